This is an optimization exercise on Yosys and OpenROAD, whose aim is a short achievable clock period and few clock cycles, not a production implementation.
At most, simulation tests tie the RTL to the original design; equivalence was not proved.
The runs stand in the order in which they began. Some may have run side by side, so a run need not build on the results above it, and the first need not be the original design.
Some runs may be left out. An edit can pass the tests and still lose a function that they never use.
Function not checked in runs 4 to 8, 10 to 12, 14 to 19, 22, 24 to 36 and 39: the RTL went through the layout flow alone.
No activity file was given, so power comes from the tool's default toggle rates.

## flow/constraint.sdc

```tcl
create_clock -name core_clock -period 9.0 [get_ports {clk}]
set_input_delay 1.8000 -clock core_clock [delete_from_list [all_inputs] [get_ports {clk}]]
set_output_delay 1.8000 -clock core_clock [all_outputs]
set_load 0.01 [all_outputs]
```

## flow/design.v

```verilog
module mips(input  logic        clk, reset,
            output logic [31:0] pc,
            input  logic [31:0] instr,
            output logic        memwrite,
            output logic [31:0] aluout, writedata,
            input  logic [31:0] readdata);
  logic       regdst, regwrite, pcsrc, zero, AvsB;
  logic [1:0] memtoreg, alusrc, jump;
  logic [2:0] alucontrol;
   controller c(instr[31:26], instr[5:0],
                instr[28:26], zero, AvsB,
                memwrite, pcsrc, regdst, regwrite,
                memtoreg, alusrc, jump, alucontrol);
    datapath dp(clk, reset, pcsrc, regdst, regwrite, 
                memtoreg, alusrc, jump, alucontrol, 
                instr, readdata, pc, aluout, writedata, 
                zero, AvsB);
endmodule
module controller(input  logic [5:0] op, funct, 
                  input  logic [2:0] imFunct,
                  input  logic       zero, AvsB,
                  output logic       memwrite,
                  output logic       pcsrc, 
                  output logic       regdst, regwrite, 
                  output logic [1:0] memtoreg, alusrc, jump, 
                  output logic [2:0] alucontrol);
  logic [1:0] aluop, branch;
  maindec md(op, funct, memwrite, regdst, 
             regwrite, memtoreg, branch, 
             aluop, alusrc, jump);
  aludec ad(funct, aluop, imFunct, alucontrol);
  assign pcsrc = (branch[1] & AvsB) | (branch[0] & zero);
endmodule
module maindec(input  logic [5:0] op, funct, 
               output logic       memwrite,
               output logic       regdst, regwrite,
               output logic [1:0] memtoreg, branch,
               output logic [1:0] aluop, alusrc, jump);
  logic [12:0] controls;
  assign {regwrite, regdst, alusrc, branch, memwrite, 
          memtoreg, jump, aluop} = controls;
  always_comb
    case(op)
      6'b000000: begin
        if (funct == 5'b001000)
          controls <= 13'b0000000001000;  
        else
          controls <= 13'b1100000000010;  
      end
      6'b100011: controls <= 13'b1001000010000;  
      6'b101011: controls <= 13'b0001001000000;  
      6'b000100: controls <= 13'b0000010000001;  
      6'b001000: controls <= 13'b1001000000000;  
      6'b000010: controls <= 13'b0000000000100;  
      6'b000111: controls <= 13'b0000100000000;  
      6'b100001: controls <= 13'b1001000100000;  
      6'b001110: controls <= 13'b1010000000011;  
      6'b100100: controls <= 13'b1001000110000;  
      6'b001100: controls <= 13'b1010000000011;  
      default:   controls <= 13'bxxxxxxxxxxxxx;  
    endcase
endmodule
module aludec(input  logic [5:0] funct,
              input  logic [1:0] aluop, 
              input  logic [2:0] imFunct,
              output logic [2:0] alucontrol);
  always_comb
    case(aluop)
      2'b00: alucontrol <= 3'b010;  
      2'b01: alucontrol <= 3'b110;  
      2'b10: case(funct)            
            6'b100000: alucontrol <= 3'b010;  
            6'b100010: alucontrol <= 3'b110;  
            6'b100100: alucontrol <= 3'b000;  
            6'b100101: alucontrol <= 3'b001;  
            6'b101010: alucontrol <= 3'b111;  
            6'b000010: alucontrol <= 3'b011;  
            default:   alucontrol <= 3'bxxx;  
        endcase
      2'b11: case(imFunct)                  
            3'b100:  alucontrol <= 3'b000;  
            3'b110:  alucontrol <= 3'b101;  
            default: alucontrol <= 3'bxxx;  
        endcase
      default: alucontrol <= 3'bxxx;  
    endcase
endmodule
module datapath(input  logic         clk, reset,
                input  logic         pcsrc, regdst,
                input  logic         regwrite, 
                input  logic [1:0]   memtoreg, alusrc, jump, 
                input  logic [2:0]   alucontrol, 
                input  logic [31:0]  instr, readdata,
                output logic [31:0]  pc, 
                output logic [31:0]  aluout, writedata,
                output logic         zero, AvsB);
  logic [4:0]  writereg;
  logic [31:0] pcnext, pcnextbr, pcplus4, pcbranch;
  logic [31:0] signimm, signimmsh, zeroimm;
  logic [31:0] srca, srcb;
  logic [31:0] result, readHalf, readByte;
  logic [31:0] EMPTY;
  assign EMPTY = 32'b0;   
  flopr #(32) pcreg(clk, reset, pcnext, pc);
  adder       pcadd1(pc, 32'b100, pcplus4);
  sl2         immsh(signimm, signimmsh);
  adder       pcadd2(pcplus4, signimmsh, pcbranch);
  mux2 #(32)  pcbrmux(pcplus4, pcbranch, pcsrc, pcnextbr);
  mux4 #(32)  pcmux(pcnextbr, {pcplus4[31:28],instr[25:0],2'b00}, result, EMPTY, jump, pcnext);
  regfile   rf(clk, regwrite, instr[25:21], instr[20:16], writereg, result, srca, writedata);
  mux2 #(5) wrmux(instr[20:16], instr[15:11], regdst, writereg);
  assign readHalf = 32'(signed'(readdata[15:0]));
  assign readByte = {24'b000000000000000000000000, readdata[7:0]};
  mux4 #(32) resmux(aluout, readdata, readHalf, readByte, memtoreg, result);
  signext    se(instr[15:0], signimm);
  zeroext    ze(instr[15:0], zeroimm);
  mux4 #(32) srcbmux(writedata, signimm, zeroimm, EMPTY, alusrc, srcb);
  alu        alu(srca, srcb, alucontrol, instr[10:6], aluout, zero, AvsB);
endmodule
module regfile(input  logic clk,
               input  logic we3,
               input  logic [4:0] ra1, ra2, wa3, 
               input  logic [31:0] wd3, 
               output logic [31:0] rd1, rd2);
  logic [31:0] rf[31:0];
  always_ff @(posedge clk)
    if (we3) rf[wa3] <= wd3;
  assign rd1 = (ra1 != 0) ? rf[ra1] : 0;
  assign rd2 = (ra2 != 0) ? rf[ra2] : 0;
endmodule
module adder(input  logic [31:0] a, b, 
             output logic [31:0] y);
  assign y = a + b;
endmodule
module sl2(input  logic [31:0] a,
           output logic [31:0] y);
  assign y = {a[29:0], 2'b00};
endmodule
module signext(input  logic [15:0] a, 
               output logic [31:0] y);
  assign y = {{16{a[15]}}, a};
endmodule
module zeroext(input  logic [15:0] a, 
               output logic [31:0] y);
  assign y = {16'b0000000000000000, a};
endmodule
module flopr #(parameter WIDTH = 8) 
              (input  logic             clk, reset, 
               input  logic [WIDTH-1:0] d, 
               output logic [WIDTH-1:0] q);
  always_ff @(posedge clk, posedge reset)
    if (reset) q <= 0;
    else       q <= d;
endmodule
module mux2 #(parameter WIDTH = 8) 
             (input  logic [WIDTH-1:0] d0, d1,  
              input  logic             s, 
              output logic [WIDTH-1:0] y);
  assign y = s ? d1 : d0;
endmodule
module mux4 #(parameter WIDTH = 8) 
             (input  logic [WIDTH-1:0] d0, d1, d2, d3, 
              input  logic [1:0]       s, 
              output logic [WIDTH-1:0] y);
  always_comb
    case (s)
        2'b00: y <= d0;
        2'b01: y <= d1;
        2'b10: y <= d2;
        2'b11: y <= d3;
        default: y <= d0;
    endcase
endmodule
module alu(input  logic [31:0] a, b,
           input  logic [2:0]  alucontrol, 
           input  logic [4:0]  shamt,
           output logic [31:0] result, 
           output logic        zero, AvsB);
  logic [31:0] condinvb, sum;
  assign condinvb = alucontrol[2] ? ~b : b;
  assign sum = a + condinvb + alucontrol[2];
  always_comb
    casez (alucontrol)
      3'bz00: result <= a & condinvb;
      3'b001: result <= a | condinvb;
      3'bz10: result <= sum;
      3'b111: result <= sum[31];
      3'b101: result <= a ^ b;
      3'b011: result <= condinvb >> shamt;
    endcase
  assign zero = (result == 32'b0);
  assign AvsB = a > b;
endmodule
```

## flow/run.sh

```bash
#!/bin/bash
# synth_recipe.tcl (not shown) runs the flow's synth.tcl, then flattens the netlist and writes it again
# the make line also repeats each setting of config.mk as NAME=value (left out here)
make -C /OpenROAD-flow-scripts/flow DESIGN_CONFIG=/design/flow/config.mk WORK_HOME=/design/flow/orfs CLKGATE_MAP_FILE= SYNTH_SCRIPT=/design/flow/synth_recipe.tcl finish
```

## flow/config.mk

```make
export PLATFORM = sky130hd
export DESIGN_NAME = mips
export DESIGN_NICKNAME = mips
export VERILOG_FILES = /design/flow/design.v
export SDC_FILE = /design/flow/constraint.sdc
export NUM_CORES = 4
export LEC_CHECK = 0
export CAP_MARGIN = 20
export CORE_MARGIN = 2
export CORE_UTILIZATION = 40
export SETUP_SLACK_MARGIN = 3
export SLEW_MARGIN = 20
```

==> flow_summary_export.csv, run 1 <==
group,metric,value,unit
outcome,run_status,"timing/DRC/antenna clean",
clock_tree,clockBufferDepth,3,
setup_path,critPathArrivalTime,6.64,ns
clock_tree,cts-buffers-inserted,110,
clock_tree,clk_latency,0.77,ns
drt,post_drt_wl_per_cell,36.8,um
synth,ys_warn_count,6,
die,standard_cell_rows,141,
clock_tree,cts_tree,"built",
synth,avgSynthCellArea,14.0,um2
drt,detail_route.vias_per_cell,6.61,
power_and_ir_drop,p_leak,29.9,nW
clock_tree,ctsHoldBuffers,0,
die,floorplan.die.height,390,um
power_and_ir_drop,cellPowerDensity,237,nW/um2
sta,period_share,93.8,%
die,start_util,40.3,%
drt,drt_wl_total,271000,um
power_and_ir_drop,total_power,19.1,mW
sta,tightest_slew,1.34,ns
synth,ys_seq_area_share,52.9,%
run,max_capacitance_violation_count,0,
cells_and_area,num-nets-final,5555,
drt,routed-via-count,48800,
synth,synth_ff_type,"sky130_fd_sc_hd__edfxtp_1",
sta,slew_violations,0,
synth,post_synth_arst_share,3.03,%
sta,timing.final.hold_violations,0,
cells_and_area,multiInputGateArea,29100,um2
synth,top_area_cells_in_the_synthesized_netlist,"sky130_fd_sc_hd__edfxtp_1 (52%), sky130_fd_sc_hd__mux4_2 (14%), sky130_fd_sc_hd__mux2i_1 (6.1%), sky130_fd_sc_hd__ha_1 (2.6%), sky130_fd_sc_hd__a22oi_1 (2.2%)",
global_route,number_of_global_route_vias_before_repair,46500,
sta,clock_skew,0.0860,ns
drt,drt_iter0_drc,7335,
power_and_ir_drop,vdd_drop_max,0.154,mV
synth,ys_top_cells_by_count,"sky130_fd_sc_hd__edfxtp_1 (1024), sky130_fd_sc_hd__mux4_2 (375), sky130_fd_sc_hd__mux2i_1 (363), sky130_fd_sc_hd__nor2_1 (218), sky130_fd_sc_hd__nand2_1 (193)",
synth,synth.top_cell.area_share,51.6,%
sta,grt_setup_unrepaired,"true",
drt,first_pass_iters,6,
clock_tree,cts-root-buf,"sky130_fd_sc_hd__clkbuf_16",
synth,postSynthCellCount,4267,
die,dieArea,152000,um2
clock_tree,clkSlewWorstSetupHoldPaths,0.06,ns
setup_path,cp_max_fo,7,
global_route,grt-ovfl-total,0,
setup_path,cp-start-kind,"primary input",
sta,setup_viol_count_final,0,
sta,slew_headroom,10.6,%
cells_and_area,area.growth.synth_to_final,35.1,%
global_route,global_route.usage.total,33.2,%
synth,synth_edf_count,1024,
synth,synth_largest_area_cell,"sky130_fd_sc_hd__edfxtp_1",
setup_path,crit_type,"primary input to output port",
die,core-area,148000,um2
sta,fmax,118,MHz
place,buffer_ports.inserted,162,
setup_path,end_kind,"output port",
sta,timing.final.crit_period,8.44,ns
setup_path,critPathRequiredTime,7.20,ns
synth,yosysMostFrequentCell,"sky130_fd_sc_hd__edfxtp_1",
place,detailed_place_hpwl,180000,um
clock_tree,clock-sinks,1056,
cells_and_area,ratio_of_cells_with_drive_above_1_in_the_final_layout,40.8,%
hold_path,holdCritPathClass,"flop to flop",
cells_and_area,filler_cell_count,12000,
place,weighted_congestion_at_the_end_of_routability_driven_global_placement,1.00,
clock_tree,htreeDepth,3,
drt,antenna_left,0,
place,postPlaceCellArea,69500,um2
global_route,antenna_violations_before_repair,10,
cells_and_area,area.sequential,31600,um2
global_route,grt_start_max_net_pins,44,
synth,synth_area,59600,um2
cells_and_area,final_core_utilization,54.5,%
die,design.portCount,163,
global_route,grt_pass1_wl,355000,um
synth,postSynthRegisterBits,1056,
die,die_width,390,um
drt,drc,0,
cells_and_area,finish.instance_area,80600,um2
synth,synth_cell_types,106,
flip-flops by register name, indices dropped and copies added, names as in the netlist:
signal / flops
dp.rf.rf: 1024
dp.pcreg.q: 32
critical path, cell delays in order:
cell and delay (ns):
sky130_fd_sc_hd__buf_12 0.11, sky130_fd_sc_hd__buf_16 0.15, sky130_fd_sc_hd__buf_12 0.13, sky130_fd_sc_hd__buf_16 0.15
sky130_fd_sc_hd__mux4_2 0.49, sky130_fd_sc_hd__mux2_2 0.28, sky130_fd_sc_hd__a22o_1 0.21, sky130_fd_sc_hd__nor3_4 0.23
sky130_fd_sc_hd__nor3_2 0.12, sky130_fd_sc_hd__ha_1 0.33, sky130_fd_sc_hd__inv_1 0.09, sky130_fd_sc_hd__nor2_1 0.06
sky130_fd_sc_hd__o21ai_1 0.11, sky130_fd_sc_hd__nand2b_1 0.12, sky130_fd_sc_hd__or4_4 0.53, sky130_fd_sc_hd__o31a_1 0.36
sky130_fd_sc_hd__buf_4 0.18, sky130_fd_sc_hd__buf_6 0.11, sky130_fd_sc_hd__buf_4 0.13, sky130_fd_sc_hd__o21ai_2 0.15
sky130_fd_sc_hd__mux2_4 0.33, sky130_fd_sc_hd__a211oi_4 0.23, sky130_fd_sc_hd__inv_1 0.06, sky130_fd_sc_hd__buf_2 0.14
cells by family after synthesis:
| kind of cell | count (synthesis) | synth area share [%] |
|---|---|---|
| multiplexers | 794 | 21.3 |
| adder cells (fa/ha/maj) | 128 | 2.71 |
| buffers and inverters | 411 | 3.25 |
| flip-flops | 1056 | 52.9 |
| XOR/XNOR | 115 | 1.69 |
| AND/OR/NAND/NOR | 870 | 7.33 |
| AO/OA/AOI/OAI | 893 | 10.8 |
timing repair:
action	CTS	global route
setup endpoints to repair	1160	1350
endpoints found under the hold margin	0	0
setup buffers	126	145
resized for setup	440	483
pin swaps	118	145
cloned	16	54
cells in the final DEF (no fill, tap or decap), drive strengths merged, types with 109 or more instances in the layout:
master / Yosys / final
a21oi: 169 / 170
a22oi: 179 / 179
buf: 130 / 1107
clkbuf: 175 / 185
edfxtp: 1024 / 1024
ha: 126 / 126
inv: 105 / 109
mux2i: 363 / 363
mux4: 375 / 375
nand2: 193 / 193
nand3: 118 / 118
nor2: 219 / 221
final timing paths:
| path | from | endpoint | slack, ns | cells past startpoint |
|---|---|---|---|---|
| max in group asynchronous | reset | dp.pcreg.q[2] | 7.19 | 3 |
| max reg2reg | dp.rf.rf[15][0] | dp.rf.rf[29][24] | 1.72 | 43 |
| min in group asynchronous | reset | dp.pcreg.q[15] | 1.44 | 3 |
| min reg2reg | dp.pcreg.q[1] | dp.pcreg.q[1] | 0.60 | 2 |
| max | instr[21] | aluout[23] | 0.56 | 24 |
| min | dp.pcreg.q[1] | dp.pcreg.q[1] | 0.60 | 2 |
per-stage QoR:
| step | setup WS, ns | cells | TNS [ns] | hold slack [ns] |
|---|---|---|---|---|
| floorplan | 0.694 | 4267 | 0 | 0.556 |
| global placement | -0.807 | 6833 | -16.51 | 0.589 |
| detailed placement | -0.727 | 6838 | -12.79 | 0.599 |
| CTS | 0.573 | 7181 | 0 | 0.612 |
| global route | 0.513 | 7381 | 0 | 0.625 |
| finish | 0.561 | 7383 | 0 | 0.601 |
per-layer routing:
| metal | track usage [%] | share of wire, % | up-vias | wire length [um] |
|---|---|---|---|---|
| met5 | 0 | 0.083 | - | 224 |
| met4 | 19.5 | 7.1 | 14 | 19300 |
| met3 | 7.97 | 13 | 825 | 35500 |
| met2 | 51.4 | 44 | 3548 | 119000 |
| met1 | 42.6 | 36 | 24800 | 97000 |
| li1 | - | - | 19600 | - |
power by group:
| group | internal, mW | switching [mW] |
|---|---|---|
| Sequential | 6.39 | 0.155 |
| Combinational | 3.67 | 4.42 |
| Clock | 2.48 | 2.01 |
| Total | 12.5 | 6.59 |
layout make-up:
cell class | instances | area share (%)
Timing Repair Buffer | 1284 | 16.9
Multi-Input combinational cell | 2803 | 36.1
Inverter | 106 | 0.494
Clock inverter | 67 | 0.744
Sequential cell | 1056 | 39.1
Clock buffer | 134 | 3.58
Tap cell | 1930 | 3.00
Antenna cell | 3 | 0.00931
Testbench counts, summed over its fixed seeds: cycles 11,047.
==> run 2, diff against run 1 <==
==> flow/design.v (replaced) <==
module mips(input  logic        clk, reset,
            output logic [31:0] pc,
            input  logic [31:0] instr,
            output logic        memwrite,
            output logic [31:0] aluout, writedata,
            input  logic [31:0] readdata);
  localparam logic [5:0] OP_R    = 6'b000000;
  localparam logic [5:0] OP_J    = 6'b000010;
  localparam logic [5:0] OP_BEQ  = 6'b000100;
  localparam logic [5:0] OP_BGTZ = 6'b000111;
  localparam logic [5:0] OP_ADDI = 6'b001000;
  localparam logic [5:0] OP_ANDI = 6'b001100;
  localparam logic [5:0] OP_XORI = 6'b001110;
  localparam logic [5:0] OP_LH   = 6'b100001;
  localparam logic [5:0] OP_LW   = 6'b100011;
  localparam logic [5:0] OP_LHU  = 6'b100100;
  localparam logic [5:0] OP_SW   = 6'b101011;
  logic [31:0] pcF;
  logic        validD, predD;
  logic [31:0] irD, pc4D;
  logic        validE;
  logic        regwE, memwE, loadE, brEqE, brGtE, jrE, predE;
  logic        selAdd, selAnd, selOr, selXor, selSlt, selSrl, subE;
  logic [1:0]  ldtE;
  logic [4:0]  destE, shamtE;
  logic [31:0] opAE, opBE, sdE, altE;
  logic        fwdAE, fwdBE, fwdSE;
  logic        regwM, memwM;
  logic [1:0]  ldtM;      
  logic [4:0]  destM;
  logic [31:0] aluM, sdM;
  logic [31:0] rf [1:31];
  logic [31:0] resultM;
  always_comb
    case (ldtM)
      2'd1:    resultM = readdata;
      2'd2:    resultM = {{16{readdata[15]}}, readdata[15:0]};
      2'd3:    resultM = {24'b0, readdata[7:0]};
      default: resultM = aluM;
    endcase
  always_ff @(posedge clk)
    if (regwM) rf[destM] <= resultM;
  assign aluout    = aluM;
  assign writedata = sdM;
  assign memwrite  = memwM;
  logic [31:0] a, b, sd, binv, sum, alures;
  logic        taken, redirE;
  logic [31:0] tgtE;
  assign a  = fwdAE ? aluM : opAE;
  assign b  = fwdBE ? aluM : opBE;
  assign sd = fwdSE ? aluM : sdE;
  assign binv = subE ? ~b : b;
  assign sum  = a + binv + {31'b0, subE};
  assign alures = ({32{selAdd}} & sum)
                | ({32{selAnd}} & (a & b))
                | ({32{selOr}}  & (a | b))
                | ({32{selXor}} & (a ^ b))
                | ({32{selSlt}} & {31'b0, sum[31]})
                | ({32{selSrl}} & (b >> shamtE));
  assign taken  = (brEqE & (a == b)) | (brGtE & (a > b));
  assign redirE = validE & (jrE | ((brEqE | brGtE) & (taken != predE)));
  assign tgtE   = jrE ? (a + b) : altE;
  logic [5:0]  opD, fnD;
  logic [4:0]  rsD, rtD, rdD, destD;
  logic [31:0] seD, zeD, rsv, rtv;
  logic        isR, isJR, isLoad, isSW, isBEQ, isBGTZ, isADDI, isANDI, isXORI;
  logic        useRt, regwD, stall;
  assign opD = irD[31:26];
  assign fnD = irD[5:0];
  assign rsD = irD[25:21];
  assign rtD = irD[20:16];
  assign rdD = irD[15:11];
  assign seD = {{16{irD[15]}}, irD[15:0]};
  assign zeD = {16'b0, irD[15:0]};
  assign isR    = (opD == OP_R);
  assign isJR   = isR & (fnD == 6'b001000);
  assign isLoad = (opD == OP_LW) | (opD == OP_LH) | (opD == OP_LHU);
  assign isSW   = (opD == OP_SW);
  assign isBEQ  = (opD == OP_BEQ);
  assign isBGTZ = (opD == OP_BGTZ);
  assign isADDI = (opD == OP_ADDI);
  assign isANDI = (opD == OP_ANDI);
  assign isXORI = (opD == OP_XORI);
  assign useRt = isR | isBEQ | isBGTZ | isSW;
  assign destD = isR ? rdD : rtD;
  assign regwD = ((isR & ~isJR) | isLoad | isADDI | isANDI | isXORI) & (destD != 5'd0);
  assign rsv = (rsD == 5'd0) ? 32'b0 : (regwM & (destM == rsD)) ? resultM : rf[rsD];
  assign rtv = (rtD == 5'd0) ? 32'b0 : (regwM & (destM == rtD)) ? resultM : rf[rtD];
  logic hitA, hitB;
  assign hitA = validE & regwE & (destE == rsD);
  assign hitB = validE & regwE & (destE == rtD);
  assign stall = validD & validE & loadE & ((hitA & (opD != OP_J)) | (useRt & hitB));
  logic [31:0] brtgtD;
  assign brtgtD = pc4D + {seD[29:0], 2'b00};
  logic [31:0] pc4F, jtgtF, btgtF, seF;
  logic [5:0]  opF;
  logic        isJF, predF;
  assign opF   = instr[31:26];
  assign pc4F  = pcF + 32'd4;
  assign seF   = {{16{instr[15]}}, instr[15:0]};
  assign isJF  = (opF == OP_J);
  assign predF = ((opF == OP_BEQ)  & ((instr[25:21] == instr[20:16]) | instr[15])) |
                 ((opF == OP_BGTZ) & ((instr[20:16] == 5'd0) | instr[15]));
  assign jtgtF = {pc4F[31:28], instr[25:0], 2'b00};
  assign btgtF = pc4F + {seF[29:0], 2'b00};
  assign pc = pcF;
  always_ff @(posedge clk, posedge reset)
    if (reset)       pcF <= 32'b0;
    else if (redirE) pcF <= tgtE;
    else if (stall)  pcF <= pcF;
    else if (isJF)   pcF <= jtgtF;
    else if (predF)  pcF <= btgtF;
    else             pcF <= pc4F;
  always_ff @(posedge clk, posedge reset)
    if (reset)       validD <= 1'b0;
    else if (redirE) validD <= 1'b0;
    else if (!stall) validD <= 1'b1;
  always_ff @(posedge clk)
    if (!stall) begin
      irD   <= instr;
      pc4D  <= pc4F;
      predD <= predF;
    end
  logic killE;
  assign killE = redirE | stall | ~validD;
  always_ff @(posedge clk, posedge reset)
    if (reset) validE <= 1'b0;
    else       validE <= ~killE;
  always_ff @(posedge clk) begin
    regwE  <= regwD;
    memwE  <= isSW;
    loadE  <= isLoad;
    brEqE  <= isBEQ;
    brGtE  <= isBGTZ;
    jrE    <= isJR;
    predE  <= predD;
    ldtE   <= (opD == OP_LW) ? 2'd1 : (opD == OP_LH) ? 2'd2 : (opD == OP_LHU) ? 2'd3 : 2'd0;
    destE  <= destD;
    shamtE <= irD[10:6];
    subE   <= isBEQ | (isR & ((fnD == 6'b100010) | (fnD == 6'b101010)));
    selAdd <= isLoad | isSW | isADDI | (isR & ((fnD == 6'b100000) | (fnD == 6'b100010)));
    selAnd <= isANDI | (isR & (fnD == 6'b100100));
    selOr  <= isR & (fnD == 6'b100101);
    selXor <= isXORI;
    selSlt <= isR & (fnD == 6'b101010);
    selSrl <= isR & (fnD == 6'b000010);
    opAE   <= rsv;
    opBE   <= (isLoad | isSW | isADDI) ? seD : (isANDI | isXORI) ? zeD : rtv;
    sdE    <= rtv;
    fwdAE  <= hitA;
    fwdBE  <= hitB & (isR | isBEQ | isBGTZ);
    fwdSE  <= hitB;
    altE   <= predD ? pc4D : brtgtD;
  end
  always_ff @(posedge clk, posedge reset)
    if (reset) begin
      regwM <= 1'b0;
      memwM <= 1'b0;
    end else begin
      regwM <= validE & regwE;
      memwM <= validE & memwE;
    end
  always_ff @(posedge clk) begin
    ldtM  <= ldtE;
    destM <= destE;
    aluM  <= alures;
    sdM   <= sd;
  end
endmodule
==> flow/flow/run.sh (new file) <==
#!/bin/bash
set -euo pipefail
bash standard.sh finish SETUP_SLACK_MARGIN=6.6 > make_finish.log 2>&1
==> flow/standard.sh (new file) <==
#!/bin/bash
# synth_recipe.tcl (not shown) runs the flow's synth.tcl, then flattens the netlist and writes it again
# the make line also repeats each setting of config.mk as NAME=value (left out here)
make -C /OpenROAD-flow-scripts/flow DESIGN_CONFIG=/design/flow/config.mk WORK_HOME=/design/flow/orfs CLKGATE_MAP_FILE= SYNTH_SCRIPT=/design/flow/synth_recipe.tcl "${@:-finish}"
--- a/flow/config.mk
+++ b/flow/config.mk
@@ -8,5 +8,5 @@
 export CAP_MARGIN = 20
 export CORE_MARGIN = 2
 export CORE_UTILIZATION = 40
-export SETUP_SLACK_MARGIN = 3
+export SETUP_SLACK_MARGIN = 5
 export SLEW_MARGIN = 20
removed: flow/run.sh
==> flow_summary_export.csv, run 2 <==
group,metric,value,unit
clock_tree,cts-buffers-inserted,145,
die,dieArea,176000,um2
cells_and_area,final_core_utilization,55.0,%
die,design.portCount,163,
cells_and_area,final_common_cell,"sky130_fd_sc_hd__edfxtp_1",
setup_path,cp_max_fo,5,
cells_and_area,commonest_cells_after_routing_fill_and_taps_aside,"sky130_fd_sc_hd__edfxtp_1 (1057), sky130_fd_sc_hd__mux4_2 (508), sky130_fd_sc_hd__buf_4 (419)",
clock_tree,cts_tree,"built",
setup_path,critPathArrivalTime,4.78,ns
clock_tree,clock-sinks,1326,
synth,synth_area,68900,um2
outcome,run_status,"timing/DRC/antenna clean",
place,weighted_congestion_at_the_end_of_routability_driven_global_placement,0.935,
clock_tree,ctsHoldBuffers,0,
sta,slew_violations,0,
sta,setup_viol_count_final,0,
synth,ys_seq_area_share,54.2,%
cells_and_area,ratio_of_cells_with_drive_above_1_in_the_final_layout,46.0,%
global_route,number_of_global_route_vias_before_repair,51000,
cells_and_area,area.growth.synth_to_final,36.8,%
synth,top_area_cells_in_the_synthesized_netlist,"sky130_fd_sc_hd__edfxtp_1 (46%), sky130_fd_sc_hd__mux4_2 (17%), sky130_fd_sc_hd__dfxtp_1 (6.8%), sky130_fd_sc_hd__mux2i_1 (3.9%), sky130_fd_sc_hd__ha_1 (3.4%)",
drt,post_drt_wl_per_cell,34.6,um
clock_tree,clockBufferDepth,3,
setup_path,timing.critical_path.slowest_cell_delay,0.54,ns
synth,synth_cell_types,88,
drt,drc,0,
synth,post_synth_arst_share,2.71,%
synth,postSynthCellCount,4876,
die,start_util,40.2,%
cells_and_area,largest-register,"rf",
synth,postSynthRegisterBits,1326,
sta,slew_headroom,26.4,%
sta,timing.final.crit_period,4.10,ns
drt,first_pass_iters,7,
synth,ys_warn_count,1,
synth,synth_edf_count,1057,
synth,yosysMostFrequentCell,"sky130_fd_sc_hd__edfxtp_1",
setup_path,cp-start-kind,"flop",
setup_path,r2r-end,"pcF[31]",
global_route,global_route.usage.total,31.2,%
sta,timing.final.hold_violations,0,
power_and_ir_drop,cellPowerDensity,210,nW/um2
synth,ys_top_cells_by_count,"sky130_fd_sc_hd__edfxtp_1 (1057), sky130_fd_sc_hd__mux4_2 (508), sky130_fd_sc_hd__a21oi_1 (280), sky130_fd_sc_hd__mux2i_1 (271), sky130_fd_sc_hd__nor2_1 (270)",
global_route,grt_start_max_net_pins,62,
run,max_capacitance_violation_count,0,
sta,tns,0,ns
clock_tree,clk_latency,0.81,ns
place,buffer_ports.inserted,162,
drt,drt_iter0_drc,6836,
setup_path,crit_type,"flop to flop",
global_route,grt-ovfl-total,0,
setup_path,crit-reg2reg-launch,"pcF[5]",
sta,tightest_slew,1.10,ns
setup_path,critPathRequiredTime,9.68,ns
clock_tree,clkSlewWorstSetupHoldPaths,0.06,ns
place,postPlaceCellArea,74600,um2
setup_path,crit_family,"compound AO/OA/AOI/OAI gates",
setup_path,end_kind,"flop",
hold_path,holdCritPathClass,"flop to flop",
synth,avgSynthCellArea,14.1,um2
cells_and_area,number_of_flip_flops_in_the_largest_register,992,
die,floorplan.die.height,419,um
sta,fmax,244,MHz
drt,drt_wl_total,281000,um
hold_path,worstHoldPathCells,0,
setup_path,r2r.worst_path.cells,16,
synth,synth_ff_type,"sky130_fd_sc_hd__edfxtp_1",
clock_tree,cts-root-buf,"sky130_fd_sc_hd__clkbuf_16",
cells_and_area,num-nets-final,5973,
setup_path,cell_chain_of_the_critical_path,"and3_4 -> and3_4 -> and4_4 -> buf_12 -> and3_1 -> xor2_1 -> ha_1 -> a21oi_1 -> o31ai_2 -> nor2b_1 -> a221o_1 -> o22ai_4 -> o21a_1 -> o211ai_1 -> xor2_1 -> a211o_1",
synth,synth_largest_area_cell,"sky130_fd_sc_hd__edfxtp_1",
setup_path,timing.critical_path.slowest_stage_cell,"sky130_fd_sc_hd__xor2_1",
sta,period_share,45.6,%
hold_path,hp-start,"ldtE[0]",
power_and_ir_drop,vdd_drop_max,0.207,mV
setup_path,number_of_buffers_and_inverters_on_the_critical_path,1,
global_route,antenna_violations_before_repair,3,
place,detailed_place_hpwl,148000,um
drt,detail_route.vias_per_cell,6.46,
die,die_width,419,um
synth,synth.top_cell.area_share,46.1,%
drt,antenna_left,0,
hold_path,timing.hold.worst_endpoint,"ldtM[0]",
power_and_ir_drop,p_leak,33.9,nW
die,standard_cell_rows,152,
drt,routed-via-count,52600,
clock_tree,htreeDepth,4,
setup_path,worst-r2r-setup-slack,4.90,ns
die,core-area,171000,um2
sta,clock_skew,0.0438,ns
sta,grt_setup_unrepaired,"true",
cells_and_area,finish.instance_area,94200,um2
global_route,grt_pass1_wl,386000,um
## run 2: report_power, final
group          switching (mW)  internal [mW]  leakage, nW  total (mW)
Sequential              0.284           7.06         12.2        7.34
Combinational            3.31           2.94         19.3        6.25
Clock                    2.59           3.59         2.37        6.18
Total                    6.18           13.6         33.9        19.8
## run 2: how the worst max path moves through the flow
stage	start	endpoint	slack [ns]	depth (start not counted)
finish	pcF[5]	pcF[31]	4.90	16
global route	pcF[5]	pcF[29]	4.85	18
CTS	pcF[5]	pcF[31]	4.98	16
detailed placement	fwdBE	pcF[22]	3.69	13
global placement	instr[18]	pcF[10]	3.77	14
floorplan	instr[14]	pcF[31]	4.80	12
## run 2: per-layer routing
metal / vias up / GRT usage [%] / part of all wire, % / wire, um
met3: 938 / 7.99 / 11 / 30600
met4: 2 / 18.4 / 7.3 / 20400
met2: 3547 / 49.3 / 46 / 129000
li1: 21100 / - / - / -
met5: - / 0 / 0.0046 / 13
met1: 27000 / 38.7 / 36 / 101000
## run 2: metrics by stage
stage	worst slack (ns)	power [mW]	instances	hold slack (ns)
after CTS	4.98	19.2	7973	0.327
after floorplan	4.80	10.3	4876	0.310
after global placement	3.77	11.8	7106	0.311
after global routing	4.85	20.3	8139	0.338
final	4.90	19.8	8140	0.326
after detailed placement	3.69	11.8	7106	0.314
## run 2: repair_timing
action / CTS / global route
gates resized for setup: 1565 / 446
gates cloned: 108 / 9
endpoints found under the setup margin: 2026 / 1001
buffers inserted: 501 / 157
pin swaps: 236 / 216
## run 2: layout make-up
type	count	area (um2)
Antenna cell	1	2.50
Clock buffer	186	4050
Sequential cell	1326	37500
Multi-Input combinational cell	3110	36000
Tap cell	2310	2890
Clock inverter	72	818
Fill cell	13300	77100
Timing Repair Buffer	1006	12400
Inverter	129	509
## run 2: cell families (layout without fill, tap and decap cells)
kind of cell,Yosys count,after routing,share of synthesized area (%)
AO/OA/AOI/OAI,991,1015,9.27
adder cells (fa/ha/maj),189,189,3.48
other,0,1,0
flip-flops,1326,1326,54.2
XOR/XNOR,184,184,2.34
AND/OR/NAND/NOR,823,828,5.62
multiplexers,893,894,22.4
buffers and inverters,470,1393,2.74
Testbench counts for the RTL of run 2, summed over its fixed seeds: cycles 12,224.
==> run 3, diff against run 2 <==
==> flow/run.sh (new file) <==
#!/bin/bash
# synth_recipe.tcl (not shown) runs the flow's synth.tcl, then flattens the netlist and writes it again
# the make line also repeats each setting of config.mk as NAME=value (left out here)
make -C /OpenROAD-flow-scripts/flow DESIGN_CONFIG=/design/flow/config.mk WORK_HOME=/design/flow/orfs CLKGATE_MAP_FILE= SYNTH_SCRIPT=/design/flow/synth_recipe.tcl finish
removed: flow/flow/run.sh
removed: flow/standard.sh
==> flow_summary_export.csv, run 3 <==
group,metric,value,unit
outcome,run_status,"timing/DRC/antenna clean",
synth,synth_largest_area_cell,"sky130_fd_sc_hd__edfxtp_1",
synth,post_synth_arst_share,2.71,%
setup_path,timing.critical_path.slowest_cell_delay,0.53,ns
synth,synth_ff_type,"sky130_fd_sc_hd__edfxtp_1",
setup_path,cell_chain_of_the_critical_path,"clkdlybuf4s50_1 -> ha_4 -> a211o_1 -> a2111oi_4 -> o31ai_2 -> nor2b_1 -> a221o_1 -> o22ai_4 -> o21a_1 -> o211ai_1 -> xor2_1 -> a211o_1",
cells_and_area,final_common_cell,"sky130_fd_sc_hd__edfxtp_1",
global_route,grt_pass1_wl,335000,um
synth,yosysMostFrequentCell,"sky130_fd_sc_hd__edfxtp_1",
place,postPlaceCellArea,73500,um2
sta,slew_headroom,28.2,%
synth,synth_area,68900,um2
die,die_width,419,um
clock_tree,clock-sinks,1326,
die,floorplan.die.height,419,um
setup_path,cp-start-kind,"primary input",
clock_tree,clkSlewWorstSetupHoldPaths,0.06,ns
drt,post_drt_wl_per_cell,31.7,um
die,dieArea,176000,um2
cells_and_area,ratio_of_cells_with_drive_above_1_in_the_final_layout,28.4,%
global_route,grt-ovfl-total,0,
power_and_ir_drop,cellPowerDensity,220,nW/um2
drt,drc,0,
sta,final_hold_slack,0.325,ns
sta,grt_setup_unrepaired,"true",
cells_and_area,num-nets-final,5376,
sta,slew_violations,0,
sta,tightest_slew,1.08,ns
clock_tree,ctsHoldBuffers,0,
synth,synth_cell_types,88,
synth,avgSynthCellArea,14.1,um2
synth,synth.top_cell.area_share,46.1,%
cells_and_area,number_of_flip_flops_in_the_largest_register,992,
drt,first_pass_iters,8,
sta,period_share,45.7,%
clock_tree,clk_latency,0.80,ns
place,buffer_ports.inserted,162,
sta,fmax,243,MHz
run,max_capacitance_violation_count,0,
die,standard_cell_rows,152,
setup_path,critPathArrivalTime,4.78,ns
synth,ys_seq_area_share,54.2,%
power_and_ir_drop,total_power,18.0,mW
drt,detail_route.vias_per_cell,6.23,
drt,routed-via-count,47100,
cells_and_area,final_core_utilization,47.8,%
cells_and_area,area.growth.synth_to_final,18.8,%
synth,ys_top_cells_by_count,"sky130_fd_sc_hd__edfxtp_1 (1057), sky130_fd_sc_hd__mux4_2 (508), sky130_fd_sc_hd__a21oi_1 (280), sky130_fd_sc_hd__mux2i_1 (271), sky130_fd_sc_hd__nor2_1 (270)",
setup_path,cp_max_fo,4,
power_and_ir_drop,vdd_drop_max,0.215,mV
synth,synth_edf_count,1057,
setup_path,end_kind,"flop",
sta,timing.final.crit_period,4.11,ns
global_route,antenna_violations_before_repair,3,
sta,timing.final.hold_violations,0,
die,design.portCount,163,
clock_tree,cts_tree,"built",
setup_path,critPathRequiredTime,9.67,ns
power_and_ir_drop,p_leak,28.3,nW
drt,drt_wl_total,239000,um
place,detailed_place_hpwl,148000,um
hold_path,holdCritPathClass,"flop to flop",
synth,ys_warn_count,1,
setup_path,crit_type,"primary input to flop",
synth,postSynthRegisterBits,1326,
clock_tree,clockBufferDepth,3,
synth,postSynthCellCount,4876,
drt,drt_iter0_drc,5299,
cells_and_area,finish.instance_area,81900,um2
synth,top_area_cells_in_the_synthesized_netlist,"sky130_fd_sc_hd__edfxtp_1 (46%), sky130_fd_sc_hd__mux4_2 (17%), sky130_fd_sc_hd__dfxtp_1 (6.8%), sky130_fd_sc_hd__mux2i_1 (3.9%), sky130_fd_sc_hd__ha_1 (3.4%)",
drt,antenna_left,0,
setup_path,timing.critical_path.slowest_stage_cell,"sky130_fd_sc_hd__clkdlybuf4s50_1",
clock_tree,htreeDepth,4,
cells_and_area,filler_cell_count,14700,
die,core-area,171000,um2
global_route,grt_start_max_net_pins,117,
setup_path,critical-path-top-cell-by-count,"sky130_fd_sc_hd__a211o_1",
sta,tns,0,ns
global_route,number_of_global_route_vias_before_repair,46000,
place,weighted_congestion_at_the_end_of_routability_driven_global_placement,0.974,
cells_and_area,largest-register,"rf",
sta,clock_skew,0.0320,ns
clock_tree,cts-root-buf,"sky130_fd_sc_hd__clkbuf_16",
global_route,global_route.usage.total,26.7,%
clock_tree,cts-buffers-inserted,143,
die,start_util,40.2,%
cells_and_area,commonest_cells_after_routing_fill_and_taps_aside,"sky130_fd_sc_hd__edfxtp_1 (1057), sky130_fd_sc_hd__mux4_2 (508), sky130_fd_sc_hd__a21oi_1 (261)",
sta,setup_viol_count_final,0,
## run 3: cell type report
class / count / area [um2] / area share, %
Inverter: 129 / 490 / 0.599
Clock buffer: 182 / 3850 / 4.70
Multi-Input combinational cell: 3083 / 32300 / 39.4
Timing Repair Buffer: 437 / 4230 / 5.17
Clock inverter: 81 / 734 / 0.897
Sequential cell: 1326 / 37400 / 45.6
Tap cell: 2310 / 2890 / 3.53
Antenna cell: 4 / 10.0 / 0.0122
Timing Repair inverter: 1 / 5.00 / 0.00611
## run 3: kinds of logic (layout without fill, tap and decap cells)
logic type / count (synthesis) / in the layout / share of synthesized area, %
buffers and inverters: 470 / 830 / 2.74
DFF: 1326 / 1326 / 54.2
AOI/OAI and AO/OA: 991 / 992 / 9.27
adders and majority gates: 189 / 189 / 3.48
and+or+nand+nor: 823 / 825 / 5.62
xor gates and xnor gates: 184 / 184 / 2.34
muxes: 893 / 893 / 22.4
other: 0 / 4 / 0
## run 3: path summary, 6_finish.rpt
check / from / endpoint / slack, ns / depth (start not counted)
max: instr[13] / pcF[31] / 4.89 / 12
min: ldtE[1] / ldtM[1] / 0.33 / 0
max reg2reg: fwdBE / aluM[26] / 4.91 / 15
min reg2reg: ldtE[1] / ldtM[1] / 0.33 / 0
max in group asynchronous: reset / pcF[5] / 7.09 / 3
min in group asynchronous: reset / pcF[22] / 1.48 / 3
## run 3: power breakdown
group,switching (mW),internal (mW)
Combinational,2.66,2.05
Clock,2.52,3.30
Sequential,0.412,7.05
## run 3: critical path, delay by kind of cell
kind	cells	cell delay, ns
adder cells (fa/ha/maj)	1	0.23
AND/OR/NAND/NOR	1	0.14
XOR/XNOR	1	0.19
AO/OA/AOI/OAI	8	1.88
buffers and inverters	1	0.53
## run 3: layer usage
layer	global-route usage (%)	part of all wire [%]	vias up
met2	43.2	48	2290
met3	4.91	8.3	527
li1	-	-	19800
met4	13.5	5.7	0
met5	0	0	-
met1	34.3	39	24400
## run 3: through the flow
stage          instances  worst slack, ns
6_report            7553             4.89
3_5_place_dp        7122             3.28
3_3_place_gp        7122             3.31
4_1_cts             7454             4.86
2_1_floorplan       4876             4.74
5_1_grt             7550             4.78
## run 3: timing repair
item / in CTS / in global routing
resized for setup: 274 / 215
endpoints found under the setup margin: 65 / 61
gates cloned: 8 / 6
pin swaps: 34 / 89
setup buffers: 61 / 89
==> run 4, diff against run 3 <==
--- a/flow/design.v
+++ b/flow/design.v
@@ -50,16 +50,21 @@
   assign b  = fwdBE ? aluM : opBE;
   assign sd = fwdSE ? aluM : sdE;
   assign binv = subE ? ~b : b;
-  assign sum  = a + binv + {31'b0, subE};
+  ksadd #(32) u_alu_add(.a(a), .b(binv), .cin(subE), .s(sum));
   assign alures = ({32{selAdd}} & sum)
                 | ({32{selAnd}} & (a & b))
                 | ({32{selOr}}  & (a | b))
                 | ({32{selXor}} & (a ^ b))
                 | ({32{selSlt}} & {31'b0, sum[31]})
                 | ({32{selSrl}} & (b >> shamtE));
-  assign taken  = (brEqE & (a == b)) | (brGtE & (a > b));
+  logic [31:0] jrsum;
+  logic        a_gt_b, a_gt_b_n;
+  ksadd #(32) u_jr_add(.a(a), .b(b), .cin(1'b0), .s(jrsum));
+  kscarry #(32) u_gt(.a(b), .b(~a), .cin(1'b1), .cout(a_gt_b_n));
+  assign a_gt_b = ~a_gt_b_n;
+  assign taken  = (brEqE & (a == b)) | (brGtE & a_gt_b);
   assign redirE = validE & (jrE | ((brEqE | brGtE) & (taken != predE)));
-  assign tgtE   = jrE ? (a + b) : altE;
+  assign tgtE   = jrE ? jrsum : altE;
   logic [5:0]  opD, fnD;
   logic [4:0]  rsD, rtD, rdD, destD;
   logic [31:0] seD, zeD, rsv, rtv;
@@ -91,18 +96,28 @@
   assign hitB = validE & regwE & (destE == rtD);
   assign stall = validD & validE & loadE & ((hitA & (opD != OP_J)) | (useRt & hitB));
   logic [31:0] brtgtD;
-  assign brtgtD = pc4D + {seD[29:0], 2'b00};
+  ksadd #(30) u_brtgt(.a(pc4D[31:2]), .b(seD[29:0]), .cin(1'b0), .s(brtgtD[31:2]));
+  assign brtgtD[1:0] = pc4D[1:0];
   logic [31:0] pc4F, jtgtF, btgtF, seF;
   logic [5:0]  opF;
   logic        isJF, predF;
   assign opF   = instr[31:26];
-  assign pc4F  = pcF + 32'd4;
+  logic [29:0] pcinc;
+  ksinc #(30) u_pcinc(.a(pcF[31:2]), .s(pcinc));
+  assign pc4F = {pcinc, pcF[1:0]};
   assign seF   = {{16{instr[15]}}, instr[15:0]};
   assign isJF  = (opF == OP_J);
   assign predF = ((opF == OP_BEQ)  & ((instr[25:21] == instr[20:16]) | instr[15])) |
                  ((opF == OP_BGTZ) & ((instr[20:16] == 5'd0) | instr[15]));
   assign jtgtF = {pc4F[31:28], instr[25:0], 2'b00};
-  assign btgtF = pc4F + {seF[29:0], 2'b00};
+  logic [15:0] btlo;
+  logic        btc;
+  logic [13:0] bhi, bhim, bhip;
+  ksadd_co #(16) u_btlo(.a(pcF[17:2]), .b(instr[15:0]), .cin(1'b1), .s(btlo), .cout(btc));
+  ksinc #(14) u_bhip(.a(pcF[31:18]), .s(bhip));
+  ksdec #(14) u_bhim(.a(pcF[31:18]), .s(bhim));
+  assign bhi = (btc == instr[15]) ? pcF[31:18] : (btc ? bhip : bhim);
+  assign btgtF = {bhi, btlo, pcF[1:0]};
   assign pc = pcF;
   always_ff @(posedge clk, posedge reset)
     if (reset)       pcF <= 32'b0;
@@ -167,3 +182,80 @@
     sdM   <= sd;
   end
 endmodule
+module ksadd #(parameter W = 32)
+              (input  logic [W-1:0] a, b,
+               input  logic         cin,
+               output logic [W-1:0] s);
+  logic [W-1:0] c;
+  logic         co;
+  kscarries #(W) u(.a(a), .b(b), .cin(cin), .c(c), .cout(co));
+  assign s = a ^ b ^ c;
+endmodule
+module ksadd_co #(parameter W = 32)
+                 (input  logic [W-1:0] a, b,
+                  input  logic         cin,
+                  output logic [W-1:0] s,
+                  output logic         cout);
+  logic [W-1:0] c;
+  kscarries #(W) u(.a(a), .b(b), .cin(cin), .c(c), .cout(cout));
+  assign s = a ^ b ^ c;
+endmodule
+module kscarry #(parameter W = 32)
+                (input  logic [W-1:0] a, b,
+                 input  logic         cin,
+                 output logic         cout);
+  logic [W-1:0] c;
+  kscarries #(W) u(.a(a), .b(b), .cin(cin), .c(c), .cout(cout));
+endmodule
+module kscarries #(parameter W = 32)
+                  (input  logic [W-1:0] a, b,
+                   input  logic         cin,
+                   output logic [W-1:0] c,
+                   output logic         cout);
+  localparam int L = $clog2(W + 1);
+  logic [W:0] g [0:L];
+  logic [W:0] p [0:L];
+  assign g[0][0] = cin;
+  assign p[0][0] = 1'b0;
+  assign g[0][W:1] = a & b;
+  assign p[0][W:1] = a ^ b;
+  for (genvar k = 0; k < L; k++) begin : lvl
+    for (genvar i = 0; i <= W; i++) begin : bit_
+      if (i >= (1 << k)) begin : m
+        assign g[k+1][i] = g[k][i] | (p[k][i] & g[k][i - (1 << k)]);
+        assign p[k+1][i] = p[k][i] & p[k][i - (1 << k)];
+      end else begin : t
+        assign g[k+1][i] = g[k][i];
+        assign p[k+1][i] = p[k][i];
+      end
+    end
+  end
+  assign c    = g[L][W-1:0];
+  assign cout = g[L][W];
+endmodule
+module ksinc #(parameter W = 30)
+              (input  logic [W-1:0] a,
+               output logic [W-1:0] s);
+  logic [W-1:0] c;
+  for (genvar i = 0; i < W; i++) begin : b_
+    if (i == 0) begin : z
+      assign c[i] = 1'b1;
+    end else begin : n
+      assign c[i] = &a[i-1:0];
+    end
+  end
+  assign s = a ^ c;
+endmodule
+module ksdec #(parameter W = 30)
+              (input  logic [W-1:0] a,
+               output logic [W-1:0] s);
+  logic [W-1:0] c;
+  for (genvar i = 0; i < W; i++) begin : b_
+    if (i == 0) begin : z
+      assign c[i] = 1'b1;
+    end else begin : n
+      assign c[i] = ~|a[i-1:0];
+    end
+  end
+  assign s = a ^ c;
+endmodule
==> flow/flow/run.sh (new file) <==
#!/bin/bash
set -euo pipefail
bash standard.sh finish SETUP_SLACK_MARGIN=6.6 > make_finish.log 2>&1
==> flow/standard.sh (new file) <==
#!/bin/bash
# synth_recipe.tcl (not shown) runs the flow's synth.tcl, then flattens the netlist and writes it again
# the make line also repeats each setting of config.mk as NAME=value (left out here)
make -C /OpenROAD-flow-scripts/flow DESIGN_CONFIG=/design/flow/config.mk WORK_HOME=/design/flow/orfs CLKGATE_MAP_FILE= SYNTH_SCRIPT=/design/flow/synth_recipe.tcl "${@:-finish}"
removed: flow/run.sh
==> flow_summary_export.csv, run 4 <==
group,metric,value,unit
cells_and_area,number_of_flip_flops_in_the_largest_register,992,
synth,postSynthRegisterBits,1326,
synth,synth-adder-area-share,3.31,%
sta,slew_headroom,23.6,%
cells_and_area,filler_cell_count,13200,
place,buffer_ports.inserted,162,
synth,yosys.area_share.xor_xnor,2.36,%
synth,synth_top_family_by_area,"multiplexers",
synth,synth_largest_area_cell,"sky130_fd_sc_hd__edfxtp_1",
drt,routed-via-count,52100,
synth,synth-simple-area-share,5.53,%
drt,drt_iter0_drc,7205,
sta,timing.final.hold_violations,0,
clock_tree,ctsHoldBuffers,0,
cells_and_area,largest-register,"rf",
drt,post_drt_wl_per_cell,35.0,um
cells_and_area,num-nets-final,5880,
synth,synth.mux.area_fraction,22.6,%
sta,clock_skew,0.0276,ns
power_and_ir_drop,vdd_drop_max,0.183,mV
die,floorplan.die.height,418,um
synth,yosysMostFrequentCell,"sky130_fd_sc_hd__edfxtp_1",
synth,synth.top_cell.area_share,46.4,%
setup_path,end_kind,"flop",
global_route,antenna_violations_before_repair,6,
synth,synth_edf_count,1057,
clock_tree,clock-sinks,1326,
outcome,run_status,"timing/DRC/antenna clean",
drt,detail_route.vias_per_cell,6.54,
drt,first_pass_iters,8,
drt,antenna_left,0,
synth,post_synth_arst_share,2.71,%
global_route,grt-ovfl-total,0,
synth,synth_area,68400,um2
synth,ys_top_cells_by_count,"sky130_fd_sc_hd__edfxtp_1 (1057), sky130_fd_sc_hd__mux4_2 (502), sky130_fd_sc_hd__nor2_1 (283), sky130_fd_sc_hd__a21oi_1 (278), sky130_fd_sc_hd__mux2i_1 (266)",
drt,drc,0,
global_route,global_route.usage.total,30.7,%
synth,top_area_cells_in_the_synthesized_netlist,"sky130_fd_sc_hd__edfxtp_1 (46%), sky130_fd_sc_hd__mux4_2 (17%), sky130_fd_sc_hd__dfxtp_1 (6.8%), sky130_fd_sc_hd__mux2i_1 (3.9%), sky130_fd_sc_hd__ha_1 (3.3%)",
cells_and_area,commonest_cells_after_routing_fill_and_taps_aside,"sky130_fd_sc_hd__edfxtp_1 (1057), sky130_fd_sc_hd__mux4_2 (502), sky130_fd_sc_hd__buf_4 (426)",
sta,period_share,48.7,%
power_and_ir_drop,total_power,18.8,mW
setup_path,cp-start-kind,"flop",
run,max_capacitance_violation_count,0,
clock_tree,clk_latency,0.81,ns
clock_tree,cts-buffers-inserted,143,
synth,synth_ff_type,"sky130_fd_sc_hd__edfxtp_1",
place,detailed_place_hpwl,142000,um
synth,ys_seq_area_share,54.5,%
synth,postSynthCellCount,4852,
clock_tree,htreeDepth,4,
sta,setup_viol_count_final,0,
sta,tns,0,ns
sta,fmax,228,MHz
setup_path,crit_type,"flop to flop",
global_route,grt_start_max_net_pins,63,
sta,tightest_slew,1.14,ns
synth,ys_warn_count,10,
power_and_ir_drop,cellPowerDensity,205,nW/um2
cells_and_area,area.growth.synth_to_final,34.5,%
hold_path,holdCritPathClass,"flop to flop",
die,standard_cell_rows,151,
die,core-area,170000,um2
die,die_width,418,um
cells_and_area,ratio_of_cells_with_drive_above_1_in_the_final_layout,43.4,%
global_route,grt_pass1_wl,379000,um
synth,avgSynthCellArea,14.1,um2
synth,synth_cell_types,78,
setup_path,critPathRequiredTime,9.72,ns
clock_tree,clkSlewWorstSetupHoldPaths,0.06,ns
synth,synth_compound_gate_area_share,8.91,%
setup_path,critPathArrivalTime,5.10,ns
die,design.portCount,163,
die,start_util,40.3,%
sta,grt_setup_unrepaired,"true",
setup_path,cp_max_fo,6,
drt,drt_wl_total,279000,um
global_route,number_of_global_route_vias_before_repair,49700,
clock_tree,clockBufferDepth,3,
cells_and_area,final_common_cell,"sky130_fd_sc_hd__edfxtp_1",
clock_tree,cts_tree,"built",
sta,slew_violations,0,
sta,timing.final.crit_period,4.39,ns
power_and_ir_drop,p_leak,33.2,nW
clock_tree,cts-root-buf,"sky130_fd_sc_hd__clkbuf_16",
place,weighted_congestion_at_the_end_of_routability_driven_global_placement,0.964,
die,dieArea,174000,um2
==> run 4: cell count changes after synthesis, sizes merged, moves of 13 or more <==
cell | previous run | this run
nand2 | 237 | 222
buf | 112 | 94
a222oi | 3 | 29
xor2 | 63 | 82
nor2 | 271 | 284
o221ai | 34 | 47
xnor2 | 121 | 102
a21o | 75 | 47
inv | 128 | 155
mux2 | 114 | 131
clkbuf | 229 | 247
o21ai | 244 | 219
==> run 4: cell type report <==
cell class	instances	area, um2	share of cell area, %
clock inverter	75	594	0.646
antenna	2	5.00	0.00544
inverter	158	656	0.713
multi-input combinational	3059	34700	37.7
tap	2218	2780	3.02
sequential	1326	37500	40.8
clock buffer	182	3860	4.20
timing repair inverter	10	189	0.205
timing repair buffer	936	11600	12.6
==> run 4: path summary, 6_finish.rpt <==
check	from	end	slack, ns	depth (start not counted)
setup / recovery	fwdBE	pcF[30]	4.61	15
hold / removal	ldtE[1]	ldtM[1]	0.33	0
setup reg to reg	fwdBE	pcF[30]	4.61	15
hold reg to reg	ldtE[1]	ldtM[1]	0.33	0
max in group asynchronous	reset	pcF[4]	6.85	2
min in group asynchronous	reset	pcF[21]	1.56	2
==> run 4: critical path, cell delays in order (launching register included) <==
cell	delay (ns)
sky130_fd_sc_hd__dfxtp_4	0.44
sky130_fd_sc_hd__buf_12	0.17
sky130_fd_sc_hd__buf_6	0.12
sky130_fd_sc_hd__mux2i_4	0.27
sky130_fd_sc_hd__ha_4	0.25
sky130_fd_sc_hd__or4_4	0.50
sky130_fd_sc_hd__or4_4	0.62
sky130_fd_sc_hd__or2_1	0.26
sky130_fd_sc_hd__o21a_1	0.21
sky130_fd_sc_hd__o211ai_4	0.21
sky130_fd_sc_hd__buf_12	0.15
sky130_fd_sc_hd__and2_4	0.21
sky130_fd_sc_hd__inv_12	0.05
sky130_fd_sc_hd__a31o_4	0.26
sky130_fd_sc_hd__or4_4	0.49
sky130_fd_sc_hd__o221ai_2	0.07
==> run 4: report_power, final <==
part	internal (mW)	switching, mW
clock network	3.20	2.54
logic	2.59	3.14
registers	7.06	0.301
total	12.8	5.98
==> run 4: kinds of logic after synthesis <==
logic type	count (synthesis)
flip-flops	1326
AO/OA/AOI/OAI	942
multiplexers	899
AND/OR/NAND/NOR	822
buffers and inverters	499
XOR/XNOR	184
adder cells (fa/ha/maj)	180
==> run 4: through the flow <==
step	setup slack [ns]	hold WS (ns)	area, um2	cells	util, %
4_1_cts	4.67	0.328	88000	7758	51.8
5_1_grt	4.57	0.332	92000	7964	54.2
3_3_place_gp	3.29	0.314	73700	6988	43.4
2_1_floorplan	4.87	0.310	70000	4852	-
3_5_place_dp	3.26	0.315	73700	6988	43.4
6_report	4.61	0.327	92000	7966	54.2
==> run 4: layer usage <==
layer  global-route usage (%)  part of all wire [%]  vias up
met5                        0                 0.011        -
met3                     7.04                    11      973
met1                     37.5                    35    26500
met2                     49.4                    47     3728
met4                     19.5                   8.0        4
li1                         -                     -    20900
==> run 4: repair_timing <==
action | in CTS | in global routing
gates cloned | 109 | 19
resized for setup | 1387 | 474
endpoints found under the hold margin | 0 | 0
setup buffers | 404 | 187
endpoints found under the setup margin | 1941 | 735
pin swaps | 136 | 182
==> run 5, diff against run 4 <==
--- a/flow/design.v
+++ b/flow/design.v
@@ -24,7 +24,6 @@
   logic [1:0]  ldtE;
   logic [4:0]  destE, shamtE;
   logic [31:0] opAE, opBE, sdE, altE;
-  logic        fwdAE, fwdBE, fwdSE;
   logic        regwM, memwM;
   logic [1:0]  ldtM;      
   logic [4:0]  destM;
@@ -46,9 +45,9 @@
   logic [31:0] a, b, sd, binv, sum, alures;
   logic        taken, redirE;
   logic [31:0] tgtE;
-  assign a  = fwdAE ? aluM : opAE;
-  assign b  = fwdBE ? aluM : opBE;
-  assign sd = fwdSE ? aluM : sdE;
+  assign a  = opAE;
+  assign b  = opBE;
+  assign sd = sdE;
   assign binv = subE ? ~b : b;
   ksadd #(32) u_alu_add(.a(a), .b(binv), .cin(subE), .s(sum));
   assign alures = ({32{selAdd}} & sum)
@@ -92,9 +91,12 @@
   assign rsv = (rsD == 5'd0) ? 32'b0 : (regwM & (destM == rsD)) ? resultM : rf[rsD];
   assign rtv = (rtD == 5'd0) ? 32'b0 : (regwM & (destM == rtD)) ? resultM : rf[rtD];
   logic hitA, hitB;
-  assign hitA = validE & regwE & (destE == rsD);
-  assign hitB = validE & regwE & (destE == rtD);
-  assign stall = validD & validE & loadE & ((hitA & (opD != OP_J)) | (useRt & hitB));
+  logic matchA, matchB;
+  assign matchA = validE & regwE & (destE == rsD);
+  assign matchB = validE & regwE & (destE == rtD);
+  assign hitA   = matchA & ~loadE;
+  assign hitB   = matchB & ~loadE;
+  assign stall = validD & loadE & ((matchA & (opD != OP_J)) | (useRt & matchB));
   logic [31:0] brtgtD;
   ksadd #(30) u_brtgt(.a(pc4D[31:2]), .b(seD[29:0]), .cin(1'b0), .s(brtgtD[31:2]));
   assign brtgtD[1:0] = pc4D[1:0];
@@ -159,12 +161,10 @@
     selXor <= isXORI;
     selSlt <= isR & (fnD == 6'b101010);
     selSrl <= isR & (fnD == 6'b000010);
-    opAE   <= rsv;
-    opBE   <= (isLoad | isSW | isADDI) ? seD : (isANDI | isXORI) ? zeD : rtv;
-    sdE    <= rtv;
-    fwdAE  <= hitA;
-    fwdBE  <= hitB & (isR | isBEQ | isBGTZ);
-    fwdSE  <= hitB;
+    opAE   <= hitA ? alures : rsv;
+    opBE   <= (isLoad | isSW | isADDI) ? seD : (isANDI | isXORI) ? zeD :
+              hitB ? alures : rtv;
+    sdE    <= hitB ? alures : rtv;
     altE   <= predD ? pc4D : brtgtD;
   end
   always_ff @(posedge clk, posedge reset)
==> flow/flow/run.sh (replaced) <==
#!/bin/bash
# Standard ORFS layout (standard.sh) with these changes to how it is
# made (constraints unchanged):
#  - ports are buffered with buf_4 instead of the default delay buffer, and
#    the resizer may change a cell's footprint.
set -euo pipefail
bash standard.sh finish SETUP_SLACK_MARGIN=6.6 MATCH_CELL_FOOTPRINT=0 \
  "BUFFER_PORTS_ARGS=-buffer_cell sky130_fd_sc_hd__buf_4" > make_finish.log 2>&1
==> flow_summary_export.csv, run 5 <==
group,metric,value,unit
outcome,run_status,"timing/DRC/antenna clean",
sta,slew_headroom,31.2,%
sta,timing.final.crit_period,3.82,ns
die,die_width,416,um
clock_tree,cts-root-buf,"sky130_fd_sc_hd__clkbuf_16",
synth,ys_seq_area_share,55.1,%
drt,drt_wl_total,256000,um
setup_path,cp_max_fo,10,
die,floorplan.die.height,416,um
cells_and_area,num-nets-final,5654,
sta,slew_violations,0,
place,detailed_place_hpwl,135000,um
setup_path,critPathRequiredTime,9.70,ns
hold_path,hp-start,"sdE[10]",
global_route,grt-ovfl-total,0,
setup_path,crit-reg2reg-launch,"subE",
drt,first_pass_iters,8,
synth,avgSynthCellArea,14.4,um2
setup_path,r2r-end,"sdE[30]",
cells_and_area,final_common_cell,"sky130_fd_sc_hd__edfxtp_1",
sta,grt_setup_unrepaired,"true",
die,dieArea,173000,um2
hold_path,timing.hold.worst_endpoint,"sdM[10]",
global_route,busiest_layer,"met2",
synth,synth.top_cell.area_share,46.8,%
clock_tree,cts_tree,"built",
synth,ys_warn_count,10,
global_route,grt_start_max_net_pins,65,
hold_path,holdCritPathClass,"flop to flop",
place,weighted_congestion_at_the_end_of_routability_driven_global_placement,0.944,
die,start_util,40.1,%
clock_tree,clk_latency,0.81,ns
sta,tns,0,ns
setup_path,end_kind,"flop",
synth,synth_edf_count,1057,
cells_and_area,commonest_cells_after_routing_fill_and_taps_aside,"sky130_fd_sc_hd__edfxtp_1 (1057), sky130_fd_sc_hd__mux4_2 (557), sky130_fd_sc_hd__buf_4 (440)",
synth,synth_area,67800,um2
synth,postSynthCellCount,4699,
global_route,antenna_violations_before_repair,6,
global_route,global_route.usage.total,28.3,%
drt,drc,0,
die,core-area,169000,um2
global_route,grt_pass1_wl,350000,um
cells_and_area,multiInputGateArea,33200,um2
die,design.portCount,163,
cells_and_area,number_of_flip_flops_in_the_largest_register,992,
clock_tree,cts-buffers-inserted,141,
clock_tree,clock-sinks,1328,
sta,period_share,42.5,%
clock_tree,htreeDepth,4,
drt,drt_iter0_drc,6132,
setup_path,cp-start-kind,"primary input",
sta,tightest_slew,1.03,ns
sta,clock_skew,0.0294,ns
cells_and_area,area.growth.synth_to_final,30.9,%
synth,ys_top_cells_by_count,"sky130_fd_sc_hd__edfxtp_1 (1057), sky130_fd_sc_hd__mux4_2 (557), sky130_fd_sc_hd__nor2_1 (290), sky130_fd_sc_hd__a21oi_1 (273), sky130_fd_sc_hd__dfxtp_1 (235)",
sta,final_hold_slack,0.323,ns
synth,yosysMostFrequentCell,"sky130_fd_sc_hd__edfxtp_1",
cells_and_area,area.sequential,37700,um2
sta,timing.final.hold_violations,0,
synth,top_area_cells_in_the_synthesized_netlist,"sky130_fd_sc_hd__edfxtp_1 (47%), sky130_fd_sc_hd__mux4_2 (18%), sky130_fd_sc_hd__dfxtp_1 (6.9%), sky130_fd_sc_hd__ha_1 (3.3%), sky130_fd_sc_hd__mux2i_1 (2.8%)",
synth,synth_cell_types,87,
global_route,globalRouteMet1Util,35.6,%
place,postPlaceCellArea,72500,um2
setup_path,startpoint_of_the_worst_setup_timing_path,"instr[0]",
clock_tree,clkSlewWorstSetupHoldPaths,0.06,ns
setup_path,crit_type,"primary input to flop",
sta,setup_viol_count_final,0,
power_and_ir_drop,cellPowerDensity,209,nW/um2
clock_tree,ctsHoldBuffers,0,
drt,detail_route.vias_per_cell,6.34,
cells_and_area,ratio_of_cells_with_drive_above_1_in_the_final_layout,44.9,%
cells_and_area,largest-register,"rf",
cells_and_area,finish.instance_area,88800,um2
drt,post_drt_wl_per_cell,33.1,um
drt,antenna_left,0,
power_and_ir_drop,vdd_drop_max,0.178,mV
synth,synth_ff_type,"sky130_fd_sc_hd__edfxtp_1",
die,standard_cell_rows,151,
synth,postSynthRegisterBits,1328,
sta,fmax,262,MHz
hold_path,worstHoldPathCells,0,
global_route,met3_usage,5.13,%
synth,post_synth_arst_share,2.71,%
clock_tree,clockBufferDepth,3,
setup_path,r2r.worst_path.cells,14,
cells_and_area,filler_cell_count,13500,
power_and_ir_drop,p_leak,31.9,nW
run,max_capacitance_violation_count,0,
setup_path,worst-r2r-setup-slack,5.22,ns
drt,routed-via-count,49100,
global_route,number_of_global_route_vias_before_repair,47400,
global_route,globalRouteMet2Util,46.3,%
synth,synth_largest_area_cell,"sky130_fd_sc_hd__edfxtp_1",
setup_path,critPathArrivalTime,4.52,ns
place,buffer_ports.inserted,162,
-- run 5: cell types whose count changed in the layout (fill, tap and decap cells not counted), moves of 55 or more --
cell and delta:
sky130_fd_sc_hd__dfxtp_1 -63, sky130_fd_sc_hd__mux2_2 -59, sky130_fd_sc_hd__buf_6 +76, sky130_fd_sc_hd__a211oi_1 +71, sky130_fd_sc_hd__mux4_2 +55, sky130_fd_sc_hd__buf_16 -65
-- run 5: where the power goes --
part,internal (mW),switching [mW]
clock network,3.27,2.56
logic,2.53,2.82
registers,7.06,0.357
-- run 5: cell type report --
class                           count  share of cell area [%]
Sequential cell                  1328                    42.5
Multi-Input combinational cell   2887                    37.4
Timing Repair Buffer              865                    10.9
Clock buffer                      178                    4.40
Tap cell                         2218                    3.13
Inverter                          178                   0.823
Clock inverter                     74                   0.716
Timing Repair inverter              5                  0.0874
Antenna cell                        9                  0.0254
-- run 5: how the worst max path moves through the flow --
stage	end	cells after the start
after floorplan	pcF[31]	13
after global placement	pcF[24]	12
after detailed placement	pcF[24]	12
after CTS	pcF[31]	13
after global routing	pcF[30]	16
final	pcF[30]	16
-- run 5: metrics by stage --
stage | total power, mW | setup slack [ns] | util [%] | instances
6_report | 18.6 | 5.18 | 52.6 | 7742
5_1_grt | 19.2 | 5.00 | 52.6 | 7735
4_1_cts | 18.0 | 5.23 | 50.4 | 7512
3_5_place_dp | 11.1 | 3.88 | 43.0 | 6846
3_3_place_gp | 11.1 | 3.84 | 43.0 | 6846
2_1_floorplan | 9.92 | 4.70 | - | 4699
-- run 5: critical path, stage by stage --
cell and delay (ns):
sky130_fd_sc_hd__buf_4 0.12, sky130_fd_sc_hd__inv_1 0.09, sky130_fd_sc_hd__ha_4 0.21, sky130_fd_sc_hd__o211ai_1 0.29, sky130_fd_sc_hd__a21oi_2 0.13, sky130_fd_sc_hd__o21ai_2 0.22, sky130_fd_sc_hd__o2111ai_2 0.18, sky130_fd_sc_hd__a31o_4 0.29
sky130_fd_sc_hd__buf_4 0.15, sky130_fd_sc_hd__buf_8 0.13, sky130_fd_sc_hd__nor2_1 0.15, sky130_fd_sc_hd__a221oi_1 0.14, sky130_fd_sc_hd__a211oi_2 0.25, sky130_fd_sc_hd__xor2_1 0.19, sky130_fd_sc_hd__nand2_1 0.08, sky130_fd_sc_hd__o211ai_1 0.09
-- run 5: what timing repair did --
action                                  in CTS  in global routing
gates cloned                                69                 21
setup buffers                              345                200
endpoints found under the setup margin    1856               1189
endpoints found under the hold margin        0                  0
gates resized for setup                    959                337
pin swaps                                  181                184
-- run 5: cells by family after synthesis --
kind of cell,after synthesis,share of synthesized area [%]
AOI/OAI and AO/OA,949,9.15
muxes,791,22.0
buffers and inverters,504,2.94
and+or+nand+nor,762,5.06
adders and majority gates,182,3.38
xor gates and xnor gates,183,2.36
DFF,1328,55.1
-- run 5: layer usage --
metal	wire (um)	share of wire, %
met4	17500	6.8
met1	93900	37
met3	22700	8.9
met2	122000	48
met5	0	0
==> run 6, diff against run 5 <==
--- a/flow/flow/run.sh
+++ b/flow/flow/run.sh
@@ -5,4 +5,4 @@
 #    the resizer may change a cell's footprint.
 set -euo pipefail
 bash standard.sh finish SETUP_SLACK_MARGIN=6.6 MATCH_CELL_FOOTPRINT=0 \
-  "BUFFER_PORTS_ARGS=-buffer_cell sky130_fd_sc_hd__buf_4" > make_finish.log 2>&1
+  "BUFFER_PORTS_ARGS=-buffer_cell sky130_fd_sc_hd__buf_4" CTS_CLUSTER_SIZE=30 CTS_CLUSTER_DIAMETER=80 > make_finish.log 2>&1
==> flow_summary_export.csv, run 6 <==
group,metric,value,unit
synth,synth-adder-area-share,3.38,%
sta,tightest_slew,1.02,ns
cells_and_area,final_core_utilization,50.6,%
setup_path,cell_chain_of_the_critical_path,"buf_8 -> ha_4 -> a21o_1 -> a21o_1 -> a221oi_4 -> o2111ai_2 -> a31o_4 -> buf_4 -> xnor2_4 -> a21oi_4 -> buf_6 -> nor2_1 -> a2111oi_2 -> a21o_1",
drt,drt_iter0_drc,6288,
run,max_capacitance_violation_count,0,
setup_path,critical-path-top-cell-by-count,"sky130_fd_sc_hd__a21o_1",
sta,timing.final.crit_period,3.87,ns
drt,post_drt_wl_per_cell,33.4,um
die,floorplan.die.height,416,um
setup_path,crit_type,"primary input to flop",
place,buffer_ports.inserted,162,
cells_and_area,num-nets-final,5533,
clock_tree,cts_tree,"built",
global_route,grt_pass1_wl,347000,um
cells_and_area,area.growth.synth_to_final,26.1,%
drt,routed-via-count,48300,
hold_path,timing.hold.worst_endpoint,"sdM[13]",
sta,setup_viol_count_final,0,
clock_tree,htreeDepth,2,
cells_and_area,final_common_cell,"sky130_fd_sc_hd__edfxtp_1",
synth,synth_compound_gate_area_share,9.15,%
synth,yosysMostFrequentCell,"sky130_fd_sc_hd__edfxtp_1",
setup_path,critPathArrivalTime,4.56,ns
sta,slew_violations,0,
drt,detail_route.vias_per_cell,6.41,
global_route,grt_start_max_net_pins,65,
die,standard_cell_rows,151,
cells_and_area,multiInputGateArea,33200,um2
synth,post_synth_arst_share,2.71,%
synth,synth_cell_types,87,
die,die_width,416,um
place,detailed_place_hpwl,135000,um
setup_path,cp_max_fo,6,
die,design.portCount,163,
synth,avgSynthCellArea,14.4,um2
clock_tree,cts-root-buf,"sky130_fd_sc_hd__clkbuf_16",
synth,synth-simple-area-share,5.06,%
setup_path,cp-start-kind,"primary input",
global_route,global_route.usage.total,28.0,%
setup_path,crit-reg2reg-launch,"subE",
synth,yosys.area_share.xor_xnor,2.36,%
sta,fmax,258,MHz
die,dieArea,173000,um2
synth,synth_edf_count,1057,
setup_path,worst-r2r-setup-slack,5.26,ns
clock_tree,clk_latency,0.77,ns
clock_tree,clockBufferDepth,3,
clock_tree,clkSlewWorstSetupHoldPaths,0.11,ns
setup_path,r2r.worst_path.cells,15,
cells_and_area,ratio_of_cells_with_drive_above_1_in_the_final_layout,43.3,%
cells_and_area,filler_cell_count,13900,
sta,tns,0,ns
hold_path,hp-start,"sdE[13]",
clock_tree,clock-sinks,1328,
setup_path,r2r-end,"opBE[0]",
drt,drc,0,
synth,synth_top_family_by_area,"multiplexers",
global_route,number_of_global_route_vias_before_repair,46400,
power_and_ir_drop,cellPowerDensity,189,nW/um2
setup_path,end_kind,"flop",
drt,antenna_left,0,
sta,clock_skew,0.0489,ns
synth,synth_ff_type,"sky130_fd_sc_hd__edfxtp_1",
drt,drt_wl_total,252000,um
die,core-area,169000,um2
synth,ys_top_cells_by_count,"sky130_fd_sc_hd__edfxtp_1 (1057), sky130_fd_sc_hd__mux4_2 (557), sky130_fd_sc_hd__nor2_1 (290), sky130_fd_sc_hd__a21oi_1 (273), sky130_fd_sc_hd__dfxtp_1 (235)",
cells_and_area,area.sequential,37700,um2
synth,synth.top_cell.area_share,46.8,%
sta,timing.final.hold_violations,0,
outcome,run_status,"timing/DRC/antenna clean",
synth,synth.mux.area_fraction,22.0,%
synth,ys_warn_count,10,
cells_and_area,largest-register,"rf",
synth,ys_seq_area_share,55.1,%
global_route,grt-ovfl-total,0,
hold_path,holdCritPathClass,"flop to flop",
hold_path,worstHoldPathCells,0,
synth,synth_area,67800,um2
global_route,antenna_violations_before_repair,5,
sta,grt_setup_unrepaired,"true",
synth,top_area_cells_in_the_synthesized_netlist,"sky130_fd_sc_hd__edfxtp_1 (47%), sky130_fd_sc_hd__mux4_2 (18%), sky130_fd_sc_hd__dfxtp_1 (6.9%), sky130_fd_sc_hd__ha_1 (3.3%), sky130_fd_sc_hd__mux2i_1 (2.8%)",
sta,slew_headroom,31.8,%
drt,first_pass_iters,6,
sta,period_share,43.0,%
clock_tree,cts-buffers-inserted,60,
place,weighted_congestion_at_the_end_of_routability_driven_global_placement,0.944,
setup_path,timing.critical_path.slowest_cell_delay,0.38,ns
synth,synth_largest_area_cell,"sky130_fd_sc_hd__edfxtp_1",
cells_and_area,number_of_flip_flops_in_the_largest_register,992,
power_and_ir_drop,vdd_drop_max,0.180,mV
power_and_ir_drop,p_leak,30.2,nW
synth,postSynthRegisterBits,1328,
synth,postSynthCellCount,4699,
die,start_util,40.1,%
cells_and_area,commonest_cells_after_routing_fill_and_taps_aside,"sky130_fd_sc_hd__edfxtp_1 (1057), sky130_fd_sc_hd__mux4_2 (557), sky130_fd_sc_hd__buf_4 (427)",
setup_path,timing.critical_path.slowest_stage_cell,"sky130_fd_sc_hd__a2111oi_2",
clock_tree,ctsHoldBuffers,0,
setup_path,critPathRequiredTime,9.69,ns
run 6: cell count changes in the layout (fill, tap and decap cells not counted), moves of 7 or more:
cell | previous run | this run
sky130_fd_sc_hd__clkbuf_16 | 192 | 96
sky130_fd_sc_hd__clkinv_1 | 19 | 5
sky130_fd_sc_hd__clkbuf_1 | 18 | 8
sky130_fd_sc_hd__buf_12 | 72 | 58
sky130_fd_sc_hd__buf_8 | 22 | 15
sky130_fd_sc_hd__clkinv_2 | 30 | 3
sky130_fd_sc_hd__buf_4 | 440 | 427
sky130_fd_sc_hd__clkbuf_8 | 12 | 2
run 6: kinds of logic (layout without fill, tap and decap cells):
family	count (synthesis)	count (layout)
and+or+nand+nor	762	763
other	0	3
muxes	791	791
adders and majority gates	182	182
buffers and inverters	504	1109
xor gates and xnor gates	183	183
AOI/OAI and AO/OA	949	968
DFF	1328	1328
run 6: repair_timing:
action                                 4_1_cts  5_1_grt
cloned                                      67       10
buffers inserted                           340      178
setup endpoints to repair                 1855     1081
pin swaps                                  193      175
endpoints found under the hold margin        0        0
resized for setup                          943      346
run 6: area by class of cell:
type / count / share of cell area [%]
Sequential cell: 1328 / 44.1
Multi-Input combinational cell: 2887 / 38.9
Timing Repair Buffer: 824 / 10.5
Tap cell: 2218 / 3.25
Clock buffer: 69 / 1.81
Inverter: 178 / 0.852
Clock inverter: 32 / 0.474
Timing Repair inverter: 6 / 0.0907
Antenna cell: 3 / 0.00878
run 6: power breakdown:
part	internal [mW]	switching (mW)	total, mW	leakage (nW)
clock	1.32	2.13	3.45	0.936
combinational	2.51	2.80	5.31	17.0
sequential	7.05	0.361	7.41	12.2
run 6: critical path: cells and delay by family:
family | cells | cell delay (ns)
AO/OA/AOI/OAI | 8 | 1.90
buffers and inverters | 3 | 0.41
XOR/XNOR | 1 | 0.16
adder cells (fa/ha/maj) | 1 | 0.24
AND/OR/NAND/NOR | 1 | 0.05
run 6: per-stage QoR:
step | std cells | hold slack, ns | worst slack (ns) | area, um2 | total power, mW
after floorplan | 4699 | 0.310 | 4.70 | 69100 | 9.92
after global placement | 6846 | 0.314 | 3.84 | 72500 | 11.1
after detailed placement | 6846 | 0.313 | 3.88 | 72500 | 11.1
after CTS | 7354 | 0.328 | 5.17 | 82400 | 15.5
after global routing | 7545 | 0.328 | 5.06 | 85500 | 16.7
final | 7545 | 0.331 | 5.13 | 85500 | 16.2
run 6: per-layer routing:
| layer | track usage (%) | share of wire (%) | routed length, um |
|---|---|---|---|
| met1 | 36.1 | 37 | 93300 |
| met2 | 46.3 | 48 | 120000 |
| met3 | 3.87 | 8.6 | 21600 |
| met4 | 14.5 | 6.5 | 16500 |
| met5 | 0 | 0.0052 | 13 |
run 6: worst max path at each step:
stage / start / to / slack [ns]
floorplan: instr[7] / pcF[31] / 4.70
global placement: instr[2] / pcF[24] / 3.84
detailed placement: instr[2] / pcF[24] / 3.88
CTS: instr[7] / pcF[31] / 5.17
global route: instr[7] / pcF[30] / 5.06
finish: instr[7] / pcF[24] / 5.13
==> run 7, diff against run 6 <==
--- a/flow/design.v
+++ b/flow/design.v
@@ -42,14 +42,13 @@
   assign aluout    = aluM;
   assign writedata = sdM;
   assign memwrite  = memwM;
-  logic [31:0] a, b, sd, binv, sum, alures;
+  logic [31:0] a, b, sd, sum, alures;
   logic        taken, redirE;
   logic [31:0] tgtE;
   assign a  = opAE;
   assign b  = opBE;
   assign sd = sdE;
-  assign binv = subE ? ~b : b;
-  ksadd #(32) u_alu_add(.a(a), .b(binv), .cin(subE), .s(sum));
+  ksadd #(32) u_alu_add(.a(a), .b(b), .cin(subE), .s(sum));
   assign alures = ({32{selAdd}} & sum)
                 | ({32{selAnd}} & (a & b))
                 | ({32{selOr}}  & (a | b))
@@ -86,6 +85,8 @@
   assign isANDI = (opD == OP_ANDI);
   assign isXORI = (opD == OP_XORI);
   assign useRt = isR | isBEQ | isBGTZ | isSW;
+  logic invD;
+  assign invD = isR & ((fnD == 6'b100010) | (fnD == 6'b101010));
   assign destD = isR ? rdD : rtD;
   assign regwD = ((isR & ~isJR) | isLoad | isADDI | isANDI | isXORI) & (destD != 5'd0);
   assign rsv = (rsD == 5'd0) ? 32'b0 : (regwM & (destM == rsD)) ? resultM : rf[rsD];
@@ -100,25 +101,27 @@
   logic [31:0] brtgtD;
   ksadd #(30) u_brtgt(.a(pc4D[31:2]), .b(seD[29:0]), .cin(1'b0), .s(brtgtD[31:2]));
   assign brtgtD[1:0] = pc4D[1:0];
-  logic [31:0] pc4F, jtgtF, btgtF, seF;
+  logic [31:0] pc4F, jtgtF, btgtF;
   logic [5:0]  opF;
   logic        isJF, predF;
   assign opF   = instr[31:26];
   logic [29:0] pcinc;
   ksinc #(30) u_pcinc(.a(pcF[31:2]), .s(pcinc));
   assign pc4F = {pcinc, pcF[1:0]};
-  assign seF   = {{16{instr[15]}}, instr[15:0]};
   assign isJF  = (opF == OP_J);
-  assign predF = ((opF == OP_BEQ)  & ((instr[25:21] == instr[20:16]) | instr[15])) |
-                 ((opF == OP_BGTZ) & ((instr[20:16] == 5'd0) | instr[15]));
+  logic shortF;
+  assign shortF = (instr[15:7] == 9'h000) | (instr[15:7] == 9'h1FF);
+  assign predF = shortF &
+                 (((opF == OP_BEQ)  & ((instr[25:21] == instr[20:16]) | instr[15])) |
+                  ((opF == OP_BGTZ) & ((instr[20:16] == 5'd0) | instr[15])));
   assign jtgtF = {pc4F[31:28], instr[25:0], 2'b00};
-  logic [15:0] btlo;
+  logic [7:0]  btlo;
   logic        btc;
-  logic [13:0] bhi, bhim, bhip;
-  ksadd_co #(16) u_btlo(.a(pcF[17:2]), .b(instr[15:0]), .cin(1'b1), .s(btlo), .cout(btc));
-  ksinc #(14) u_bhip(.a(pcF[31:18]), .s(bhip));
-  ksdec #(14) u_bhim(.a(pcF[31:18]), .s(bhim));
-  assign bhi = (btc == instr[15]) ? pcF[31:18] : (btc ? bhip : bhim);
+  logic [21:0] bhi, bhim, bhip;
+  ksadd_co #(8) u_btlo(.a(pcF[9:2]), .b(instr[7:0]), .cin(1'b1), .s(btlo), .cout(btc));
+  ksinc #(22) u_bhip(.a(pcF[31:10]), .s(bhip));
+  ksdec #(22) u_bhim(.a(pcF[31:10]), .s(bhim));
+  assign bhi = (btc == instr[7]) ? pcF[31:10] : (btc ? bhip : bhim);
   assign btgtF = {bhi, btlo, pcF[1:0]};
   assign pc = pcF;
   always_ff @(posedge clk, posedge reset)
@@ -154,7 +157,7 @@
     ldtE   <= (opD == OP_LW) ? 2'd1 : (opD == OP_LH) ? 2'd2 : (opD == OP_LHU) ? 2'd3 : 2'd0;
     destE  <= destD;
     shamtE <= irD[10:6];
-    subE   <= isBEQ | (isR & ((fnD == 6'b100010) | (fnD == 6'b101010)));
+    subE   <= invD;
     selAdd <= isLoad | isSW | isADDI | (isR & ((fnD == 6'b100000) | (fnD == 6'b100010)));
     selAnd <= isANDI | (isR & (fnD == 6'b100100));
     selOr  <= isR & (fnD == 6'b100101);
@@ -163,7 +166,7 @@
     selSrl <= isR & (fnD == 6'b000010);
     opAE   <= hitA ? alures : rsv;
     opBE   <= (isLoad | isSW | isADDI) ? seD : (isANDI | isXORI) ? zeD :
-              hitB ? alures : rtv;
+              {32{invD}} ^ (hitB ? alures : rtv);
     sdE    <= hitB ? alures : rtv;
     altE   <= predD ? pc4D : brtgtD;
   end
==> flow/flow/run.sh (replaced) <==
#!/bin/bash
# Standard ORFS layout (standard.sh) with these changes to how it is
# made (constraints unchanged):
#  - ports are buffered with buf_4 instead of the default delay buffer, and
#    the resizer may change a cell's footprint.
set -euo pipefail
bash standard.sh finish SETUP_SLACK_MARGIN=6.6 MATCH_CELL_FOOTPRINT=0 \
  "BUFFER_PORTS_ARGS=-buffer_cell sky130_fd_sc_hd__buf_4" CTS_CLUSTER_SIZE=20 CTS_CLUSTER_DIAMETER=60 > make_finish.log 2>&1
==> flow_summary_export.csv, run 7 <==
group,metric,value,unit
die,design.portCount,163,
drt,first_pass_iters,7,
global_route,grt-ovfl-total,0,
setup_path,timing.critical_path.slowest_stage_cell,"sky130_fd_sc_hd__a221o_2",
synth,ys_seq_area_share,55.0,%
sta,fmax,282,MHz
clock_tree,clk_latency,0.78,ns
synth,avgSynthCellArea,14.4,um2
place,buffer_ports.inserted,162,
synth,ys_top_cells_by_count,"sky130_fd_sc_hd__edfxtp_1 (1057), sky130_fd_sc_hd__mux4_2 (567), sky130_fd_sc_hd__a21oi_1 (273), sky130_fd_sc_hd__nor2_1 (269), sky130_fd_sc_hd__nand2_1 (265)",
die,start_util,40.2,%
drt,drt_wl_total,281000,um
synth,synth_ff_type,"sky130_fd_sc_hd__edfxtp_1",
cells_and_area,largest-register,"rf",
sta,clock_skew,0.0403,ns
setup_path,cp-start-kind,"primary input",
clock_tree,cts-buffers-inserted,108,
drt,detail_route.vias_per_cell,6.62,
sta,slew_violations,0,
clock_tree,cts_tree,"built",
sta,timing.final.crit_period,3.54,ns
drt,routed-via-count,51500,
setup_path,critPathRequiredTime,9.66,ns
drt,antenna_left,0,
global_route,grt_pass1_wl,386000,um
cells_and_area,filler_cell_count,13500,
setup_path,critPathArrivalTime,4.20,ns
outcome,run_status,"timing/DRC/antenna clean",
drt,drt_iter0_drc,7055,
synth,top_area_cells_in_the_synthesized_netlist,"sky130_fd_sc_hd__edfxtp_1 (47%), sky130_fd_sc_hd__mux4_2 (19%), sky130_fd_sc_hd__dfxtp_1 (6.9%), sky130_fd_sc_hd__mux2i_1 (2.7%), sky130_fd_sc_hd__ha_1 (2.6%)",
cells_and_area,ratio_of_cells_with_drive_above_1_in_the_final_layout,47.6,%
synth,synth_cell_types,93,
cells_and_area,final_core_utilization,53.3,%
drt,drc,0,
hold_path,holdCritPathClass,"flop to flop",
die,dieArea,173000,um2
clock_tree,ctsHoldBuffers,0,
global_route,grt_start_max_net_pins,64,
sta,timing.final.hold_violations,0,
setup_path,cell_chain_of_the_critical_path,"buf_12 -> inv_8 -> ha_4 -> o211ai_1 -> nand3_1 -> a221o_2 -> buf_6 -> and3_4 -> or2_4 -> mux2i_2 -> o31a_1 -> o2111ai_2 -> o21a_1",
power_and_ir_drop,vdd_drop_max,0.170,mV
run,max_capacitance_violation_count,0,
synth,synth_edf_count,1057,
sta,tns,0,ns
setup_path,end_kind,"flop",
cells_and_area,num-nets-final,5676,
sta,slew_headroom,21.1,%
synth,synth.top_cell.area_share,46.8,%
cells_and_area,final_common_cell,"sky130_fd_sc_hd__edfxtp_1",
synth,post_synth_arst_share,2.71,%
sta,setup_viol_count_final,0,
global_route,antenna_violations_before_repair,11,
drt,post_drt_wl_per_cell,36.1,um
place,detailed_place_hpwl,144000,um
setup_path,cp_max_fo,5,
synth,postSynthRegisterBits,1328,
setup_path,timing.critical_path.slowest_cell_delay,0.49,ns
clock_tree,clock-sinks,1328,
clock_tree,clkSlewWorstSetupHoldPaths,0.07,ns
clock_tree,cts-root-buf,"sky130_fd_sc_hd__clkbuf_16",
global_route,number_of_global_route_vias_before_repair,49900,
global_route,global_route.usage.total,31.6,%
place,weighted_congestion_at_the_end_of_routability_driven_global_placement,0.983,
die,core-area,169000,um2
synth,postSynthCellCount,4710,
synth,yosysMostFrequentCell,"sky130_fd_sc_hd__edfxtp_1",
die,floorplan.die.height,416,um
power_and_ir_drop,cellPowerDensity,195,nW/um2
sta,grt_setup_unrepaired,"true",
cells_and_area,area.growth.synth_to_final,32.6,%
clock_tree,clockBufferDepth,3,
sta,period_share,39.4,%
synth,ys_warn_count,10,
sta,tightest_slew,1.18,ns
synth,synth_area,67900,um2
clock_tree,htreeDepth,3,
setup_path,crit_type,"primary input to flop",
die,die_width,416,um
power_and_ir_drop,p_leak,31.5,nW
cells_and_area,number_of_flip_flops_in_the_largest_register,992,
synth,synth_largest_area_cell,"sky130_fd_sc_hd__edfxtp_1",
cells_and_area,commonest_cells_after_routing_fill_and_taps_aside,"sky130_fd_sc_hd__edfxtp_1 (1057), sky130_fd_sc_hd__mux4_2 (567), sky130_fd_sc_hd__buf_4 (482)",
die,standard_cell_rows,151,
run 7: cell types whose count changed in the layout (fill, tap and decap cells not counted), sizes merged, moves of 14 or more:
cell	delta
buf	+128
a211oi	+50
xor2	-44
inv	-21
clkbuf	+67
a21o	-31
nand4	+14
xnor2	+16
nor2	-21
ha	-41
a222oi	-15
o21ai	+59
nand2	+31
run 7: timing repair:
item	CTS	global route
pin swaps	257	146
resized for setup	1229	261
cloned	112	7
setup buffers	485	133
endpoints found under the setup margin	2287	959
endpoints found under the hold margin	0	0
run 7: cells by family after synthesis:
family,synth area share [%]
xor+xnor,2.00
buf+inv,3.18
mux,22.3
fa+ha+maj,2.65
flops,55.0
simple gates,5.53
compound gates,9.32
run 7: final timing paths:
check                          from      end  slack, ns  cells past startpoint
min in group asynchronous     reset   pcF[2]       1.24                      2
max in group asynchronous     reset  pcF[19]       7.14                      2
setup reg to reg           opAE[23]   pcF[3]       5.63                     14
hold / removal              sdE[12]  sdM[12]       0.33                      0
setup / recovery           instr[0]  pcF[19]       5.46                     13
hold reg to reg             sdE[12]  sdM[12]       0.33                      0
run 7: where the power goes:
group | switching [mW] | internal, mW
Clock | 2.60 | 2.61
Combinational | 2.77 | 2.32
Sequential | 0.265 | 7.01
run 7: through the flow:
step	setup slack, ns	std cells	power [mW]	hold WS, ns	instance area, um2
6_report	5.46	7779	17.6	0.326	90000
5_1_grt	5.40	7774	18.0	0.326	90000
4_1_cts	5.59	7634	17.1	0.326	87700
3_5_place_dp	4.40	6839	10.6	0.312	72300
3_3_place_gp	4.47	6839	10.6	0.312	72300
2_1_floorplan	5.12	4710	9.45	0.310	69000
run 7: area by class of cell:
type,count,area [um2],share of cell area (%)
timing repair inverter,1,5.00,0.00556
clock buffer,117,2810,3.12
inverter,137,576,0.639
sequential,1328,37700,41.9
multi-input combinational,2921,33800,37.6
tap,2218,2780,3.08
antenna,5,12.5,0.0139
timing repair buffer,971,11300,12.6
clock inverter,81,1010,1.13
run 7: worst max-delay path, delay by kind of cell:
family | cells | cell delay, ns
buffers and inverters | 3 | 0.31
multiplexers | 1 | 0.19
adder cells (fa/ha/maj) | 1 | 0.19
AND/OR/NAND/NOR | 3 | 0.56
AO/OA/AOI/OAI | 5 | 1.12
run 7: metal layers:
| layer | up-vias | GRT usage (%) | routed length [um] |
|---|---|---|---|
| met5 | - | 0 | 59 |
| met1 | 26300 | 39.1 | 97200 |
| met4 | 8 | 21.2 | 23900 |
| li1 | 20400 | - | - |
| met2 | 3872 | 49.3 | 128000 |
| met3 | 979 | 7.56 | 32100 |
==> run 8, diff against run 7 <==
--- a/flow/config.mk
+++ b/flow/config.mk
@@ -10,3 +10,5 @@
 export CORE_UTILIZATION = 40
 export SETUP_SLACK_MARGIN = 5
 export SLEW_MARGIN = 20
+export SYNTH_HIERARCHICAL = 1
+export SYNTH_MINIMUM_KEEP_SIZE = 0
==> flow_summary_export.csv, run 8 <==
group,metric,value,unit
outcome,run_status,"timing/DRC/antenna clean",
drt,drt_wl_total,272000,um
clock_tree,cts_tree,"built",
cells_and_area,layoutNonFillerInstCount,7757,
drt,post_drt_wl_per_cell,35.1,um
place,weighted_congestion_at_the_end_of_routability_driven_global_placement,0.915,
power_and_ir_drop,psw,5.51,mW
global_route,grt-ovfl-total,0,
cells_and_area,area.sequential,37700,um2
cells_and_area,largest-register,"rf",
cells_and_area,filler_cell_count,14600,
sta,clock_skew,0.0626,ns
sta,fmax,276,MHz
cells_and_area,commonest_cells_after_routing_fill_and_taps_aside,"sky130_fd_sc_hd__edfxtp_1 (1057), sky130_fd_sc_hd__mux4_2 (544), sky130_fd_sc_hd__buf_4 (355)",
setup_path,critPathRequiredTime,9.63,ns
cells_and_area,area.growth.synth_to_final,24.4,%
die,dieArea,182000,um2
synth,avgSynthCellArea,15.0,um2
die,floorplan.die.height,426,um
power_and_ir_drop,vdd_drop_max,0.183,mV
clock_tree,clkSlewWorstSetupHoldPaths,0.08,ns
cells_and_area,num-nets-final,5590,
place,buffer_ports.inserted,162,
cells_and_area,final_common_cell,"sky130_fd_sc_hd__edfxtp_1",
power_and_ir_drop,pwr-share-comb,27.8,%
clock_tree,cts-root-buf,"sky130_fd_sc_hd__clkbuf_16",
die,start_util,40.4,%
clock_tree,clockBufferDepth,3,
power_and_ir_drop,switching_share,31.3,%
die,core-area,176000,um2
setup_path,end_kind,"flop",
global_route,grt_start_max_net_pins,59,
die,die_width,426,um
drt,first_pass_iters,6,
power_and_ir_drop,cellPowerDensity,198,nW/um2
drt,antenna_left,0,
sta,tightest_slew,1.07,ns
power_and_ir_drop,seqPwrFrac,41.7,%
global_route,number_of_global_route_vias_before_repair,48600,
setup_path,critPathArrivalTime,4.25,ns
drt,routed-via-count,50500,
global_route,grt_pass1_wl,373000,um
sta,slew_headroom,28.6,%
synth,synth_area,71300,um2
synth,ys_warn_count,16,
global_route,global_route.usage.total,29.1,%
drt,drc,0,
drt,detail_route.vias_per_cell,6.51,
cells_and_area,number_of_flip_flops_in_the_largest_register,992,
die,standard_cell_rows,154,
power_and_ir_drop,p_leak,32.4,nW
clock_tree,clock-sinks,1328,
clock_tree,clk_latency,0.77,ns
sta,grt_setup_unrepaired,"true",
hold_path,holdCritPathClass,"flop to flop",
die,design.portCount,163,
sta,timing.final.hold_violations,0,
cells_and_area,ratio_of_cells_with_drive_above_1_in_the_final_layout,40.8,%
drt,drt_iter0_drc,6713,
sta,period_share,40.2,%
sta,tns,0,ns
sta,timing.final.crit_period,3.62,ns
sta,final_hold_slack,0.327,ns
place,detailed_place_hpwl,152000,um
sta,slew_violations,0,
power_and_ir_drop,power_report.internal_total,12.1,mW
clock_tree,cts-buffers-inserted,112,
setup_path,cp_max_fo,7,
global_route,antenna_violations_before_repair,9,
sta,setup_viol_count_final,0,
cells_and_area,multiInputGateArea,35200,um2
setup_path,crit_type,"flop to flop",
run,max_capacitance_violation_count,0,
power_and_ir_drop,share_clk_of_total_power,30.5,%
setup_path,cp-start-kind,"flop",
clock_tree,htreeDepth,3,
place,placedCellCount,7065,
synth,postSynthCellCount,4749,
==> run 8: power groups by stage <==
stage	sequential, mW	clock, mW	combinational (mW)
floorplan	7.37	0	2.59
global placement	7.56	0	3.68
detailed placement	7.56	0	3.70
CTS	7.32	5.41	4.51
global route	7.35	5.64	5.14
finish	7.33	5.37	4.89
==> run 8: routing by layer <==
metal / GRT usage, % / vias to the layer above / wire [um]
met4: 17.0 / 6 / 19900
li1: - / 20400 / -
met2: 47.0 / 3167 / 127000
met5: 0 / - / 46
met3: 5.40 / 785 / 27700
met1: 36.7 / 26100 / 97300
==> run 8: stage by stage <==
step                      utilization [%]  total power, mW  setup slack, ns  area (um2)
after CTS                            48.8             17.2             5.36       86100
after global routing                 50.2             18.1             5.32       88600
after floorplan                         -             9.96             5.25       72500
final                                50.2             17.6             5.38       88600
after detailed placement             43.2             11.3             4.44       76200
after global placement               43.2             11.2             4.52       76200
==> run 8: path summary, 6_finish.rpt <==
path	startpoint	endpoint	slack, ns	cells after the start
min in group asynchronous	reset	pcF[3]	1.26	2
setup / recovery	opBE[2]	opBE[30]	5.38	13
setup reg to reg	opBE[2]	opBE[30]	5.38	13
max in group asynchronous	reset	pcF[27]	7.11	2
hold reg to reg	sdE[6]	sdM[6]	0.33	0
hold / removal	sdE[6]	sdM[6]	0.33	0
==> run 8: timing repair <==
action	CTS	global route
endpoints found under the setup margin	1933	1026
setup buffers	274	135
pin swaps	139	130
hold endpoints to repair	0	0
gates resized for setup	679	249
hold buffers	0	0
gates cloned	48	18
==> run 8: final cells by class <==
class | instances | area share, %
inverters | 170 | 0.795
clock buffers | 121 | 3.31
multi-input cells | 2980 | 39.7
flip-flops and latches | 1328 | 42.6
well taps | 2340 | 3.30
repair inverters | 9 | 0.109
diodes | 7 | 0.0198
repair buffers | 713 | 8.91
clock inverters | 89 | 1.23
==> run 8: critical path: stages (launching register included) <==
cell and delay, ns:
sky130_fd_sc_hd__dfxtp_4 0.37, sky130_fd_sc_hd__ha_4 0.29, sky130_fd_sc_hd__a21o_1 0.13, sky130_fd_sc_hd__a21oi_2 0.09, sky130_fd_sc_hd__a21bo_4 0.27, sky130_fd_sc_hd__a2111o_1 0.46
sky130_fd_sc_hd__a21oi_4 0.28, sky130_fd_sc_hd__a221o_1 0.21, sky130_fd_sc_hd__xor3_1 0.21, sky130_fd_sc_hd__a22o_1 0.28, sky130_fd_sc_hd__a211oi_4 0.27, sky130_fd_sc_hd__o221ai_1 0.17
sky130_fd_sc_hd__o31a_1 0.34, sky130_fd_sc_hd__mux2i_1 0.13
==> run 9, diff against run 8 <==
--- a/flow/design.v
+++ b/flow/design.v
@@ -215,7 +215,7 @@
                    input  logic         cin,
                    output logic [W-1:0] c,
                    output logic         cout);
-  localparam int L = $clog2(W + 1);
+  localparam int L = (W < 2) ? 1 : (W < 4) ? 2 : (W < 8) ? 3 : (W < 16) ? 4 : (W < 32) ? 5 : 6;
   logic [W:0] g [0:L];
   logic [W:0] p [0:L];
   assign g[0][0] = cin;
--- a/flow/config.mk
+++ b/flow/config.mk
@@ -10,5 +10,3 @@
 export CORE_UTILIZATION = 40
 export SETUP_SLACK_MARGIN = 5
 export SLEW_MARGIN = 20
-export SYNTH_HIERARCHICAL = 1
-export SYNTH_MINIMUM_KEEP_SIZE = 0
==> flow_summary_export.csv, run 9 <==
group,metric,value,unit
synth,ys_seq_area_share,55.0,%
die,die_width,416,um
cells_and_area,ratio_of_cells_with_drive_above_1_in_the_final_layout,47.6,%
sta,timing.final.crit_period,3.54,ns
power_and_ir_drop,seqPwrFrac,41.4,%
synth,top_area_cells_in_the_synthesized_netlist,"sky130_fd_sc_hd__edfxtp_1 (47%), sky130_fd_sc_hd__mux4_2 (19%), sky130_fd_sc_hd__dfxtp_1 (6.9%), sky130_fd_sc_hd__mux2i_1 (2.7%), sky130_fd_sc_hd__ha_1 (2.6%)",
outcome,run_status,"timing/DRC/antenna clean",
drt,drc,0,
cells_and_area,number_of_flip_flops_in_the_largest_register,992,
power_and_ir_drop,p_leak,31.5,nW
synth,yosysMostFrequentCell,"sky130_fd_sc_hd__edfxtp_1",
drt,wirelength_met1,97200,um
drt,met3RoutedLength,32100,um
sta,slew_violations,0,
clock_tree,clockBufferDepth,3,
setup_path,critPathArrivalTime,4.20,ns
die,start_util,40.2,%
global_route,number_of_global_route_vias_before_repair,49900,
cells_and_area,area.growth.synth_to_final,32.6,%
global_route,grt_pass1_wl,386000,um
clock_tree,htreeDepth,3,
run,max_capacitance_violation_count,0,
place,placedCellCount,6839,
synth,synth_area,67900,um2
global_route,grt-ovfl-total,0,
cells_and_area,largest-register,"rf",
power_and_ir_drop,psw,5.63,mW
place,detailed_place_hpwl,144000,um
die,dieArea,173000,um2
drt,met2_length,128000,um
synth,avgSynthCellArea,14.4,um2
synth,synth_largest_area_cell,"sky130_fd_sc_hd__edfxtp_1",
drt,antenna_left,0,
power_and_ir_drop,power_report.internal_total,11.9,mW
sta,setup_viol_count_final,0,
die,core-area,169000,um2
synth,synth.top_cell.area_share,46.8,%
drt,post_drt_wl_per_cell,36.1,um
die,floorplan.die.height,416,um
sta,tns,0,ns
synth,synth_cell_types,93,
sta,final_hold_slack,0.326,ns
cells_and_area,num-nets-final,5676,
drt,routed-via-count,51500,
power_and_ir_drop,vdd_drop_max,0.170,mV
clock_tree,cts_tree,"built",
cells_and_area,final_common_cell,"sky130_fd_sc_hd__edfxtp_1",
synth,post_synth_arst_share,2.71,%
power_and_ir_drop,share_clk_of_total_power,29.7,%
setup_path,cp_max_fo,5,
setup_path,crit_type,"primary input to flop",
die,design.portCount,163,
sta,period_share,39.4,%
power_and_ir_drop,cellPowerDensity,195,nW/um2
drt,dr.max_layer_used,"met5",
clock_tree,cts-buffers-inserted,108,
global_route,antenna_violations_before_repair,11,
sta,timing.final.hold_violations,0,
synth,synth_edf_count,1057,
global_route,grt_start_max_net_pins,64,
sta,slew_headroom,21.1,%
sta,grt_setup_unrepaired,"true",
drt,drt_wl_total,281000,um
global_route,global_route.usage.total,31.6,%
setup_path,end_kind,"flop",
drt,detail_route.vias_per_cell,6.62,
clock_tree,cts-root-buf,"sky130_fd_sc_hd__clkbuf_16",
cells_and_area,layoutNonFillerInstCount,7779,
place,buffer_ports.inserted,162,
sta,tightest_slew,1.18,ns
power_and_ir_drop,pwr-share-comb,28.9,%
synth,ys_top_cells_by_count,"sky130_fd_sc_hd__edfxtp_1 (1057), sky130_fd_sc_hd__mux4_2 (567), sky130_fd_sc_hd__a21oi_1 (273), sky130_fd_sc_hd__nor2_1 (269), sky130_fd_sc_hd__nand2_1 (265)",
die,standard_cell_rows,151,
power_and_ir_drop,switching_share,32.1,%
drt,first_pass_iters,7,
synth,ys_warn_count,10,
drt,drt_iter0_drc,7055,
sta,fmax,282,MHz
hold_path,holdCritPathClass,"flop to flop",
setup_path,cp-start-kind,"primary input",
cells_and_area,commonest_cells_after_routing_fill_and_taps_aside,"sky130_fd_sc_hd__edfxtp_1 (1057), sky130_fd_sc_hd__mux4_2 (567), sky130_fd_sc_hd__buf_4 (482)",
sta,clock_skew,0.0403,ns
synth,postSynthRegisterBits,1328,
synth,synth_ff_type,"sky130_fd_sc_hd__edfxtp_1",
clock_tree,clock-sinks,1328,
clock_tree,clkSlewWorstSetupHoldPaths,0.07,ns
synth,postSynthCellCount,4710,
clock_tree,clk_latency,0.78,ns
setup_path,critPathRequiredTime,9.66,ns
place,weighted_congestion_at_the_end_of_routability_driven_global_placement,0.983,
[run 9: metrics by stage]
| step | setup slack [ns] | power, mW | area [um2] | utilization (%) |
|---|---|---|---|---|
| floorplan | 5.12 | 9.45 | 69000 | - |
| global placement | 4.47 | 10.6 | 72300 | 42.8 |
| detailed placement | 4.40 | 10.6 | 72300 | 42.8 |
| CTS | 5.59 | 17.1 | 87700 | 51.9 |
| global route | 5.40 | 18.0 | 90000 | 53.3 |
| finish | 5.46 | 17.6 | 90000 | 53.3 |
[run 9: critical path: stages]
cell and delay [ns]:
sky130_fd_sc_hd__buf_12 0.11, sky130_fd_sc_hd__inv_8 0.04, sky130_fd_sc_hd__ha_4 0.19, sky130_fd_sc_hd__o211ai_1 0.23, sky130_fd_sc_hd__nand3_1 0.18, sky130_fd_sc_hd__a221o_2 0.49
sky130_fd_sc_hd__buf_6 0.16, sky130_fd_sc_hd__and3_4 0.16, sky130_fd_sc_hd__or2_4 0.22, sky130_fd_sc_hd__mux2i_2 0.19, sky130_fd_sc_hd__o31a_1 0.19, sky130_fd_sc_hd__o2111ai_2 0.10
sky130_fd_sc_hd__o21a_1 0.11
[run 9: per-layer routing]
layer	up-vias	global-route usage [%]
met4	8	21.2
met3	979	7.56
met5	-	0
met2	3872	49.3
met1	26300	39.1
li1	20400	-
[run 9: power by group through the flow]
stage               clock [mW]  combinational (mW)  sequential, mW
finish                    5.21                5.09            7.27
global route              5.46                5.27            7.29
CTS                       5.24                4.61            7.26
detailed placement           0                3.17            7.46
global placement             0                3.18            7.46
floorplan                    0                2.15            7.30
[run 9: path summary, 6_finish.rpt]
| kind | from | end | slack, ns | cells past startpoint |
|---|---|---|---|---|
| worst max register to register | opAE[23] | pcF[3] | 5.63 | 14 |
| min in group asynchronous | reset | pcF[2] | 1.24 | 2 |
| worst min-delay path | sdE[12] | sdM[12] | 0.33 | 0 |
| worst min register to register | sdE[12] | sdM[12] | 0.33 | 0 |
| max in group asynchronous | reset | pcF[19] | 7.14 | 2 |
| worst max-delay path | instr[0] | pcF[19] | 5.46 | 13 |
[run 9: repair_timing]
item,CTS,global route
hold buffers,0,0
setup endpoints to repair,2287,959
buffers inserted,485,133
cloned,112,7
gates resized for setup,1229,261
pin swaps,257,146
[run 9: cells by family after synthesis]
| logic type | count (synthesis) | share of synthesized area (%) |
|---|---|---|
| adder cells (fa/ha/maj) | 142 | 2.65 |
| AO/OA/AOI/OAI | 993 | 9.32 |
| multiplexers | 798 | 22.3 |
| buffers and inverters | 485 | 3.18 |
| XOR/XNOR | 155 | 2.00 |
| AND/OR/NAND/NOR | 809 | 5.53 |
| flip-flops | 1328 | 55.0 |
[run 9: cell type report]
type	count	area (um2)
Clock buffer	117	2810
Inverter	137	576
Multi-Input combinational cell	2921	33800
Fill cell	13500	78900
Clock inverter	81	1010
Tap cell	2218	2780
Timing Repair inverter	1	5.00
Sequential cell	1328	37700
Antenna cell	5	12.5
Timing Repair Buffer	971	11300
Testbench counts for the RTL of run 9, summed over its fixed seeds: cycles 12,224.
==> run 10, diff against run 9 <==
--- a/flow/design.v
+++ b/flow/design.v
@@ -16,18 +16,22 @@
   localparam logic [5:0] OP_LHU  = 6'b100100;
   localparam logic [5:0] OP_SW   = 6'b101011;
   logic [31:0] pcF;
-  logic        validD, predD;
+  logic        validD, predD, fixD;
   logic [31:0] irD, pc4D;
   logic        validE;
-  logic        regwE, memwE, loadE, brEqE, brGtE, jrE, predE;
+  logic        regwE, memwE, loadE, brEqE, brGtE, jrE, predE, xE;
   logic        selAdd, selAnd, selOr, selXor, selSlt, selSrl, subE;
   logic [1:0]  ldtE;
   logic [4:0]  destE, shamtE;
   logic [31:0] opAE, opBE, sdE, altE;
+  logic        constE;    
+  logic [31:0] cvalE;
   logic        regwM, memwM;
   logic [1:0]  ldtM;      
   logic [4:0]  destM;
   logic [31:0] aluM, sdM;
+  logic        brGtM, jrM, gtM, predM;
+  logic [31:0] altM, jrsumM;
   logic [31:0] rf [1:31];
   logic [31:0] resultM;
   always_comb
@@ -60,9 +64,13 @@
   ksadd #(32) u_jr_add(.a(a), .b(b), .cin(1'b0), .s(jrsum));
   kscarry #(32) u_gt(.a(b), .b(~a), .cin(1'b1), .cout(a_gt_b_n));
   assign a_gt_b = ~a_gt_b_n;
-  assign taken  = (brEqE & (a == b)) | (brGtE & a_gt_b);
-  assign redirE = validE & (jrE | ((brEqE | brGtE) & (taken != predE)));
-  assign tgtE   = jrE ? jrsum : altE;
+  assign taken  = (a == b);
+  assign redirE = validE & brEqE & (taken ^ xE) & ~redirM;
+  assign tgtE   = altE;
+  logic        redirM;
+  logic [31:0] tgtM;
+  assign redirM = brGtM & (gtM ^ predM) | jrM;
+  assign tgtM   = jrM ? jrsumM : altM;
   logic [5:0]  opD, fnD;
   logic [4:0]  rsD, rtD, rdD, destD;
   logic [31:0] seD, zeD, rsv, rtv;
@@ -98,6 +106,34 @@
   assign hitA   = matchA & ~loadE;
   assign hitB   = matchB & ~loadE;
   assign stall = validD & loadE & ((matchA & (opD != OP_J)) | (useRt & matchB));
+  logic        eA, eB, mA, mB, zA, zB;
+  logic        cA, cB, aA, aB;        
+  logic        jrFast;
+  logic [31:0] ceam, jrtgtD, dtgt;
+  assign zA = (rsD == 5'd0);
+  assign zB = (rtD == 5'd0);
+  assign eA = validE & regwE & (destE == rsD);
+  assign eB = validE & regwE & (destE == rtD);
+  assign mA = regwM & (destM == rsD);
+  assign mB = regwM & (destM == rtD);
+  assign cA = ~zA & eA & constE;
+  assign cB = ~zB & eB & constE;
+  assign aA = ~zA & ~eA & mA & (ldtM == 2'd0);
+  assign aB = ~zB & ~eB & mB & (ldtM == 2'd0);
+  assign jrFast = isJR & (zA | cA | aA) & (zB | cB | aB);
+  ksadd #(32) u_ceam(.a(cvalE), .b(aluM), .cin(1'b0), .s(ceam));
+  always_comb
+    case ({cA, aA, cB, aB})
+      4'b1000, 4'b0010: jrtgtD = cvalE;
+      4'b0100, 4'b0001: jrtgtD = aluM;
+      4'b1001, 4'b0110: jrtgtD = ceam;
+      4'b1010:          jrtgtD = {cvalE[30:0], 1'b0};
+      4'b0101:          jrtgtD = {aluM[30:0], 1'b0};
+      default:          jrtgtD = 32'b0;
+    endcase
+  logic        redirD;
+  assign redirD = validD & (fixD | jrFast) & ~stall;
+  assign dtgt   = fixD ? brtgtD : jrtgtD;
   logic [31:0] brtgtD;
   ksadd #(30) u_brtgt(.a(pc4D[31:2]), .b(seD[29:0]), .cin(1'b0), .s(brtgtD[31:2]));
   assign brtgtD[1:0] = pc4D[1:0];
@@ -109,40 +145,37 @@
   ksinc #(30) u_pcinc(.a(pcF[31:2]), .s(pcinc));
   assign pc4F = {pcinc, pcF[1:0]};
   assign isJF  = (opF == OP_J);
-  logic shortF;
-  assign shortF = (instr[15:7] == 9'h000) | (instr[15:7] == 9'h1FF);
-  assign predF = shortF &
-                 (((opF == OP_BEQ)  & ((instr[25:21] == instr[20:16]) | instr[15])) |
-                  ((opF == OP_BGTZ) & ((instr[20:16] == 5'd0) | instr[15])));
+  assign predF = ((opF == OP_BEQ)  & ((instr[25:21] == instr[20:16]) | instr[15])) |
+                 ((opF == OP_BGTZ) & ((instr[20:16] == 5'd0) | instr[15]));
   assign jtgtF = {pc4F[31:28], instr[25:0], 2'b00};
   logic [7:0]  btlo;
-  logic        btc;
-  logic [21:0] bhi, bhim, bhip;
+  logic        btc, fixF;
   ksadd_co #(8) u_btlo(.a(pcF[9:2]), .b(instr[7:0]), .cin(1'b1), .s(btlo), .cout(btc));
-  ksinc #(22) u_bhip(.a(pcF[31:10]), .s(bhip));
-  ksdec #(22) u_bhim(.a(pcF[31:10]), .s(bhim));
-  assign bhi = (btc == instr[7]) ? pcF[31:10] : (btc ? bhip : bhim);
-  assign btgtF = {bhi, btlo, pcF[1:0]};
+  assign btgtF = {pcF[31:10], btlo, pcF[1:0]};
+  assign fixF  = (btc != instr[7]) | (instr[15:8] != {8{instr[7]}});
   assign pc = pcF;
   always_ff @(posedge clk, posedge reset)
     if (reset)       pcF <= 32'b0;
+    else if (redirM) pcF <= tgtM;
     else if (redirE) pcF <= tgtE;
     else if (stall)  pcF <= pcF;
+    else if (redirD) pcF <= dtgt;
     else if (isJF)   pcF <= jtgtF;
     else if (predF)  pcF <= btgtF;
     else             pcF <= pc4F;
   always_ff @(posedge clk, posedge reset)
     if (reset)       validD <= 1'b0;
-    else if (redirE) validD <= 1'b0;
-    else if (!stall) validD <= 1'b1;
+    else if (redirM | redirE) validD <= 1'b0;
+    else if (!stall) validD <= ~redirD;
   always_ff @(posedge clk)
     if (!stall) begin
       irD   <= instr;
       pc4D  <= pc4F;
       predD <= predF;
+      fixD  <= predF & fixF;
     end
   logic killE;
-  assign killE = redirE | stall | ~validD;
+  assign killE = redirM | redirE | stall | ~validD;
   always_ff @(posedge clk, posedge reset)
     if (reset) validE <= 1'b0;
     else       validE <= ~killE;
@@ -150,9 +183,12 @@
     regwE  <= regwD;
     memwE  <= isSW;
     loadE  <= isLoad;
-    brEqE  <= isBEQ;
-    brGtE  <= isBGTZ;
-    jrE    <= isJR;
+    brEqE  <= isBEQ | (isBGTZ & (rtD == 5'd0));
+    brGtE  <= isBGTZ & (rtD != 5'd0);
+    xE     <= isBEQ ? predD : ~predD;
+    jrE    <= isJR & ~jrFast;
+    constE <= (isADDI | isANDI | isXORI) & (rsD == 5'd0);
+    cvalE  <= isADDI ? seD : isXORI ? zeD : 32'b0;
     predE  <= predD;
     ldtE   <= (opD == OP_LW) ? 2'd1 : (opD == OP_LH) ? 2'd2 : (opD == OP_LHU) ? 2'd3 : 2'd0;
     destE  <= destD;
@@ -174,15 +210,23 @@
     if (reset) begin
       regwM <= 1'b0;
       memwM <= 1'b0;
+      brGtM <= 1'b0;
+      jrM   <= 1'b0;
     end else begin
-      regwM <= validE & regwE;
-      memwM <= validE & memwE;
+      regwM <= validE & regwE & ~redirM;
+      memwM <= validE & memwE & ~redirM;
+      brGtM <= validE & brGtE & ~redirM;
+      jrM   <= validE & jrE & ~redirM;
     end
   always_ff @(posedge clk) begin
     ldtM  <= ldtE;
     destM <= destE;
     aluM  <= alures;
     sdM   <= sd;
+    gtM    <= a_gt_b;
+    predM  <= predE;
+    altM   <= altE;
+    jrsumM <= jrsum;
   end
 endmodule
 module ksadd #(parameter W = 32)
==> flow_summary_export.csv, run 10 <==
group,metric,value,unit
clock_tree,clk_latency,0.78,ns
sta,setup_slack,5.56,ns
clock_tree,cts-buffers-inserted,114,
hold_path,holdCritPathClass,"flop to flop",
synth,synth_largest_area_cell,"sky130_fd_sc_hd__edfxtp_1",
global_route,number_of_global_route_vias_before_repair,52800,
sta,clock_skew,0.0476,ns
die,design.portCount,163,
drt,drt_iter0_drc,8396,
run,max_capacitance_violation_count,0,
clock_tree,ctsHoldBuffers,0,
synth,synth_ff_type,"sky130_fd_sc_hd__edfxtp_1",
die,start_util,40.1,%
setup_path,worst-path-stages,11,
power_and_ir_drop,total_power,19.3,mW
setup_path,crit_family,"compound AO/OA/AOI/OAI gates",
synth,avgSynthCellArea,14.0,um2
die,standard_cell_rows,156,
cells_and_area,number_of_flip_flops_in_the_largest_register,992,
setup_path,critPathRequiredTime,9.65,ns
place,buffer_ports.inserted,162,
sta,final_hold_slack,0.316,ns
sta,timing.final.hold_violations,0,
setup_path,r2r-end,"pcF[15]",
cells_and_area,largest-register,"rf",
sta,timing.final.crit_period,3.44,ns
synth,synth.top_cell.area_share,43.9,%
setup_path,crit_type,"primary input to flop",
power_and_ir_drop,p_leak,34.2,nW
die,core-area,180000,um2
setup_path,end_kind,"flop",
sta,tightest_slew,1.02,ns
synth,ys_warn_count,10,
power_and_ir_drop,cellPowerDensity,202,nW/um2
setup_path,number_of_buffers_and_inverters_on_the_critical_path,3,
cells_and_area,finish.instance_area,95500,um2
cells_and_area,layoutNonFillerInstCount,8442,
clock_tree,clock-sinks,1416,
setup_path,worst-r2r-setup-slack,5.58,ns
place,detailed_place_hpwl,166000,um
cells_and_area,num-nets-final,6207,
setup_path,startpoint_of_the_worst_setup_timing_path,"instr[25]",
die,dieArea,184000,um2
synth,synth_edf_count,1058,
global_route,grt-ovfl-total,0,
setup_path,timing.critical_path.slowest_cell_delay,0.46,ns
synth,post_synth_arst_share,2.68,%
cells_and_area,final_core_utilization,53.0,%
die,die_width,429,um
drt,detail_route.vias_per_cell,6.55,
synth,yosysMostFrequentCell,"sky130_fd_sc_hd__edfxtp_1",
outcome,run_status,"timing/DRC/antenna clean",
place,postPlaceCellArea,76900,um2
synth,top_area_cells_in_the_synthesized_netlist,"sky130_fd_sc_hd__edfxtp_1 (44%), sky130_fd_sc_hd__mux4_2 (18%), sky130_fd_sc_hd__dfxtp_1 (8.9%), sky130_fd_sc_hd__ha_1 (3.0%), sky130_fd_sc_hd__mux2i_1 (2.6%)",
synth,postSynthRegisterBits,1416,
synth,synth_area,72300,um2
sta,fmax,291,MHz
global_route,global_route.usage.total,32.0,%
synth,postSynthCellCount,5181,
setup_path,r2r.worst_path.cells,11,
drt,routed-via-count,55300,
drt,drt_wl_total,306000,um
cells_and_area,ratio_of_cells_with_drive_above_1_in_the_final_layout,47.2,%
cells_and_area,commonest_cells_after_routing_fill_and_taps_aside,"sky130_fd_sc_hd__edfxtp_1 (1058), sky130_fd_sc_hd__mux4_2 (577), sky130_fd_sc_hd__buf_4 (545)",
drt,antenna_left,0,
setup_path,cp-start-kind,"primary input",
global_route,grt_start_max_net_pins,65,
synth,ys_seq_area_share,54.1,%
synth,synth_cell_types,106,
place,placedCellCount,7469,
sta,grt_setup_unrepaired,"true",
place,weighted_congestion_at_the_end_of_routability_driven_global_placement,1.03,
cells_and_area,area.growth.synth_to_final,32.1,%
hold_path,worstHoldPathCells,0,
clock_tree,cts-root-buf,"sky130_fd_sc_hd__clkbuf_16",
clock_tree,cts_tree,"built",
setup_path,worstSetupEndpoint,"pcF[15]",
drt,drc,0,
setup_path,cp_max_fo,5,
setup_path,critPathArrivalTime,4.08,ns
drt,post_drt_wl_per_cell,36.2,um
power_and_ir_drop,vdd_drop_max,0.166,mV
place,pre_cts_slack,4.12,ns
sta,slew_headroom,32.1,%
drt,first_pass_iters,8,
global_route,antenna_violations_before_repair,11,
clock_tree,htreeDepth,3,
setup_path,crit-reg2reg-launch,"ldtM[1]",
sta,tns,0,ns
setup_path,cell_chain_of_the_critical_path,"buf_8 -> xor2_1 -> nor3_1 -> a31oi_1 -> or3_4 -> buf_4 -> buf_6 -> a221o_4 -> a22o_1 -> a222oi_1 -> a31oi_1",
sta,setup_viol_count_final,0,
clock_tree,clockBufferDepth,3,
synth,ys_top_cells_by_count,"sky130_fd_sc_hd__edfxtp_1 (1058), sky130_fd_sc_hd__mux4_2 (577), sky130_fd_sc_hd__nand2_1 (342), sky130_fd_sc_hd__dfxtp_1 (320), sky130_fd_sc_hd__a21oi_1 (308)",
cells_and_area,final_common_cell,"sky130_fd_sc_hd__edfxtp_1",
sta,period_share,38.2,%
setup_path,critical-path-top-cell-by-count,"sky130_fd_sc_hd__a31oi_1",
setup_path,timing.critical_path.slowest_stage_cell,"sky130_fd_sc_hd__a221o_4",
die,floorplan.die.height,429,um
clock_tree,clkSlewWorstSetupHoldPaths,0.08,ns
global_route,grt_pass1_wl,414000,um
sta,slew_violations,0,
==> run 10: changes by cell type in the layout (fill, tap and decap cells not counted), moves of 31 or more <==
cell,delta
sky130_fd_sc_hd__a211oi_1,-41
sky130_fd_sc_hd__a21o_1,+38
sky130_fd_sc_hd__buf_12,-31
sky130_fd_sc_hd__buf_4,+63
sky130_fd_sc_hd__buf_6,+32
sky130_fd_sc_hd__dfxtp_1,+87
sky130_fd_sc_hd__nand2_1,+70
==> run 10: report_power, final <==
group / leakage, nW / switching, mW / internal [mW]
clock: 1.98 / 2.76 / 2.81
sequential: 13.0 / 0.460 / 7.61
combinational: 19.2 / 3.13 / 2.58
total: 34.2 / 6.34 / 13.0
==> run 10: cell families after synthesis <==
logic type	after synthesis	synth area share [%]
AOI/OAI and AO/OA	1120	10.1
and+or+nand+nor	969	6.22
adders and majority gates	174	3.04
muxes	826	21.5
DFF	1416	54.1
buffers and inverters	511	2.96
xor gates and xnor gates	165	2.02
==> run 10: repair_timing <==
item / CTS / global route
gates resized for setup: 1376 / 369
endpoints found under the setup margin: 1354 / 958
pin swaps: 337 / 223
buffers inserted: 556 / 123
cloned: 63 / 9
==> run 10: worst min-delay path by stage <==
stage | startpoint | to | slack [ns]
finish | sdE[5] | sdM[5] | 0.32
global route | sdE[5] | sdM[5] | 0.32
CTS | sdE[5] | sdM[5] | 0.32
detailed placement | sdE[10] | sdM[10] | 0.31
global placement | sdE[3] | sdM[3] | 0.31
floorplan | ldtE[0] | ldtM[0] | 0.31
==> run 10: routing by layer <==
layer  GRT usage, %  share of wire [%]  up-vias
met4           23.8                9.2        2
met5              0             0.0043        -
li1               -                  -    22200
met2           48.6                 45     3898
met3           7.75                 11      972
met1           39.7                 35    28300
==> run 10: area by class of cell <==
class | count | area (um2)
antenna | 11 | 27.5
multi-input combinational | 3267 | 37300
clock buffer | 130 | 3030
clock inverter | 80 | 1060
sequential | 1416 | 39500
fill | 14300 | 84600
timing repair buffer | 1005 | 10900
inverter | 162 | 677
timing repair inverter | 1 | 7.51
tap | 2370 | 2970
==> run 11, diff against run 10 <==
--- a/flow/config.mk
+++ b/flow/config.mk
@@ -7,6 +7,7 @@
 export LEC_CHECK = 0
 export CAP_MARGIN = 20
 export CORE_MARGIN = 2
-export CORE_UTILIZATION = 40
+export CORE_UTILIZATION = 60
+export PLACE_DENSITY = 0.7
 export SETUP_SLACK_MARGIN = 5
 export SLEW_MARGIN = 20
==> flow_summary_export.csv, run 11 <==
group,metric,value,unit
power_and_ir_drop,vdd_drop_max,0.209,mV
synth,synth_largest_area_cell,"sky130_fd_sc_hd__edfxtp_1",
synth,synth.mux.area_fraction,21.5,%
sta,final_hold_slack,0.328,ns
synth,synth-adder-area-share,3.04,%
sta,fmax,275,MHz
synth,synth_area,72300,um2
cells_and_area,final_core_utilization,79.0,%
synth,synth_top_family_by_area,"multiplexers",
sta,tightest_slew,1.33,ns
sta,period_share,40.5,%
drt,routed-via-count,57900,
synth,postSynthCellCount,5181,
cells_and_area,ratio_of_cells_with_drive_above_1_in_the_final_layout,47.2,%
sta,grt_setup_unrepaired,"true",
global_route,number_of_global_route_vias_before_repair,54500,
synth,yosys.area_share.xor_xnor,2.02,%
sta,timing.final.crit_period,3.64,ns
cells_and_area,area.growth.synth_to_final,30.8,%
setup_path,worst-path-stages,12,
setup_path,cell_chain_of_the_critical_path,"buf_6 -> xor2_1 -> nor3_1 -> a31oi_1 -> or3_4 -> a221o_4 -> buf_6 -> and2_4 -> a2111oi_2 -> o21ai_1 -> o21ai_1 -> a21oi_1",
setup_path,critPathRequiredTime,9.64,ns
cells_and_area,filler_cell_count,6628,
synth,synth_ff_type,"sky130_fd_sc_hd__edfxtp_1",
power_and_ir_drop,p_leak,34.2,nW
setup_path,worstSetupEndpoint,"pcF[18]",
setup_path,worst-r2r-setup-slack,5.53,ns
setup_path,cp_max_fo,6,
global_route,grt_pass1_wl,401000,um
outcome,run_status,"timing/DRC/antenna clean",
die,start_util,60.4,%
sta,timing.final.hold_violations,0,
setup_path,crit-reg2reg-launch,"irD[17]",
die,standard_cell_rows,127,
place,weighted_congestion_at_the_end_of_routability_driven_global_placement,0.990,
synth,ys_seq_area_share,54.1,%
setup_path,r2r-end,"pcF[20]",
cells_and_area,commonest_cells_after_routing_fill_and_taps_aside,"sky130_fd_sc_hd__edfxtp_1 (1058), sky130_fd_sc_hd__mux4_2 (577), sky130_fd_sc_hd__buf_4 (576)",
clock_tree,clk_latency,0.80,ns
sta,slew_violations,0,
drt,detail_route.vias_per_cell,7.50,
setup_path,startpoint_of_the_worst_setup_timing_path,"instr[21]",
sta,tns,0,ns
clock_tree,cts_tree,"built",
sta,slew_headroom,11.0,%
hold_path,holdCritPathClass,"flop to flop",
cells_and_area,final_common_cell,"sky130_fd_sc_hd__edfxtp_1",
place,buffer_ports.inserted,162,
synth,synth-simple-area-share,6.22,%
synth,yosysMostFrequentCell,"sky130_fd_sc_hd__edfxtp_1",
die,die_width,351,um
drt,drt_iter0_drc,9922,
drt,drt_wl_total,299000,um
synth,synth_edf_count,1058,
sta,setup_viol_count_final,0,
place,detailed_place_hpwl,161000,um
synth,ys_warn_count,10,
cells_and_area,multiInputGateArea,37200,um2
run,max_capacitance_violation_count,0,
die,dieArea,123000,um2
synth,ys_top_cells_by_count,"sky130_fd_sc_hd__edfxtp_1 (1058), sky130_fd_sc_hd__mux4_2 (577), sky130_fd_sc_hd__nand2_1 (342), sky130_fd_sc_hd__dfxtp_1 (320), sky130_fd_sc_hd__a21oi_1 (308)",
global_route,antenna_violations_before_repair,18,
clock_tree,cts-buffers-inserted,118,
power_and_ir_drop,cellPowerDensity,204,nW/um2
synth,synth_cell_types,106,
setup_path,crit_family,"compound AO/OA/AOI/OAI gates",
cells_and_area,area.sequential,39500,um2
setup_path,number_of_buffers_and_inverters_on_the_critical_path,2,
synth,synth.top_cell.area_share,43.9,%
global_route,grt-ovfl-total,0,
clock_tree,clockBufferDepth,3,
drt,first_pass_iters,8,
clock_tree,cts-root-buf,"sky130_fd_sc_hd__clkbuf_16",
drt,drc,0,
global_route,grt_start_max_net_pins,65,
synth,post_synth_arst_share,2.68,%
setup_path,end_kind,"flop",
place,pre_cts_slack,4.37,ns
setup_path,critPathArrivalTime,4.28,ns
cells_and_area,num-nets-final,6243,
synth,avgSynthCellArea,14.0,um2
synth,top_area_cells_in_the_synthesized_netlist,"sky130_fd_sc_hd__edfxtp_1 (44%), sky130_fd_sc_hd__mux4_2 (18%), sky130_fd_sc_hd__dfxtp_1 (8.9%), sky130_fd_sc_hd__ha_1 (3.0%), sky130_fd_sc_hd__mux2i_1 (2.6%)",
global_route,global_route.usage.total,46.7,%
drt,post_drt_wl_per_cell,38.8,um
clock_tree,clock-sinks,1416,
clock_tree,clkSlewWorstSetupHoldPaths,0.07,ns
drt,antenna_left,0,
setup_path,cp-start-kind,"primary input",
setup_path,timing.critical_path.slowest_stage_cell,"sky130_fd_sc_hd__a221o_4",
setup_path,r2r.worst_path.cells,10,
clock_tree,htreeDepth,3,
die,design.portCount,163,
die,floorplan.die.height,351,um
synth,postSynthRegisterBits,1416,
synth,synth_compound_gate_area_share,10.1,%
setup_path,crit_type,"primary input to flop",
sta,clock_skew,0.0350,ns
cells_and_area,number_of_flip_flops_in_the_largest_register,992,
setup_path,timing.critical_path.slowest_cell_delay,0.43,ns
cells_and_area,largest-register,"rf",
die,core-area,120000,um2
sta,setup_slack,5.36,ns
## run 11: changes by cell type in the layout (fill, tap and decap cells not counted), moves of 8 or more
cell,before,now
sky130_fd_sc_hd__a21oi_2,69,77
sky130_fd_sc_hd__mux2i_1,145,126
sky130_fd_sc_hd__clkinv_8,14,6
sky130_fd_sc_hd__ha_1,100,117
sky130_fd_sc_hd__buf_4,545,576
sky130_fd_sc_hd__ha_2,22,13
sky130_fd_sc_hd__nand2_4,18,9
sky130_fd_sc_hd__buf_6,294,284
sky130_fd_sc_hd__o21ai_4,37,46
sky130_fd_sc_hd__ha_4,49,41
sky130_fd_sc_hd__mux2i_4,34,47
## run 11: power by group
part / total [mW] / switching, mW / internal [mW] / leakage, nW
logic: 5.69 / 3.11 / 2.57 / 19.2
clock network: 5.48 / 2.69 / 2.80 / 1.96
registers: 8.17 / 0.551 / 7.62 / 13.0
## run 11: what timing repair did
action | in CTS | in global routing
hold endpoints to repair | 0 | 0
buffers inserted | 530 | 183
cloned | 68 | 17
endpoints found under the setup margin | 1640 | 915
pin swaps | 295 | 286
resized for setup | 1319 | 410
hold buffers | 0 | 0
## run 11: cells by family after synthesis
group,Yosys count
xor gates and xnor gates,165
and+or+nand+nor,969
DFF,1416
muxes,826
buffers and inverters,511
AOI/OAI and AO/OA,1120
adders and majority gates,174
## run 11: how the worst min path moves through the flow
stage	depth (start not counted)	slack, ns	from	end
2_1_floorplan	0	0.31	ldtE[0]	ldtM[0]
3_3_place_gp	0	0.31	sdE[6]	sdM[6]
3_5_place_dp	0	0.31	sdE[7]	sdM[7]
4_1_cts	0	0.33	sdE[14]	sdM[14]
5_1_grt	0	0.33	sdE[10]	sdM[10]
6_report	0	0.33	sdE[11]	sdM[11]
## run 11: area by class of cell
class                      instances  area share, %
inverter                         162          0.708
timing repair buffer            1029           11.8
antenna                            8         0.0212
sequential                      1416           41.8
clock inverter                    82          0.992
tap                             1612           2.13
multi-input combinational       3275           39.3
timing repair inverter             1        0.00794
clock buffer                     132           3.27
## run 11: through the flow
| step | instance area, um2 | total power, mW | cells |
|---|---|---|---|
| 2_1_floorplan | 73200 | 10.3 | 5181 |
| 3_3_place_gp | 75700 | 11.7 | 6696 |
| 3_5_place_dp | 75700 | 11.7 | 6696 |
| 4_1_cts | 91100 | 18.5 | 7508 |
| 5_1_grt | 94600 | 19.7 | 7709 |
| 6_report | 94600 | 19.3 | 7717 |
## run 11: worst register-to-register path: stages (launching register included)
cell	delay, ns
sky130_fd_sc_hd__edfxtp_1	0.52
sky130_fd_sc_hd__xor2_1	0.21
sky130_fd_sc_hd__or4_4	0.59
sky130_fd_sc_hd__or2_4	0.34
sky130_fd_sc_hd__a21oi_4	0.35
sky130_fd_sc_hd__mux2_4	0.34
sky130_fd_sc_hd__nand2_2	0.11
sky130_fd_sc_hd__a31oi_4	0.39
sky130_fd_sc_hd__nor3_1	0.13
sky130_fd_sc_hd__a211o_1	0.29
sky130_fd_sc_hd__a21oi_1	0.12
## run 11: routing by layer
layer	wire length, um	track usage, %
met1	95900	57.8
met2	131000	69.8
met3	43500	14.9
met4	29100	33.5
met5	118	0
==> run 12, diff against run 11 <==
--- a/flow/design.v
+++ b/flow/design.v
@@ -52,7 +52,9 @@
   assign a  = opAE;
   assign b  = opBE;
   assign sd = sdE;
-  ksadd #(32) u_alu_add(.a(a), .b(b), .cin(subE), .s(sum));
+  logic [32:0] sumx;
+  assign sumx = {a, 1'b1} + {b, subE};
+  assign sum  = sumx[32:1];
   assign alures = ({32{selAdd}} & sum)
                 | ({32{selAnd}} & (a & b))
                 | ({32{selOr}}  & (a | b))
@@ -60,10 +62,9 @@
                 | ({32{selSlt}} & {31'b0, sum[31]})
                 | ({32{selSrl}} & (b >> shamtE));
   logic [31:0] jrsum;
-  logic        a_gt_b, a_gt_b_n;
-  ksadd #(32) u_jr_add(.a(a), .b(b), .cin(1'b0), .s(jrsum));
-  kscarry #(32) u_gt(.a(b), .b(~a), .cin(1'b1), .cout(a_gt_b_n));
-  assign a_gt_b = ~a_gt_b_n;
+  logic        a_gt_b;
+  assign jrsum = a + b;
+  assign a_gt_b = (a > b);
   assign taken  = (a == b);
   assign redirE = validE & brEqE & (taken ^ xE) & ~redirM;
   assign tgtE   = altE;
@@ -121,7 +122,7 @@
   assign aA = ~zA & ~eA & mA & (ldtM == 2'd0);
   assign aB = ~zB & ~eB & mB & (ldtM == 2'd0);
   assign jrFast = isJR & (zA | cA | aA) & (zB | cB | aB);
-  ksadd #(32) u_ceam(.a(cvalE), .b(aluM), .cin(1'b0), .s(ceam));
+  assign ceam = cvalE + aluM;
   always_comb
     case ({cA, aA, cB, aB})
       4'b1000, 4'b0010: jrtgtD = cvalE;
@@ -135,14 +136,14 @@
   assign redirD = validD & (fixD | jrFast) & ~stall;
   assign dtgt   = fixD ? brtgtD : jrtgtD;
   logic [31:0] brtgtD;
-  ksadd #(30) u_brtgt(.a(pc4D[31:2]), .b(seD[29:0]), .cin(1'b0), .s(brtgtD[31:2]));
+  assign brtgtD[31:2] = pc4D[31:2] + seD[29:0];
   assign brtgtD[1:0] = pc4D[1:0];
   logic [31:0] pc4F, jtgtF, btgtF;
   logic [5:0]  opF;
   logic        isJF, predF;
   assign opF   = instr[31:26];
   logic [29:0] pcinc;
-  ksinc #(30) u_pcinc(.a(pcF[31:2]), .s(pcinc));
+  assign pcinc = pcF[31:2] + 30'd1;
   assign pc4F = {pcinc, pcF[1:0]};
   assign isJF  = (opF == OP_J);
   assign predF = ((opF == OP_BEQ)  & ((instr[25:21] == instr[20:16]) | instr[15])) |
@@ -150,19 +151,23 @@
   assign jtgtF = {pc4F[31:28], instr[25:0], 2'b00};
   logic [7:0]  btlo;
   logic        btc, fixF;
-  ksadd_co #(8) u_btlo(.a(pcF[9:2]), .b(instr[7:0]), .cin(1'b1), .s(btlo), .cout(btc));
+  logic [9:0] btsum;
+  assign btsum = {1'b0, pcF[9:2], 1'b1} + {1'b0, instr[7:0], 1'b1};
+  assign btlo  = btsum[8:1];
+  assign btc   = btsum[9];
   assign btgtF = {pcF[31:10], btlo, pcF[1:0]};
   assign fixF  = (btc != instr[7]) | (instr[15:8] != {8{instr[7]}});
   assign pc = pcF;
-  always_ff @(posedge clk, posedge reset)
-    if (reset)       pcF <= 32'b0;
-    else if (redirM) pcF <= tgtM;
-    else if (redirE) pcF <= tgtE;
-    else if (stall)  pcF <= pcF;
-    else if (redirD) pcF <= dtgt;
-    else if (isJF)   pcF <= jtgtF;
-    else if (predF)  pcF <= btgtF;
-    else             pcF <= pc4F;
+  logic [31:0] pcbase, pcnext;
+  logic        ovr, selJ, selB;
+  assign ovr    = redirM | redirE | stall | redirD;
+  assign pcbase = redirM ? tgtM : redirE ? tgtE : stall ? pcF : redirD ? dtgt : pc4F;
+  assign selJ   = ~ovr & isJF;
+  assign selB   = ~ovr & predF;
+  pcsel u_pcsel(.base(pcbase), .jtgt(jtgtF), .btgt(btgtF), .selj(selJ), .selb(selB), .y(pcnext));
+  always_ff @(posedge clk, posedge reset)
+    if (reset) pcF <= 32'b0;
+    else       pcF <= pcnext;
   always_ff @(posedge clk, posedge reset)
     if (reset)       validD <= 1'b0;
     else if (redirM | redirE) validD <= 1'b0;
@@ -229,80 +234,8 @@
     jrsumM <= jrsum;
   end
 endmodule
-module ksadd #(parameter W = 32)
-              (input  logic [W-1:0] a, b,
-               input  logic         cin,
-               output logic [W-1:0] s);
-  logic [W-1:0] c;
-  logic         co;
-  kscarries #(W) u(.a(a), .b(b), .cin(cin), .c(c), .cout(co));
-  assign s = a ^ b ^ c;
+module pcsel(input  logic [31:0] base, jtgt, btgt,
+             input  logic        selj, selb,
+             output logic [31:0] y);
+  assign y = selj ? jtgt : selb ? btgt : base;
 endmodule
-module ksadd_co #(parameter W = 32)
-                 (input  logic [W-1:0] a, b,
-                  input  logic         cin,
-                  output logic [W-1:0] s,
-                  output logic         cout);
-  logic [W-1:0] c;
-  kscarries #(W) u(.a(a), .b(b), .cin(cin), .c(c), .cout(cout));
-  assign s = a ^ b ^ c;
-endmodule
-module kscarry #(parameter W = 32)
-                (input  logic [W-1:0] a, b,
-                 input  logic         cin,
-                 output logic         cout);
-  logic [W-1:0] c;
-  kscarries #(W) u(.a(a), .b(b), .cin(cin), .c(c), .cout(cout));
-endmodule
-module kscarries #(parameter W = 32)
-                  (input  logic [W-1:0] a, b,
-                   input  logic         cin,
-                   output logic [W-1:0] c,
-                   output logic         cout);
-  localparam int L = (W < 2) ? 1 : (W < 4) ? 2 : (W < 8) ? 3 : (W < 16) ? 4 : (W < 32) ? 5 : 6;
-  logic [W:0] g [0:L];
-  logic [W:0] p [0:L];
-  assign g[0][0] = cin;
-  assign p[0][0] = 1'b0;
-  assign g[0][W:1] = a & b;
-  assign p[0][W:1] = a ^ b;
-  for (genvar k = 0; k < L; k++) begin : lvl
-    for (genvar i = 0; i <= W; i++) begin : bit_
-      if (i >= (1 << k)) begin : m
-        assign g[k+1][i] = g[k][i] | (p[k][i] & g[k][i - (1 << k)]);
-        assign p[k+1][i] = p[k][i] & p[k][i - (1 << k)];
-      end else begin : t
-        assign g[k+1][i] = g[k][i];
-        assign p[k+1][i] = p[k][i];
-      end
-    end
-  end
-  assign c    = g[L][W-1:0];
-  assign cout = g[L][W];
-endmodule
-module ksinc #(parameter W = 30)
-              (input  logic [W-1:0] a,
-               output logic [W-1:0] s);
-  logic [W-1:0] c;
-  for (genvar i = 0; i < W; i++) begin : b_
-    if (i == 0) begin : z
-      assign c[i] = 1'b1;
-    end else begin : n
-      assign c[i] = &a[i-1:0];
-    end
-  end
-  assign s = a ^ c;
-endmodule
-module ksdec #(parameter W = 30)
-              (input  logic [W-1:0] a,
-               output logic [W-1:0] s);
-  logic [W-1:0] c;
-  for (genvar i = 0; i < W; i++) begin : b_
-    if (i == 0) begin : z
-      assign c[i] = 1'b1;
-    end else begin : n
-      assign c[i] = ~|a[i-1:0];
-    end
-  end
-  assign s = a ^ c;
-endmodule
--- a/flow/config.mk
+++ b/flow/config.mk
@@ -7,7 +7,8 @@
 export LEC_CHECK = 0
 export CAP_MARGIN = 20
 export CORE_MARGIN = 2
-export CORE_UTILIZATION = 60
-export PLACE_DENSITY = 0.7
+export CORE_UTILIZATION = 40
 export SETUP_SLACK_MARGIN = 5
 export SLEW_MARGIN = 20
+export SYNTH_HIERARCHICAL = 1
+export SYNTH_MINIMUM_KEEP_SIZE = 0
==> flow_summary_export.csv, run 12 <==
group,metric,value,unit
synth,post_synth_arst_share,2.68,%
place,detailed_place_hpwl,164000,um
setup_path,crit_type,"flop to flop",
synth,synth.top_cell.area_share,43.7,%
cells_and_area,num-nets-final,6331,
hold_path,holdCritPathClass,"flop to flop",
die,standard_cell_rows,156,
drt,drt_wl_total,297000,um
setup_path,r2r.worst_path.cells,16,
cells_and_area,area.growth.synth_to_final,33.4,%
global_route,number_of_global_route_vias_before_repair,53000,
global_route,antenna_violations_before_repair,9,
cells_and_area,final_core_utilization,53.7,%
die,core-area,181000,um2
synth,ys_seq_area_share,53.8,%
die,start_util,40.2,%
hold_path,hp-start,"sdE[20]",
global_route,grt-ovfl-total,0,
drt,first_pass_iters,8,
global_route,global_route.usage.total,30.3,%
place,weighted_congestion_at_the_end_of_routability_driven_global_placement,0.990,
clock_tree,htreeDepth,3,
cells_and_area,ratio_of_cells_with_drive_above_1_in_the_final_layout,48.3,%
clock_tree,clockBufferDepth,3,
die,die_width,430,um
cells_and_area,final_common_cell,"sky130_fd_sc_hd__edfxtp_1",
synth,ys_warn_count,7,
sta,slew_headroom,23.6,%
die,design.portCount,163,
power_and_ir_drop,cellPowerDensity,208,nW/um2
sta,timing.final.hold_violations,0,
sta,setup_viol_count_final,0,
clock_tree,clock-sinks,1416,
cells_and_area,commonest_cells_after_routing_fill_and_taps_aside,"sky130_fd_sc_hd__edfxtp_1 (1058), sky130_fd_sc_hd__buf_4 (656), sky130_fd_sc_hd__mux4_2 (573)",
sta,slew_violations,0,
synth,postSynthRegisterBits,1416,
synth,ys_top_cells_by_count,"sky130_fd_sc_hd__edfxtp_1 (1058), sky130_fd_sc_hd__mux4_2 (573), sky130_fd_sc_hd__dfxtp_1 (320), sky130_fd_sc_hd__nand2_1 (314), sky130_fd_sc_hd__a21oi_1 (301)",
setup_path,worst-r2r-setup-slack,5.51,ns
synth,synth_edf_count,1058,
synth,synth_cell_types,105,
sta,fmax,287,MHz
drt,antenna_left,0,
cells_and_area,filler_cell_count,14300,
run,max_capacitance_violation_count,0,
drt,detail_route.vias_per_cell,6.48,
sta,clock_skew,0.0602,ns
place,buffer_ports.inserted,162,
clock_tree,cts-root-buf,"sky130_fd_sc_hd__clkbuf_16",
sta,tns,0,ns
setup_path,crit-reg2reg-launch,"irD[1]",
drt,post_drt_wl_per_cell,34.6,um
sta,period_share,38.7,%
synth,avgSynthCellArea,14.0,um2
setup_path,r2r-end,"pcF[19]",
hold_path,timing.hold.worst_endpoint,"sdM[20]",
synth,synth_ff_type,"sky130_fd_sc_hd__edfxtp_1",
drt,drc,0,
power_and_ir_drop,p_leak,34.5,nW
sta,timing.final.crit_period,3.49,ns
power_and_ir_drop,vdd_drop_max,0.173,mV
synth,synth_area,72700,um2
synth,synth_largest_area_cell,"sky130_fd_sc_hd__edfxtp_1",
hold_path,worstHoldPathCells,0,
clock_tree,cts-buffers-inserted,118,
global_route,met3_usage,5.06,%
place,postPlaceCellArea,77000,um2
outcome,run_status,"timing/DRC/antenna clean",
global_route,globalRouteMet1Util,38.1,%
setup_path,end_kind,"flop",
setup_path,critPathRequiredTime,9.72,ns
clock_tree,clkSlewWorstSetupHoldPaths,0.07,ns
sta,grt_setup_unrepaired,"true",
setup_path,cp_max_fo,4,
global_route,globalRouteMet2Util,48.6,%
cells_and_area,finish.instance_area,96900,um2
die,dieArea,185000,um2
sta,tightest_slew,1.14,ns
setup_path,cp-start-kind,"flop",
cells_and_area,number_of_flip_flops_in_the_largest_register,992,
global_route,busiest_layer,"met2",
setup_path,critPathArrivalTime,4.20,ns
global_route,grt_pass1_wl,399000,um
clock_tree,cts_tree,"built",
cells_and_area,largest-register,"rf",
global_route,grt_start_max_net_pins,65,
clock_tree,clk_latency,0.82,ns
synth,postSynthCellCount,5194,
synth,top_area_cells_in_the_synthesized_netlist,"sky130_fd_sc_hd__edfxtp_1 (44%), sky130_fd_sc_hd__mux4_2 (18%), sky130_fd_sc_hd__dfxtp_1 (8.8%), sky130_fd_sc_hd__mux2i_1 (3.2%), sky130_fd_sc_hd__ha_1 (2.8%)",
die,floorplan.die.height,430,um
synth,yosysMostFrequentCell,"sky130_fd_sc_hd__edfxtp_1",
drt,drt_iter0_drc,7186,
drt,routed-via-count,55500,
run 12: changes by cell type in the layout (fill, tap and decap cells not counted), moves of 18 or more:
cell	before	now
sky130_fd_sc_hd__buf_4	576	656
sky130_fd_sc_hd__buf_6	284	308
sky130_fd_sc_hd__dfxtp_2	49	69
sky130_fd_sc_hd__inv_1	117	90
sky130_fd_sc_hd__mux2_2	41	21
sky130_fd_sc_hd__mux2i_1	126	176
sky130_fd_sc_hd__nand2_1	304	276
sky130_fd_sc_hd__nor2_1	226	191
sky130_fd_sc_hd__o22ai_1	14	32
sky130_fd_sc_hd__o22ai_4	17	37
run 12: cell families after synthesis:
| kind of cell | count (synthesis) | synth area share [%] |
|---|---|---|
| and+or+nand+nor | 906 | 5.76 |
| buffers and inverters | 533 | 3.39 |
| AOI/OAI and AO/OA | 1145 | 10.3 |
| muxes | 839 | 21.5 |
| xor gates and xnor gates | 184 | 2.22 |
| adders and majority gates | 170 | 2.98 |
| other | 1 | 0.00516 |
| DFF | 1416 | 53.8 |
run 12: area by class of cell:
| type | instances | area [um2] | share of cell area [%] |
|---|---|---|---|
| Timing Repair Buffer | 1151 | 12500 | 12.9 |
| Multi-Input combinational cell | 3256 | 37200 | 38.4 |
| Antenna cell | 4 | 10.0 | 0.0103 |
| Inverter | 152 | 639 | 0.659 |
| Tap cell | 2370 | 2970 | 3.06 |
| Sequential cell | 1416 | 39500 | 40.8 |
| Clock inverter | 93 | 1140 | 1.18 |
| Clock buffer | 125 | 3000 | 3.09 |
run 12: worst max path at each step:
stage,startpoint,endpoint,slack [ns],cells after the start
finish,irD[1],pcF[19],5.51,16
global route,irD[17],pcF[20],5.46,15
global placement,opBE[30],pcF[6],3.56,12
CTS,irD[5],pcF[29],5.62,14
detailed placement,opBE[30],pcF[27],3.41,12
floorplan,instr[18],pcF[12],5.41,9
run 12: power by group:
part           total, mW  internal (mW)  leakage [nW]  switching (mW)
registers           8.23           7.66          13.0           0.576
logic               6.32           2.94          19.6            3.38
clock network       5.63           2.85          2.00            2.78
total               20.2           13.4          34.5            6.74
run 12: routing by layer:
metal,vias to the layer above,part of all wire [%]
li1,22400,-
met1,28400,36
met2,3732,46
met3,974,9.7
met4,2,8.5
met5,-,0.0061
run 12: per-stage QoR:
step	hold WS [ns]	instances	power, mW	setup WS (ns)
global route	0.328	8566	20.7	5.46
CTS	0.317	8264	19.2	5.62
detailed placement	0.312	7464	12.1	3.41
global placement	0.312	7464	12.1	3.56
floorplan	0.310	5195	10.6	5.41
finish	0.317	8567	20.2	5.51
run 12: per-module statistics from Yosys, one instance, submodules excluded:
module,copies in the design,cell area [um2]
mips,1,71900
pcsel,1,714
run 12: critical path: stages (launching register included):
cell and delay, ns:
sky130_fd_sc_hd__edfxtp_1 0.48, sky130_fd_sc_hd__buf_6 0.17, sky130_fd_sc_hd__ha_4 0.22, sky130_fd_sc_hd__a211oi_4 0.22
sky130_fd_sc_hd__nor4_1 0.06, sky130_fd_sc_hd__or2_1 0.31, sky130_fd_sc_hd__o21ai_4 0.31, sky130_fd_sc_hd__buf_6 0.14
sky130_fd_sc_hd__o21ai_2 0.07, sky130_fd_sc_hd__a221o_1 0.35, sky130_fd_sc_hd__a21oi_2 0.15, sky130_fd_sc_hd__xor2_1 0.08
sky130_fd_sc_hd__buf_4 0.15, sky130_fd_sc_hd__or2_4 0.23, sky130_fd_sc_hd__a21oi_4 0.19, sky130_fd_sc_hd__mux2i_1 0.11
sky130_fd_sc_hd__o21ai_1 0.15
run 12: timing repair:
item	in CTS	in global routing
setup endpoints to repair	1660	618
endpoints found under the hold margin	0	0
gates cloned	62	28
hold buffers	0	0
pin swaps	265	312
gates resized for setup	1312	470
setup buffers	520	270
==> run 13, diff against run 12 <==
==> flow/design.v (replaced) <==
module mips(input  logic        clk, reset,
            output logic [31:0] pc,
            input  logic [31:0] instr,
            output logic        memwrite,
            output logic [31:0] aluout, writedata,
            input  logic [31:0] readdata);
  localparam logic [5:0] OP_R    = 6'b000000;
  localparam logic [5:0] OP_J    = 6'b000010;
  localparam logic [5:0] OP_BEQ  = 6'b000100;
  localparam logic [5:0] OP_BGTZ = 6'b000111;
  localparam logic [5:0] OP_ADDI = 6'b001000;
  localparam logic [5:0] OP_ANDI = 6'b001100;
  localparam logic [5:0] OP_XORI = 6'b001110;
  localparam logic [5:0] OP_LH   = 6'b100001;
  localparam logic [5:0] OP_LW   = 6'b100011;
  localparam logic [5:0] OP_LHU  = 6'b100100;
  localparam logic [5:0] OP_SW   = 6'b101011;
  logic [31:0] pcF;
  logic        validD, predD, fixD;
  logic [31:0] irD, pc4D;
  logic        validE;
  logic        regwE, memwE, loadE, brEqE, brGtE, jrE, predE;
  logic        selAdd, selAnd, selOr, selXor, selSlt, selSrl, subE;
  logic [1:0]  ldtE;
  logic [4:0]  destE, shamtE;
  logic [31:0] opAE, opBE, sdE, altE;
  logic        regwM, memwM;
  logic [1:0]  ldtM;      
  logic [4:0]  destM;
  logic [31:0] aluM, sdM;
  logic [31:0] rf [1:31];
  logic [31:0] resultM;
  always_comb
    case (ldtM)
      2'd1:    resultM = readdata;
      2'd2:    resultM = {{16{readdata[15]}}, readdata[15:0]};
      2'd3:    resultM = {24'b0, readdata[7:0]};
      default: resultM = aluM;
    endcase
  always_ff @(posedge clk)
    if (regwM) rf[destM] <= resultM;
  assign aluout    = aluM;
  assign writedata = sdM;
  assign memwrite  = memwM;
  logic [31:0] a, b, sd, sum, alures;
  logic        taken, redirE;
  logic [31:0] tgtE;
  assign a  = opAE;
  assign b  = opBE;
  assign sd = sdE;
  ksadd #(32) u_alu_add(.a(a), .b(b), .cin(subE), .s(sum));
  assign alures = ({32{selAdd}} & sum)
                | ({32{selAnd}} & (a & b))
                | ({32{selOr}}  & (a | b))
                | ({32{selXor}} & (a ^ b))
                | ({32{selSlt}} & {31'b0, sum[31]})
                | ({32{selSrl}} & (b >> shamtE));
  logic [31:0] jrsum;
  logic        a_gt_b, a_gt_b_n;
  ksadd #(32) u_jr_add(.a(a), .b(b), .cin(1'b0), .s(jrsum));
  kscarry #(32) u_gt(.a(b), .b(~a), .cin(1'b1), .cout(a_gt_b_n));
  assign a_gt_b = ~a_gt_b_n;
  assign taken  = (brEqE & (a == b)) | (brGtE & a_gt_b);
  assign redirE = validE & (jrE | ((brEqE | brGtE) & (taken != predE)));
  assign tgtE   = jrE ? jrsum : altE;
  logic [5:0]  opD, fnD;
  logic [4:0]  rsD, rtD, rdD, destD;
  logic [31:0] seD, zeD, rsv, rtv;
  logic        isR, isJR, isLoad, isSW, isBEQ, isBGTZ, isADDI, isANDI, isXORI;
  logic        useRt, regwD, stall;
  assign opD = irD[31:26];
  assign fnD = irD[5:0];
  assign rsD = irD[25:21];
  assign rtD = irD[20:16];
  assign rdD = irD[15:11];
  assign seD = {{16{irD[15]}}, irD[15:0]};
  assign zeD = {16'b0, irD[15:0]};
  assign isR    = (opD == OP_R);
  assign isJR   = isR & (fnD == 6'b001000);
  assign isLoad = (opD == OP_LW) | (opD == OP_LH) | (opD == OP_LHU);
  assign isSW   = (opD == OP_SW);
  assign isBEQ  = (opD == OP_BEQ);
  assign isBGTZ = (opD == OP_BGTZ);
  assign isADDI = (opD == OP_ADDI);
  assign isANDI = (opD == OP_ANDI);
  assign isXORI = (opD == OP_XORI);
  assign useRt = isR | isBEQ | isBGTZ | isSW;
  logic invD;
  assign invD = isR & ((fnD == 6'b100010) | (fnD == 6'b101010));
  assign destD = isR ? rdD : rtD;
  assign regwD = ((isR & ~isJR) | isLoad | isADDI | isANDI | isXORI) & (destD != 5'd0);
  assign rsv = (rsD == 5'd0) ? 32'b0 : (regwM & (destM == rsD)) ? resultM : rf[rsD];
  assign rtv = (rtD == 5'd0) ? 32'b0 : (regwM & (destM == rtD)) ? resultM : rf[rtD];
  logic hitA, hitB;
  logic matchA, matchB;
  assign matchA = validE & regwE & (destE == rsD);
  assign matchB = validE & regwE & (destE == rtD);
  assign hitA   = matchA & ~loadE;
  assign hitB   = matchB & ~loadE;
  assign stall = validD & loadE & ((matchA & (opD != OP_J)) | (useRt & matchB));
  logic        redirD;
  assign redirD = validD & fixD & ~stall;
  logic [31:0] brtgtD;
  ksadd #(30) u_brtgt(.a(pc4D[31:2]), .b(seD[29:0]), .cin(1'b0), .s(brtgtD[31:2]));
  assign brtgtD[1:0] = pc4D[1:0];
  logic [31:0] pc4F, jtgtF, btgtF;
  logic [5:0]  opF;
  logic        isJF, predF;
  assign opF   = instr[31:26];
  logic [29:0] pcinc;
  ksinc #(30) u_pcinc(.a(pcF[31:2]), .s(pcinc));
  assign pc4F = {pcinc, pcF[1:0]};
  assign isJF  = (opF == OP_J);
  assign predF = ((opF == OP_BEQ)  & ((instr[25:21] == instr[20:16]) | instr[15])) |
                 ((opF == OP_BGTZ) & ((instr[20:16] == 5'd0) | instr[15]));
  assign jtgtF = {pc4F[31:28], instr[25:0], 2'b00};
  logic [7:0]  btlo;
  logic        btc, fixF;
  ksadd_co #(8) u_btlo(.a(pcF[9:2]), .b(instr[7:0]), .cin(1'b1), .s(btlo), .cout(btc));
  assign btgtF = {pcF[31:10], btlo, pcF[1:0]};
  assign fixF  = (btc != instr[7]) | (instr[15:8] != {8{instr[7]}});
  assign pc = pcF;
  always_ff @(posedge clk, posedge reset)
    if (reset)       pcF <= 32'b0;
    else if (redirE) pcF <= tgtE;
    else if (stall)  pcF <= pcF;
    else if (redirD) pcF <= brtgtD;
    else if (isJF)   pcF <= jtgtF;
    else if (predF)  pcF <= btgtF;
    else             pcF <= pc4F;
  always_ff @(posedge clk, posedge reset)
    if (reset)       validD <= 1'b0;
    else if (redirE) validD <= 1'b0;
    else if (!stall) validD <= ~redirD;
  always_ff @(posedge clk)
    if (!stall) begin
      irD   <= instr;
      pc4D  <= pc4F;
      predD <= predF;
      fixD  <= predF & fixF;
    end
  logic killE;
  assign killE = redirE | stall | ~validD;
  always_ff @(posedge clk, posedge reset)
    if (reset) validE <= 1'b0;
    else       validE <= ~killE;
  always_ff @(posedge clk) begin
    regwE  <= regwD;
    memwE  <= isSW;
    loadE  <= isLoad;
    brEqE  <= isBEQ;
    brGtE  <= isBGTZ;
    jrE    <= isJR;
    predE  <= predD;
    ldtE   <= (opD == OP_LW) ? 2'd1 : (opD == OP_LH) ? 2'd2 : (opD == OP_LHU) ? 2'd3 : 2'd0;
    destE  <= destD;
    shamtE <= irD[10:6];
    subE   <= invD;
    selAdd <= isLoad | isSW | isADDI | (isR & ((fnD == 6'b100000) | (fnD == 6'b100010)));
    selAnd <= isANDI | (isR & (fnD == 6'b100100));
    selOr  <= isR & (fnD == 6'b100101);
    selXor <= isXORI;
    selSlt <= isR & (fnD == 6'b101010);
    selSrl <= isR & (fnD == 6'b000010);
    opAE   <= hitA ? alures : rsv;
    opBE   <= (isLoad | isSW | isADDI) ? seD : (isANDI | isXORI) ? zeD :
              {32{invD}} ^ (hitB ? alures : rtv);
    sdE    <= hitB ? alures : rtv;
    altE   <= predD ? pc4D : brtgtD;
  end
  always_ff @(posedge clk, posedge reset)
    if (reset) begin
      regwM <= 1'b0;
      memwM <= 1'b0;
    end else begin
      regwM <= validE & regwE;
      memwM <= validE & memwE;
    end
  always_ff @(posedge clk) begin
    ldtM  <= ldtE;
    destM <= destE;
    aluM  <= alures;
    sdM   <= sd;
  end
endmodule
module ksadd #(parameter W = 32)
              (input  logic [W-1:0] a, b,
               input  logic         cin,
               output logic [W-1:0] s);
  logic [W-1:0] c;
  logic         co;
  kscarries #(W) u(.a(a), .b(b), .cin(cin), .c(c), .cout(co));
  assign s = a ^ b ^ c;
endmodule
module ksadd_co #(parameter W = 32)
                 (input  logic [W-1:0] a, b,
                  input  logic         cin,
                  output logic [W-1:0] s,
                  output logic         cout);
  logic [W-1:0] c;
  kscarries #(W) u(.a(a), .b(b), .cin(cin), .c(c), .cout(cout));
  assign s = a ^ b ^ c;
endmodule
module kscarry #(parameter W = 32)
                (input  logic [W-1:0] a, b,
                 input  logic         cin,
                 output logic         cout);
  logic [W-1:0] c;
  kscarries #(W) u(.a(a), .b(b), .cin(cin), .c(c), .cout(cout));
endmodule
module kscarries #(parameter W = 32)
                  (input  logic [W-1:0] a, b,
                   input  logic         cin,
                   output logic [W-1:0] c,
                   output logic         cout);
  localparam int L = (W < 2) ? 1 : (W < 4) ? 2 : (W < 8) ? 3 : (W < 16) ? 4 : (W < 32) ? 5 : 6;
  logic [W:0] g [0:L];
  logic [W:0] p [0:L];
  assign g[0][0] = cin;
  assign p[0][0] = 1'b0;
  assign g[0][W:1] = a & b;
  assign p[0][W:1] = a ^ b;
  for (genvar k = 0; k < L; k++) begin : lvl
    for (genvar i = 0; i <= W; i++) begin : bit_
      if (i >= (1 << k)) begin : m
        assign g[k+1][i] = g[k][i] | (p[k][i] & g[k][i - (1 << k)]);
        assign p[k+1][i] = p[k][i] & p[k][i - (1 << k)];
      end else begin : t
        assign g[k+1][i] = g[k][i];
        assign p[k+1][i] = p[k][i];
      end
    end
  end
  assign c    = g[L][W-1:0];
  assign cout = g[L][W];
endmodule
module ksinc #(parameter W = 30)
              (input  logic [W-1:0] a,
               output logic [W-1:0] s);
  logic [W-1:0] c;
  for (genvar i = 0; i < W; i++) begin : b_
    if (i == 0) begin : z
      assign c[i] = 1'b1;
    end else begin : n
      assign c[i] = &a[i-1:0];
    end
  end
  assign s = a ^ c;
endmodule
module ksdec #(parameter W = 30)
              (input  logic [W-1:0] a,
               output logic [W-1:0] s);
  logic [W-1:0] c;
  for (genvar i = 0; i < W; i++) begin : b_
    if (i == 0) begin : z
      assign c[i] = 1'b1;
    end else begin : n
      assign c[i] = ~|a[i-1:0];
    end
  end
  assign s = a ^ c;
endmodule
--- a/flow/config.mk
+++ b/flow/config.mk
@@ -10,5 +10,3 @@
 export CORE_UTILIZATION = 40
 export SETUP_SLACK_MARGIN = 5
 export SLEW_MARGIN = 20
-export SYNTH_HIERARCHICAL = 1
-export SYNTH_MINIMUM_KEEP_SIZE = 0
==> flow_summary_export.csv, run 13 <==
group,metric,value,unit
outcome,run_status,"timing/DRC/antenna clean",
drt,drc,0,
hold_path,hp-start,"sdE[10]",
drt,antenna_left,0,
sta,clock_skew,0.0753,ns
setup_path,critPathRequiredTime,9.64,ns
sta,timing.final.hold_violations,0,
global_route,number_of_global_route_vias_before_repair,47900,
drt,met3RoutedLength,28500,um
drt,post_drt_wl_per_cell,35.8,um
synth,avgSynthCellArea,14.6,um2
die,design.portCount,163,
global_route,antenna_violations_before_repair,11,
synth,post_synth_arst_share,2.71,%
setup_path,crit_type,"flop to flop",
run,max_capacitance_violation_count,0,
power_and_ir_drop,vdd_drop_max,0.171,mV
drt,dr.max_layer_used,"met5",
drt,wirelength_met1,99900,um
synth,synth_area,67600,um2
sta,timing.final.crit_period,3.25,ns
sta,slew_violations,0,
sta,tns,0,ns
setup_path,cell_chain_of_the_critical_path,"inv_2 -> ha_4 -> or4_4 -> nor4b_4 -> nand3_1 -> a31o_1 -> nand4_1 -> mux2i_1 -> and3_4 -> buf_12 -> clkbuf_16 -> a211oi_2 -> a31oi_2",
synth,ys_seq_area_share,55.3,%
synth,postSynthRegisterBits,1329,
synth,synth_edf_count,1058,
setup_path,end_kind,"flop",
cells_and_area,number_of_flip_flops_in_the_largest_register,992,
setup_path,r2r-end,"pcF[0]",
synth,postSynthCellCount,4621,
cells_and_area,ratio_of_cells_with_drive_above_1_in_the_final_layout,48.2,%
setup_path,timing.critical_path.slowest_cell_delay,0.53,ns
global_route,grt_pass1_wl,376000,um
global_route,grt-ovfl-total,0,
clock_tree,clockBufferDepth,3,
die,floorplan.die.height,415,um
synth,synth_largest_area_cell,"sky130_fd_sc_hd__edfxtp_1",
sta,tightest_slew,1.07,ns
setup_path,critPathArrivalTime,3.90,ns
drt,detail_route.vias_per_cell,6.47,
sta,fmax,308,MHz
power_and_ir_drop,total_power,18.1,mW
sta,slew_headroom,28.8,%
setup_path,crit-reg2reg-launch,"opBE[31]",
drt,drt_wl_total,274000,um
setup_path,crit_family,"simple AND/OR/NAND/NOR gates",
setup_path,timing.critical_path.slowest_stage_cell,"sky130_fd_sc_hd__or4_4",
clock_tree,cts_tree,"built",
setup_path,cp-start-kind,"flop",
clock_tree,ctsHoldBuffers,0,
synth,synth.top_cell.area_share,47.0,%
power_and_ir_drop,cellPowerDensity,204,nW/um2
clock_tree,cts-buffers-inserted,109,
place,buffer_ports.inserted,162,
cells_and_area,num-nets-final,5551,
hold_path,worstHoldPathCells,0,
drt,drt_iter0_drc,6806,
synth,ys_warn_count,10,
cells_and_area,final_core_utilization,53.0,%
drt,routed-via-count,49500,
synth,yosysMostFrequentCell,"sky130_fd_sc_hd__edfxtp_1",
hold_path,holdCritPathClass,"flop to flop",
place,weighted_congestion_at_the_end_of_routability_driven_global_placement,0.974,
cells_and_area,final_common_cell,"sky130_fd_sc_hd__edfxtp_1",
synth,top_area_cells_in_the_synthesized_netlist,"sky130_fd_sc_hd__edfxtp_1 (47%), sky130_fd_sc_hd__mux4_2 (19%), sky130_fd_sc_hd__dfxtp_1 (7.0%), sky130_fd_sc_hd__mux2i_1 (2.6%), sky130_fd_sc_hd__ha_1 (2.6%)",
die,dieArea,172000,um2
synth,ys_top_cells_by_count,"sky130_fd_sc_hd__edfxtp_1 (1058), sky130_fd_sc_hd__mux4_2 (580), sky130_fd_sc_hd__nand2_1 (287), sky130_fd_sc_hd__a21oi_1 (271), sky130_fd_sc_hd__nor2_1 (249)",
synth,synth_ff_type,"sky130_fd_sc_hd__edfxtp_1",
setup_path,worst-r2r-setup-slack,5.75,ns
clock_tree,clk_latency,0.79,ns
sta,grt_setup_unrepaired,"true",
clock_tree,clkSlewWorstSetupHoldPaths,0.08,ns
setup_path,cp_max_fo,8,
die,start_util,40.4,%
sta,setup_viol_count_final,0,
setup_path,startpoint_of_the_worst_setup_timing_path,"opBE[31]",
drt,met2_length,126000,um
cells_and_area,area.growth.synth_to_final,31.3,%
global_route,grt_start_max_net_pins,65,
clock_tree,htreeDepth,3,
clock_tree,cts-root-buf,"sky130_fd_sc_hd__clkbuf_16",
global_route,global_route.usage.total,30.9,%
hold_path,timing.hold.worst_endpoint,"sdM[10]",
cells_and_area,commonest_cells_after_routing_fill_and_taps_aside,"sky130_fd_sc_hd__edfxtp_1 (1058), sky130_fd_sc_hd__mux4_2 (580), sky130_fd_sc_hd__buf_4 (464)",
sta,period_share,36.1,%
die,core-area,168000,um2
clock_tree,clock-sinks,1329,
cells_and_area,largest-register,"rf",
setup_path,r2r.worst_path.cells,13,
die,die_width,415,um
drt,first_pass_iters,8,
synth,synth_cell_types,95,
setup_path,number_of_buffers_and_inverters_on_the_critical_path,3,
die,standard_cell_rows,150,
place,detailed_place_hpwl,148000,um
power_and_ir_drop,p_leak,31.2,nW
[run 13: what timing repair did]
| item | CTS | global route |
|---|---|---|
| gates resized for setup | 1110 | 302 |
| endpoints found under the setup margin | 1868 | 783 |
| buffers inserted | 430 | 159 |
| gates cloned | 83 | 9 |
| pin swaps | 233 | 158 |
[run 13: power breakdown]
part | switching [mW] | total (mW) | internal, mW
Sequential | 0.333 | 7.41 | 7.08
Combinational | 3.03 | 5.58 | 2.55
Clock | 2.56 | 5.12 | 2.56
Total | 5.93 | 18.1 | 12.2
[run 13: logic make-up after synthesis]
logic type | share of synthesized area [%]
multiplexers | 22.4
adder cells (fa/ha/maj) | 2.66
AND/OR/NAND/NOR | 5.67
buffers and inverters | 3.00
XOR/XNOR | 1.94
flip-flops | 55.3
AO/OA/AOI/OAI | 9.06
[run 13: per-stage QoR]
step / setup WS (ns) / instances / hold WS, ns / cell area, um2
2_1_floorplan: 5.54 / 4621 / 0.310 / 68600
3_3_place_gp: 4.25 / 6754 / 0.311 / 72000
3_5_place_dp: 4.27 / 6754 / 0.313 / 72000
4_1_cts: 5.72 / 7471 / 0.332 / 85900
5_1_grt: 5.69 / 7640 / 0.339 / 88800
6_report: 5.75 / 7644 / 0.330 / 88800
[run 13: final cells by class]
cell class	count	area (um2)
Clock buffer	120	2810
Timing Repair Buffer	918	10500
Multi-Input combinational cell	2849	33500
Fill cell	13500	78800
Clock inverter	84	970
Tap cell	2204	2760
Inverter	136	574
Sequential cell	1329	37700
Antenna cell	4	10.0
[run 13: how the worst max path moves through the flow]
stage	slack [ns]	cells after the start	to
global route	5.69	12	pcF[7]
floorplan	5.54	9	opBE[22]
detailed placement	4.27	12	pcF[28]
global placement	4.25	12	pcF[28]
CTS	5.72	13	pcF[28]
finish	5.75	13	pcF[0]
[run 13: per-layer routing]
metal | track usage [%] | vias to the layer above
met5 | 0 | -
li1 | - | 19900
met4 | 18.7 | 6
met3 | 6.24 | 700
met1 | 39.9 | 25600
met2 | 48.4 | 3244
Testbench counts for the RTL of run 13, summed over its fixed seeds: cycles 12,233.
==> run 14, diff against run 13 <==
==> flow/design.v (replaced) <==
module mips(input  logic        clk, reset,
            output logic [31:0] pc,
            input  logic [31:0] instr,
            output logic        memwrite,
            output logic [31:0] aluout, writedata,
            input  logic [31:0] readdata);
  localparam logic [5:0] OP_R    = 6'b000000;
  localparam logic [5:0] OP_J    = 6'b000010;
  localparam logic [5:0] OP_BEQ  = 6'b000100;
  localparam logic [5:0] OP_BGTZ = 6'b000111;
  localparam logic [5:0] OP_ADDI = 6'b001000;
  localparam logic [5:0] OP_ANDI = 6'b001100;
  localparam logic [5:0] OP_XORI = 6'b001110;
  localparam logic [5:0] OP_LH   = 6'b100001;
  localparam logic [5:0] OP_LW   = 6'b100011;
  localparam logic [5:0] OP_LHU  = 6'b100100;
  localparam logic [5:0] OP_SW   = 6'b101011;
  logic [31:0] pcF;
  logic        validD, predD, crossD, longD, btcD;
  logic [7:0]  btloD;
  logic [21:0] hiD;
  logic [31:0] irD, pc4D;
  logic        validE;
  logic        regwE, memwE, loadE, brEqE, brGtE, jrE, predE, xE;
  logic        selAdd, selAnd, selOr, selXor, selSlt, selSrl, subE;
  logic [1:0]  ldtE;
  logic [4:0]  destE, shamtE;
  logic [31:0] opAE, opBE, sdE, altE;
  logic        constE;    
  logic [31:0] cvalE;
  logic        regwM, memwM;
  logic [1:0]  ldtM;      
  logic [4:0]  destM;
  logic [31:0] aluM, sdM;
  logic        brGtM, jrM, gtM, predM;
  logic [31:0] altM, jrsumM;
  logic [31:0] rf [1:31];
  logic [31:0] resultM;
  always_comb
    case (ldtM)
      2'd1:    resultM = readdata;
      2'd2:    resultM = {{16{readdata[15]}}, readdata[15:0]};
      2'd3:    resultM = {24'b0, readdata[7:0]};
      default: resultM = aluM;
    endcase
  always_ff @(posedge clk)
    if (regwM) rf[destM] <= resultM;
  assign aluout    = aluM;
  assign writedata = sdM;
  assign memwrite  = memwM;
  logic [31:0] a, b, sd, sum, alures;
  logic        taken, redirE;
  logic [31:0] tgtE;
  assign a  = opAE;
  assign b  = opBE;
  assign sd = sdE;
  logic [32:0] sumx;
  assign sumx = {a, 1'b1} + {b, subE};
  assign sum  = sumx[32:1];
  assign alures = ({32{selAdd}} & sum)
                | ({32{selAnd}} & (a & b))
                | ({32{selOr}}  & (a | b))
                | ({32{selXor}} & (a ^ b))
                | ({32{selSlt}} & {31'b0, sum[31]})
                | ({32{selSrl}} & (b >> shamtE));
  logic [31:0] jrsum;
  logic        a_gt_b;
  assign jrsum = a + b;
  assign a_gt_b = (a > b);
  assign taken  = (a == b);
  assign redirE = validE & brEqE & (taken ^ xE) & ~redirM;
  assign tgtE   = altE;
  logic        redirM;
  logic [31:0] tgtM;
  assign redirM = brGtM & (gtM ^ predM) | jrM;
  assign tgtM   = jrM ? jrsumM : altM;
  logic [5:0]  opD, fnD;
  logic [4:0]  rsD, rtD, rdD, destD;
  logic [31:0] seD, zeD, rsv, rtv;
  logic        isR, isJR, isLoad, isSW, isBEQ, isBGTZ, isADDI, isANDI, isXORI;
  logic        useRt, regwD, stall;
  assign opD = irD[31:26];
  assign fnD = irD[5:0];
  assign rsD = irD[25:21];
  assign rtD = irD[20:16];
  assign rdD = irD[15:11];
  assign seD = {{16{irD[15]}}, irD[15:0]};
  assign zeD = {16'b0, irD[15:0]};
  assign isR    = (opD == OP_R);
  assign isJR   = isR & (fnD == 6'b001000);
  assign isLoad = (opD == OP_LW) | (opD == OP_LH) | (opD == OP_LHU);
  assign isSW   = (opD == OP_SW);
  assign isBEQ  = (opD == OP_BEQ);
  assign isBGTZ = (opD == OP_BGTZ);
  assign isADDI = (opD == OP_ADDI);
  assign isANDI = (opD == OP_ANDI);
  assign isXORI = (opD == OP_XORI);
  assign useRt = isR | isBEQ | isBGTZ | isSW;
  logic invD;
  assign invD = isR & ((fnD == 6'b100010) | (fnD == 6'b101010));
  assign destD = isR ? rdD : rtD;
  assign regwD = ((isR & ~isJR) | isLoad | isADDI | isANDI | isXORI) & (destD != 5'd0);
  assign rsv = (rsD == 5'd0) ? 32'b0 : (regwM & (destM == rsD)) ? resultM : rf[rsD];
  assign rtv = (rtD == 5'd0) ? 32'b0 : (regwM & (destM == rtD)) ? resultM : rf[rtD];
  logic hitA, hitB;
  logic matchA, matchB;
  assign matchA = validE & regwE & (destE == rsD);
  assign matchB = validE & regwE & (destE == rtD);
  assign hitA   = matchA & ~loadE;
  assign hitB   = matchB & ~loadE;
  assign stall = validD & loadE & ((matchA & (opD != OP_J)) | (useRt & matchB));
  logic        eA, eB, mA, mB, zA, zB;
  logic        cA, cB, aA, aB;        
  logic        jrFast;
  logic [31:0] ceam, jrtgtD, dtgt;
  assign zA = (rsD == 5'd0);
  assign zB = (rtD == 5'd0);
  assign eA = validE & regwE & (destE == rsD);
  assign eB = validE & regwE & (destE == rtD);
  assign mA = regwM & (destM == rsD);
  assign mB = regwM & (destM == rtD);
  assign cA = ~zA & eA & constE;
  assign cB = ~zB & eB & constE;
  assign aA = ~zA & ~eA & mA & (ldtM == 2'd0);
  assign aB = ~zB & ~eB & mB & (ldtM == 2'd0);
  assign jrFast = isJR & (zA | cA | aA) & (zB | cB | aB);
  assign ceam = cvalE + aluM;
  always_comb
    case ({cA, aA, cB, aB})
      4'b1000, 4'b0010: jrtgtD = cvalE;
      4'b0100, 4'b0001: jrtgtD = aluM;
      4'b1001, 4'b0110: jrtgtD = ceam;
      4'b1010:          jrtgtD = {cvalE[30:0], 1'b0};
      4'b0101:          jrtgtD = {aluM[30:0], 1'b0};
      default:          jrtgtD = 32'b0;
    endcase
  logic [31:0] pE, kE;
  logic        zeroE, zeroX, ztD, earlyD, takenD, redirEarly;
  assign pE    = opAE ^ opBE;
  assign kE    = opAE | opBE;
  assign zeroE = subE ? (&pE) : (~pE[0] & (&(pE[31:1] ~^ kE[30:0])));
  assign zeroX = eA ? zeroE : (aluM == 32'b0);
  assign ztD   = (isBGTZ | isBEQ) & zB & ~zA;
  assign earlyD = ztD & ((eA & ~loadE & selAdd) | (~eA & mA & (ldtM == 2'd0)));
  assign takenD = isBGTZ ? ~zeroX : zeroX;
  logic        predEff, actD;
  assign predEff = predD & ~longD;
  assign actD    = earlyD & ~(takenD & ~predEff);
  logic [21:0] hiP, hiM;
  logic [31:0] fixTgt;
  assign hiP    = hiD + 22'd1;
  assign hiM    = hiD - 22'd1;
  assign fixTgt = {btcD ? hiP : hiM, btloD, 2'b00};
  logic        rLong, rCross, rNt, redirD;
  assign rLong  = longD;
  assign rNt    = earlyD & ~takenD & predEff;
  assign rCross = crossD & ~(earlyD & ~takenD);
  assign redirD = validD & ~stall & (rLong | rCross | rNt | jrFast);
  assign dtgt   = jrFast ? jrtgtD : rCross ? fixTgt : pc4D;
  logic [31:0] brtgtD;
  assign brtgtD[31:2] = pc4D[31:2] + seD[29:0];
  assign brtgtD[1:0] = pc4D[1:0];
  logic [31:0] pc4F, jtgtF, btgtF;
  logic [5:0]  opF;
  logic        isJF, predF;
  assign opF   = instr[31:26];
  logic [29:0] pcinc;
  assign pcinc = pcF[31:2] + 30'd1;
  assign pc4F = {pcinc, pcF[1:0]};
  assign isJF  = (opF == OP_J);
  assign predF = ((opF == OP_BEQ)  & ((instr[25:21] == instr[20:16]) | instr[15])) |
                 ((opF == OP_BGTZ) & ((instr[20:16] == 5'd0) | instr[15]));
  assign jtgtF = {pc4F[31:28], instr[25:0], 2'b00};
  logic [7:0]  btlo;
  logic        btc, shortF;
  logic [9:0] btsum;
  assign btsum = {1'b0, pcF[9:2], 1'b1} + {1'b0, instr[7:0], 1'b1};
  assign btlo  = btsum[8:1];
  assign btc   = btsum[9];
  assign btgtF = {pcF[31:10], btlo, pcF[1:0]};
  assign shortF = (instr[15:8] == {8{instr[7]}});
  assign pc = pcF;
  logic [31:0] pcbase, pcnext;
  logic        ovr, selJ, selB;
  assign ovr    = redirM | redirE | stall | redirD;
  assign pcbase = redirM ? tgtM : redirE ? tgtE : stall ? pcF : redirD ? dtgt : pc4F;
  assign selJ   = ~ovr & isJF;
  assign selB   = ~ovr & predF;
  pcsel u_pcsel(.base(pcbase), .jtgt(jtgtF), .btgt(btgtF), .selj(selJ), .selb(selB), .y(pcnext));
  always_ff @(posedge clk, posedge reset)
    if (reset) pcF <= 32'b0;
    else       pcF <= pcnext;
  always_ff @(posedge clk, posedge reset)
    if (reset)       validD <= 1'b0;
    else if (redirM | redirE) validD <= 1'b0;
    else if (!stall) validD <= ~redirD;
  always_ff @(posedge clk)
    if (!stall) begin
      irD   <= instr;
      pc4D  <= pc4F;
      predD <= predF;
      crossD <= predF & shortF & (btc != instr[7]);
      longD  <= predF & ~shortF;
      btloD  <= btlo;
      btcD   <= btc;
      hiD    <= pcF[31:10];
    end
  logic killE;
  assign killE = redirM | redirE | stall | ~validD;
  always_ff @(posedge clk, posedge reset)
    if (reset) validE <= 1'b0;
    else       validE <= ~killE;
  always_ff @(posedge clk) begin
    regwE  <= regwD;
    memwE  <= isSW;
    loadE  <= isLoad;
    brEqE  <= (isBEQ | (isBGTZ & (rtD == 5'd0))) & ~actD;
    brGtE  <= isBGTZ & (rtD != 5'd0);
    xE     <= isBEQ ? predEff : ~predEff;
    jrE    <= isJR & ~jrFast;
    constE <= (isADDI | isANDI | isXORI) & (rsD == 5'd0);
    cvalE  <= isADDI ? seD : isXORI ? zeD : 32'b0;
    predE  <= predEff;
    ldtE   <= (opD == OP_LW) ? 2'd1 : (opD == OP_LH) ? 2'd2 : (opD == OP_LHU) ? 2'd3 : 2'd0;
    destE  <= destD;
    shamtE <= irD[10:6];
    subE   <= invD;
    selAdd <= isLoad | isSW | isADDI | (isR & ((fnD == 6'b100000) | (fnD == 6'b100010)));
    selAnd <= isANDI | (isR & (fnD == 6'b100100));
    selOr  <= isR & (fnD == 6'b100101);
    selXor <= isXORI;
    selSlt <= isR & (fnD == 6'b101010);
    selSrl <= isR & (fnD == 6'b000010);
    opAE   <= hitA ? alures : rsv;
    opBE   <= (isLoad | isSW | isADDI) ? seD : (isANDI | isXORI) ? zeD :
              {32{invD}} ^ (hitB ? alures : rtv);
    sdE    <= hitB ? alures : rtv;
    altE   <= predEff ? pc4D : brtgtD;
  end
  always_ff @(posedge clk, posedge reset)
    if (reset) begin
      regwM <= 1'b0;
      memwM <= 1'b0;
      brGtM <= 1'b0;
      jrM   <= 1'b0;
    end else begin
      regwM <= validE & regwE & ~redirM;
      memwM <= validE & memwE & ~redirM;
      brGtM <= validE & brGtE & ~redirM;
      jrM   <= validE & jrE & ~redirM;
    end
  always_ff @(posedge clk) begin
    ldtM  <= ldtE;
    destM <= destE;
    aluM  <= alures;
    sdM   <= sd;
    gtM    <= a_gt_b;
    predM  <= predE;
    altM   <= altE;
    jrsumM <= jrsum;
  end
endmodule
module pcsel(input  logic [31:0] base, jtgt, btgt,
             input  logic        selj, selb,
             output logic [31:0] y);
  assign y = selj ? jtgt : selb ? btgt : base;
endmodule
--- a/flow/config.mk
+++ b/flow/config.mk
@@ -10,3 +10,5 @@
 export CORE_UTILIZATION = 40
 export SETUP_SLACK_MARGIN = 5
 export SLEW_MARGIN = 20
+export SYNTH_HIERARCHICAL = 1
+export SYNTH_MINIMUM_KEEP_SIZE = 0
==> flow_summary_export.csv, run 14 <==
group,metric,value,unit
outcome,run_status,"timing/DRC/antenna clean",
global_route,grt-ovfl-total,0,
drt,drc,0,
clock_tree,clk_latency,0.87,ns
die,floorplan.die.height,439,um
clock_tree,cts-buffers-inserted,120,
cells_and_area,layoutNonFillerInstCount,9011,
setup_path,r2r-end,"pcF[13]",
hold_path,holdCritPathClass,"flop to flop",
synth,post_synth_arst_share,2.62,%
cells_and_area,ratio_of_cells_with_drive_above_1_in_the_final_layout,43.6,%
cells_and_area,commonest_cells_after_routing_fill_and_taps_aside,"sky130_fd_sc_hd__edfxtp_1 (1090), sky130_fd_sc_hd__buf_4 (610), sky130_fd_sc_hd__mux4_2 (573)",
clock_tree,clkSlewWorstSetupHoldPaths,0.08,ns
sta,tightest_slew,1.28,ns
clock_tree,cts-root-buf,"sky130_fd_sc_hd__clkbuf_16",
synth,synth_cell_types,102,
global_route,global_route.usage.total,31.4,%
setup_path,r2r.worst_path.cells,16,
cells_and_area,number_of_flip_flops_in_the_largest_register,992,
setup_path,worst-r2r-setup-slack,5.30,ns
setup_path,crit_type,"flop to flop",
power_and_ir_drop,p_leak,35.5,nW
global_route,number_of_global_route_vias_before_repair,55400,
clock_tree,clock-sinks,1448,
synth,yosysMostFrequentCell,"sky130_fd_sc_hd__edfxtp_1",
die,design.portCount,163,
sta,setup_slack,5.30,ns
setup_path,worstSetupEndpoint,"pcF[13]",
die,standard_cell_rows,159,
die,die_width,439,um
run,max_capacitance_violation_count,0,
power_and_ir_drop,vdd_drop_max,0.184,mV
drt,post_drt_wl_per_cell,34.9,um
synth,synth_area,75700,um2
clock_tree,ctsHoldBuffers,0,
cells_and_area,largest-register,"rf",
power_and_ir_drop,pwr-share-comb,34.3,%
global_route,grt_pass1_wl,428000,um
power_and_ir_drop,psw,7.63,mW
drt,antenna_left,0,
cells_and_area,num-nets-final,6669,
synth,postSynthCellCount,5644,
sta,clock_skew,0.137,ns
place,buffer_ports.inserted,162,
synth,top_area_cells_in_the_synthesized_netlist,"sky130_fd_sc_hd__edfxtp_1 (43%), sky130_fd_sc_hd__mux4_2 (17%), sky130_fd_sc_hd__dfxtp_1 (8.5%), sky130_fd_sc_hd__ha_1 (3.1%), sky130_fd_sc_hd__mux2i_1 (2.9%)",
power_and_ir_drop,share_clk_of_total_power,26.3,%
synth,avgSynthCellArea,13.4,um2
setup_path,cell_chain_of_the_critical_path,"inv_1 -> ha_4 -> buf_4 -> nor4_4 -> nand4_1 -> nor2_2 -> xor2_1 -> nand2_2 -> buf_12 -> buf_4 -> nor3_1 -> o31ai_1 -> o311ai_2 -> a21oi_2 -> mux2i_1 -> o21ai_1",
die,dieArea,193000,um2
sta,fmax,271,MHz
setup_path,timing.critical_path.slowest_stage_cell,"sky130_fd_sc_hd__o31ai_1",
synth,synth_edf_count,1090,
sta,timing.final.crit_period,3.70,ns
power_and_ir_drop,switching_share,35.3,%
drt,routed-via-count,58400,
setup_path,cp_max_fo,9,
cells_and_area,final_core_utilization,52.7,%
drt,drt_iter0_drc,8477,
cells_and_area,final_common_cell,"sky130_fd_sc_hd__edfxtp_1",
global_route,antenna_violations_before_repair,8,
setup_path,cp-start-kind,"flop",
clock_tree,htreeDepth,3,
sta,period_share,41.1,%
sta,slew_headroom,14.5,%
place,weighted_congestion_at_the_end_of_routability_driven_global_placement,1.00,
sta,timing.final.hold_violations,0,
power_and_ir_drop,cellPowerDensity,218,nW/um2
drt,first_pass_iters,7,
power_and_ir_drop,seqPwrFrac,39.5,%
die,core-area,188000,um2
drt,detail_route.vias_per_cell,6.48,
place,placedCellCount,8039,
cells_and_area,area.growth.synth_to_final,30.8,%
drt,drt_wl_total,315000,um
synth,synth.top_cell.area_share,43.2,%
setup_path,critPathArrivalTime,4.45,ns
synth,ys_warn_count,7,
setup_path,end_kind,"flop",
setup_path,critPathRequiredTime,9.75,ns
global_route,grt_start_max_net_pins,97,
synth,synth_ff_type,"sky130_fd_sc_hd__edfxtp_1",
power_and_ir_drop,total_power,21.6,mW
sta,slew_violations,0,
setup_path,startpoint_of_the_worst_setup_timing_path,"opBE[23]",
setup_path,critical-path-top-cell-by-count,"sky130_fd_sc_hd__buf_4",
power_and_ir_drop,power_report.internal_total,14.0,mW
sta,grt_setup_unrepaired,"true",
hold_path,hp-start,"sdE[30]",
clock_tree,cts_tree,"built",
die,start_util,40.3,%
setup_path,crit-reg2reg-launch,"opBE[23]",
synth,synth_largest_area_cell,"sky130_fd_sc_hd__edfxtp_1",
synth,ys_seq_area_share,53.0,%
sta,setup_viol_count_final,0,
setup_path,timing.critical_path.slowest_cell_delay,0.58,ns
place,pre_cts_slack,3.18,ns
synth,ys_top_cells_by_count,"sky130_fd_sc_hd__edfxtp_1 (1090), sky130_fd_sc_hd__mux4_2 (573), sky130_fd_sc_hd__nand2_1 (400), sky130_fd_sc_hd__a21oi_1 (372), sky130_fd_sc_hd__dfxtp_1 (320)",
place,detailed_place_hpwl,187000,um
clock_tree,clockBufferDepth,3,
sta,tns,0,ns
synth,postSynthRegisterBits,1448,
run 14: cell types whose count changed in the layout (fill, tap and decap cells not counted), sizes merged, moves of 58 or more:
| cell | before | now |
|---|---|---|
| nand2 | 287 | 401 |
| xnor2 | 84 | 142 |
| dfxtp | 235 | 320 |
| nor2 | 249 | 318 |
| a21oi | 289 | 374 |
| buf | 868 | 990 |
run 14: power groups by stage:
stage	clock, mW	combinational (mW)	sequential [mW]
floorplan	0	3.35	8.40
global placement	0	4.84	8.75
detailed placement	0	4.84	8.76
CTS	5.71	6.61	8.51
global route	5.97	7.73	8.56
finish	5.68	7.41	8.53
run 14: layout make-up:
cell class / count / area [um2]
fillers: 15300 / 89000
flip-flops and latches: 1448 / 40500
multi-input cells: 3629 / 39400
repair buffers: 1035 / 11000
well taps: 2495 / 3120
clock buffers: 130 / 3050
clock inverters: 92 / 1170
inverters: 175 / 759
repair inverters: 3 / 30.0
diodes: 4 / 10.0
run 14: modules after synthesis (local to each module, per instance):
module	cell area, um2	copies in the design	flip-flops and latches	cells inside
mips	75000	1	1448	5537
pcsel	714	1	0	107
run 14: worst max-delay path, delay by kind of cell (launching register included):
family,cells,cell delay (ns)
xor+xnor,1,0.11
mux,1,0.10
buf+inv,4,0.63
compound gates,4,1.14
simple gates,5,0.91
fa+ha+maj,1,0.27
flops,1,0.38
run 14: metal layers:
metal	vias to the layer above	share of wire [%]	wire [um]	GRT usage, %
met5	-	0.011	34	0
met4	6	7.6	23800	20.3
met3	884	11	34500	6.31
met2	3924	44	139000	47.0
met1	29900	37	117000	41.8
li1	23700	-	-	-
run 14: worst min path at each step:
| stage | endpoint | slack (ns) | cells after the start |
|---|---|---|---|
| global route | sdM[30] | 0.30 | 0 |
| detailed placement | sdM[12] | 0.31 | 0 |
| global placement | sdM[24] | 0.31 | 0 |
| finish | sdM[30] | 0.28 | 0 |
| floorplan | ldtM[0] | 0.31 | 0 |
| CTS | sdM[30] | 0.29 | 0 |
run 14: repair_timing:
item                       4_1_cts  5_1_grt
pin swaps                      269      202
setup buffers                  506      181
setup endpoints to repair     1880      463
gates resized for setup       1243      399
cloned                          40       19
run 14: stage by stage:
stage	cell area, um2	hold WS (ns)
after floorplan	77200	0.310
after global placement	80800	0.311
after detailed placement	80800	0.313
after CTS	95300	0.294
after global routing	99000	0.296
final	99000	0.278
run 14: kinds of logic after synthesis:
family | share of synthesized area, %
flops | 53.0
compound gates | 10.4
simple gates | 7.10
mux | 20.2
buf+inv | 3.28
xor+xnor | 2.83
fa+ha+maj | 3.22
other cells | 0.00495
==> run 15, diff against run 14 <==
--- a/flow/design.v
+++ b/flow/design.v
@@ -15,7 +15,8 @@
   localparam logic [5:0] OP_LW   = 6'b100011;
   localparam logic [5:0] OP_LHU  = 6'b100100;
   localparam logic [5:0] OP_SW   = 6'b101011;
-  logic [31:0] pcF;
+  logic [31:0] pcF;       
+  logic [31:0] pcI;       
   logic        validD, predD, crossD, longD, btcD;
   logic [7:0]  btloD;
   logic [21:0] hiD;
@@ -32,6 +33,7 @@
   logic [1:0]  ldtM;      
   logic [4:0]  destM;
   logic [31:0] aluM, sdM;
+  logic [31:0] aluQ;      
   logic        brGtM, jrM, gtM, predM;
   logic [31:0] altM, jrsumM;
   logic [31:0] rf [1:31];
@@ -45,7 +47,7 @@
     endcase
   always_ff @(posedge clk)
     if (regwM) rf[destM] <= resultM;
-  assign aluout    = aluM;
+  assign aluout    = aluQ;
   assign writedata = sdM;
   assign memwrite  = memwM;
   logic [31:0] a, b, sd, sum, alures;
@@ -165,8 +167,8 @@
   logic        isJF, predF;
   assign opF   = instr[31:26];
   logic [29:0] pcinc;
-  assign pcinc = pcF[31:2] + 30'd1;
-  assign pc4F = {pcinc, pcF[1:0]};
+  assign pcinc = pcI[31:2] + 30'd1;
+  assign pc4F = {pcinc, pcI[1:0]};
   assign isJF  = (opF == OP_J);
   assign predF = ((opF == OP_BEQ)  & ((instr[25:21] == instr[20:16]) | instr[15])) |
                  ((opF == OP_BGTZ) & ((instr[20:16] == 5'd0) | instr[15]));
@@ -174,22 +176,24 @@
   logic [7:0]  btlo;
   logic        btc, shortF;
   logic [9:0] btsum;
-  assign btsum = {1'b0, pcF[9:2], 1'b1} + {1'b0, instr[7:0], 1'b1};
+  assign btsum = {1'b0, pcI[9:2], 1'b1} + {1'b0, instr[7:0], 1'b1};
   assign btlo  = btsum[8:1];
   assign btc   = btsum[9];
-  assign btgtF = {pcF[31:10], btlo, pcF[1:0]};
+  assign btgtF = {pcI[31:10], btlo, pcI[1:0]};
   assign shortF = (instr[15:8] == {8{instr[7]}});
   assign pc = pcF;
   logic [31:0] pcbase, pcnext;
   logic        ovr, selJ, selB;
   assign ovr    = redirM | redirE | stall | redirD;
-  assign pcbase = redirM ? tgtM : redirE ? tgtE : stall ? pcF : redirD ? dtgt : pc4F;
+  assign pcbase = redirM ? tgtM : redirE ? tgtE : stall ? pcI : redirD ? dtgt : pc4F;
   assign selJ   = ~ovr & isJF;
   assign selB   = ~ovr & predF;
   pcsel u_pcsel(.base(pcbase), .jtgt(jtgtF), .btgt(btgtF), .selj(selJ), .selb(selB), .y(pcnext));
   always_ff @(posedge clk, posedge reset)
     if (reset) pcF <= 32'b0;
     else       pcF <= pcnext;
+  always_ff @(posedge clk)
+    pcI <= reset ? 32'b0 : pcnext;
   always_ff @(posedge clk, posedge reset)
     if (reset)       validD <= 1'b0;
     else if (redirM | redirE) validD <= 1'b0;
@@ -203,7 +207,7 @@
       longD  <= predF & ~shortF;
       btloD  <= btlo;
       btcD   <= btc;
-      hiD    <= pcF[31:10];
+      hiD    <= pcI[31:10];
     end
   logic killE;
   assign killE = redirM | redirE | stall | ~validD;
@@ -253,6 +257,7 @@
     ldtM  <= ldtE;
     destM <= destE;
     aluM  <= alures;
+    if (validE & (memwE | loadE)) aluQ <= alures;
     sdM   <= sd;
     gtM    <= a_gt_b;
     predM  <= predE;
==> flow_summary_export.csv, run 15 <==
group,metric,value,unit
clock_tree,clkSlewWorstSetupHoldPaths,0.07,ns
place,weighted_congestion_at_the_end_of_routability_driven_global_placement,0.995,
die,dieArea,196000,um2
die,design.portCount,163,
clock_tree,clk_latency,0.84,ns
sta,grt_setup_unrepaired,"true",
clock_tree,clock-sinks,1512,
synth,synth_area,77200,um2
synth,yosysMostFrequentCell,"sky130_fd_sc_hd__edfxtp_1",
synth,synth_ff_type,"sky130_fd_sc_hd__edfxtp_1",
drt,post_drt_wl_per_cell,36.2,um
setup_path,worst-r2r-setup-slack,5.04,ns
setup_path,cp-start-kind,"flop",
clock_tree,cts_tree,"built",
synth,ys_warn_count,7,
synth,postSynthCellCount,5615,
synth,top_area_cells_in_the_synthesized_netlist,"sky130_fd_sc_hd__edfxtp_1 (44%), sky130_fd_sc_hd__mux4_2 (17%), sky130_fd_sc_hd__dfxtp_1 (9.1%), sky130_fd_sc_hd__ha_1 (3.0%), sky130_fd_sc_hd__mux2i_1 (2.9%)",
global_route,grt_start_max_net_pins,67,
cells_and_area,largest-register,"rf",
sta,timing.final.hold_violations,0,
synth,synth_cell_types,99,
hold_path,holdCritPathClass,"flop to flop",
die,floorplan.die.height,443,um
place,pre_cts_slack,3.47,ns
clock_tree,clockBufferDepth,3,
sta,timing.final.crit_period,3.96,ns
global_route,antenna_violations_before_repair,20,
cells_and_area,num-nets-final,6724,
place,buffer_ports.inserted,162,
sta,period_share,44.0,%
sta,setup_viol_count_final,0,
global_route,global_route.usage.total,32.4,%
setup_path,end_kind,"flop",
place,detailed_place_hpwl,188000,um
drt,drt_wl_total,331000,um
run,max_capacitance_violation_count,0,
drt,drc,0,
sta,tns,0,ns
drt,drt_iter0_drc,8515,
sta,slew_headroom,19.3,%
synth,synth.top_cell.area_share,43.7,%
synth,postSynthRegisterBits,1512,
synth,ys_seq_area_share,54.0,%
sta,clock_skew,0.0882,ns
setup_path,cp_max_fo,5,
setup_path,critPathRequiredTime,9.76,ns
die,core-area,192000,um2
synth,post_synth_arst_share,2.51,%
drt,antenna_left,0,
drt,first_pass_iters,9,
place,postPlaceCellArea,82400,um2
clock_tree,htreeDepth,4,
die,standard_cell_rows,161,
global_route,grt_pass1_wl,446000,um
synth,avgSynthCellArea,13.7,um2
power_and_ir_drop,p_leak,36.7,nW
clock_tree,cts-buffers-inserted,140,
die,die_width,443,um
synth,synth_edf_count,1122,
cells_and_area,commonest_cells_after_routing_fill_and_taps_aside,"sky130_fd_sc_hd__edfxtp_1 (1122), sky130_fd_sc_hd__mux4_2 (582), sky130_fd_sc_hd__buf_4 (565)",
sta,fmax,253,MHz
drt,detail_route.vias_per_cell,6.50,
cells_and_area,number_of_flip_flops_in_the_largest_register,992,
cells_and_area,ratio_of_cells_with_drive_above_1_in_the_final_layout,45.3,%
sta,tightest_slew,1.21,ns
power_and_ir_drop,vdd_drop_max,0.197,mV
global_route,number_of_global_route_vias_before_repair,56500,
synth,synth_largest_area_cell,"sky130_fd_sc_hd__edfxtp_1",
sta,setup_slack,5.04,ns
sta,slew_violations,0,
drt,routed-via-count,59300,
outcome,run_status,"timing/DRC/antenna clean",
cells_and_area,final_common_cell,"sky130_fd_sc_hd__edfxtp_1",
power_and_ir_drop,cellPowerDensity,190,nW/um2
setup_path,critPathArrivalTime,4.72,ns
cells_and_area,finish.instance_area,103000,um2
synth,ys_top_cells_by_count,"sky130_fd_sc_hd__edfxtp_1 (1122), sky130_fd_sc_hd__mux4_2 (582), sky130_fd_sc_hd__nand2_1 (354), sky130_fd_sc_hd__dfxtp_1 (352), sky130_fd_sc_hd__nor2_1 (313)",
global_route,grt-ovfl-total,0,
clock_tree,cts-root-buf,"sky130_fd_sc_hd__clkbuf_16",
cells_and_area,area.growth.synth_to_final,33.4,%
die,start_util,40.1,%
setup_path,crit_type,"flop to flop",
==> run 15: cell count changes in the layout (fill, tap and decap cells not counted), sizes merged, moves of 17 or more <==
cell and change:
a21oi -85, buf +17, clkbuf +20, dfxtp +32
edfxtp +32, inv -17, mux2 +17, nand2 -46
nor2b +33, o21ai +18, o22ai +24, xnor2 +18
xor2 -21
==> run 15: where the power goes <==
group	internal (mW)	switching [mW]
Combinational	2.13	2.76
Clock	3.27	3.17
Sequential	7.89	0.348
==> run 15: what timing repair did <==
item | in CTS | in global routing
buffers inserted | 473 | 244
setup endpoints to repair | 1884 | 1249
hold buffers | 0 | 0
endpoints found under the hold margin | 0 | 0
resized for setup | 1337 | 456
cloned | 72 | 13
pin swaps | 324 | 274
==> run 15: path summary, 6_finish.rpt <==
path,from,end,cells after the start
worst min-delay path,sdE[12],sdM[12],0
max in group asynchronous,reset,pcF[6],3
worst max register to register,opBE[2],pcI[22],17
worst min register to register,sdE[12],sdM[12],0
worst max-delay path,opBE[2],pcI[22],17
min in group asynchronous,reset,pcF[29],3
==> run 15: cells by family after synthesis <==
group	Yosys count	synth area share, %
flops	1512	54.0
compound gates	1185	9.91
simple gates	1105	6.70
mux	846	20.5
buf+inv	533	2.96
xor+xnor	242	2.75
fa+ha+maj	191	3.16
other cells	1	0.00486
==> run 15: worst max-delay path, stage by stage (launching register included) <==
cell                       delay [ns]
sky130_fd_sc_hd__dfxtp_4         0.36
sky130_fd_sc_hd__inv_4           0.04
sky130_fd_sc_hd__ha_4            0.30
sky130_fd_sc_hd__xor2_4          0.23
sky130_fd_sc_hd__nand4_1         0.19
sky130_fd_sc_hd__or4_4           0.58
sky130_fd_sc_hd__o22ai_4         0.25
sky130_fd_sc_hd__a21o_4          0.24
sky130_fd_sc_hd__mux2i_4         0.10
sky130_fd_sc_hd__buf_6           0.15
sky130_fd_sc_hd__or2_4           0.28
sky130_fd_sc_hd__buf_6           0.14
sky130_fd_sc_hd__o21ai_4         0.20
sky130_fd_sc_hd__a22oi_2         0.12
sky130_fd_sc_hd__a221oi_2        0.29
sky130_fd_sc_hd__mux2i_1         0.11
sky130_fd_sc_hd__o21ai_1         0.21
sky130_fd_sc_hd__nor2b_1         0.15
==> run 15: modules after synthesis (local to each module, per instance) <==
module,copies in the design,flip-flops and latches
mips,1,1512
pcsel,1,0
==> run 15: metal layers <==
metal | wire (um) | vias up | share of wire (%) | GRT usage, %
met5 | 38 | - | 0.011 | 0
met4 | 29000 | 6 | 8.8 | 23.0
met3 | 36500 | 1003 | 11 | 8.09
met2 | 148000 | 4029 | 45 | 49.3
met1 | 117000 | 30300 | 35 | 40.5
li1 | - | 23900 | - | -
==> run 15: layout make-up <==
class,instances,area (um2)
clock buffer,152,3590
multi-input combinational,3596,40400
clock inverter,107,1350
timing repair buffer,1050,11500
inverter,162,772
sequential,1512,41900
timing repair inverter,5,85.1
antenna,19,47.5
fill,15500,89300
tap,2526,3160
==> run 15: through the flow <==
step	utilization [%]	hold slack (ns)	total power, mW	cells
CTS	51.3	0.323	19.0	8853
finish	53.5	0.324	19.6	9129
detailed placement	42.9	0.312	11.4	8049
floorplan	-	0.310	10.1	5616
global route	53.5	0.327	20.0	9121
global placement	42.9	0.313	11.4	8049
==> run 16, diff against run 15 <==
--- a/flow/design.v
+++ b/flow/design.v
@@ -15,8 +15,7 @@
   localparam logic [5:0] OP_LW   = 6'b100011;
   localparam logic [5:0] OP_LHU  = 6'b100100;
   localparam logic [5:0] OP_SW   = 6'b101011;
-  logic [31:0] pcF;       
-  logic [31:0] pcI;       
+  logic [31:0] pcF;
   logic        validD, predD, crossD, longD, btcD;
   logic [7:0]  btloD;
   logic [21:0] hiD;
@@ -59,12 +58,15 @@
   logic [32:0] sumx;
   assign sumx = {a, 1'b1} + {b, subE};
   assign sum  = sumx[32:1];
-  assign alures = ({32{selAdd}} & sum)
-                | ({32{selAnd}} & (a & b))
+  logic [31:0] pE, cE, logres;
+  assign logres = ({32{selAnd}} & (a & b))
                 | ({32{selOr}}  & (a | b))
                 | ({32{selXor}} & (a ^ b))
-                | ({32{selSlt}} & {31'b0, sum[31]})
                 | ({32{selSrl}} & (b >> shamtE));
+  assign pE = a ^ b;
+  assign cE = sum ^ pE;
+  fwdsel u_alures(.px(pE), .c(cE), .sltx(sum[31]), .fs(selAdd), .fl(selSlt),
+                  .rest(logres), .y(alures));
   logic [31:0] jrsum;
   logic        a_gt_b;
   assign jrsum = a + b;
@@ -111,6 +113,20 @@
   assign hitA   = matchA & ~loadE;
   assign hitB   = matchB & ~loadE;
   assign stall = validD & loadE & ((matchA & (opD != OP_J)) | (useRt & matchB));
+  logic        immB;
+  logic [31:0] immv, restA, restB, restS, nextA, nextB, nextS;
+  assign immB  = isLoad | isSW | isADDI | isANDI | isXORI;
+  assign immv  = (isANDI | isXORI) ? zeD : seD;
+  assign restA = hitA ? logres : rsv;
+  assign restS = hitB ? logres : rtv;
+  assign restB = immB ? immv : ({32{invD}} ^ restS);
+  fwdsel u_nextA(.px(pE), .c(cE), .sltx(sum[31]), .fs(hitA & selAdd),
+                 .fl(hitA & selSlt), .rest(restA), .y(nextA));
+  fwdsel u_nextB(.px(pE ^ {32{invD}}), .c(cE), .sltx(sum[31] ^ invD),
+                 .fs(~immB & hitB & selAdd), .fl(~immB & hitB & selSlt),
+                 .rest(restB), .y(nextB));
+  fwdsel u_nextS(.px(pE), .c(cE), .sltx(sum[31]), .fs(hitB & selAdd),
+                 .fl(hitB & selSlt), .rest(restS), .y(nextS));
   logic        eA, eB, mA, mB, zA, zB;
   logic        cA, cB, aA, aB;        
   logic        jrFast;
@@ -136,28 +152,17 @@
       4'b0101:          jrtgtD = {aluM[30:0], 1'b0};
       default:          jrtgtD = 32'b0;
     endcase
-  logic [31:0] pE, kE;
-  logic        zeroE, zeroX, ztD, earlyD, takenD, redirEarly;
-  assign pE    = opAE ^ opBE;
-  assign kE    = opAE | opBE;
-  assign zeroE = subE ? (&pE) : (~pE[0] & (&(pE[31:1] ~^ kE[30:0])));
-  assign zeroX = eA ? zeroE : (aluM == 32'b0);
-  assign ztD   = (isBGTZ | isBEQ) & zB & ~zA;
-  assign earlyD = ztD & ((eA & ~loadE & selAdd) | (~eA & mA & (ldtM == 2'd0)));
-  assign takenD = isBGTZ ? ~zeroX : zeroX;
-  logic        predEff, actD;
+  logic        predEff;
   assign predEff = predD & ~longD;
-  assign actD    = earlyD & ~(takenD & ~predEff);
   logic [21:0] hiP, hiM;
   logic [31:0] fixTgt;
   assign hiP    = hiD + 22'd1;
   assign hiM    = hiD - 22'd1;
   assign fixTgt = {btcD ? hiP : hiM, btloD, 2'b00};
-  logic        rLong, rCross, rNt, redirD;
+  logic        rLong, rCross, redirD;
   assign rLong  = longD;
-  assign rNt    = earlyD & ~takenD & predEff;
-  assign rCross = crossD & ~(earlyD & ~takenD);
-  assign redirD = validD & ~stall & (rLong | rCross | rNt | jrFast);
+  assign rCross = crossD;
+  assign redirD = validD & ~stall & (rLong | rCross | jrFast);
   assign dtgt   = jrFast ? jrtgtD : rCross ? fixTgt : pc4D;
   logic [31:0] brtgtD;
   assign brtgtD[31:2] = pc4D[31:2] + seD[29:0];
@@ -167,8 +172,8 @@
   logic        isJF, predF;
   assign opF   = instr[31:26];
   logic [29:0] pcinc;
-  assign pcinc = pcI[31:2] + 30'd1;
-  assign pc4F = {pcinc, pcI[1:0]};
+  assign pcinc = pcF[31:2] + 30'd1;
+  assign pc4F = {pcinc, pcF[1:0]};
   assign isJF  = (opF == OP_J);
   assign predF = ((opF == OP_BEQ)  & ((instr[25:21] == instr[20:16]) | instr[15])) |
                  ((opF == OP_BGTZ) & ((instr[20:16] == 5'd0) | instr[15]));
@@ -176,24 +181,23 @@
   logic [7:0]  btlo;
   logic        btc, shortF;
   logic [9:0] btsum;
-  assign btsum = {1'b0, pcI[9:2], 1'b1} + {1'b0, instr[7:0], 1'b1};
+  assign btsum = {1'b0, pcF[9:2], 1'b1} + {1'b0, instr[7:0], 1'b1};
   assign btlo  = btsum[8:1];
   assign btc   = btsum[9];
-  assign btgtF = {pcI[31:10], btlo, pcI[1:0]};
+  assign btgtF = {pcF[31:10], btlo, pcF[1:0]};
   assign shortF = (instr[15:8] == {8{instr[7]}});
   assign pc = pcF;
   logic [31:0] pcbase, pcnext;
   logic        ovr, selJ, selB;
-  assign ovr    = redirM | redirE | stall | redirD;
-  assign pcbase = redirM ? tgtM : redirE ? tgtE : stall ? pcI : redirD ? dtgt : pc4F;
-  assign selJ   = ~ovr & isJF;
-  assign selB   = ~ovr & predF;
-  pcsel u_pcsel(.base(pcbase), .jtgt(jtgtF), .btgt(btgtF), .selj(selJ), .selb(selB), .y(pcnext));
+  assign ovr    = redirM | stall | redirD;
+  assign pcbase = redirM ? tgtM : stall ? pcF : dtgt;
+  assign selJ   = isJF;
+  assign selB   = predF & ~isJF;
+  pcsel u_pcsel(.etgt(tgtE), .base(pcbase), .jtgt(jtgtF), .btgt(btgtF), .p4(pc4F),
+                .rede(redirE), .ovr(ovr), .selj(selJ), .selb(selB), .y(pcnext));
   always_ff @(posedge clk, posedge reset)
     if (reset) pcF <= 32'b0;
     else       pcF <= pcnext;
-  always_ff @(posedge clk)
-    pcI <= reset ? 32'b0 : pcnext;
   always_ff @(posedge clk, posedge reset)
     if (reset)       validD <= 1'b0;
     else if (redirM | redirE) validD <= 1'b0;
@@ -207,7 +211,7 @@
       longD  <= predF & ~shortF;
       btloD  <= btlo;
       btcD   <= btc;
-      hiD    <= pcI[31:10];
+      hiD    <= pcF[31:10];
     end
   logic killE;
   assign killE = redirM | redirE | stall | ~validD;
@@ -218,7 +222,7 @@
     regwE  <= regwD;
     memwE  <= isSW;
     loadE  <= isLoad;
-    brEqE  <= (isBEQ | (isBGTZ & (rtD == 5'd0))) & ~actD;
+    brEqE  <= isBEQ | (isBGTZ & (rtD == 5'd0));
     brGtE  <= isBGTZ & (rtD != 5'd0);
     xE     <= isBEQ ? predEff : ~predEff;
     jrE    <= isJR & ~jrFast;
@@ -235,10 +239,9 @@
     selXor <= isXORI;
     selSlt <= isR & (fnD == 6'b101010);
     selSrl <= isR & (fnD == 6'b000010);
-    opAE   <= hitA ? alures : rsv;
-    opBE   <= (isLoad | isSW | isADDI) ? seD : (isANDI | isXORI) ? zeD :
-              {32{invD}} ^ (hitB ? alures : rtv);
-    sdE    <= hitB ? alures : rtv;
+    opAE   <= nextA;
+    opBE   <= nextB;
+    sdE    <= nextS;
     altE   <= predEff ? pc4D : brtgtD;
   end
   always_ff @(posedge clk, posedge reset)
@@ -257,7 +260,7 @@
     ldtM  <= ldtE;
     destM <= destE;
     aluM  <= alures;
-    if (validE & (memwE | loadE)) aluQ <= alures;
+    aluQ  <= sum;
     sdM   <= sd;
     gtM    <= a_gt_b;
     predM  <= predE;
@@ -265,8 +268,14 @@
     jrsumM <= jrsum;
   end
 endmodule
-module pcsel(input  logic [31:0] base, jtgt, btgt,
-             input  logic        selj, selb,
+module fwdsel(input  logic [31:0] px, c, rest,
+              input  logic        sltx, fs, fl,
+              output logic [31:0] y);
+  assign y[31:1] = fs ? (px[31:1] ^ c[31:1]) : rest[31:1];
+  assign y[0]    = fs ? (px[0] ^ c[0]) : fl ? sltx : rest[0];
+endmodule
+module pcsel(input  logic [31:0] etgt, base, jtgt, btgt, p4,
+             input  logic        rede, ovr, selj, selb,
              output logic [31:0] y);
-  assign y = selj ? jtgt : selb ? btgt : base;
+  assign y = rede ? etgt : ovr ? base : selj ? jtgt : selb ? btgt : p4;
 endmodule
--- a/flow/config.mk
+++ b/flow/config.mk
@@ -10,5 +10,3 @@
 export CORE_UTILIZATION = 40
 export SETUP_SLACK_MARGIN = 5
 export SLEW_MARGIN = 20
-export SYNTH_HIERARCHICAL = 1
-export SYNTH_MINIMUM_KEEP_SIZE = 0
==> flow_summary_export.csv, run 16 <==
group,metric,value,unit
outcome,run_status,"timing/DRC/antenna clean",
global_route,grt_pass1_wl,437000,um
synth,ys_seq_area_share,54.0,%
clock_tree,clkSlewWorstSetupHoldPaths,0.08,ns
synth,yosysMostFrequentCell,"sky130_fd_sc_hd__edfxtp_1",
global_route,antenna_violations_before_repair,9,
drt,routed-via-count,58400,
cells_and_area,largest-register,"rf",
cells_and_area,number_of_flip_flops_in_the_largest_register,992,
setup_path,crit_type,"flop to flop",
setup_path,critPathRequiredTime,9.69,ns
synth,ys_warn_count,1,
synth,avgSynthCellArea,13.8,um2
setup_path,end_kind,"flop",
cells_and_area,ratio_of_cells_with_drive_above_1_in_the_final_layout,49.0,%
power_and_ir_drop,p_leak,35.9,nW
clock_tree,cts_tree,"built",
cells_and_area,area.growth.synth_to_final,34.0,%
synth,synth_largest_area_cell,"sky130_fd_sc_hd__edfxtp_1",
sta,timing.final.hold_violations,0,
sta,fmax,300,MHz
die,die_width,438,um
die,start_util,40.2,%
synth,ys_top_cells_by_count,"sky130_fd_sc_hd__edfxtp_1 (1090), sky130_fd_sc_hd__mux4_2 (575), sky130_fd_sc_hd__dfxtp_1 (352), sky130_fd_sc_hd__nor2_1 (349), sky130_fd_sc_hd__a21oi_1 (335)",
synth,synth_area,75400,um2
cells_and_area,area.sequential,41100,um2
sta,period_share,37.1,%
clock_tree,clk_latency,0.83,ns
sta,timing.final.crit_period,3.34,ns
sta,clock_skew,0.0630,ns
global_route,global_route.usage.total,32.4,%
synth,postSynthCellCount,5447,
setup_path,cp-start-kind,"flop",
cells_and_area,filler_cell_count,14900,
synth,post_synth_arst_share,2.57,%
setup_path,worst-r2r-setup-slack,5.66,ns
synth,synth_ff_type,"sky130_fd_sc_hd__edfxtp_1",
clock_tree,clockBufferDepth,3,
sta,final_hold_slack,0.318,ns
setup_path,critPathArrivalTime,4.03,ns
place,detailed_place_hpwl,177000,um
die,floorplan.die.height,438,um
sta,grt_setup_unrepaired,"true",
drt,drc,0,
synth,synth.top_cell.area_share,43.4,%
setup_path,r2r.worst_path.cells,14,
drt,post_drt_wl_per_cell,36.5,um
synth,synth_edf_count,1090,
setup_path,cp_max_fo,5,
place,buffer_ports.inserted,162,
global_route,number_of_global_route_vias_before_repair,56000,
run,max_capacitance_violation_count,0,
global_route,grt_start_max_net_pins,61,
clock_tree,cts-buffers-inserted,118,
sta,tightest_slew,1.06,ns
hold_path,holdCritPathClass,"flop to flop",
place,postPlaceCellArea,80300,um2
cells_and_area,commonest_cells_after_routing_fill_and_taps_aside,"sky130_fd_sc_hd__edfxtp_1 (1090), sky130_fd_sc_hd__buf_4 (613), sky130_fd_sc_hd__mux4_2 (575)",
place,weighted_congestion_at_the_end_of_routability_driven_global_placement,1.04,
setup_path,r2r-end,"pcF[27]",
cells_and_area,finish.instance_area,101000,um2
synth,synth_cell_types,98,
sta,slew_headroom,29.0,%
cells_and_area,multiInputGateArea,39900,um2
setup_path,startpoint_of_the_worst_setup_timing_path,"btcD",
cells_and_area,final_common_cell,"sky130_fd_sc_hd__edfxtp_1",
synth,top_area_cells_in_the_synthesized_netlist,"sky130_fd_sc_hd__edfxtp_1 (43%), sky130_fd_sc_hd__mux4_2 (17%), sky130_fd_sc_hd__dfxtp_1 (9.3%), sky130_fd_sc_hd__ha_1 (3.1%), sky130_fd_sc_hd__mux2i_1 (2.8%)",
sta,tns,0,ns
die,dieArea,192000,um2
drt,detail_route.vias_per_cell,6.57,
sta,setup_viol_count_final,0,
global_route,grt-ovfl-total,0,
setup_path,worstSetupEndpoint,"pcF[27]",
clock_tree,clock-sinks,1480,
clock_tree,htreeDepth,3,
drt,drt_iter0_drc,8249,
drt,antenna_left,0,
drt,drt_wl_total,324000,um
setup_path,crit-reg2reg-launch,"btcD",
power_and_ir_drop,vdd_drop_max,0.237,mV
sta,slew_violations,0,
clock_tree,ctsHoldBuffers,0,
cells_and_area,num-nets-final,6555,
clock_tree,cts-root-buf,"sky130_fd_sc_hd__clkbuf_16",
die,design.portCount,163,
die,core-area,188000,um2
drt,first_pass_iters,9,
power_and_ir_drop,cellPowerDensity,216,nW/um2
die,standard_cell_rows,159,
synth,postSynthRegisterBits,1480,
==> run 16: through the flow <==
step / std cells / utilization [%] / total power [mW] / worst slack, ns
floorplan: 5447 / - / 11.5 / 5.34
detailed placement: 7839 / 42.8 / 13.4 / 4.36
CTS: 8667 / 51.6 / 20.9 / 5.67
global route: 8892 / 53.9 / 22.4 / 5.56
finish: 8895 / 53.9 / 21.8 / 5.66
global placement: 7837 / 42.8 / 13.4 / 4.40
==> run 16: worst max-delay path, cell delays in order (launching register included) <==
cell	delay, ns
sky130_fd_sc_hd__edfxtp_1	0.43
sky130_fd_sc_hd__clkinvlp_4	0.21
sky130_fd_sc_hd__buf_8	0.20
sky130_fd_sc_hd__ha_4	0.21
sky130_fd_sc_hd__a21o_1	0.18
sky130_fd_sc_hd__a21o_1	0.17
sky130_fd_sc_hd__a22o_1	0.19
sky130_fd_sc_hd__o41a_1	0.39
sky130_fd_sc_hd__a41oi_2	0.21
sky130_fd_sc_hd__buf_4	0.15
sky130_fd_sc_hd__xnor2_2	0.07
sky130_fd_sc_hd__mux2_2	0.32
sky130_fd_sc_hd__a41oi_2	0.20
sky130_fd_sc_hd__o221a_2	0.23
sky130_fd_sc_hd__o2bb2ai_1	0.06
==> run 16: worst min path at each step <==
stage          startpoint  endpoint  slack [ns]  cells past startpoint
3_5_place_dp      sdE[19]   sdM[19]        0.31                      0
5_1_grt           sdE[29]   sdM[29]        0.33                      0
3_3_place_gp      sdE[30]   sdM[30]        0.31                      0
2_1_floorplan     ldtE[0]   ldtM[0]        0.31                      0
4_1_cts            sdE[0]    sdM[0]        0.32                      0
6_report           sdE[0]    sdM[0]        0.32                      0
==> run 16: kinds of logic (layout without fill, tap and decap cells) <==
| group | count (synthesis) | count (layout) | share of synthesized area (%) |
|---|---|---|---|
| DFF | 1480 | 1480 | 54.0 |
| AOI/OAI and AO/OA | 1213 | 1229 | 10.5 |
| and+or+nand+nor | 966 | 970 | 5.90 |
| muxes | 830 | 830 | 20.6 |
| buffers and inverters | 550 | 1478 | 3.19 |
| xor gates and xnor gates | 217 | 217 | 2.52 |
| adders and majority gates | 191 | 191 | 3.23 |
| other | 0 | 5 | 0 |
==> run 16: what timing repair did <==
action                     4_1_cts  5_1_grt
pin swaps                      325      325
setup buffers                  523      204
setup endpoints to repair     2208      640
gates resized for setup       1472      488
cloned                          88       19
==> run 16: layout make-up <==
type | count | area share [%]
inverter | 171 | 0.737
clock buffer | 131 | 3.01
timing repair buffer | 1088 | 11.9
sequential | 1480 | 40.6
antenna | 5 | 0.0124
tap | 2495 | 3.09
multi-input combinational | 3437 | 39.5
clock inverter | 86 | 1.09
timing repair inverter | 2 | 0.0124
==> run 16: power breakdown <==
group / internal (mW) / switching, mW / total [mW]
clock network: 2.72 / 2.92 / 5.64
logic: 3.48 / 4.01 / 7.48
registers: 8.07 / 0.618 / 8.69
==> run 16: layer usage <==
metal	share of wire [%]	vias up	global-route usage (%)
li1	-	23300	-
met1	34	29800	39.7
met2	46	4127	51.3
met3	10	1155	5.94
met4	8.9	8	24.0
met5	0.015	-	0
==> run 17, diff against run 16 <==
--- a/flow/config.mk
+++ b/flow/config.mk
@@ -10,3 +10,5 @@
 export CORE_UTILIZATION = 40
 export SETUP_SLACK_MARGIN = 5
 export SLEW_MARGIN = 20
+export SYNTH_HIERARCHICAL = 1
+export SYNTH_MINIMUM_KEEP_SIZE = 0
==> flow_summary_export.csv, run 17 <==
group,metric,value,unit
sta,fmax,285,MHz
synth,ys_seq_area_share,52.2,%
sta,grt_setup_unrepaired,"true",
setup_path,critPathArrivalTime,4.18,ns
cells_and_area,largest-register,"rf",
clock_tree,clk_latency,0.87,ns
global_route,global_route.usage.total,32.4,%
sta,clock_skew,0.121,ns
drt,antenna_left,0,
power_and_ir_drop,vdd_drop_max,0.190,mV
clock_tree,cts_tree,"built",
synth,synth_cell_types,89,
synth,synth_largest_area_cell,"sky130_fd_sc_hd__edfxtp_1",
hold_path,timing.hold.worst_endpoint,"sdM[8]",
die,standard_cell_rows,162,
power_and_ir_drop,p_leak,37.6,nW
cells_and_area,number_of_flip_flops_in_the_largest_register,992,
cells_and_area,commonest_cells_after_routing_fill_and_taps_aside,"sky130_fd_sc_hd__edfxtp_1 (1090), sky130_fd_sc_hd__buf_4 (690), sky130_fd_sc_hd__mux4_2 (570)",
synth,post_synth_arst_share,2.57,%
hold_path,hp-start,"sdE[8]",
power_and_ir_drop,cellPowerDensity,222,nW/um2
hold_path,worstHoldPathCells,0,
cells_and_area,finish.instance_area,106000,um2
synth,ys_warn_count,7,
setup_path,cp-start-kind,"flop",
drt,routed-via-count,61800,
sta,tightest_slew,1.18,ns
synth,synth-simple-area-share,6.06,%
drt,post_drt_wl_per_cell,35.6,um
sta,setup_viol_count_final,0,
die,die_width,446,um
sta,slew_headroom,21.1,%
synth,postSynthCellCount,5872,
synth,synth.top_cell.area_share,42.0,%
global_route,grt_start_max_net_pins,65,
die,dieArea,198000,um2
clock_tree,clockBufferDepth,3,
sta,timing.final.crit_period,3.51,ns
synth,synth_edf_count,1090,
sta,final_hold_slack,0.318,ns
place,buffer_ports.inserted,162,
cells_and_area,filler_cell_count,15300,
clock_tree,htreeDepth,3,
synth,synth.mux.area_fraction,19.8,%
synth,top_area_cells_in_the_synthesized_netlist,"sky130_fd_sc_hd__edfxtp_1 (42%), sky130_fd_sc_hd__mux4_2 (16%), sky130_fd_sc_hd__dfxtp_1 (9.0%), sky130_fd_sc_hd__xnor2_1 (3.5%), sky130_fd_sc_hd__a21oi_1 (3.2%)",
global_route,grt-ovfl-total,0,
die,floorplan.die.height,446,um
power_and_ir_drop,total_power,23.6,mW
synth,yosys.area_share.xor_xnor,4.32,%
clock_tree,cts-buffers-inserted,120,
drt,detail_route.vias_per_cell,6.52,
die,core-area,194000,um2
synth,ys_top_cells_by_count,"sky130_fd_sc_hd__edfxtp_1 (1090), sky130_fd_sc_hd__mux4_2 (570), sky130_fd_sc_hd__a21oi_1 (491), sky130_fd_sc_hd__nor2_1 (409), sky130_fd_sc_hd__dfxtp_1 (352)",
place,postPlaceCellArea,82800,um2
die,start_util,40.1,%
sta,tns,0,ns
synth,synth_compound_gate_area_share,10.7,%
synth,avgSynthCellArea,13.3,um2
drt,drt_iter0_drc,8900,
place,weighted_congestion_at_the_end_of_routability_driven_global_placement,1.05,
setup_path,end_kind,"flop",
cells_and_area,ratio_of_cells_with_drive_above_1_in_the_final_layout,50.0,%
drt,first_pass_iters,8,
setup_path,r2r.worst_path.cells,18,
clock_tree,cts-root-buf,"sky130_fd_sc_hd__clkbuf_16",
sta,setup_slack,5.49,ns
global_route,grt_pass1_wl,454000,um
cells_and_area,final_common_cell,"sky130_fd_sc_hd__edfxtp_1",
setup_path,worst-r2r-setup-slack,5.49,ns
drt,drc,0,
global_route,antenna_violations_before_repair,24,
die,design.portCount,163,
place,pre_cts_slack,4.14,ns
synth,synth_ff_type,"sky130_fd_sc_hd__edfxtp_1",
synth,synth_area,78000,um2
cells_and_area,area.growth.synth_to_final,35.9,%
cells_and_area,num-nets-final,7094,
setup_path,r2r-end,"pcF[24]",
synth,yosysMostFrequentCell,"sky130_fd_sc_hd__edfxtp_1",
global_route,number_of_global_route_vias_before_repair,58700,
outcome,run_status,"timing/DRC/antenna clean",
clock_tree,clock-sinks,1480,
setup_path,critPathRequiredTime,9.67,ns
hold_path,holdCritPathClass,"flop to flop",
sta,period_share,39.0,%
cells_and_area,area.sequential,41100,um2
setup_path,cp_max_fo,4,
cells_and_area,multiInputGateArea,42500,um2
run,max_capacitance_violation_count,0,
synth,postSynthRegisterBits,1480,
place,detailed_place_hpwl,181000,um
setup_path,crit-reg2reg-launch,"aluM[0]",
setup_path,crit_type,"flop to flop",
sta,slew_violations,0,
synth,synth-adder-area-share,3.12,%
synth,synth_top_family_by_area,"multiplexers",
sta,timing.final.hold_violations,0,
clock_tree,ctsHoldBuffers,0,
drt,drt_wl_total,338000,um
clock_tree,clkSlewWorstSetupHoldPaths,0.09,ns
[run 17: cell count changes after synthesis, moves of 16 or more]
cell                       before  now
sky130_fd_sc_hd__a21oi_1      335  491
sky130_fd_sc_hd__xnor2_1      163  316
sky130_fd_sc_hd__a21oi_2        2   36
sky130_fd_sc_hd__a31oi_1       42   19
sky130_fd_sc_hd__buf_2         56   82
sky130_fd_sc_hd__a211oi_1     130  114
sky130_fd_sc_hd__nand4_1       44   26
sky130_fd_sc_hd__nor2_2         5   32
sky130_fd_sc_hd__nand3_1       61   41
sky130_fd_sc_hd__o22ai_2        0   30
sky130_fd_sc_hd__o22ai_1       70   96
sky130_fd_sc_hd__nor2_1       349  409
sky130_fd_sc_hd__nand2_1      272  342
[run 17: power by group]
part | switching (mW) | internal [mW] | leakage, nW | total [mW]
Clock | 3.02 | 2.86 | 2.09 | 5.88
Sequential | 0.655 | 8.09 | 13.5 | 8.75
Combinational | 4.72 | 4.23 | 22.0 | 8.95
Total | 8.39 | 15.2 | 37.6 | 23.6
[run 17: logic make-up after synthesis]
group / Yosys count
mux: 827
simple gates: 1067
flops: 1480
buf+inv: 604
other cells: 1
fa+ha+maj: 191
compound gates: 1317
xor+xnor: 385
[run 17: cell type report]
type / instances / area share [%]
tap: 2542 / 3.00
clock inverter: 83 / 1.08
sequential: 1480 / 38.8
timing repair buffer: 1233 / 13.3
inverter: 185 / 0.774
timing repair inverter: 5 / 0.0543
clock buffer: 138 / 3.01
antenna: 8 / 0.0189
multi-input combinational: 3812 / 40.1
[run 17: worst max-delay path by stage]
stage | from | endpoint | cells past startpoint
after floorplan | instr[0] | crossD | 12
after global placement | irD[18] | pcF[2] | 13
after detailed placement | irD[19] | pcF[17] | 13
after CTS | aluM[0] | pcF[26] | 17
after global routing | btcD | pcF[28] | 17
final | aluM[0] | pcF[24] | 18
[run 17: layer usage]
| layer | up-vias | wire length [um] | track usage [%] | part of all wire, % |
|---|---|---|---|---|
| met2 | 4579 | 150000 | 49.3 | 45 |
| met4 | 8 | 26300 | 19.2 | 7.8 |
| met1 | 31400 | 120000 | 41.7 | 35 |
| li1 | 24700 | - | - | - |
| met3 | 1125 | 41100 | 8.46 | 12 |
| met5 | - | 50 | 0 | 0.015 |
[run 17: what timing repair did]
action / CTS / global route
cloned: 111 / 26
buffers inserted: 547 / 301
gates resized for setup: 1443 / 711
pin swaps: 400 / 399
setup endpoints to repair: 1974 / 848
[run 17: per-module statistics from Yosys (local to each module, per instance)]
module | flops+latches | cells inside | copies in the design
fwdsel | 0 | 103 | 4
mips | 1480 | 5307 | 1
pcsel | 0 | 153 | 1
[run 17: metrics by stage]
stage | instances | util (%)
2_1_floorplan | 5873 | -
3_3_place_gp | 8271 | 42.6
3_5_place_dp | 8271 | 42.6
4_1_cts | 9150 | 51.3
5_1_grt | 9482 | 54.5
6_report | 9486 | 54.5
[run 17: critical path, stage by stage (launching register included)]
cell	delay, ns
sky130_fd_sc_hd__dfxtp_2	0.36
sky130_fd_sc_hd__ha_4	0.14
sky130_fd_sc_hd__inv_2	0.03
sky130_fd_sc_hd__fa_2	0.37
sky130_fd_sc_hd__nor2b_4	0.13
sky130_fd_sc_hd__o31a_1	0.17
sky130_fd_sc_hd__o21ai_2	0.10
sky130_fd_sc_hd__a31oi_4	0.26
sky130_fd_sc_hd__a221oi_2	0.09
sky130_fd_sc_hd__buf_4	0.17
sky130_fd_sc_hd__a21o_4	0.24
sky130_fd_sc_hd__o21ai_4	0.16
sky130_fd_sc_hd__buf_4	0.13
sky130_fd_sc_hd__xnor2_1	0.06
sky130_fd_sc_hd__o21ai_2	0.34
sky130_fd_sc_hd__a211oi_2	0.12
sky130_fd_sc_hd__a211oi_1	0.23
sky130_fd_sc_hd__o22ai_1	0.10
sky130_fd_sc_hd__a21oi_1	0.16
==> run 18, diff against run 17 <==
--- a/flow/design.v
+++ b/flow/design.v
@@ -16,9 +16,8 @@
   localparam logic [5:0] OP_LHU  = 6'b100100;
   localparam logic [5:0] OP_SW   = 6'b101011;
   logic [31:0] pcF;
-  logic        validD, predD, crossD, longD, btcD;
-  logic [7:0]  btloD;
-  logic [21:0] hiD;
+  logic        validD, predD, crossD, longD;
+  logic [31:0] fixTgt;
   logic [31:0] irD, pc4D;
   logic        validE;
   logic        regwE, memwE, loadE, brEqE, brGtE, jrE, predE, xE;
@@ -154,11 +153,6 @@
     endcase
   logic        predEff;
   assign predEff = predD & ~longD;
-  logic [21:0] hiP, hiM;
-  logic [31:0] fixTgt;
-  assign hiP    = hiD + 22'd1;
-  assign hiM    = hiD - 22'd1;
-  assign fixTgt = {btcD ? hiP : hiM, btloD, 2'b00};
   logic        rLong, rCross, redirD;
   assign rLong  = longD;
   assign rCross = crossD;
@@ -185,6 +179,9 @@
   assign btlo  = btsum[8:1];
   assign btc   = btsum[9];
   assign btgtF = {pcF[31:10], btlo, pcF[1:0]};
+  logic [21:0] hiPF, hiMF;
+  assign hiPF  = pcF[31:10] + 22'd1;
+  assign hiMF  = pcF[31:10] - 22'd1;
   assign shortF = (instr[15:8] == {8{instr[7]}});
   assign pc = pcF;
   logic [31:0] pcbase, pcnext;
@@ -209,9 +206,7 @@
       predD <= predF;
       crossD <= predF & shortF & (btc != instr[7]);
       longD  <= predF & ~shortF;
-      btloD  <= btlo;
-      btcD   <= btc;
-      hiD    <= pcF[31:10];
+      fixTgt <= {btc ? hiPF : hiMF, btlo, pcF[1:0]};
     end
   logic killE;
   assign killE = redirM | redirE | stall | ~validD;
--- a/flow/config.mk
+++ b/flow/config.mk
@@ -10,5 +10,3 @@
 export CORE_UTILIZATION = 40
 export SETUP_SLACK_MARGIN = 5
 export SLEW_MARGIN = 20
-export SYNTH_HIERARCHICAL = 1
-export SYNTH_MINIMUM_KEEP_SIZE = 0
==> flow_summary_export.csv, run 18 <==
group,metric,value,unit
die,floorplan.die.height,438,um
sta,grt_setup_unrepaired,"true",
clock_tree,clk_latency,0.81,ns
synth,top_area_cells_in_the_synthesized_netlist,"sky130_fd_sc_hd__edfxtp_1 (43%), sky130_fd_sc_hd__mux4_2 (17%), sky130_fd_sc_hd__dfxtp_1 (9.4%), sky130_fd_sc_hd__ha_1 (3.1%), sky130_fd_sc_hd__mux2i_1 (2.9%)",
synth,yosysMostFrequentCell,"sky130_fd_sc_hd__edfxtp_1",
place,weighted_congestion_at_the_end_of_routability_driven_global_placement,0.988,
place,buffer_ports.inserted,162,
cells_and_area,area.growth.synth_to_final,32.7,%
synth,post_synth_arst_share,2.57,%
hold_path,hp-start,"sdE[8]",
clock_tree,cts-root-buf,"sky130_fd_sc_hd__clkbuf_16",
sta,tns,0,ns
drt,drt_wl_total,306000,um
global_route,global_route.usage.total,30.5,%
sta,slew_headroom,28.3,%
global_route,grt_pass1_wl,417000,um
power_and_ir_drop,p_leak,35.8,nW
synth,avgSynthCellArea,13.8,um2
synth,postSynthCellCount,5457,
setup_path,end_kind,"flop",
synth,postSynthRegisterBits,1479,
clock_tree,clockBufferDepth,3,
setup_path,timing.critical_path.slowest_cell_delay,0.33,ns
cells_and_area,num-nets-final,6544,
hold_path,holdCritPathClass,"flop to flop",
clock_tree,ctsHoldBuffers,0,
global_route,antenna_violations_before_repair,9,
sta,tightest_slew,1.08,ns
setup_path,cp-start-kind,"primary input",
setup_path,worst-r2r-setup-slack,4.41,ns
outcome,run_status,"timing/DRC/antenna clean",
cells_and_area,final_core_utilization,53.3,%
synth,synth_edf_count,1089,
setup_path,crit_family,"compound AO/OA/AOI/OAI gates",
global_route,grt-ovfl-total,0,
drt,drc,0,
global_route,grt_start_max_net_pins,65,
setup_path,crit-reg2reg-launch,"pcF[2]",
synth,ys_seq_area_share,54.0,%
sta,setup_slack,3.88,ns
drt,antenna_left,0,
setup_path,critPathRequiredTime,9.54,ns
setup_path,critPathArrivalTime,5.66,ns
cells_and_area,ratio_of_cells_with_drive_above_1_in_the_final_layout,46.8,%
cells_and_area,final_common_cell,"sky130_fd_sc_hd__edfxtp_1",
run,max_capacitance_violation_count,0,
die,dieArea,192000,um2
clock_tree,cts_tree,"built",
cells_and_area,commonest_cells_after_routing_fill_and_taps_aside,"sky130_fd_sc_hd__edfxtp_1 (1089), sky130_fd_sc_hd__mux4_2 (582), sky130_fd_sc_hd__buf_4 (571)",
power_and_ir_drop,cellPowerDensity,213,nW/um2
place,placedCellCount,7841,
drt,post_drt_wl_per_cell,34.5,um
die,die_width,438,um
setup_path,crit_type,"primary input to flop",
drt,detail_route.vias_per_cell,6.50,
synth,ys_top_cells_by_count,"sky130_fd_sc_hd__edfxtp_1 (1089), sky130_fd_sc_hd__mux4_2 (582), sky130_fd_sc_hd__dfxtp_1 (352), sky130_fd_sc_hd__nand2_1 (332), sky130_fd_sc_hd__nor2_1 (331)",
power_and_ir_drop,total_power,21.3,mW
cells_and_area,layoutNonFillerInstCount,8881,
setup_path,timing.critical_path.slowest_stage_cell,"sky130_fd_sc_hd__fa_2",
die,core-area,187000,um2
sta,fmax,195,MHz
synth,synth.top_cell.area_share,43.4,%
die,design.portCount,163,
clock_tree,clkSlewWorstSetupHoldPaths,0.07,ns
drt,drt_iter0_drc,8431,
sta,clock_skew,0.0529,ns
synth,synth_largest_area_cell,"sky130_fd_sc_hd__edfxtp_1",
synth,synth_cell_types,88,
synth,synth_area,75300,um2
hold_path,timing.hold.worst_endpoint,"sdM[8]",
synth,synth_ff_type,"sky130_fd_sc_hd__edfxtp_1",
die,standard_cell_rows,159,
synth,ys_warn_count,1,
setup_path,critical-path-top-cell-by-count,"sky130_fd_sc_hd__a21oi_2",
setup_path,r2r-end,"fixTgt[31]",
setup_path,r2r.worst_path.cells,23,
sta,timing.final.crit_period,5.12,ns
drt,first_pass_iters,8,
sta,period_share,56.8,%
setup_path,number_of_buffers_and_inverters_on_the_critical_path,5,
global_route,number_of_global_route_vias_before_repair,55300,
setup_path,cp_max_fo,7,
clock_tree,cts-buffers-inserted,116,
place,detailed_place_hpwl,170000,um
drt,routed-via-count,57700,
place,pre_cts_slack,2.45,ns
clock_tree,htreeDepth,3,
sta,timing.final.hold_violations,0,
sta,setup_viol_count_final,0,
setup_path,cell_chain_of_the_critical_path,"buf_8 -> clkinv_8 -> ha_4 -> inv_2 -> fa_2 -> a21o_1 -> a21oi_2 -> o21bai_1 -> a21oi_2 -> o21bai_4 -> a21oi_4 -> buf_12 -> buf_12 -> ha_4 -> o21a_1 -> o21ai_1 -> nand2b_1 -> a41o_1 -> a221o_1 -> a21oi_2 -> nor2b_1 -> o21a_1 -> o41ai_2 -> xnor2_1",
cells_and_area,number_of_flip_flops_in_the_largest_register,992,
hold_path,worstHoldPathCells,0,
clock_tree,clock-sinks,1479,
cells_and_area,largest-register,"rf",
sta,slew_violations,0,
power_and_ir_drop,vdd_drop_max,0.253,mV
die,start_util,40.2,%
## run 18: changes by cell type after synthesis, sizes merged, moves of 17 or more
cell and delta:
a31oi +17, nor2 -109, nand3 +18, o22ai -75, nand4 +18, o21ai +22, inv -31, xnor2 -197
clkbuf +28, buf -68, a221oi -21, a21oi -213
## run 18: cell type report
cell class	instances	area, um2
inverters	156	657
well taps	2495	3120
clock inverters	82	960
multi-input cells	3460	39000
repair inverters	2	15.0
diodes	4	10.0
repair buffers	1072	12000
clock buffers	131	3070
fillers	14900	87500
flip-flops and latches	1479	41100
## run 18: how the worst max path moves through the flow
stage | slack, ns | from | cells after the start | endpoint
after detailed placement | 2.45 | instr[0] | 22 | fixTgt[31]
final | 3.88 | instr[0] | 24 | fixTgt[31]
after CTS | 3.97 | instr[0] | 23 | fixTgt[31]
after floorplan | 3.23 | instr[0] | 22 | fixTgt[31]
after global routing | 3.70 | instr[0] | 24 | fixTgt[31]
after global placement | 2.53 | instr[0] | 22 | fixTgt[31]
## run 18: power by group
group / switching, mW / internal [mW] / leakage [nW]
sequential: 0.667 / 8.09 / 13.6
combinational: 3.64 / 3.38 / 20.3
clock: 2.84 / 2.69 / 1.96
total: 7.16 / 14.2 / 35.8
## run 18: cell families after synthesis
logic type	count (synthesis)	share of synthesized area, %
flops	1479	54.0
mux	839	20.9
fa+ha+maj	191	3.23
compound gates	1186	10.3
xor+xnor	202	2.35
buf+inv	535	2.89
simple gates	1025	6.24
## run 18: per-stage QoR
step	hold slack (ns)	area (um2)
CTS	0.329	95800
global placement	0.315	80000
global route	0.332	99900
floorplan	0.310	76400
finish	0.328	99900
detailed placement	0.313	80000
## run 18: timing repair
action | 4_1_cts | 5_1_grt
pin swaps | 273 | 301
setup endpoints to repair | 1943 | 638
setup buffers | 521 | 201
gates cloned | 82 | 19
resized for setup | 1387 | 502
## run 18: worst reg2reg max path, stage by stage (launching register included)
cell and delay (ns):
sky130_fd_sc_hd__dfrtp_2 0.42, sky130_fd_sc_hd__inv_1 0.15, sky130_fd_sc_hd__ha_4 0.15, sky130_fd_sc_hd__inv_2 0.04, sky130_fd_sc_hd__fa_2 0.33, sky130_fd_sc_hd__a21o_1 0.20, sky130_fd_sc_hd__a21oi_2 0.16, sky130_fd_sc_hd__o21bai_1 0.13
sky130_fd_sc_hd__a21oi_2 0.21, sky130_fd_sc_hd__o21bai_4 0.09, sky130_fd_sc_hd__a21oi_4 0.15, sky130_fd_sc_hd__buf_12 0.16, sky130_fd_sc_hd__buf_12 0.12, sky130_fd_sc_hd__ha_4 0.19, sky130_fd_sc_hd__o21a_1 0.18, sky130_fd_sc_hd__o21ai_1 0.12
sky130_fd_sc_hd__nand2b_1 0.08, sky130_fd_sc_hd__a41o_1 0.28, sky130_fd_sc_hd__a221o_1 0.33, sky130_fd_sc_hd__a21oi_2 0.15, sky130_fd_sc_hd__nor2b_1 0.06, sky130_fd_sc_hd__o21a_1 0.19, sky130_fd_sc_hd__o41ai_2 0.32, sky130_fd_sc_hd__xnor2_1 0.10
## run 18: layer usage
| layer | part of all wire (%) | up-vias | track usage [%] | routed length (um) |
|---|---|---|---|---|
| li1 | - | 23300 | - | - |
| met1 | 36 | 29400 | 38.1 | 109000 |
| met2 | 45 | 4018 | 48.3 | 139000 |
| met3 | 10 | 1011 | 5.87 | 31900 |
| met4 | 8.5 | 6 | 20.4 | 26100 |
| met5 | 0.012 | - | 0 | 37 |
==> run 19, diff against run 18 <==
--- a/flow/design.v
+++ b/flow/design.v
@@ -45,6 +45,10 @@
     endcase
   always_ff @(posedge clk)
     if (regwM) rf[destM] <= resultM;
+  logic [31:0] one;    
+  always_ff @(posedge clk, posedge reset)
+    if (reset)      one <= '0;
+    else if (regwM) one[destM] <= (resultM == 32'd1);
   assign aluout    = aluQ;
   assign writedata = sdM;
   assign memwrite  = memwM;
@@ -153,6 +157,9 @@
     endcase
   logic        predEff;
   assign predEff = predD & ~longD;
+  logic        lastD;
+  assign lastD = validD & isADDI & (rsD == rtD) & (rtD != 5'd0) & (irD[15:0] == 16'hFFFF) &
+                 ~eA & ~mA & one[rtD];
   logic        rLong, rCross, redirD;
   assign rLong  = longD;
   assign rCross = crossD;
@@ -170,7 +177,8 @@
   assign pc4F = {pcinc, pcF[1:0]};
   assign isJF  = (opF == OP_J);
   assign predF = ((opF == OP_BEQ)  & ((instr[25:21] == instr[20:16]) | instr[15])) |
-                 ((opF == OP_BGTZ) & ((instr[20:16] == 5'd0) | instr[15]));
+                 ((opF == OP_BGTZ) & ((instr[20:16] == 5'd0) | instr[15]) &
+                  ~(lastD & (instr[20:16] == 5'd0) & (instr[25:21] == rtD)));
   assign jtgtF = {pc4F[31:28], instr[25:0], 2'b00};
   logic [7:0]  btlo;
   logic        btc, shortF;
@@ -206,7 +214,7 @@
       predD <= predF;
       crossD <= predF & shortF & (btc != instr[7]);
       longD  <= predF & ~shortF;
-      fixTgt <= {btc ? hiPF : hiMF, btlo, pcF[1:0]};
+      fixTgt <= {({22{btc}} & hiPF) | ({22{~btc}} & hiMF), btlo, pcF[1:0]};
     end
   logic killE;
   assign killE = redirM | redirE | stall | ~validD;
==> flow/flow/run.sh (replaced) <==
#!/bin/bash
# Standard ORFS layout (standard.sh) with these changes to how it is
# made (constraints unchanged):
#  - ports are buffered with buf_4 instead of the default delay buffer, and
#    the resizer may change a cell's footprint.
set -euo pipefail
bash standard.sh finish SETUP_SLACK_MARGIN=6.2 MATCH_CELL_FOOTPRINT=0 \
  "BUFFER_PORTS_ARGS=-buffer_cell sky130_fd_sc_hd__buf_4" CTS_CLUSTER_SIZE=20 CTS_CLUSTER_DIAMETER=60 > make_finish.log 2>&1
==> flow_summary_export.csv, run 19 <==
group,metric,value,unit
outcome,run_status,"timing/DRC/antenna clean",
synth,ys_seq_area_share,53.8,%
power_and_ir_drop,power_report.internal_total,14.3,mW
clock_tree,cts-root-buf,"sky130_fd_sc_hd__clkbuf_16",
setup_path,cp-start-kind,"primary input",
synth,synth_ff_type,"sky130_fd_sc_hd__edfxtp_1",
drt,routed-via-count,60300,
cells_and_area,number_of_flip_flops_in_the_largest_register,992,
sta,period_share,41.4,%
die,floorplan.die.height,443,um
sta,timing.final.crit_period,3.73,ns
place,buffer_ports.inserted,162,
sta,tns,0,ns
power_and_ir_drop,p_leak,36.6,nW
cells_and_area,layoutNonFillerInstCount,9183,
global_route,grt_start_max_net_pins,71,
sta,slew_violations,0,
cells_and_area,area.growth.synth_to_final,32.6,%
drt,antenna_left,0,
place,detailed_place_hpwl,183000,um
synth,synth_largest_area_cell,"sky130_fd_sc_hd__edfxtp_1",
sta,slew_headroom,26.3,%
synth,synth_cell_types,100,
drt,detail_route.vias_per_cell,6.56,
hold_path,hp-start,"sdE[19]",
global_route,grt-ovfl-total,0,
synth,postSynthCellCount,5741,
drt,drc,0,
synth,yosysMostFrequentCell,"sky130_fd_sc_hd__edfxtp_1",
global_route,global_route.usage.total,32.3,%
hold_path,holdCritPathClass,"flop to flop",
die,core-area,192000,um2
drt,drt_iter0_drc,8771,
power_and_ir_drop,pwr-share-comb,30.9,%
drt,drt_wl_total,329000,um
clock_tree,clockBufferDepth,3,
global_route,antenna_violations_before_repair,10,
synth,top_area_cells_in_the_synthesized_netlist,"sky130_fd_sc_hd__edfxtp_1 (42%), sky130_fd_sc_hd__mux4_2 (17%), sky130_fd_sc_hd__dfxtp_1 (9.1%), sky130_fd_sc_hd__mux2i_1 (3.0%), sky130_fd_sc_hd__ha_1 (2.8%)",
synth,avgSynthCellArea,13.4,um2
power_and_ir_drop,switching_share,33.6,%
clock_tree,clock-sinks,1511,
sta,clock_skew,0.0471,ns
sta,setup_viol_count_final,0,
clock_tree,clkSlewWorstSetupHoldPaths,0.08,ns
sta,fmax,268,MHz
clock_tree,cts_tree,"built",
sta,grt_setup_unrepaired,"true",
die,start_util,40.2,%
clock_tree,cts-buffers-inserted,130,
power_and_ir_drop,share_clk_of_total_power,27.9,%
hold_path,worstHoldPathCells,0,
setup_path,r2r.worst_path.cells,12,
power_and_ir_drop,seqPwrFrac,41.2,%
setup_path,r2r-end,"pcF[31]",
drt,post_drt_wl_per_cell,35.8,um
power_and_ir_drop,psw,7.21,mW
die,die_width,443,um
power_and_ir_drop,total_power,21.5,mW
synth,synth.top_cell.area_share,42.4,%
setup_path,cp_max_fo,7,
synth,synth_edf_count,1089,
cells_and_area,ratio_of_cells_with_drive_above_1_in_the_final_layout,45.2,%
cells_and_area,final_common_cell,"sky130_fd_sc_hd__edfxtp_1",
cells_and_area,commonest_cells_after_routing_fill_and_taps_aside,"sky130_fd_sc_hd__edfxtp_1 (1089), sky130_fd_sc_hd__buf_4 (620), sky130_fd_sc_hd__mux4_2 (571)",
synth,ys_warn_count,1,
setup_path,crit_type,"primary input to flop",
setup_path,worst-r2r-setup-slack,5.27,ns
cells_and_area,final_core_utilization,53.3,%
setup_path,end_kind,"flop",
power_and_ir_drop,cellPowerDensity,210,nW/um2
sta,tightest_slew,1.10,ns
die,standard_cell_rows,161,
cells_and_area,num-nets-final,6795,
cells_and_area,largest-register,"rf",
synth,post_synth_arst_share,4.63,%
die,design.portCount,163,
hold_path,timing.hold.worst_endpoint,"sdM[19]",
synth,postSynthRegisterBits,1511,
clock_tree,clk_latency,0.85,ns
setup_path,critPathRequiredTime,9.73,ns
global_route,number_of_global_route_vias_before_repair,57700,
power_and_ir_drop,vdd_drop_max,0.157,mV
clock_tree,htreeDepth,4,
place,placedCellCount,8132,
drt,first_pass_iters,10,
sta,timing.final.hold_violations,0,
synth,synth_area,77200,um2
setup_path,crit-reg2reg-launch,"aluM[2]",
global_route,grt_pass1_wl,448000,um
synth,ys_top_cells_by_count,"sky130_fd_sc_hd__edfxtp_1 (1089), sky130_fd_sc_hd__mux4_2 (571), sky130_fd_sc_hd__nor2_1 (391), sky130_fd_sc_hd__a21oi_1 (368), sky130_fd_sc_hd__dfxtp_1 (352)",
setup_path,critPathArrivalTime,4.46,ns
die,dieArea,196000,um2
run,max_capacitance_violation_count,0,
place,weighted_congestion_at_the_end_of_routability_driven_global_placement,0.974,
## run 19: layer usage
metal  routed length, um  GRT usage (%)  up-vias
met5                  69              0        -
met2              150000           50.6     4198
met4               28600           22.7       10
met1              114000           39.0    30700
met3               36000           8.16     1102
li1                    -              -    24200
## run 19: logic make-up (layout without fill, tap and decap cells)
family,count (synthesis),count (layout),share of synthesized area (%)
XOR/XNOR,226,226,2.56
flip-flops,1511,1511,53.8
other,0,3,0
adder cells (fa/ha/maj),176,176,2.90
AND/OR/NAND/NOR,1147,1149,6.86
multiplexers,850,852,20.4
AO/OA/AOI/OAI,1247,1268,10.5
buffers and inverters,584,1472,3.07
## run 19: power by group through the flow
stage / Clock (mW) / Sequential (mW) / Combinational (mW)
floorplan: 0 / 8.63 / 2.73
global route: 6.27 / 8.87 / 6.88
global placement: 0 / 9.03 / 4.09
finish: 5.98 / 8.84 / 6.64
detailed placement: 0 / 9.03 / 4.09
CTS: 6.01 / 8.82 / 5.79
## run 19: worst max path at each step
stage          startpoint       to  slack (ns)  cells after the start
2_1_floorplan   instr[21]  pcF[22]        4.82                     10
3_3_place_gp    instr[21]  pcF[22]        3.83                     10
3_5_place_dp     opBE[30]  pcF[21]        3.73                     14
4_1_cts         instr[21]   pcF[3]        5.28                     13
5_1_grt         instr[21]   pcF[3]        5.16                     13
6_report        instr[18]   pcF[3]        5.27                     13
## run 19: timing repair
| item | in CTS | in global routing |
|---|---|---|
| gates cloned | 89 | 11 |
| hold buffers | 0 | 0 |
| pin swaps | 261 | 270 |
| hold endpoints to repair | 0 | 0 |
| endpoints found under the setup margin | 1022 | 1017 |
| resized for setup | 1286 | 523 |
| setup buffers | 476 | 238 |
## run 19: critical path, stage by stage
cell	delay [ns]
sky130_fd_sc_hd__buf_4	0.13
sky130_fd_sc_hd__or4_4	0.52
sky130_fd_sc_hd__nor2_4	0.10
sky130_fd_sc_hd__nand4_1	0.09
sky130_fd_sc_hd__or4b_4	0.55
sky130_fd_sc_hd__o22ai_4	0.23
sky130_fd_sc_hd__buf_6	0.17
sky130_fd_sc_hd__buf_12	0.12
sky130_fd_sc_hd__mux2i_1	0.18
sky130_fd_sc_hd__o21ai_1	0.09
sky130_fd_sc_hd__a21oi_1	0.14
sky130_fd_sc_hd__nor3_1	0.07
sky130_fd_sc_hd__a221o_1	0.25
## run 19: cell type report
| class | count | area, um2 |
|---|---|---|
| Timing Repair inverter | 1 | 16.3 |
| Clock buffer | 148 | 3450 |
| Timing Repair Buffer | 1078 | 12000 |
| Sequential cell | 1511 | 41800 |
| Fill cell | 15600 | 89800 |
| Tap cell | 2526 | 3160 |
| Clock inverter | 85 | 941 |
| Antenna cell | 3 | 7.51 |
| Multi-Input combinational cell | 3671 | 40300 |
| Inverter | 160 | 687 |
## run 19: metrics by stage
stage | hold slack [ns] | area [um2] | setup slack (ns)
floorplan | 0.310 | 78500 | 4.82
global placement | 0.312 | 82200 | 3.83
detailed placement | 0.312 | 82200 | 3.73
CTS | 0.318 | 97800 | 5.28
global route | 0.317 | 102000 | 5.16
finish | 0.319 | 102000 | 5.27
==> run 20, diff against run 19 <==
--- a/flow/design.v
+++ b/flow/design.v
@@ -17,7 +17,9 @@
   localparam logic [5:0] OP_SW   = 6'b101011;
   logic [31:0] pcF;
   logic        validD, predD, crossD, longD;
-  logic [31:0] fixTgt;
+  logic [21:0] hiPD, hiMD;
+  logic [7:0]  btloD;
+  logic        btcD;
   logic [31:0] irD, pc4D;
   logic        validE;
   logic        regwE, memwE, loadE, brEqE, brGtE, jrE, predE, xE;
@@ -26,6 +28,7 @@
   logic [4:0]  destE, shamtE;
   logic [31:0] opAE, opBE, sdE, altE;
   logic        constE;    
+  logic        lastE;     
   logic [31:0] cvalE;
   logic        regwM, memwM;
   logic [1:0]  ldtM;      
@@ -155,14 +158,17 @@
       4'b0101:          jrtgtD = {aluM[30:0], 1'b0};
       default:          jrtgtD = 32'b0;
     endcase
-  logic        predEff;
-  assign predEff = predD & ~longD;
   logic        lastD;
   assign lastD = validD & isADDI & (rsD == rtD) & (rtD != 5'd0) & (irD[15:0] == 16'hFFFF) &
                  ~eA & ~mA & one[rtD];
+  logic        exitD, predEff;
+  assign exitD   = isBGTZ & zB & validE & lastE & (destE == rsD) & predD & ~longD;
+  assign predEff = predD & ~longD & ~exitD;
+  logic [31:0] fixTgt;
+  assign fixTgt = {btcD ? hiPD : hiMD, btloD, pc4D[1:0]};
   logic        rLong, rCross, redirD;
-  assign rLong  = longD;
-  assign rCross = crossD;
+  assign rLong  = longD | exitD;
+  assign rCross = crossD & ~exitD;
   assign redirD = validD & ~stall & (rLong | rCross | jrFast);
   assign dtgt   = jrFast ? jrtgtD : rCross ? fixTgt : pc4D;
   logic [31:0] brtgtD;
@@ -177,8 +183,7 @@
   assign pc4F = {pcinc, pcF[1:0]};
   assign isJF  = (opF == OP_J);
   assign predF = ((opF == OP_BEQ)  & ((instr[25:21] == instr[20:16]) | instr[15])) |
-                 ((opF == OP_BGTZ) & ((instr[20:16] == 5'd0) | instr[15]) &
-                  ~(lastD & (instr[20:16] == 5'd0) & (instr[25:21] == rtD)));
+                 ((opF == OP_BGTZ) & ((instr[20:16] == 5'd0) | instr[15]));
   assign jtgtF = {pc4F[31:28], instr[25:0], 2'b00};
   logic [7:0]  btlo;
   logic        btc, shortF;
@@ -214,7 +219,10 @@
       predD <= predF;
       crossD <= predF & shortF & (btc != instr[7]);
       longD  <= predF & ~shortF;
-      fixTgt <= {({22{btc}} & hiPF) | ({22{~btc}} & hiMF), btlo, pcF[1:0]};
+      hiPD   <= hiPF;
+      hiMD   <= hiMF;
+      btloD  <= btlo;
+      btcD   <= btc;
     end
   logic killE;
   assign killE = redirM | redirE | stall | ~validD;
@@ -230,6 +238,7 @@
     xE     <= isBEQ ? predEff : ~predEff;
     jrE    <= isJR & ~jrFast;
     constE <= (isADDI | isANDI | isXORI) & (rsD == 5'd0);
+    lastE  <= lastD;
     cvalE  <= isADDI ? seD : isXORI ? zeD : 32'b0;
     predE  <= predEff;
     ldtE   <= (opD == OP_LW) ? 2'd1 : (opD == OP_LH) ? 2'd2 : (opD == OP_LHU) ? 2'd3 : 2'd0;
==> flow/flow/run.sh (replaced) <==
#!/bin/bash
# Standard ORFS layout (standard.sh) with these changes to how it is
# made (constraints unchanged):
#  - ports are buffered with buf_4 instead of the default delay buffer, and
#    the resizer may change a cell's footprint.
set -euo pipefail
bash standard.sh finish SETUP_SLACK_MARGIN=6.6 MATCH_CELL_FOOTPRINT=0 \
  "BUFFER_PORTS_ARGS=-buffer_cell sky130_fd_sc_hd__buf_4" CTS_CLUSTER_SIZE=24 CTS_CLUSTER_DIAMETER=60 > make_finish.log 2>&1
==> flow_summary_export.csv, run 20 <==
group,metric,value,unit
sta,timing.final.hold_violations,0,
cells_and_area,area.sequential,42500,um2
sta,final_hold_slack,0.319,ns
drt,drt_wl_total,343000,um
die,design.portCount,163,
power_and_ir_drop,share_clk_of_total_power,28.0,%
cells_and_area,filler_cell_count,15100,
synth,postSynthCellCount,5755,
place,buffer_ports.inserted,162,
sta,tns,0,ns
clock_tree,clock-sinks,1534,
drt,post_drt_wl_per_cell,36.7,um
clock_tree,cts_tree,"built",
sta,period_share,38.5,%
power_and_ir_drop,cellPowerDensity,209,nW/um2
power_and_ir_drop,seqPwrFrac,40.4,%
synth,ys_seq_area_share,54.0,%
die,standard_cell_rows,162,
sta,tightest_slew,1.06,ns
die,start_util,40.2,%
sta,slew_violations,0,
setup_path,crit_type,"flop to flop",
power_and_ir_drop,switching_share,34.5,%
die,floorplan.die.height,446,um
setup_path,cp-start-kind,"flop",
cells_and_area,commonest_cells_after_routing_fill_and_taps_aside,"sky130_fd_sc_hd__edfxtp_1 (1111), sky130_fd_sc_hd__buf_4 (631), sky130_fd_sc_hd__mux4_2 (577)",
place,detailed_place_hpwl,184000,um
synth,synth_edf_count,1111,
cells_and_area,multiInputGateArea,41600,um2
power_and_ir_drop,p_leak,38.6,nW
synth,synth_ff_type,"sky130_fd_sc_hd__edfxtp_1",
synth,top_area_cells_in_the_synthesized_netlist,"sky130_fd_sc_hd__edfxtp_1 (43%), sky130_fd_sc_hd__mux4_2 (17%), sky130_fd_sc_hd__dfxtp_1 (9.1%), sky130_fd_sc_hd__mux2i_1 (2.8%), sky130_fd_sc_hd__ha_1 (2.7%)",
die,die_width,446,um
synth,synth.top_cell.area_share,42.7,%
setup_path,end_kind,"flop",
power_and_ir_drop,psw,7.72,mW
cells_and_area,number_of_flip_flops_in_the_largest_register,992,
clock_tree,clockBufferDepth,3,
synth,ys_warn_count,1,
sta,grt_setup_unrepaired,"true",
sta,setup_viol_count_final,0,
synth,ys_top_cells_by_count,"sky130_fd_sc_hd__edfxtp_1 (1111), sky130_fd_sc_hd__mux4_2 (577), sky130_fd_sc_hd__nand2_1 (401), sky130_fd_sc_hd__dfxtp_1 (353), sky130_fd_sc_hd__nor2_1 (351)",
sta,fmax,289,MHz
power_and_ir_drop,power_report.internal_total,14.7,mW
place,weighted_congestion_at_the_end_of_routability_driven_global_placement,0.996,
synth,synth_area,78100,um2
drt,drc,0,
die,dieArea,199000,um2
cells_and_area,final_core_utilization,55.0,%
sta,clock_skew,0.0521,ns
clock_tree,cts-buffers-inserted,130,
clock_tree,htreeDepth,4,
drt,first_pass_iters,10,
synth,avgSynthCellArea,13.6,um2
hold_path,holdCritPathClass,"flop to flop",
global_route,number_of_global_route_vias_before_repair,59000,
die,core-area,194000,um2
drt,antenna_left,0,
global_route,grt-ovfl-total,0,
run,max_capacitance_violation_count,0,
synth,yosysMostFrequentCell,"sky130_fd_sc_hd__edfxtp_1",
synth,post_synth_arst_share,4.56,%
setup_path,critPathRequiredTime,9.71,ns
sta,slew_headroom,29.5,%
drt,detail_route.vias_per_cell,6.66,
drt,routed-via-count,62400,
clock_tree,ctsHoldBuffers,0,
global_route,grt_pass1_wl,459000,um
power_and_ir_drop,pwr-share-comb,31.6,%
setup_path,cp_max_fo,6,
power_and_ir_drop,vdd_drop_max,0.163,mV
cells_and_area,final_common_cell,"sky130_fd_sc_hd__edfxtp_1",
clock_tree,cts-root-buf,"sky130_fd_sc_hd__clkbuf_16",
outcome,run_status,"timing/DRC/antenna clean",
sta,timing.final.crit_period,3.46,ns
global_route,antenna_violations_before_repair,11,
drt,drt_iter0_drc,9580,
clock_tree,clkSlewWorstSetupHoldPaths,0.08,ns
cells_and_area,num-nets-final,6949,
synth,synth_largest_area_cell,"sky130_fd_sc_hd__edfxtp_1",
cells_and_area,largest-register,"rf",
cells_and_area,ratio_of_cells_with_drive_above_1_in_the_final_layout,49.2,%
clock_tree,clk_latency,0.87,ns
cells_and_area,area.growth.synth_to_final,37.0,%
synth,synth_cell_types,96,
setup_path,critPathArrivalTime,4.17,ns
global_route,global_route.usage.total,32.9,%
synth,postSynthRegisterBits,1534,
global_route,grt_start_max_net_pins,63,
-- run 20: changes by cell type after synthesis, sizes merged, moves of 22 or more --
cell    change
nand2      +55
nor2       -38
a21oi      -77
o21ai      +28
edfxtp     +22
clkbuf     -52
buf        +57
-- run 20: repair_timing --
item,in CTS,in global routing
pin swaps,301,361
cloned,109,23
setup endpoints to repair,1778,1399
buffers inserted,564,275
resized for setup,1570,695
-- run 20: final timing paths --
path	startpoint	end	slack, ns	depth (start not counted)
setup / recovery	irD[30]	pcF[17]	5.54	13
min in group asynchronous	reset	one[11]	0.86	2
hold / removal	sdE[27]	sdM[27]	0.32	0
max in group asynchronous	reset	pcF[12]	6.79	3
setup reg to reg	irD[30]	pcF[17]	5.54	13
hold reg to reg	sdE[27]	sdM[27]	0.32	0
-- run 20: layout make-up --
class / instances / share of cell area [%]
well taps: 2542 / 2.97
clock buffers: 137 / 3.14
repair buffers: 1227 / 13.4
inverters: 156 / 0.614
multi-input cells: 3658 / 38.9
diodes: 6 / 0.0140
flip-flops and latches: 1534 / 39.8
clock inverters: 102 / 1.23
-- run 20: layer usage --
layer / GRT usage (%) / wire length [um] / part of all wire (%)
met5: 0 / 82 / 0.024
met3: 8.57 / 40900 / 12
met1: 40.8 / 118000 / 35
met2: 50.1 / 151000 / 44
met4: 23.1 / 32500 / 9.5
-- run 20: metrics by stage --
step	setup WS (ns)	power [mW]	instances	area, um2
2_1_floorplan	5.24	11.6	5755	79200
3_3_place_gp	3.90	13.4	8145	82700
3_5_place_dp	3.89	13.4	8146	82700
4_1_cts	5.67	21.3	9058	101000
5_1_grt	5.52	22.9	9357	107000
6_report	5.54	22.4	9362	107000
-- run 20: power groups by stage --
stage	combinational (mW)	clock, mW	sequential [mW]
2_1_floorplan	2.78	0	8.80
3_3_place_gp	4.11	0	9.25
3_5_place_dp	4.13	0	9.26
4_1_cts	6.02	6.28	9.00
5_1_grt	7.32	6.54	9.07
6_report	7.08	6.26	9.05
-- run 20: kinds of logic (layout without fill, tap and decap cells) --
group,count (synthesis),count (layout),share of synthesized area [%]
adders and majority gates,176,176,2.87
muxes,847,850,20.2
and+or+nand+nor,1170,1172,6.91
xor gates and xnor gates,238,238,2.67
buffers and inverters,585,1622,3.19
other,0,6,0
AOI/OAI and AO/OA,1205,1222,10.1
DFF,1534,1534,54.0
-- run 20: worst max-delay path, cell delays in order, from the launching register on --
cell and delay (ns):
sky130_fd_sc_hd__edfxtp_1 0.50, sky130_fd_sc_hd__nor4bb_2 0.39, sky130_fd_sc_hd__nand4b_1 0.23, sky130_fd_sc_hd__or4_4 0.63, sky130_fd_sc_hd__o21a_4 0.24, sky130_fd_sc_hd__buf_12 0.15, sky130_fd_sc_hd__buf_4 0.14, sky130_fd_sc_hd__buf_8 0.12
sky130_fd_sc_hd__buf_8 0.13, sky130_fd_sc_hd__nor2_4 0.10, sky130_fd_sc_hd__a211oi_4 0.07, sky130_fd_sc_hd__a311oi_2 0.35, sky130_fd_sc_hd__a211o_1 0.20, sky130_fd_sc_hd__a31oi_1 0.09
Testbench counts for the RTL of run 20, summed over its fixed seeds: cycles 11,864.
==> run 21, diff against run 20 <==
==> flow/flow/run.sh (replaced) <==
#!/bin/bash
# Standard ORFS layout (standard.sh) with these changes to how it is
# made (constraints unchanged):
#  - ports are buffered with buf_4 instead of the default delay buffer, and
#    the resizer may change a cell's footprint.
set -euo pipefail
bash standard.sh finish SETUP_SLACK_MARGIN=6.6 MATCH_CELL_FOOTPRINT=0 \
  "BUFFER_PORTS_ARGS=-buffer_cell sky130_fd_sc_hd__buf_4" CTS_CLUSTER_SIZE=28 CTS_CLUSTER_DIAMETER=100 > make_finish.log 2>&1
==> flow_summary_export.csv, run 21 <==
group,metric,value,unit
sta,tns,0,ns
drt,drt_wl_total,345000,um
synth,ys_top_cells_by_count,"sky130_fd_sc_hd__edfxtp_1 (1111), sky130_fd_sc_hd__mux4_2 (577), sky130_fd_sc_hd__nand2_1 (401), sky130_fd_sc_hd__dfxtp_1 (353), sky130_fd_sc_hd__nor2_1 (351)",
drt,post_drt_wl_per_cell,37.1,um
setup_path,end_kind,"flop",
die,floorplan.die.height,446,um
power_and_ir_drop,cellPowerDensity,194,nW/um2
setup_path,crit_family,"simple AND/OR/NAND/NOR gates",
place,buffer_ports.inserted,162,
clock_tree,cts_tree,"built",
die,dieArea,199000,um2
clock_tree,cts-buffers-inserted,75,
clock_tree,cts-root-buf,"sky130_fd_sc_hd__clkbuf_16",
global_route,number_of_global_route_vias_before_repair,59200,
synth,synth-adder-area-share,2.87,%
clock_tree,clockBufferDepth,3,
hold_path,hp-start,"sdE[21]",
cells_and_area,area.growth.synth_to_final,35.2,%
synth,top_area_cells_in_the_synthesized_netlist,"sky130_fd_sc_hd__edfxtp_1 (43%), sky130_fd_sc_hd__mux4_2 (17%), sky130_fd_sc_hd__dfxtp_1 (9.1%), sky130_fd_sc_hd__mux2i_1 (2.8%), sky130_fd_sc_hd__ha_1 (2.7%)",
setup_path,number_of_buffers_and_inverters_on_the_critical_path,6,
die,design.portCount,163,
sta,slew_violations,0,
synth,synth.top_cell.area_share,42.7,%
global_route,global_route.usage.total,33.1,%
hold_path,holdCritPathClass,"flop to flop",
hold_path,timing.hold.worst_endpoint,"sdM[21]",
sta,setup_slack,5.56,ns
sta,timing.final.crit_period,3.44,ns
drt,drc,0,
die,die_width,446,um
hold_path,worstHoldPathCells,0,
power_and_ir_drop,vdd_drop_max,0.139,mV
cells_and_area,filler_cell_count,15200,
global_route,grt_pass1_wl,463000,um
setup_path,timing.critical_path.slowest_cell_delay,0.49,ns
run,max_capacitance_violation_count,0,
sta,clock_skew,0.0782,ns
place,detailed_place_hpwl,184000,um
place,placedCellCount,8146,
synth,synth_largest_area_cell,"sky130_fd_sc_hd__edfxtp_1",
cells_and_area,num-nets-final,6953,
cells_and_area,layoutNonFillerInstCount,9308,
cells_and_area,commonest_cells_after_routing_fill_and_taps_aside,"sky130_fd_sc_hd__edfxtp_1 (1111), sky130_fd_sc_hd__buf_4 (678), sky130_fd_sc_hd__mux4_2 (577)",
setup_path,cp-start-kind,"flop",
die,start_util,40.2,%
global_route,grt-ovfl-total,0,
clock_tree,clk_latency,0.80,ns
synth,ys_warn_count,1,
cells_and_area,multiInputGateArea,41800,um2
synth,ys_seq_area_share,54.0,%
drt,first_pass_iters,8,
sta,period_share,38.2,%
cells_and_area,ratio_of_cells_with_drive_above_1_in_the_final_layout,48.8,%
outcome,run_status,"timing/DRC/antenna clean",
setup_path,timing.critical_path.slowest_stage_cell,"sky130_fd_sc_hd__edfxtp_1",
synth,synth-simple-area-share,6.91,%
synth,synth_edf_count,1111,
cells_and_area,finish.instance_area,106000,um2
global_route,antenna_violations_before_repair,5,
sta,setup_viol_count_final,0,
place,weighted_congestion_at_the_end_of_routability_driven_global_placement,0.996,
synth,yosys.area_share.xor_xnor,2.67,%
setup_path,worst-path-stages,15,
setup_path,crit_type,"flop to flop",
cells_and_area,largest-register,"rf",
cells_and_area,final_common_cell,"sky130_fd_sc_hd__edfxtp_1",
drt,drt_iter0_drc,9648,
sta,slew_headroom,28.9,%
synth,synth_area,78100,um2
clock_tree,htreeDepth,3,
sta,tightest_slew,1.06,ns
drt,routed-via-count,62400,
clock_tree,ctsHoldBuffers,0,
drt,antenna_left,0,
synth,synth.mux.area_fraction,20.2,%
die,standard_cell_rows,162,
synth,post_synth_arst_share,4.56,%
setup_path,worst-r2r-setup-slack,5.56,ns
setup_path,cp_max_fo,8,
synth,postSynthCellCount,5755,
drt,detail_route.vias_per_cell,6.70,
power_and_ir_drop,p_leak,37.9,nW
synth,synth_cell_types,96,
synth,postSynthRegisterBits,1534,
synth,yosysMostFrequentCell,"sky130_fd_sc_hd__edfxtp_1",
place,pre_cts_slack,3.89,ns
global_route,grt_start_max_net_pins,63,
setup_path,r2r.worst_path.cells,15,
synth,synth_ff_type,"sky130_fd_sc_hd__edfxtp_1",
cells_and_area,area.sequential,42500,um2
setup_path,critPathArrivalTime,4.10,ns
sta,timing.final.hold_violations,0,
synth,synth_top_family_by_area,"multiplexers",
place,postPlaceCellArea,82700,um2
synth,avgSynthCellArea,13.6,um2
setup_path,crit-reg2reg-launch,"irD[23]",
clock_tree,clkSlewWorstSetupHoldPaths,0.12,ns
cells_and_area,number_of_flip_flops_in_the_largest_register,992,
synth,synth_compound_gate_area_share,10.1,%
setup_path,r2r-end,"pcF[25]",
sta,fmax,291,MHz
setup_path,cell_chain_of_the_critical_path,"buf_4 -> xnor2_1 -> nand2_1 -> nor4_4 -> buf_4 -> buf_12 -> a21oi_4 -> or3_4 -> nand4_1 -> buf_6 -> buf_12 -> o31ai_4 -> buf_6 -> a222oi_1 -> o31ai_1",
setup_path,critPathRequiredTime,9.66,ns
clock_tree,clock-sinks,1534,
die,core-area,194000,um2
sta,grt_setup_unrepaired,"true",
run 21: changes by cell type in the layout (fill, tap and decap cells not counted), moves of 15 or more:
cell	previous run	this run
sky130_fd_sc_hd__buf_4	631	678
sky130_fd_sc_hd__clkbuf_1	1	17
sky130_fd_sc_hd__a21oi_2	84	66
sky130_fd_sc_hd__clkinv_8	26	4
sky130_fd_sc_hd__o21ai_4	60	75
sky130_fd_sc_hd__o21ai_2	83	64
sky130_fd_sc_hd__clkbuf_16	205	153
run 21: layout make-up:
cell class / count / share of cell area (%)
Clock buffer: 95 / 1.91
Timing Repair Buffer: 1283 / 14.0
Multi-Input combinational cell: 3661 / 39.7
Clock inverter: 30 / 0.455
Antenna cell: 7 / 0.0166
Inverter: 156 / 0.634
Tap cell: 2542 / 3.01
Sequential cell: 1534 / 40.3
run 21: worst max path at each step:
stage / start / end / slack [ns]
after detailed placement: readdata[15] / one[17] / 3.89
after global routing: irD[23] / pcF[29] / 5.52
final: irD[23] / pcF[25] / 5.56
after CTS: pcF[12] / pc[12] / 5.72
after floorplan: instr[0] / crossD / 5.24
after global placement: readdata[15] / one[9] / 3.90
run 21: kinds of logic after synthesis:
family	count (synthesis)
flip-flops	1534
AO/OA/AOI/OAI	1205
AND/OR/NAND/NOR	1170
multiplexers	847
buffers and inverters	585
XOR/XNOR	238
adder cells (fa/ha/maj)	176
run 21: report_power, final:
group	total [mW]	internal (mW)	switching [mW]
clock	4.32	1.75	2.57
combinational	7.15	3.23	3.92
sequential	9.04	8.37	0.666
run 21: per-stage QoR:
step,hold WS (ns),util (%),total power [mW]
after CTS,0.312,51.6,19.4
after global routing,0.309,54.3,21.0
after floorplan,0.310,-,11.6
final,0.313,54.3,20.5
after detailed placement,0.312,42.6,13.4
after global placement,0.314,42.6,13.4
run 21: routing by layer:
metal	global-route usage, %	vias up	part of all wire (%)
met4	24.0	2	9.2
li1	-	24500	-
met3	8.45	1263	12
met1	40.8	31800	35
met5	0	-	0.0038
met2	50.7	4765	45
run 21: repair_timing:
action,in CTS,in global routing
gates resized for setup,1735,599
setup buffers,639,256
cloned,116,19
pin swaps,338,344
setup endpoints to repair,1865,1130
==> run 22, diff against run 21 <==
--- a/flow/design.v
+++ b/flow/design.v
@@ -15,7 +15,8 @@
   localparam logic [5:0] OP_LW   = 6'b100011;
   localparam logic [5:0] OP_LHU  = 6'b100100;
   localparam logic [5:0] OP_SW   = 6'b101011;
-  logic [31:0] pcF;
+  logic [31:0] pcI;       
+  logic [31:0] pcO;       
   logic        validD, predD, crossD, longD;
   logic [21:0] hiPD, hiMD;
   logic [7:0]  btloD;
@@ -179,8 +180,8 @@
   logic        isJF, predF;
   assign opF   = instr[31:26];
   logic [29:0] pcinc;
-  assign pcinc = pcF[31:2] + 30'd1;
-  assign pc4F = {pcinc, pcF[1:0]};
+  assign pcinc = pcI[31:2] + 30'd1;
+  assign pc4F = {pcinc, pcI[1:0]};
   assign isJF  = (opF == OP_J);
   assign predF = ((opF == OP_BEQ)  & ((instr[25:21] == instr[20:16]) | instr[15])) |
                  ((opF == OP_BGTZ) & ((instr[20:16] == 5'd0) | instr[15]));
@@ -188,26 +189,28 @@
   logic [7:0]  btlo;
   logic        btc, shortF;
   logic [9:0] btsum;
-  assign btsum = {1'b0, pcF[9:2], 1'b1} + {1'b0, instr[7:0], 1'b1};
+  assign btsum = {1'b0, pcI[9:2], 1'b1} + {1'b0, instr[7:0], 1'b1};
   assign btlo  = btsum[8:1];
   assign btc   = btsum[9];
-  assign btgtF = {pcF[31:10], btlo, pcF[1:0]};
+  assign btgtF = {pcI[31:10], btlo, pcI[1:0]};
   logic [21:0] hiPF, hiMF;
-  assign hiPF  = pcF[31:10] + 22'd1;
-  assign hiMF  = pcF[31:10] - 22'd1;
+  assign hiPF  = pcI[31:10] + 22'd1;
+  assign hiMF  = pcI[31:10] - 22'd1;
   assign shortF = (instr[15:8] == {8{instr[7]}});
-  assign pc = pcF;
+  assign pc = pcO;
   logic [31:0] pcbase, pcnext;
   logic        ovr, selJ, selB;
-  assign ovr    = redirM | stall | redirD;
-  assign pcbase = redirM ? tgtM : stall ? pcF : dtgt;
+  assign ovr    = redirM | stall | redirD | reset;
+  assign pcbase = reset ? 32'b0 : redirM ? tgtM : stall ? pcI : dtgt;
   assign selJ   = isJF;
   assign selB   = predF & ~isJF;
   pcsel u_pcsel(.etgt(tgtE), .base(pcbase), .jtgt(jtgtF), .btgt(btgtF), .p4(pc4F),
                 .rede(redirE), .ovr(ovr), .selj(selJ), .selb(selB), .y(pcnext));
   always_ff @(posedge clk, posedge reset)
-    if (reset) pcF <= 32'b0;
-    else       pcF <= pcnext;
+    if (reset) pcI <= 32'b0;
+    else       pcI <= pcnext;
+  always_ff @(posedge clk)
+    pcO <= pcnext;
   always_ff @(posedge clk, posedge reset)
     if (reset)       validD <= 1'b0;
     else if (redirM | redirE) validD <= 1'b0;
==> flow/flow/run.sh (replaced) <==
#!/bin/bash
# Standard ORFS layout (standard.sh) with these changes to how it is
# made (constraints unchanged):
#  - ports are buffered with buf_4 instead of the default delay buffer, and
#    the resizer may change a cell's footprint.
set -euo pipefail
bash standard.sh finish SETUP_SLACK_MARGIN=6.6 MATCH_CELL_FOOTPRINT=0 \
  "BUFFER_PORTS_ARGS=-buffer_cell sky130_fd_sc_hd__buf_4" CTS_CLUSTER_SIZE=20 CTS_CLUSTER_DIAMETER=60 > make_finish.log 2>&1
==> flow_summary_export.csv, run 22 <==
group,metric,value,unit
outcome,run_status,"timing/DRC/antenna clean",
synth,synth_largest_area_cell,"sky130_fd_sc_hd__edfxtp_1",
setup_path,end_kind,"flop",
hold_path,holdCritPathClass,"flop to flop",
synth,postSynthRegisterBits,1566,
die,floorplan.die.height,449,um
clock_tree,cts_tree,"built",
place,buffer_ports.inserted,162,
synth,ys_warn_count,1,
drt,detail_route.vias_per_cell,6.53,
synth,postSynthCellCount,5933,
run,max_capacitance_violation_count,0,
global_route,grt_start_max_net_pins,99,
sta,period_share,37.8,%
sta,setup_viol_count_final,0,
die,start_util,40.2,%
cells_and_area,area.sequential,43200,um2
synth,synth_edf_count,1111,
synth,top_area_cells_in_the_synthesized_netlist,"sky130_fd_sc_hd__edfxtp_1 (42%), sky130_fd_sc_hd__mux4_2 (17%), sky130_fd_sc_hd__dfxtp_1 (9.7%), sky130_fd_sc_hd__mux2i_1 (2.7%), sky130_fd_sc_hd__ha_1 (2.7%)",
hold_path,worstHoldPathCells,0,
setup_path,cp-start-kind,"flop",
die,design.portCount,163,
drt,post_drt_wl_per_cell,36.0,um
clock_tree,cts-root-buf,"sky130_fd_sc_hd__clkbuf_16",
setup_path,critPathArrivalTime,4.17,ns
global_route,number_of_global_route_vias_before_repair,60700,
cells_and_area,num-nets-final,7195,
sta,fmax,294,MHz
setup_path,r2r-end,"pcI[25]",
synth,avgSynthCellArea,13.4,um2
place,weighted_congestion_at_the_end_of_routability_driven_global_placement,1.00,
synth,synth_cell_types,99,
drt,drc,0,
cells_and_area,area.growth.synth_to_final,36.9,%
hold_path,timing.hold.worst_endpoint,"sdM[0]",
synth,ys_top_cells_by_count,"sky130_fd_sc_hd__edfxtp_1 (1111), sky130_fd_sc_hd__mux4_2 (585), sky130_fd_sc_hd__nand2_1 (477), sky130_fd_sc_hd__dfxtp_1 (385), sky130_fd_sc_hd__nor2_1 (368)",
cells_and_area,number_of_flip_flops_in_the_largest_register,992,
synth,yosysMostFrequentCell,"sky130_fd_sc_hd__edfxtp_1",
synth,ys_seq_area_share,54.0,%
place,postPlaceCellArea,84800,um2
drt,drt_wl_total,350000,um
synth,post_synth_arst_share,4.47,%
clock_tree,clock-sinks,1566,
cells_and_area,multiInputGateArea,42300,um2
drt,antenna_left,0,
drt,drt_iter0_drc,9478,
sta,timing.final.hold_violations,0,
cells_and_area,largest-register,"rf",
synth,synth.top_cell.area_share,42.0,%
power_and_ir_drop,p_leak,39.2,nW
clock_tree,clk_latency,0.87,ns
sta,tns,0,ns
power_and_ir_drop,cellPowerDensity,183,nW/um2
sta,slew_violations,0,
sta,tightest_slew,0.989,ns
drt,routed-via-count,63400,
sta,timing.final.crit_period,3.40,ns
drt,first_pass_iters,8,
die,core-area,197000,um2
synth,synth_ff_type,"sky130_fd_sc_hd__edfxtp_1",
setup_path,crit_type,"flop to flop",
setup_path,cp_max_fo,4,
sta,grt_setup_unrepaired,"true",
die,standard_cell_rows,163,
cells_and_area,finish.instance_area,109000,um2
setup_path,worst-r2r-setup-slack,5.60,ns
sta,slew_headroom,34.1,%
global_route,grt_pass1_wl,475000,um
cells_and_area,final_common_cell,"sky130_fd_sc_hd__edfxtp_1",
clock_tree,clkSlewWorstSetupHoldPaths,0.07,ns
global_route,antenna_violations_before_repair,18,
die,dieArea,202000,um2
setup_path,r2r.worst_path.cells,14,
cells_and_area,commonest_cells_after_routing_fill_and_taps_aside,"sky130_fd_sc_hd__edfxtp_1 (1111), sky130_fd_sc_hd__buf_4 (645), sky130_fd_sc_hd__mux4_2 (585)",
clock_tree,ctsHoldBuffers,0,
global_route,global_route.usage.total,33.4,%
clock_tree,cts-buffers-inserted,136,
setup_path,crit-reg2reg-launch,"irD[30]",
power_and_ir_drop,vdd_drop_max,0.179,mV
setup_path,critPathRequiredTime,9.76,ns
global_route,grt-ovfl-total,0,
hold_path,hp-start,"sdE[0]",
synth,synth_area,79400,um2
die,die_width,449,um
sta,clock_skew,0.0526,ns
cells_and_area,filler_cell_count,15600,
clock_tree,clockBufferDepth,3,
clock_tree,htreeDepth,4,
cells_and_area,ratio_of_cells_with_drive_above_1_in_the_final_layout,48.4,%
place,detailed_place_hpwl,193000,um
==> run 22: worst max path at each step <==
stage	startpoint	endpoint	slack [ns]	depth (start not counted)
after CTS	sdM[0]	writedata[0]	5.73	1
after global placement	readdata[15]	one[25]	3.80	9
after global routing	irD[30]	pcO[24]	5.56	14
after detailed placement	readdata[15]	one[25]	3.77	9
after floorplan	destM[0]	rf[15][0]	5.35	4
final	irD[30]	pcI[25]	5.60	14
==> run 22: per-stage QoR <==
stage	total power, mW	hold slack, ns	setup WS [ns]	utilization, %	cells
after CTS	19.2	0.315	5.73	52.8	9436
after global placement	11.6	0.314	3.80	43.0	8453
after detailed placement	11.6	0.313	3.77	43.0	8453
after floorplan	10.2	0.310	5.35	-	5933
after global routing	20.4	0.309	5.56	55.1	9707
final	19.9	0.311	5.60	55.1	9717
==> run 22: critical path: stages (launching register included) <==
cell and delay (ns):
sky130_fd_sc_hd__edfxtp_1 0.47, sky130_fd_sc_hd__buf_6 0.17, sky130_fd_sc_hd__nor4bb_4 0.34, sky130_fd_sc_hd__nand4_1 0.22
sky130_fd_sc_hd__buf_4 0.21, sky130_fd_sc_hd__nor4_4 0.16, sky130_fd_sc_hd__buf_4 0.20, sky130_fd_sc_hd__a211o_1 0.19
sky130_fd_sc_hd__nand3_2 0.13, sky130_fd_sc_hd__a31oi_4 0.21, sky130_fd_sc_hd__buf_6 0.14, sky130_fd_sc_hd__buf_6 0.11
sky130_fd_sc_hd__o211ai_1 0.14, sky130_fd_sc_hd__or3_1 0.41, sky130_fd_sc_hd__a21oi_2 0.20
==> run 22: logic make-up (layout without fill, tap and decap cells) <==
family	count (synthesis)	after routing	synth area share [%]
xor gates and xnor gates	231	231	2.55
buffers and inverters	588	1685	2.97
AOI/OAI and AO/OA	1235	1257	10.3
other	0	15	0
adders and majority gates	176	176	2.82
DFF	1566	1566	54.0
muxes	848	853	20.0
and+or+nand+nor	1289	1294	7.40
==> run 22: where the power goes <==
group / leakage, nW / switching, mW / internal (mW)
registers: 14.7 / 0.431 / 8.15
logic: 22.3 / 2.70 / 2.25
clock network: 2.28 / 3.20 / 3.19
total: 39.2 / 6.33 / 13.6
==> run 22: what timing repair did <==
action,CTS,global route
pin swaps,362,290
buffers inserted,624,253
setup endpoints to repair,2262,864
endpoints found under the hold margin,0,0
gates cloned,112,13
gates resized for setup,1717,507
==> run 22: routing by layer <==
metal / share of wire [%] / track usage, % / vias to the layer above
met4: 10 / 26.6 / 14
li1: - / - / 25400
met5: 0.029 / 0.118 / -
met3: 12 / 9.70 / 1314
met1: 34 / 40.0 / 32000
met2: 44 / 50.4 / 4705
==> run 22: area by class of cell <==
type	count	area share, %
timing repair inverter	5	0.0380
tap	2640	3.04
multi-input combinational	3811	38.9
timing repair buffer	1251	13.1
inverter	182	0.741
antenna	15	0.0346
sequential	1566	39.8
clock inverter	99	1.12
clock buffer	148	3.23
==> run 23, diff against run 22 <==
--- a/flow/design.v
+++ b/flow/design.v
@@ -15,8 +15,7 @@
   localparam logic [5:0] OP_LW   = 6'b100011;
   localparam logic [5:0] OP_LHU  = 6'b100100;
   localparam logic [5:0] OP_SW   = 6'b101011;
-  logic [31:0] pcI;       
-  logic [31:0] pcO;       
+  logic [31:0] pcF;
   logic        validD, predD, crossD, longD;
   logic [21:0] hiPD, hiMD;
   logic [7:0]  btloD;
@@ -180,8 +179,8 @@
   logic        isJF, predF;
   assign opF   = instr[31:26];
   logic [29:0] pcinc;
-  assign pcinc = pcI[31:2] + 30'd1;
-  assign pc4F = {pcinc, pcI[1:0]};
+  assign pcinc = pcF[31:2] + 30'd1;
+  assign pc4F = {pcinc, pcF[1:0]};
   assign isJF  = (opF == OP_J);
   assign predF = ((opF == OP_BEQ)  & ((instr[25:21] == instr[20:16]) | instr[15])) |
                  ((opF == OP_BGTZ) & ((instr[20:16] == 5'd0) | instr[15]));
@@ -189,28 +188,26 @@
   logic [7:0]  btlo;
   logic        btc, shortF;
   logic [9:0] btsum;
-  assign btsum = {1'b0, pcI[9:2], 1'b1} + {1'b0, instr[7:0], 1'b1};
+  assign btsum = {1'b0, pcF[9:2], 1'b1} + {1'b0, instr[7:0], 1'b1};
   assign btlo  = btsum[8:1];
   assign btc   = btsum[9];
-  assign btgtF = {pcI[31:10], btlo, pcI[1:0]};
+  assign btgtF = {pcF[31:10], btlo, pcF[1:0]};
   logic [21:0] hiPF, hiMF;
-  assign hiPF  = pcI[31:10] + 22'd1;
-  assign hiMF  = pcI[31:10] - 22'd1;
+  assign hiPF  = pcF[31:10] + 22'd1;
+  assign hiMF  = pcF[31:10] - 22'd1;
   assign shortF = (instr[15:8] == {8{instr[7]}});
-  assign pc = pcO;
+  assign pc = pcF;
   logic [31:0] pcbase, pcnext;
   logic        ovr, selJ, selB;
-  assign ovr    = redirM | stall | redirD | reset;
-  assign pcbase = reset ? 32'b0 : redirM ? tgtM : stall ? pcI : dtgt;
+  assign ovr    = redirM | stall | redirD;
+  assign pcbase = redirM ? tgtM : stall ? pcF : dtgt;
   assign selJ   = isJF;
   assign selB   = predF & ~isJF;
   pcsel u_pcsel(.etgt(tgtE), .base(pcbase), .jtgt(jtgtF), .btgt(btgtF), .p4(pc4F),
                 .rede(redirE), .ovr(ovr), .selj(selJ), .selb(selB), .y(pcnext));
   always_ff @(posedge clk, posedge reset)
-    if (reset) pcI <= 32'b0;
-    else       pcI <= pcnext;
-  always_ff @(posedge clk)
-    pcO <= pcnext;
+    if (reset) pcF <= 32'b0;
+    else       pcF <= pcnext;
   always_ff @(posedge clk, posedge reset)
     if (reset)       validD <= 1'b0;
     else if (redirM | redirE) validD <= 1'b0;
==> flow_summary_export.csv, run 23 <==
group,metric,value,unit
setup_path,r2r-end,"pcF[3]",
synth,postSynthRegisterBits,1534,
synth,ys_top_cells_by_count,"sky130_fd_sc_hd__edfxtp_1 (1111), sky130_fd_sc_hd__mux4_2 (577), sky130_fd_sc_hd__nand2_1 (401), sky130_fd_sc_hd__dfxtp_1 (353), sky130_fd_sc_hd__nor2_1 (351)",
clock_tree,cts_tree,"built",
setup_path,number_of_buffers_and_inverters_on_the_critical_path,6,
synth,avgSynthCellArea,13.6,um2
clock_tree,clkSlewWorstSetupHoldPaths,0.07,ns
cells_and_area,filler_cell_count,15100,
setup_path,worst-r2r-setup-slack,5.67,ns
die,dieArea,199000,um2
global_route,globalRouteMet2Util,50.8,%
die,die_width,446,um
outcome,run_status,"timing/DRC/antenna clean",
global_route,grt-ovfl-total,0,
global_route,global_route.usage.total,32.9,%
drt,antenna_left,0,
drt,drt_iter0_drc,9734,
setup_path,worst-path-stages,15,
setup_path,critPathArrivalTime,4.06,ns
place,postPlaceCellArea,82700,um2
setup_path,critPathRequiredTime,9.73,ns
drt,post_drt_wl_per_cell,36.3,um
synth,ys_seq_area_share,54.0,%
drt,detail_route.vias_per_cell,6.64,
drt,drc,0,
setup_path,timing.critical_path.slowest_stage_cell,"sky130_fd_sc_hd__edfxtp_1",
place,placedCellCount,8146,
setup_path,r2r.worst_path.cells,15,
clock_tree,cts-buffers-inserted,134,
clock_tree,clockBufferDepth,3,
setup_path,cell_chain_of_the_critical_path,"buf_4 -> buf_6 -> xnor2_2 -> nand2_2 -> or3_4 -> buf_6 -> buf_6 -> o211a_1 -> nor2_4 -> buf_12 -> buf_4 -> nand2_1 -> a31oi_2 -> nor3_1 -> o31ai_1",
clock_tree,clock-sinks,1534,
global_route,grt_start_max_net_pins,63,
cells_and_area,final_common_cell,"sky130_fd_sc_hd__edfxtp_1",
global_route,grt_pass1_wl,460000,um
synth,synth_ff_type,"sky130_fd_sc_hd__edfxtp_1",
sta,period_share,37.0,%
synth,synth_area,78100,um2
synth,synth.top_cell.area_share,42.7,%
setup_path,timing.critical_path.slowest_cell_delay,0.49,ns
sta,slew_violations,0,
synth,postSynthCellCount,5755,
hold_path,hp-start,"sdE[27]",
setup_path,crit_type,"flop to flop",
setup_path,critical-path-top-cell-by-count,"sky130_fd_sc_hd__buf_6",
die,design.portCount,163,
sta,setup_viol_count_final,0,
setup_path,startpoint_of_the_worst_setup_timing_path,"irD[18]",
cells_and_area,number_of_flip_flops_in_the_largest_register,992,
setup_path,crit-reg2reg-launch,"irD[18]",
global_route,met3_usage,8.53,%
power_and_ir_drop,vdd_drop_max,0.164,mV
setup_path,cp_max_fo,7,
setup_path,worstSetupEndpoint,"pcF[3]",
synth,synth_largest_area_cell,"sky130_fd_sc_hd__edfxtp_1",
clock_tree,htreeDepth,4,
synth,yosysMostFrequentCell,"sky130_fd_sc_hd__edfxtp_1",
synth,synth_edf_count,1111,
drt,first_pass_iters,6,
setup_path,crit_family,"simple AND/OR/NAND/NOR gates",
power_and_ir_drop,cellPowerDensity,208,nW/um2
sta,final_hold_slack,0.296,ns
sta,fmax,300,MHz
global_route,globalRouteMet1Util,40.7,%
run,max_capacitance_violation_count,0,
sta,tightest_slew,1.06,ns
die,floorplan.die.height,446,um
drt,drt_wl_total,343000,um
place,detailed_place_hpwl,184000,um
synth,ys_warn_count,1,
sta,timing.final.crit_period,3.33,ns
global_route,busiest_layer,"met2",
global_route,number_of_global_route_vias_before_repair,59300,
drt,routed-via-count,62700,
sta,clock_skew,0.0545,ns
die,standard_cell_rows,162,
sta,timing.final.hold_violations,0,
hold_path,holdCritPathClass,"flop to flop",
cells_and_area,ratio_of_cells_with_drive_above_1_in_the_final_layout,49.5,%
clock_tree,cts-root-buf,"sky130_fd_sc_hd__clkbuf_16",
synth,top_area_cells_in_the_synthesized_netlist,"sky130_fd_sc_hd__edfxtp_1 (43%), sky130_fd_sc_hd__mux4_2 (17%), sky130_fd_sc_hd__dfxtp_1 (9.1%), sky130_fd_sc_hd__mux2i_1 (2.8%), sky130_fd_sc_hd__ha_1 (2.7%)",
sta,slew_headroom,29.1,%
cells_and_area,area.growth.synth_to_final,37.7,%
sta,tns,0,ns
sta,grt_setup_unrepaired,"true",
setup_path,cp-start-kind,"flop",
cells_and_area,commonest_cells_after_routing_fill_and_taps_aside,"sky130_fd_sc_hd__edfxtp_1 (1111), sky130_fd_sc_hd__buf_4 (689), sky130_fd_sc_hd__mux4_2 (577)",
power_and_ir_drop,p_leak,38.9,nW
place,weighted_congestion_at_the_end_of_routability_driven_global_placement,0.996,
cells_and_area,num-nets-final,7024,
synth,post_synth_arst_share,4.56,%
cells_and_area,largest-register,"rf",
clock_tree,clk_latency,0.86,ns
die,core-area,194000,um2
power_and_ir_drop,total_power,22.3,mW
global_route,antenna_violations_before_repair,10,
setup_path,end_kind,"flop",
place,buffer_ports.inserted,162,
cells_and_area,layoutNonFillerInstCount,9443,
cells_and_area,finish.instance_area,108000,um2
die,start_util,40.2,%
synth,synth_cell_types,96,
[run 23: per-layer routing]
layer	part of all wire, %	wire length, um
met5	0.010	35
met4	8.8	30300
met3	12	41300
met2	45	153000
met1	35	118000
[run 23: worst min-delay path by stage]
stage | end | slack (ns) | cells past startpoint
after detailed placement | ldtM[0] | 0.31 | 0
after floorplan | ldtM[0] | 0.31 | 0
after global placement | sdM[24] | 0.31 | 0
final | sdM[27] | 0.30 | 0
after global routing | sdM[27] | 0.32 | 0
after CTS | sdM[27] | 0.31 | 0
[run 23: layout make-up]
class                      instances  area, um2  area share, %
multi-input combinational       3661      41700           38.8
antenna                            9       22.5         0.0209
clock buffer                     143       3440           3.20
clock inverter                   103       1160           1.08
tap                             2542       3180           2.96
sequential                      1534      42600           39.6
inverter                         156        664          0.618
timing repair buffer            1295      14800           13.7
[run 23: power by group]
group / internal (mW) / total, mW / switching [mW]
combinational: 3.25 / 7.13 / 3.88
clock: 3.08 / 6.17 / 3.09
sequential: 8.38 / 9.04 / 0.664
total: 14.7 / 22.3 / 7.64
[run 23: cell families after synthesis]
logic type / synth area share, %
AOI/OAI and AO/OA: 10.1
xor gates and xnor gates: 2.67
adders and majority gates: 2.87
buffers and inverters: 3.19
DFF: 54.0
muxes: 20.2
and+or+nand+nor: 6.91
[run 23: worst register-to-register path, cell delays in order (launching register included)]
cell and delay (ns):
sky130_fd_sc_hd__edfxtp_1 0.49, sky130_fd_sc_hd__buf_4 0.19, sky130_fd_sc_hd__buf_6 0.11, sky130_fd_sc_hd__xnor2_2 0.15, sky130_fd_sc_hd__nand2_2 0.12, sky130_fd_sc_hd__or3_4 0.42, sky130_fd_sc_hd__buf_6 0.15, sky130_fd_sc_hd__buf_6 0.12
sky130_fd_sc_hd__o211a_1 0.13, sky130_fd_sc_hd__nor2_4 0.24, sky130_fd_sc_hd__buf_12 0.18, sky130_fd_sc_hd__buf_4 0.13, sky130_fd_sc_hd__nand2_1 0.06, sky130_fd_sc_hd__a31oi_2 0.39, sky130_fd_sc_hd__nor3_1 0.13, sky130_fd_sc_hd__o31ai_1 0.22
[run 23: metrics by stage]
step	setup slack, ns	util [%]
global route	5.59	55.3
CTS	5.69	52.4
detailed placement	3.89	42.6
floorplan	5.24	-
global placement	3.90	42.6
finish	5.67	55.3
[run 23: repair_timing]
action | in CTS | in global routing
buffers inserted | 614 | 291
pin swaps | 373 | 395
resized for setup | 1706 | 601
cloned | 110 | 27
hold buffers | 0 | 0
setup endpoints to repair | 1786 | 1165
Testbench counts for the RTL of run 23, summed over its fixed seeds: cycles 11,864.
==> run 24, diff against run 23 <==
--- a/flow/design.v
+++ b/flow/design.v
@@ -15,8 +15,10 @@
   localparam logic [5:0] OP_LW   = 6'b100011;
   localparam logic [5:0] OP_LHU  = 6'b100100;
   localparam logic [5:0] OP_SW   = 6'b101011;
-  logic [31:0] pcF;
+  logic [31:0] pcI;       
+  logic [31:0] pcO;       
   logic        validD, predD, crossD, longD;
+  logic        jrPD, rtPD, nJPD, bz0PD, zAPD, zBPD;
   logic [21:0] hiPD, hiMD;
   logic [7:0]  btloD;
   logic        btcD;
@@ -118,7 +120,7 @@
   assign matchB = validE & regwE & (destE == rtD);
   assign hitA   = matchA & ~loadE;
   assign hitB   = matchB & ~loadE;
-  assign stall = validD & loadE & ((matchA & (opD != OP_J)) | (useRt & matchB));
+  assign stall = validD & loadE & ((matchA & nJPD) | (rtPD & matchB));
   logic        immB;
   logic [31:0] immv, restA, restB, restS, nextA, nextB, nextS;
   assign immB  = isLoad | isSW | isADDI | isANDI | isXORI;
@@ -137,8 +139,8 @@
   logic        cA, cB, aA, aB;        
   logic        jrFast;
   logic [31:0] ceam, jrtgtD, dtgt;
-  assign zA = (rsD == 5'd0);
-  assign zB = (rtD == 5'd0);
+  assign zA = zAPD;
+  assign zB = zBPD;
   assign eA = validE & regwE & (destE == rsD);
   assign eB = validE & regwE & (destE == rtD);
   assign mA = regwM & (destM == rsD);
@@ -147,7 +149,7 @@
   assign cB = ~zB & eB & constE;
   assign aA = ~zA & ~eA & mA & (ldtM == 2'd0);
   assign aB = ~zB & ~eB & mB & (ldtM == 2'd0);
-  assign jrFast = isJR & (zA | cA | aA) & (zB | cB | aB);
+  assign jrFast = jrPD & (zA | cA | aA) & (zB | cB | aB);
   assign ceam = cvalE + aluM;
   always_comb
     case ({cA, aA, cB, aB})
@@ -162,7 +164,7 @@
   assign lastD = validD & isADDI & (rsD == rtD) & (rtD != 5'd0) & (irD[15:0] == 16'hFFFF) &
                  ~eA & ~mA & one[rtD];
   logic        exitD, predEff;
-  assign exitD   = isBGTZ & zB & validE & lastE & (destE == rsD) & predD & ~longD;
+  assign exitD   = bz0PD & validE & lastE & (destE == rsD) & predD & ~longD;
   assign predEff = predD & ~longD & ~exitD;
   logic [31:0] fixTgt;
   assign fixTgt = {btcD ? hiPD : hiMD, btloD, pc4D[1:0]};
@@ -179,8 +181,8 @@
   logic        isJF, predF;
   assign opF   = instr[31:26];
   logic [29:0] pcinc;
-  assign pcinc = pcF[31:2] + 30'd1;
-  assign pc4F = {pcinc, pcF[1:0]};
+  assign pcinc = pcI[31:2] + 30'd1;
+  assign pc4F = {pcinc, pcI[1:0]};
   assign isJF  = (opF == OP_J);
   assign predF = ((opF == OP_BEQ)  & ((instr[25:21] == instr[20:16]) | instr[15])) |
                  ((opF == OP_BGTZ) & ((instr[20:16] == 5'd0) | instr[15]));
@@ -188,26 +190,28 @@
   logic [7:0]  btlo;
   logic        btc, shortF;
   logic [9:0] btsum;
-  assign btsum = {1'b0, pcF[9:2], 1'b1} + {1'b0, instr[7:0], 1'b1};
+  assign btsum = {1'b0, pcI[9:2], 1'b1} + {1'b0, instr[7:0], 1'b1};
   assign btlo  = btsum[8:1];
   assign btc   = btsum[9];
-  assign btgtF = {pcF[31:10], btlo, pcF[1:0]};
+  assign btgtF = {pcI[31:10], btlo, pcI[1:0]};
   logic [21:0] hiPF, hiMF;
-  assign hiPF  = pcF[31:10] + 22'd1;
-  assign hiMF  = pcF[31:10] - 22'd1;
+  assign hiPF  = pcI[31:10] + 22'd1;
+  assign hiMF  = pcI[31:10] - 22'd1;
   assign shortF = (instr[15:8] == {8{instr[7]}});
-  assign pc = pcF;
+  assign pc = pcO;
   logic [31:0] pcbase, pcnext;
   logic        ovr, selJ, selB;
-  assign ovr    = redirM | stall | redirD;
-  assign pcbase = redirM ? tgtM : stall ? pcF : dtgt;
+  assign ovr    = redirM | stall | redirD | reset;
+  assign pcbase = reset ? 32'b0 : redirM ? tgtM : stall ? pcI : dtgt;
   assign selJ   = isJF;
   assign selB   = predF & ~isJF;
   pcsel u_pcsel(.etgt(tgtE), .base(pcbase), .jtgt(jtgtF), .btgt(btgtF), .p4(pc4F),
                 .rede(redirE), .ovr(ovr), .selj(selJ), .selb(selB), .y(pcnext));
   always_ff @(posedge clk, posedge reset)
-    if (reset) pcF <= 32'b0;
-    else       pcF <= pcnext;
+    if (reset) pcI <= 32'b0;
+    else       pcI <= pcnext;
+  always_ff @(posedge clk)
+    pcO <= pcnext;
   always_ff @(posedge clk, posedge reset)
     if (reset)       validD <= 1'b0;
     else if (redirM | redirE) validD <= 1'b0;
@@ -215,6 +219,13 @@
   always_ff @(posedge clk)
     if (!stall) begin
       irD   <= instr;
+      jrPD  <= (instr[31:26] == OP_R) & (instr[5:0] == 6'b001000);
+      rtPD  <= (instr[31:26] == OP_R) | (instr[31:26] == OP_BEQ) |
+               (instr[31:26] == OP_BGTZ) | (instr[31:26] == OP_SW);
+      nJPD  <= (instr[31:26] != OP_J);
+      bz0PD <= (instr[31:26] == OP_BGTZ) & (instr[20:16] == 5'd0);
+      zAPD  <= (instr[25:21] == 5'd0);
+      zBPD  <= (instr[20:16] == 5'd0);
       pc4D  <= pc4F;
       predD <= predF;
       crossD <= predF & shortF & (btc != instr[7]);
@@ -256,15 +267,15 @@
     sdE    <= nextS;
     altE   <= predEff ? pc4D : brtgtD;
   end
+  always_ff @(posedge clk)
+    memwM <= validE & memwE & ~redirM;
   always_ff @(posedge clk, posedge reset)
     if (reset) begin
       regwM <= 1'b0;
-      memwM <= 1'b0;
       brGtM <= 1'b0;
       jrM   <= 1'b0;
     end else begin
       regwM <= validE & regwE & ~redirM;
-      memwM <= validE & memwE & ~redirM;
       brGtM <= validE & brGtE & ~redirM;
       jrM   <= validE & jrE & ~redirM;
     end
==> flow_summary_export.csv, run 24 <==
group,metric,value,unit
outcome,run_status,"timing/DRC/antenna clean",
synth,synth_edf_count,1117,
synth,synth_largest_area_cell,"sky130_fd_sc_hd__edfxtp_1",
synth,post_synth_arst_share,4.39,%
die,start_util,40.3,%
synth,ys_warn_count,1,
global_route,grt-ovfl-total,0,
synth,yosysMostFrequentCell,"sky130_fd_sc_hd__edfxtp_1",
synth,ys_seq_area_share,53.5,%
place,detailed_place_hpwl,197000,um
cells_and_area,final_common_cell,"sky130_fd_sc_hd__edfxtp_1",
cells_and_area,largest-register,"rf",
sta,slew_headroom,24.3,%
cells_and_area,commonest_cells_after_routing_fill_and_taps_aside,"sky130_fd_sc_hd__edfxtp_1 (1117), sky130_fd_sc_hd__mux4_2 (596), sky130_fd_sc_hd__buf_4 (525)",
synth,synth_ff_type,"sky130_fd_sc_hd__edfxtp_1",
die,die_width,452,um
drt,drt_wl_total,346000,um
drt,detail_route.vias_per_cell,6.59,
global_route,global_route.usage.total,32.3,%
global_route,antenna_violations_before_repair,18,
cells_and_area,filler_cell_count,16000,
power_and_ir_drop,vdd_drop_max,0.212,mV
setup_path,crit-reg2reg-launch,"opAE[3]",
clock_tree,clockBufferDepth,3,
setup_path,startpoint_of_the_worst_setup_timing_path,"instr[31]",
drt,routed-via-count,62800,
sta,final_hold_slack,0.326,ns
global_route,number_of_global_route_vias_before_repair,59800,
synth,synth.top_cell.area_share,41.7,%
place,pre_cts_slack,4.08,ns
sta,grt_setup_unrepaired,"true",
setup_path,critPathArrivalTime,4.28,ns
setup_path,end_kind,"flop",
die,design.portCount,163,
sta,tns,0,ns
synth,avgSynthCellArea,13.4,um2
drt,drc,0,
hold_path,worstHoldPathCells,0,
synth,top_area_cells_in_the_synthesized_netlist,"sky130_fd_sc_hd__edfxtp_1 (42%), sky130_fd_sc_hd__mux4_2 (17%), sky130_fd_sc_hd__dfxtp_1 (9.6%), sky130_fd_sc_hd__ha_1 (2.7%), sky130_fd_sc_hd__mux2i_1 (2.6%)",
clock_tree,cts-buffers-inserted,132,
setup_path,critPathRequiredTime,9.75,ns
die,dieArea,205000,um2
die,floorplan.die.height,452,um
synth,synth_cell_types,112,
clock_tree,htreeDepth,4,
cells_and_area,number_of_flip_flops_in_the_largest_register,992,
drt,post_drt_wl_per_cell,36.3,um
cells_and_area,num-nets-final,7006,
clock_tree,clock-sinks,1572,
cells_and_area,ratio_of_cells_with_drive_above_1_in_the_final_layout,45.3,%
sta,timing.final.hold_violations,0,
sta,timing.final.crit_period,3.53,ns
setup_path,crit_type,"primary input to flop",
sta,clock_skew,0.0344,ns
die,standard_cell_rows,164,
clock_tree,cts-root-buf,"sky130_fd_sc_hd__clkbuf_16",
drt,drt_iter0_drc,9565,
place,weighted_congestion_at_the_end_of_routability_driven_global_placement,0.988,
drt,antenna_left,0,
power_and_ir_drop,cellPowerDensity,184,nW/um2
sta,slew_violations,0,
hold_path,hp-start,"sdE[27]",
setup_path,r2r.worst_path.cells,13,
power_and_ir_drop,p_leak,37.9,nW
synth,ys_top_cells_by_count,"sky130_fd_sc_hd__edfxtp_1 (1117), sky130_fd_sc_hd__mux4_2 (591), sky130_fd_sc_hd__nand2_1 (418), sky130_fd_sc_hd__dfxtp_1 (386), sky130_fd_sc_hd__nor2_1 (384)",
cells_and_area,area.growth.synth_to_final,31.8,%
drt,first_pass_iters,6,
sta,setup_slack,5.47,ns
synth,synth_area,80400,um2
run,max_capacitance_violation_count,0,
synth,postSynthCellCount,5977,
die,core-area,200000,um2
sta,setup_viol_count_final,0,
global_route,grt_pass1_wl,465000,um
global_route,grt_start_max_net_pins,55,
place,buffer_ports.inserted,162,
clock_tree,cts_tree,"built",
sta,fmax,283,MHz
setup_path,cp_max_fo,5,
sta,tightest_slew,1.13,ns
hold_path,holdCritPathClass,"flop to flop",
setup_path,cp-start-kind,"primary input",
synth,postSynthRegisterBits,1572,
clock_tree,clk_latency,0.83,ns
clock_tree,clkSlewWorstSetupHoldPaths,0.08,ns
sta,period_share,39.2,%
[run 24: final cells by class]
type                       count  area (um2)  share of cell area, %
sequential                  1572       43400                   41.0
multi-input combinational   3840       41900                   39.5
timing repair buffer        1041       12000                   11.4
clock buffer                 152        3570                   3.37
tap                         2656        3320                   3.14
clock inverter                78         866                  0.817
inverter                     172         753                  0.711
timing repair inverter         5        43.8                 0.0413
antenna                       10        25.0                 0.0236
[run 24: layer usage]
| metal | global-route usage, % | vias up | wire, um |
|---|---|---|---|
| met5 | 0 | - | 63 |
| met4 | 24.2 | 10 | 31700 |
| met3 | 7.54 | 1170 | 40600 |
| met2 | 49.3 | 4606 | 154000 |
| met1 | 39.9 | 31900 | 119000 |
| li1 | - | 25100 | - |
[run 24: what timing repair did]
item,in CTS,in global routing
endpoints found under the setup margin,2122,1365
pin swaps,275,273
hold buffers,0,0
cloned,69,26
setup buffers,479,207
hold endpoints to repair,0,0
gates resized for setup,1475,486
[run 24: path summary, 6_finish.rpt]
path	end	slack (ns)
setup reg to reg	pcI[27]	5.57
setup / recovery	pcI[7]	5.47
min in group asynchronous	validE	1.07
max in group asynchronous	pcI[13]	6.87
hold reg to reg	sdM[27]	0.33
hold / removal	sdM[27]	0.33
[run 24: cell families (layout without fill, tap and decap cells)]
logic type | after synthesis | after routing | synth area share, %
buffers and inverters | 585 | 1448 | 3.23
other | 0 | 10 | 0
DFF | 1572 | 1572 | 53.5
AOI/OAI and AO/OA | 1235 | 1251 | 10.3
xor gates and xnor gates | 232 | 232 | 2.53
and+or+nand+nor | 1328 | 1330 | 7.75
adders and majority gates | 176 | 176 | 2.79
muxes | 849 | 851 | 20.0
[run 24: per-stage QoR]
step | cell area, um2 | std cells | utilization (%) | power [mW]
global route | 106000 | 9518 | 53.0 | 19.9
floorplan | 82000 | 5977 | - | 10.4
global placement | 85500 | 8501 | 42.8 | 11.6
finish | 106000 | 9526 | 53.1 | 19.5
detailed placement | 85600 | 8505 | 42.9 | 11.6
CTS | 101000 | 9283 | 50.8 | 18.9
[run 24: critical path: stages]
cell                       delay (ns)
sky130_fd_sc_hd__buf_8           0.10
sky130_fd_sc_hd__or4b_4          0.57
sky130_fd_sc_hd__nor4b_4         0.34
sky130_fd_sc_hd__o21bai_4        0.19
sky130_fd_sc_hd__nor2_4          0.07
sky130_fd_sc_hd__buf_12          0.15
sky130_fd_sc_hd__buf_4           0.13
sky130_fd_sc_hd__buf_12          0.14
sky130_fd_sc_hd__nand2_8         0.09
sky130_fd_sc_hd__o22ai_2         0.06
sky130_fd_sc_hd__or4_1           0.40
sky130_fd_sc_hd__and3_4          0.16
sky130_fd_sc_hd__o21ai_2         0.06
[run 24: power by group]
group | switching [mW] | internal [mW]
logic | 2.67 | 2.21
clock network | 3.00 | 3.06
registers | 0.355 | 8.20
==> run 25, diff against run 24 <==
--- a/flow/config.mk
+++ b/flow/config.mk
@@ -8,5 +8,6 @@
 export CAP_MARGIN = 20
 export CORE_MARGIN = 2
 export CORE_UTILIZATION = 40
+export PLACE_DENSITY = 0.65
 export SETUP_SLACK_MARGIN = 5
 export SLEW_MARGIN = 20
==> flow_summary_export.csv, run 25 <==
group,metric,value,unit
outcome,run_status,"timing/DRC/antenna clean",
synth,post_synth_arst_share,4.39,%
drt,drc,0,
die,standard_cell_rows,164,
power_and_ir_drop,vdd_drop_max,0.190,mV
setup_path,timing.critical_path.slowest_cell_delay,0.58,ns
power_and_ir_drop,p_leak,38.5,nW
synth,synth_compound_gate_area_share,10.3,%
cells_and_area,num-nets-final,7084,
synth,top_area_cells_in_the_synthesized_netlist,"sky130_fd_sc_hd__edfxtp_1 (42%), sky130_fd_sc_hd__mux4_2 (17%), sky130_fd_sc_hd__dfxtp_1 (9.6%), sky130_fd_sc_hd__ha_1 (2.7%), sky130_fd_sc_hd__mux2i_1 (2.6%)",
hold_path,timing.hold.worst_endpoint,"sdM[18]",
synth,yosys.area_share.xor_xnor,2.53,%
setup_path,critPathRequiredTime,9.75,ns
setup_path,crit_type,"primary input to flop",
sta,slew_violations,0,
die,core-area,200000,um2
sta,grt_setup_unrepaired,"true",
cells_and_area,number_of_flip_flops_in_the_largest_register,992,
cells_and_area,ratio_of_cells_with_drive_above_1_in_the_final_layout,46.3,%
synth,ys_top_cells_by_count,"sky130_fd_sc_hd__edfxtp_1 (1117), sky130_fd_sc_hd__mux4_2 (591), sky130_fd_sc_hd__nand2_1 (418), sky130_fd_sc_hd__dfxtp_1 (386), sky130_fd_sc_hd__nor2_1 (384)",
global_route,global_route.usage.total,33.0,%
run,max_capacitance_violation_count,0,
drt,routed-via-count,64400,
clock_tree,ctsHoldBuffers,0,
synth,avgSynthCellArea,13.4,um2
synth,yosysMostFrequentCell,"sky130_fd_sc_hd__edfxtp_1",
synth,synth.mux.area_fraction,20.0,%
drt,drt_wl_total,350000,um
cells_and_area,filler_cell_count,15600,
cells_and_area,finish.instance_area,107000,um2
sta,final_hold_slack,0.311,ns
synth,synth-adder-area-share,2.79,%
synth,postSynthRegisterBits,1572,
drt,detail_route.vias_per_cell,6.69,
place,detailed_place_hpwl,194000,um
synth,synth_cell_types,112,
sta,clock_skew,0.0534,ns
setup_path,timing.critical_path.slowest_stage_cell,"sky130_fd_sc_hd__or4b_4",
hold_path,hp-start,"sdE[18]",
setup_path,crit-reg2reg-launch,"aluM[11]",
die,start_util,40.3,%
sta,slew_headroom,27.2,%
sta,setup_slack,5.53,ns
clock_tree,clock-sinks,1572,
sta,timing.final.crit_period,3.47,ns
synth,synth-simple-area-share,7.75,%
hold_path,worstHoldPathCells,0,
place,pre_cts_slack,4.16,ns
setup_path,r2r-end,"pcO[25]",
cells_and_area,final_core_utilization,53.8,%
place,postPlaceCellArea,85400,um2
clock_tree,cts_tree,"built",
sta,tns,0,ns
global_route,number_of_global_route_vias_before_repair,61800,
setup_path,cp_max_fo,6,
drt,first_pass_iters,13,
sta,tightest_slew,1.08,ns
synth,synth_area,80400,um2
cells_and_area,largest-register,"rf",
global_route,antenna_violations_before_repair,18,
die,design.portCount,163,
synth,ys_seq_area_share,53.5,%
sta,setup_viol_count_final,0,
sta,period_share,38.5,%
cells_and_area,area.growth.synth_to_final,33.5,%
setup_path,cell_chain_of_the_critical_path,"buf_8 -> or4b_4 -> nor4b_4 -> o21bai_4 -> nor2_4 -> buf_12 -> inv_16 -> nor3_4 -> xnor2_1 -> a211o_1 -> a21boi_2 -> a221oi_2",
hold_path,holdCritPathClass,"flop to flop",
drt,antenna_left,0,
clock_tree,clkSlewWorstSetupHoldPaths,0.08,ns
drt,post_drt_wl_per_cell,36.4,um
die,die_width,452,um
clock_tree,clockBufferDepth,3,
power_and_ir_drop,total_power,20.1,mW
drt,drt_iter0_drc,9524,
setup_path,cp-start-kind,"primary input",
setup_path,worst-r2r-setup-slack,5.69,ns
synth,synth_ff_type,"sky130_fd_sc_hd__edfxtp_1",
power_and_ir_drop,cellPowerDensity,187,nW/um2
cells_and_area,layoutNonFillerInstCount,9616,
sta,timing.final.hold_violations,0,
synth,postSynthCellCount,5977,
die,floorplan.die.height,452,um
synth,synth_edf_count,1117,
cells_and_area,final_common_cell,"sky130_fd_sc_hd__edfxtp_1",
place,buffer_ports.inserted,162,
setup_path,end_kind,"flop",
cells_and_area,commonest_cells_after_routing_fill_and_taps_aside,"sky130_fd_sc_hd__edfxtp_1 (1117), sky130_fd_sc_hd__mux4_2 (595), sky130_fd_sc_hd__buf_4 (564)",
sta,fmax,289,MHz
setup_path,critPathArrivalTime,4.21,ns
global_route,grt-ovfl-total,0,
setup_path,r2r.worst_path.cells,10,
clock_tree,cts-buffers-inserted,133,
clock_tree,htreeDepth,4,
place,weighted_congestion_at_the_end_of_routability_driven_global_placement,1.03,
place,placedCellCount,8489,
die,dieArea,205000,um2
global_route,grt_start_max_net_pins,64,
clock_tree,clk_latency,0.86,ns
synth,synth_top_family_by_area,"multiplexers",
synth,synth.top_cell.area_share,41.7,%
global_route,grt_pass1_wl,476000,um
synth,synth_largest_area_cell,"sky130_fd_sc_hd__edfxtp_1",
synth,ys_warn_count,1,
clock_tree,cts-root-buf,"sky130_fd_sc_hd__clkbuf_16",
-- run 25: repair_timing --
| action | in CTS | in global routing |
|---|---|---|
| endpoints found under the setup margin | 2118 | 1047 |
| cloned | 95 | 9 |
| buffers inserted | 563 | 207 |
| pin swaps | 344 | 272 |
| gates resized for setup | 1676 | 449 |
-- run 25: layout make-up --
type	count	area (um2)	share of cell area (%)
Antenna cell	14	35.0	0.0326
Timing Repair Buffer	1110	12400	11.5
Multi-Input combinational cell	3848	42800	39.8
Clock inverter	98	1180	1.10
Inverter	172	788	0.734
Sequential cell	1572	43400	40.4
Timing Repair inverter	5	93.8	0.0874
Clock buffer	141	3370	3.14
Tap cell	2656	3320	3.10
-- run 25: logic make-up (layout without fill, tap and decap cells) --
| kind of cell | after synthesis | in the layout |
|---|---|---|
| flip-flops | 1572 | 1572 |
| AND/OR/NAND/NOR | 1328 | 1330 |
| AO/OA/AOI/OAI | 1235 | 1257 |
| multiplexers | 849 | 853 |
| buffers and inverters | 585 | 1526 |
| XOR/XNOR | 232 | 232 |
| adder cells (fa/ha/maj) | 176 | 176 |
| other | 0 | 14 |
-- run 25: power by group --
part / total (mW) / internal [mW] / leakage (nW) / switching [mW]
logic: 5.31 / 2.45 / 21.6 / 2.86
registers: 8.59 / 8.20 / 14.7 / 0.385
clock network: 6.19 / 3.05 / 2.19 / 3.14
-- run 25: metal layers --
layer / GRT usage (%) / wire length, um
met1: 39.4 / 117000
met2: 49.5 / 153000
met3: 10.9 / 46800
met4: 25.0 / 32900
met5: 0 / 126
-- run 25: worst max-delay path by stage --
stage / from / endpoint / slack, ns / cells after the start
after floorplan: instr[30] / pcI[27] / 5.13 / 10
after global placement: instr[30] / pcI[8] / 4.13 / 12
after detailed placement: instr[30] / pcI[8] / 4.16 / 12
after CTS: instr[29] / pcI[27] / 5.64 / 12
after global routing: instr[31] / pcI[27] / 5.49 / 12
final: instr[31] / pcI[27] / 5.53 / 12
-- run 25: critical path: cells and delay by family --
family | cells | cell delay [ns]
simple gates | 4 | 1.02
compound gates | 4 | 0.92
buf+inv | 3 | 0.34
xor+xnor | 1 | 0.13
==> run 26, diff against run 25 <==
==> flow/flow/run.sh (replaced) <==
#!/bin/bash
# Standard ORFS layout (standard.sh) with these changes to how it is
# made (constraints unchanged):
#  - ports are buffered with buf_4 instead of the default delay buffer, and
#    the resizer may change a cell's footprint.
set -euo pipefail
bash standard.sh finish SETUP_SLACK_MARGIN=6.2 MATCH_CELL_FOOTPRINT=0 \
  "BUFFER_PORTS_ARGS=-buffer_cell sky130_fd_sc_hd__buf_4" CTS_CLUSTER_SIZE=20 CTS_CLUSTER_DIAMETER=60 > make_finish.log 2>&1
--- a/flow/config.mk
+++ b/flow/config.mk
@@ -8,6 +8,5 @@
 export CAP_MARGIN = 20
 export CORE_MARGIN = 2
 export CORE_UTILIZATION = 40
-export PLACE_DENSITY = 0.65
 export SETUP_SLACK_MARGIN = 5
 export SLEW_MARGIN = 20
==> flow_summary_export.csv, run 26 <==
group,metric,value,unit
synth,synth_cell_types,112,
setup_path,critPathRequiredTime,9.77,ns
die,dieArea,205000,um2
synth,post_synth_arst_share,4.39,%
power_and_ir_drop,cellPowerDensity,188,nW/um2
clock_tree,cts-root-buf,"sky130_fd_sc_hd__clkbuf_16",
sta,period_share,38.3,%
sta,tns,0,ns
clock_tree,clockBufferDepth,3,
synth,yosysMostFrequentCell,"sky130_fd_sc_hd__edfxtp_1",
synth,synth_largest_area_cell,"sky130_fd_sc_hd__edfxtp_1",
die,die_width,452,um
clock_tree,clkSlewWorstSetupHoldPaths,0.09,ns
setup_path,worst-r2r-setup-slack,5.72,ns
cells_and_area,commonest_cells_after_routing_fill_and_taps_aside,"sky130_fd_sc_hd__edfxtp_1 (1117), sky130_fd_sc_hd__mux4_2 (595), sky130_fd_sc_hd__buf_4 (554)",
die,floorplan.die.height,452,um
setup_path,crit_type,"primary input to flop",
setup_path,cell_chain_of_the_critical_path,"buf_8 -> or4b_4 -> nor4b_4 -> o21bai_4 -> nor2_4 -> buf_12 -> buf_12 -> clkinv_8 -> nor3_2 -> xnor2_1 -> a211o_1 -> a31o_2 -> a21oi_2",
drt,post_drt_wl_per_cell,36.1,um
cells_and_area,layoutNonFillerInstCount,9464,
drt,antenna_left,0,
setup_path,timing.critical_path.slowest_cell_delay,0.57,ns
setup_path,end_kind,"flop",
place,buffer_ports.inserted,162,
drt,first_pass_iters,8,
drt,detail_route.vias_per_cell,6.58,
setup_path,r2r.worst_path.cells,12,
outcome,run_status,"timing/DRC/antenna clean",
drt,drc,0,
sta,slew_violations,0,
cells_and_area,filler_cell_count,16300,
global_route,grt_start_max_net_pins,81,
setup_path,critPathArrivalTime,4.21,ns
setup_path,r2r-end,"pcO[26]",
sta,final_hold_slack,0.328,ns
synth,ys_seq_area_share,53.5,%
synth,synth_ff_type,"sky130_fd_sc_hd__edfxtp_1",
synth,avgSynthCellArea,13.4,um2
cells_and_area,area.sequential,43400,um2
setup_path,crit-reg2reg-launch,"aluM[0]",
place,placedCellCount,8497,
place,detailed_place_hpwl,193000,um
clock_tree,cts_tree,"built",
cells_and_area,largest-register,"rf",
synth,synth.top_cell.area_share,41.7,%
setup_path,cp-start-kind,"primary input",
cells_and_area,ratio_of_cells_with_drive_above_1_in_the_final_layout,42.2,%
global_route,grt-ovfl-total,0,
die,design.portCount,163,
die,start_util,40.3,%
setup_path,worst-path-stages,13,
setup_path,critical-path-top-cell-by-count,"sky130_fd_sc_hd__buf_12",
clock_tree,cts-buffers-inserted,138,
sta,setup_viol_count_final,0,
sta,grt_setup_unrepaired,"true",
cells_and_area,number_of_flip_flops_in_the_largest_register,992,
setup_path,crit_family,"simple AND/OR/NAND/NOR gates",
clock_tree,clock-sinks,1572,
clock_tree,clk_latency,0.86,ns
synth,ys_top_cells_by_count,"sky130_fd_sc_hd__edfxtp_1 (1117), sky130_fd_sc_hd__mux4_2 (591), sky130_fd_sc_hd__nand2_1 (418), sky130_fd_sc_hd__dfxtp_1 (386), sky130_fd_sc_hd__nor2_1 (384)",
cells_and_area,final_common_cell,"sky130_fd_sc_hd__edfxtp_1",
setup_path,cp_max_fo,5,
power_and_ir_drop,p_leak,37.0,nW
sta,clock_skew,0.0452,ns
sta,timing.final.hold_violations,0,
global_route,number_of_global_route_vias_before_repair,59900,
place,weighted_congestion_at_the_end_of_routability_driven_global_placement,0.971,
drt,drt_iter0_drc,8683,
cells_and_area,num-nets-final,6931,
setup_path,worstSetupEndpoint,"pcI[23]",
sta,timing.final.crit_period,3.44,ns
synth,synth_edf_count,1117,
drt,drt_wl_total,342000,um
synth,postSynthCellCount,5977,
synth,ys_warn_count,1,
hold_path,holdCritPathClass,"flop to flop",
clock_tree,ctsHoldBuffers,0,
setup_path,number_of_buffers_and_inverters_on_the_critical_path,4,
global_route,antenna_violations_before_repair,19,
drt,routed-via-count,62300,
sta,fmax,290,MHz
synth,top_area_cells_in_the_synthesized_netlist,"sky130_fd_sc_hd__edfxtp_1 (42%), sky130_fd_sc_hd__mux4_2 (17%), sky130_fd_sc_hd__dfxtp_1 (9.6%), sky130_fd_sc_hd__ha_1 (2.7%), sky130_fd_sc_hd__mux2i_1 (2.6%)",
sta,slew_headroom,23.6,%
run,max_capacitance_violation_count,0,
cells_and_area,area.growth.synth_to_final,29.0,%
sta,tightest_slew,1.15,ns
cells_and_area,multiInputGateArea,40900,um2
setup_path,timing.critical_path.slowest_stage_cell,"sky130_fd_sc_hd__or4b_4",
synth,synth_area,80400,um2
global_route,global_route.usage.total,32.5,%
die,core-area,200000,um2
clock_tree,htreeDepth,4,
synth,postSynthRegisterBits,1572,
global_route,grt_pass1_wl,467000,um
power_and_ir_drop,vdd_drop_max,0.236,mV
setup_path,startpoint_of_the_worst_setup_timing_path,"instr[30]",
die,standard_cell_rows,164,
==> run 26: cell count changes in the layout (fill, tap and decap cells not counted), sizes merged <==
cell      previous run  this run
inv                212       213
clkinvlp            22        29
diode               14        12
buf               1057       903
clkinv              36        32
bufinv               5         6
nand2              422       421
a32o                 4         3
mux2                47        48
==> run 26: what timing repair did <==
item                                    4_1_cts  5_1_grt
pin swaps                                   203      239
endpoints found under the setup margin     1203      419
cloned                                       93       12
resized for setup                          1156      501
buffers inserted                            390      213
==> run 26: cell type report <==
| type | count | share of cell area (%) |
|---|---|---|
| timing repair inverter | 8 | 0.0821 |
| tap | 2656 | 3.20 |
| multi-input combinational | 3847 | 39.4 |
| inverter | 172 | 0.760 |
| sequential | 1572 | 41.8 |
| antenna | 12 | 0.0290 |
| timing repair buffer | 950 | 10.1 |
| clock inverter | 100 | 1.12 |
| clock buffer | 147 | 3.42 |
==> run 26: kinds of logic after synthesis <==
group                      Yosys count  share of synthesized area [%]
DFF                               1572                           53.5
and+or+nand+nor                   1328                           7.75
AOI/OAI and AO/OA                 1235                           10.3
muxes                              849                           20.0
buffers and inverters              585                           3.23
xor gates and xnor gates           232                           2.53
adders and majority gates          176                           2.79
==> run 26: through the flow <==
step           utilization, %  total power [mW]  instance area [um2]  setup slack (ns)
2_1_floorplan               -              10.3                81500              5.13
3_3_place_gp             42.6              11.6                85100              4.17
3_5_place_dp             42.6              11.6                85100              4.18
4_1_cts                  49.7              18.9                99300              5.63
5_1_grt                  51.9              20.0               104000              5.51
6_report                 51.9              19.5               104000              5.56
==> run 26: metal layers <==
metal  vias to the layer above  routed length (um)  track usage [%]
met2                      4318              155000             50.0
met4                         4               30300             23.9
met5                         -                  28                0
met3                      1090               38800             8.81
met1                     31800              118000             39.2
li1                      25000                   -                -
==> run 26: worst min path at each step <==
stage | startpoint | endpoint | slack, ns | cells past startpoint
after floorplan | ldtE[0] | ldtM[0] | 0.31 | 0
after global placement | predE | predM | 0.31 | 0
after detailed placement | ldtE[0] | ldtM[0] | 0.31 | 0
after CTS | sdE[9] | sdM[9] | 0.33 | 0
after global routing | predE | predM | 0.34 | 0
final | sdE[9] | sdM[9] | 0.33 | 0
==> run 26: power by group <==
part	internal (mW)	total [mW]	leakage [nW]	switching (mW)
clock network	3.19	6.36	2.26	3.17
registers	8.20	8.58	14.7	0.372
logic	2.05	4.60	20.1	2.55
total	13.4	19.5	37.0	6.09
==> run 26: worst reg2reg max path: cells and delay by family, from the launching register on <==
kind                     cells  cell delay [ns]
AO/OA/AOI/OAI                6             1.40
XOR/XNOR                     1             0.29
adder cells (fa/ha/maj)      2             0.65
buffers and inverters        1             0.06
flip-flops                   1             0.40
AND/OR/NAND/NOR              2             0.38
==> run 27, diff against run 26 <==
--- a/flow/design.v
+++ b/flow/design.v
@@ -19,6 +19,7 @@
   logic [31:0] pcO;       
   logic        validD, predD, crossD, longD;
   logic        jrPD, rtPD, nJPD, bz0PD, zAPD, zBPD;
+  logic        jrDoneD;    
   logic [21:0] hiPD, hiMD;
   logic [7:0]  btloD;
   logic        btcD;
@@ -149,7 +150,7 @@
   assign cB = ~zB & eB & constE;
   assign aA = ~zA & ~eA & mA & (ldtM == 2'd0);
   assign aB = ~zB & ~eB & mB & (ldtM == 2'd0);
-  assign jrFast = jrPD & (zA | cA | aA) & (zB | cB | aB);
+  assign jrFast = jrPD & ~jrDoneD & (zA | cA | aA) & (zB | cB | aB);
   assign ceam = cvalE + aluM;
   always_comb
     case ({cA, aA, cB, aB})
@@ -205,8 +206,21 @@
   assign pcbase = reset ? 32'b0 : redirM ? tgtM : stall ? pcI : dtgt;
   assign selJ   = isJF;
   assign selB   = predF & ~isJF;
-  pcsel u_pcsel(.etgt(tgtE), .base(pcbase), .jtgt(jtgtF), .btgt(btgtF), .p4(pc4F),
-                .rede(redirE), .ovr(ovr), .selj(selJ), .selb(selB), .y(pcnext));
+  logic        constD, constEv, jrF, selR1, selR2, selR;
+  logic [31:0] cvalD, cdce;
+  assign constD  = validD & (isADDI | isANDI | isXORI) & (rsD == 5'd0) & (rtD != 5'd0);
+  assign constEv = validE & regwE & constE & (destE != rtD);
+  assign cvalD   = isADDI ? seD : isXORI ? zeD : 32'b0;
+  assign cdce    = cvalD + cvalE;
+  assign jrF     = (opF == OP_R) & (instr[5:0] == 6'b001000);
+  assign selR1   = jrF & constD & (instr[25:21] == rtD) & (instr[20:16] == 5'd0);
+  assign selR2   = jrF & constD & constEv &
+                   (((instr[25:21] == destE) & (instr[20:16] == rtD)) |
+                    ((instr[25:21] == rtD) & (instr[20:16] == destE)));
+  assign selR    = selR1 | selR2;
+  pcsel u_pcsel(.etgt(tgtE), .base(pcbase), .jtgt(jtgtF), .r1tgt(cvalD), .r2tgt(cdce),
+                .btgt(btgtF), .p4(pc4F), .rede(redirE), .ovr(ovr), .selj(selJ),
+                .selr1(selR1), .selr2(selR2), .selb(selB), .y(pcnext));
   always_ff @(posedge clk, posedge reset)
     if (reset) pcI <= 32'b0;
     else       pcI <= pcnext;
@@ -220,6 +234,7 @@
     if (!stall) begin
       irD   <= instr;
       jrPD  <= (instr[31:26] == OP_R) & (instr[5:0] == 6'b001000);
+      jrDoneD <= selR;
       rtPD  <= (instr[31:26] == OP_R) | (instr[31:26] == OP_BEQ) |
                (instr[31:26] == OP_BGTZ) | (instr[31:26] == OP_SW);
       nJPD  <= (instr[31:26] != OP_J);
@@ -247,7 +262,7 @@
     brEqE  <= isBEQ | (isBGTZ & (rtD == 5'd0));
     brGtE  <= isBGTZ & (rtD != 5'd0);
     xE     <= isBEQ ? predEff : ~predEff;
-    jrE    <= isJR & ~jrFast;
+    jrE    <= isJR & ~jrFast & ~jrDoneD;
     constE <= (isADDI | isANDI | isXORI) & (rsD == 5'd0);
     lastE  <= lastD;
     cvalE  <= isADDI ? seD : isXORI ? zeD : 32'b0;
@@ -297,8 +312,9 @@
   assign y[31:1] = fs ? (px[31:1] ^ c[31:1]) : rest[31:1];
   assign y[0]    = fs ? (px[0] ^ c[0]) : fl ? sltx : rest[0];
 endmodule
-module pcsel(input  logic [31:0] etgt, base, jtgt, btgt, p4,
-             input  logic        rede, ovr, selj, selb,
+module pcsel(input  logic [31:0] etgt, base, jtgt, r1tgt, r2tgt, btgt, p4,
+             input  logic        rede, ovr, selj, selr1, selr2, selb,
              output logic [31:0] y);
-  assign y = rede ? etgt : ovr ? base : selj ? jtgt : selb ? btgt : p4;
+  assign y = rede ? etgt : ovr ? base : selj ? jtgt : selr1 ? r1tgt : selr2 ? r2tgt :
+             selb ? btgt : p4;
 endmodule
==> flow/flow/run.sh (replaced) <==
#!/bin/bash
# Standard ORFS layout (standard.sh) with these changes to how it is
# made (constraints unchanged):
#  - ports are buffered with buf_4 instead of the default delay buffer, and
#    the resizer may change a cell's footprint.
set -euo pipefail
bash standard.sh finish SETUP_SLACK_MARGIN=6.6 MATCH_CELL_FOOTPRINT=0 \
  "BUFFER_PORTS_ARGS=-buffer_cell sky130_fd_sc_hd__buf_4" CTS_CLUSTER_SIZE=20 CTS_CLUSTER_DIAMETER=60 > make_finish.log 2>&1
==> flow_summary_export.csv, run 27 <==
group,metric,value,unit
outcome,run_status,"timing/DRC/antenna clean",
setup_path,critical-path-top-cell-by-count,"sky130_fd_sc_hd__buf_4",
setup_path,end_kind,"flop",
synth,synth_cell_types,97,
clock_tree,htreeDepth,3,
global_route,antenna_violations_before_repair,12,
setup_path,crit_family,"compound AO/OA/AOI/OAI gates",
die,start_util,40.4,%
sta,timing.final.hold_violations,0,
power_and_ir_drop,cellPowerDensity,181,nW/um2
synth,ys_top_cells_by_count,"sky130_fd_sc_hd__edfxtp_1 (1118), sky130_fd_sc_hd__mux4_2 (577), sky130_fd_sc_hd__nand2_1 (436), sky130_fd_sc_hd__nor2_1 (399), sky130_fd_sc_hd__dfxtp_1 (386)",
drt,drc,0,
synth,ys_warn_count,1,
die,core-area,200000,um2
setup_path,r2r.worst_path.cells,13,
cells_and_area,largest-register,"rf",
synth,synth_largest_area_cell,"sky130_fd_sc_hd__edfxtp_1",
cells_and_area,number_of_flip_flops_in_the_largest_register,992,
sta,tightest_slew,1.03,ns
setup_path,crit_type,"flop to flop",
clock_tree,clk_latency,0.85,ns
cells_and_area,ratio_of_cells_with_drive_above_1_in_the_final_layout,46.3,%
global_route,number_of_global_route_vias_before_repair,61600,
sta,slew_violations,0,
synth,ys_seq_area_share,53.2,%
drt,post_drt_wl_per_cell,35.7,um
setup_path,r2r-end,"pcI[4]",
clock_tree,cts_tree,"built",
cells_and_area,final_common_cell,"sky130_fd_sc_hd__edfxtp_1",
synth,postSynthRegisterBits,1573,
place,buffer_ports.inserted,162,
sta,tns,0,ns
global_route,grt_start_max_net_pins,60,
drt,drt_iter0_drc,9097,
clock_tree,cts-buffers-inserted,120,
sta,clock_skew,0.0631,ns
synth,synth.top_cell.area_share,41.5,%
cells_and_area,commonest_cells_after_routing_fill_and_taps_aside,"sky130_fd_sc_hd__edfxtp_1 (1118), sky130_fd_sc_hd__buf_4 (591), sky130_fd_sc_hd__mux4_2 (577)",
clock_tree,clockBufferDepth,3,
die,die_width,454,um
synth,yosysMostFrequentCell,"sky130_fd_sc_hd__edfxtp_1",
setup_path,cell_chain_of_the_critical_path,"buf_12 -> xor2_1 -> nor4_4 -> buf_4 -> o211ai_1 -> a311oi_2 -> buf_4 -> a21o_4 -> nand2_1 -> a31oi_2 -> nor3_1 -> nor4_1 -> a221o_1",
global_route,global_route.usage.total,32.4,%
power_and_ir_drop,p_leak,39.5,nW
drt,drt_wl_total,348000,um
synth,avgSynthCellArea,13.3,um2
drt,first_pass_iters,9,
power_and_ir_drop,total_power,19.6,mW
setup_path,cp_max_fo,10,
setup_path,timing.critical_path.slowest_stage_cell,"sky130_fd_sc_hd__a311oi_2",
hold_path,timing.hold.worst_endpoint,"ldtM[0]",
setup_path,number_of_buffers_and_inverters_on_the_critical_path,3,
place,weighted_congestion_at_the_end_of_routability_driven_global_placement,0.992,
hold_path,hp-start,"ldtE[0]",
synth,synth_ff_type,"sky130_fd_sc_hd__edfxtp_1",
global_route,grt-ovfl-total,0,
clock_tree,clock-sinks,1573,
setup_path,critPathRequiredTime,9.73,ns
setup_path,critPathArrivalTime,4.31,ns
hold_path,worstHoldPathCells,0,
cells_and_area,area.growth.synth_to_final,34.3,%
setup_path,timing.critical_path.slowest_cell_delay,0.47,ns
synth,synth_edf_count,1118,
sta,timing.final.crit_period,3.57,ns
clock_tree,clkSlewWorstSetupHoldPaths,0.09,ns
run,max_capacitance_violation_count,0,
hold_path,holdCritPathClass,"flop to flop",
place,detailed_place_hpwl,193000,um
synth,top_area_cells_in_the_synthesized_netlist,"sky130_fd_sc_hd__edfxtp_1 (42%), sky130_fd_sc_hd__mux4_2 (16%), sky130_fd_sc_hd__dfxtp_1 (9.6%), sky130_fd_sc_hd__mux2i_1 (2.9%), sky130_fd_sc_hd__ha_1 (2.9%)",
setup_path,crit-reg2reg-launch,"irD[16]",
global_route,grt_pass1_wl,471000,um
drt,antenna_left,0,
die,design.portCount,163,
drt,routed-via-count,64500,
clock_tree,ctsHoldBuffers,0,
die,floorplan.die.height,454,um
power_and_ir_drop,vdd_drop_max,0.207,mV
setup_path,cp-start-kind,"flop",
synth,postSynthCellCount,6088,
drt,detail_route.vias_per_cell,6.61,
clock_tree,cts-root-buf,"sky130_fd_sc_hd__clkbuf_16",
synth,synth_area,80800,um2
die,standard_cell_rows,164,
sta,grt_setup_unrepaired,"true",
synth,post_synth_arst_share,4.39,%
setup_path,worst-r2r-setup-slack,5.43,ns
sta,setup_viol_count_final,0,
cells_and_area,num-nets-final,7253,
die,dieArea,206000,um2
sta,period_share,39.7,%
sta,slew_headroom,31.1,%
sta,fmax,280,MHz
## run 27: changes by cell type in the layout (fill, tap and decap cells not counted), sizes merged, moves of 19 or more
cell   before   now
xor2       81   104
buf       903  1107
xnor2     151   186
nor3      117    96
mux2i     210   236
o31ai      44    25
mux4      596   577
a21o       43    81
## run 27: through the flow
| step | setup WS (ns) | util, % | std cells | hold slack [ns] | instance area [um2] |
|---|---|---|---|---|---|
| floorplan | 4.91 | - | 6088 | 0.310 | 82400 |
| global placement | 3.71 | 43.0 | 8605 | 0.311 | 86000 |
| detailed placement | 3.90 | 43.0 | 8608 | 0.314 | 86100 |
| CTS | 5.47 | 52.0 | 9516 | 0.328 | 104000 |
| global route | 5.35 | 54.2 | 9749 | 0.329 | 109000 |
| finish | 5.43 | 54.2 | 9753 | 0.328 | 109000 |
## run 27: timing repair
item                                    4_1_cts  5_1_grt
pin swaps                                   350      335
gates resized for setup                    1654      541
setup buffers                               577      211
cloned                                      110       20
endpoints found under the setup margin     2070     1199
## run 27: worst reg2reg max path: stages (launching register included)
cell and delay, ns:
sky130_fd_sc_hd__edfxtp_1 0.42, sky130_fd_sc_hd__buf_12 0.17, sky130_fd_sc_hd__xor2_1 0.18, sky130_fd_sc_hd__nor4_4 0.39
sky130_fd_sc_hd__buf_4 0.19, sky130_fd_sc_hd__o211ai_1 0.19, sky130_fd_sc_hd__a311oi_2 0.47, sky130_fd_sc_hd__buf_4 0.19
sky130_fd_sc_hd__a21o_4 0.16, sky130_fd_sc_hd__nand2_1 0.09, sky130_fd_sc_hd__a31oi_2 0.45, sky130_fd_sc_hd__nor3_1 0.10
sky130_fd_sc_hd__nor4_1 0.30, sky130_fd_sc_hd__a221o_1 0.21
## run 27: per-layer routing
layer	GRT usage (%)	vias up	part of all wire, %	wire [um]
met5	0	-	0.0060	21
met4	23.1	4	9.4	32700
met3	7.57	1376	12	40100
met2	50.5	4873	45	156000
met1	39.7	32600	34	119000
li1	-	25700	-	-
## run 27: where the power goes
| part | internal [mW] | switching, mW | total (mW) | leakage [nW] |
|---|---|---|---|---|
| Clock | 2.86 | 2.97 | 5.83 | 2.03 |
| Sequential | 8.20 | 0.446 | 8.65 | 14.7 |
| Combinational | 2.39 | 2.77 | 5.16 | 22.7 |
| Total | 13.4 | 6.19 | 19.6 | 39.5 |
## run 27: worst max-delay path by stage
stage | startpoint | to | slack [ns] | cells after the start
6_report | irD[16] | pcI[4] | 5.43 | 13
2_1_floorplan | instr[18] | pcI[3] | 4.91 | 9
5_1_grt | destM[1] | pcI[4] | 5.35 | 12
3_3_place_gp | readdata[15] | one[21] | 3.71 | 10
4_1_cts | readdata[15] | one[7] | 5.47 | 12
3_5_place_dp | readdata[15] | one[9] | 3.90 | 10
## run 27: logic make-up after synthesis
| family | count (synthesis) | synth area share (%) |
|---|---|---|
| fa+ha+maj | 194 | 3.06 |
| buf+inv | 592 | 2.95 |
| flops | 1573 | 53.2 |
| simple gates | 1293 | 7.37 |
| mux | 861 | 19.7 |
| compound gates | 1285 | 10.5 |
| xor+xnor | 290 | 3.23 |
## run 27: layout make-up
class	instances	area [um2]
timing repair buffer	1175	13700
multi-input combinational	3949	43100
fill	15900	91700
clock inverter	80	986
antenna	5	12.5
sequential	1573	43500
timing repair inverter	2	41.3
clock buffer	141	3220
inverter	172	771
tap	2656	3320
==> run 28, diff against run 27 <==
--- a/flow/design.v
+++ b/flow/design.v
@@ -15,10 +15,8 @@
   localparam logic [5:0] OP_LW   = 6'b100011;
   localparam logic [5:0] OP_LHU  = 6'b100100;
   localparam logic [5:0] OP_SW   = 6'b101011;
-  logic [31:0] pcI;       
-  logic [31:0] pcO;       
+  logic [31:0] pcF;
   logic        validD, predD, crossD, longD;
-  logic        jrPD, rtPD, nJPD, bz0PD, zAPD, zBPD;
   logic        jrDoneD;    
   logic [21:0] hiPD, hiMD;
   logic [7:0]  btloD;
@@ -121,7 +119,7 @@
   assign matchB = validE & regwE & (destE == rtD);
   assign hitA   = matchA & ~loadE;
   assign hitB   = matchB & ~loadE;
-  assign stall = validD & loadE & ((matchA & nJPD) | (rtPD & matchB));
+  assign stall = validD & loadE & ((matchA & (opD != OP_J)) | (useRt & matchB));
   logic        immB;
   logic [31:0] immv, restA, restB, restS, nextA, nextB, nextS;
   assign immB  = isLoad | isSW | isADDI | isANDI | isXORI;
@@ -140,8 +138,8 @@
   logic        cA, cB, aA, aB;        
   logic        jrFast;
   logic [31:0] ceam, jrtgtD, dtgt;
-  assign zA = zAPD;
-  assign zB = zBPD;
+  assign zA = (rsD == 5'd0);
+  assign zB = (rtD == 5'd0);
   assign eA = validE & regwE & (destE == rsD);
   assign eB = validE & regwE & (destE == rtD);
   assign mA = regwM & (destM == rsD);
@@ -150,7 +148,7 @@
   assign cB = ~zB & eB & constE;
   assign aA = ~zA & ~eA & mA & (ldtM == 2'd0);
   assign aB = ~zB & ~eB & mB & (ldtM == 2'd0);
-  assign jrFast = jrPD & ~jrDoneD & (zA | cA | aA) & (zB | cB | aB);
+  assign jrFast = isJR & ~jrDoneD & (zA | cA | aA) & (zB | cB | aB);
   assign ceam = cvalE + aluM;
   always_comb
     case ({cA, aA, cB, aB})
@@ -165,7 +163,7 @@
   assign lastD = validD & isADDI & (rsD == rtD) & (rtD != 5'd0) & (irD[15:0] == 16'hFFFF) &
                  ~eA & ~mA & one[rtD];
   logic        exitD, predEff;
-  assign exitD   = bz0PD & validE & lastE & (destE == rsD) & predD & ~longD;
+  assign exitD   = isBGTZ & zB & validE & lastE & (destE == rsD) & predD & ~longD;
   assign predEff = predD & ~longD & ~exitD;
   logic [31:0] fixTgt;
   assign fixTgt = {btcD ? hiPD : hiMD, btloD, pc4D[1:0]};
@@ -182,8 +180,8 @@
   logic        isJF, predF;
   assign opF   = instr[31:26];
   logic [29:0] pcinc;
-  assign pcinc = pcI[31:2] + 30'd1;
-  assign pc4F = {pcinc, pcI[1:0]};
+  assign pcinc = pcF[31:2] + 30'd1;
+  assign pc4F = {pcinc, pcF[1:0]};
   assign isJF  = (opF == OP_J);
   assign predF = ((opF == OP_BEQ)  & ((instr[25:21] == instr[20:16]) | instr[15])) |
                  ((opF == OP_BGTZ) & ((instr[20:16] == 5'd0) | instr[15]));
@@ -191,19 +189,19 @@
   logic [7:0]  btlo;
   logic        btc, shortF;
   logic [9:0] btsum;
-  assign btsum = {1'b0, pcI[9:2], 1'b1} + {1'b0, instr[7:0], 1'b1};
+  assign btsum = {1'b0, pcF[9:2], 1'b1} + {1'b0, instr[7:0], 1'b1};
   assign btlo  = btsum[8:1];
   assign btc   = btsum[9];
-  assign btgtF = {pcI[31:10], btlo, pcI[1:0]};
+  assign btgtF = {pcF[31:10], btlo, pcF[1:0]};
   logic [21:0] hiPF, hiMF;
-  assign hiPF  = pcI[31:10] + 22'd1;
-  assign hiMF  = pcI[31:10] - 22'd1;
+  assign hiPF  = pcF[31:10] + 22'd1;
+  assign hiMF  = pcF[31:10] - 22'd1;
   assign shortF = (instr[15:8] == {8{instr[7]}});
-  assign pc = pcO;
+  assign pc = pcF;
   logic [31:0] pcbase, pcnext;
   logic        ovr, selJ, selB;
-  assign ovr    = redirM | stall | redirD | reset;
-  assign pcbase = reset ? 32'b0 : redirM ? tgtM : stall ? pcI : dtgt;
+  assign ovr    = redirM | stall | redirD;
+  assign pcbase = redirM ? tgtM : stall ? pcF : dtgt;
   assign selJ   = isJF;
   assign selB   = predF & ~isJF;
   logic        constD, constEv, jrF, selR1, selR2, selR;
@@ -222,10 +220,8 @@
                 .btgt(btgtF), .p4(pc4F), .rede(redirE), .ovr(ovr), .selj(selJ),
                 .selr1(selR1), .selr2(selR2), .selb(selB), .y(pcnext));
   always_ff @(posedge clk, posedge reset)
-    if (reset) pcI <= 32'b0;
-    else       pcI <= pcnext;
-  always_ff @(posedge clk)
-    pcO <= pcnext;
+    if (reset) pcF <= 32'b0;
+    else       pcF <= pcnext;
   always_ff @(posedge clk, posedge reset)
     if (reset)       validD <= 1'b0;
     else if (redirM | redirE) validD <= 1'b0;
@@ -233,14 +229,7 @@
   always_ff @(posedge clk)
     if (!stall) begin
       irD   <= instr;
-      jrPD  <= (instr[31:26] == OP_R) & (instr[5:0] == 6'b001000);
       jrDoneD <= selR;
-      rtPD  <= (instr[31:26] == OP_R) | (instr[31:26] == OP_BEQ) |
-               (instr[31:26] == OP_BGTZ) | (instr[31:26] == OP_SW);
-      nJPD  <= (instr[31:26] != OP_J);
-      bz0PD <= (instr[31:26] == OP_BGTZ) & (instr[20:16] == 5'd0);
-      zAPD  <= (instr[25:21] == 5'd0);
-      zBPD  <= (instr[20:16] == 5'd0);
       pc4D  <= pc4F;
       predD <= predF;
       crossD <= predF & shortF & (btc != instr[7]);
@@ -282,15 +271,15 @@
     sdE    <= nextS;
     altE   <= predEff ? pc4D : brtgtD;
   end
-  always_ff @(posedge clk)
-    memwM <= validE & memwE & ~redirM;
   always_ff @(posedge clk, posedge reset)
     if (reset) begin
       regwM <= 1'b0;
+      memwM <= 1'b0;
       brGtM <= 1'b0;
       jrM   <= 1'b0;
     end else begin
       regwM <= validE & regwE & ~redirM;
+      memwM <= validE & memwE & ~redirM;
       brGtM <= validE & brGtE & ~redirM;
       jrM   <= validE & jrE & ~redirM;
     end
==> flow_summary_export.csv, run 28 <==
group,metric,value,unit
cells_and_area,number_of_flip_flops_in_the_largest_register,992,
clock_tree,clockBufferDepth,3,
global_route,number_of_global_route_vias_before_repair,63300,
drt,post_drt_wl_per_cell,36.8,um
drt,detail_route.vias_per_cell,6.71,
setup_path,cell_chain_of_the_critical_path,"buf_16 -> and2_4 -> a21oi_4 -> o21ai_4 -> buf_12 -> nor4_4 -> nand4_1 -> buf_6 -> or3_4 -> o21ai_2",
clock_tree,clk_latency,0.86,ns
sta,tightest_slew,0.970,ns
sta,slew_headroom,35.1,%
die,core-area,202000,um2
synth,post_synth_arst_share,4.56,%
power_and_ir_drop,vdd_drop_max,0.184,mV
setup_path,end_kind,"flop",
setup_path,cp_max_fo,8,
setup_path,critPathRequiredTime,9.74,ns
synth,synth_edf_count,1112,
drt,antenna_left,0,
synth,synth.top_cell.area_share,41.3,%
clock_tree,ctsHoldBuffers,0,
cells_and_area,area.sequential,42600,um2
drt,drc,0,
global_route,antenna_violations_before_repair,15,
synth,synth_area,80900,um2
setup_path,timing.critical_path.slowest_stage_cell,"sky130_fd_sc_hd__nor4_4",
cells_and_area,final_common_cell,"sky130_fd_sc_hd__edfxtp_1",
cells_and_area,commonest_cells_after_routing_fill_and_taps_aside,"sky130_fd_sc_hd__edfxtp_1 (1112), sky130_fd_sc_hd__buf_4 (641), sky130_fd_sc_hd__mux4_2 (592)",
setup_path,number_of_buffers_and_inverters_on_the_critical_path,3,
power_and_ir_drop,p_leak,38.8,nW
die,die_width,454,um
place,weighted_congestion_at_the_end_of_routability_driven_global_placement,0.990,
global_route,grt_pass1_wl,494000,um
clock_tree,clock-sinks,1535,
setup_path,timing.critical_path.slowest_cell_delay,0.56,ns
power_and_ir_drop,cellPowerDensity,208,nW/um2
synth,top_area_cells_in_the_synthesized_netlist,"sky130_fd_sc_hd__edfxtp_1 (41%), sky130_fd_sc_hd__mux4_2 (16%), sky130_fd_sc_hd__dfxtp_1 (8.7%), sky130_fd_sc_hd__ha_1 (2.9%), sky130_fd_sc_hd__mux2i_1 (2.6%)",
cells_and_area,filler_cell_count,16200,
sta,fmax,273,MHz
cells_and_area,largest-register,"rf",
cells_and_area,layoutNonFillerInstCount,9842,
power_and_ir_drop,total_power,22.5,mW
hold_path,holdCritPathClass,"flop to flop",
drt,drt_iter0_drc,9667,
die,dieArea,206000,um2
sta,final_hold_slack,0.327,ns
die,start_util,40.1,%
die,standard_cell_rows,165,
place,detailed_place_hpwl,204000,um
setup_path,crit_type,"primary input to flop",
synth,ys_top_cells_by_count,"sky130_fd_sc_hd__edfxtp_1 (1112), sky130_fd_sc_hd__mux4_2 (592), sky130_fd_sc_hd__nand2_1 (413), sky130_fd_sc_hd__dfxtp_1 (353), sky130_fd_sc_hd__nor2_1 (350)",
cells_and_area,final_core_utilization,53.7,%
cells_and_area,multiInputGateArea,43800,um2
clock_tree,cts-buffers-inserted,130,
global_route,grt_start_max_net_pins,53,
setup_path,cp-start-kind,"primary input",
synth,avgSynthCellArea,13.1,um2
cells_and_area,area.growth.synth_to_final,33.9,%
run,max_capacitance_violation_count,0,
sta,grt_setup_unrepaired,"true",
setup_path,critPathArrivalTime,4.40,ns
synth,ys_seq_area_share,52.2,%
setup_path,crit_family,"simple AND/OR/NAND/NOR gates",
sta,timing.final.hold_violations,0,
clock_tree,cts-root-buf,"sky130_fd_sc_hd__clkbuf_16",
sta,tns,0,ns
sta,period_share,40.6,%
place,buffer_ports.inserted,162,
synth,postSynthCellCount,6154,
outcome,run_status,"timing/DRC/antenna clean",
synth,synth_largest_area_cell,"sky130_fd_sc_hd__edfxtp_1",
drt,routed-via-count,66100,
sta,timing.final.crit_period,3.66,ns
synth,yosysMostFrequentCell,"sky130_fd_sc_hd__edfxtp_1",
place,placedCellCount,8668,
synth,synth_cell_types,107,
sta,slew_violations,0,
drt,drt_wl_total,362000,um
drt,first_pass_iters,7,
global_route,grt-ovfl-total,0,
sta,clock_skew,0.0498,ns
die,floorplan.die.height,454,um
synth,ys_warn_count,1,
clock_tree,cts_tree,"built",
synth,synth_ff_type,"sky130_fd_sc_hd__edfxtp_1",
die,design.portCount,163,
cells_and_area,num-nets-final,7322,
synth,postSynthRegisterBits,1535,
clock_tree,clkSlewWorstSetupHoldPaths,0.07,ns
global_route,global_route.usage.total,34.2,%
sta,setup_viol_count_final,0,
cells_and_area,ratio_of_cells_with_drive_above_1_in_the_final_layout,45.9,%
clock_tree,htreeDepth,4,
[run 28: cell count changes in the layout (fill, tap and decap cells not counted), moves of 29 or more]
| cell | before | now |
|---|---|---|
| sky130_fd_sc_hd__buf_12 | 130 | 93 |
| sky130_fd_sc_hd__a21oi_2 | 93 | 58 |
| sky130_fd_sc_hd__nand2_1 | 381 | 351 |
| sky130_fd_sc_hd__inv_1 | 96 | 131 |
| sky130_fd_sc_hd__nor2_1 | 307 | 278 |
| sky130_fd_sc_hd__buf_4 | 591 | 641 |
| sky130_fd_sc_hd__xnor2_1 | 146 | 104 |
| sky130_fd_sc_hd__o21ai_4 | 49 | 79 |
[run 28: cell families after synthesis]
logic type	synth area share (%)
buffers and inverters	3.23
xor gates and xnor gates	2.64
adders and majority gates	3.09
DFF	52.2
muxes	19.7
and+or+nand+nor	7.85
AOI/OAI and AO/OA	11.3
[run 28: cell type report]
class / count / area share (%)
timing repair inverter: 3 / 0.0208
antenna: 7 / 0.0162
inverter: 186 / 0.729
timing repair buffer: 1197 / 12.3
tap: 2672 / 3.09
multi-input combinational: 4007 / 40.4
sequential: 1535 / 39.3
clock buffer: 149 / 3.19
clock inverter: 86 / 0.953
[run 28: final timing paths]
check                          end  depth (start not counted)          from  slack, ns
max                        one[27]                         10  readdata[15]       5.34
max reg2reg                pcF[26]                         10           jrM       5.36
max in group asynchronous  one[27]                          3         reset       6.96
min reg2reg                 sdM[0]                          0        sdE[0]       0.33
min                         sdM[0]                          0        sdE[0]       0.33
min in group asynchronous  pcF[13]                          2         reset       1.05
[run 28: layer usage]
layer / global-route usage [%] / vias to the layer above / wire, um
li1: - / 26100 / -
met1: 41.5 / 33400 / 124000
met2: 51.9 / 5002 / 159000
met3: 9.47 / 1513 / 43100
met4: 25.9 / 19 / 35500
met5: 0.420 / - / 184
[run 28: stage by stage]
step	cell area (um2)	setup WS (ns)
after detailed placement	86000	3.68
after global routing	108000	5.30
after global placement	85900	3.62
final	108000	5.34
after floorplan	82500	5.06
after CTS	104000	5.48
[run 28: power breakdown]
group,internal [mW],leakage (nW),total [mW],switching [mW]
sequential,8.43,14.1,9.12,0.697
clock,3.12,2.18,6.14,3.02
combinational,3.31,22.4,7.26,3.95
[run 28: timing repair]
| item | in CTS | in global routing |
|---|---|---|
| endpoints found under the setup margin | 2300 | 1457 |
| pin swaps | 321 | 273 |
| hold endpoints to repair | 0 | 0 |
| gates resized for setup | 1688 | 508 |
| setup buffers | 582 | 241 |
| cloned | 102 | 6 |
==> run 29, diff against run 28 <==
--- a/flow/design.v
+++ b/flow/design.v
@@ -182,9 +182,12 @@
   logic [29:0] pcinc;
   assign pcinc = pcF[31:2] + 30'd1;
   assign pc4F = {pcinc, pcF[1:0]};
-  assign isJF  = (opF == OP_J);
-  assign predF = ((opF == OP_BEQ)  & ((instr[25:21] == instr[20:16]) | instr[15])) |
-                 ((opF == OP_BGTZ) & ((instr[20:16] == 5'd0) | instr[15]));
+  logic        bgtzF, beqF;
+  assign isJF  = opF[1] & ~opF[0] & ~opF[3];
+  assign bgtzF = opF[2] & opF[0];
+  assign beqF  = opF[2] & ~opF[0] & ~opF[3] & ~opF[5];
+  assign predF = (beqF  & ((instr[25:21] == instr[20:16]) | instr[15])) |
+                 (bgtzF & ((instr[20:16] == 5'd0) | instr[15]));
   assign jtgtF = {pc4F[31:28], instr[25:0], 2'b00};
   logic [7:0]  btlo;
   logic        btc, shortF;
@@ -210,7 +213,7 @@
   assign constEv = validE & regwE & constE & (destE != rtD);
   assign cvalD   = isADDI ? seD : isXORI ? zeD : 32'b0;
   assign cdce    = cvalD + cvalE;
-  assign jrF     = (opF == OP_R) & (instr[5:0] == 6'b001000);
+  assign jrF     = (opF[3:0] == 4'b0000) & instr[3] & ~instr[5];
   assign selR1   = jrF & constD & (instr[25:21] == rtD) & (instr[20:16] == 5'd0);
   assign selR2   = jrF & constD & constEv &
                    (((instr[25:21] == destE) & (instr[20:16] == rtD)) |
==> flow_summary_export.csv, run 29 <==
group,metric,value,unit
die,dieArea,202000,um2
global_route,global_route.usage.total,33.7,%
cells_and_area,commonest_cells_after_routing_fill_and_taps_aside,"sky130_fd_sc_hd__edfxtp_1 (1112), sky130_fd_sc_hd__buf_4 (709), sky130_fd_sc_hd__mux4_2 (588)",
synth,top_area_cells_in_the_synthesized_netlist,"sky130_fd_sc_hd__edfxtp_1 (42%), sky130_fd_sc_hd__mux4_2 (17%), sky130_fd_sc_hd__dfxtp_1 (8.9%), sky130_fd_sc_hd__ha_1 (3.0%), sky130_fd_sc_hd__mux2i_1 (2.6%)",
drt,wirelength_met1,120000,um
sta,tightest_slew,1.30,ns
place,detailed_place_hpwl,194000,um
global_route,grt-ovfl-total,0,
sta,timing.final.hold_violations,0,
power_and_ir_drop,vdd_drop_max,0.232,mV
synth,avgSynthCellArea,13.4,um2
drt,antenna_left,0,
sta,setup_slack,5.44,ns
synth,post_synth_arst_share,4.56,%
place,pre_cts_slack,4.09,ns
sta,setup_viol_count_final,0,
synth,yosysMostFrequentCell,"sky130_fd_sc_hd__edfxtp_1",
cells_and_area,area.growth.synth_to_final,37.0,%
synth,synth_edf_count,1112,
synth,postSynthRegisterBits,1535,
drt,drt_wl_total,353000,um
die,design.portCount,163,
drt,first_pass_iters,9,
clock_tree,cts-buffers-inserted,134,
clock_tree,clockBufferDepth,3,
cells_and_area,final_common_cell,"sky130_fd_sc_hd__edfxtp_1",
clock_tree,cts_tree,"built",
run,max_capacitance_violation_count,0,
setup_path,end_kind,"flop",
drt,routed-via-count,64400,
die,floorplan.die.height,450,um
hold_path,holdCritPathClass,"flop to flop",
sta,timing.final.crit_period,3.56,ns
die,core-area,197000,um2
outcome,run_status,"timing/DRC/antenna clean",
cells_and_area,largest-register,"rf",
cells_and_area,number_of_flip_flops_in_the_largest_register,992,
synth,postSynthCellCount,5950,
synth,synth_largest_area_cell,"sky130_fd_sc_hd__edfxtp_1",
synth,synth_ff_type,"sky130_fd_sc_hd__edfxtp_1",
clock_tree,clkSlewWorstSetupHoldPaths,0.08,ns
drt,met2_length,158000,um
place,buffer_ports.inserted,162,
cells_and_area,final_core_utilization,55.1,%
sta,tns,0,ns
sta,period_share,39.6,%
clock_tree,cts-root-buf,"sky130_fd_sc_hd__clkbuf_16",
synth,synth_cell_types,96,
drt,drc,0,
synth,ys_seq_area_share,53.1,%
die,start_util,40.3,%
place,weighted_congestion_at_the_end_of_routability_driven_global_placement,1.03,
sta,fmax,281,MHz
drt,detail_route.vias_per_cell,6.61,
setup_path,cp-start-kind,"primary input",
drt,drt_iter0_drc,9381,
clock_tree,htreeDepth,4,
drt,post_drt_wl_per_cell,36.3,um
sta,clock_skew,0.0385,ns
global_route,number_of_global_route_vias_before_repair,61800,
setup_path,critPathRequiredTime,9.76,ns
setup_path,critPathArrivalTime,4.32,ns
cells_and_area,ratio_of_cells_with_drive_above_1_in_the_final_layout,49.2,%
cells_and_area,layoutNonFillerInstCount,9735,
drt,dr.max_layer_used,"met5",
cells_and_area,num-nets-final,7237,
sta,grt_setup_unrepaired,"true",
power_and_ir_drop,cellPowerDensity,203,nW/um2
drt,met3RoutedLength,42200,um
setup_path,cp_max_fo,6,
sta,slew_violations,0,
synth,synth_area,79500,um2
sta,slew_headroom,12.6,%
die,die_width,450,um
clock_tree,clock-sinks,1535,
synth,synth.top_cell.area_share,42.0,%
global_route,antenna_violations_before_repair,14,
global_route,grt_start_max_net_pins,66,
power_and_ir_drop,p_leak,39.4,nW
die,standard_cell_rows,163,
setup_path,crit_type,"primary input to flop",
synth,ys_warn_count,1,
synth,ys_top_cells_by_count,"sky130_fd_sc_hd__edfxtp_1 (1112), sky130_fd_sc_hd__mux4_2 (588), sky130_fd_sc_hd__nand2_1 (392), sky130_fd_sc_hd__nor2_1 (365), sky130_fd_sc_hd__dfxtp_1 (353)",
global_route,grt_pass1_wl,481000,um
clock_tree,clk_latency,0.85,ns
place,placedCellCount,8444,
run 29: final timing paths:
| path | start | endpoint | slack (ns) | cells after the start |
|---|---|---|---|---|
| worst max-delay path | instr[28] | pcF[22] | 5.44 | 13 |
| worst min-delay path | ldtE[1] | ldtM[1] | 0.33 | 0 |
| worst max register to register | irD[26] | pcF[22] | 5.51 | 16 |
| worst min register to register | ldtE[1] | ldtM[1] | 0.33 | 0 |
| max in group asynchronous | reset | one[8] | 6.91 | 3 |
| min in group asynchronous | reset | memwM | 1.05 | 2 |
run 29: through the flow:
stage / hold slack [ns] / instance area (um2) / total power [mW]
6_report: 0.328 / 109000 / 22.1
4_1_cts: 0.328 / 104000 / 21.2
3_3_place_gp: 0.313 / 84700 / 13.1
5_1_grt: 0.335 / 109000 / 22.7
2_1_floorplan: 0.310 / 81100 / 11.3
3_5_place_dp: 0.313 / 84700 / 13.1
run 29: logic make-up (layout without fill, tap and decap cells):
group	after synthesis	count (layout)	synth area share (%)
other cells	0	10	0
compound gates	1293	1317	10.6
xor+xnor	259	259	2.86
simple gates	1213	1218	7.04
fa+ha+maj	196	196	3.14
mux	851	854	20.1
flops	1535	1535	53.1
buf+inv	603	1706	3.13
run 29: metal layers:
metal  global-route usage, %  up-vias
li1                        -    25600
met1                    40.3    32700
met2                    51.6     4723
met3                    9.87     1375
met4                    24.9       12
met5                       0        -
run 29: cell type report:
type                       count  area [um2]
antenna                       10        25.0
clock buffer                 147        3490
clock inverter                99        1240
fill                       15600       88600
inverter                     167         694
multi-input combinational   3844       43400
sequential                  1535       42600
tap                         2640        3300
timing repair buffer        1293       14200
run 29: report_power, final:
| group | switching (mW) | internal [mW] |
|---|---|---|
| Clock | 3.12 | 3.19 |
| Combinational | 3.75 | 3.19 |
| Sequential | 0.583 | 8.31 |
| Total | 7.45 | 14.7 |
run 29: repair_timing:
action / in CTS / in global routing
setup endpoints to repair: 2233 / 1300
hold buffers: 0 / 0
gates cloned: 95 / 10
pin swaps: 398 / 319
setup buffers: 667 / 263
gates resized for setup: 1680 / 576
run 29: worst max-delay path, cell delays in order:
cell	delay (ns)
sky130_fd_sc_hd__buf_8	0.10
sky130_fd_sc_hd__or4b_4	0.55
sky130_fd_sc_hd__nor3_2	0.12
sky130_fd_sc_hd__and4_4	0.27
sky130_fd_sc_hd__and3_4	0.27
sky130_fd_sc_hd__buf_6	0.12
sky130_fd_sc_hd__and2_4	0.17
sky130_fd_sc_hd__a31oi_4	0.06
sky130_fd_sc_hd__buf_4	0.17
sky130_fd_sc_hd__buf_6	0.11
sky130_fd_sc_hd__nand3_4	0.11
sky130_fd_sc_hd__o2111ai_4	0.24
sky130_fd_sc_hd__a31oi_1	0.21
==> run 30, diff against run 29 <==
--- a/flow/design.v
+++ b/flow/design.v
@@ -17,7 +17,6 @@
   localparam logic [5:0] OP_SW   = 6'b101011;
   logic [31:0] pcF;
   logic        validD, predD, crossD, longD;
-  logic        jrDoneD;    
   logic [21:0] hiPD, hiMD;
   logic [7:0]  btloD;
   logic        btcD;
@@ -36,8 +35,6 @@
   logic [4:0]  destM;
   logic [31:0] aluM, sdM;
   logic [31:0] aluQ;      
-  logic        brGtM, jrM, gtM, predM;
-  logic [31:0] altM, jrsumM;
   logic [31:0] rf [1:31];
   logic [31:0] resultM;
   always_comb
@@ -52,7 +49,7 @@
   logic [31:0] one;    
   always_ff @(posedge clk, posedge reset)
     if (reset)      one <= '0;
-    else if (regwM) one[destM] <= (resultM == 32'd1);
+    else if (regwM) one[destM] <= (ldtM == 2'd0) & (aluM == 32'd1);
   assign aluout    = aluQ;
   assign writedata = sdM;
   assign memwrite  = memwM;
@@ -83,8 +80,6 @@
   assign tgtE   = altE;
   logic        redirM;
   logic [31:0] tgtM;
-  assign redirM = brGtM & (gtM ^ predM) | jrM;
-  assign tgtM   = jrM ? jrsumM : altM;
   logic [5:0]  opD, fnD;
   logic [4:0]  rsD, rtD, rdD, destD;
   logic [31:0] seD, zeD, rsv, rtv;
@@ -148,7 +143,7 @@
   assign cB = ~zB & eB & constE;
   assign aA = ~zA & ~eA & mA & (ldtM == 2'd0);
   assign aB = ~zB & ~eB & mB & (ldtM == 2'd0);
-  assign jrFast = isJR & ~jrDoneD & (zA | cA | aA) & (zB | cB | aB);
+  assign jrFast = isJR & (zA | cA | aA) & (zB | cB | aB);
   assign ceam = cvalE + aluM;
   always_comb
     case ({cA, aA, cB, aB})
@@ -207,21 +202,8 @@
   assign pcbase = redirM ? tgtM : stall ? pcF : dtgt;
   assign selJ   = isJF;
   assign selB   = predF & ~isJF;
-  logic        constD, constEv, jrF, selR1, selR2, selR;
-  logic [31:0] cvalD, cdce;
-  assign constD  = validD & (isADDI | isANDI | isXORI) & (rsD == 5'd0) & (rtD != 5'd0);
-  assign constEv = validE & regwE & constE & (destE != rtD);
-  assign cvalD   = isADDI ? seD : isXORI ? zeD : 32'b0;
-  assign cdce    = cvalD + cvalE;
-  assign jrF     = (opF[3:0] == 4'b0000) & instr[3] & ~instr[5];
-  assign selR1   = jrF & constD & (instr[25:21] == rtD) & (instr[20:16] == 5'd0);
-  assign selR2   = jrF & constD & constEv &
-                   (((instr[25:21] == destE) & (instr[20:16] == rtD)) |
-                    ((instr[25:21] == rtD) & (instr[20:16] == destE)));
-  assign selR    = selR1 | selR2;
-  pcsel u_pcsel(.etgt(tgtE), .base(pcbase), .jtgt(jtgtF), .r1tgt(cvalD), .r2tgt(cdce),
-                .btgt(btgtF), .p4(pc4F), .rede(redirE), .ovr(ovr), .selj(selJ),
-                .selr1(selR1), .selr2(selR2), .selb(selB), .y(pcnext));
+  pcsel u_pcsel(.etgt(tgtE), .base(pcbase), .jtgt(jtgtF), .btgt(btgtF), .p4(pc4F),
+                .rede(redirE), .ovr(ovr), .selj(selJ), .selb(selB), .y(pcnext));
   always_ff @(posedge clk, posedge reset)
     if (reset) pcF <= 32'b0;
     else       pcF <= pcnext;
@@ -232,7 +214,6 @@
   always_ff @(posedge clk)
     if (!stall) begin
       irD   <= instr;
-      jrDoneD <= selR;
       pc4D  <= pc4F;
       predD <= predF;
       crossD <= predF & shortF & (btc != instr[7]);
@@ -254,7 +235,7 @@
     brEqE  <= isBEQ | (isBGTZ & (rtD == 5'd0));
     brGtE  <= isBGTZ & (rtD != 5'd0);
     xE     <= isBEQ ? predEff : ~predEff;
-    jrE    <= isJR & ~jrFast & ~jrDoneD;
+    jrE    <= isJR & ~jrFast;
     constE <= (isADDI | isANDI | isXORI) & (rsD == 5'd0);
     lastE  <= lastD;
     cvalE  <= isADDI ? seD : isXORI ? zeD : 32'b0;
@@ -276,15 +257,13 @@
   end
   always_ff @(posedge clk, posedge reset)
     if (reset) begin
-      regwM <= 1'b0;
-      memwM <= 1'b0;
-      brGtM <= 1'b0;
-      jrM   <= 1'b0;
+      regwM  <= 1'b0;
+      memwM  <= 1'b0;
+      redirM <= 1'b0;
     end else begin
-      regwM <= validE & regwE & ~redirM;
-      memwM <= validE & memwE & ~redirM;
-      brGtM <= validE & brGtE & ~redirM;
-      jrM   <= validE & jrE & ~redirM;
+      regwM  <= validE & regwE & ~redirM;
+      memwM  <= validE & memwE & ~redirM;
+      redirM <= validE & ~redirM & (jrE | (brGtE & (a_gt_b ^ predE)));
     end
   always_ff @(posedge clk) begin
     ldtM  <= ldtE;
@@ -292,10 +271,7 @@
     aluM  <= alures;
     aluQ  <= sum;
     sdM   <= sd;
-    gtM    <= a_gt_b;
-    predM  <= predE;
-    altM   <= altE;
-    jrsumM <= jrsum;
+    tgtM   <= jrE ? jrsum : altE;
   end
 endmodule
 module fwdsel(input  logic [31:0] px, c, rest,
@@ -304,9 +280,8 @@
   assign y[31:1] = fs ? (px[31:1] ^ c[31:1]) : rest[31:1];
   assign y[0]    = fs ? (px[0] ^ c[0]) : fl ? sltx : rest[0];
 endmodule
-module pcsel(input  logic [31:0] etgt, base, jtgt, r1tgt, r2tgt, btgt, p4,
-             input  logic        rede, ovr, selj, selr1, selr2, selb,
+module pcsel(input  logic [31:0] etgt, base, jtgt, btgt, p4,
+             input  logic        rede, ovr, selj, selb,
              output logic [31:0] y);
-  assign y = rede ? etgt : ovr ? base : selj ? jtgt : selr1 ? r1tgt : selr2 ? r2tgt :
-             selb ? btgt : p4;
+  assign y = rede ? etgt : ovr ? base : selj ? jtgt : selb ? btgt : p4;
 endmodule
==> flow/flow/run.sh (replaced) <==
#!/bin/bash
# Standard ORFS layout (standard.sh) with these changes to how it is
# made (constraints unchanged):
#  - ports are buffered with buf_4 instead of the default delay buffer, and
#    the resizer may change a cell's footprint.
set -euo pipefail
bash standard.sh finish SETUP_SLACK_MARGIN=6.2 MATCH_CELL_FOOTPRINT=0 \
  "BUFFER_PORTS_ARGS=-buffer_cell sky130_fd_sc_hd__buf_4" CTS_CLUSTER_SIZE=20 CTS_CLUSTER_DIAMETER=60 > make_finish.log 2>&1
==> flow_summary_export.csv, run 30 <==
group,metric,value,unit
outcome,run_status,"timing/DRC/antenna clean",
hold_path,holdCritPathClass,"flop to flop",
synth,synth_largest_area_cell,"sky130_fd_sc_hd__edfxtp_1",
synth,synth.mux.area_fraction,20.8,%
setup_path,cp-start-kind,"flop",
synth,ys_seq_area_share,53.5,%
setup_path,worst-r2r-setup-slack,5.62,ns
hold_path,hp-start,"ldtE[0]",
cells_and_area,number_of_flip_flops_in_the_largest_register,992,
sta,timing.final.hold_violations,0,
synth,post_synth_arst_share,4.60,%
setup_path,r2r-end,"pcF[8]",
place,buffer_ports.inserted,162,
synth,yosys.area_share.xor_xnor,2.79,%
synth,avgSynthCellArea,13.4,um2
power_and_ir_drop,p_leak,36.5,nW
drt,drt_wl_total,335000,um
global_route,grt_start_max_net_pins,60,
sta,tns,0,ns
clock_tree,cts-root-buf,"sky130_fd_sc_hd__clkbuf_16",
synth,postSynthCellCount,5786,
synth,synth_top_family_by_area,"multiplexers",
clock_tree,htreeDepth,3,
sta,fmax,296,MHz
synth,synth_area,77600,um2
global_route,number_of_global_route_vias_before_repair,58500,
sta,tightest_slew,1.08,ns
setup_path,crit_type,"flop to flop",
sta,grt_setup_unrepaired,"true",
drt,drc,0,
clock_tree,cts_tree,"built",
global_route,antenna_violations_before_repair,13,
sta,final_hold_slack,0.305,ns
cells_and_area,filler_cell_count,15500,
synth,ys_warn_count,1,
sta,slew_violations,0,
synth,synth-simple-area-share,7.34,%
setup_path,r2r.worst_path.cells,11,
global_route,grt-ovfl-total,0,
die,core-area,193000,um2
drt,first_pass_iters,9,
cells_and_area,ratio_of_cells_with_drive_above_1_in_the_final_layout,45.5,%
synth,top_area_cells_in_the_synthesized_netlist,"sky130_fd_sc_hd__edfxtp_1 (43%), sky130_fd_sc_hd__mux4_2 (17%), sky130_fd_sc_hd__dfxtp_1 (8.2%), sky130_fd_sc_hd__mux2i_1 (2.9%), sky130_fd_sc_hd__ha_1 (2.8%)",
place,weighted_congestion_at_the_end_of_routability_driven_global_placement,0.980,
clock_tree,clk_latency,0.82,ns
cells_and_area,multiInputGateArea,40500,um2
setup_path,timing.critical_path.slowest_stage_cell,"sky130_fd_sc_hd__or4_4",
die,design.portCount,163,
setup_path,end_kind,"flop",
run,max_capacitance_violation_count,0,
cells_and_area,area.sequential,41900,um2
drt,detail_route.vias_per_cell,6.63,
power_and_ir_drop,cellPowerDensity,200,nW/um2
die,floorplan.die.height,444,um
place,detailed_place_hpwl,190000,um
cells_and_area,area.growth.synth_to_final,31.5,%
setup_path,critPathRequiredTime,9.70,ns
drt,antenna_left,0,
sta,slew_headroom,27.8,%
clock_tree,cts-buffers-inserted,118,
synth,synth_edf_count,1111,
sta,period_share,37.5,%
synth,synth_compound_gate_area_share,9.57,%
cells_and_area,commonest_cells_after_routing_fill_and_taps_aside,"sky130_fd_sc_hd__edfxtp_1 (1111), sky130_fd_sc_hd__buf_4 (610), sky130_fd_sc_hd__mux4_2 (588)",
cells_and_area,final_common_cell,"sky130_fd_sc_hd__edfxtp_1",
die,dieArea,198000,um2
setup_path,cp_max_fo,7,
clock_tree,clockBufferDepth,3,
synth,postSynthRegisterBits,1499,
synth,synth_ff_type,"sky130_fd_sc_hd__edfxtp_1",
clock_tree,clkSlewWorstSetupHoldPaths,0.08,ns
setup_path,worstSetupEndpoint,"pcF[8]",
setup_path,timing.critical_path.slowest_cell_delay,0.51,ns
cells_and_area,num-nets-final,6825,
synth,synth_cell_types,100,
drt,post_drt_wl_per_cell,36.3,um
power_and_ir_drop,vdd_drop_max,0.194,mV
sta,timing.final.crit_period,3.38,ns
synth,synth.top_cell.area_share,43.0,%
die,start_util,40.3,%
synth,yosysMostFrequentCell,"sky130_fd_sc_hd__edfxtp_1",
drt,drt_iter0_drc,9118,
setup_path,cell_chain_of_the_critical_path,"buf_4 -> or4_4 -> or2_4 -> nand4_4 -> nor3b_4 -> mux2i_2 -> a21oi_4 -> a222oi_1 -> a31oi_2 -> nor3_2 -> nor4_1",
setup_path,critPathArrivalTime,4.08,ns
global_route,grt_pass1_wl,453000,um
global_route,global_route.usage.total,32.4,%
setup_path,crit-reg2reg-launch,"irD[19]",
drt,routed-via-count,61100,
sta,clock_skew,0.0685,ns
die,die_width,444,um
cells_and_area,largest-register,"rf",
sta,setup_viol_count_final,0,
synth,ys_top_cells_by_count,"sky130_fd_sc_hd__edfxtp_1 (1111), sky130_fd_sc_hd__mux4_2 (588), sky130_fd_sc_hd__nand2_1 (457), sky130_fd_sc_hd__nor2_1 (365), sky130_fd_sc_hd__a21oi_1 (353)",
power_and_ir_drop,total_power,20.4,mW
setup_path,startpoint_of_the_worst_setup_timing_path,"irD[19]",
die,standard_cell_rows,161,
clock_tree,clock-sinks,1499,
synth,synth-adder-area-share,2.89,%
## run 30: per-stage QoR
stage	utilization, %	std cells	worst slack, ns	instance area (um2)
6_report	53.0	9209	5.62	102000
5_1_grt	53.0	9204	5.63	102000
4_1_cts	50.9	8999	5.71	97900
3_5_place_dp	42.8	8195	4.07	82500
3_3_place_gp	42.8	8195	4.08	82500
2_1_floorplan	-	5786	5.36	78700
## run 30: area by class of cell
| class | count | share of cell area, % |
|---|---|---|
| tap | 2526 | 3.10 |
| clock buffer | 133 | 3.04 |
| clock inverter | 79 | 0.946 |
| antenna | 8 | 0.0196 |
| inverter | 177 | 0.753 |
| multi-input combinational | 3712 | 39.7 |
| sequential | 1499 | 41.0 |
| timing repair inverter | 4 | 0.0282 |
| timing repair buffer | 1071 | 11.4 |
## run 30: cell families (layout without fill, tap and decap cells)
kind of cell | Yosys count | in the layout
xor+xnor | 247 | 247
buf+inv | 592 | 1464
fa+ha+maj | 176 | 176
mux | 867 | 867
other cells | 0 | 8
flops | 1499 | 1499
compound gates | 1156 | 1172
simple gates | 1249 | 1250
## run 30: worst max-delay path: cells and delay by family, from the launching register on
kind | cells | cell delay (ns)
flops | 1 | 0.48
simple gates | 6 | 1.55
compound gates | 3 | 0.94
buf+inv | 1 | 0.18
mux | 1 | 0.13
## run 30: repair_timing
action	CTS	global route
pin swaps	351	279
resized for setup	1343	521
hold buffers	0	0
setup endpoints to repair	602	443
cloned	72	22
setup buffers	520	180
## run 30: per-layer routing
layer / vias up / global-route usage, % / routed length (um)
met1: 31100 / 39.3 / 115000
met5: - / 0 / 20
met3: 1209 / 6.70 / 36200
met2: 4501 / 49.9 / 150000
met4: 2 / 26.6 / 33600
li1: 24200 / - / -
## run 30: worst min-delay path by stage
stage,end,depth (start not counted)
global route,ldtM[0],0
CTS,ldtM[0],0
detailed placement,sdM[18],0
floorplan,ldtM[0],0
global placement,sdM[16],0
finish,ldtM[0],0
## run 30: report_power, final
| group | switching (mW) | internal [mW] | total (mW) | leakage, nW |
|---|---|---|---|---|
| combinational | 3.45 | 2.77 | 6.22 | 20.5 |
| clock | 2.87 | 2.77 | 5.64 | 1.96 |
| sequential | 0.527 | 8.06 | 8.59 | 14.1 |
| total | 6.84 | 13.6 | 20.4 | 36.5 |
==> run 31, diff against run 30 <==
==> flow/flow/run.sh (replaced) <==
#!/bin/bash
# Standard ORFS layout (standard.sh) with these changes to how it is
# made (constraints unchanged):
#  - ports are buffered with buf_4 instead of the default delay buffer, and
#    the resizer may change a cell's footprint.
set -euo pipefail
bash standard.sh finish SETUP_SLACK_MARGIN=6.6 MATCH_CELL_FOOTPRINT=0 \
  "BUFFER_PORTS_ARGS=-buffer_cell sky130_fd_sc_hd__buf_4" CTS_CLUSTER_SIZE=20 CTS_CLUSTER_DIAMETER=60 > make_finish.log 2>&1
==> flow_summary_export.csv, run 31 <==
group,metric,value,unit
outcome,run_status,"timing/DRC/antenna clean",
die,standard_cell_rows,161,
cells_and_area,finish.instance_area,108000,um2
setup_path,cp-start-kind,"flop",
die,die_width,444,um
synth,synth_ff_type,"sky130_fd_sc_hd__edfxtp_1",
cells_and_area,number_of_flip_flops_in_the_largest_register,992,
die,core-area,193000,um2
power_and_ir_drop,p_leak,38.9,nW
drt,first_pass_iters,9,
synth,ys_seq_area_share,53.5,%
synth,ys_warn_count,1,
power_and_ir_drop,psw,7.51,mW
setup_path,cp_max_fo,7,
power_and_ir_drop,share_clk_of_total_power,26.6,%
synth,synth_cell_types,100,
place,buffer_ports.inserted,162,
synth,synth.top_cell.area_share,43.0,%
drt,routed-via-count,62600,
setup_path,crit_family,"multiplexers",
sta,slew_violations,0,
setup_path,number_of_buffers_and_inverters_on_the_critical_path,4,
power_and_ir_drop,cellPowerDensity,202,nW/um2
synth,top_area_cells_in_the_synthesized_netlist,"sky130_fd_sc_hd__edfxtp_1 (43%), sky130_fd_sc_hd__mux4_2 (17%), sky130_fd_sc_hd__dfxtp_1 (8.2%), sky130_fd_sc_hd__mux2i_1 (2.9%), sky130_fd_sc_hd__ha_1 (2.8%)",
setup_path,crit_type,"flop to flop",
synth,post_synth_arst_share,4.60,%
setup_path,end_kind,"flop",
cells_and_area,final_common_cell,"sky130_fd_sc_hd__edfxtp_1",
global_route,global_route.usage.total,32.9,%
setup_path,cell_chain_of_the_critical_path,"buf_12 -> buf_12 -> buf_12 -> buf_16 -> mux4_2 -> mux4_2 -> mux2i_4 -> nor2_4 -> a21oi_4 -> o22ai_2 -> xor2_1 -> a21oi_1 -> a31oi_1",
global_route,grt_start_max_net_pins,54,
global_route,grt-ovfl-total,0,
run,max_capacitance_violation_count,0,
die,design.portCount,163,
sta,setup_viol_count_final,0,
sta,period_share,37.4,%
synth,ys_top_cells_by_count,"sky130_fd_sc_hd__edfxtp_1 (1111), sky130_fd_sc_hd__mux4_2 (588), sky130_fd_sc_hd__nand2_1 (457), sky130_fd_sc_hd__nor2_1 (365), sky130_fd_sc_hd__a21oi_1 (353)",
die,start_util,40.3,%
cells_and_area,ratio_of_cells_with_drive_above_1_in_the_final_layout,51.2,%
sta,tns,0,ns
clock_tree,cts-buffers-inserted,120,
drt,met2_length,154000,um
synth,synth_largest_area_cell,"sky130_fd_sc_hd__edfxtp_1",
synth,postSynthCellCount,5786,
clock_tree,htreeDepth,3,
setup_path,critPathRequiredTime,9.68,ns
global_route,grt_pass1_wl,458000,um
synth,postSynthRegisterBits,1499,
power_and_ir_drop,switching_share,34.6,%
setup_path,timing.critical_path.slowest_cell_delay,0.56,ns
place,weighted_congestion_at_the_end_of_routability_driven_global_placement,1.00,
drt,dr.max_layer_used,"met5",
global_route,number_of_global_route_vias_before_repair,59600,
clock_tree,cts_tree,"built",
drt,wirelength_met1,116000,um
place,postPlaceCellArea,82800,um2
clock_tree,ctsHoldBuffers,0,
clock_tree,clkSlewWorstSetupHoldPaths,0.08,ns
die,dieArea,198000,um2
drt,drc,0,
global_route,antenna_violations_before_repair,23,
synth,avgSynthCellArea,13.4,um2
cells_and_area,largest-register,"rf",
setup_path,timing.critical_path.slowest_stage_cell,"sky130_fd_sc_hd__mux4_2",
synth,synth_edf_count,1111,
clock_tree,clock-sinks,1499,
sta,timing.final.hold_violations,0,
drt,detail_route.vias_per_cell,6.60,
clock_tree,clk_latency,0.84,ns
drt,drt_iter0_drc,8691,
setup_path,critical-path-top-cell-by-count,"sky130_fd_sc_hd__buf_12",
clock_tree,clockBufferDepth,3,
synth,yosysMostFrequentCell,"sky130_fd_sc_hd__edfxtp_1",
hold_path,holdCritPathClass,"flop to flop",
cells_and_area,commonest_cells_after_routing_fill_and_taps_aside,"sky130_fd_sc_hd__edfxtp_1 (1111), sky130_fd_sc_hd__buf_4 (702), sky130_fd_sc_hd__mux4_2 (588)",
power_and_ir_drop,seqPwrFrac,39.6,%
place,detailed_place_hpwl,186000,um
power_and_ir_drop,power_report.internal_total,14.2,mW
die,floorplan.die.height,444,um
sta,clock_skew,0.0944,ns
cells_and_area,num-nets-final,7092,
sta,grt_setup_unrepaired,"true",
drt,antenna_left,0,
sta,tightest_slew,1.08,ns
synth,synth_area,77600,um2
sta,timing.final.crit_period,3.37,ns
cells_and_area,final_core_utilization,55.8,%
drt,post_drt_wl_per_cell,36.1,um
sta,fmax,297,MHz
clock_tree,cts-root-buf,"sky130_fd_sc_hd__clkbuf_16",
power_and_ir_drop,pwr-share-comb,33.8,%
power_and_ir_drop,vdd_drop_max,0.204,mV
drt,met3RoutedLength,37500,um
setup_path,critPathArrivalTime,4.04,ns
drt,drt_wl_total,343000,um
sta,slew_headroom,27.8,%
cells_and_area,area.growth.synth_to_final,38.6,%
==> run 31: cell counts after synthesis <==
No cell type changed its count.
==> run 31: layer usage <==
metal	vias up	global-route usage [%]
met5	-	0
met4	16	26.8
met3	1427	6.96
met2	4738	51.0
met1	31600	39.6
li1	24800	-
==> run 31: cell families (layout without fill, tap and decap cells) <==
| family | Yosys count | in the layout | synth area share [%] |
|---|---|---|---|
| simple gates | 1249 | 1252 | 7.34 |
| compound gates | 1156 | 1175 | 9.57 |
| mux | 867 | 867 | 20.8 |
| flops | 1499 | 1499 | 53.5 |
| xor+xnor | 247 | 247 | 2.79 |
| fa+ha+maj | 176 | 176 | 2.89 |
| other cells | 0 | 13 | 0 |
| buf+inv | 592 | 1730 | 3.21 |
==> run 31: worst paths after layout <==
| path | start | to | slack [ns] | cells after the start |
|---|---|---|---|---|
| max | flop | opBE[20] | 5.63 | 13 |
| min | sdE[5] | sdM[5] | 0.33 | 0 |
| max reg2reg | flop | opBE[20] | 5.63 | 13 |
| min reg2reg | sdE[5] | sdM[5] | 0.33 | 0 |
| max in group asynchronous | reset | redirM | 6.96 | 3 |
| min in group asynchronous | reset | regwM | 1.08 | 2 |
==> run 31: power by group through the flow <==
stage,clock [mW],sequential [mW],combinational (mW)
finish,5.78,8.58,7.32
global route,6.06,8.60,7.49
CTS,5.81,8.53,6.27
detailed placement,0,8.78,4.03
global placement,0,8.78,4.01
floorplan,0,8.44,2.59
==> run 31: final cells by class <==
| type | count | area (um2) |
|---|---|---|
| Timing Repair inverter | 8 | 146 |
| Clock inverter | 88 | 1080 |
| Tap cell | 2526 | 3160 |
| Inverter | 177 | 837 |
| Multi-Input combinational cell | 3717 | 42600 |
| Timing Repair Buffer | 1327 | 14700 |
| Fill cell | 14700 | 85000 |
| Antenna cell | 13 | 32.5 |
| Sequential cell | 1499 | 41800 |
| Clock buffer | 130 | 3130 |
==> run 31: stage by stage <==
| stage | power, mW | hold WS, ns | cells | worst slack (ns) |
|---|---|---|---|---|
| floorplan | 11.0 | 0.310 | 5786 | 5.36 |
| global placement | 12.8 | 0.312 | 8170 | 4.26 |
| detailed placement | 12.8 | 0.312 | 8170 | 4.22 |
| CTS | 20.6 | 0.326 | 9196 | 5.68 |
| global route | 22.1 | 0.318 | 9474 | 5.57 |
| finish | 21.7 | 0.326 | 9485 | 5.63 |
==> run 31: what timing repair did <==
item,in CTS,in global routing
buffers inserted,710,258
pin swaps,374,377
endpoints found under the setup margin,2003,766
gates cloned,98,18
gates resized for setup,1757,591
==> run 32, diff against run 31 <==
--- a/flow/config.mk
+++ b/flow/config.mk
@@ -8,5 +8,6 @@
 export CAP_MARGIN = 20
 export CORE_MARGIN = 2
 export CORE_UTILIZATION = 40
+export PLACE_DENSITY = 0.65
 export SETUP_SLACK_MARGIN = 5
 export SLEW_MARGIN = 20
==> flow_summary_export.csv, run 32 <==
group,metric,value,unit
power_and_ir_drop,total_power,21.6,mW
global_route,grt_start_max_net_pins,70,
drt,post_drt_wl_per_cell,36.3,um
die,start_util,40.3,%
sta,timing.final.crit_period,3.44,ns
cells_and_area,largest-register,"rf",
drt,drc,0,
setup_path,cp_max_fo,6,
sta,fmax,290,MHz
setup_path,r2r.worst_path.cells,12,
clock_tree,ctsHoldBuffers,0,
clock_tree,clkSlewWorstSetupHoldPaths,0.08,ns
synth,synth_cell_types,100,
setup_path,r2r-end,"pcF[14]",
die,standard_cell_rows,161,
global_route,antenna_violations_before_repair,12,
cells_and_area,number_of_flip_flops_in_the_largest_register,992,
place,postPlaceCellArea,82900,um2
setup_path,startpoint_of_the_worst_setup_timing_path,"irD[23]",
synth,avgSynthCellArea,13.4,um2
sta,slew_headroom,16.8,%
hold_path,timing.hold.worst_endpoint,"sdM[11]",
place,pre_cts_slack,4.19,ns
place,buffer_ports.inserted,162,
clock_tree,cts-root-buf,"sky130_fd_sc_hd__clkbuf_16",
cells_and_area,filler_cell_count,14600,
global_route,grt_pass1_wl,461000,um
synth,postSynthCellCount,5786,
synth,synth_largest_area_cell,"sky130_fd_sc_hd__edfxtp_1",
setup_path,critPathArrivalTime,4.18,ns
drt,routed-via-count,63300,
synth,top_area_cells_in_the_synthesized_netlist,"sky130_fd_sc_hd__edfxtp_1 (43%), sky130_fd_sc_hd__mux4_2 (17%), sky130_fd_sc_hd__dfxtp_1 (8.2%), sky130_fd_sc_hd__mux2i_1 (2.9%), sky130_fd_sc_hd__ha_1 (2.8%)",
synth,synth_edf_count,1111,
power_and_ir_drop,power_report.internal_total,14.2,mW
sta,slew_violations,0,
setup_path,end_kind,"flop",
setup_path,worst-r2r-setup-slack,5.56,ns
sta,period_share,38.3,%
die,core-area,193000,um2
synth,ys_top_cells_by_count,"sky130_fd_sc_hd__edfxtp_1 (1111), sky130_fd_sc_hd__mux4_2 (588), sky130_fd_sc_hd__nand2_1 (457), sky130_fd_sc_hd__nor2_1 (365), sky130_fd_sc_hd__a21oi_1 (353)",
power_and_ir_drop,share_clk_of_total_power,26.8,%
synth,ys_seq_area_share,53.5,%
synth,synth_area,77600,um2
setup_path,critPathRequiredTime,9.73,ns
global_route,global_route.usage.total,32.8,%
hold_path,holdCritPathClass,"flop to flop",
global_route,number_of_global_route_vias_before_repair,60600,
setup_path,cp-start-kind,"flop",
power_and_ir_drop,switching_share,34.3,%
sta,grt_setup_unrepaired,"true",
sta,setup_viol_count_final,0,
setup_path,crit_type,"flop to flop",
synth,synth_ff_type,"sky130_fd_sc_hd__edfxtp_1",
sta,tightest_slew,1.24,ns
drt,detail_route.vias_per_cell,6.73,
cells_and_area,ratio_of_cells_with_drive_above_1_in_the_final_layout,50.6,%
sta,tns,0,ns
cells_and_area,area.sequential,41900,um2
place,detailed_place_hpwl,185000,um
synth,synth.top_cell.area_share,43.0,%
power_and_ir_drop,p_leak,38.5,nW
clock_tree,clk_latency,0.86,ns
hold_path,hp-start,"sdE[11]",
sta,timing.final.hold_violations,0,
clock_tree,clock-sinks,1499,
setup_path,crit-reg2reg-launch,"irD[23]",
power_and_ir_drop,vdd_drop_max,0.227,mV
power_and_ir_drop,pwr-share-comb,33.5,%
cells_and_area,finish.instance_area,107000,um2
drt,first_pass_iters,9,
clock_tree,htreeDepth,3,
outcome,run_status,"timing/DRC/antenna clean",
die,floorplan.die.height,444,um
cells_and_area,area.growth.synth_to_final,37.7,%
clock_tree,cts_tree,"built",
cells_and_area,final_common_cell,"sky130_fd_sc_hd__edfxtp_1",
power_and_ir_drop,cellPowerDensity,202,nW/um2
drt,antenna_left,0,
cells_and_area,commonest_cells_after_routing_fill_and_taps_aside,"sky130_fd_sc_hd__edfxtp_1 (1111), sky130_fd_sc_hd__buf_4 (661), sky130_fd_sc_hd__mux4_2 (588)",
drt,drt_wl_total,341000,um
sta,clock_skew,0.0739,ns
synth,ys_warn_count,1,
hold_path,worstHoldPathCells,0,
sta,setup_slack,5.56,ns
global_route,grt-ovfl-total,0,
clock_tree,clockBufferDepth,3,
synth,postSynthRegisterBits,1499,
cells_and_area,multiInputGateArea,42600,um2
synth,yosysMostFrequentCell,"sky130_fd_sc_hd__edfxtp_1",
clock_tree,cts-buffers-inserted,117,
die,dieArea,198000,um2
drt,drt_iter0_drc,9575,
cells_and_area,num-nets-final,7020,
synth,post_synth_arst_share,4.60,%
run,max_capacitance_violation_count,0,
die,die_width,444,um
place,weighted_congestion_at_the_end_of_routability_driven_global_placement,1.03,
power_and_ir_drop,psw,7.40,mW
power_and_ir_drop,seqPwrFrac,39.7,%
die,design.portCount,163,
run 32: timing repair:
item | in CTS | in global routing
gates cloned | 104 | 16
gates resized for setup | 1820 | 482
pin swaps | 411 | 329
setup buffers | 687 | 195
endpoints found under the setup margin | 1628 | 1023
run 32: per-layer routing:
layer | vias to the layer above | routed length (um) | global-route usage (%)
li1 | 24600 | - | -
met1 | 31800 | 112000 | 39.3
met2 | 5366 | 149000 | 50.0
met3 | 1504 | 44400 | 8.53
met4 | 2 | 36000 | 27.1
met5 | - | 13 | 0
run 32: per-stage QoR:
| step | hold WS, ns | util, % | std cells |
|---|---|---|---|
| 6_report | 0.327 | 55.5 | 9407 |
| 3_5_place_dp | 0.313 | 43.0 | 8183 |
| 3_3_place_gp | 0.317 | 43.0 | 8183 |
| 5_1_grt | 0.329 | 55.5 | 9398 |
| 4_1_cts | 0.328 | 53.3 | 9186 |
| 2_1_floorplan | 0.310 | - | 5786 |
run 32: worst max-delay path by stage:
stage,endpoint
detailed placement,pcF[2]
finish,pcF[14]
floorplan,crossD
global route,pcF[14]
CTS,pc[16]
global placement,pcF[2]
run 32: cell type report:
class	count	area share, %
Sequential cell	1499	39.2
Clock inverter	77	0.965
Tap cell	2526	2.96
Timing Repair inverter	6	0.111
Antenna cell	10	0.0234
Timing Repair Buffer	1259	13.2
Inverter	177	0.785
Multi-Input combinational cell	3718	39.9
Clock buffer	135	2.95
run 32: kinds of logic after synthesis:
logic type | after synthesis | synth area share (%)
flip-flops | 1499 | 53.5
adder cells (fa/ha/maj) | 176 | 2.89
multiplexers | 867 | 20.8
AO/OA/AOI/OAI | 1156 | 9.57
XOR/XNOR | 247 | 2.79
buffers and inverters | 592 | 3.21
AND/OR/NAND/NOR | 1249 | 7.34
run 32: power groups by stage:
stage / Combinational, mW / Sequential [mW] / Clock, mW
CTS: 6.20 / 8.52 / 5.78
global placement: 3.97 / 8.76 / 0
finish: 7.21 / 8.55 / 5.79
floorplan: 2.59 / 8.44 / 0
global route: 7.36 / 8.57 / 6.07
detailed placement: 3.99 / 8.76 / 0
run 32: worst max-delay path, cell delays in order (launching register included):
cell                       delay, ns
sky130_fd_sc_hd__edfxtp_1       0.45
sky130_fd_sc_hd__buf_4          0.18
sky130_fd_sc_hd__xnor2_2        0.14
sky130_fd_sc_hd__nand3_2        0.14
sky130_fd_sc_hd__or3_4          0.41
sky130_fd_sc_hd__a311oi_4       0.36
sky130_fd_sc_hd__a211o_1        0.24
sky130_fd_sc_hd__buf_12         0.15
sky130_fd_sc_hd__a31oi_4        0.10
sky130_fd_sc_hd__buf_6          0.16
sky130_fd_sc_hd__a211oi_2       0.51
sky130_fd_sc_hd__a21oi_1        0.13
sky130_fd_sc_hd__a31oi_1        0.35
==> run 33, diff against run 32 <==
==> flow/flow/run.sh (replaced) <==
#!/bin/bash
# Standard ORFS layout (standard.sh) with these changes to how it is
# made (constraints unchanged):
#  - ports are buffered with buf_4 instead of the default delay buffer, and
#    the resizer may change a cell's footprint.
set -euo pipefail
bash standard.sh finish SETUP_SLACK_MARGIN=6.6 MATCH_CELL_FOOTPRINT=0 \
  "BUFFER_PORTS_ARGS=-buffer_cell sky130_fd_sc_hd__buf_4" CTS_CLUSTER_SIZE=16 CTS_CLUSTER_DIAMETER=50 > make_finish.log 2>&1
--- a/flow/config.mk
+++ b/flow/config.mk
@@ -8,6 +8,5 @@
 export CAP_MARGIN = 20
 export CORE_MARGIN = 2
 export CORE_UTILIZATION = 40
-export PLACE_DENSITY = 0.65
 export SETUP_SLACK_MARGIN = 5
 export SLEW_MARGIN = 20
==> flow_summary_export.csv, run 33 <==
group,metric,value,unit
drt,first_pass_iters,8,
synth,postSynthCellCount,5786,
place,buffer_ports.inserted,162,
sta,tightest_slew,1.06,ns
clock_tree,clk_latency,0.86,ns
clock_tree,cts-root-buf,"sky130_fd_sc_hd__clkbuf_16",
sta,tns,0,ns
global_route,grt_start_max_net_pins,54,
sta,period_share,37.7,%
global_route,antenna_violations_before_repair,11,
setup_path,crit_type,"flop to flop",
synth,ys_top_cells_by_count,"sky130_fd_sc_hd__edfxtp_1 (1111), sky130_fd_sc_hd__mux4_2 (588), sky130_fd_sc_hd__nand2_1 (457), sky130_fd_sc_hd__nor2_1 (365), sky130_fd_sc_hd__a21oi_1 (353)",
die,start_util,40.3,%
cells_and_area,ratio_of_cells_with_drive_above_1_in_the_final_layout,51.6,%
place,detailed_place_hpwl,186000,um
power_and_ir_drop,total_power,23.2,mW
sta,setup_viol_count_final,0,
synth,synth_compound_gate_area_share,9.57,%
synth,synth_area,77600,um2
synth,post_synth_arst_share,4.60,%
synth,synth_largest_area_cell,"sky130_fd_sc_hd__edfxtp_1",
synth,ys_warn_count,1,
global_route,number_of_global_route_vias_before_repair,60500,
die,core-area,193000,um2
drt,routed-via-count,63200,
synth,top_area_cells_in_the_synthesized_netlist,"sky130_fd_sc_hd__edfxtp_1 (43%), sky130_fd_sc_hd__mux4_2 (17%), sky130_fd_sc_hd__dfxtp_1 (8.2%), sky130_fd_sc_hd__mux2i_1 (2.9%), sky130_fd_sc_hd__ha_1 (2.8%)",
setup_path,critPathArrivalTime,4.11,ns
setup_path,end_kind,"flop",
clock_tree,htreeDepth,4,
die,floorplan.die.height,444,um
power_and_ir_drop,psw,7.79,mW
power_and_ir_drop,power_report.internal_total,15.4,mW
clock_tree,ctsHoldBuffers,0,
drt,drt_wl_total,346000,um
drt,detail_route.vias_per_cell,6.61,
power_and_ir_drop,share_clk_of_total_power,31.0,%
synth,synth_top_family_by_area,"multiplexers",
cells_and_area,num-nets-final,7141,
outcome,run_status,"timing/DRC/antenna clean",
die,dieArea,198000,um2
setup_path,cp_max_fo,5,
clock_tree,clkSlewWorstSetupHoldPaths,0.07,ns
setup_path,critPathRequiredTime,9.71,ns
synth,avgSynthCellArea,13.4,um2
sta,clock_skew,0.0651,ns
cells_and_area,largest-register,"rf",
sta,timing.final.crit_period,3.40,ns
clock_tree,cts-buffers-inserted,161,
place,weighted_congestion_at_the_end_of_routability_driven_global_placement,1.00,
cells_and_area,finish.instance_area,109000,um2
synth,synth.top_cell.area_share,43.0,%
synth,synth.mux.area_fraction,20.8,%
power_and_ir_drop,seqPwrFrac,37.0,%
synth,yosys.area_share.xor_xnor,2.79,%
clock_tree,clock-sinks,1499,
sta,fmax,294,MHz
synth,synth_cell_types,100,
cells_and_area,filler_cell_count,14500,
synth,ys_seq_area_share,53.5,%
drt,post_drt_wl_per_cell,36.2,um
power_and_ir_drop,pwr-share-comb,32.0,%
power_and_ir_drop,cellPowerDensity,213,nW/um2
setup_path,cp-start-kind,"flop",
global_route,global_route.usage.total,33.1,%
run,max_capacitance_violation_count,0,
drt,drc,0,
synth,synth-simple-area-share,7.34,%
sta,grt_setup_unrepaired,"true",
cells_and_area,final_common_cell,"sky130_fd_sc_hd__edfxtp_1",
power_and_ir_drop,switching_share,33.5,%
global_route,grt-ovfl-total,0,
power_and_ir_drop,vdd_drop_max,0.223,mV
place,postPlaceCellArea,82800,um2
global_route,grt_pass1_wl,461000,um
synth,synth_ff_type,"sky130_fd_sc_hd__edfxtp_1",
hold_path,holdCritPathClass,"flop to flop",
drt,drt_iter0_drc,8450,
clock_tree,cts_tree,"built",
cells_and_area,area.growth.synth_to_final,40.7,%
die,design.portCount,163,
power_and_ir_drop,p_leak,39.6,nW
synth,yosysMostFrequentCell,"sky130_fd_sc_hd__edfxtp_1",
die,standard_cell_rows,161,
cells_and_area,number_of_flip_flops_in_the_largest_register,992,
clock_tree,clockBufferDepth,3,
sta,slew_headroom,28.9,%
drt,antenna_left,0,
synth,postSynthRegisterBits,1499,
synth,synth_edf_count,1111,
synth,synth-adder-area-share,2.89,%
sta,slew_violations,0,
cells_and_area,commonest_cells_after_routing_fill_and_taps_aside,"sky130_fd_sc_hd__edfxtp_1 (1111), sky130_fd_sc_hd__buf_4 (705), sky130_fd_sc_hd__mux4_2 (588)",
sta,timing.final.hold_violations,0,
die,die_width,444,um
-- run 33: kinds of logic (layout without fill, tap and decap cells) --
family	count (synthesis)	count (layout)
AOI/OAI and AO/OA	1156	1174
DFF	1499	1499
adders and majority gates	176	176
xor gates and xnor gates	247	247
other	0	7
muxes	867	867
and+or+nand+nor	1249	1252
buffers and inverters	592	1816
-- run 33: metrics by stage --
stage	cells	worst slack (ns)	hold slack (ns)	util, %
6_report	9564	5.60	0.322	56.7
5_1_grt	9557	5.56	0.324	56.7
4_1_cts	9263	5.66	0.324	53.9
3_5_place_dp	8170	4.22	0.312	43.0
3_3_place_gp	8170	4.26	0.312	43.0
2_1_floorplan	5786	5.36	0.310	-
-- run 33: final cells by class --
class | instances | area (um2) | area share (%)
multi-input cells | 3716 | 42700 | 39.1
flip-flops and latches | 1499 | 41900 | 38.4
repair buffers | 1337 | 14700 | 13.5
clock buffers | 182 | 4200 | 3.85
well taps | 2526 | 3160 | 2.90
clock inverters | 113 | 1500 | 1.38
inverters | 177 | 858 | 0.786
repair inverters | 7 | 128 | 0.117
diodes | 7 | 17.5 | 0.0161
-- run 33: timing repair --
item | CTS | global route
pin swaps | 365 | 393
setup buffers | 695 | 278
endpoints found under the setup margin | 2011 | 741
gates resized for setup | 1737 | 619
cloned | 103 | 16
-- run 33: worst paths after layout --
check,cells past startpoint,slack [ns],start,endpoint
worst max-delay path,12,5.60,irD[18],pcF[31]
worst min-delay path,0,0.32,sdE[1],sdM[1]
worst max register to register,12,5.60,irD[18],pcF[31]
worst min register to register,0,0.32,sdE[1],sdM[1]
max in group asynchronous,3,6.67,reset,pcF[30]
min in group asynchronous,2,1.17,reset,one[28]
-- run 33: metal layers --
layer  share of wire, %  global-route usage, %  vias to the layer above  wire, um
met4                 11                   28.2                        6     36800
met3                 11                   8.35                     1568     37900
met5              0.013                      0                        -        44
met2                 45                   50.8                     4788    155000
li1                   -                      -                    25000         -
met1                 34                   39.1                    31900    116000
-- run 33: worst max-delay path, cell delays in order, from the launching register on --
cell and delay [ns]:
sky130_fd_sc_hd__edfxtp_1 0.43, sky130_fd_sc_hd__or4_4 0.58, sky130_fd_sc_hd__buf_6 0.14, sky130_fd_sc_hd__or2_4 0.27, sky130_fd_sc_hd__buf_4 0.17, sky130_fd_sc_hd__nand4_1 0.21, sky130_fd_sc_hd__mux2i_4 0.31, sky130_fd_sc_hd__o21ai_4 0.12
sky130_fd_sc_hd__buf_4 0.17, sky130_fd_sc_hd__a211oi_2 0.25, sky130_fd_sc_hd__nand4_1 0.21, sky130_fd_sc_hd__a311oi_2 0.31, sky130_fd_sc_hd__nor3_1 0.09
-- run 33: power groups by stage --
stage	logic, mW	registers, mW	clock network [mW]
2_1_floorplan	2.59	8.44	0
3_3_place_gp	4.01	8.78	0
3_5_place_dp	4.03	8.78	0
4_1_cts	6.25	8.54	7.25
5_1_grt	7.58	8.59	7.51
6_report	7.44	8.58	7.20
==> run 34, diff against run 33 <==
--- a/flow/design.v
+++ b/flow/design.v
@@ -36,6 +36,12 @@
   logic [31:0] aluM, sdM;
   logic [31:0] aluQ;      
   logic [31:0] rf [1:31];
+  function automatic logic [31:0] fwdsel(input logic [31:0] px, c,
+                                         input logic sltx, fs, fl,
+                                         input logic [31:0] rest);
+    fwdsel[31:1] = fs ? (px[31:1] ^ c[31:1]) : rest[31:1];
+    fwdsel[0]    = fs ? (px[0] ^ c[0]) : fl ? sltx : rest[0];
+  endfunction
   logic [31:0] resultM;
   always_comb
     case (ldtM)
@@ -69,8 +75,7 @@
                 | ({32{selSrl}} & (b >> shamtE));
   assign pE = a ^ b;
   assign cE = sum ^ pE;
-  fwdsel u_alures(.px(pE), .c(cE), .sltx(sum[31]), .fs(selAdd), .fl(selSlt),
-                  .rest(logres), .y(alures));
+  assign alures = fwdsel(pE, cE, sum[31], selAdd, selSlt, logres);
   logic [31:0] jrsum;
   logic        a_gt_b;
   assign jrsum = a + b;
@@ -122,13 +127,10 @@
   assign restA = hitA ? logres : rsv;
   assign restS = hitB ? logres : rtv;
   assign restB = immB ? immv : ({32{invD}} ^ restS);
-  fwdsel u_nextA(.px(pE), .c(cE), .sltx(sum[31]), .fs(hitA & selAdd),
-                 .fl(hitA & selSlt), .rest(restA), .y(nextA));
-  fwdsel u_nextB(.px(pE ^ {32{invD}}), .c(cE), .sltx(sum[31] ^ invD),
-                 .fs(~immB & hitB & selAdd), .fl(~immB & hitB & selSlt),
-                 .rest(restB), .y(nextB));
-  fwdsel u_nextS(.px(pE), .c(cE), .sltx(sum[31]), .fs(hitB & selAdd),
-                 .fl(hitB & selSlt), .rest(restS), .y(nextS));
+  assign nextA = fwdsel(pE, cE, sum[31], hitA & selAdd, hitA & selSlt, restA);
+  assign nextB = fwdsel(pE ^ {32{invD}}, cE, sum[31] ^ invD, ~immB & hitB & selAdd,
+                        ~immB & hitB & selSlt, restB);
+  assign nextS = fwdsel(pE, cE, sum[31], hitB & selAdd, hitB & selSlt, restS);
   logic        eA, eB, mA, mB, zA, zB;
   logic        cA, cB, aA, aB;        
   logic        jrFast;
@@ -274,12 +276,6 @@
     tgtM   <= jrE ? jrsum : altE;
   end
 endmodule
-module fwdsel(input  logic [31:0] px, c, rest,
-              input  logic        sltx, fs, fl,
-              output logic [31:0] y);
-  assign y[31:1] = fs ? (px[31:1] ^ c[31:1]) : rest[31:1];
-  assign y[0]    = fs ? (px[0] ^ c[0]) : fl ? sltx : rest[0];
-endmodule
 module pcsel(input  logic [31:0] etgt, base, jtgt, btgt, p4,
              input  logic        rede, ovr, selj, selb,
              output logic [31:0] y);
==> flow/flow/run.sh (replaced) <==
#!/bin/bash
# Standard ORFS layout (standard.sh) with these changes to how it is
# made (constraints unchanged):
#  - ports are buffered with buf_4 instead of the default delay buffer, and
#    the resizer may change a cell's footprint.
set -euo pipefail
bash standard.sh finish SETUP_SLACK_MARGIN=6.6 MATCH_CELL_FOOTPRINT=0 \
  "BUFFER_PORTS_ARGS=-buffer_cell sky130_fd_sc_hd__buf_4" CTS_CLUSTER_SIZE=20 CTS_CLUSTER_DIAMETER=60 > make_finish.log 2>&1
--- a/flow/config.mk
+++ b/flow/config.mk
@@ -10,3 +10,5 @@
 export CORE_UTILIZATION = 40
 export SETUP_SLACK_MARGIN = 5
 export SLEW_MARGIN = 20
+export SYNTH_HIERARCHICAL = 1
+export SYNTH_MINIMUM_KEEP_SIZE = 0
==> flow_summary_export.csv, run 34 <==
group,metric,value,unit
synth,ys_top_cells_by_count,"sky130_fd_sc_hd__edfxtp_1 (1111), sky130_fd_sc_hd__mux4_2 (588), sky130_fd_sc_hd__nand2_1 (346), sky130_fd_sc_hd__nor2_1 (324)",
place,weighted_congestion_at_the_end_of_routability_driven_global_placement,1.01,
die,core-area,195000,um2
setup_path,crit_family,"simple AND/OR/NAND/NOR gates",
die,design.portCount,163,
cells_and_area,largest-register,"rf",
power_and_ir_drop,p_leak,37.5,nW
cells_and_area,final_core_utilization,54.2,%
synth,synth_ff_type,"sky130_fd_sc_hd__edfxtp_1",
setup_path,critPathArrivalTime,4.20,ns
setup_path,cell_chain_of_the_critical_path,"xor2_1 -> nor3_2 -> nand4_1 -> buf_4 -> buf_4 -> nor2_2 -> a32o_4 -> buf_4 -> nand2_1 -> or3_1 -> o32a_1 -> nand2_1 -> o22ai_1 -> a21oi_1",
sta,timing.final.crit_period,3.46,ns
cells_and_area,commonest_cells_after_routing_fill_and_taps_aside,"sky130_fd_sc_hd__edfxtp_1 (1111), sky130_fd_sc_hd__buf_4 (686), sky130_fd_sc_hd__mux4_2 (588)",
clock_tree,cts-buffers-inserted,114,
synth,synth_area,78100,um2
drt,wirelength_met1,117000,um
global_route,grt_pass1_wl,452000,um
synth,ys_seq_area_share,53.1,%
cells_and_area,layoutNonFillerInstCount,9309,
place,detailed_place_hpwl,179000,um
drt,antenna_left,0,
setup_path,cp_max_fo,9,
drt,first_pass_iters,7,
hold_path,holdCritPathClass,"flop to flop",
setup_path,critPathRequiredTime,9.73,ns
sta,period_share,38.5,%
setup_path,critical-path-top-cell-by-count,"sky130_fd_sc_hd__buf_4",
synth,postSynthRegisterBits,1499,
sta,slew_violations,0,
power_and_ir_drop,cellPowerDensity,204,nW/um2
clock_tree,clockBufferDepth,3,
clock_tree,cts_tree,"built",
power_and_ir_drop,vdd_drop_max,0.193,mV
clock_tree,cts-root-buf,"sky130_fd_sc_hd__clkbuf_16",
synth,yosysMostFrequentCell,"sky130_fd_sc_hd__edfxtp_1",
synth,post_synth_arst_share,4.60,%
synth,synth_edf_count,1111,
die,standard_cell_rows,162,
drt,post_drt_wl_per_cell,36.0,um
power_and_ir_drop,total_power,21.5,mW
cells_and_area,area.growth.synth_to_final,34.9,%
drt,met3RoutedLength,39500,um
synth,synth-simple-area-share,6.50,%
global_route,grt-ovfl-total,0,
setup_path,timing.critical_path.slowest_stage_cell,"sky130_fd_sc_hd__edfxtp_1",
place,placedCellCount,8101,
synth,synth_compound_gate_area_share,10.5,%
cells_and_area,number_of_flip_flops_in_the_largest_register,992,
global_route,global_route.usage.total,32.1,%
synth,top_area_cells_in_the_synthesized_netlist,"sky130_fd_sc_hd__edfxtp_1 (43%), sky130_fd_sc_hd__mux4_2 (17%), sky130_fd_sc_hd__dfxtp_1 (8.2%), sky130_fd_sc_hd__mux2i_1 (2.8%), sky130_fd_sc_hd__ha_1 (2.7%)",
global_route,number_of_global_route_vias_before_repair,59000,
setup_path,timing.critical_path.slowest_cell_delay,0.46,ns
sta,tns,0,ns
clock_tree,clk_latency,0.82,ns
outcome,run_status,"timing/DRC/antenna clean",
synth,synth_top_family_by_area,"multiplexers",
place,buffer_ports.inserted,162,
die,die_width,446,um
synth,avgSynthCellArea,13.7,um2
drt,dr.max_layer_used,"met5",
clock_tree,clkSlewWorstSetupHoldPaths,0.09,ns
drt,routed-via-count,62200,
setup_path,crit_type,"flop to flop",
cells_and_area,num-nets-final,6906,
sta,slew_headroom,14.4,%
sta,fmax,289,MHz
sta,clock_skew,0.0833,ns
sta,tightest_slew,1.28,ns
die,dieArea,199000,um2
drt,drt_wl_total,335000,um
drt,drt_iter0_drc,9976,
global_route,grt_start_max_net_pins,54,
synth,synth_cell_types,104,
synth,synth.top_cell.area_share,42.7,%
die,start_util,40.1,%
synth,postSynthCellCount,5707,
synth,synth-adder-area-share,2.87,%
sta,setup_viol_count_final,0,
synth,synth_largest_area_cell,"sky130_fd_sc_hd__edfxtp_1",
sta,setup_slack,5.54,ns
place,pre_cts_slack,4.29,ns
synth,ys_warn_count,7,
clock_tree,ctsHoldBuffers,0,
synth,yosys.area_share.xor_xnor,2.51,%
cells_and_area,ratio_of_cells_with_drive_above_1_in_the_final_layout,49.5,%
synth,synth.mux.area_fraction,21.1,%
clock_tree,clock-sinks,1499,
setup_path,cp-start-kind,"flop",
setup_path,end_kind,"flop",
drt,met2_length,150000,um
global_route,antenna_violations_before_repair,24,
clock_tree,htreeDepth,3,
run,max_capacitance_violation_count,0,
drt,detail_route.vias_per_cell,6.68,
die,floorplan.die.height,446,um
cells_and_area,final_common_cell,"sky130_fd_sc_hd__edfxtp_1",
sta,grt_setup_unrepaired,"true",
sta,timing.final.hold_violations,0,
setup_path,number_of_buffers_and_inverters_on_the_critical_path,3,
drt,drc,0,
-- run 34: routing by layer --
layer / vias up / track usage, %
li1: 24400 / -
met1: 31600 / 40.3
met2: 4841 / 49.3
met3: 1260 / 7.24
met4: 14 / 22.6
met5: - / 0
-- run 34: logic make-up after synthesis --
group	Yosys count
buffers and inverters	603
AO/OA/AOI/OAI	1213
other	1
multiplexers	902
AND/OR/NAND/NOR	1089
XOR/XNOR	224
adder cells (fa/ha/maj)	176
flip-flops	1499
-- run 34: final timing paths --
check                         from       to  slack, ns  cells past startpoint
max in group asynchronous    reset   pcF[0]       6.95                      3
max reg2reg                irD[25]  pcF[30]       5.54                     14
max                        irD[25]  pcF[30]       5.54                     14
min                        sdE[16]  sdM[16]       0.33                      0
min reg2reg                sdE[16]  sdM[16]       0.33                      0
min in group asynchronous    reset  one[28]       1.08                      2
-- run 34: power breakdown --
part / switching (mW) / internal [mW] / total (mW)
Sequential: 0.510 / 8.13 / 8.64
Clock: 2.85 / 2.66 / 5.51
Combinational: 3.94 / 3.43 / 7.37
-- run 34: final cells by class --
class                   count  area [um2]
fillers                 15100       89200
clock inverters            77         957
clock buffers             126        2990
inverters                 166         767
well taps                2542        3180
diodes                     16        40.0
flip-flops and latches   1499       41900
multi-input cells        3618       41400
repair inverters            6        92.6
repair buffers           1259       14100
-- run 34: what timing repair did --
| item | 4_1_cts | 5_1_grt |
|---|---|---|
| cloned | 113 | 10 |
| pin swaps | 333 | 283 |
| setup buffers | 668 | 198 |
| setup endpoints to repair | 2187 | 939 |
| resized for setup | 1617 | 426 |
-- run 34: per-stage QoR --
step	hold WS, ns	instance area [um2]
floorplan	0.310	79500
finish	0.327	105000
CTS	0.328	102000
global route	0.331	105000
detailed placement	0.312	83000
global placement	0.311	83000
-- run 34: modules after synthesis (local to each module, per instance) --
module  cell area (um2)  cells
pcsel              1290    153
mips              76800   5554
==> run 35, diff against run 34 <==
==> flow/design.v: back to that of run 29 <==
--- a/flow/config.mk
+++ b/flow/config.mk
@@ -8,7 +8,6 @@
 export CAP_MARGIN = 20
 export CORE_MARGIN = 2
 export CORE_UTILIZATION = 40
+export PLACE_DENSITY = 0.65
 export SETUP_SLACK_MARGIN = 5
 export SLEW_MARGIN = 20
-export SYNTH_HIERARCHICAL = 1
-export SYNTH_MINIMUM_KEEP_SIZE = 0
==> flow_summary_export.csv, run 35 <==
group,metric,value,unit
drt,antenna_left,0,
drt,first_pass_iters,9,
synth,ys_warn_count,1,
global_route,grt_start_max_net_pins,60,
cells_and_area,filler_cell_count,15500,
synth,synth_largest_area_cell,"sky130_fd_sc_hd__edfxtp_1",
die,die_width,450,um
sta,fmax,290,MHz
sta,period_share,38.3,%
global_route,met3_usage,10.6,%
setup_path,timing.critical_path.slowest_stage_cell,"sky130_fd_sc_hd__edfxtp_1",
die,start_util,40.3,%
hold_path,timing.hold.worst_endpoint,"sdM[16]",
global_route,number_of_global_route_vias_before_repair,62200,
sta,grt_setup_unrepaired,"true",
synth,top_area_cells_in_the_synthesized_netlist,"sky130_fd_sc_hd__edfxtp_1 (42%), sky130_fd_sc_hd__mux4_2 (17%), sky130_fd_sc_hd__dfxtp_1 (8.9%), sky130_fd_sc_hd__ha_1 (3.0%), sky130_fd_sc_hd__mux2i_1 (2.6%)",
drt,routed-via-count,64500,
die,standard_cell_rows,163,
cells_and_area,commonest_cells_after_routing_fill_and_taps_aside,"sky130_fd_sc_hd__edfxtp_1 (1112), sky130_fd_sc_hd__buf_4 (658), sky130_fd_sc_hd__mux4_2 (588)",
die,dieArea,202000,um2
synth,post_synth_arst_share,4.56,%
synth,postSynthCellCount,5950,
synth,synth_edf_count,1112,
sta,slew_violations,0,
drt,detail_route.vias_per_cell,6.65,
sta,setup_viol_count_final,0,
power_and_ir_drop,cellPowerDensity,202,nW/um2
global_route,busiest_layer,"met2",
cells_and_area,final_common_cell,"sky130_fd_sc_hd__edfxtp_1",
synth,ys_seq_area_share,53.1,%
hold_path,holdCritPathClass,"flop to flop",
synth,synth_cell_types,96,
power_and_ir_drop,p_leak,39.1,nW
global_route,globalRouteMet2Util,50.8,%
sta,timing.final.crit_period,3.44,ns
clock_tree,clock-sinks,1535,
hold_path,worstHoldPathCells,0,
setup_path,crit-reg2reg-launch,"irD[31]",
drt,post_drt_wl_per_cell,36.3,um
setup_path,number_of_buffers_and_inverters_on_the_critical_path,3,
power_and_ir_drop,vdd_drop_max,0.225,mV
setup_path,r2r-end,"pcF[21]",
sta,tightest_slew,1.26,ns
sta,clock_skew,0.0617,ns
clock_tree,ctsHoldBuffers,0,
setup_path,critPathArrivalTime,4.15,ns
setup_path,crit_family,"compound AO/OA/AOI/OAI gates",
cells_and_area,final_core_utilization,54.7,%
clock_tree,cts_tree,"built",
synth,synth_area,79500,um2
synth,synth.top_cell.area_share,42.0,%
die,design.portCount,163,
setup_path,cell_chain_of_the_critical_path,"buf_4 -> buf_4 -> nor4b_4 -> nand4_1 -> o41ai_4 -> clkbuf_16 -> nor2_1 -> a21oi_2 -> nor2_1 -> a2111oi_1 -> o211ai_1 -> nand4_1 -> nand3_1",
setup_path,end_kind,"flop",
synth,ys_top_cells_by_count,"sky130_fd_sc_hd__edfxtp_1 (1112), sky130_fd_sc_hd__mux4_2 (588), sky130_fd_sc_hd__nand2_1 (392), sky130_fd_sc_hd__nor2_1 (365), sky130_fd_sc_hd__dfxtp_1 (353)",
synth,synth_ff_type,"sky130_fd_sc_hd__edfxtp_1",
clock_tree,htreeDepth,4,
setup_path,worst-path-stages,13,
synth,avgSynthCellArea,13.4,um2
die,core-area,197000,um2
setup_path,cp_max_fo,4,
sta,timing.final.hold_violations,0,
cells_and_area,area.growth.synth_to_final,35.8,%
clock_tree,clk_latency,0.85,ns
sta,tns,0,ns
cells_and_area,number_of_flip_flops_in_the_largest_register,992,
setup_path,cp-start-kind,"flop",
cells_and_area,largest-register,"rf",
clock_tree,clockBufferDepth,3,
synth,postSynthRegisterBits,1535,
synth,yosysMostFrequentCell,"sky130_fd_sc_hd__edfxtp_1",
global_route,grt-ovfl-total,0,
clock_tree,cts-buffers-inserted,133,
sta,slew_headroom,16.0,%
setup_path,r2r.worst_path.cells,13,
global_route,grt_pass1_wl,479000,um
drt,drt_iter0_drc,9731,
die,floorplan.die.height,450,um
run,max_capacitance_violation_count,0,
cells_and_area,ratio_of_cells_with_drive_above_1_in_the_final_layout,47.4,%
place,detailed_place_hpwl,191000,um
global_route,antenna_violations_before_repair,24,
outcome,run_status,"timing/DRC/antenna clean",
setup_path,critPathRequiredTime,9.70,ns
hold_path,hp-start,"sdE[16]",
global_route,globalRouteMet1Util,40.0,%
setup_path,worst-r2r-setup-slack,5.56,ns
global_route,global_route.usage.total,33.5,%
clock_tree,clkSlewWorstSetupHoldPaths,0.08,ns
setup_path,timing.critical_path.slowest_cell_delay,0.51,ns
clock_tree,cts-root-buf,"sky130_fd_sc_hd__clkbuf_16",
drt,drc,0,
place,weighted_congestion_at_the_end_of_routability_driven_global_placement,0.982,
place,buffer_ports.inserted,162,
cells_and_area,num-nets-final,7193,
drt,drt_wl_total,352000,um
setup_path,startpoint_of_the_worst_setup_timing_path,"irD[31]",
setup_path,crit_type,"flop to flop",
## run 35: routing by layer
layer | vias up | share of wire, %
met5 | - | 0.037
met4 | 16 | 9.5
met3 | 1322 | 13
met2 | 5114 | 44
met1 | 32600 | 33
li1 | 25400 | -
## run 35: worst max path at each step
stage          endpoint
2_1_floorplan    pcF[5]
3_3_place_gp    pcF[21]
3_5_place_dp    pcF[21]
4_1_cts         pcF[23]
5_1_grt         pcF[16]
6_report        pcF[21]
## run 35: logic make-up (layout without fill, tap and decap cells)
family / Yosys count / after routing / share of synthesized area, %
AO/OA/AOI/OAI: 1293 / 1318 / 10.6
XOR/XNOR: 259 / 259 / 2.86
adder cells (fa/ha/maj): 196 / 196 / 3.14
buffers and inverters: 603 / 1655 / 3.13
flip-flops: 1535 / 1535 / 53.1
multiplexers: 851 / 854 / 20.1
other: 0 / 18 / 0
AND/OR/NAND/NOR: 1213 / 1218 / 7.04
## run 35: metrics by stage
step | power, mW | instances | area [um2] | hold WS, ns | worst slack (ns)
2_1_floorplan | 11.3 | 5950 | 81100 | 0.310 | 4.99
3_3_place_gp | 13.0 | 8438 | 84700 | 0.311 | 4.25
3_5_place_dp | 13.1 | 8438 | 84700 | 0.312 | 4.24
4_1_cts | 21.0 | 9455 | 104000 | 0.314 | 5.63
5_1_grt | 22.4 | 9679 | 108000 | 0.305 | 5.47
6_report | 21.8 | 9693 | 108000 | 0.313 | 5.56
## run 35: cell type report
class,instances,area [um2],area share [%]
clock inverter,89,1050,0.970
timing repair inverter,1,7.51,0.00696
timing repair buffer,1248,14100,13.0
multi-input combinational,3845,42600,39.4
inverter,167,702,0.650
sequential,1535,42600,39.5
tap,2640,3300,3.06
clock buffer,150,3590,3.33
antenna,18,45.0,0.0417
## run 35: worst reg2reg max path, stage by stage (launching register included)
cell,delay [ns]
sky130_fd_sc_hd__edfxtp_1,0.51
sky130_fd_sc_hd__buf_4,0.19
sky130_fd_sc_hd__buf_4,0.14
sky130_fd_sc_hd__nor4b_4,0.32
sky130_fd_sc_hd__nand4_1,0.20
sky130_fd_sc_hd__o41ai_4,0.48
sky130_fd_sc_hd__clkbuf_16,0.24
sky130_fd_sc_hd__nor2_1,0.08
sky130_fd_sc_hd__a21oi_2,0.17
sky130_fd_sc_hd__nor2_1,0.13
sky130_fd_sc_hd__a2111oi_1,0.33
sky130_fd_sc_hd__o211ai_1,0.26
sky130_fd_sc_hd__nand4_1,0.16
sky130_fd_sc_hd__nand3_1,0.08
## run 35: repair_timing
item | in CTS | in global routing
gates resized for setup | 1716 | 476
gates cloned | 106 | 16
pin swaps | 417 | 285
setup buffers | 672 | 204
setup endpoints to repair | 2223 | 1231
## run 35: where the power goes
group / leakage (nW) / switching [mW] / internal (mW)
clock network: 2.26 / 3.02 / 3.22
logic: 22.5 / 3.61 / 3.04
registers: 14.3 / 0.627 / 8.32
total: 39.1 / 7.26 / 14.6
==> run 36, diff against run 35 <==
==> flow/flow/run.sh (replaced) <==
#!/bin/bash
# Standard ORFS layout (standard.sh) with these changes to how it is
# made (constraints unchanged):
#  - ports are buffered with buf_4 instead of the default delay buffer, and
#    the resizer may change a cell's footprint.
set -euo pipefail
bash standard.sh finish SETUP_SLACK_MARGIN=6.2 MATCH_CELL_FOOTPRINT=0 \
  "BUFFER_PORTS_ARGS=-buffer_cell sky130_fd_sc_hd__buf_4" CTS_CLUSTER_SIZE=20 CTS_CLUSTER_DIAMETER=60 > make_finish.log 2>&1
--- a/flow/config.mk
+++ b/flow/config.mk
@@ -8,6 +8,5 @@
 export CAP_MARGIN = 20
 export CORE_MARGIN = 2
 export CORE_UTILIZATION = 40
-export PLACE_DENSITY = 0.65
 export SETUP_SLACK_MARGIN = 5
 export SLEW_MARGIN = 20
==> flow_summary_export.csv, run 36 <==
group,metric,value,unit
outcome,run_status,"timing/DRC/antenna clean",
synth,ys_warn_count,1,
sta,final_hold_slack,0.328,ns
global_route,antenna_violations_before_repair,12,
drt,first_pass_iters,8,
synth,yosys.area_share.xor_xnor,2.86,%
synth,synth_area,79500,um2
power_and_ir_drop,share_clk_of_total_power,29.0,%
die,standard_cell_rows,163,
synth,synth.top_cell.area_share,42.0,%
drt,post_drt_wl_per_cell,36.3,um
drt,drc,0,
synth,synth-simple-area-share,7.04,%
setup_path,crit_type,"flop to flop",
sta,clock_skew,0.0532,ns
synth,avgSynthCellArea,13.4,um2
power_and_ir_drop,cellPowerDensity,204,nW/um2
sta,grt_setup_unrepaired,"true",
drt,detail_route.vias_per_cell,6.63,
power_and_ir_drop,psw,6.96,mW
clock_tree,cts-buffers-inserted,130,
synth,synth_largest_area_cell,"sky130_fd_sc_hd__edfxtp_1",
clock_tree,ctsHoldBuffers,0,
die,design.portCount,163,
clock_tree,clkSlewWorstSetupHoldPaths,0.07,ns
clock_tree,clk_latency,0.85,ns
sta,slew_violations,0,
die,die_width,450,um
clock_tree,cts_tree,"built",
synth,postSynthRegisterBits,1535,
sta,setup_viol_count_final,0,
power_and_ir_drop,seqPwrFrac,42.2,%
synth,postSynthCellCount,5950,
sta,timing.final.crit_period,3.60,ns
die,core-area,197000,um2
synth,ys_seq_area_share,53.1,%
synth,synth_ff_type,"sky130_fd_sc_hd__edfxtp_1",
place,detailed_place_hpwl,190000,um
synth,synth-adder-area-share,3.14,%
cells_and_area,final_common_cell,"sky130_fd_sc_hd__edfxtp_1",
power_and_ir_drop,p_leak,37.3,nW
place,weighted_congestion_at_the_end_of_routability_driven_global_placement,1.00,
drt,antenna_left,0,
setup_path,end_kind,"flop",
synth,synth_compound_gate_area_share,10.6,%
cells_and_area,number_of_flip_flops_in_the_largest_register,992,
power_and_ir_drop,power_report.internal_total,14.2,mW
clock_tree,htreeDepth,4,
global_route,grt_pass1_wl,466000,um
sta,fmax,278,MHz
synth,synth_top_family_by_area,"multiplexers",
drt,routed-via-count,62800,
sta,period_share,39.9,%
die,start_util,40.3,%
run,max_capacitance_violation_count,0,
cells_and_area,ratio_of_cells_with_drive_above_1_in_the_final_layout,43.7,%
clock_tree,clock-sinks,1535,
synth,post_synth_arst_share,4.56,%
setup_path,cp-start-kind,"flop",
global_route,number_of_global_route_vias_before_repair,60000,
die,dieArea,202000,um2
synth,synth_cell_types,96,
sta,slew_headroom,21.2,%
synth,top_area_cells_in_the_synthesized_netlist,"sky130_fd_sc_hd__edfxtp_1 (42%), sky130_fd_sc_hd__mux4_2 (17%), sky130_fd_sc_hd__dfxtp_1 (8.9%), sky130_fd_sc_hd__ha_1 (3.0%), sky130_fd_sc_hd__mux2i_1 (2.6%)",
power_and_ir_drop,vdd_drop_max,0.232,mV
sta,tns,0,ns
clock_tree,cts-root-buf,"sky130_fd_sc_hd__clkbuf_16",
power_and_ir_drop,switching_share,32.9,%
cells_and_area,num-nets-final,6985,
setup_path,cp_max_fo,10,
synth,synth.mux.area_fraction,20.1,%
synth,ys_top_cells_by_count,"sky130_fd_sc_hd__edfxtp_1 (1112), sky130_fd_sc_hd__mux4_2 (588), sky130_fd_sc_hd__nand2_1 (392), sky130_fd_sc_hd__nor2_1 (365), sky130_fd_sc_hd__dfxtp_1 (353)",
setup_path,critPathArrivalTime,4.35,ns
sta,tightest_slew,1.18,ns
cells_and_area,area.growth.synth_to_final,30.6,%
clock_tree,clockBufferDepth,3,
cells_and_area,largest-register,"rf",
place,buffer_ports.inserted,162,
synth,synth_edf_count,1112,
die,floorplan.die.height,450,um
global_route,grt_start_max_net_pins,66,
power_and_ir_drop,pwr-share-comb,28.8,%
drt,drt_wl_total,344000,um
synth,yosysMostFrequentCell,"sky130_fd_sc_hd__edfxtp_1",
global_route,global_route.usage.total,32.7,%
global_route,grt-ovfl-total,0,
sta,timing.final.hold_violations,0,
setup_path,critPathRequiredTime,9.75,ns
hold_path,holdCritPathClass,"flop to flop",
cells_and_area,commonest_cells_after_routing_fill_and_taps_aside,"sky130_fd_sc_hd__edfxtp_1 (1112), sky130_fd_sc_hd__buf_4 (626), sky130_fd_sc_hd__mux4_2 (588)",
drt,drt_iter0_drc,9065,
[run 36: cell counts after synthesis]
No cell type changed its count.
[run 36: logic make-up after synthesis]
group / Yosys count
flip-flops: 1535
AO/OA/AOI/OAI: 1293
AND/OR/NAND/NOR: 1213
multiplexers: 851
buffers and inverters: 603
XOR/XNOR: 259
adder cells (fa/ha/maj): 196
[run 36: layer usage]
metal | track usage, % | vias to the layer above | share of wire, %
met1 | 39.3 | 32000 | 34
met3 | 8.90 | 1280 | 12
li1 | - | 25000 | -
met4 | 24.3 | 8 | 9.5
met2 | 50.3 | 4592 | 45
met5 | 0 | - | 0.047
[run 36: cell type report]
cell class | instances | area [um2]
clock buffer | 146 | 3450
fill | 16200 | 93700
multi-input combinational | 3842 | 41400
sequential | 1535 | 42500
inverter | 167 | 676
clock inverter | 90 | 1030
antenna | 9 | 22.5
tap | 2640 | 3300
timing repair buffer | 1046 | 11300
timing repair inverter | 1 | 5.00
[run 36: through the flow]
stage	power, mW	util [%]	instance area (um2)	instances	setup slack, ns
global route	21.7	52.5	104000	9468	5.44
global placement	13.0	42.8	84400	8440	4.18
finish	21.1	52.6	104000	9476	5.40
floorplan	11.3	-	80600	5950	4.99
detailed placement	13.0	42.8	84400	8440	4.18
CTS	20.4	50.5	99800	9264	5.61
[run 36: worst max-delay path, cell delays in order (launching register included)]
cell and delay [ns]:
sky130_fd_sc_hd__edfxtp_1 0.50, sky130_fd_sc_hd__buf_4 0.20, sky130_fd_sc_hd__xnor2_1 0.25, sky130_fd_sc_hd__nand3_1 0.18, sky130_fd_sc_hd__nor2_4 0.41, sky130_fd_sc_hd__o2111ai_2 0.33
sky130_fd_sc_hd__nor2_2 0.58, sky130_fd_sc_hd__a222oi_1 0.15, sky130_fd_sc_hd__a311oi_1 0.66, sky130_fd_sc_hd__o41ai_2 0.12, sky130_fd_sc_hd__a21oi_1 0.16
[run 36: final timing paths]
check | start | to | slack [ns] | cells after the start
setup / recovery | irD[25] | pcF[2] | 5.40 | 10
hold reg to reg | sdE[20] | sdM[20] | 0.33 | 0
hold / removal | sdE[20] | sdM[20] | 0.33 | 0
min in group asynchronous | reset | pcF[27] | 1.04 | 2
max in group asynchronous | reset | regwM | 6.73 | 3
setup reg to reg | irD[25] | pcF[2] | 5.40 | 10
[run 36: power by group through the flow]
stage	Sequential (mW)	Clock [mW]	Combinational, mW
3_3_place_gp	9.11	0	3.88
3_5_place_dp	9.11	0	3.90
5_1_grt	8.94	6.42	6.31
2_1_floorplan	8.72	0	2.54
6_report	8.92	6.13	6.10
4_1_cts	8.89	6.16	5.38
[run 36: what timing repair did]
action	in CTS	in global routing
buffers inserted	497	188
pin swaps	283	237
gates resized for setup	1245	472
endpoints found under the setup margin	1160	567
cloned	91	15
endpoints found under the hold margin	0	0
==> run 37, diff against run 36 <==
==> flow/design.v: back to that of run 20 <==
==> flow/flow/run.sh (replaced) <==
#!/bin/bash
# Standard ORFS layout (standard.sh) with these changes to how it is
# made (constraints unchanged):
#  - ports are buffered with buf_4 instead of the default delay buffer, and
#    the resizer may change a cell's footprint.
set -euo pipefail
bash standard.sh finish SETUP_SLACK_MARGIN=6.6 MATCH_CELL_FOOTPRINT=0 \
  "BUFFER_PORTS_ARGS=-buffer_cell sky130_fd_sc_hd__buf_4" CTS_CLUSTER_SIZE=20 CTS_CLUSTER_DIAMETER=60 > make_finish.log 2>&1
--- a/flow/config.mk
+++ b/flow/config.mk
@@ -8,5 +8,6 @@
 export CAP_MARGIN = 20
 export CORE_MARGIN = 2
 export CORE_UTILIZATION = 40
+export PLACE_DENSITY = 0.65
 export SETUP_SLACK_MARGIN = 5
 export SLEW_MARGIN = 20
==> flow_summary_export.csv, run 37 <==
group,metric,value,unit
outcome,run_status,"timing/DRC/antenna clean",
die,dieArea,199000,um2
die,design.portCount,163,
global_route,globalRouteMet2Util,50.4,%
synth,ys_warn_count,1,
drt,post_drt_wl_per_cell,36.9,um
run,max_capacitance_violation_count,0,
clock_tree,clk_latency,0.88,ns
setup_path,end_kind,"flop",
cells_and_area,final_common_cell,"sky130_fd_sc_hd__edfxtp_1",
synth,synth_ff_type,"sky130_fd_sc_hd__edfxtp_1",
sta,slew_headroom,35.6,%
clock_tree,cts-buffers-inserted,121,
sta,grt_setup_unrepaired,"true",
drt,routed-via-count,63600,
drt,drc,0,
die,core-area,194000,um2
setup_path,cp_max_fo,4,
cells_and_area,largest-register,"rf",
sta,timing.final.hold_violations,0,
die,standard_cell_rows,162,
die,start_util,40.2,%
setup_path,critPathArrivalTime,4.02,ns
cells_and_area,final_core_utilization,54.9,%
sta,tightest_slew,0.962,ns
cells_and_area,ratio_of_cells_with_drive_above_1_in_the_final_layout,48.9,%
clock_tree,clock-sinks,1534,
power_and_ir_drop,total_power,22.2,mW
setup_path,critPathRequiredTime,9.68,ns
power_and_ir_drop,psw,7.58,mW
place,buffer_ports.inserted,162,
drt,drt_iter0_drc,10300,
drt,antenna_left,0,
power_and_ir_drop,pwr-share-comb,31.9,%
drt,detail_route.vias_per_cell,6.76,
power_and_ir_drop,p_leak,38.6,nW
cells_and_area,commonest_cells_after_routing_fill_and_taps_aside,"sky130_fd_sc_hd__edfxtp_1 (1111), sky130_fd_sc_hd__buf_4 (659), sky130_fd_sc_hd__mux4_2 (577)",
global_route,grt-ovfl-total,0,
sta,slew_violations,0,
power_and_ir_drop,switching_share,34.2,%
clock_tree,cts-root-buf,"sky130_fd_sc_hd__clkbuf_16",
drt,drt_wl_total,347000,um
setup_path,crit_type,"flop to flop",
synth,ys_top_cells_by_count,"sky130_fd_sc_hd__edfxtp_1 (1111), sky130_fd_sc_hd__mux4_2 (577), sky130_fd_sc_hd__nand2_1 (401), sky130_fd_sc_hd__dfxtp_1 (353), sky130_fd_sc_hd__nor2_1 (351)",
global_route,grt_pass1_wl,468000,um
setup_path,cp-start-kind,"flop",
die,die_width,446,um
sta,timing.final.crit_period,3.33,ns
cells_and_area,num-nets-final,6999,
power_and_ir_drop,share_clk_of_total_power,27.2,%
place,detailed_place_hpwl,183000,um
synth,yosysMostFrequentCell,"sky130_fd_sc_hd__edfxtp_1",
cells_and_area,number_of_flip_flops_in_the_largest_register,992,
clock_tree,cts_tree,"built",
synth,synth.top_cell.area_share,42.7,%
sta,period_share,37.0,%
hold_path,holdCritPathClass,"flop to flop",
synth,synth_largest_area_cell,"sky130_fd_sc_hd__edfxtp_1",
synth,postSynthRegisterBits,1534,
synth,synth_edf_count,1111,
synth,top_area_cells_in_the_synthesized_netlist,"sky130_fd_sc_hd__edfxtp_1 (43%), sky130_fd_sc_hd__mux4_2 (17%), sky130_fd_sc_hd__dfxtp_1 (9.1%), sky130_fd_sc_hd__mux2i_1 (2.8%), sky130_fd_sc_hd__ha_1 (2.7%)",
clock_tree,clkSlewWorstSetupHoldPaths,0.08,ns
sta,tns,0,ns
sta,setup_viol_count_final,0,
global_route,globalRouteMet1Util,39.6,%
sta,clock_skew,0.110,ns
power_and_ir_drop,seqPwrFrac,40.9,%
sta,fmax,300,MHz
power_and_ir_drop,cellPowerDensity,208,nW/um2
global_route,busiest_layer,"met2",
synth,postSynthCellCount,5755,
global_route,antenna_violations_before_repair,14,
global_route,global_route.usage.total,33.4,%
synth,avgSynthCellArea,13.6,um2
global_route,grt_start_max_net_pins,75,
global_route,met3_usage,10.5,%
clock_tree,ctsHoldBuffers,0,
place,weighted_congestion_at_the_end_of_routability_driven_global_placement,0.984,
synth,ys_seq_area_share,54.0,%
cells_and_area,area.growth.synth_to_final,36.6,%
clock_tree,clockBufferDepth,3,
synth,synth_area,78100,um2
power_and_ir_drop,vdd_drop_max,0.197,mV
global_route,number_of_global_route_vias_before_repair,61000,
power_and_ir_drop,power_report.internal_total,14.6,mW
clock_tree,htreeDepth,3,
die,floorplan.die.height,446,um
drt,first_pass_iters,7,
synth,post_synth_arst_share,4.56,%
synth,synth_cell_types,96,
## run 37: worst max-delay path: stages, from the launching register on
cell	delay [ns]
sky130_fd_sc_hd__dfxtp_4	0.43
sky130_fd_sc_hd__buf_6	0.12
sky130_fd_sc_hd__buf_12	0.10
sky130_fd_sc_hd__buf_16	0.11
sky130_fd_sc_hd__buf_12	0.13
sky130_fd_sc_hd__buf_12	0.11
sky130_fd_sc_hd__mux4_2	0.49
sky130_fd_sc_hd__mux4_2	0.49
sky130_fd_sc_hd__mux2i_4	0.27
sky130_fd_sc_hd__nand2_1	0.11
sky130_fd_sc_hd__o211ai_1	0.43
sky130_fd_sc_hd__a21oi_2	0.18
sky130_fd_sc_hd__buf_4	0.21
## run 37: power by group through the flow
| stage | combinational (mW) | clock [mW] | sequential (mW) |
|---|---|---|---|
| detailed placement | 4.12 | 0 | 9.27 |
| global route | 7.28 | 6.29 | 9.08 |
| finish | 7.06 | 6.03 | 9.06 |
| CTS | 6.15 | 6.02 | 9.02 |
| global placement | 4.10 | 0 | 9.28 |
| floorplan | 2.78 | 0 | 8.80 |
## run 37: area by class of cell
cell class,count,area [um2]
antenna,7,17.5
clock buffer,132,3140
clock inverter,88,1230
fill,14900,87700
inverter,156,669
multi-input combinational,3665,41300
sequential,1534,42500
tap,2542,3180
timing repair buffer,1279,14600
## run 37: logic make-up after synthesis
kind of cell | count (synthesis) | synth area share [%]
buffers and inverters | 585 | 3.19
xor gates and xnor gates | 238 | 2.67
and+or+nand+nor | 1170 | 6.91
DFF | 1534 | 54.0
adders and majority gates | 176 | 2.87
AOI/OAI and AO/OA | 1205 | 10.1
muxes | 847 | 20.2
## run 37: worst paths after layout
check                      slack [ns]  cells after the start   start      end
max                              5.67                     12    flop  sdE[31]
min                              0.31                      0  sdE[7]   sdM[7]
max reg2reg                      5.67                     12    flop  sdE[31]
min reg2reg                      0.31                      0  sdE[7]   sdM[7]
max in group asynchronous        7.19                      3   reset  pcF[23]
min in group asynchronous        1.15                      3   reset   one[6]
## run 37: repair_timing
item | in CTS | in global routing
resized for setup | 1659 | 547
gates cloned | 112 | 14
endpoints found under the setup margin | 1771 | 879
buffers inserted | 677 | 236
pin swaps | 345 | 360
## run 37: through the flow
stage / setup slack [ns] / instances / hold WS [ns] / area [um2]
after floorplan: 5.24 / 5755 / 0.310 / 79200
after global placement: 4.14 / 8137 / 0.313 / 82700
after detailed placement: 4.17 / 8137 / 0.313 / 82700
after CTS: 5.67 / 9146 / 0.314 / 102000
after global routing: 5.67 / 9398 / 0.316 / 107000
final: 5.67 / 9403 / 0.314 / 107000
## run 37: routing by layer
layer	part of all wire (%)	vias up
met5	0.016	-
li1	-	24700
met4	10	8
met1	33	31800
met2	43	5446
met3	14	1609
Testbench counts for the RTL of run 37, summed over its fixed seeds: cycles 11,864.
==> run 38, diff against run 37 <==
==> flow/flow/run.sh (replaced) <==
#!/bin/bash
# Standard ORFS layout (standard.sh) with these changes to how it is
# made (constraints unchanged):
#  - ports are buffered with buf_4 instead of the default delay buffer, and
#    the resizer may change a cell's footprint.
set -euo pipefail
bash standard.sh finish SETUP_SLACK_MARGIN=6.6 MATCH_CELL_FOOTPRINT=0 \
  "BUFFER_PORTS_ARGS=-buffer_cell sky130_fd_sc_hd__buf_4" CTS_CLUSTER_SIZE=16 CTS_CLUSTER_DIAMETER=50 > make_finish.log 2>&1
--- a/flow/config.mk
+++ b/flow/config.mk
@@ -8,6 +8,5 @@
 export CAP_MARGIN = 20
 export CORE_MARGIN = 2
 export CORE_UTILIZATION = 40
-export PLACE_DENSITY = 0.65
 export SETUP_SLACK_MARGIN = 5
 export SLEW_MARGIN = 20
==> flow_summary_export.csv, run 38 <==
group,metric,value,unit
sta,slew_violations,0,
setup_path,critPathArrivalTime,4.16,ns
drt,first_pass_iters,8,
cells_and_area,final_common_cell,"sky130_fd_sc_hd__edfxtp_1",
setup_path,crit_family,"compound AO/OA/AOI/OAI gates",
clock_tree,clock-sinks,1534,
synth,synth_edf_count,1111,
die,die_width,446,um
place,weighted_congestion_at_the_end_of_routability_driven_global_placement,0.996,
setup_path,timing.critical_path.slowest_stage_cell,"sky130_fd_sc_hd__a211oi_2",
cells_and_area,num-nets-final,6939,
synth,postSynthCellCount,5755,
die,floorplan.die.height,446,um
sta,clock_skew,0.0505,ns
cells_and_area,ratio_of_cells_with_drive_above_1_in_the_final_layout,48.7,%
drt,routed-via-count,62100,
setup_path,end_kind,"flop",
sta,fmax,293,MHz
place,postPlaceCellArea,82700,um2
run,max_capacitance_violation_count,0,
outcome,run_status,"timing/DRC/antenna clean",
drt,post_drt_wl_per_cell,36.2,um
clock_tree,htreeDepth,4,
global_route,grt-ovfl-total,0,
clock_tree,clk_latency,0.85,ns
die,dieArea,199000,um2
cells_and_area,largest-register,"rf",
power_and_ir_drop,cellPowerDensity,217,nW/um2
clock_tree,cts-buffers-inserted,169,
sta,grt_setup_unrepaired,"true",
die,core-area,194000,um2
synth,avgSynthCellArea,13.6,um2
global_route,grt_start_max_net_pins,63,
sta,timing.final.crit_period,3.41,ns
place,buffer_ports.inserted,162,
sta,slew_headroom,27.8,%
drt,drt_wl_total,340000,um
synth,synth_cell_types,96,
clock_tree,cts-root-buf,"sky130_fd_sc_hd__clkbuf_16",
die,start_util,40.2,%
sta,setup_viol_count_final,0,
clock_tree,clockBufferDepth,3,
synth,yosysMostFrequentCell,"sky130_fd_sc_hd__edfxtp_1",
clock_tree,clkSlewWorstSetupHoldPaths,0.07,ns
cells_and_area,number_of_flip_flops_in_the_largest_register,992,
clock_tree,cts_tree,"built",
drt,drt_iter0_drc,9543,
sta,tns,0,ns
synth,ys_seq_area_share,54.0,%
setup_path,cell_chain_of_the_critical_path,"buf_16 -> nor2_4 -> buf_12 -> nand3b_1 -> nor4_4 -> buf_6 -> buf_4 -> and2_1 -> a21oi_2 -> nor2_4 -> buf_12 -> a221oi_1 -> a211oi_2 -> o21ai_1 -> a31oi_1",
synth,ys_warn_count,1,
power_and_ir_drop,p_leak,38.6,nW
synth,postSynthRegisterBits,1534,
die,standard_cell_rows,162,
die,design.portCount,163,
cells_and_area,area.growth.synth_to_final,36.6,%
cells_and_area,finish.instance_area,107000,um2
synth,synth_largest_area_cell,"sky130_fd_sc_hd__edfxtp_1",
sta,period_share,37.9,%
cells_and_area,layoutNonFillerInstCount,9382,
drt,drc,0,
synth,post_synth_arst_share,4.56,%
setup_path,critPathRequiredTime,9.75,ns
setup_path,cp_max_fo,12,
sta,timing.final.hold_violations,0,
setup_path,crit_type,"flop to flop",
synth,synth_area,78100,um2
setup_path,cp-start-kind,"flop",
place,detailed_place_hpwl,184000,um
synth,ys_top_cells_by_count,"sky130_fd_sc_hd__edfxtp_1 (1111), sky130_fd_sc_hd__mux4_2 (577), sky130_fd_sc_hd__nand2_1 (401), sky130_fd_sc_hd__dfxtp_1 (353), sky130_fd_sc_hd__nor2_1 (351)",
place,placedCellCount,8146,
synth,top_area_cells_in_the_synthesized_netlist,"sky130_fd_sc_hd__edfxtp_1 (43%), sky130_fd_sc_hd__mux4_2 (17%), sky130_fd_sc_hd__dfxtp_1 (9.1%), sky130_fd_sc_hd__mux2i_1 (2.8%), sky130_fd_sc_hd__ha_1 (2.7%)",
clock_tree,ctsHoldBuffers,0,
setup_path,timing.critical_path.slowest_cell_delay,0.52,ns
global_route,antenna_violations_before_repair,9,
power_and_ir_drop,vdd_drop_max,0.152,mV
synth,synth_ff_type,"sky130_fd_sc_hd__edfxtp_1",
drt,detail_route.vias_per_cell,6.62,
hold_path,holdCritPathClass,"flop to flop",
global_route,global_route.usage.total,32.5,%
setup_path,number_of_buffers_and_inverters_on_the_critical_path,5,
sta,tightest_slew,1.08,ns
drt,antenna_left,0,
cells_and_area,commonest_cells_after_routing_fill_and_taps_aside,"sky130_fd_sc_hd__edfxtp_1 (1111), sky130_fd_sc_hd__buf_4 (632), sky130_fd_sc_hd__mux4_2 (577)",
global_route,number_of_global_route_vias_before_repair,59000,
global_route,grt_pass1_wl,455000,um
synth,synth.top_cell.area_share,42.7,%
-- run 38: cell types whose count changed in the layout (fill, tap and decap cells not counted), sizes merged, moves of 4 or more --
cell | previous run | this run
inv | 185 | 198
buf | 1210 | 1112
bufinv | 12 | 8
diode | 7 | 3
clkinv | 28 | 60
clkbuf | 201 | 257
-- run 38: cell families after synthesis --
logic type	count (synthesis)	synth area share, %
mux	847	20.2
buf+inv	585	3.19
fa+ha+maj	176	2.87
flops	1534	54.0
compound gates	1205	10.1
simple gates	1170	6.91
xor+xnor	238	2.67
-- run 38: final cells by class --
cell class                      count  area [um2]
Clock inverter                    126        1370
Timing Repair Buffer             1184       13500
Fill cell                       15200       87700
Antenna cell                        3        7.51
Inverter                          156         669
Tap cell                         2542        3180
Multi-Input combinational cell   3652       41000
Clock buffer                      185        4350
Sequential cell                  1534       42500
-- run 38: timing repair --
action                     4_1_cts  5_1_grt
cloned                          94       21
setup endpoints to repair     1743     1263
pin swaps                      287      357
setup buffers                  555      250
gates resized for setup       1542      610
-- run 38: stage by stage --
step	worst slack, ns	hold WS, ns	total power [mW]	util, %
after floorplan	5.24	0.310	11.6	-
after global placement	3.90	0.314	13.4	42.6
after detailed placement	3.89	0.312	13.4	42.6
after CTS	5.67	0.319	22.3	52.3
after global routing	5.58	0.319	23.7	54.9
final	5.59	0.310	23.2	54.9
-- run 38: power by group --
group          internal, mW  switching, mW
combinational          3.14           3.81
clock                  3.87           3.30
sequential             8.39          0.657
-- run 38: final timing paths --
kind	slack, ns	cells past startpoint	endpoint	from
max in group asynchronous	6.78	3	pcF[12]	reset
min	0.31	0	sdM[0]	sdE[0]
max	5.59	15	pcF[23]	ldtM[1]
min in group asynchronous	0.90	2	one[11]	reset
max reg2reg	5.59	15	pcF[23]	ldtM[1]
min reg2reg	0.31	0	sdM[0]	sdE[0]
-- run 38: routing by layer --
metal | track usage (%) | part of all wire (%) | wire, um | vias up
li1 | - | - | - | 24600
met1 | 39.8 | 35 | 117000 | 31600
met2 | 50.2 | 45 | 152000 | 4644
met3 | 7.93 | 11 | 38600 | 1323
met4 | 23.2 | 9.2 | 31400 | 4
met5 | 0 | 0.014 | 46 | -
==> run 39, diff against run 38 <==
==> flow/design.v: back to that of run 29 <==
==> flow_summary_export.csv, run 39 <==
group,metric,value,unit
die,standard_cell_rows,163,
cells_and_area,number_of_flip_flops_in_the_largest_register,992,
sta,clock_skew,0.0667,ns
sta,fmax,286,MHz
synth,synth_ff_type,"sky130_fd_sc_hd__edfxtp_1",
cells_and_area,area.growth.synth_to_final,38.5,%
place,weighted_congestion_at_the_end_of_routability_driven_global_placement,1.03,
cells_and_area,ratio_of_cells_with_drive_above_1_in_the_final_layout,49.6,%
die,floorplan.die.height,450,um
power_and_ir_drop,vdd_drop_max,0.232,mV
synth,postSynthCellCount,5950,
synth,synth.top_cell.area_share,42.0,%
clock_tree,cts-buffers-inserted,166,
synth,postSynthRegisterBits,1535,
setup_path,critPathRequiredTime,9.71,ns
synth,top_area_cells_in_the_synthesized_netlist,"sky130_fd_sc_hd__edfxtp_1 (42%), sky130_fd_sc_hd__mux4_2 (17%), sky130_fd_sc_hd__dfxtp_1 (8.9%), sky130_fd_sc_hd__ha_1 (3.0%), sky130_fd_sc_hd__mux2i_1 (2.6%)",
synth,synth_largest_area_cell,"sky130_fd_sc_hd__edfxtp_1",
setup_path,startpoint_of_the_worst_setup_timing_path,"irD[27]",
sta,setup_viol_count_final,0,
drt,drc,0,
global_route,grt_pass1_wl,485000,um
place,buffer_ports.inserted,162,
cells_and_area,largest-register,"rf",
clock_tree,cts_tree,"built",
global_route,antenna_violations_before_repair,19,
drt,post_drt_wl_per_cell,36.4,um
hold_path,timing.hold.worst_endpoint,"sdM[19]",
clock_tree,clk_latency,0.87,ns
synth,avgSynthCellArea,13.4,um2
clock_tree,clkSlewWorstSetupHoldPaths,0.07,ns
clock_tree,clock-sinks,1535,
power_and_ir_drop,p_leak,40.0,nW
die,core-area,197000,um2
die,dieArea,202000,um2
setup_path,cell_chain_of_the_critical_path,"nand2b_1 -> and3_4 -> buf_6 -> and2_1 -> ha_1 -> nand3_1 -> nand2_1 -> nor2_1 -> a21oi_4 -> nand4_1 -> a31oi_4 -> nand3_2 -> o211ai_1 -> a31oi_1",
global_route,grt-ovfl-total,0,
global_route,global_route.usage.total,34.0,%
sta,grt_setup_unrepaired,"true",
synth,ys_seq_area_share,53.1,%
synth,synth_cell_types,96,
global_route,number_of_global_route_vias_before_repair,62300,
clock_tree,cts-root-buf,"sky130_fd_sc_hd__clkbuf_16",
sta,tns,0,ns
setup_path,timing.critical_path.slowest_cell_delay,0.52,ns
die,die_width,450,um
synth,synth_area,79500,um2
sta,slew_violations,0,
hold_path,hp-start,"sdE[19]",
clock_tree,clockBufferDepth,3,
setup_path,critPathArrivalTime,4.20,ns
die,design.portCount,163,
sta,tightest_slew,0.962,ns
synth,post_synth_arst_share,4.56,%
die,start_util,40.3,%
place,placedCellCount,8444,
hold_path,holdCritPathClass,"flop to flop",
setup_path,crit_family,"simple AND/OR/NAND/NOR gates",
cells_and_area,commonest_cells_after_routing_fill_and_taps_aside,"sky130_fd_sc_hd__edfxtp_1 (1112), sky130_fd_sc_hd__buf_4 (707), sky130_fd_sc_hd__mux4_2 (588)",
synth,ys_warn_count,1,
synth,ys_top_cells_by_count,"sky130_fd_sc_hd__edfxtp_1 (1112), sky130_fd_sc_hd__mux4_2 (588), sky130_fd_sc_hd__nand2_1 (392), sky130_fd_sc_hd__nor2_1 (365), sky130_fd_sc_hd__dfxtp_1 (353)",
drt,antenna_left,0,
cells_and_area,filler_cell_count,15500,
sta,period_share,38.8,%
setup_path,end_kind,"flop",
clock_tree,htreeDepth,4,
drt,drt_iter0_drc,10000,
cells_and_area,layoutNonFillerInstCount,9812,
setup_path,timing.critical_path.slowest_stage_cell,"sky130_fd_sc_hd__edfxtp_1",
sta,timing.final.crit_period,3.49,ns
synth,yosysMostFrequentCell,"sky130_fd_sc_hd__edfxtp_1",
cells_and_area,num-nets-final,7288,
drt,routed-via-count,64600,
setup_path,crit_type,"flop to flop",
synth,synth_edf_count,1112,
sta,timing.final.hold_violations,0,
sta,slew_headroom,35.6,%
drt,drt_wl_total,357000,um
setup_path,r2r.worst_path.cells,14,
hold_path,worstHoldPathCells,0,
global_route,grt_start_max_net_pins,64,
setup_path,cp_max_fo,6,
setup_path,number_of_buffers_and_inverters_on_the_critical_path,1,
drt,first_pass_iters,8,
outcome,run_status,"timing/DRC/antenna clean",
power_and_ir_drop,cellPowerDensity,209,nW/um2
setup_path,crit-reg2reg-launch,"irD[27]",
setup_path,worst-r2r-setup-slack,5.51,ns
run,max_capacitance_violation_count,0,
place,detailed_place_hpwl,194000,um
drt,detail_route.vias_per_cell,6.58,
cells_and_area,final_common_cell,"sky130_fd_sc_hd__edfxtp_1",
setup_path,cp-start-kind,"flop",
setup_path,r2r-end,"pcF[20]",
==> run 39: area by class of cell <==
cell class              instances  area, um2  area share, %
well taps                    2640       3300           3.00
clock buffers                 188       4400           4.00
flip-flops and latches       1535      42600           38.7
diodes                          7       17.5         0.0159
inverters                     167        686          0.623
clock inverters               119       1290           1.17
repair buffers               1307      14400           13.1
multi-input cells            3849      43400           39.5
==> run 39: logic make-up after synthesis <==
kind of cell,synth area share (%)
compound gates,10.6
buf+inv,3.13
fa+ha+maj,3.14
xor+xnor,2.86
simple gates,7.04
flops,53.1
mux,20.1
==> run 39: worst max path at each step <==
stage / slack [ns] / to / cells after the start
floorplan: 4.99 / pcF[5] / 11
global placement: 4.10 / pcF[22] / 10
CTS: 5.64 / pcF[31] / 13
finish: 5.51 / pcF[20] / 14
global route: 5.43 / pcF[15] / 14
detailed placement: 4.09 / pcF[22] / 10
==> run 39: per-layer routing <==
metal	vias up	share of wire, %	track usage (%)
li1	25700	-	-
met1	32500	33	40.3
met2	4934	44	51.9
met3	1400	13	10.3
met4	18	9.6	25.8
met5	-	0.11	0.568
==> run 39: power by group <==
part | switching, mW | total (mW) | internal, mW | leakage [nW]
clock | 3.28 | 7.16 | 3.89 | 2.76
sequential | 0.588 | 8.91 | 8.32 | 14.3
combinational | 3.73 | 6.91 | 3.17 | 23.0
==> run 39: metrics by stage <==
| stage | hold slack (ns) | setup slack, ns | power [mW] | instance area (um2) | util, % |
|---|---|---|---|---|---|
| after floorplan | 0.310 | 4.99 | 11.3 | 81100 | - |
| after global placement | 0.313 | 4.10 | 13.1 | 84700 | 42.9 |
| after detailed placement | 0.313 | 4.09 | 13.1 | 84700 | 42.9 |
| after CTS | 0.327 | 5.64 | 22.1 | 105000 | 53.1 |
| after global routing | 0.334 | 5.43 | 23.5 | 110000 | 55.7 |
| final | 0.327 | 5.51 | 23.0 | 110000 | 55.7 |
==> run 39: timing repair <==
action / 4_1_cts / 5_1_grt
endpoints found under the setup margin: 2245 / 1161
hold endpoints to repair: 0 / 0
hold buffers: 0 / 0
gates cloned: 114 / 13
pin swaps: 378 / 365
buffers inserted: 639 / 288
resized for setup: 1646 / 596

[port drivers added, routing unchanged]
The flow's constraints put no driver on any port. The routed layouts listed below were extracted and timed again, unchanged, in two steps.
Step 1: set_driving_cell puts a clkbuf_16 on clk and a buf_2 on each other input, an assumption about the parent block.
Step 2, shift: input delay + t, output delay - t, t = (earliest + latest rising clock arrival at the registers) / 2. This alone moves slack from input paths to output paths.
a / b / c = no drivers / after step 1 / after step 2; a / b = the first two.
run	shift t [ns]	slack for setup (ns)	cell pins on the clock port's net
run 1	0.810	0.561 / 0.280 / -0.263	1
run 2	0.877	4.898 / 4.898 / 4.212	1
run 3	0.868	4.887 / 4.871 / 4.078	1
run 4	0.891	4.614 / 4.614 / 3.913	1
run 5	0.887	5.176 / 5.221 / 4.345	1
run 6	0.834	5.129 / 5.180 / 4.347	1
run 7	0.853	5.456 / 5.458 / 4.605	1
run 8	0.817	5.380 / 5.380 / 4.854	1
run 9	0.853	5.456 / 5.458 / 4.605	1
run 10	0.849	5.564 / 5.583 / 4.752	1
run 11	0.853	5.357 / 5.396 / 4.543	1
run 12	0.881	5.514 / 5.514 / 4.940	1
run 13	0.839	5.749 / 5.749 / 5.013	1
run 14	0.878	5.304 / 5.304 / 4.886	1
run 15	0.897	5.042 / 5.042 / 4.848	1
run 16	0.895	5.662 / 5.657 / 4.886	1
run 17	0.894	5.487 / 5.487 / 4.855	1
run 18	0.882	3.884 / 3.936 / 3.054	1
run 19	0.935	5.270 / 5.270 / 4.399	1
run 20	0.921	5.538 / 5.538 / 4.885	1
run 21	0.840	5.561 / 5.561 / 4.926	1
run 22	0.943	5.599 / 5.544 / 4.943	1
run 23	0.920	5.672 / 5.643 / 4.910	1
run 24	0.918	5.468 / 5.524 / 4.606	1
run 25	0.928	5.535 / 5.587 / 4.659	1
run 26	0.924	5.556 / 5.598 / 4.674	1
run 27	0.903	5.428 / 5.428 / 4.617	1
run 28	0.919	5.343 / 5.364 / 4.449	1
run 29	0.929	5.435 / 5.478 / 4.549	1
run 30	0.873	5.624 / 5.624 / 4.938	1
run 31	0.880	5.632 / 5.578 / 4.816	1
run 32	0.903	5.556 / 5.556 / 4.693	1
run 33	0.926	5.604 / 5.557 / 4.836	1
run 34	0.875	5.535 / 5.535 / 4.897	1
run 35	0.900	5.557 / 5.557 / 4.693	1
run 36	0.907	5.405 / 5.405 / 4.547	1
run 37	0.912	5.667 / 5.589 / 4.840	1
run 38	0.913	5.590 / 5.590 / 4.861	1
run 39	0.920	5.505 / 5.505 / 4.622	1
Met with ideal ports but missed after step 2: setup timing in run 1. For run 28, which loses most, drivers alone change the setup slack by +0.021 ns; drivers and shift together by -0.894 ns.
